This design comes from an exercise in tuning for small area and a short achievable clock period on the open sky130 flow, not from production work. Function was checked by simulation only, so behaviour that the tests miss may differ from the original. Runs are listed by start time; runs that overlapped did not see each other's results, and the first one shown may already differ from the original design. The series may have gaps, and a smaller design here may also do less where the tests do not look.

==> design/flow/design.v <==
module TRN_RMS(
    input wire clk,
    input wire reset,
    input wire [DATA_WIDTH-1:0] data_in,
	output wire rms_tlast,
    output wire [39:0] result
);
parameter DATA_WIDTH = 20;
parameter SAMPLE_COUNT = 128;
localparam SHIFT_AMOUNT = $clog2(SAMPLE_COUNT);  
reg signed [46:0] sum;  
reg [7:0] sample_counter;  
reg signed [DATA_WIDTH-1:0] square_input;
reg [39:0] result_reg;
reg [39:0] old_data;
reg rms_tlast_reg;
always @(posedge clk or posedge reset) begin
    if (reset) begin
        sum <= 0;
        sample_counter <= 0;
        square_input <= 0;
        result_reg <= 0;
		rms_tlast_reg <= 0;
		old_data <= 0;
    end else begin
        square_input <= $signed(data_in);
		sum <= sum + square_input * square_input;
		sample_counter <= sample_counter + 1;
        if (sample_counter == SAMPLE_COUNT - 1) begin
            result_reg <= sum >> SHIFT_AMOUNT;
            sum <= 0;
            sample_counter <= 0;
			old_data <= result_reg;
			rms_tlast_reg <= 1;			
        end else begin
			result_reg <= old_data;
			rms_tlast_reg <= 0;
		end 
    end
end 
assign result = result_reg;
assign rms_tlast = rms_tlast_reg;
endmodule
==> design/flow/run.sh <==
#!/bin/bash
# synth_recipe.tcl (not shown) runs the flow's synth.tcl, then flattens the netlist and writes it again
# the make line also repeats each setting of config.mk as NAME=value (left out here)
make -C /OpenROAD-flow-scripts/flow DESIGN_CONFIG=/design/flow/config.mk WORK_HOME=/design/flow/orfs CLKGATE_MAP_FILE= SYNTH_SCRIPT=/design/flow/synth_recipe.tcl finish
==> design/flow/config.mk <==
export PLATFORM = sky130hd
export DESIGN_NAME = TRN_RMS
export DESIGN_NICKNAME = TRN_RMS
export VERILOG_FILES = /design/flow/design.v
export SDC_FILE = /design/flow/constraint.sdc
export NUM_CORES = 4
export LEC_CHECK = 0
export CAP_MARGIN = 20
export CORE_MARGIN = 2
export CORE_UTILIZATION = 40
export SLEW_MARGIN = 20
==> design/flow/constraint.sdc <==
create_clock -name core_clock -period 8.0 [get_ports {clk}]
set_input_delay 1.6000 -clock core_clock [delete_from_list [all_inputs] [get_ports {clk}]]
set_output_delay 1.6000 -clock core_clock [all_outputs]
set_load 0.01 [all_outputs]
==> results of run 1 <==
per-stage QoR:
stage                     cell area [um^2]  instances  setup slack [ns]
after floorplan                      22600       2351             0.660
after global placement               24200       3142             0.756
after detailed placement             24200       3142             0.573
after CTS                            24800       3174             0.499
after global routing                 24800       3174            0.0943
final                                24800       3175             0.429
synthesized netlist by cell type, types with 4 or more instances:
| library cell | n | area, um^2 |
|---|---|---|
| sky130_fd_sc_hd__inv_1 | 716 | 2690 |
| sky130_fd_sc_hd__fa_1 | 476 | 9530 |
| sky130_fd_sc_hd__nand2_1 | 294 | 1100 |
| sky130_fd_sc_hd__ha_1 | 163 | 2040 |
| sky130_fd_sc_hd__dfrtp_1 | 156 | 3900 |
| sky130_fd_sc_hd__nor2_1 | 80 | 300 |
| sky130_fd_sc_hd__and2_1 | 67 | 419 |
| sky130_fd_sc_hd__clkbuf_1 | 54 | 203 |
| sky130_fd_sc_hd__o21ai_0 | 54 | 270 |
| sky130_fd_sc_hd__xnor2_1 | 37 | 324 |
| sky130_fd_sc_hd__a21oi_1 | 36 | 180 |
| sky130_fd_sc_hd__a21o_1 | 31 | 233 |
| sky130_fd_sc_hd__xor2_1 | 18 | 158 |
| sky130_fd_sc_hd__nand3_1 | 13 | 65.1 |
| sky130_fd_sc_hd__nor3_1 | 13 | 65.1 |
| sky130_fd_sc_hd__nand2b_1 | 12 | 75.1 |
| sky130_fd_sc_hd__buf_1 | 10 | 37.5 |
| sky130_fd_sc_hd__nand4_1 | 10 | 62.6 |
| sky130_fd_sc_hd__mux2i_1 | 8 | 80.1 |
| sky130_fd_sc_hd__o21a_1 | 8 | 60.1 |
| sky130_fd_sc_hd__a211oi_1 | 7 | 52.6 |
| sky130_fd_sc_hd__and3_1 | 7 | 43.8 |
| sky130_fd_sc_hd__a31oi_1 | 6 | 37.5 |
| sky130_fd_sc_hd__buf_2 | 5 | 25.0 |
| sky130_fd_sc_hd__nor2b_1 | 5 | 31.3 |
| sky130_fd_sc_hd__a31o_2 | 4 | 35.0 |
| sky130_fd_sc_hd__o31ai_1 | 4 | 30.0 |
critical path: stages, from the launching register on:
cell and delay, ns:
sky130_fd_sc_hd__dfrtp_1 0.65, sky130_fd_sc_hd__and2_1 0.42, sky130_fd_sc_hd__inv_1 0.31, sky130_fd_sc_hd__buf_4 0.33, sky130_fd_sc_hd__fa_1 0.51, sky130_fd_sc_hd__inv_1 0.04, sky130_fd_sc_hd__ha_1 0.27, sky130_fd_sc_hd__inv_1 0.06
sky130_fd_sc_hd__fa_1 0.54, sky130_fd_sc_hd__inv_1 0.06, sky130_fd_sc_hd__fa_1 0.50, sky130_fd_sc_hd__fa_1 0.51, sky130_fd_sc_hd__fa_1 0.51, sky130_fd_sc_hd__inv_1 0.05, sky130_fd_sc_hd__fa_1 0.47, sky130_fd_sc_hd__inv_1 0.04
sky130_fd_sc_hd__ha_1 0.36, sky130_fd_sc_hd__nand3_1 0.15, sky130_fd_sc_hd__nor3_1 0.35, sky130_fd_sc_hd__o211ai_1 0.30, sky130_fd_sc_hd__and3_1 0.33, sky130_fd_sc_hd__a211oi_1 0.31, sky130_fd_sc_hd__o21ai_0 0.13, sky130_fd_sc_hd__nor3b_1 0.16
layer usage:
layer	wire length [um]	GRT usage	up-vias
li1	-	-	6915
met1	20100	0.222	7840
met2	29000	0.358	199
met3	1470	0.0260	58
met4	1080	0.0477	2
met5	13	0	-
area by class of cell:
class | instances | area share
diodes | 1 | 0.000101
clock buffers | 18 | 0.0177
clock inverters | 14 | 0.00530
inverters | 717 | 0.109
multi-input cells | 1406 | 0.634
flip-flops and latches | 156 | 0.157
well taps | 756 | 0.0382
repair buffers | 107 | 0.0387
how the worst max path moves through the flow:
stage	startpoint	end
2_1_floorplan	square_input[19]	sum[45]
3_3_place_gp	square_input[19]	sum[45]
3_5_place_dp	square_input[19]	sum[39]
4_1_cts	square_input[19]	sum[39]
5_1_grt	square_input[19]	sum[39]
6_report	square_input[19]	sum[39]
cells by family after synthesis:
family                   after synthesis
adder cells (fa/ha/maj)              639
multiplexers                           8
buffers and inverters                789
XOR/XNOR                              55
AND/OR/NAND/NOR                      516
flip-flops                           156
AO/OA/AOI/OAI                        188
==> metrics.cfg, run 1 <==
[setup_path]
required_ns = 8.32
r2r_start = square_input[19]
worstPathMaxFanout = 17
worst-r2r-setup-slack_ns = 0.43
worst_r2r_endpoint = sum[39]
worstSetupStartpointType = register
worst-setup-path-type = reg2reg
cp_data_arrival_time_ns = 7.89
endpoint_kind = register
timing.reg2reg.worst_path_depth = 23

[drt]
routed_wire_length_per_instance_um = 16.3
dr_total_vias = 15000
routed_wl_um = 51700
antenna_left = 0
via_per_inst = 4.73
first_iter_violations = 720
route.detailed.drc = 0
detailed_routing_iteration_count_for_the_pre_antenna_repair_pass = 6

[final_layout]
multi_input_area_um2 = 15700
share_of_final_layout_standard_cells_stronger_than_drive_strength_1 = 0.0443
fin_util = 0.441
syn_to_final_growth_pct = 9.70
register_area_um2 = 3900
layout.cells.most_common_list = sky130_fd_sc_hd__inv_1 (715), sky130_fd_sc_hd__fa_1 (476), sky130_fd_sc_hd__nand2_1 (293)
finalNetCount = 3066
largest_register_ffs = 47
final.fill_count = 5494
final_common_cell = sky130_fd_sc_hd__inv_1

[synth]
synthesis.area_um2 = 22600
synthesized_area_fraction_occupied_by_adder_cells = 0.512
synth_simple_gate_area_share = 0.101
ys.flop_type = sky130_fd_sc_hd__dfrtp_1
synth_async_sr_flop_share = 1.00
yosys_warnings = 1
synth_top_family_by_area = adder cells
yosys-mux-area-fraction = 0.00354
synth_seq_cells = 156
synth_xor_area_frac = 0.0213
synth_edf_count = 0
synth.yosys.seq_area_share = 0.173
synth_compound_area_frac = 0.0571
synth.distinct_cells = 67
avgSynthCellArea_um2 = 9.61
synthCells = 2351

[cts]
clk_path_buf_depth = 2
clk-insertion-delay-late_ns = 0.49
sink_count = 156
ctsResizeCount = 0
total_setup_buffers_inserted_after_cts = 0
cts_root_buffer = sky130_fd_sc_hd__clkbuf_16
cts_hold_buffers = 0
tritoncts = done
clk_transition_reported_paths_ns = 0.09
numCtsBuffers = 17
clock_tree.htree_level_count = 4

[placement]
portBuffers = 62
detailed_place_hpwl_um = 43800
finalWeightedCongestion = 0.910

[hold_path]
hp-start = old_data[18]
worstHoldEndpoint = old_data[18]
depth_of_the_worst_hold_timing_path = 2
worst_min_delay_path_category = reg2reg

[global_route]
wire_length_of_the_first_global_routing_pass_um = 86600
grt_max_degree = 94
gr-total-overflow = 0
groute.usage.overall = 0.188
via_count_of_the_first_global_routing_pass = 16900
antenna_found_initial = 1

[sta]
fin_hold_ws_ns = 0.459
tightestPinTransition_ns = 1.03
report.final.hold_viol_count = 0
rsz0062_at_grt = no
fin_tns_setup_ns = 0
max-slew-margin-rel = 0.310
setup_viol_count_final = 0
final.min_clock_period_ns = 7.57
clock.fmax_mhz = 132
min_period_over_period = 0.946
maxSlewViolCount = 0
timing.clock.skew_ns = 0.0233

[floorplanning]
die-height_um = 242
rows = 87
die-width_um = 242
die-area_um2 = 58400
placeableCoreArea_um2 = 56200
io_pins = 63
initial_utilization = 0.402

[outcome]
status = complete, no violations

[job]
max-cap-violations = 0

Power of run 1 is left out: the tool's default activity adds up to more than one toggle a clock period on the data nets, which glitch-free logic cannot reach.
==> inputs of run 2 (changes only) <==
==> design/flow/design.v (replaced) <==
module TRN_RMS(
    input wire clk,
    input wire reset,
    input wire [19:0] data_in,
    output wire rms_tlast,
    output wire [39:0] result
);
reg [18:0] v;
reg s;
reg xb0;             
reg [6:0] cnt;       
reg tlast;
reg ld;              
always @(posedge clk or posedge reset) begin
    if (reset) begin
        v <= 19'd0;
        s <= 1'b0;
        xb0 <= 1'b0;
        cnt <= 7'd0;
        tlast <= 1'b0;
    end else begin
        v <= data_in[18:0] ^ {19{data_in[19]}};
        s <= data_in[19];
        xb0 <= data_in[0];
        cnt <= cnt + 7'd1;
        tlast <= (cnt == 7'd127);
    end
end
always @(posedge clk)
    ld <= (cnt == 7'd0);
  wire s1 = v[8] ^ (v[0] & v[15]);
  wire c2 = v[8] & (v[0] & v[15]);
  wire s3 = (v[0] & v[16]) ^ (v[1] & v[15]);
  wire c4 = (v[0] & v[16]) & (v[1] & v[15]);
  wire s5 = v[9] ^ (v[0] & v[17]) ^ (v[1] & v[16]);
  wire c6 = (v[9] & (v[0] & v[17])) | (v[9] & (v[1] & v[16])) | ((v[0] & v[17]) & (v[1] & v[16]));
  wire s7 = (v[2] & v[15]) ^ (v[3] & v[14]);
  wire c8 = (v[2] & v[15]) & (v[3] & v[14]);
  wire s9 = (v[0] & v[18]) ^ (v[1] & v[17]) ^ (v[2] & v[16]);
  wire c10 = ((v[0] & v[18]) & (v[1] & v[17])) | ((v[0] & v[18]) & (v[2] & v[16])) | ((v[1] & v[17]) & (v[2] & v[16]));
  wire s11 = (v[3] & v[15]) ^ (v[4] & v[14]);
  wire c12 = (v[3] & v[15]) & (v[4] & v[14]);
  wire s13 = v[10] ^ (v[1] & v[18]) ^ (v[2] & v[17]);
  wire c14 = (v[10] & (v[1] & v[18])) | (v[10] & (v[2] & v[17])) | ((v[1] & v[18]) & (v[2] & v[17]));
  wire s15 = (v[3] & v[16]) ^ (v[4] & v[15]);
  wire c16 = (v[3] & v[16]) & (v[4] & v[15]);
  wire s17 = (v[2] & v[18]) ^ (v[3] & v[17]);
  wire c18 = (v[2] & v[18]) & (v[3] & v[17]);
  wire s19 = v[11] ^ (v[3] & v[18]);
  wire c20 = v[11] & (v[3] & v[18]);
  wire s21 = v[5] ^ (v[0] & v[9]);
  wire c22 = v[5] & (v[0] & v[9]);
  wire s23 = (v[0] & v[10]) ^ (v[1] & v[9]);
  wire c24 = (v[0] & v[10]) & (v[1] & v[9]);
  wire s25 = v[6] ^ (v[0] & v[11]) ^ (v[1] & v[10]);
  wire c26 = (v[6] & (v[0] & v[11])) | (v[6] & (v[1] & v[10])) | ((v[0] & v[11]) & (v[1] & v[10]));
  wire s27 = (v[2] & v[9]) ^ (v[3] & v[8]);
  wire c28 = (v[2] & v[9]) & (v[3] & v[8]);
  wire s29 = (v[0] & v[12]) ^ (v[1] & v[11]) ^ (v[2] & v[10]);
  wire c30 = ((v[0] & v[12]) & (v[1] & v[11])) | ((v[0] & v[12]) & (v[2] & v[10])) | ((v[1] & v[11]) & (v[2] & v[10]));
  wire s31 = (v[3] & v[9]) ^ (v[4] & v[8]);
  wire c32 = (v[3] & v[9]) & (v[4] & v[8]);
  wire s33 = v[7] ^ (v[0] & v[13]) ^ (v[1] & v[12]);
  wire c34 = (v[7] & (v[0] & v[13])) | (v[7] & (v[1] & v[12])) | ((v[0] & v[13]) & (v[1] & v[12]));
  wire s35 = (v[2] & v[11]) ^ (v[3] & v[10]) ^ (v[4] & v[9]);
  wire c36 = ((v[2] & v[11]) & (v[3] & v[10])) | ((v[2] & v[11]) & (v[4] & v[9])) | ((v[3] & v[10]) & (v[4] & v[9]));
  wire s37 = (v[5] & v[8]) ^ (v[6] & v[7]);
  wire c38 = (v[5] & v[8]) & (v[6] & v[7]);
  wire s39 = (v[0] & v[14]) ^ (v[1] & v[13]) ^ (v[2] & v[12]);
  wire c40 = ((v[0] & v[14]) & (v[1] & v[13])) | ((v[0] & v[14]) & (v[2] & v[12])) | ((v[1] & v[13]) & (v[2] & v[12]));
  wire s41 = (v[3] & v[11]) ^ (v[4] & v[10]) ^ (v[5] & v[9]);
  wire c42 = ((v[3] & v[11]) & (v[4] & v[10])) | ((v[3] & v[11]) & (v[5] & v[9])) | ((v[4] & v[10]) & (v[5] & v[9]));
  wire s43 = (v[6] & v[8]) ^ (s & v[14]);
  wire c44 = (v[6] & v[8]) & (s & v[14]);
  wire s45 = (v[1] & v[14]) ^ (v[2] & v[13]) ^ (v[3] & v[12]);
  wire c46 = ((v[1] & v[14]) & (v[2] & v[13])) | ((v[1] & v[14]) & (v[3] & v[12])) | ((v[2] & v[13]) & (v[3] & v[12]));
  wire s47 = (v[4] & v[11]) ^ (v[5] & v[10]) ^ (v[6] & v[9]);
  wire c48 = ((v[4] & v[11]) & (v[5] & v[10])) | ((v[4] & v[11]) & (v[6] & v[9])) | ((v[5] & v[10]) & (v[6] & v[9]));
  wire s49 = (v[7] & v[8]) ^ (s & v[15]) ^ s1;
  wire c50 = ((v[7] & v[8]) & (s & v[15])) | ((v[7] & v[8]) & s1) | ((s & v[15]) & s1);
  wire s51 = (v[2] & v[14]) ^ (v[3] & v[13]) ^ (v[4] & v[12]);
  wire c52 = ((v[2] & v[14]) & (v[3] & v[13])) | ((v[2] & v[14]) & (v[4] & v[12])) | ((v[3] & v[13]) & (v[4] & v[12]));
  wire s53 = (v[5] & v[11]) ^ (v[6] & v[10]) ^ (v[7] & v[9]);
  wire c54 = ((v[5] & v[11]) & (v[6] & v[10])) | ((v[5] & v[11]) & (v[7] & v[9])) | ((v[6] & v[10]) & (v[7] & v[9]));
  wire s55 = (s & v[16]) ^ c2 ^ s3;
  wire c56 = ((s & v[16]) & c2) | ((s & v[16]) & s3) | (c2 & s3);
  wire s57 = (v[4] & v[13]) ^ (v[5] & v[12]) ^ (v[6] & v[11]);
  wire c58 = ((v[4] & v[13]) & (v[5] & v[12])) | ((v[4] & v[13]) & (v[6] & v[11])) | ((v[5] & v[12]) & (v[6] & v[11]));
  wire s59 = (v[7] & v[10]) ^ (v[8] & v[9]) ^ (s & v[17]);
  wire c60 = ((v[7] & v[10]) & (v[8] & v[9])) | ((v[7] & v[10]) & (s & v[17])) | ((v[8] & v[9]) & (s & v[17]));
  wire s61 = c4 ^ s7 ^ s5;
  wire c62 = (c4 & s7) | (c4 & s5) | (s7 & s5);
  wire s63 = (v[5] & v[13]) ^ (v[6] & v[12]) ^ (v[7] & v[11]);
  wire c64 = ((v[5] & v[13]) & (v[6] & v[12])) | ((v[5] & v[13]) & (v[7] & v[11])) | ((v[6] & v[12]) & (v[7] & v[11]));
  wire s65 = (v[8] & v[10]) ^ (s & v[18]) ^ c8;
  wire c66 = ((v[8] & v[10]) & (s & v[18])) | ((v[8] & v[10]) & c8) | ((s & v[18]) & c8);
  wire s67 = s11 ^ c6 ^ s9;
  wire c68 = (s11 & c6) | (s11 & s9) | (c6 & s9);
  wire s69 = (v[5] & v[14]) ^ (v[6] & v[13]) ^ (v[7] & v[12]);
  wire c70 = ((v[5] & v[14]) & (v[6] & v[13])) | ((v[5] & v[14]) & (v[7] & v[12])) | ((v[6] & v[13]) & (v[7] & v[12]));
  wire s71 = (v[8] & v[11]) ^ (v[9] & v[10]) ^ c12;
  wire c72 = ((v[8] & v[11]) & (v[9] & v[10])) | ((v[8] & v[11]) & c12) | ((v[9] & v[10]) & c12);
  wire s73 = s15 ^ c10 ^ s13;
  wire c74 = (s15 & c10) | (s15 & s13) | (c10 & s13);
  wire s75 = (v[4] & v[16]) ^ (v[5] & v[15]) ^ (v[6] & v[14]);
  wire c76 = ((v[4] & v[16]) & (v[5] & v[15])) | ((v[4] & v[16]) & (v[6] & v[14])) | ((v[5] & v[15]) & (v[6] & v[14]));
  wire s77 = (v[7] & v[13]) ^ (v[8] & v[12]) ^ (v[9] & v[11]);
  wire c78 = ((v[7] & v[13]) & (v[8] & v[12])) | ((v[7] & v[13]) & (v[9] & v[11])) | ((v[8] & v[12]) & (v[9] & v[11]));
  wire s79 = c16 ^ s17 ^ c14;
  wire c80 = (c16 & s17) | (c16 & c14) | (s17 & c14);
  wire s81 = (v[4] & v[17]) ^ (v[5] & v[16]) ^ (v[6] & v[15]);
  wire c82 = ((v[4] & v[17]) & (v[5] & v[16])) | ((v[4] & v[17]) & (v[6] & v[15])) | ((v[5] & v[16]) & (v[6] & v[15]));
  wire s83 = (v[7] & v[14]) ^ (v[8] & v[13]) ^ (v[9] & v[12]);
  wire c84 = ((v[7] & v[14]) & (v[8] & v[13])) | ((v[7] & v[14]) & (v[9] & v[12])) | ((v[8] & v[13]) & (v[9] & v[12]));
  wire s85 = (v[10] & v[11]) ^ c18 ^ s19;
  wire c86 = ((v[10] & v[11]) & c18) | ((v[10] & v[11]) & s19) | (c18 & s19);
  wire s87 = (v[4] & v[18]) ^ (v[5] & v[17]) ^ (v[6] & v[16]);
  wire c88 = ((v[4] & v[18]) & (v[5] & v[17])) | ((v[4] & v[18]) & (v[6] & v[16])) | ((v[5] & v[17]) & (v[6] & v[16]));
  wire s89 = (v[7] & v[15]) ^ (v[8] & v[14]) ^ (v[9] & v[13]);
  wire c90 = ((v[7] & v[15]) & (v[8] & v[14])) | ((v[7] & v[15]) & (v[9] & v[13])) | ((v[8] & v[14]) & (v[9] & v[13]));
  wire s91 = (v[10] & v[12]) ^ c20;
  wire c92 = (v[10] & v[12]) & c20;
  wire s93 = v[12] ^ (v[5] & v[18]) ^ (v[6] & v[17]);
  wire c94 = (v[12] & (v[5] & v[18])) | (v[12] & (v[6] & v[17])) | ((v[5] & v[18]) & (v[6] & v[17]));
  wire s95 = (v[7] & v[16]) ^ (v[8] & v[15]) ^ (v[9] & v[14]);
  wire c96 = ((v[7] & v[16]) & (v[8] & v[15])) | ((v[7] & v[16]) & (v[9] & v[14])) | ((v[8] & v[15]) & (v[9] & v[14]));
  wire s97 = (v[10] & v[13]) ^ (v[11] & v[12]);
  wire c98 = (v[10] & v[13]) & (v[11] & v[12]);
  wire s99 = (v[6] & v[18]) ^ (v[7] & v[17]) ^ (v[8] & v[16]);
  wire c100 = ((v[6] & v[18]) & (v[7] & v[17])) | ((v[6] & v[18]) & (v[8] & v[16])) | ((v[7] & v[17]) & (v[8] & v[16]));
  wire s101 = (v[9] & v[15]) ^ (v[10] & v[14]);
  wire c102 = (v[9] & v[15]) & (v[10] & v[14]);
  wire s103 = v[13] ^ (v[7] & v[18]) ^ (v[8] & v[17]);
  wire c104 = (v[13] & (v[7] & v[18])) | (v[13] & (v[8] & v[17])) | ((v[7] & v[18]) & (v[8] & v[17]));
  wire s105 = (v[9] & v[16]) ^ (v[10] & v[15]);
  wire c106 = (v[9] & v[16]) & (v[10] & v[15]);
  wire s107 = (v[8] & v[18]) ^ (v[9] & v[17]);
  wire c108 = (v[8] & v[18]) & (v[9] & v[17]);
  wire s109 = v[14] ^ (v[9] & v[18]);
  wire c110 = v[14] & (v[9] & v[18]);
  wire s111 = v[3] ^ (v[0] & v[5]);
  wire c112 = v[3] & (v[0] & v[5]);
  wire s113 = (v[0] & v[6]) ^ (v[1] & v[5]);
  wire c114 = (v[0] & v[6]) & (v[1] & v[5]);
  wire s115 = v[4] ^ (v[0] & v[7]) ^ (v[1] & v[6]);
  wire c116 = (v[4] & (v[0] & v[7])) | (v[4] & (v[1] & v[6])) | ((v[0] & v[7]) & (v[1] & v[6]));
  wire s117 = (v[2] & v[5]) ^ (v[3] & v[4]);
  wire c118 = (v[2] & v[5]) & (v[3] & v[4]);
  wire s119 = (v[0] & v[8]) ^ (v[1] & v[7]) ^ (v[2] & v[6]);
  wire c120 = ((v[0] & v[8]) & (v[1] & v[7])) | ((v[0] & v[8]) & (v[2] & v[6])) | ((v[1] & v[7]) & (v[2] & v[6]));
  wire s121 = (v[3] & v[5]) ^ (s & v[8]);
  wire c122 = (v[3] & v[5]) & (s & v[8]);
  wire s123 = (v[1] & v[8]) ^ (v[2] & v[7]) ^ (v[3] & v[6]);
  wire c124 = ((v[1] & v[8]) & (v[2] & v[7])) | ((v[1] & v[8]) & (v[3] & v[6])) | ((v[2] & v[7]) & (v[3] & v[6]));
  wire s125 = (v[4] & v[5]) ^ (s & v[9]) ^ s21;
  wire c126 = ((v[4] & v[5]) & (s & v[9])) | ((v[4] & v[5]) & s21) | ((s & v[9]) & s21);
  wire s127 = (v[2] & v[8]) ^ (v[3] & v[7]) ^ (v[4] & v[6]);
  wire c128 = ((v[2] & v[8]) & (v[3] & v[7])) | ((v[2] & v[8]) & (v[4] & v[6])) | ((v[3] & v[7]) & (v[4] & v[6]));
  wire s129 = (s & v[10]) ^ c22 ^ s23;
  wire c130 = ((s & v[10]) & c22) | ((s & v[10]) & s23) | (c22 & s23);
  wire s131 = (v[4] & v[7]) ^ (v[5] & v[6]) ^ (s & v[11]);
  wire c132 = ((v[4] & v[7]) & (v[5] & v[6])) | ((v[4] & v[7]) & (s & v[11])) | ((v[5] & v[6]) & (s & v[11]));
  wire s133 = c24 ^ s27 ^ s25;
  wire c134 = (c24 & s27) | (c24 & s25) | (s27 & s25);
  wire s135 = (v[5] & v[7]) ^ (s & v[12]) ^ c28;
  wire c136 = ((v[5] & v[7]) & (s & v[12])) | ((v[5] & v[7]) & c28) | ((s & v[12]) & c28);
  wire s137 = s31 ^ c26 ^ s29;
  wire c138 = (s31 & c26) | (s31 & s29) | (c26 & s29);
  wire s139 = (s & v[13]) ^ c32 ^ s37;
  wire c140 = ((s & v[13]) & c32) | ((s & v[13]) & s37) | (c32 & s37);
  wire s141 = c30 ^ s33 ^ s35;
  wire c142 = (c30 & s33) | (c30 & s35) | (s33 & s35);
  wire s143 = c38 ^ s43 ^ c34;
  wire c144 = (c38 & s43) | (c38 & c34) | (s43 & c34);
  wire s145 = c36 ^ s39 ^ s41;
  wire c146 = (c36 & s39) | (c36 & s41) | (s39 & s41);
  wire s147 = c44 ^ c40 ^ c42;
  wire c148 = (c44 & c40) | (c44 & c42) | (c40 & c42);
  wire s149 = s45 ^ s47 ^ s49;
  wire c150 = (s45 & s47) | (s45 & s49) | (s47 & s49);
  wire s151 = c46 ^ c48 ^ s51;
  wire c152 = (c46 & c48) | (c46 & s51) | (c48 & s51);
  wire s153 = s53 ^ c50 ^ s55;
  wire c154 = (s53 & c50) | (s53 & s55) | (c50 & s55);
  wire s155 = c52 ^ c54 ^ s57;
  wire c156 = (c52 & c54) | (c52 & s57) | (c54 & s57);
  wire s157 = s59 ^ c56 ^ s61;
  wire c158 = (s59 & c56) | (s59 & s61) | (c56 & s61);
  wire s159 = c58 ^ c60 ^ s63;
  wire c160 = (c58 & c60) | (c58 & s63) | (c60 & s63);
  wire s161 = s65 ^ c62 ^ s67;
  wire c162 = (s65 & c62) | (s65 & s67) | (c62 & s67);
  wire s163 = c64 ^ s69 ^ s71;
  wire c164 = (c64 & s69) | (c64 & s71) | (s69 & s71);
  wire s165 = c66 ^ c68 ^ s73;
  wire c166 = (c66 & c68) | (c66 & s73) | (c68 & s73);
  wire s167 = c70 ^ s75 ^ s77;
  wire c168 = (c70 & s75) | (c70 & s77) | (s75 & s77);
  wire s169 = c72 ^ s79 ^ c74;
  wire c170 = (c72 & s79) | (c72 & c74) | (s79 & c74);
  wire s171 = c76 ^ c78 ^ s81;
  wire c172 = (c76 & c78) | (c76 & s81) | (c78 & s81);
  wire s173 = s83 ^ s85 ^ c80;
  wire c174 = (s83 & s85) | (s83 & c80) | (s85 & c80);
  wire s175 = c82 ^ c84 ^ s87;
  wire c176 = (c82 & c84) | (c82 & s87) | (c84 & s87);
  wire s177 = s89 ^ s91 ^ c86;
  wire c178 = (s89 & s91) | (s89 & c86) | (s91 & c86);
  wire s179 = s97 ^ c88 ^ c90;
  wire c180 = (s97 & c88) | (s97 & c90) | (c88 & c90);
  wire s181 = c92 ^ s93 ^ s95;
  wire c182 = (c92 & s93) | (c92 & s95) | (s93 & s95);
  wire s183 = (v[11] & v[13]) ^ c98 ^ s101;
  wire c184 = ((v[11] & v[13]) & c98) | ((v[11] & v[13]) & s101) | (c98 & s101);
  wire s185 = c94 ^ c96 ^ s99;
  wire c186 = (c94 & c96) | (c94 & s99) | (c96 & s99);
  wire s187 = (v[11] & v[14]) ^ (v[12] & v[13]) ^ c102;
  wire c188 = ((v[11] & v[14]) & (v[12] & v[13])) | ((v[11] & v[14]) & c102) | ((v[12] & v[13]) & c102);
  wire s189 = s105 ^ c100 ^ s103;
  wire c190 = (s105 & c100) | (s105 & s103) | (c100 & s103);
  wire s191 = (v[10] & v[16]) ^ (v[11] & v[15]) ^ (v[12] & v[14]);
  wire c192 = ((v[10] & v[16]) & (v[11] & v[15])) | ((v[10] & v[16]) & (v[12] & v[14])) | ((v[11] & v[15]) & (v[12] & v[14]));
  wire s193 = c106 ^ s107 ^ c104;
  wire c194 = (c106 & s107) | (c106 & c104) | (s107 & c104);
  wire s195 = (v[10] & v[17]) ^ (v[11] & v[16]) ^ (v[12] & v[15]);
  wire c196 = ((v[10] & v[17]) & (v[11] & v[16])) | ((v[10] & v[17]) & (v[12] & v[15])) | ((v[11] & v[16]) & (v[12] & v[15]));
  wire s197 = (v[13] & v[14]) ^ c108 ^ s109;
  wire c198 = ((v[13] & v[14]) & c108) | ((v[13] & v[14]) & s109) | (c108 & s109);
  wire s199 = (v[10] & v[18]) ^ (v[11] & v[17]) ^ (v[12] & v[16]);
  wire c200 = ((v[10] & v[18]) & (v[11] & v[17])) | ((v[10] & v[18]) & (v[12] & v[16])) | ((v[11] & v[17]) & (v[12] & v[16]));
  wire s201 = (v[13] & v[15]) ^ c110;
  wire c202 = (v[13] & v[15]) & c110;
  wire s203 = v[15] ^ (v[11] & v[18]) ^ (v[12] & v[17]);
  wire c204 = (v[15] & (v[11] & v[18])) | (v[15] & (v[12] & v[17])) | ((v[11] & v[18]) & (v[12] & v[17]));
  wire s205 = (v[13] & v[16]) ^ (v[14] & v[15]);
  wire c206 = (v[13] & v[16]) & (v[14] & v[15]);
  wire s207 = (v[12] & v[18]) ^ (v[13] & v[17]);
  wire c208 = (v[12] & v[18]) & (v[13] & v[17]);
  wire s209 = v[16] ^ (v[13] & v[18]);
  wire c210 = v[16] & (v[13] & v[18]);
  wire s211 = v[1] ^ (s & v[0]);
  wire c212 = v[1] & (s & v[0]);
  wire s213 = v[2] ^ (v[0] & v[3]);
  wire c214 = v[2] & (v[0] & v[3]);
  wire s215 = (v[0] & v[4]) ^ (v[1] & v[3]);
  wire c216 = (v[0] & v[4]) & (v[1] & v[3]);
  wire s217 = (v[1] & v[4]) ^ (v[2] & v[3]) ^ (s & v[5]);
  wire c218 = ((v[1] & v[4]) & (v[2] & v[3])) | ((v[1] & v[4]) & (s & v[5])) | ((v[2] & v[3]) & (s & v[5]));
  wire s219 = (v[2] & v[4]) ^ (s & v[6]) ^ c112;
  wire c220 = ((v[2] & v[4]) & (s & v[6])) | ((v[2] & v[4]) & c112) | ((s & v[6]) & c112);
  wire s221 = (s & v[7]) ^ c114 ^ s117;
  wire c222 = ((s & v[7]) & c114) | ((s & v[7]) & s117) | (c114 & s117);
  wire s223 = c118 ^ s121 ^ c116;
  wire c224 = (c118 & s121) | (c118 & c116) | (s121 & c116);
  wire s225 = c122 ^ c120 ^ s123;
  wire c226 = (c122 & c120) | (c122 & s123) | (c120 & s123);
  wire s227 = c124 ^ s127 ^ c126;
  wire c228 = (c124 & s127) | (c124 & c126) | (s127 & c126);
  wire s229 = c128 ^ s131 ^ c130;
  wire c230 = (c128 & s131) | (c128 & c130) | (s131 & c130);
  wire s231 = c132 ^ s135 ^ c134;
  wire c232 = (c132 & s135) | (c132 & c134) | (s135 & c134);
  wire s233 = c136 ^ s139 ^ c138;
  wire c234 = (c136 & s139) | (c136 & c138) | (s139 & c138);
  wire s235 = c140 ^ s143 ^ c142;
  wire c236 = (c140 & s143) | (c140 & c142) | (s143 & c142);
  wire s237 = c144 ^ c146 ^ s147;
  wire c238 = (c144 & c146) | (c144 & s147) | (c146 & s147);
  wire s239 = c148 ^ s151 ^ c150;
  wire c240 = (c148 & s151) | (c148 & c150) | (s151 & c150);
  wire s241 = c152 ^ s155 ^ c154;
  wire c242 = (c152 & s155) | (c152 & c154) | (s155 & c154);
  wire s243 = c156 ^ s159 ^ c158;
  wire c244 = (c156 & s159) | (c156 & c158) | (s159 & c158);
  wire s245 = c160 ^ s163 ^ c162;
  wire c246 = (c160 & s163) | (c160 & c162) | (s163 & c162);
  wire s247 = s167 ^ c164 ^ s169;
  wire c248 = (s167 & c164) | (s167 & s169) | (c164 & s169);
  wire s249 = c168 ^ s171 ^ s173;
  wire c250 = (c168 & s171) | (c168 & s173) | (s171 & s173);
  wire s251 = c172 ^ s175 ^ s177;
  wire c252 = (c172 & s175) | (c172 & s177) | (s175 & s177);
  wire s253 = c176 ^ s179 ^ s181;
  wire c254 = (c176 & s179) | (c176 & s181) | (s179 & s181);
  wire s255 = s183 ^ c180 ^ c182;
  wire c256 = (s183 & c180) | (s183 & c182) | (c180 & c182);
  wire s257 = s187 ^ c184 ^ c186;
  wire c258 = (s187 & c184) | (s187 & c186) | (c184 & c186);
  wire s259 = s191 ^ c188 ^ s193;
  wire c260 = (s191 & c188) | (s191 & s193) | (c188 & s193);
  wire s261 = c192 ^ s195 ^ s197;
  wire c262 = (c192 & s195) | (c192 & s197) | (s195 & s197);
  wire s263 = c196 ^ s199 ^ s201;
  wire c264 = (c196 & s199) | (c196 & s201) | (s199 & s201);
  wire s265 = s205 ^ c200 ^ c202;
  wire c266 = (s205 & c200) | (s205 & c202) | (c200 & c202);
  wire s267 = (v[14] & v[16]) ^ c206 ^ s207;
  wire c268 = ((v[14] & v[16]) & c206) | ((v[14] & v[16]) & s207) | (c206 & s207);
  wire s269 = (v[14] & v[17]) ^ (v[15] & v[16]) ^ c208;
  wire c270 = ((v[14] & v[17]) & (v[15] & v[16])) | ((v[14] & v[17]) & c208) | ((v[15] & v[16]) & c208);
  wire s271 = (v[14] & v[18]) ^ (v[15] & v[17]);
  wire c272 = (v[14] & v[18]) & (v[15] & v[17]);
  wire s273 = v[17] ^ (v[15] & v[18]);
  wire c274 = v[17] & (v[15] & v[18]);
  wire s275 = (v[0] & v[1]) ^ (s & v[1]);
  wire c276 = (v[0] & v[1]) & (s & v[1]);
  wire s277 = (v[0] & v[2]) ^ (s & v[2]) ^ c212;
  wire c278 = ((v[0] & v[2]) & (s & v[2])) | ((v[0] & v[2]) & c212) | ((s & v[2]) & c212);
  wire s279 = (v[1] & v[2]) ^ (s & v[3]) ^ s213;
  wire c280 = ((v[1] & v[2]) & (s & v[3])) | ((v[1] & v[2]) & s213) | ((s & v[3]) & s213);
  wire s281 = (s & v[4]) ^ c214 ^ s215;
  wire c282 = ((s & v[4]) & c214) | ((s & v[4]) & s215) | (c214 & s215);
  wire s283 = c216 ^ s111 ^ s217;
  wire c284 = (c216 & s111) | (c216 & s217) | (s111 & s217);
  wire s285 = s113 ^ c218 ^ s219;
  wire c286 = (s113 & c218) | (s113 & s219) | (c218 & s219);
  wire s287 = s115 ^ c220 ^ s221;
  wire c288 = (s115 & c220) | (s115 & s221) | (c220 & s221);
  wire s289 = s119 ^ c222 ^ s223;
  wire c290 = (s119 & c222) | (s119 & s223) | (c222 & s223);
  wire s291 = s125 ^ c224 ^ s225;
  wire c292 = (s125 & c224) | (s125 & s225) | (c224 & s225);
  wire s293 = s129 ^ c226 ^ s227;
  wire c294 = (s129 & c226) | (s129 & s227) | (c226 & s227);
  wire s295 = s133 ^ s229 ^ c228;
  wire c296 = (s133 & s229) | (s133 & c228) | (s229 & c228);
  wire s297 = s137 ^ c230 ^ s231;
  wire c298 = (s137 & c230) | (s137 & s231) | (c230 & s231);
  wire s299 = s141 ^ s233 ^ c232;
  wire c300 = (s141 & s233) | (s141 & c232) | (s233 & c232);
  wire s301 = s145 ^ s235 ^ c234;
  wire c302 = (s145 & s235) | (s145 & c234) | (s235 & c234);
  wire s303 = s149 ^ c236 ^ s237;
  wire c304 = (s149 & c236) | (s149 & s237) | (c236 & s237);
  wire s305 = s153 ^ c238 ^ s239;
  wire c306 = (s153 & c238) | (s153 & s239) | (c238 & s239);
  wire s307 = s157 ^ s241 ^ c240;
  wire c308 = (s157 & s241) | (s157 & c240) | (s241 & c240);
  wire s309 = s161 ^ c242 ^ s243;
  wire c310 = (s161 & c242) | (s161 & s243) | (c242 & s243);
  wire s311 = s165 ^ s245 ^ c244;
  wire c312 = (s165 & s245) | (s165 & c244) | (s245 & c244);
  wire s313 = c166 ^ s247 ^ c246;
  wire c314 = (c166 & s247) | (c166 & c246) | (s247 & c246);
  wire s315 = c170 ^ s249 ^ c248;
  wire c316 = (c170 & s249) | (c170 & c248) | (s249 & c248);
  wire s317 = c174 ^ s251 ^ c250;
  wire c318 = (c174 & s251) | (c174 & c250) | (s251 & c250);
  wire s319 = c178 ^ s253 ^ c252;
  wire c320 = (c178 & s253) | (c178 & c252) | (s253 & c252);
  wire s321 = s185 ^ s255 ^ c254;
  wire c322 = (s185 & s255) | (s185 & c254) | (s255 & c254);
  wire s323 = s189 ^ s257 ^ c256;
  wire c324 = (s189 & s257) | (s189 & c256) | (s257 & c256);
  wire s325 = c190 ^ s259 ^ c258;
  wire c326 = (c190 & s259) | (c190 & c258) | (s259 & c258);
  wire s327 = c194 ^ s261 ^ c260;
  wire c328 = (c194 & s261) | (c194 & c260) | (s261 & c260);
  wire s329 = c198 ^ s263 ^ c262;
  wire c330 = (c198 & s263) | (c198 & c262) | (s263 & c262);
  wire s331 = s203 ^ c264 ^ s265;
  wire c332 = (s203 & c264) | (s203 & s265) | (c264 & s265);
  wire s333 = c204 ^ s267 ^ c266;
  wire c334 = (c204 & s267) | (c204 & c266) | (s267 & c266);
  wire s335 = s209 ^ s269 ^ c268;
  wire c336 = (s209 & s269) | (s209 & c268) | (s269 & c268);
  wire s337 = c210 ^ s271 ^ c270;
  wire c338 = (c210 & s271) | (c210 & c270) | (s271 & c270);
  wire s339 = (v[16] & v[17]) ^ c272 ^ s273;
  wire c340 = ((v[16] & v[17]) & c272) | ((v[16] & v[17]) & s273) | (c272 & s273);
  wire s341 = (v[16] & v[18]) ^ c274;
  wire c342 = (v[16] & v[18]) & c274;
  wire s343 = v[18] ^ (v[17] & v[18]);
  wire c344 = v[18] & (v[17] & v[18]);
  reg [36:0] sq_s;
  reg [34:0] sq_c;
  always @(posedge clk) begin
    sq_s[0] <= xb0;
    sq_s[1] <= s275;
    sq_s[2] <= c276;
    sq_s[3] <= c278;
    sq_s[4] <= c280;
    sq_s[5] <= c282;
    sq_s[6] <= c284;
    sq_s[7] <= c286;
    sq_s[8] <= c288;
    sq_s[9] <= c290;
    sq_s[10] <= c292;
    sq_s[11] <= c294;
    sq_s[12] <= c296;
    sq_s[13] <= c298;
    sq_s[14] <= c300;
    sq_s[15] <= c302;
    sq_s[16] <= c304;
    sq_s[17] <= c306;
    sq_s[18] <= c308;
    sq_s[19] <= c310;
    sq_s[20] <= c312;
    sq_s[21] <= c314;
    sq_s[22] <= c316;
    sq_s[23] <= c318;
    sq_s[24] <= c320;
    sq_s[25] <= c322;
    sq_s[26] <= c324;
    sq_s[27] <= c326;
    sq_s[28] <= c328;
    sq_s[29] <= c330;
    sq_s[30] <= c332;
    sq_s[31] <= c334;
    sq_s[32] <= c336;
    sq_s[33] <= c338;
    sq_s[34] <= c340;
    sq_s[35] <= c342;
    sq_s[36] <= c344;
    sq_c[0] <= s211;
    sq_c[1] <= s277;
    sq_c[2] <= s279;
    sq_c[3] <= s281;
    sq_c[4] <= s283;
    sq_c[5] <= s285;
    sq_c[6] <= s287;
    sq_c[7] <= s289;
    sq_c[8] <= s291;
    sq_c[9] <= s293;
    sq_c[10] <= s295;
    sq_c[11] <= s297;
    sq_c[12] <= s299;
    sq_c[13] <= s301;
    sq_c[14] <= s303;
    sq_c[15] <= s305;
    sq_c[16] <= s307;
    sq_c[17] <= s309;
    sq_c[18] <= s311;
    sq_c[19] <= s313;
    sq_c[20] <= s315;
    sq_c[21] <= s317;
    sq_c[22] <= s319;
    sq_c[23] <= s321;
    sq_c[24] <= s323;
    sq_c[25] <= s325;
    sq_c[26] <= s327;
    sq_c[27] <= s329;
    sq_c[28] <= s331;
    sq_c[29] <= s333;
    sq_c[30] <= s335;
    sq_c[31] <= s337;
    sq_c[32] <= s339;
    sq_c[33] <= s341;
    sq_c[34] <= s343;
  end
  wire [44:0] row_s = {1'b0, 1'b0, 1'b0, 1'b0, 1'b0, 1'b0, 1'b0, sq_s[36], sq_s[35], sq_s[34], sq_s[33], sq_s[32], sq_s[31], sq_s[30], sq_s[29], sq_s[28], sq_s[27], sq_s[26], sq_s[25], sq_s[24], sq_s[23], sq_s[22], sq_s[21], sq_s[20], sq_s[19], sq_s[18], sq_s[17], sq_s[16], sq_s[15], sq_s[14], sq_s[13], sq_s[12], sq_s[11], sq_s[10], sq_s[9], sq_s[8], sq_s[7], sq_s[6], sq_s[5], sq_s[4], sq_s[3], sq_s[2], sq_s[1], 1'b0, sq_s[0]};
  wire [44:0] row_c = {1'b0, 1'b0, 1'b0, 1'b0, 1'b0, 1'b0, 1'b0, 1'b0, sq_c[34], sq_c[33], sq_c[32], sq_c[31], sq_c[30], sq_c[29], sq_c[28], sq_c[27], sq_c[26], sq_c[25], sq_c[24], sq_c[23], sq_c[22], sq_c[21], sq_c[20], sq_c[19], sq_c[18], sq_c[17], sq_c[16], sq_c[15], sq_c[14], sq_c[13], sq_c[12], sq_c[11], sq_c[10], sq_c[9], sq_c[8], sq_c[7], sq_c[6], sq_c[5], sq_c[4], sq_c[3], sq_c[2], sq_c[1], sq_c[0], 1'b0, 1'b0};
reg [44:0] acc;
always @(posedge clk)
    acc <= (ld ? 45'd0 : acc) + row_s + row_c;
assign rms_tlast = tlast;
assign result = {2'b00, acc[44:7]};
endmodule
==> metrics.cfg, run 2 <==
[sta]
report.final.hold_viol_count = 0  ; unchanged
final.min_clock_period_ns = 3.81  ; was 7.57 ns
maxSlewViolCount = 0  ; unchanged
fin_tns_setup_ns = 0  ; unchanged
rsz0062_at_grt = no  ; unchanged
setup_viol_count_final = 0  ; unchanged
clock.fmax_mhz = 262  ; was 132 MHz
tightestPinTransition_ns = 0.847  ; was 1.03 ns
min_period_over_period = 0.476  ; was 0.946
max-slew-margin-rel = 0.435  ; was 0.310
timing.clock.skew_ns = 0.0180  ; was 0.0233 ns

[placement]
detailed_place_hpwl_um = 18900  ; was 43,800 um
finalWeightedCongestion = 0.840  ; was 0.910
portBuffers = 60  ; was 62
post-place-cells = 1547  ; was 3,142

[global_route]
gr-total-overflow = 0  ; unchanged
wire_length_of_the_first_global_routing_pass_um = 42100  ; was 86,600 um
antenna_found_initial = 0  ; was 1
grt_max_degree = 47  ; was 94
via_count_of_the_first_global_routing_pass = 8125  ; was 16,900
groute.usage.overall = 0.174  ; was 0.188

[cts]
cts_root_buffer = sky130_fd_sc_hd__clkbuf_16  ; unchanged
total_setup_buffers_inserted_after_cts = 0  ; unchanged
sink_count = 147  ; was 156
clock_tree.htree_level_count = 4  ; unchanged
ctsResizeCount = 0  ; unchanged
numCtsBuffers = 17  ; unchanged
cts_hold_buffers = 0  ; unchanged
tritoncts = done  ; unchanged
clk_transition_reported_paths_ns = 0.07  ; was 0.09 ns
clk_path_buf_depth = 2  ; unchanged
clk-insertion-delay-late_ns = 0.44  ; was 0.49 ns

[drt]
routed_wire_length_per_instance_um = 15.6  ; was 16.3 um
dr_total_vias = 7469  ; was 15,000
routed_wl_um = 24700  ; was 51,700 um
via_per_inst = 4.73  ; about the same
first_iter_violations = 467  ; was 720
route.detailed.drc = 0  ; unchanged
detailed_routing_iteration_count_for_the_pre_antenna_repair_pass = 5  ; was 6
antenna_left = 0  ; unchanged

[setup_path]
worst_path_max_delay_cell = sky130_fd_sc_hd__buf_4  ; was sky130_fd_sc_hd__dfrtp_1
cp_cell_sequence = buf_4 > nor2b_1 > fa_1 > ha_1 > nand3_1 > o22ai_1 > o21ai_1 > a31oi_1 > a21oi_1 > o41ai_1 > o22a_1 > a21boi_1 > xnor2_1  ; was and2_1 > inv_1 > buf_4 > fa_1 > inv_1 > ha_1 > inv_1 > fa_1 > inv_1 > fa_1 > fa_1 > fa_1 > inv_1 > fa_1 > inv_1 > ha_1 > nand3_1 > nor3_1 > o211ai_1 > and3_1 > a211oi_1 > o21ai_0 > nor3b_1
required_ns = 8.31  ; was 8.32 ns
worst-r2r-setup-slack_ns = 4.19  ; was 0.43 ns
endpoint_kind = register  ; unchanged
critical-path-max-stage-delay_ns = 0.46  ; was 0.65 ns
timing.critical_path.buf_inv = 1  ; was 7
worstSetupStartpointType = register  ; unchanged
cp_data_arrival_time_ns = 4.12  ; was 7.89 ns
worst-setup-path-type = reg2reg  ; unchanged
worstPathMaxFanout = 46  ; was 17
critPathTopFamily = compound AO/OA/AOI/OAI gates  ; was adder cells

[floorplanning]
placeableCoreArea_um2 = 28800  ; was 56,200 um^2
io_pins = 63  ; unchanged
die-width_um = 175  ; was 242 um
die-height_um = 175  ; was 242 um
die-area_um2 = 30700  ; was 58,400 um^2
initial_utilization = 0.408  ; was 0.402
rows = 62  ; was 87

[final_layout]
share_of_final_layout_standard_cells_stronger_than_drive_strength_1 = 0.0335  ; was 0.0443
syn_to_final_growth_pct = 10.7  ; was 9.70%
finalNetCount = 1452  ; was 3,066
layoutNonFillerInstCount = 1579  ; was 3,175
layout.cells.most_common_list = sky130_fd_sc_hd__inv_1 (172), sky130_fd_sc_hd__fa_1 (172), sky130_fd_sc_hd__and2_1 (124)  ; was sky130_fd_sc_hd__inv_1 (715), sky130_fd_sc_hd__fa_1 (476), sky130_fd_sc_hd__nand2_1 (293)
final.fill_count = 2726  ; was 5,494
fin_util = 0.451  ; was 0.441
antennaDiodeCount = 0  ; was 1
largest_register_ffs = 45  ; was 47
registers.top_by_ff_count = acc

[synth]
ys.flop_type = sky130_fd_sc_hd__dfxtp_1  ; was sky130_fd_sc_hd__dfrtp_1
post-synth-top-area-fraction = 0.294  ; was 0.422
yosys_warnings = 1  ; unchanged
synth_seq_cells = 147  ; was 156
synthCells = 1177  ; was 2,351
synth.yosys.seq_area_share = 0.263  ; was 0.173
synth.top_cells.by_area = sky130_fd_sc_hd__fa_1 (29%), sky130_fd_sc_hd__dfxtp_1 (20%), sky130_fd_sc_hd__ha_1 (8.1%)  ; was sky130_fd_sc_hd__fa_1 (42%), sky130_fd_sc_hd__dfrtp_1 (17%), sky130_fd_sc_hd__inv_1 (12%)
post_synth_most_frequent_cells = sky130_fd_sc_hd__inv_1 (173), sky130_fd_sc_hd__fa_1 (172), sky130_fd_sc_hd__and2_1 (124), sky130_fd_sc_hd__dfxtp_1 (118), sky130_fd_sc_hd__nand2_1 (101)  ; was sky130_fd_sc_hd__inv_1 (716), sky130_fd_sc_hd__fa_1 (476), sky130_fd_sc_hd__nand2_1 (294), sky130_fd_sc_hd__ha_1 (163), sky130_fd_sc_hd__dfrtp_1 (156)
synth_edf_count = 0  ; unchanged
synth_most_common_cell = sky130_fd_sc_hd__inv_1  ; unchanged
synthDominantAreaCellType = sky130_fd_sc_hd__fa_1  ; unchanged
synthesis.area_um2 = 11700  ; was 22,600 um^2
synth_async_sr_flop_share = 0.197  ; was 1.00
avgSynthCellArea_um2 = 9.96  ; was 9.61 um^2
synth.distinct_cells = 50  ; was 67

[hold_path]
worst_min_delay_path_category = reg2reg  ; unchanged

[outcome]
status = complete, no violations  ; unchanged

[job]
max-cap-violations = 0  ; unchanged

run 2: changes by cell type in the layout (fill, tap and decap cells not counted), sizes merged, moves of 41 or more:
| cell | delta |
|---|---|
| and2 | +56 |
| buf | -43 |
| dfrtp | -127 |
| dfxtp | +118 |
| fa | -304 |
| ha | -87 |
| inv | -541 |
| nand2 | -193 |
| nor2 | -54 |
| o21ai | -41 |
run 2: per-stage QoR:
stage / setup WS [ns] / hold slack, ns / area (um^2)
floorplan: 4.55 / 0.324 / 11700
global route: 3.86 / 0.382 / 13000
CTS: 4.14 / 0.377 / 13000
detailed placement: 4.17 / 0.353 / 12400
finish: 4.19 / 0.367 / 13000
global placement: 4.24 / 0.333 / 12400
run 2: path summary, 6_finish.rpt:
kind	startpoint	to	cells after the start
max	ld	acc[33]	13
min	xb0	sq_s[0]	0
max reg2reg	ld	acc[33]	13
min reg2reg	xb0	sq_s[0]	0
max in group asynchronous	reset	cnt[2]	2
min in group asynchronous	reset	v[7]	2
run 2: cells by family after synthesis:
group                    synth area share
flip-flops                          0.263
XOR/XNOR                           0.0478
other                            0.000320
AND/OR/NAND/NOR                     0.158
buffers and inverters              0.0926
AO/OA/AOI/OAI                      0.0634
adder cells (fa/ha/maj)             0.375
run 2: final cells by class:
type,count,area [um^2],area share
multi-input combinational,782,7560,0.582
sequential,147,3090,0.238
inverter,173,649,0.0500
timing repair buffer,61,603,0.0464
tap,384,480,0.0370
clock buffer,17,425,0.0328
clock inverter,15,183,0.0141
run 2: layer usage:
layer / vias up / GRT usage / share of wire
li1: 3612 / - / -
met1: 3722 / 0.257 / 0.52
met2: 119 / 0.268 / 0.44
met3: 16 / 0.0265 / 0.029
met4: 0 / 0.0441 / 0.0086
met5: - / 0 / 0
Power of run 2 is not shown: the default activity estimate is doubtful for this run.
==> inputs of run 3 (changes only) <==
--- a/design/flow/config.mk
+++ b/design/flow/config.mk
@@ -6,4 +6,5 @@
 export NUM_CORES = 4
 export LEC_CHECK = 0
+export ABC_AREA = 1
 export CAP_MARGIN = 20
 export CORE_MARGIN = 2
==> metrics.cfg, run 3 <==
[floorplanning]
rows = 66  ; was 62
die-height_um = 186  ; was 175 um
placeableCoreArea_um2 = 32500  ; was 28,800 um^2
initial_utilization = 0.406  ; was 0.408
die-width_um = 186  ; was 175 um
io_pins = 63  ; unchanged
die-area_um2 = 34500  ; was 30,700 um^2

[synth]
synth.distinct_cells = 35  ; was 50
post_synth_most_frequent_cells = sky130_fd_sc_hd__nand2_1 (488), sky130_fd_sc_hd__inv_1 (477), sky130_fd_sc_hd__fa_1 (172), sky130_fd_sc_hd__dfxtp_1 (118), sky130_fd_sc_hd__nor2_1 (111)  ; was sky130_fd_sc_hd__inv_1 (173), sky130_fd_sc_hd__fa_1 (172), sky130_fd_sc_hd__and2_1 (124), sky130_fd_sc_hd__dfxtp_1 (118), sky130_fd_sc_hd__nand2_1 (101)
synth_async_sr_flop_share = 0.197  ; unchanged
avgSynthCellArea_um2 = 7.62  ; was 9.96 um^2
synthCells = 1736  ; was 1,177
synthesis.area_um2 = 13200  ; was 11,700 um^2
synth.top_cells.by_area = sky130_fd_sc_hd__fa_1 (26%), sky130_fd_sc_hd__dfxtp_1 (18%), sky130_fd_sc_hd__nand2_1 (14%)  ; was sky130_fd_sc_hd__fa_1 (29%), sky130_fd_sc_hd__dfxtp_1 (20%), sky130_fd_sc_hd__ha_1 (8.1%)
synth_most_common_cell = sky130_fd_sc_hd__nand2_1  ; was sky130_fd_sc_hd__inv_1
synthDominantAreaCellType = sky130_fd_sc_hd__fa_1  ; unchanged
yosys_warnings = 1  ; unchanged
synth_edf_count = 0  ; unchanged
synth_seq_cells = 147  ; unchanged
synth.yosys.seq_area_share = 0.234  ; was 0.263
post-synth-top-area-fraction = 0.260  ; was 0.294
ys.flop_type = sky130_fd_sc_hd__dfxtp_1  ; unchanged

[cts]
clk_path_buf_depth = 2  ; unchanged
clk_transition_reported_paths_ns = 0.07  ; about the same
sink_count = 147  ; unchanged
clk-insertion-delay-late_ns = 0.44  ; about the same
total_setup_buffers_inserted_after_cts = 0  ; unchanged
clock_tree.htree_level_count = 4  ; unchanged
numCtsBuffers = 17  ; unchanged
cts_root_buffer = sky130_fd_sc_hd__clkbuf_16  ; unchanged
tritoncts = done  ; unchanged
ctsResizeCount = 0  ; unchanged
cts_hold_buffers = 0  ; unchanged

[drt]
antenna_left = 0  ; unchanged
routed_wire_length_per_instance_um = 13.7  ; was 15.6 um
detailed_routing_iteration_count_for_the_pre_antenna_repair_pass = 6  ; was 5
routed_wl_um = 29900  ; was 24,700 um
via_per_inst = 4.34  ; was 4.73
dr_total_vias = 9489  ; was 7,469
first_iter_violations = 541  ; was 467
route.detailed.drc = 0  ; unchanged

[hold_path]
depth_of_the_worst_hold_timing_path = 0  ; unchanged
worst_min_delay_path_category = reg2reg  ; unchanged

[sta]
report.final.hold_viol_count = 0  ; unchanged
maxSlewViolCount = 0  ; unchanged
tightestPinTransition_ns = 0.828  ; was 0.847 ns
setup_viol_count_final = 0  ; unchanged
rsz0062_at_grt = no  ; unchanged
clock.fmax_mhz = 281  ; was 262 MHz
fin_tns_setup_ns = 0  ; unchanged
min_period_over_period = 0.446  ; was 0.476
final.min_clock_period_ns = 3.56  ; was 3.81 ns
max-slew-margin-rel = 0.448  ; was 0.435
timing.clock.skew_ns = 0.0168  ; was 0.0180 ns

[setup_path]
r2r_start = v[1]  ; was ld
timing.reg2reg.worst_path_depth = 9  ; was 13
required_ns = 8.31  ; about the same
worstPathMaxFanout = 20  ; was 46
worstSetupStartpointType = register  ; unchanged
worst-r2r-setup-slack_ns = 4.44  ; was 4.19 ns
worst-setup-path-type = reg2reg  ; unchanged
critical_path.endpoint = sq_c[19]  ; was acc[33]
worst_r2r_endpoint = sq_c[19]  ; was acc[33]
cp_data_arrival_time_ns = 3.88  ; was 4.12 ns
crit_path_start = v[1]  ; was ld
endpoint_kind = register  ; unchanged

[final_layout]
layout.cells.most_common_list = sky130_fd_sc_hd__nand2_1 (488), sky130_fd_sc_hd__inv_1 (477), sky130_fd_sc_hd__fa_1 (172)  ; was sky130_fd_sc_hd__inv_1 (172), sky130_fd_sc_hd__fa_1 (172), sky130_fd_sc_hd__and2_1 (124)
largest_register_ffs = 45  ; unchanged
share_of_final_layout_standard_cells_stronger_than_drive_strength_1 = 0.0481  ; was 0.0335
antennaDiodeCount = 0  ; unchanged
syn_to_final_growth_pct = 10.2  ; was 10.7%
registers.top_by_ff_count = acc  ; unchanged
final_common_cell = sky130_fd_sc_hd__nand2_1
final.fill_count = 3287  ; was 2,726
finalNetCount = 2002  ; was 1,452

[global_route]
gr-total-overflow = 0  ; unchanged
grt_busiest_layer = met2  ; unchanged
global_route.usage.met3 = 0.0248  ; was 0.0265
globalRouteMet2Util = 0.309  ; was 0.268
grt_max_degree = 45  ; was 47
antenna_found_initial = 0  ; unchanged
wire_length_of_the_first_global_routing_pass_um = 50400  ; was 42,100 um
via_count_of_the_first_global_routing_pass = 10000  ; was 8,125
globalRouteMet1Util = 0.258  ; was 0.257
groute.usage.overall = 0.187  ; was 0.174

[placement]
finalWeightedCongestion = 0.897  ; was 0.840
portBuffers = 60  ; unchanged
detailed_place_hpwl_um = 23900  ; was 18,900 um

[outcome]
status = complete, no violations  ; unchanged

[job]
max-cap-violations = 0  ; unchanged

-- run 3: through the flow --
stage	worst slack (ns)	util	std cells	cell area [um^2]	hold WS (ns)
after detailed placement	4.43	0.428	2155	13900	0.331
after global placement	4.46	0.428	2155	13900	0.329
after global routing	4.24	0.448	2187	14600	0.365
final	4.44	0.448	2187	14600	0.342
after floorplan	4.48	-	1737	13200	0.324
after CTS	4.42	0.448	2187	14600	0.345
-- run 3: per-layer routing --
layer | share of wire | vias up
met5 | 0 | -
met4 | 0.015 | 0
met3 | 0.043 | 26
met2 | 0.46 | 190
met1 | 0.48 | 4443
li1 | - | 4830
-- run 3: cell type report --
class	count	area, um^2	share of cell area
clock buffers	18	429	0.0295
clock inverters	14	224	0.0154
multi-input cells	1021	7840	0.538
flip-flops and latches	147	3090	0.212
inverters	482	1810	0.124
repair buffers	63	623	0.0428
well taps	442	553	0.0380
-- run 3: critical path: stages, from the launching register on --
cell                      delay, ns
sky130_fd_sc_hd__dfrtp_1       0.80
sky130_fd_sc_hd__nand2_1       0.16
sky130_fd_sc_hd__fa_1          0.44
sky130_fd_sc_hd__fa_1          0.49
sky130_fd_sc_hd__inv_1         0.05
sky130_fd_sc_hd__fa_1          0.50
sky130_fd_sc_hd__inv_1         0.05
sky130_fd_sc_hd__fa_1          0.47
sky130_fd_sc_hd__inv_1         0.05
sky130_fd_sc_hd__fa_1          0.43
-- run 3: cell families (layout without fill, tap and decap cells) --
logic type	Yosys count	count (layout)	synth area share
adders and majority gates	248	248	0.332
and+or+nand+nor	687	687	0.213
buffers and inverters	569	577	0.174
xor gates and xnor gates	49	49	0.0325
other	1	2	0.000284
DFF	147	147	0.234
AOI/OAI and AO/OA	35	35	0.0145
-- run 3: worst min-delay path by stage --
| stage | slack (ns) | from | to |
|---|---|---|---|
| floorplan | 0.32 | xb0 | sq_s[0] |
| global placement | 0.33 | xb0 | sq_s[0] |
| detailed placement | 0.33 | xb0 | sq_s[0] |
| CTS | 0.34 | xb0 | sq_s[0] |
| global route | 0.36 | xb0 | sq_s[0] |
| finish | 0.34 | xb0 | sq_s[0] |
Power of run 3 is not shown: default switching activity piles up to over one toggle a cycle in this logic, so the estimate is an artifact.
==> inputs of run 4 (changes only) <==
--- a/design/flow/design.v
+++ b/design/flow/design.v
@@ -11,5 +11,4 @@
 reg [6:0] cnt;       
 reg tlast;
-reg ld;              
 always @(posedge clk or posedge reset) begin
     if (reset) begin
@@ -27,6 +26,4 @@
     end
 end
-always @(posedge clk)
-    ld <= (cnt == 7'd0);
   wire s1 = v[8] ^ (v[0] & v[15]);
   wire c2 = v[8] & (v[0] & v[15]);
@@ -452,6 +449,7 @@
   wire [44:0] row_c = {1'b0, 1'b0, 1'b0, 1'b0, 1'b0, 1'b0, 1'b0, 1'b0, sq_c[34], sq_c[33], sq_c[32], sq_c[31], sq_c[30], sq_c[29], sq_c[28], sq_c[27], sq_c[26], sq_c[25], sq_c[24], sq_c[23], sq_c[22], sq_c[21], sq_c[20], sq_c[19], sq_c[18], sq_c[17], sq_c[16], sq_c[15], sq_c[14], sq_c[13], sq_c[12], sq_c[11], sq_c[10], sq_c[9], sq_c[8], sq_c[7], sq_c[6], sq_c[5], sq_c[4], sq_c[3], sq_c[2], sq_c[1], sq_c[0], 1'b0, 1'b0};
 reg [44:0] acc;
+wire [44:0] acc_sum = acc + row_s + row_c;
 always @(posedge clk)
-    acc <= (ld ? 45'd0 : acc) + row_s + row_c;
+    acc <= (cnt == 7'd0) ? 45'd0 : acc_sum;
 assign rms_tlast = tlast;
 assign result = {2'b00, acc[44:7]};
--- a/design/flow/config.mk
+++ b/design/flow/config.mk
@@ -6,7 +6,8 @@
 export NUM_CORES = 4
 export LEC_CHECK = 0
-export ABC_AREA = 1
 export CAP_MARGIN = 20
 export CORE_MARGIN = 2
 export CORE_UTILIZATION = 40
+export SETUP_SLACK_MARGIN = 5
 export SLEW_MARGIN = 20
+export TNS_END_PERCENT = 100
==> metrics.cfg, run 4 <==
[outcome]
status = complete, no violations  ; unchanged

[synth]
synth_most_common_cell = sky130_fd_sc_hd__inv_1  ; was sky130_fd_sc_hd__nand2_1
synth.distinct_cells = 60  ; was 35
synth.top_cells.by_area = sky130_fd_sc_hd__fa_1 (29%), sky130_fd_sc_hd__dfxtp_1 (20%), sky130_fd_sc_hd__ha_1 (8.0%)  ; was sky130_fd_sc_hd__fa_1 (26%), sky130_fd_sc_hd__dfxtp_1 (18%), sky130_fd_sc_hd__nand2_1 (14%)
synth.yosys.seq_area_share = 0.257  ; was 0.234
synthCells = 1218  ; was 1,736
post_synth_most_frequent_cells = sky130_fd_sc_hd__inv_1 (175), sky130_fd_sc_hd__fa_1 (172), sky130_fd_sc_hd__and2_1 (125), sky130_fd_sc_hd__dfxtp_1 (117), sky130_fd_sc_hd__nand2_1 (107)  ; was sky130_fd_sc_hd__nand2_1 (488), sky130_fd_sc_hd__inv_1 (477), sky130_fd_sc_hd__fa_1 (172), sky130_fd_sc_hd__dfxtp_1 (118), sky130_fd_sc_hd__nor2_1 (111)
synthDominantAreaCellType = sky130_fd_sc_hd__fa_1  ; unchanged
yosys_warnings = 1  ; unchanged
synth_seq_cells = 146  ; was 147
avgSynthCellArea_um2 = 9.79  ; was 7.62 um^2
ys.flop_type = sky130_fd_sc_hd__dfxtp_1  ; unchanged
synth_edf_count = 0  ; unchanged
post-synth-top-area-fraction = 0.289  ; was 0.260
synth_async_sr_flop_share = 0.199  ; was 0.197
synthesis.area_um2 = 11900  ; was 13,200 um^2

[final_layout]
largest_register_ffs = 45  ; unchanged
finalNetCount = 1538  ; was 2,002
final_common_cell = sky130_fd_sc_hd__inv_1  ; was sky130_fd_sc_hd__nand2_1
layout.cells.most_common_list = sky130_fd_sc_hd__inv_1 (166), sky130_fd_sc_hd__fa_1 (162), sky130_fd_sc_hd__and2_1 (120)  ; was sky130_fd_sc_hd__nand2_1 (488), sky130_fd_sc_hd__inv_1 (477), sky130_fd_sc_hd__fa_1 (172)
registers.top_by_ff_count = acc  ; unchanged
share_of_final_layout_standard_cells_stronger_than_drive_strength_1 = 0.168  ; was 0.0481
syn_to_final_growth_pct = 19.0  ; was 10.2%
fin_area_um2 = 14200  ; was 14,600 um^2
layoutNonFillerInstCount = 1670  ; was 2,187
antennaDiodeCount = 0  ; unchanged

[placement]
placed_area_um2 = 12500  ; was 13,900 um^2
portBuffers = 60  ; unchanged
detailed_place_hpwl_um = 20300  ; was 23,900 um
finalWeightedCongestion = 0.878  ; was 0.897
post-place-cells = 1583  ; was 2,155

[global_route]
grt_max_degree = 41  ; was 45
antenna_found_initial = 0  ; unchanged
wire_length_of_the_first_global_routing_pass_um = 46200  ; was 50,400 um
gr-total-overflow = 0  ; unchanged
groute.usage.overall = 0.192  ; was 0.187
via_count_of_the_first_global_routing_pass = 8657  ; was 10,000

[cts]
tritoncts = done  ; unchanged
numCtsBuffers = 17  ; unchanged
cts_root_buffer = sky130_fd_sc_hd__clkbuf_16  ; unchanged
clk-insertion-delay-late_ns = 0.43  ; was 0.44 ns
cts_hold_buffers = 0  ; unchanged
clock_tree.htree_level_count = 4  ; unchanged
clk_path_buf_depth = 2  ; unchanged
clk_transition_reported_paths_ns = 0.07  ; about the same
sink_count = 146  ; was 147

[sta]
max-slew-margin-rel = 0.491  ; was 0.448
rsz0062_at_grt = yes  ; was no
maxSlewViolCount = 0  ; unchanged
tightestPinTransition_ns = 0.762  ; was 0.828 ns
fin_tns_setup_ns = 0  ; unchanged
clock.fmax_mhz = 319  ; was 281 MHz
timing.clock.skew_ns = 0.0117  ; was 0.0168 ns
report.final.hold_viol_count = 0  ; unchanged
min_period_over_period = 0.392  ; was 0.446
setup_viol_count_final = 0  ; unchanged
final.min_clock_period_ns = 3.14  ; was 3.56 ns

[setup_path]
worst-r2r-setup-slack_ns = 4.86  ; was 4.44 ns
worstPathMaxFanout = 7  ; was 20
required_ns = 8.30  ; was 8.31 ns
cp_data_arrival_time_ns = 3.44  ; was 3.88 ns
worst_r2r_endpoint = sq_c[19]  ; unchanged
endpoint_kind = register  ; unchanged
worstSetupStartpointType = register  ; unchanged
worst-setup-path-type = reg2reg  ; unchanged
crit_path_start = v[17]  ; was v[1]
timing.reg2reg.worst_path_depth = 10  ; was 9
r2r_start = v[17]  ; was v[1]

[floorplanning]
initial_utilization = 0.404  ; was 0.406
die-height_um = 177  ; was 186 um
rows = 63  ; was 66
die-width_um = 177  ; was 186 um
io_pins = 63  ; unchanged
placeableCoreArea_um2 = 29500  ; was 32,500 um^2
die-area_um2 = 31200  ; was 34,500 um^2

[drt]
detailed_routing_iteration_count_for_the_pre_antenna_repair_pass = 5  ; was 6
routed_wl_um = 28500  ; was 29,900 um
via_per_inst = 4.86  ; was 4.34
dr_total_vias = 8113  ; was 9,489
antenna_left = 0  ; unchanged
first_iter_violations = 418  ; was 541
routed_wire_length_per_instance_um = 17.1  ; was 13.7 um
route.detailed.drc = 0  ; unchanged

[hold_path]
depth_of_the_worst_hold_timing_path = 0  ; unchanged
worst_min_delay_path_category = reg2reg  ; unchanged
worstHoldEndpoint = sq_s[0]  ; unchanged
hp-start = xb0  ; unchanged

[job]
max-cap-violations = 0  ; unchanged

-- run 4: cell count changes in the layout (fill, tap and decap cells not counted), sizes merged, moves of 20 or more --
cell | previous run | this run
inv | 486 | 176
and2 | 2 | 125
clkdlybuf4s50 | 60 | 39
o21ai | 2 | 29
nand2 | 511 | 107
nand3 | 41 | 15
a21oi | 24 | 45
buf | 3 | 58
nor2 | 123 | 60
xnor2 | 5 | 25
-- run 4: critical path: stages (launching register included) --
cell and delay (ns):
sky130_fd_sc_hd__dfrtp_4 0.54, sky130_fd_sc_hd__and2_4 0.17, sky130_fd_sc_hd__ha_4 0.26, sky130_fd_sc_hd__inv_2 0.03
sky130_fd_sc_hd__fa_1 0.48, sky130_fd_sc_hd__inv_1 0.05, sky130_fd_sc_hd__fa_1 0.49, sky130_fd_sc_hd__inv_2 0.04
sky130_fd_sc_hd__fa_1 0.47, sky130_fd_sc_hd__inv_1 0.05, sky130_fd_sc_hd__fa_1 0.42
-- run 4: cells by family (layout without fill, tap and decap cells) --
logic type | Yosys count | count (layout) | synth area share
muxes | 3 | 3 | 0.00252
xor gates and xnor gates | 56 | 56 | 0.0411
other | 1 | 2 | 0.000315
and+or+nand+nor | 366 | 366 | 0.155
AOI/OAI and AO/OA | 135 | 135 | 0.0785
buffers and inverters | 263 | 324 | 0.0966
adders and majority gates | 248 | 248 | 0.369
DFF | 146 | 146 | 0.257
-- run 4: how the worst max path moves through the flow --
| stage | end | slack, ns | cells past startpoint |
|---|---|---|---|
| 3_5_place_dp | sq_c[18] | 4.45 | 9 |
| 6_report | sq_c[19] | 4.86 | 10 |
| 5_1_grt | sq_c[19] | 4.82 | 10 |
| 3_3_place_gp | sq_c[18] | 4.53 | 9 |
| 4_1_cts | sq_c[19] | 4.89 | 10 |
| 2_1_floorplan | sq_c[19] | 4.88 | 10 |
-- run 4: routing by layer --
metal,track usage,part of all wire,vias to the layer above
met3,0.0335,0.047,25
li1,-,-,3868
met4,0.0678,0.018,0
met5,0,0,-
met1,0.270,0.48,4030
met2,0.298,0.46,190
-- run 4: through the flow --
step | hold slack (ns) | utilization | setup WS [ns]
floorplan | 0.324 | - | 4.88
global placement | 0.325 | 0.426 | 4.53
detailed placement | 0.330 | 0.426 | 4.45
CTS | 0.344 | 0.465 | 4.89
global route | 0.346 | 0.481 | 4.82
finish | 0.343 | 0.481 | 4.86
-- run 4: layout make-up --
| class | count | area, um^2 |
|---|---|---|
| fill | 2785 | 15300 |
| sequential | 146 | 3140 |
| multi-input combinational | 810 | 8200 |
| tap | 390 | 488 |
| clock buffer | 21 | 493 |
| inverter | 175 | 661 |
| timing repair buffer | 118 | 1080 |
| clock inverter | 10 | 121 |
-- run 4: timing repair --
action,4_1_cts,5_1_grt
pin swaps,17,36
gates resized for setup,92,85
buffers inserted,37,19
setup endpoints to repair,58,50
Power of run 4 is left out for the same reason.
==> inputs of run 5 (changes only) <==
--- a/design/flow/config.mk
+++ b/design/flow/config.mk
@@ -9,5 +9,3 @@
 export CORE_MARGIN = 2
 export CORE_UTILIZATION = 40
-export SETUP_SLACK_MARGIN = 5
 export SLEW_MARGIN = 20
-export TNS_END_PERCENT = 100
==> metrics.cfg, run 5 <==
[final_layout]
fin_area_um2 = 13100  ; was 14,200 um^2
syn_to_final_growth_pct = 10.2  ; was 19.0%
share_of_final_layout_standard_cells_stronger_than_drive_strength_1 = 0.0376  ; was 0.168
registers.top_by_ff_count = acc  ; unchanged
final_common_cell = sky130_fd_sc_hd__inv_1  ; unchanged
fin_util = 0.445  ; was 0.481
register_area_um2 = 3070  ; was 3140 um^2
antennaDiodeCount = 0  ; unchanged
finalNetCount = 1482  ; was 1,538
largest_register_ffs = 45  ; unchanged
layout.cells.most_common_list = sky130_fd_sc_hd__inv_1 (175), sky130_fd_sc_hd__fa_1 (172), sky130_fd_sc_hd__and2_1 (125)  ; was sky130_fd_sc_hd__inv_1 (166), sky130_fd_sc_hd__fa_1 (162), sky130_fd_sc_hd__and2_1 (120)
final.fill_count = 2803  ; was 2,785
multi_input_area_um2 = 7700  ; was 8200 um^2

[sta]
rsz0062_at_grt = no  ; was yes
clock.fmax_mhz = 279  ; was 319 MHz
max-slew-margin-rel = 0.467  ; was 0.491
setup_viol_count_final = 0  ; unchanged
timing.clock.skew_ns = 0.0113  ; was 0.0117 ns
tightestPinTransition_ns = 0.799  ; was 0.762 ns
min_period_over_period = 0.448  ; was 0.392
final.min_clock_period_ns = 3.58  ; was 3.14 ns
maxSlewViolCount = 0  ; unchanged
report.final.hold_viol_count = 0  ; unchanged
fin_tns_setup_ns = 0  ; unchanged

[synth]
synth_seq_cells = 146  ; unchanged
ys.flop_type = sky130_fd_sc_hd__dfxtp_1  ; unchanged
avgSynthCellArea_um2 = 9.79  ; unchanged
synthCells = 1218  ; unchanged
synth.top_cells.by_area = sky130_fd_sc_hd__fa_1 (29%), sky130_fd_sc_hd__dfxtp_1 (20%), sky130_fd_sc_hd__ha_1 (8.0%)  ; unchanged
synth.distinct_cells = 60  ; unchanged
yosys_warnings = 1  ; unchanged
synthDominantAreaCellType = sky130_fd_sc_hd__fa_1  ; unchanged
synth_edf_count = 0  ; unchanged
post_synth_most_frequent_cells = sky130_fd_sc_hd__inv_1 (175), sky130_fd_sc_hd__fa_1 (172), sky130_fd_sc_hd__and2_1 (125), sky130_fd_sc_hd__dfxtp_1 (117), sky130_fd_sc_hd__nand2_1 (107)  ; unchanged
post-synth-top-area-fraction = 0.289  ; unchanged
synth.yosys.seq_area_share = 0.257  ; unchanged
synth_most_common_cell = sky130_fd_sc_hd__inv_1  ; unchanged
synth_async_sr_flop_share = 0.199  ; unchanged
synthesis.area_um2 = 11900  ; unchanged

[drt]
routed_wl_um = 26500  ; was 28,500 um
routed_wire_length_per_instance_um = 16.4  ; was 17.1 um
antenna_left = 0  ; unchanged
first_iter_violations = 442  ; was 418
detailed_routing_iteration_count_for_the_pre_antenna_repair_pass = 4  ; was 5
route.detailed.drc = 0  ; unchanged
dr_total_vias = 7816  ; was 8,113
via_per_inst = 4.84  ; was 4.86

[placement]
finalWeightedCongestion = 0.864  ; was 0.878
placed_area_um2 = 12500  ; about the same
detailed_place_hpwl_um = 20200  ; was 20,300 um
portBuffers = 60  ; unchanged

[floorplanning]
io_pins = 63  ; unchanged
rows = 63  ; unchanged
die-area_um2 = 31200  ; unchanged
placeableCoreArea_um2 = 29500  ; unchanged
die-height_um = 177  ; unchanged
initial_utilization = 0.404  ; unchanged
die-width_um = 177  ; unchanged

[setup_path]
timing.critical_path.buf_inv = 4  ; unchanged
required_ns = 8.30  ; about the same
worstPathMaxFanout = 20  ; was 7
worst-setup-path-type = reg2reg  ; unchanged
worstSetupStartpointType = register  ; unchanged
critPathMostFrequentCell = sky130_fd_sc_hd__fa_1  ; unchanged
endpoint_kind = register  ; unchanged
worst_path_max_delay_cell = sky130_fd_sc_hd__dfrtp_1  ; was sky130_fd_sc_hd__dfrtp_4
critPathTopFamily = adder cells  ; unchanged
cp_cell_sequence = inv_1 > fa_1 > fa_1 > inv_1 > fa_1 > inv_1 > fa_1 > inv_1 > fa_1  ; was and2_4 > ha_4 > inv_2 > fa_1 > inv_1 > fa_1 > inv_2 > fa_1 > inv_1 > fa_1
critical-path-max-stage-delay_ns = 0.78  ; was 0.54 ns
cp_data_arrival_time_ns = 3.88  ; was 3.44 ns

[cts]
cts_hold_buffers = 0  ; unchanged
clk_transition_reported_paths_ns = 0.06  ; was 0.07 ns
clk_path_buf_depth = 2  ; unchanged
numCtsBuffers = 17  ; unchanged
sink_count = 146  ; unchanged
cts_root_buffer = sky130_fd_sc_hd__clkbuf_16  ; unchanged
ctsResizeCount = 0  ; was 92
clk-insertion-delay-late_ns = 0.43  ; about the same
clock_tree.htree_level_count = 4  ; unchanged
total_setup_buffers_inserted_after_cts = 0  ; was 37
tritoncts = done  ; unchanged

[hold_path]
worst_min_delay_path_category = reg2reg  ; unchanged

[global_route]
gr-total-overflow = 0  ; unchanged
wire_length_of_the_first_global_routing_pass_um = 44000  ; was 46,200 um
grt_max_degree = 41  ; unchanged
via_count_of_the_first_global_routing_pass = 8273  ; was 8,657
groute.usage.overall = 0.182  ; was 0.192
antenna_found_initial = 0  ; unchanged

[job]
max-cap-violations = 0  ; unchanged

[outcome]
status = complete, no violations  ; unchanged

==> run 5: cell counts after synthesis <==
Identical to the previous run, type by type.
==> run 5: final timing paths <==
| path | start | end | slack [ns] | cells past startpoint |
|---|---|---|---|---|
| setup / recovery | v[10] | sq_c[19] | 4.42 | 9 |
| hold / removal | xb0 | sq_s[0] | 0.34 | 0 |
| setup reg to reg | v[10] | sq_c[19] | 4.42 | 9 |
| hold reg to reg | xb0 | sq_s[0] | 0.34 | 0 |
| max in group asynchronous | reset | v[5] | 6.17 | 3 |
| min in group asynchronous | reset | cnt[0] | 1.55 | 3 |
==> run 5: cell type report <==
class | instances | area share
multi-input combinational | 810 | 0.587
sequential | 146 | 0.234
inverter | 175 | 0.0500
timing repair buffer | 62 | 0.0465
tap | 390 | 0.0372
clock buffer | 19 | 0.0345
clock inverter | 13 | 0.0113
==> run 5: through the flow <==
step           worst slack [ns]  hold slack, ns  std cells
3_3_place_gp               4.49           0.327       1583
6_report                   4.42           0.342       1615
5_1_grt                    4.26           0.353       1615
2_1_floorplan              4.67           0.324       1219
3_5_place_dp               4.43           0.328       1583
4_1_cts                    4.41           0.342       1615
==> run 5: per-layer routing <==
| metal | global-route usage | wire length [um] | vias to the layer above |
|---|---|---|---|
| met5 | 0 | 0 | - |
| met4 | 0.0582 | 561 | 0 |
| met3 | 0.0294 | 1080 | 32 |
| met2 | 0.278 | 11500 | 170 |
| met1 | 0.264 | 13300 | 3852 |
| li1 | - | - | 3762 |
==> run 5: kinds of logic after synthesis <==
family / after synthesis / share of synthesized area
simple gates: 366 / 0.155
xor+xnor: 56 / 0.0411
mux: 3 / 0.00252
flops: 146 / 0.257
buf+inv: 263 / 0.0966
other cells: 1 / 0.000315
fa+ha+maj: 248 / 0.369
compound gates: 135 / 0.0785
Power of run 5 is left out for the same reason.
==> inputs of run 6 (changes only) <==
==> design/flow/flow/run.sh (new file) <==
#!/bin/bash
# Standard layout, run through the standard flow's own script.
bash standard.sh > standard.log 2>&1
==> design/flow/standard.sh (new file) <==
#!/bin/bash
# synth_recipe.tcl (not shown) runs the flow's synth.tcl, then flattens the netlist and writes it again
# the make line also repeats each setting of config.mk as NAME=value (left out here)
make -C /OpenROAD-flow-scripts/flow DESIGN_CONFIG=/design/flow/config.mk WORK_HOME=/design/flow/orfs CLKGATE_MAP_FILE= SYNTH_SCRIPT=/design/flow/synth_recipe.tcl "${@:-finish}"
--- a/design/flow/config.mk
+++ b/design/flow/config.mk
@@ -9,3 +9,5 @@
 export CORE_MARGIN = 2
 export CORE_UTILIZATION = 40
+export SETUP_SLACK_MARGIN = 5
 export SLEW_MARGIN = 20
+export TNS_END_PERCENT = 100
removed: design/flow/run.sh
==> metrics.cfg, run 6 <==
[drt]
detailed_routing_iteration_count_for_the_pre_antenna_repair_pass = 5  ; was 4
routed_wl_um = 28500  ; was 26,500 um
dr_total_vias = 8113  ; was 7,816
routed_wire_length_per_instance_um = 17.1  ; was 16.4 um
route.detailed.drc = 0  ; unchanged
first_iter_violations = 418  ; was 442
via_per_inst = 4.86  ; was 4.84
antenna_left = 0  ; unchanged

[placement]
post-place-cells = 1583  ; unchanged
finalWeightedCongestion = 0.878  ; was 0.864
detailed_place_hpwl_um = 20300  ; was 20,200 um
portBuffers = 60  ; unchanged
dp_worst_setup_slack_ns = 4.45  ; was 4.43 ns

[final_layout]
layoutNonFillerInstCount = 1670  ; was 1,615
multi_input_area_um2 = 8200  ; was 7700 um^2
largest_register_ffs = 45  ; unchanged
antennaDiodeCount = 0  ; unchanged
finalNetCount = 1538  ; was 1,482
final.fill_count = 2785  ; was 2,803
share_of_final_layout_standard_cells_stronger_than_drive_strength_1 = 0.168  ; was 0.0376
registers.top_by_ff_count = acc  ; unchanged
register_area_um2 = 3140  ; was 3070 um^2
final_common_cell = sky130_fd_sc_hd__inv_1  ; unchanged
syn_to_final_growth_pct = 19.0  ; was 10.2%
layout.cells.most_common_list = sky130_fd_sc_hd__inv_1 (166), sky130_fd_sc_hd__fa_1 (162), sky130_fd_sc_hd__and2_1 (120)  ; was sky130_fd_sc_hd__inv_1 (175), sky130_fd_sc_hd__fa_1 (172), sky130_fd_sc_hd__and2_1 (125)

[synth]
synth_async_sr_flop_share = 0.199  ; unchanged
ys.flop_type = sky130_fd_sc_hd__dfxtp_1  ; unchanged
synthCells = 1218  ; unchanged
avgSynthCellArea_um2 = 9.79  ; unchanged
post-synth-top-area-fraction = 0.289  ; unchanged
synth.yosys.seq_area_share = 0.257  ; unchanged
post_synth_most_frequent_cells = sky130_fd_sc_hd__inv_1 (175), sky130_fd_sc_hd__fa_1 (172), sky130_fd_sc_hd__and2_1 (125), sky130_fd_sc_hd__dfxtp_1 (117), sky130_fd_sc_hd__nand2_1 (107)  ; unchanged
synth.top_cells.by_area = sky130_fd_sc_hd__fa_1 (29%), sky130_fd_sc_hd__dfxtp_1 (20%), sky130_fd_sc_hd__ha_1 (8.0%)  ; unchanged
synth_seq_cells = 146  ; unchanged
synth_edf_count = 0  ; unchanged
synth.distinct_cells = 60  ; unchanged
synth_most_common_cell = sky130_fd_sc_hd__inv_1  ; unchanged
synthDominantAreaCellType = sky130_fd_sc_hd__fa_1  ; unchanged
synthesis.area_um2 = 11900  ; unchanged
yosys_warnings = 1  ; unchanged

[hold_path]
worst_min_delay_path_category = reg2reg  ; unchanged

[sta]
timing.clock.skew_ns = 0.0117  ; was 0.0113 ns
min_period_over_period = 0.392  ; was 0.448
max-slew-margin-rel = 0.491  ; was 0.467
final.min_clock_period_ns = 3.14  ; was 3.58 ns
maxSlewViolCount = 0  ; unchanged
report.final.hold_viol_count = 0  ; unchanged
setup_ws_ns = 4.86  ; was 4.42 ns
tightestPinTransition_ns = 0.762  ; was 0.799 ns
setup_viol_count_final = 0  ; unchanged
fin_hold_ws_ns = 0.343  ; was 0.342 ns
fin_tns_setup_ns = 0  ; unchanged
rsz0062_at_grt = yes  ; was no
clock.fmax_mhz = 319  ; was 279 MHz

[floorplanning]
placeableCoreArea_um2 = 29500  ; unchanged
io_pins = 63  ; unchanged
initial_utilization = 0.404  ; unchanged
die-width_um = 177  ; unchanged
die-area_um2 = 31200  ; unchanged
die-height_um = 177  ; unchanged
rows = 63  ; unchanged

[job]
max-cap-violations = 0  ; unchanged

[global_route]
via_count_of_the_first_global_routing_pass = 8657  ; was 8,273
groute.usage.overall = 0.192  ; was 0.182
grt_max_degree = 41  ; unchanged
wire_length_of_the_first_global_routing_pass_um = 46200  ; was 44,000 um
globalRouteMet1Util = 0.270  ; was 0.264
grt_busiest_layer = met2  ; unchanged
gr-total-overflow = 0  ; unchanged
global_route.usage.met3 = 0.0335  ; was 0.0294
globalRouteMet2Util = 0.298  ; was 0.278
antenna_found_initial = 0  ; unchanged

[cts]
sink_count = 146  ; unchanged
clk_path_buf_depth = 2  ; unchanged
cts_hold_buffers = 0  ; unchanged
clk-insertion-delay-late_ns = 0.43  ; about the same
numCtsBuffers = 17  ; unchanged
tritoncts = done  ; unchanged
clk_transition_reported_paths_ns = 0.07  ; was 0.06 ns
clock_tree.htree_level_count = 4  ; unchanged
cts_root_buffer = sky130_fd_sc_hd__clkbuf_16  ; unchanged

[setup_path]
worst_path_max_delay_cell = sky130_fd_sc_hd__dfrtp_4  ; was sky130_fd_sc_hd__dfrtp_1
critPathMostFrequentCell = sky130_fd_sc_hd__fa_1  ; unchanged
critical-path-max-stage-delay_ns = 0.54  ; was 0.78 ns
worstPathMaxFanout = 7  ; was 20
cp_cell_sequence = and2_4 > ha_4 > inv_2 > fa_1 > inv_1 > fa_1 > inv_2 > fa_1 > inv_1 > fa_1  ; was inv_1 > fa_1 > fa_1 > inv_1 > fa_1 > inv_1 > fa_1 > inv_1 > fa_1
critPathTopFamily = adder cells  ; unchanged
required_ns = 8.30  ; about the same
worstSetupStartpointType = register  ; unchanged
timing.critical_path.buf_inv = 4  ; unchanged
endpoint_kind = register  ; unchanged
worst-setup-path-type = reg2reg  ; unchanged
cp_data_arrival_time_ns = 3.44  ; was 3.88 ns

[outcome]
status = complete, no violations  ; unchanged

==> run 6: cell types whose count changed in the layout (fill, tap and decap cells not counted), moves of 14 or more <==
cell and delta:
sky130_fd_sc_hd__dfrtp_1 -19, sky130_fd_sc_hd__ha_1 -29, sky130_fd_sc_hd__dfrtp_4 +16, sky130_fd_sc_hd__ha_4 +14
sky130_fd_sc_hd__ha_2 +15, sky130_fd_sc_hd__buf_4 +48, sky130_fd_sc_hd__clkdlybuf4s50_1 -20
==> run 6: final cells by class <==
class                           instances  share of cell area
Sequential cell                       146               0.222
Timing Repair Buffer                  118              0.0762
Multi-Input combinational cell        810               0.578
Inverter                              175              0.0466
Clock inverter                         10             0.00856
Tap cell                              390              0.0344
Clock buffer                           21              0.0348
==> run 6: repair_timing <==
item | CTS | global route
resized for setup | 92 | 85
pin swaps | 17 | 36
buffers inserted | 37 | 19
endpoints found under the setup margin | 58 | 50
==> run 6: path summary, 6_finish.rpt <==
path                            start  cells after the start  slack [ns]       end
worst min-delay path              xb0                      0        0.34   sq_s[0]
worst max register to register  v[17]                     10        4.86  sq_c[19]
min in group asynchronous       reset                      3        1.54     v[13]
worst min register to register    xb0                      0        0.34   sq_s[0]
max in group asynchronous       reset                      3        6.14      v[1]
worst max-delay path            v[17]                     10        4.86  sq_c[19]
==> run 6: stage by stage <==
stage           util  area (um^2)
2_1_floorplan      -        12000
3_3_place_gp   0.426        12500
3_5_place_dp   0.426        12500
5_1_grt        0.481        14200
4_1_cts        0.465        13700
6_report       0.481        14200
==> run 6: kinds of logic (layout without fill, tap and decap cells) <==
| group | Yosys count | in the layout | share of synthesized area |
|---|---|---|---|
| multiplexers | 3 | 3 | 0.00252 |
| AO/OA/AOI/OAI | 135 | 135 | 0.0785 |
| flip-flops | 146 | 146 | 0.257 |
| AND/OR/NAND/NOR | 366 | 366 | 0.155 |
| XOR/XNOR | 56 | 56 | 0.0411 |
| buffers and inverters | 263 | 324 | 0.0966 |
| other | 1 | 2 | 0.000315 |
| adder cells (fa/ha/maj) | 248 | 248 | 0.369 |
==> run 6: per-layer routing <==
metal	part of all wire	wire length, um
met1	0.48	13600
met2	0.46	13000
met3	0.047	1350
met4	0.018	522
met5	0	0
Power of run 6 is left out for the same reason.
## Run 7: large edit since run 6, in outline
design/flow/design.v: 456 -> 456 lines; modules unchanged: 0
  TRN_RMS: edited, 456 -> 456 lines, shown in part
==> module TRN_RMS as of run 7, first 49 of 456 lines <==
module TRN_RMS(
    input wire clk,
    input wire reset,
    input wire [19:0] data_in,
    output wire rms_tlast,
    output wire [39:0] result
);
reg [18:0] v;
reg s;
reg xb0;             
reg [6:0] cnt;       
reg tlast;
always @(posedge clk or posedge reset) begin
    if (reset) begin
        v <= 19'd0;
        s <= 1'b0;
        xb0 <= 1'b0;
        cnt <= 7'd0;
        tlast <= 1'b0;
    end else begin
        v <= data_in[18:0] ^ {19{data_in[19]}};
        s <= data_in[19];
        xb0 <= data_in[0];
        cnt <= cnt + 7'd1;
        tlast <= (cnt == 7'd127);
    end
end
  wire s191 = v[8] ^ (v[0] & v[15]);
  wire c192 = v[8] & (v[0] & v[15]);
  wire s193 = (v[0] & v[16]) ^ (v[1] & v[15]);
  wire c194 = (v[0] & v[16]) & (v[1] & v[15]);
  wire s195 = v[9] ^ (v[0] & v[17]) ^ (v[1] & v[16]);
  wire c196 = (v[9] & (v[0] & v[17])) | (v[9] & (v[1] & v[16])) | ((v[0] & v[17]) & (v[1] & v[16]));
  wire s197 = (v[2] & v[15]) ^ (v[3] & v[14]);
  wire c198 = (v[2] & v[15]) & (v[3] & v[14]);
  wire s199 = (v[0] & v[18]) ^ (v[1] & v[17]) ^ (v[2] & v[16]);
  wire c200 = ((v[0] & v[18]) & (v[1] & v[17])) | ((v[0] & v[18]) & (v[2] & v[16])) | ((v[1] & v[17]) & (v[2] & v[16]));
  wire s201 = (v[3] & v[15]) ^ (v[4] & v[14]);
  wire c202 = (v[3] & v[15]) & (v[4] & v[14]);
  wire s203 = v[10] ^ (v[1] & v[18]) ^ (v[2] & v[17]);
  wire c204 = (v[10] & (v[1] & v[18])) | (v[10] & (v[2] & v[17])) | ((v[1] & v[18]) & (v[2] & v[17]));
  wire s205 = (v[3] & v[16]) ^ (v[4] & v[15]);
  wire c206 = (v[3] & v[16]) & (v[4] & v[15]);
  wire s207 = (v[2] & v[18]) ^ (v[3] & v[17]);
  wire c208 = (v[2] & v[18]) & (v[3] & v[17]);
  wire s209 = v[11] ^ (v[3] & v[18]);
  wire c210 = v[11] & (v[3] & v[18]);
  wire s211 = v[5] ^ (v[0] & v[9]);
  wire c212 = v[5] & (v[0] & v[9]);
new, not shown: design/flow/flow/patch.py
new, not shown: design/flow/flow/tree.txt
==> design/flow/flow/run.sh (replaced) <==
#!/bin/bash
# Layout flow: the standard ORFS flow (standard.sh), with two changes:
#  - after the standard synthesis, the logic between the sample registers and
#    the squarer's carry-save registers (sq_s, sq_c) is replaced by the
#    hand-mapped tree in flow/tree.txt (flow/patch.py); registers are untouched;
#  - repair aims at a tighter setup margin, may resize across cell footprints,
#    and ports get buf_2 buffers.
set -euo pipefail
MARGIN=${MARGIN:-5.3}
R=$PWD/orfs/results/sky130hd/TRN_RMS/base
python3 - "$MARGIN" <<'PY'
import re, sys
s = open("standard.sh").read()
s2 = re.sub(r'SETUP_SLACK_MARGIN=\S+', 'SETUP_SLACK_MARGIN=' + sys.argv[1], s)
s2 = s2.replace('"${@:-finish}"', 'MATCH_CELL_FOOTPRINT=0 "${@:-finish}"')
assert s2.count('MATCH_CELL_FOOTPRINT=0') == 1 and 'SETUP_SLACK_MARGIN=' + sys.argv[1] in s2
open("my_standard.sh", "w").write(s2)
PY
export BUFFER_PORTS_ARGS="-buffer_cell sky130_fd_sc_hd__buf_2"
bash my_standard.sh "$R/1_2_yosys.v" > synth.log 2>&1
cp "$R/1_2_yosys.v" "$R/1_2_yosys_standard.v"
python3 flow/patch.py "$R/1_2_yosys_standard.v" flow/tree.txt "$R/1_2_yosys.v" > patch.log 2>&1
bash my_standard.sh > layout.log 2>&1
==> metrics.cfg, run 7 <==
[floorplanning]
rows = 59  ; was 63
placeableCoreArea_um2 = 26000  ; was 29,500 um^2
die-width_um = 166  ; was 177 um
io_pins = 63  ; unchanged
die-area_um2 = 27700  ; was 31,200 um^2
initial_utilization = 0.406  ; was 0.404
die-height_um = 166  ; was 177 um

[cts]
cts_root_buffer = sky130_fd_sc_hd__clkbuf_16  ; unchanged
sink_count = 146  ; unchanged
tritoncts = done  ; unchanged
clock_tree.htree_level_count = 4  ; unchanged
clk_transition_reported_paths_ns = 0.06  ; was 0.07 ns
clk_path_buf_depth = 2  ; unchanged
clk-insertion-delay-late_ns = 0.44  ; was 0.43 ns
numCtsBuffers = 17  ; unchanged

[final_layout]
syn_to_final_growth_pct = 27.4  ; was 19.0%
layout.cells.most_common_list = sky130_fd_sc_hd__nor2_1 (195), sky130_fd_sc_hd__fa_1 (122), sky130_fd_sc_hd__dfxtp_1 (112)  ; was sky130_fd_sc_hd__inv_1 (166), sky130_fd_sc_hd__fa_1 (162), sky130_fd_sc_hd__and2_1 (120)
final_common_cell = sky130_fd_sc_hd__nor2_1  ; was sky130_fd_sc_hd__inv_1
finalNetCount = 1368  ; was 1,538
share_of_final_layout_standard_cells_stronger_than_drive_strength_1 = 0.346  ; was 0.168
largest_register_ffs = 45  ; unchanged
registers.top_by_ff_count = acc  ; unchanged
antennaDiodeCount = 0  ; unchanged

[global_route]
groute.usage.overall = 0.187  ; was 0.192
gr-total-overflow = 0  ; unchanged
wire_length_of_the_first_global_routing_pass_um = 40700  ; was 46,200 um
via_count_of_the_first_global_routing_pass = 7595  ; was 8,657
antenna_found_initial = 0  ; unchanged
grt_max_degree = 30  ; was 41

[synth]
avgSynthCellArea_um2 = 11.0  ; was 9.79 um^2
synthCells = 964  ; was 1,218
synthesis.area_um2 = 10600  ; was 11,900 um^2
yosys_warnings = 1  ; unchanged

[placement]
portBuffers = 60  ; unchanged
finalWeightedCongestion = 0.870  ; was 0.878
detailed_place_hpwl_um = 17000  ; was 20,300 um

[drt]
detailed_routing_iteration_count_for_the_pre_antenna_repair_pass = 5  ; unchanged
routed_wire_length_per_instance_um = 17.9  ; was 17.1 um
antenna_left = 0  ; unchanged
route.detailed.drc = 0  ; unchanged
dr_total_vias = 7357  ; was 8,113
routed_wl_um = 25800  ; was 28,500 um
via_per_inst = 5.09  ; was 4.86
first_iter_violations = 462  ; was 418

[sta]
final.min_clock_period_ns = 3.08  ; was 3.14 ns
maxSlewViolCount = 0  ; unchanged
rsz0062_at_grt = yes  ; unchanged
max-slew-margin-rel = 0.328  ; was 0.491
setup_viol_count_final = 0  ; unchanged
tightestPinTransition_ns = 1.00  ; was 0.762 ns
timing.clock.skew_ns = 0.0203  ; was 0.0117 ns
clock.fmax_mhz = 324  ; was 319 MHz
min_period_over_period = 0.386  ; was 0.392
report.final.hold_viol_count = 0  ; unchanged
fin_tns_setup_ns = 0  ; unchanged

[outcome]
status = complete, no violations  ; unchanged

[setup_path]
worst-setup-path-type = reg2reg  ; unchanged
cp_cell_sequence = fa_1 > ha_4 > nand2_2 > or3_4 > nor2_4 > a31oi_4 > a21oi_4 > a32oi_4 > o221ai_4 > nand3_2 > mux2_4  ; was and2_4 > ha_4 > inv_2 > fa_1 > inv_1 > fa_1 > inv_2 > fa_1 > inv_1 > fa_1
endpoint_kind = register  ; unchanged
critical-path-max-stage-delay_ns = 0.52  ; was 0.54 ns
cp_data_arrival_time_ns = 3.40  ; was 3.44 ns
worst-r2r-setup-slack_ns = 4.92  ; was 4.86 ns
required_ns = 8.31  ; was 8.30 ns
worst_path_max_delay_cell = sky130_fd_sc_hd__fa_1  ; was sky130_fd_sc_hd__dfrtp_4
worstSetupStartpointType = register  ; unchanged
worstPathMaxFanout = 4  ; was 7

[hold_path]
worst_min_delay_path_category = reg2reg  ; unchanged

[job]
max-cap-violations = 0  ; unchanged

run 7: routing by layer:
metal / GRT usage / up-vias / share of wire
met5: 0 / - / 0
met4: 0.0510 / 0 / 0.014
met3: 0.0316 / 26 / 0.051
met2: 0.298 / 192 / 0.48
met1: 0.268 / 3745 / 0.46
li1: - / 3394 / -
run 7: worst paths after layout:
path | start | endpoint | depth (start not counted)
max | sq_c[14] | acc[41] | 11
max reg2reg | sq_c[14] | acc[41] | 11
min | xb0 | sq_s[0] | 0
min in group asynchronous | reset | v[16] | 3
max in group asynchronous | reset | v[4] | 3
min reg2reg | xb0 | sq_s[0] | 0
run 7: timing repair:
action                                 in CTS  in global routing
gates resized for setup                   147                 96
cloned                                      1                  1
pin swaps                                  67                 68
hold buffers                                0                  0
setup endpoints to repair                  60                 67
buffers inserted                           69                 29
endpoints found under the hold margin       0                  0
run 7: critical path, delay by kind of cell, from the launching register on:
| kind | cells | cell delay (ns) |
|---|---|---|
| compound gates | 4 | 0.79 |
| fa+ha+maj | 2 | 0.83 |
| mux | 1 | 0.30 |
| simple gates | 4 | 0.72 |
| flops | 1 | 0.32 |
run 7: area by class of cell:
cell class                 count  area (um^2)
fill                        2281        12500
clock buffer                  20          457
inverter                      32          223
multi-input combinational    739         7920
timing repair buffer         160         1240
clock inverter                11          104
timing repair inverter         1         8.76
tap                          335          419
sequential                   146         3080
run 7: per-stage QoR:
step	std cells	instance area, um^2	hold WS [ns]	util	worst slack (ns)
CTS	1414	12800	0.344	0.494	4.93
global route	1444	13400	0.359	0.518	4.80
global placement	1313	11200	0.329	0.431	4.84
floorplan	965	10800	0.324	-	5.08
finish	1444	13400	0.341	0.518	4.92
detailed placement	1313	11200	0.330	0.431	4.77
Power of run 7 is not shown: the default activity estimate is doubtful for this run.
==> inputs of run 8 (changes only) <==
--- a/design/flow/flow/run.sh
+++ b/design/flow/flow/run.sh
@@ -7,5 +7,5 @@
 #    and ports get buf_2 buffers.
 set -euo pipefail
-MARGIN=${MARGIN:-5.3}
+MARGIN=${MARGIN:-5.0}
 R=$PWD/orfs/results/sky130hd/TRN_RMS/base
 python3 - "$MARGIN" <<'PY'
==> metrics.cfg, run 8 <==
[sta]
min_period_over_period = 0.384  ; was 0.386
timing.clock.skew_ns = 0.0168  ; was 0.0203 ns
final.min_clock_period_ns = 3.07  ; was 3.08 ns
setup_viol_count_final = 0  ; unchanged
tightestPinTransition_ns = 0.593  ; was 1.00 ns
clock.fmax_mhz = 326  ; was 324 MHz
fin_tns_setup_ns = 0  ; unchanged
maxSlewViolCount = 0  ; unchanged
report.final.hold_viol_count = 0  ; unchanged
rsz0062_at_grt = yes  ; unchanged
max-slew-margin-rel = 0.605  ; was 0.328

[placement]
finalWeightedCongestion = 0.807  ; was 0.870
portBuffers = 60  ; unchanged
detailed_place_hpwl_um = 16900  ; was 17,000 um
post-place-cells = 1313  ; unchanged

[drt]
detailed_routing_iteration_count_for_the_pre_antenna_repair_pass = 7  ; was 5
routed_wl_um = 24700  ; was 25,800 um
route.detailed.drc = 0  ; unchanged
dr_total_vias = 7309  ; was 7,357
antenna_left = 0  ; unchanged
routed_wire_length_per_instance_um = 17.4  ; was 17.9 um
first_iter_violations = 512  ; was 462
via_per_inst = 5.15  ; was 5.09

[synth]
yosys_warnings = 1  ; unchanged
synthesis.area_um2 = 10600  ; unchanged
avgSynthCellArea_um2 = 11.0  ; unchanged
synthCells = 964  ; unchanged

[final_layout]
largest_register_ffs = 45  ; unchanged
antennaDiodeCount = 0  ; unchanged
finalNetCount = 1341  ; was 1,368
syn_to_final_growth_pct = 21.3  ; was 27.4%
multi_input_area_um2 = 7570  ; was 7920 um^2
registers.top_by_ff_count = acc  ; unchanged
final.fill_count = 2329  ; was 2,281
layoutNonFillerInstCount = 1418  ; was 1,444
register_area_um2 = 3080  ; about the same
final_common_cell = sky130_fd_sc_hd__nor2_1  ; unchanged
share_of_final_layout_standard_cells_stronger_than_drive_strength_1 = 0.268  ; was 0.346
layout.cells.most_common_list = sky130_fd_sc_hd__nor2_1 (219), sky130_fd_sc_hd__fa_1 (161), sky130_fd_sc_hd__dfxtp_1 (111)  ; was sky130_fd_sc_hd__nor2_1 (195), sky130_fd_sc_hd__fa_1 (122), sky130_fd_sc_hd__dfxtp_1 (112)

[cts]
clock_tree.htree_level_count = 4  ; unchanged
cts_hold_buffers = 0  ; unchanged
clk-insertion-delay-late_ns = 0.43  ; was 0.44 ns
cts_root_buffer = sky130_fd_sc_hd__clkbuf_16  ; unchanged
clk_path_buf_depth = 2  ; unchanged
clk_transition_reported_paths_ns = 0.07  ; was 0.06 ns
numCtsBuffers = 17  ; unchanged
tritoncts = done  ; unchanged
sink_count = 146  ; unchanged

[floorplanning]
initial_utilization = 0.406  ; unchanged
die-area_um2 = 27700  ; unchanged
io_pins = 63  ; unchanged
placeableCoreArea_um2 = 26000  ; unchanged
die-width_um = 166  ; unchanged
die-height_um = 166  ; unchanged
rows = 59  ; unchanged

[setup_path]
crit_path_start = acc[17]  ; was sq_c[14]
endpoint_kind = register  ; unchanged
required_ns = 8.32  ; was 8.31 ns
worst_path_max_delay_cell = sky130_fd_sc_hd__fa_1  ; unchanged
cp_cell_sequence = fa_1 > ha_4 > nand2_2 > or3_4 > nor2_4 > a31oi_2 > buf_4 > a21oi_4 > a32oi_4 > o221ai_4 > nand3_2 > mux2_4  ; was fa_1 > ha_4 > nand2_2 > or3_4 > nor2_4 > a31oi_4 > a21oi_4 > a32oi_4 > o221ai_4 > nand3_2 > mux2_4
critical-path-max-stage-delay_ns = 0.52  ; about the same
r2r_start = acc[17]  ; was sq_c[14]
worst-setup-path-type = reg2reg  ; unchanged
worst_r2r_endpoint = acc[41]  ; unchanged
cp_data_arrival_time_ns = 3.39  ; was 3.40 ns
worst-r2r-setup-slack_ns = 4.93  ; was 4.92 ns
worstSetupStartpointType = register  ; unchanged
critical_path.endpoint = acc[41]  ; unchanged
timing.reg2reg.worst_path_depth = 12  ; was 11
worstPathMaxFanout = 3  ; was 4

[hold_path]
worst_min_delay_path_category = reg2reg  ; unchanged
hp-start = xb0  ; unchanged

[global_route]
antenna_found_initial = 0  ; unchanged
wire_length_of_the_first_global_routing_pass_um = 39900  ; was 40,700 um
global_route.usage.met3 = 0.0409  ; was 0.0316
via_count_of_the_first_global_routing_pass = 7627  ; was 7,595
globalRouteMet1Util = 0.258  ; was 0.268
gr-total-overflow = 0  ; unchanged
groute.usage.overall = 0.181  ; was 0.187
grt_busiest_layer = met2  ; unchanged
grt_max_degree = 47  ; was 30
globalRouteMet2Util = 0.280  ; was 0.298

[outcome]
status = complete, no violations  ; unchanged

[job]
max-cap-violations = 0  ; unchanged

run 8: worst max-delay path: cells and delay by family, from the launching register on:
| kind | cells | cell delay [ns] |
|---|---|---|
| buf+inv | 1 | 0.16 |
| mux | 1 | 0.30 |
| compound gates | 4 | 0.67 |
| fa+ha+maj | 2 | 0.82 |
| simple gates | 4 | 0.68 |
| flops | 1 | 0.33 |
run 8: layout make-up:
cell class / count / share of cell area
Multi-Input combinational cell: 738 / 0.591
Clock buffer: 20 / 0.0374
Inverter: 32 / 0.0151
Timing Repair inverter: 1 / 0.000391
Sequential cell: 146 / 0.240
Timing Repair Buffer: 134 / 0.0725
Tap cell: 335 / 0.0327
Clock inverter: 12 / 0.0102
run 8: how the worst min path moves through the flow:
stage / to / slack [ns] / cells after the start
2_1_floorplan: sq_s[0] / 0.32 / 0
3_3_place_gp: sq_s[0] / 0.33 / 0
3_5_place_dp: sq_s[0] / 0.33 / 0
4_1_cts: sq_s[0] / 0.35 / 0
5_1_grt: sq_s[0] / 0.35 / 0
6_report: sq_s[0] / 0.34 / 0
run 8: layer usage:
metal | routed length [um] | vias up
met5 | 0 | -
met4 | 442 | 0
met3 | 1390 | 41
met2 | 11600 | 215
met1 | 11300 | 3713
li1 | - | 3340
run 8: stage by stage:
step / area, um^2 / hold slack [ns] / setup WS (ns) / utilization
finish: 12800 / 0.343 / 4.93 / 0.493
global route: 12800 / 0.348 / 4.81 / 0.493
CTS: 12300 / 0.346 / 4.94 / 0.474
detailed placement: 11000 / 0.331 / 4.66 / 0.423
global placement: 11000 / 0.329 / 4.72 / 0.422
floorplan: 10600 / 0.324 / 5.01 / -
run 8: what timing repair did:
| item | CTS | global route |
|---|---|---|
| resized for setup | 88 | 88 |
| endpoints found under the setup margin | 32 | 41 |
| pin swaps | 43 | 54 |
| setup buffers | 53 | 19 |
| cloned | 0 | 1 |
Power of run 8 is left out: the tool's default activity adds up to more than one toggle a clock period on the data nets, which glitch-free logic cannot reach.
==> run 9: too many edits to list; what changed since run 8 <==
design/flow/design.v: 456 -> 454 lines; modules unchanged: 0
  TRN_RMS: edited, 456 -> 454 lines, shown in part
==> module TRN_RMS as of run 9, first 47 of 454 lines <==
module TRN_RMS(
    input wire clk,
    input wire reset,
    input wire [19:0] data_in,
    output wire rms_tlast,
    output wire [39:0] result
);
reg [18:0] v;
reg s;
reg xb0;             
reg [6:0] cnt;       
reg tlast;
always @(posedge clk or posedge reset) begin
    if (reset) begin
        v <= 19'd0;
        s <= 1'b0;
        xb0 <= 1'b0;
        cnt <= 7'd0;
        tlast <= 1'b0;
    end else begin
        v <= data_in[18:0] ^ {19{data_in[19]}};
        s <= data_in[19];
        xb0 <= data_in[0];
        cnt <= cnt + 7'd1;
        tlast <= (cnt == 7'd127);
    end
end
  wire w421 = (s & v[0]) ^ (v[0] & v[1]) ^ (s & v[1]);
  wire w422 = ((s & v[0]) & (v[0] & v[1])) | ((s & v[0]) & (s & v[1])) | ((v[0] & v[1]) & (s & v[1]));
  wire w424 = (v[0] & v[2]) ^ (s & v[2]);
  wire w425 = (v[0] & v[2]) & (s & v[2]);
  wire w427 = (v[0] & v[3]) ^ (v[1] & v[2]) ^ (s & v[3]);
  wire w428 = ((v[0] & v[3]) & (v[1] & v[2])) | ((v[0] & v[3]) & (s & v[3])) | ((v[1] & v[2]) & (s & v[3]));
  wire w430 = v[2] ^ w425;
  wire w431 = v[2] & w425;
  wire w433 = (v[0] & v[4]) ^ (v[1] & v[3]) ^ (s & v[4]);
  wire w434 = ((v[0] & v[4]) & (v[1] & v[3])) | ((v[0] & v[4]) & (s & v[4])) | ((v[1] & v[3]) & (s & v[4]));
  wire w436 = w428 ^ w431;
  wire w437 = w428 & w431;
  wire w439 = (v[0] & v[5]) ^ (v[1] & v[4]) ^ (v[2] & v[3]);
  wire w440 = ((v[0] & v[5]) & (v[1] & v[4])) | ((v[0] & v[5]) & (v[2] & v[3])) | ((v[1] & v[4]) & (v[2] & v[3]));
  wire w442 = (s & v[5]) ^ v[3] ^ w434;
  wire w443 = ((s & v[5]) & v[3]) | ((s & v[5]) & w434) | (v[3] & w434);
  wire w445 = w439 ^ w437;
  wire w446 = w439 & w437;
  wire w448 = (v[0] & v[6]) ^ (v[1] & v[5]) ^ (v[2] & v[4]);
  wire w449 = ((v[0] & v[6]) & (v[1] & v[5])) | ((v[0] & v[6]) & (v[2] & v[4])) | ((v[1] & v[5]) & (v[2] & v[4]));
changed, not shown: design/flow/flow/tree.txt
--- a/design/flow/flow/run.sh
+++ b/design/flow/flow/run.sh
@@ -7,5 +7,5 @@
 #    and ports get buf_2 buffers.
 set -euo pipefail
-MARGIN=${MARGIN:-5.0}
+MARGIN=${MARGIN:-5.3}
 R=$PWD/orfs/results/sky130hd/TRN_RMS/base
 python3 - "$MARGIN" <<'PY'
==> metrics.cfg, run 9 <==
[outcome]
status = complete, no violations  ; unchanged

[synth]
yosys_warnings = 1  ; unchanged
synthCells = 1062  ; was 964
avgSynthCellArea_um2 = 9.84  ; was 11.0 um^2
synthesis.area_um2 = 10400  ; was 10,600 um^2

[drt]
detailed_routing_iteration_count_for_the_pre_antenna_repair_pass = 5  ; was 7
via_per_inst = 4.88  ; was 5.15
routed_wire_length_per_instance_um = 16.1  ; was 17.4 um
routed_wl_um = 25400  ; was 24,700 um
first_iter_violations = 456  ; was 512
antenna_left = 0  ; unchanged
dr_total_vias = 7712  ; was 7,309
route.detailed.drc = 0  ; unchanged

[sta]
min_period_over_period = 0.399  ; was 0.384
report.final.hold_viol_count = 0  ; unchanged
rsz0062_at_grt = yes  ; unchanged
clock.fmax_mhz = 313  ; was 326 MHz
tightestPinTransition_ns = 1.00  ; was 0.593 ns
timing.clock.skew_ns = 0.0148  ; was 0.0168 ns
setup_viol_count_final = 0  ; unchanged
final.min_clock_period_ns = 3.19  ; was 3.07 ns
max-slew-margin-rel = 0.330  ; was 0.605
maxSlewViolCount = 0  ; unchanged
fin_tns_setup_ns = 0  ; unchanged

[global_route]
via_count_of_the_first_global_routing_pass = 8021  ; was 7,627
antenna_found_initial = 0  ; unchanged
wire_length_of_the_first_global_routing_pass_um = 40300  ; was 39,900 um
gr-total-overflow = 0  ; unchanged
groute.usage.overall = 0.184  ; was 0.181
grt_max_degree = 46  ; was 47

[cts]
cts_hold_buffers = 0  ; unchanged
clk_path_buf_depth = 2  ; unchanged
numCtsBuffers = 17  ; unchanged
clk-insertion-delay-late_ns = 0.43  ; about the same
tritoncts = done  ; unchanged
cts_root_buffer = sky130_fd_sc_hd__clkbuf_16  ; unchanged
clk_transition_reported_paths_ns = 0.06  ; was 0.07 ns
sink_count = 146  ; unchanged
clock_tree.htree_level_count = 4  ; unchanged

[placement]
portBuffers = 60  ; unchanged
detailed_place_hpwl_um = 16000  ; was 16,900 um
finalWeightedCongestion = 0.825  ; was 0.807

[final_layout]
registers.top_by_ff_count = acc  ; unchanged
largest_register_ffs = 45  ; unchanged
share_of_final_layout_standard_cells_stronger_than_drive_strength_1 = 0.355  ; was 0.268
antennaDiodeCount = 0  ; unchanged
final_common_cell = sky130_fd_sc_hd__nor2_1  ; unchanged
syn_to_final_growth_pct = 28.8  ; was 21.3%
layout.cells.most_common_list = sky130_fd_sc_hd__nor2_1 (249), sky130_fd_sc_hd__dfxtp_1 (114), sky130_fd_sc_hd__fa_1 (103)  ; was sky130_fd_sc_hd__nor2_1 (219), sky130_fd_sc_hd__fa_1 (161), sky130_fd_sc_hd__dfxtp_1 (111)
finalNetCount = 1462  ; was 1,341

[floorplanning]
die-height_um = 166  ; about the same
die-width_um = 166  ; about the same
die-area_um2 = 27400  ; was 27,700 um^2
io_pins = 63  ; unchanged
rows = 59  ; unchanged
placeableCoreArea_um2 = 25800  ; was 26,000 um^2
initial_utilization = 0.404  ; was 0.406

[setup_path]
required_ns = 8.30  ; was 8.32 ns
worstPathMaxFanout = 8  ; was 3
worst-setup-path-type = reg2reg  ; unchanged
worstSetupStartpointType = register  ; unchanged
cp_data_arrival_time_ns = 3.50  ; was 3.39 ns
timing.reg2reg.worst_path_depth = 8  ; was 12
endpoint_kind = register  ; unchanged

[job]
max-cap-violations = 0  ; unchanged

[hold_path]
worst_min_delay_path_category = reg2reg  ; unchanged
depth_of_the_worst_hold_timing_path = 0  ; unchanged

[run 9: layer usage]
layer | GRT usage | part of all wire | vias to the layer above
met1 | 0.245 | 0.42 | 3845
met2 | 0.300 | 0.50 | 232
met3 | 0.0435 | 0.064 | 30
li1 | - | - | 3605
met5 | 0.00522 | 0 | -
met4 | 0.0567 | 0.017 | 0
[run 9: area by class of cell]
class                           instances  area (um^2)
Clock buffer                           20          457
Clock inverter                         12          154
Fill cell                            2265        12400
Inverter                               69          368
Multi-Input combinational cell        806         7570
Sequential cell                       146         3080
Tap cell                              335          419
Timing Repair Buffer                  185         1370
Timing Repair inverter                  6         33.8
[run 9: metrics by stage]
stage	hold WS (ns)	area [um^2]	setup WS [ns]	util	cells
3_5_place_dp	0.327	11000	4.73	0.428	1419
6_report	0.341	13500	4.81	0.521	1579
5_1_grt	0.343	13500	4.72	0.521	1579
3_3_place_gp	0.327	11000	4.76	0.428	1419
4_1_cts	0.341	12700	4.82	0.493	1549
2_1_floorplan	0.324	10600	4.92	-	1063
[run 9: worst paths after layout]
kind | from | endpoint | slack (ns)
worst max-delay path | v[5] | sq_c[19] | 4.81
worst min-delay path | xb0 | sq_s[0] | 0.34
worst max register to register | v[5] | sq_c[19] | 4.81
worst min register to register | xb0 | sq_s[0] | 0.34
max in group asynchronous | reset | v[2] | 6.44
min in group asynchronous | reset | v[16] | 1.24
[run 9: timing repair]
item,4_1_cts,5_1_grt
pin swaps,34,70
endpoints found under the setup margin,55,63
gates resized for setup,135,147
buffers inserted,92,29
gates cloned,6,1
[run 9: worst max-delay path: stages, from the launching register on]
cell,delay [ns]
sky130_fd_sc_hd__dfrtp_1,0.41
sky130_fd_sc_hd__clkinv_4,0.13
sky130_fd_sc_hd__nor2_4,0.13
sky130_fd_sc_hd__fa_1,0.46
sky130_fd_sc_hd__fa_2,0.38
sky130_fd_sc_hd__fa_2,0.34
sky130_fd_sc_hd__fa_1,0.50
sky130_fd_sc_hd__fa_1,0.42
sky130_fd_sc_hd__ha_1,0.29
Power of run 9 is not shown: the default activity estimate is doubtful for this run.
==> inputs of run 10 (changes only) <==
--- a/design/flow/flow/run.sh
+++ b/design/flow/flow/run.sh
@@ -7,5 +7,5 @@
 #    and ports get buf_2 buffers.
 set -euo pipefail
-MARGIN=${MARGIN:-5.3}
+MARGIN=${MARGIN:-5.0}
 R=$PWD/orfs/results/sky130hd/TRN_RMS/base
 python3 - "$MARGIN" <<'PY'
==> metrics.cfg, run 10 <==
[outcome]
status = complete, no violations  ; unchanged

[floorplanning]
die-height_um = 166  ; unchanged
rows = 59  ; unchanged
die-width_um = 166  ; unchanged
initial_utilization = 0.404  ; unchanged
placeableCoreArea_um2 = 25800  ; unchanged
io_pins = 63  ; unchanged
die-area_um2 = 27400  ; unchanged

[setup_path]
endpoint_kind = register  ; unchanged
cp_cell_sequence = clkinv_4 > nor2_2 > fa_2 > fa_2 > fa_2 > fa_1 > fa_1 > ha_1  ; was clkinv_4 > nor2_4 > fa_1 > fa_2 > fa_2 > fa_1 > fa_1 > ha_1
r2r_start = v[2]  ; was v[5]
worst_path_max_delay_cell = sky130_fd_sc_hd__fa_1  ; unchanged
worstSetupStartpointType = register  ; unchanged
critPathMostFrequentCell = sky130_fd_sc_hd__fa_2  ; was sky130_fd_sc_hd__fa_1
critical-path-max-stage-delay_ns = 0.51  ; was 0.50 ns
worst-setup-path-type = reg2reg  ; unchanged
crit_path_start = v[2]  ; was v[5]
required_ns = 8.31  ; was 8.30 ns
worstPathMaxFanout = 5  ; was 8
cp_data_arrival_time_ns = 3.51  ; was 3.50 ns

[synth]
avgSynthCellArea_um2 = 9.84  ; unchanged
synthCells = 1062  ; unchanged
yosys_warnings = 1  ; unchanged
synthesis.area_um2 = 10400  ; unchanged

[final_layout]
finalNetCount = 1436  ; was 1,462
layoutNonFillerInstCount = 1553  ; was 1,579
share_of_final_layout_standard_cells_stronger_than_drive_strength_1 = 0.242  ; was 0.355
final_common_cell = sky130_fd_sc_hd__nor2_1  ; unchanged
layout.cells.most_common_list = sky130_fd_sc_hd__nor2_1 (291), sky130_fd_sc_hd__fa_1 (143), sky130_fd_sc_hd__dfxtp_1 (117)  ; was sky130_fd_sc_hd__nor2_1 (249), sky130_fd_sc_hd__dfxtp_1 (114), sky130_fd_sc_hd__fa_1 (103)
antennaDiodeCount = 0  ; unchanged
syn_to_final_growth_pct = 21.7  ; was 28.8%
fin_util = 0.492  ; was 0.521
registers.top_by_ff_count = acc  ; unchanged
final.fill_count = 2359  ; was 2,265
largest_register_ffs = 45  ; unchanged

[sta]
clock.fmax_mhz = 312  ; was 313 MHz
max-slew-margin-rel = 0.319  ; was 0.330
fin_tns_setup_ns = 0  ; unchanged
maxSlewViolCount = 0  ; unchanged
setup_ws_ns = 4.79  ; was 4.81 ns
report.final.hold_viol_count = 0  ; unchanged
final.min_clock_period_ns = 3.21  ; was 3.19 ns
setup_viol_count_final = 0  ; unchanged
tightestPinTransition_ns = 1.02  ; was 1.00 ns
timing.clock.skew_ns = 0.00913  ; was 0.0148 ns
min_period_over_period = 0.401  ; was 0.399
rsz0062_at_grt = yes  ; unchanged

[cts]
clock_tree.htree_level_count = 4  ; unchanged
sink_count = 146  ; unchanged
clk_path_buf_depth = 2  ; unchanged
cts_root_buffer = sky130_fd_sc_hd__clkbuf_16  ; unchanged
numCtsBuffers = 17  ; unchanged
clk_transition_reported_paths_ns = 0.07  ; was 0.06 ns
clk-insertion-delay-late_ns = 0.42  ; was 0.43 ns
cts_hold_buffers = 0  ; unchanged
tritoncts = done  ; unchanged

[drt]
via_per_inst = 4.83  ; was 4.88
antenna_left = 0  ; unchanged
dr_total_vias = 7505  ; was 7,712
routed_wire_length_per_instance_um = 15.0  ; was 16.1 um
first_iter_violations = 459  ; was 456
detailed_routing_iteration_count_for_the_pre_antenna_repair_pass = 5  ; unchanged
routed_wl_um = 23400  ; was 25,400 um
route.detailed.drc = 0  ; unchanged

[placement]
portBuffers = 60  ; unchanged
detailed_place_hpwl_um = 15400  ; was 16,000 um
finalWeightedCongestion = 0.828  ; was 0.825
dp_worst_setup_slack_ns = 4.30  ; was 4.73 ns
post-place-cells = 1419  ; unchanged

[global_route]
wire_length_of_the_first_global_routing_pass_um = 39000  ; was 40,300 um
groute.usage.overall = 0.177  ; was 0.184
via_count_of_the_first_global_routing_pass = 7827  ; was 8,021
antenna_found_initial = 0  ; unchanged
grt_max_degree = 46  ; unchanged
gr-total-overflow = 0  ; unchanged

[job]
max-cap-violations = 0  ; unchanged

[hold_path]
worst_min_delay_path_category = reg2reg  ; unchanged
hp-start = xb0  ; unchanged

==> run 10: area by class of cell <==
| type | count | area (um^2) | share of cell area |
|---|---|---|---|
| tap | 335 | 419 | 0.0330 |
| clock inverter | 12 | 121 | 0.00955 |
| clock buffer | 20 | 468 | 0.0368 |
| inverter | 69 | 359 | 0.0282 |
| multi-input combinational | 806 | 7100 | 0.559 |
| sequential | 146 | 3070 | 0.242 |
| timing repair inverter | 1 | 5.00 | 0.000394 |
| timing repair buffer | 164 | 1160 | 0.0915 |
==> run 10: timing repair <==
action / CTS / global route
gates cloned: 0 / 1
endpoints found under the setup margin: 53 / 48
buffers inserted: 90 / 11
resized for setup: 82 / 52
pin swaps: 11 / 20
endpoints found under the hold margin: 0 / 0
==> run 10: per-layer routing <==
layer | GRT usage | share of wire
met5 | 0 | 0
met4 | 0.0420 | 0.012
met3 | 0.0356 | 0.053
met2 | 0.292 | 0.49
met1 | 0.241 | 0.45
==> run 10: path summary, 6_finish.rpt <==
path | endpoint | slack (ns) | cells after the start
worst min-delay path | sq_s[0] | 0.33 | 0
worst max register to register | sq_c[19] | 4.79 | 8
worst min register to register | sq_s[0] | 0.33 | 0
max in group asynchronous | v[15] | 6.45 | 3
min in group asynchronous | v[16] | 1.24 | 3
worst max-delay path | sq_c[19] | 4.79 | 8
==> run 10: critical path: cells and delay by family (launching register included) <==
family / cells / cell delay [ns]
adder cells (fa/ha/maj): 6 / 2.39
AND/OR/NAND/NOR: 1 / 0.15
buffers and inverters: 1 / 0.11
flip-flops: 1 / 0.44
==> run 10: metrics by stage <==
stage / hold WS, ns / instance area [um^2]
after global routing: 0.343 / 12700
after floorplan: 0.324 / 10600
after CTS: 0.338 / 12500
final: 0.335 / 12700
after detailed placement: 0.327 / 11000
after global placement: 0.328 / 11000
Power of run 10 is not shown: the default activity estimate is doubtful for this run.
## Run 11: large edit since run 10, in outline
design/flow/design.v: 454 -> 381 lines; modules unchanged: 0
  TRN_RMS: edited, 454 -> 381 lines, shown in part
==> module TRN_RMS, changes in run 11, first 49 of 798 lines <==
@@ -6,444 +6,371 @@
     output wire [39:0] result
 );
-reg [18:0] v;
-reg s;
-reg xb0;             
+wire [19:0] a = data_in[19] ? (~data_in + 20'd1) : data_in;
+reg [18:0] u;
+reg a19;
 reg [6:0] cnt;       
 reg tlast;
 always @(posedge clk or posedge reset) begin
     if (reset) begin
-        v <= 19'd0;
-        s <= 1'b0;
-        xb0 <= 1'b0;
+        u <= 19'd0;
+        a19 <= 1'b0;
         cnt <= 7'd0;
         tlast <= 1'b0;
     end else begin
-        v <= data_in[18:0] ^ {19{data_in[19]}};
-        s <= data_in[19];
-        xb0 <= data_in[0];
+        u <= a[18:0];
+        a19 <= a[19];
         cnt <= cnt + 7'd1;
         tlast <= (cnt == 7'd127);
     end
 end
-  wire w421 = (s & v[0]) ^ (v[0] & v[1]) ^ (s & v[1]);
-  wire w422 = ((s & v[0]) & (v[0] & v[1])) | ((s & v[0]) & (s & v[1])) | ((v[0] & v[1]) & (s & v[1]));
-  wire w424 = (v[0] & v[2]) ^ (s & v[2]);
-  wire w425 = (v[0] & v[2]) & (s & v[2]);
-  wire w427 = (v[0] & v[3]) ^ (v[1] & v[2]) ^ (s & v[3]);
-  wire w428 = ((v[0] & v[3]) & (v[1] & v[2])) | ((v[0] & v[3]) & (s & v[3])) | ((v[1] & v[2]) & (s & v[3]));
-  wire w430 = v[2] ^ w425;
-  wire w431 = v[2] & w425;
-  wire w433 = (v[0] & v[4]) ^ (v[1] & v[3]) ^ (s & v[4]);
-  wire w434 = ((v[0] & v[4]) & (v[1] & v[3])) | ((v[0] & v[4]) & (s & v[4])) | ((v[1] & v[3]) & (s & v[4]));
-  wire w436 = w428 ^ w431;
-  wire w437 = w428 & w431;
-  wire w439 = (v[0] & v[5]) ^ (v[1] & v[4]) ^ (v[2] & v[3]);
-  wire w440 = ((v[0] & v[5]) & (v[1] & v[4])) | ((v[0] & v[5]) & (v[2] & v[3])) | ((v[1] & v[4]) & (v[2] & v[3]));
-  wire w442 = (s & v[5]) ^ v[3] ^ w434;
-  wire w443 = ((s & v[5]) & v[3]) | ((s & v[5]) & w434) | (v[3] & w434);
-  wire w445 = w439 ^ w437;
-  wire w446 = w439 & w437;
-  wire w448 = (v[0] & v[6]) ^ (v[1] & v[5]) ^ (v[2] & v[4]);
changed, not shown: design/flow/flow/tree.txt
==> metrics.cfg, run 11 <==
[drt]
antenna_left = 0  ; unchanged
dr_total_vias = 7287  ; was 7,505
route.detailed.drc = 0  ; unchanged
routed_wl_um = 22600  ; was 23,400 um
detailed_routing_iteration_count_for_the_pre_antenna_repair_pass = 5  ; unchanged
first_iter_violations = 484  ; was 459
via_per_inst = 4.86  ; was 4.83
routed_wire_length_per_instance_um = 15.1  ; was 15.0 um

[setup_path]
required_ns = 8.31  ; about the same
r2r_start = u[5]  ; was v[2]
worstPathMaxFanout = 7  ; was 5
worst-setup-path-type = reg2reg  ; unchanged
critical_path.endpoint = sq_c[14]  ; was sq_c[19]
cp_data_arrival_time_ns = 3.33  ; was 3.51 ns
worst_r2r_endpoint = sq_c[14]  ; was sq_c[19]
worst-r2r-setup-slack_ns = 4.98  ; was 4.79 ns
timing.reg2reg.worst_path_depth = 9  ; was 8
crit_path_start = u[5]  ; was v[2]
endpoint_kind = register  ; unchanged
worstSetupStartpointType = register  ; unchanged

[global_route]
grt_busiest_layer = met2  ; unchanged
via_count_of_the_first_global_routing_pass = 7217  ; was 7,827
antenna_found_initial = 0  ; unchanged
grt_max_degree = 46  ; unchanged
gr-total-overflow = 0  ; unchanged
groute.usage.overall = 0.177  ; about the same
wire_length_of_the_first_global_routing_pass_um = 36100  ; was 39,000 um
globalRouteMet1Util = 0.236  ; was 0.241
global_route.usage.met3 = 0.0370  ; was 0.0356
globalRouteMet2Util = 0.294  ; was 0.292

[sta]
final.min_clock_period_ns = 3.02  ; was 3.21 ns
setup_viol_count_final = 0  ; unchanged
clock.fmax_mhz = 331  ; was 312 MHz
tightestPinTransition_ns = 1.00  ; was 1.02 ns
max-slew-margin-rel = 0.330  ; was 0.319
maxSlewViolCount = 0  ; unchanged
timing.clock.skew_ns = 0.00705  ; was 0.00913 ns
fin_tns_setup_ns = 0  ; unchanged
min_period_over_period = 0.377  ; was 0.401
report.final.hold_viol_count = 0  ; unchanged
rsz0062_at_grt = yes  ; unchanged

[outcome]
status = complete, no violations  ; unchanged

[floorplanning]
placeableCoreArea_um2 = 24300  ; was 25,800 um^2
initial_utilization = 0.408  ; was 0.404
die-area_um2 = 26100  ; was 27,400 um^2
die-height_um = 162  ; was 166 um
io_pins = 63  ; unchanged
rows = 57  ; was 59
die-width_um = 162  ; was 166 um

[cts]
clk_path_buf_depth = 2  ; unchanged
clk-insertion-delay-late_ns = 0.43  ; was 0.42 ns
clock_tree.htree_level_count = 4  ; unchanged
cts_root_buffer = sky130_fd_sc_hd__clkbuf_16  ; unchanged
tritoncts = done  ; unchanged
numCtsBuffers = 17  ; unchanged
sink_count = 144  ; was 146
clk_transition_reported_paths_ns = 0.06  ; was 0.07 ns

[final_layout]
final.fill_count = 2195  ; was 2,359
final_common_cell = sky130_fd_sc_hd__nor2_1  ; unchanged
layout.cells.most_common_list = sky130_fd_sc_hd__nor2_1 (280), sky130_fd_sc_hd__fa_1 (137), sky130_fd_sc_hd__dfxtp_1 (116)  ; was sky130_fd_sc_hd__nor2_1 (291), sky130_fd_sc_hd__fa_1 (143), sky130_fd_sc_hd__dfxtp_1 (117)
registers.top_by_ff_count = acc  ; unchanged
finalNetCount = 1359  ; was 1,436
syn_to_final_growth_pct = 22.1  ; was 21.7%
layoutNonFillerInstCount = 1500  ; was 1,553
fin_area_um2 = 12100  ; was 12,700 um^2
antennaDiodeCount = 0  ; unchanged
share_of_final_layout_standard_cells_stronger_than_drive_strength_1 = 0.235  ; was 0.242
largest_register_ffs = 45  ; unchanged

[synth]
avgSynthCellArea_um2 = 9.57  ; was 9.84 um^2
synthCells = 1037  ; was 1,062
synthesis.area_um2 = 9930  ; was 10,400 um^2
yosys_warnings = 1  ; unchanged

[placement]
post-place-cells = 1382  ; was 1,419
placed_area_um2 = 10500  ; was 11,000 um^2
detailed_place_hpwl_um = 15200  ; was 15,400 um
portBuffers = 60  ; unchanged
finalWeightedCongestion = 0.824  ; was 0.828

[hold_path]
worst_min_delay_path_category = reg2reg  ; unchanged

[job]
max-cap-violations = 0  ; unchanged

-- run 11: cell count changes in the layout (fill, tap and decap cells not counted), sizes merged, moves of 16 or more --
cell,previous run,this run
buf,164,147
fa,173,155
ha,36,19
nor2,321,302
xnor2,26,42
xor2,78,60
-- run 11: per-layer routing --
layer	vias to the layer above	share of wire
met4	0	0.021
met5	-	0
met2	211	0.50
met3	28	0.057
li1	3449	-
met1	3599	0.42
-- run 11: how the worst min path moves through the flow --
stage | startpoint | endpoint | slack (ns) | cells after the start
floorplan | a19 | sq_s[36] | 0.32 | 0
global placement | a19 | sq_s[36] | 0.36 | 0
detailed placement | a19 | sq_s[36] | 0.36 | 0
CTS | a19 | sq_s[36] | 0.38 | 0
global route | a19 | sq_s[36] | 0.38 | 0
finish | a19 | sq_s[36] | 0.37 | 0
-- run 11: worst max-delay path, stage by stage (launching register included) --
cell and delay (ns):
sky130_fd_sc_hd__dfrtp_1 0.43, sky130_fd_sc_hd__clkinv_4 0.10, sky130_fd_sc_hd__buf_4 0.17, sky130_fd_sc_hd__buf_4 0.13, sky130_fd_sc_hd__nor2_1 0.05, sky130_fd_sc_hd__fa_1 0.40, sky130_fd_sc_hd__fa_2 0.39, sky130_fd_sc_hd__fa_2 0.55
sky130_fd_sc_hd__fa_1 0.41, sky130_fd_sc_hd__ha_1 0.28
-- run 11: repair_timing --
| item | CTS | global route |
|---|---|---|
| hold buffers | 0 | 0 |
| pin swaps | 3 | 16 |
| setup buffers | 48 | 38 |
| endpoints found under the setup margin | 43 | 33 |
| resized for setup | 80 | 75 |
-- run 11: stage by stage --
step | hold slack [ns] | utilization | setup slack (ns)
6_report | 0.369 | 0.499 | 4.98
5_1_grt | 0.382 | 0.499 | 4.91
4_1_cts | 0.379 | 0.478 | 4.94
3_5_place_dp | 0.363 | 0.431 | 4.39
3_3_place_gp | 0.362 | 0.431 | 4.47
2_1_floorplan | 0.324 | - | 4.74
-- run 11: cell type report --
class,instances,area (um^2),area share
Multi-Input combinational cell,782,6630,0.547
Tap cell,324,405,0.0334
Clock buffer,18,429,0.0354
Sequential cell,144,3030,0.250
Timing Repair Buffer,148,1030,0.0853
Clock inverter,14,180,0.0149
Inverter,70,410,0.0338
Power of run 11 is not shown: the default activity estimate is doubtful for this run.
==> inputs of run 12 (changes only) <==
--- a/design/flow/flow/run.sh
+++ b/design/flow/flow/run.sh
@@ -7,5 +7,5 @@
 #    and ports get buf_2 buffers.
 set -euo pipefail
-MARGIN=${MARGIN:-5.0}
+MARGIN=${MARGIN:-5.2}
 R=$PWD/orfs/results/sky130hd/TRN_RMS/base
 python3 - "$MARGIN" <<'PY'
==> metrics.cfg, run 12 <==
[setup_path]
critPathTopFamily = simple AND/OR/NAND/NOR gates  ; was adder cells
worst_r2r_endpoint = sq_c[19]  ; was sq_c[14]
worstPathMaxFanout = 4  ; was 7
worst-setup-path-type = in2reg  ; was reg2reg
timing.reg2reg.worst_path_depth = 8  ; was 9
worst-r2r-setup-slack_ns = 5.02  ; was 4.98 ns
critPathMostFrequentCell = sky130_fd_sc_hd__or3_4
r2r_start = u[2]  ; was u[5]
endpoint_kind = register  ; unchanged
timing.critical_path.buf_inv = 1  ; was 3
worst_path_max_delay_cell = sky130_fd_sc_hd__or4_4  ; was sky130_fd_sc_hd__fa_2
required_ns = 8.35  ; was 8.31 ns
critical-path-max-stage-delay_ns = 0.53  ; was 0.55 ns
cp_cell_sequence = buf_8 > or4_4 > or3_4 > or3_4 > o41ai_4 > xnor2_1  ; was clkinv_4 > buf_4 > buf_4 > nor2_1 > fa_1 > fa_2 > fa_2 > fa_1 > ha_1
cp_data_arrival_time_ns = 3.35  ; was 3.33 ns
worstSetupStartpointType = primary input  ; was register

[drt]
first_iter_violations = 452  ; was 484
dr_total_vias = 7568  ; was 7,287
detailed_routing_iteration_count_for_the_pre_antenna_repair_pass = 5  ; unchanged
routed_wire_length_per_instance_um = 15.8  ; was 15.1 um
via_per_inst = 4.92  ; was 4.86
antenna_left = 0  ; unchanged
route.detailed.drc = 0  ; unchanged
routed_wl_um = 24200  ; was 22,600 um

[floorplanning]
die-width_um = 162  ; unchanged
initial_utilization = 0.408  ; unchanged
placeableCoreArea_um2 = 24300  ; unchanged
rows = 57  ; unchanged
io_pins = 63  ; unchanged
die-area_um2 = 26100  ; unchanged
die-height_um = 162  ; unchanged

[sta]
final.min_clock_period_ns = 3.00  ; was 3.02 ns
maxSlewViolCount = 0  ; unchanged
report.final.hold_viol_count = 0  ; unchanged
clock.fmax_mhz = 333  ; was 331 MHz
timing.clock.skew_ns = 0.0106  ; was 0.00705 ns
setup_viol_count_final = 0  ; unchanged
min_period_over_period = 0.375  ; was 0.377
fin_tns_setup_ns = 0  ; unchanged
tightestPinTransition_ns = 0.994  ; was 1.00 ns
rsz0062_at_grt = yes  ; unchanged
max-slew-margin-rel = 0.337  ; was 0.330
setup_ws_ns = 5.00  ; was 4.98 ns

[placement]
finalWeightedCongestion = 0.854  ; was 0.824
dp_worst_setup_slack_ns = 4.44  ; was 4.39 ns
placed_area_um2 = 10600  ; was 10,500 um^2
detailed_place_hpwl_um = 15600  ; was 15,200 um
portBuffers = 60  ; unchanged

[final_layout]
fin_area_um2 = 13000  ; was 12,100 um^2
layout.cells.most_common_list = sky130_fd_sc_hd__nor2_1 (248), sky130_fd_sc_hd__dfxtp_1 (115), sky130_fd_sc_hd__fa_1 (112)  ; was sky130_fd_sc_hd__nor2_1 (280), sky130_fd_sc_hd__fa_1 (137), sky130_fd_sc_hd__dfxtp_1 (116)
share_of_final_layout_standard_cells_stronger_than_drive_strength_1 = 0.334  ; was 0.235
largest_register_ffs = 45  ; unchanged
registers.top_by_ff_count = acc  ; unchanged
final_common_cell = sky130_fd_sc_hd__nor2_1  ; unchanged
syn_to_final_growth_pct = 30.8  ; was 22.1%
finalNetCount = 1397  ; was 1,359
fin_util = 0.534  ; was 0.499

[synth]
synthesis.area_um2 = 9930  ; unchanged
avgSynthCellArea_um2 = 9.57  ; unchanged
synthCells = 1037  ; unchanged
yosys_warnings = 1  ; unchanged

[cts]
clk_transition_reported_paths_ns = 0.07  ; was 0.06 ns
clk_path_buf_depth = 2  ; unchanged
sink_count = 144  ; unchanged
numCtsBuffers = 17  ; unchanged
clk-insertion-delay-late_ns = 0.42  ; was 0.43 ns
clock_tree.htree_level_count = 4  ; unchanged
cts_root_buffer = sky130_fd_sc_hd__clkbuf_16  ; unchanged
cts_hold_buffers = 0  ; unchanged
tritoncts = done  ; unchanged

[global_route]
grt_max_degree = 46  ; unchanged
wire_length_of_the_first_global_routing_pass_um = 37700  ; was 36,100 um
via_count_of_the_first_global_routing_pass = 7600  ; was 7,217
gr-total-overflow = 0  ; unchanged
antenna_found_initial = 3  ; was 0
groute.usage.overall = 0.185  ; was 0.177

[hold_path]
hp-start = a19  ; unchanged
worstHoldEndpoint = sq_s[36]  ; unchanged
worst_min_delay_path_category = reg2reg  ; unchanged
depth_of_the_worst_hold_timing_path = 0  ; unchanged

[outcome]
status = complete, no violations  ; unchanged

[job]
max-cap-violations = 0  ; unchanged

==> run 12: cell count changes in the layout (fill, tap and decap cells not counted), sizes merged <==
cell      previous run  this run
buf                147       184
clkinv              25        18
inv                 53        60
a21oi               41        42
bufinv               3         4
clkinvlp             3         2
diode                0         1
==> run 12: worst max path at each step <==
stage	startpoint	endpoint	slack [ns]	cells past startpoint
final	data_in[4]	u[17]	5.00	6
after global routing	u[5]	sq_c[17]	4.96	7
after detailed placement	data_in[0]	u[17]	4.44	8
after global placement	data_in[0]	u[17]	4.48	8
after CTS	data_in[4]	u[17]	5.00	6
after floorplan	data_in[4]	u[17]	4.74	5
==> run 12: through the flow <==
stage / instances / hold WS [ns]
after floorplan: 1038 / 0.324
after detailed placement: 1381 / 0.330
after global placement: 1381 / 0.331
after CTS: 1513 / 0.352
final: 1539 / 0.347
after global routing: 1538 / 0.353
==> run 12: timing repair <==
item                       CTS  global route
setup endpoints to repair   53            60
pin swaps                   32            46
cloned                       2             0
gates resized for setup    142           108
buffers inserted            98            25
==> run 12: worst register-to-register path, cell delays in order, from the launching register on <==
cell	delay [ns]
sky130_fd_sc_hd__dfrtp_1	0.41
sky130_fd_sc_hd__clkinv_4	0.12
sky130_fd_sc_hd__buf_6	0.14
sky130_fd_sc_hd__nor2_2	0.06
sky130_fd_sc_hd__fa_2	0.36
sky130_fd_sc_hd__fa_1	0.47
sky130_fd_sc_hd__fa_2	0.36
sky130_fd_sc_hd__fa_2	0.54
sky130_fd_sc_hd__fa_2	0.42
==> run 12: area by class of cell <==
class | instances | area, um^2
diodes | 1 | 2.50
clock buffers | 19 | 443
clock inverters | 13 | 200
fillers | 2094 | 11300
inverters | 70 | 423
multi-input cells | 783 | 7060
flip-flops and latches | 144 | 3040
well taps | 324 | 405
repair buffers | 184 | 1410
repair inverters | 1 | 5.00
==> run 12: metal layers <==
layer,global-route usage,routed length (um),vias to the layer above
met5,0,27,-
met4,0.0532,462,4
met3,0.0483,1370,37
met2,0.312,12400,216
met1,0.236,9940,3770
li1,-,-,3541
Power of run 12 is not shown: the default activity estimate is doubtful for this run.
## Run 13: large edit since run 12, in outline
changed, not shown: design/flow/flow/tree.txt
--- a/design/flow/flow/run.sh
+++ b/design/flow/flow/run.sh
@@ -7,5 +7,5 @@
 #    and ports get buf_2 buffers.
 set -euo pipefail
-MARGIN=${MARGIN:-5.2}
+MARGIN=${MARGIN:-5.0}
 R=$PWD/orfs/results/sky130hd/TRN_RMS/base
 python3 - "$MARGIN" <<'PY'
==> metrics.cfg, run 13 <==
[setup_path]
worstPathMaxFanout = 4  ; unchanged
required_ns = 8.34  ; was 8.35 ns
worstSetupStartpointType = primary input  ; unchanged
endpoint_kind = register  ; unchanged
worst-setup-path-type = in2reg  ; unchanged
cp_data_arrival_time_ns = 3.35  ; about the same

[floorplanning]
placeableCoreArea_um2 = 25000  ; was 24,300 um^2
die-height_um = 163  ; was 162 um
io_pins = 63  ; unchanged
rows = 58  ; was 57
die-width_um = 163  ; was 162 um
die-area_um2 = 26400  ; was 26,100 um^2
initial_utilization = 0.403  ; was 0.408

[placement]
portBuffers = 60  ; unchanged
finalWeightedCongestion = 0.815  ; was 0.854
detailed_place_hpwl_um = 15000  ; was 15,600 um
placed_area_um2 = 10600  ; about the same

[final_layout]
share_of_final_layout_standard_cells_stronger_than_drive_strength_1 = 0.209  ; was 0.334
finalNetCount = 1386  ; was 1,397
final_common_cell = sky130_fd_sc_hd__nor2_1  ; unchanged
layout.cells.most_common_list = sky130_fd_sc_hd__nor2_1 (272), sky130_fd_sc_hd__fa_1 (139), sky130_fd_sc_hd__dfxtp_1 (116)  ; was sky130_fd_sc_hd__nor2_1 (248), sky130_fd_sc_hd__dfxtp_1 (115), sky130_fd_sc_hd__fa_1 (112)
largest_register_ffs = 45  ; unchanged
syn_to_final_growth_pct = 21.1  ; was 30.8%
fin_area_um2 = 12200  ; was 13,000 um^2
registers.top_by_ff_count = acc  ; unchanged

[cts]
numCtsBuffers = 17  ; unchanged
tritoncts = done  ; unchanged
clk-insertion-delay-late_ns = 0.42  ; about the same
cts_root_buffer = sky130_fd_sc_hd__clkbuf_16  ; unchanged
clk_transition_reported_paths_ns = 0.06  ; was 0.07 ns
cts_hold_buffers = 0  ; unchanged
sink_count = 144  ; unchanged
clock_tree.htree_level_count = 4  ; unchanged
clk_path_buf_depth = 2  ; unchanged

[job]
max-cap-violations = 0  ; unchanged

[sta]
final.min_clock_period_ns = 3.01  ; was 3.00 ns
fin_tns_setup_ns = 0  ; unchanged
maxSlewViolCount = 0  ; unchanged
max-slew-margin-rel = 0.311  ; was 0.337
rsz0062_at_grt = yes  ; unchanged
tightestPinTransition_ns = 1.03  ; was 0.994 ns
min_period_over_period = 0.377  ; was 0.375
report.final.hold_viol_count = 0  ; unchanged
clock.fmax_mhz = 332  ; was 333 MHz
timing.clock.skew_ns = 0.0146  ; was 0.0106 ns
setup_viol_count_final = 0  ; unchanged

[synth]
synthesis.area_um2 = 10100  ; was 9930 um^2
yosys_warnings = 1  ; unchanged
avgSynthCellArea_um2 = 9.38  ; was 9.57 um^2
synthCells = 1073  ; was 1,037

[hold_path]
worst_min_delay_path_category = reg2reg  ; unchanged

[drt]
routed_wl_um = 22300  ; was 24,200 um
first_iter_violations = 421  ; was 452
detailed_routing_iteration_count_for_the_pre_antenna_repair_pass = 5  ; unchanged
antenna_left = 0  ; unchanged
routed_wire_length_per_instance_um = 14.5  ; was 15.8 um
dr_total_vias = 7390  ; was 7,568
route.detailed.drc = 0  ; unchanged
via_per_inst = 4.81  ; was 4.92

[global_route]
antenna_found_initial = 2  ; was 3
via_count_of_the_first_global_routing_pass = 7590  ; was 7,600
gr-total-overflow = 0  ; unchanged
groute.usage.overall = 0.178  ; was 0.185
grt_max_degree = 46  ; unchanged
wire_length_of_the_first_global_routing_pass_um = 37100  ; was 37,700 um

[outcome]
status = complete, no violations  ; unchanged

==> run 13: cell types whose count changed in the layout (fill, tap and decap cells not counted), moves of 12 or more <==
cell / delta
sky130_fd_sc_hd__a21oi_2: -12
sky130_fd_sc_hd__a21oi_1: +22
sky130_fd_sc_hd__nor2_4: -20
sky130_fd_sc_hd__nor2_1: +24
sky130_fd_sc_hd__buf_4: -19
sky130_fd_sc_hd__inv_1: +37
sky130_fd_sc_hd__nor2_2: -13
sky130_fd_sc_hd__fa_1: +27
sky130_fd_sc_hd__nand2_1: +12
sky130_fd_sc_hd__o21ai_1: +47
sky130_fd_sc_hd__buf_6: -24
sky130_fd_sc_hd__fa_2: -28
sky130_fd_sc_hd__o21ai_0: -44
==> run 13: repair_timing <==
item                       CTS  global route
setup buffers               63            11
setup endpoints to repair   28            24
pin swaps                    2            16
resized for setup           81            45
==> run 13: worst paths after layout <==
kind,depth (start not counted),slack [ns],to,startpoint
setup / recovery,6,4.99,u[17],data_in[4]
hold / removal,0,0.38,sq_s[36],a19
setup reg to reg,7,5.02,sq_c[18],u[14]
hold reg to reg,0,0.38,sq_s[36],a19
max in group asynchronous,3,6.23,u[10],reset
min in group asynchronous,2,1.24,u[2],reset
==> run 13: critical path, stage by stage <==
cell and delay (ns):
sky130_fd_sc_hd__buf_8 0.10, sky130_fd_sc_hd__or4_4 0.53, sky130_fd_sc_hd__or3_4 0.38, sky130_fd_sc_hd__or3_4 0.38
sky130_fd_sc_hd__o41ai_4 0.22, sky130_fd_sc_hd__xnor2_1 0.15
==> run 13: cell type report <==
| type | instances | area, um^2 |
|---|---|---|
| Timing Repair Buffer | 139 | 962 |
| Inverter | 103 | 526 |
| Sequential cell | 144 | 3030 |
| Tap cell | 330 | 413 |
| Multi-Input combinational cell | 785 | 6580 |
| Clock inverter | 12 | 203 |
| Fill cell | 2331 | 12800 |
| Clock buffer | 20 | 468 |
| Antenna cell | 2 | 5.00 |
==> run 13: per-stage QoR <==
stage / util / std cells / hold slack (ns) / worst slack [ns]
final: 0.488 / 1535 / 0.380 / 4.99
after global routing: 0.488 / 1533 / 0.384 / 4.94
after CTS: 0.479 / 1522 / 0.376 / 4.99
after detailed placement: 0.427 / 1427 / 0.347 / 4.44
after global placement: 0.426 / 1426 / 0.356 / 4.47
after floorplan: - / 1074 / 0.324 / 4.73
==> run 13: layer usage <==
layer / track usage / routed length, um / vias up
li1: - / - / 3500
met1: 0.222 / 9440 / 3663
met2: 0.302 / 11200 / 195
met3: 0.0537 / 1340 / 32
met4: 0.0467 / 352 / 0
met5: 0 / 0 / -
Power of run 13 is not shown: the default activity estimate is doubtful for this run.
==> run 14: too many edits to list; what changed since run 13 <==
design/flow/design.v: 381 -> 381 lines; modules unchanged: 0
  TRN_RMS: edited, 381 -> 381 lines, shown in part
==> module TRN_RMS as of run 14, first 46 of 381 lines <==
module TRN_RMS(
    input wire clk,
    input wire reset,
    input wire [19:0] data_in,
    output wire rms_tlast,
    output wire [39:0] result
);
wire [19:0] a = data_in[19] ? (~data_in + 20'd1) : data_in;
reg [18:0] u;
reg a19;
reg [6:0] cnt;       
reg tlast;
always @(posedge clk or posedge reset) begin
    if (reset) begin
        u <= 19'd0;
        a19 <= 1'b0;
        cnt <= 7'd0;
        tlast <= 1'b0;
    end else begin
        u <= a[18:0];
        a19 <= a[19];
        cnt <= cnt + 7'd1;
        tlast <= (cnt == 7'd127);
    end
end
  wire w653 = (u[0] & u[3]) ^ (u[1] & u[2]);
  wire w654 = (u[0] & u[3]) & (u[1] & u[2]);
  wire w656 = (u[0] & u[4]) ^ (u[1] & u[3]);
  wire w657 = (u[0] & u[4]) & (u[1] & u[3]);
  wire w659 = (u[0] & u[5]) ^ (u[1] & u[4]) ^ (u[2] & u[3]);
  wire w660 = ((u[0] & u[5]) & (u[1] & u[4])) | ((u[0] & u[5]) & (u[2] & u[3])) | ((u[1] & u[4]) & (u[2] & u[3]));
  wire w662 = u[3] ^ w657;
  wire w663 = u[3] & w657;
  wire w665 = (u[0] & u[6]) ^ (u[1] & u[5]) ^ (u[2] & u[4]);
  wire w666 = ((u[0] & u[6]) & (u[1] & u[5])) | ((u[0] & u[6]) & (u[2] & u[4])) | ((u[1] & u[5]) & (u[2] & u[4]));
  wire w668 = w660 ^ w663;
  wire w669 = w660 & w663;
  wire w671 = (u[0] & u[7]) ^ (u[1] & u[6]) ^ (u[2] & u[5]);
  wire w672 = ((u[0] & u[7]) & (u[1] & u[6])) | ((u[0] & u[7]) & (u[2] & u[5])) | ((u[1] & u[6]) & (u[2] & u[5]));
  wire w674 = (u[3] & u[4]) ^ u[4] ^ w666;
  wire w675 = ((u[3] & u[4]) & u[4]) | ((u[3] & u[4]) & w666) | (u[4] & w666);
  wire w677 = w671 ^ w669;
  wire w678 = w671 & w669;
  wire w680 = (u[0] & u[8]) ^ (u[1] & u[7]) ^ (u[2] & u[6]);
  wire w681 = ((u[0] & u[8]) & (u[1] & u[7])) | ((u[0] & u[8]) & (u[2] & u[6])) | ((u[1] & u[7]) & (u[2] & u[6]));
  wire w683 = (u[3] & u[5]) ^ w672 ^ w680;
changed, not shown: design/flow/flow/tree.txt
--- a/design/flow/flow/patch.py
+++ b/design/flow/flow/patch.py
@@ -45,4 +45,6 @@
     if f[0] == "CELL":
         tree_cells.append((f[1], f[2], dict(kv.split("=", 1) for kv in f[3:])))
+    elif f[0] == "C":   # compact: C type pin=net ...
+        tree_cells.append(("sky130_fd_sc_hd__" + f[1], "ti_%d" % len(tree_cells), dict(kv.split("=", 1) for kv in f[2:])))
     elif f[0] == "OUT":
         outs.append((f[1], f[2]))
@@ -60,4 +62,8 @@
         if d != qnet(net[4:]):
             sys.exit("patch: %s is not fed straight from %s" % (r, net[4:]))
+        continue
+    if net.startswith("port:"):
+        if d != net[5:]:
+            sys.exit("patch: %s is not fed straight from port %s" % (r, net[5:]))
         continue
     rename[net] = d
@@ -109,4 +115,6 @@
     if n.startswith("reg:"):
         return qnet(n[4:])
+    if n.startswith("port:"):
+        return n[5:]
     return rename.get(n, "tn_" + n)
 
==> metrics.cfg, run 14 <==
[setup_path]
timing.critical_path.buf_inv = 1  ; unchanged
worstSetupStartpointType = register  ; was primary input
cp_data_arrival_time_ns = 3.26  ; was 3.35 ns
worst-setup-path-type = reg2reg  ; was in2reg
critPathTopFamily = adder cells  ; was simple AND/OR/NAND/NOR gates
cp_cell_sequence = inv_4 > nor2_1 > fa_2 > fa_2 > fa_2 > fa_1 > fa_1  ; was buf_8 > or4_4 > or3_4 > or3_4 > o41ai_4 > xnor2_1
worst_path_max_delay_cell = sky130_fd_sc_hd__fa_1  ; was sky130_fd_sc_hd__or4_4
critical-path-max-stage-delay_ns = 0.51  ; was 0.53 ns
critPathMostFrequentCell = sky130_fd_sc_hd__fa_2  ; was sky130_fd_sc_hd__or3_4
worst-r2r-setup-slack_ns = 5.05  ; was 5.02 ns
endpoint_kind = register  ; unchanged
worstPathMaxFanout = 7  ; was 4
required_ns = 8.31  ; was 8.34 ns

[sta]
max-slew-margin-rel = 0.593  ; was 0.311
setup_ws_ns = 5.05  ; was 4.99 ns
rsz0062_at_grt = yes  ; unchanged
tightestPinTransition_ns = 0.610  ; was 1.03 ns
maxSlewViolCount = 0  ; unchanged
report.final.hold_viol_count = 0  ; unchanged
final.min_clock_period_ns = 2.95  ; was 3.01 ns
timing.clock.skew_ns = 0.0105  ; was 0.0146 ns
min_period_over_period = 0.369  ; was 0.377
fin_tns_setup_ns = 0  ; unchanged
clock.fmax_mhz = 339  ; was 332 MHz
setup_viol_count_final = 0  ; unchanged

[final_layout]
syn_to_final_growth_pct = 14.0  ; was 21.1%
final_common_cell = sky130_fd_sc_hd__nor2_1  ; unchanged
layout.cells.most_common_list = sky130_fd_sc_hd__nor2_1 (323), sky130_fd_sc_hd__fa_1 (144), sky130_fd_sc_hd__dfxtp_1 (116)  ; was sky130_fd_sc_hd__nor2_1 (272), sky130_fd_sc_hd__fa_1 (139), sky130_fd_sc_hd__dfxtp_1 (116)
registers.top_by_ff_count = acc  ; unchanged
finalNetCount = 1421  ; was 1,386
largest_register_ffs = 45  ; unchanged
antennaDiodeCount = 0  ; was 2
share_of_final_layout_standard_cells_stronger_than_drive_strength_1 = 0.182  ; was 0.209

[synth]
synthesis.area_um2 = 10300  ; was 10,100 um^2
avgSynthCellArea_um2 = 8.92  ; was 9.38 um^2
yosys_warnings = 1  ; unchanged
synthCells = 1154  ; was 1,073

[job]
max-cap-violations = 0  ; unchanged

[cts]
cts_hold_buffers = 0  ; unchanged
cts_root_buffer = sky130_fd_sc_hd__clkbuf_16  ; unchanged
tritoncts = done  ; unchanged
numCtsBuffers = 17  ; unchanged
clk-insertion-delay-late_ns = 0.43  ; was 0.42 ns
clk_transition_reported_paths_ns = 0.07  ; was 0.06 ns
clock_tree.htree_level_count = 4  ; unchanged
sink_count = 144  ; unchanged
clk_path_buf_depth = 2  ; unchanged

[floorplanning]
die-height_um = 164  ; was 163 um
io_pins = 63  ; unchanged
initial_utilization = 0.408  ; was 0.403
rows = 58  ; unchanged
die-area_um2 = 27000  ; was 26,400 um^2
placeableCoreArea_um2 = 25300  ; was 25,000 um^2
die-width_um = 164  ; was 163 um

[drt]
dr_total_vias = 7225  ; was 7,390
detailed_routing_iteration_count_for_the_pre_antenna_repair_pass = 6  ; was 5
via_per_inst = 4.60  ; was 4.81
antenna_left = 0  ; unchanged
first_iter_violations = 354  ; was 421
routed_wire_length_per_instance_um = 13.0  ; was 14.5 um
route.detailed.drc = 0  ; unchanged
routed_wl_um = 20400  ; was 22,300 um

[outcome]
status = complete, no violations  ; unchanged

[placement]
finalWeightedCongestion = 0.834  ; was 0.815
dp_worst_setup_slack_ns = 4.75  ; was 4.44 ns
detailed_place_hpwl_um = 15700  ; was 15,000 um
portBuffers = 60  ; unchanged

[global_route]
groute.usage.overall = 0.164  ; was 0.178
gr-total-overflow = 0  ; unchanged
antenna_found_initial = 0  ; was 2
wire_length_of_the_first_global_routing_pass_um = 34800  ; was 37,100 um
grt_max_degree = 46  ; unchanged
via_count_of_the_first_global_routing_pass = 7308  ; was 7,590

[hold_path]
worst_min_delay_path_category = reg2reg  ; unchanged

run 14: cell type report:
cell class | instances | area [um^2]
timing repair buffer | 92 | 577
inverter | 162 | 656
clock inverter | 13 | 153
tap | 330 | 413
fill | 2454 | 13500
sequential | 144 | 3050
clock buffer | 19 | 443
multi-input combinational | 809 | 6450
run 14: what timing repair did:
action,in CTS,in global routing
setup endpoints to repair,22,18
setup buffers,9,19
pin swaps,1,8
resized for setup,36,26
run 14: stage by stage:
stage	utilization	area (um^2)	hold slack, ns	instances
2_1_floorplan	-	10300	0.324	1155
3_3_place_gp	0.425	10700	0.325	1508
3_5_place_dp	0.426	10700	0.334	1508
4_1_cts	0.455	11500	0.350	1549
5_1_grt	0.465	11700	0.373	1569
6_report	0.465	11700	0.347	1569
run 14: final timing paths:
check / startpoint / cells after the start / endpoint
worst min-delay path: a19 / 0 / sq_s[36]
worst max register to register: u[10] / 7 / sq_c[17]
min in group asynchronous: reset / 2 / u[2]
worst max-delay path: u[10] / 7 / sq_c[17]
max in group asynchronous: reset / 2 / u[18]
worst min register to register: a19 / 0 / sq_s[36]
run 14: routing by layer:
layer / part of all wire / routed length [um] / global-route usage
met2: 0.49 / 9920 / 0.268
met3: 0.035 / 723 / 0.0291
met1: 0.47 / 9550 / 0.224
met4: 0.012 / 253 / 0.0462
met5: 0 / 0 / 0
Power of run 14 is not shown: the default activity estimate is doubtful for this run.
==> inputs of run 15 (changes only) <==
--- a/design/flow/config.mk
+++ b/design/flow/config.mk
@@ -9,4 +9,5 @@
 export CORE_MARGIN = 2
 export CORE_UTILIZATION = 40
+export CTS_BUF_LIST = sky130_fd_sc_hd__clkbuf_8
 export SETUP_SLACK_MARGIN = 5
 export SLEW_MARGIN = 20
==> metrics.cfg, run 15 <==
[setup_path]
critPathMostFrequentCell = sky130_fd_sc_hd__fa_1  ; was sky130_fd_sc_hd__fa_2
timing.reg2reg.worst_path_depth = 7  ; unchanged
worstSetupStartpointType = register  ; unchanged
worst_r2r_endpoint = sq_c[18]  ; was sq_c[17]
worst-setup-path-type = reg2reg  ; unchanged
r2r_start = u[2]  ; was u[10]
cp_data_arrival_time_ns = 3.31  ; was 3.26 ns
required_ns = 8.34  ; was 8.31 ns
endpoint_kind = register  ; unchanged
cp_cell_sequence = inv_4 > nor2_2 > fa_2 > fa_2 > fa_1 > fa_1 > fa_1  ; was inv_4 > nor2_1 > fa_2 > fa_2 > fa_2 > fa_1 > fa_1
critical-path-max-stage-delay_ns = 0.51  ; about the same
worst_path_max_delay_cell = sky130_fd_sc_hd__fa_1  ; unchanged
timing.critical_path.buf_inv = 1  ; unchanged
critPathTopFamily = adder cells  ; unchanged
worstPathMaxFanout = 4  ; was 7
worst-r2r-setup-slack_ns = 5.04  ; was 5.05 ns

[global_route]
wire_length_of_the_first_global_routing_pass_um = 34500  ; was 34,800 um
via_count_of_the_first_global_routing_pass = 7246  ; was 7,308
antenna_found_initial = 0  ; unchanged
groute.usage.overall = 0.162  ; was 0.164
grt_max_degree = 46  ; unchanged
gr-total-overflow = 0  ; unchanged

[sta]
max-slew-margin-rel = 0.292  ; was 0.593
final.min_clock_period_ns = 2.96  ; was 2.95 ns
timing.clock.skew_ns = 0.0140  ; was 0.0105 ns
setup_ws_ns = 5.04  ; was 5.05 ns
maxSlewViolCount = 0  ; unchanged
fin_tns_setup_ns = 0  ; unchanged
min_period_over_period = 0.370  ; was 0.369
setup_viol_count_final = 0  ; unchanged
rsz0062_at_grt = yes  ; unchanged
clock.fmax_mhz = 338  ; was 339 MHz
tightestPinTransition_ns = 1.06  ; was 0.610 ns
report.final.hold_viol_count = 0  ; unchanged

[floorplanning]
die-area_um2 = 27000  ; unchanged
initial_utilization = 0.408  ; unchanged
io_pins = 63  ; unchanged
die-height_um = 164  ; unchanged
rows = 58  ; unchanged
die-width_um = 164  ; unchanged
placeableCoreArea_um2 = 25300  ; unchanged

[drt]
met3_wirelength_um = 758  ; was 723 um
route.detailed.drc = 0  ; unchanged
met1_length_um = 9650  ; was 9550 um
first_iter_violations = 329  ; was 354
via_per_inst = 4.58  ; was 4.60
dr_total_vias = 7185  ; was 7,225
routed_wl_um = 20400  ; about the same
detailroute.wirelength.met2_um = 9770  ; was 9920 um
maxUsedRoutingLayer = met4  ; unchanged
detailed_routing_iteration_count_for_the_pre_antenna_repair_pass = 5  ; was 6
routed_wire_length_per_instance_um = 13.0  ; about the same
antenna_left = 0  ; unchanged

[synth]
synthCells = 1154  ; unchanged
avgSynthCellArea_um2 = 8.92  ; unchanged
yosys_warnings = 1  ; unchanged
synthesis.area_um2 = 10300  ; unchanged

[job]
max-cap-violations = 0  ; unchanged

[placement]
finalWeightedCongestion = 0.834  ; unchanged
detailed_place_hpwl_um = 15700  ; unchanged
placed_area_um2 = 10700  ; unchanged
portBuffers = 60  ; unchanged
dp_worst_setup_slack_ns = 4.75  ; unchanged

[hold_path]
hp-start = a19  ; unchanged
depth_of_the_worst_hold_timing_path = 0  ; unchanged
worst_min_delay_path_category = reg2reg  ; unchanged
worstHoldEndpoint = sq_s[36]  ; unchanged

[cts]
clk_path_buf_depth = 2  ; unchanged
cts_hold_buffers = 0  ; unchanged
cts_root_buffer = sky130_fd_sc_hd__clkbuf_8  ; was sky130_fd_sc_hd__clkbuf_16
clk_transition_reported_paths_ns = 0.09  ; was 0.07 ns
clock_tree.htree_level_count = 4  ; unchanged
tritoncts = done  ; unchanged
clk-insertion-delay-late_ns = 0.46  ; was 0.43 ns
numCtsBuffers = 17  ; unchanged
sink_count = 144  ; unchanged

[final_layout]
final.fill_count = 2470  ; was 2,454
antennaDiodeCount = 0  ; unchanged
share_of_final_layout_standard_cells_stronger_than_drive_strength_1 = 0.186  ; was 0.182
fin_area_um2 = 11600  ; was 11,700 um^2
layout.cells.most_common_list = sky130_fd_sc_hd__nor2_1 (324), sky130_fd_sc_hd__fa_1 (138), sky130_fd_sc_hd__dfxtp_1 (116)  ; was sky130_fd_sc_hd__nor2_1 (323), sky130_fd_sc_hd__fa_1 (144), sky130_fd_sc_hd__dfxtp_1 (116)
largest_register_ffs = 45  ; unchanged
final_common_cell = sky130_fd_sc_hd__nor2_1  ; unchanged
syn_to_final_growth_pct = 12.2  ; was 14.0%
registers.top_by_ff_count = acc  ; unchanged
finalNetCount = 1422  ; was 1,421

[outcome]
status = complete, no violations  ; unchanged

-- run 15: worst reg2reg max path: cells and delay by family, from the launching register on --
family | cells | cell delay, ns
simple gates | 1 | 0.14
flops | 1 | 0.47
buf+inv | 1 | 0.07
fa+ha+maj | 5 | 2.18
-- run 15: metal layers --
metal  global-route usage  up-vias
met5                    0        -
met4               0.0368        0
met3               0.0347       15
met2                0.265      118
met1                0.222     3483
li1                     -     3569
-- run 15: worst max-delay path by stage --
stage	startpoint	slack [ns]	endpoint	depth (start not counted)
4_1_cts	u[2]	4.98	sq_c[18]	7
3_5_place_dp	acc[17]	4.75	acc[38]	10
6_report	u[2]	5.04	sq_c[18]	7
5_1_grt	u[2]	4.98	sq_c[18]	7
3_3_place_gp	acc[17]	4.48	acc[38]	10
2_1_floorplan	u[16]	5.01	sq_c[17]	7
-- run 15: cell type report --
class                      instances  area (um^2)  share of cell area
inverter                         162          651              0.0563
clock buffer                      18          248              0.0214
tap                              330          413              0.0357
sequential                       144         3050               0.264
clock inverter                    14          156              0.0135
multi-input combinational        809         6460               0.559
timing repair buffer              93          577              0.0499
-- run 15: timing repair --
action	CTS	global route
setup endpoints to repair	22	23
endpoints found under the hold margin	0	0
gates cloned	0	0
resized for setup	42	23
buffers inserted	20	10
pin swaps	5	11
-- run 15: per-stage QoR --
step / instances / util / hold slack [ns]
2_1_floorplan: 1155 / - / 0.324
3_3_place_gp: 1508 / 0.425 / 0.325
3_5_place_dp: 1508 / 0.426 / 0.334
4_1_cts: 1560 / 0.451 / 0.357
5_1_grt: 1570 / 0.457 / 0.374
6_report: 1570 / 0.457 / 0.353
Power of run 15 is not shown: the default activity estimate is doubtful for this run.
--- run 16: outline of the changes from run 15 ---
design/flow/design.v: 381 -> 412 lines; modules unchanged: 0
  TRN_RMS: edited, 381 -> 412 lines, shown in part
==> module TRN_RMS as of run 16, first 46 of 412 lines <==
module TRN_RMS(
    input wire clk,
    input wire reset,
    input wire [19:0] data_in,
    output wire rms_tlast,
    output wire [39:0] result
);
wire [19:0] a = data_in[19] ? (~data_in + 20'd1) : data_in;
reg [18:0] u;
reg a19;
reg [6:0] cnt;       
reg tlast;
always @(posedge clk or posedge reset) begin
    if (reset) begin
        u <= 19'd0;
        a19 <= 1'b0;
        cnt <= 7'd0;
        tlast <= 1'b0;
    end else begin
        u <= a[18:0];
        a19 <= a[19];
        cnt <= cnt + 7'd1;
        tlast <= (cnt == 7'd127);
    end
end
  wire w701 = (u[0] & u[18]) ^ (u[1] & u[17]);
  wire w702 = (u[0] & u[18]) & (u[1] & u[17]);
  wire w704 = (u[1] & u[18]) ^ (u[2] & u[17]);
  wire w705 = (u[1] & u[18]) & (u[2] & u[17]);
  wire w707 = (u[2] & u[18]) ^ (u[3] & u[17]);
  wire w708 = (u[2] & u[18]) & (u[3] & u[17]);
  wire w710 = (u[3] & u[18]) ^ (u[4] & u[17]);
  wire w711 = (u[3] & u[18]) & (u[4] & u[17]);
  wire w713 = (u[0] & u[11]) ^ (u[1] & u[10]);
  wire w714 = (u[0] & u[11]) & (u[1] & u[10]);
  wire w716 = (u[0] & u[12]) ^ (u[1] & u[11]);
  wire w717 = (u[0] & u[12]) & (u[1] & u[11]);
  wire w719 = (u[0] & u[13]) ^ (u[1] & u[12]) ^ (u[2] & u[11]);
  wire w720 = ((u[0] & u[13]) & (u[1] & u[12])) | ((u[0] & u[13]) & (u[2] & u[11])) | ((u[1] & u[12]) & (u[2] & u[11]));
  wire w722 = (u[3] & u[10]) ^ (u[4] & u[9]);
  wire w723 = (u[3] & u[10]) & (u[4] & u[9]);
  wire w725 = (u[0] & u[14]) ^ (u[1] & u[13]) ^ (u[2] & u[12]);
  wire w726 = ((u[0] & u[14]) & (u[1] & u[13])) | ((u[0] & u[14]) & (u[2] & u[12])) | ((u[1] & u[13]) & (u[2] & u[12]));
  wire w728 = (u[3] & u[11]) ^ (u[4] & u[10]);
  wire w729 = (u[3] & u[11]) & (u[4] & u[10]);
  wire w731 = (u[0] & u[15]) ^ (u[1] & u[14]) ^ (u[2] & u[13]);
changed, not shown: design/flow/flow/tree.txt
==> metrics.cfg, run 16 <==
[outcome]
status = complete, no violations  ; unchanged

[cts]
sink_count = 145  ; was 144
clk_transition_reported_paths_ns = 0.10  ; was 0.09 ns
numCtsBuffers = 17  ; unchanged
tritoncts = done  ; unchanged
clk_path_buf_depth = 2  ; unchanged
cts_root_buffer = sky130_fd_sc_hd__clkbuf_8  ; unchanged
clock_tree.htree_level_count = 4  ; unchanged
total_setup_buffers_inserted_after_cts = 0  ; was 20
clk-insertion-delay-late_ns = 0.47  ; was 0.46 ns

[job]
max-cap-violations = 0  ; unchanged

[floorplanning]
die-area_um2 = 29300  ; was 27,000 um^2
placeableCoreArea_um2 = 27600  ; was 25,300 um^2
die-width_um = 171  ; was 164 um
die-height_um = 171  ; was 164 um
rows = 61  ; was 58
initial_utilization = 0.405  ; was 0.408
io_pins = 63  ; unchanged

[synth]
synthCells = 1318  ; was 1,154
avgSynthCellArea_um2 = 8.49  ; was 8.92 um^2
synthesis.area_um2 = 11200  ; was 10,300 um^2
yosys_warnings = 1  ; unchanged

[drt]
via_per_inst = 4.91  ; was 4.58
antenna_left = 0  ; unchanged
route.detailed.drc = 0  ; unchanged
detailed_routing_iteration_count_for_the_pre_antenna_repair_pass = 5  ; unchanged
routed_wire_length_per_instance_um = 16.8  ; was 13.0 um
first_iter_violations = 617  ; was 329
routed_wl_um = 29400  ; was 20,400 um
dr_total_vias = 8595  ; was 7,185

[sta]
final.min_clock_period_ns = 2.90  ; was 2.96 ns
timing.clock.skew_ns = 0.0250  ; was 0.0140 ns
tightestPinTransition_ns = 0.565  ; was 1.06 ns
report.final.hold_viol_count = 0  ; unchanged
min_period_over_period = 0.362  ; was 0.370
clock.fmax_mhz = 345  ; was 338 MHz
max-slew-margin-rel = 0.624  ; was 0.292
rsz0062_at_grt = no  ; was yes
fin_tns_setup_ns = 0  ; unchanged
setup_viol_count_final = 0  ; unchanged
maxSlewViolCount = 0  ; unchanged

[global_route]
grt_max_degree = 46  ; unchanged
gr-total-overflow = 0  ; unchanged
groute.usage.overall = 0.213  ; was 0.162
via_count_of_the_first_global_routing_pass = 8996  ; was 7,246
antenna_found_initial = 0  ; unchanged
wire_length_of_the_first_global_routing_pass_um = 47500  ; was 34,500 um

[final_layout]
layout.cells.most_common_list = sky130_fd_sc_hd__nor2_1 (404), sky130_fd_sc_hd__fa_1 (153), sky130_fd_sc_hd__nand2_1 (136)  ; was sky130_fd_sc_hd__nor2_1 (324), sky130_fd_sc_hd__fa_1 (138), sky130_fd_sc_hd__dfxtp_1 (116)
multi_input_area_um2 = 7480  ; was 6460 um^2
final_common_cell = sky130_fd_sc_hd__nor2_1  ; unchanged
share_of_final_layout_standard_cells_stronger_than_drive_strength_1 = 0.111  ; was 0.186
final.fill_count = 2841  ; was 2,470
registers.top_by_ff_count = acc  ; unchanged
syn_to_final_growth_pct = 8.27  ; was 12.2%
register_area_um2 = 3040  ; was 3050 um^2
largest_register_ffs = 45  ; unchanged
antennaDiodeCount = 0  ; unchanged
finalNetCount = 1572  ; was 1,422

[setup_path]
cp_data_arrival_time_ns = 3.24  ; was 3.31 ns
worstSetupStartpointType = register  ; unchanged
timing.reg2reg.worst_path_depth = 7  ; unchanged
required_ns = 8.34  ; about the same
worstPathMaxFanout = 7  ; was 4
endpoint_kind = register  ; unchanged
worst-setup-path-type = reg2reg  ; unchanged

[hold_path]
worst_min_delay_path_category = reg2reg  ; unchanged
depth_of_the_worst_hold_timing_path = 0  ; unchanged

[placement]
detailed_place_hpwl_um = 24900  ; was 15,700 um
finalWeightedCongestion = 0.922  ; was 0.834
portBuffers = 60  ; unchanged

-- run 16: what timing repair did --
item | CTS | global route
hold buffers | 0 | 0
setup endpoints to repair | 0 | 8
gates resized for setup | 0 | 2
-- run 16: final cells by class --
cell class	instances	area share
multi-input cells	1034	0.617
flip-flops and latches	145	0.251
well taps	378	0.0390
inverters	100	0.0310
repair buffers	62	0.0260
clock buffers	18	0.0205
clock inverters	14	0.0149
-- run 16: per-stage QoR --
step	std cells	area (um^2)	setup slack [ns]	hold WS (ns)	util
6_report	1751	12100	5.10	0.343	0.438
5_1_grt	1751	12100	5.00	0.360	0.438
4_1_cts	1751	12100	5.03	0.348	0.438
3_5_place_dp	1719	11700	5.07	0.331	0.423
3_3_place_gp	1719	11700	5.11	0.330	0.423
2_1_floorplan	1319	11200	5.30	0.324	-
-- run 16: path summary, 6_finish.rpt --
check	startpoint	endpoint	slack, ns
max	u[17]	sq_c[17]	5.10
min	a19	sq_s[37]	0.34
max reg2reg	u[17]	sq_c[17]	5.10
min reg2reg	a19	sq_s[37]	0.34
max in group asynchronous	reset	u[17]	6.50
min in group asynchronous	reset	cnt[4]	1.19
-- run 16: critical path, cell delays in order, from the launching register on --
cell and delay (ns):
sky130_fd_sc_hd__dfrtp_2 0.49, sky130_fd_sc_hd__inv_2 0.14, sky130_fd_sc_hd__nor2_1 0.06, sky130_fd_sc_hd__ha_1 0.29, sky130_fd_sc_hd__fa_1 0.46, sky130_fd_sc_hd__fa_1 0.39
sky130_fd_sc_hd__fa_1 0.53, sky130_fd_sc_hd__fa_1 0.42
-- run 16: metal layers --
layer / wire, um / track usage
met1: 14000 / 0.298
met2: 13800 / 0.350
met3: 1040 / 0.0299
met4: 541 / 0.0545
met5: 0 / 0
Power of run 16 is not shown: default switching activity piles up to over one toggle a cycle in this logic, so the estimate is an artifact.
## Run 17: large edit since run 16, in outline
changed, not shown: design/flow/flow/tree.txt
==> metrics.cfg, run 17 <==
[outcome]
status = complete, no violations  ; unchanged

[global_route]
grt_max_degree = 46  ; unchanged
groute.usage.overall = 0.165  ; was 0.213
antenna_found_initial = 0  ; unchanged
gr-total-overflow = 0  ; unchanged
via_count_of_the_first_global_routing_pass = 7615  ; was 8,996
wire_length_of_the_first_global_routing_pass_um = 37200  ; was 47,500 um

[setup_path]
cp_data_arrival_time_ns = 3.23  ; was 3.24 ns
worstSetupStartpointType = register  ; unchanged
crit_path_start = u[18]  ; was u[17]
worstPathMaxFanout = 7  ; unchanged
worst-r2r-setup-slack_ns = 5.09  ; was 5.10 ns
worst-setup-path-type = reg2reg  ; unchanged
endpoint_kind = register  ; unchanged
r2r_start = u[18]  ; was u[17]
timing.reg2reg.worst_path_depth = 7  ; unchanged
worst_r2r_endpoint = sq_c[18]  ; was sq_c[17]
required_ns = 8.32  ; was 8.34 ns

[sta]
timing.clock.skew_ns = 0.0130  ; was 0.0250 ns
min_period_over_period = 0.364  ; was 0.362
maxSlewViolCount = 0  ; unchanged
max-slew-margin-rel = 0.591  ; was 0.624
clock.fmax_mhz = 343  ; was 345 MHz
report.final.hold_viol_count = 0  ; unchanged
final.min_clock_period_ns = 2.91  ; was 2.90 ns
tightestPinTransition_ns = 0.614  ; was 0.565 ns
fin_tns_setup_ns = 0  ; unchanged
setup_viol_count_final = 0  ; unchanged
rsz0062_at_grt = no  ; unchanged

[final_layout]
fin_util = 0.444  ; was 0.438
share_of_final_layout_standard_cells_stronger_than_drive_strength_1 = 0.129  ; was 0.111
registers.top_by_ff_count = acc  ; unchanged
register_area_um2 = 3050  ; was 3040 um^2
final.fill_count = 2567  ; was 2,841
largest_register_ffs = 45  ; unchanged
finalNetCount = 1453  ; was 1,572
layout.cells.most_common_list = sky130_fd_sc_hd__nor2_1 (349), sky130_fd_sc_hd__fa_1 (153), sky130_fd_sc_hd__dfxtp_1 (117)  ; was sky130_fd_sc_hd__nor2_1 (404), sky130_fd_sc_hd__fa_1 (153), sky130_fd_sc_hd__nand2_1 (136)
syn_to_final_growth_pct = 8.89  ; was 8.27%
multi_input_area_um2 = 6740  ; was 7480 um^2
final_common_cell = sky130_fd_sc_hd__nor2_1  ; unchanged
fin_area_um2 = 11600  ; was 12,100 um^2
antennaDiodeCount = 0  ; unchanged

[placement]
detailed_place_hpwl_um = 17300  ; was 24,900 um
portBuffers = 60  ; unchanged
finalWeightedCongestion = 0.856  ; was 0.922
placed_area_um2 = 11100  ; was 11,700 um^2

[cts]
tritoncts = done  ; unchanged
numCtsBuffers = 17  ; unchanged
clk_transition_reported_paths_ns = 0.08  ; was 0.10 ns
clk-insertion-delay-late_ns = 0.45  ; was 0.47 ns
cts_root_buffer = sky130_fd_sc_hd__clkbuf_8  ; unchanged
sink_count = 145  ; unchanged
cts_hold_buffers = 0  ; unchanged
clock_tree.htree_level_count = 4  ; unchanged
clk_path_buf_depth = 2  ; unchanged

[floorplanning]
die-width_um = 167  ; was 171 um
placeableCoreArea_um2 = 26100  ; was 27,600 um^2
initial_utilization = 0.408  ; was 0.405
rows = 59  ; was 61
die-area_um2 = 27900  ; was 29,300 um^2
die-height_um = 167  ; was 171 um
io_pins = 63  ; unchanged

[drt]
first_iter_violations = 291  ; was 617
antenna_left = 0  ; unchanged
detailed_routing_iteration_count_for_the_pre_antenna_repair_pass = 4  ; was 5
routed_wire_length_per_instance_um = 13.6  ; was 16.8 um
via_per_inst = 4.66  ; was 4.91
dr_total_vias = 7403  ; was 8,595
route.detailed.drc = 0  ; unchanged
routed_wl_um = 21600  ; was 29,400 um

[synth]
yosys_warnings = 1  ; unchanged
synthCells = 1198  ; was 1,318
avgSynthCellArea_um2 = 8.87  ; was 8.49 um^2
synthesis.area_um2 = 10600  ; was 11,200 um^2

[hold_path]
depth_of_the_worst_hold_timing_path = 0  ; unchanged
hp-start = a19  ; unchanged
worstHoldEndpoint = sq_s[37]  ; unchanged
worst_min_delay_path_category = reg2reg  ; unchanged

[job]
max-cap-violations = 0  ; unchanged

-- run 17: changes by cell type in the layout (fill, tap and decap cells not counted), moves of 2 or more --
cell	delta
sky130_fd_sc_hd__inv_1	+56
sky130_fd_sc_hd__nor2_1	-55
sky130_fd_sc_hd__o21ai_1	-51
sky130_fd_sc_hd__a21oi_1	-42
sky130_fd_sc_hd__nand2_1	-35
sky130_fd_sc_hd__a21oi_2	+4
sky130_fd_sc_hd__inv_6	-4
sky130_fd_sc_hd__clkbuf_8	+2
sky130_fd_sc_hd__clkinv_2	+2
sky130_fd_sc_hd__inv_8	-2
-- run 17: worst max-delay path, cell delays in order (launching register included) --
cell	delay, ns
sky130_fd_sc_hd__dfrtp_1	0.45
sky130_fd_sc_hd__inv_2	0.15
sky130_fd_sc_hd__nor2_1	0.06
sky130_fd_sc_hd__ha_1	0.31
sky130_fd_sc_hd__fa_1	0.48
sky130_fd_sc_hd__fa_1	0.41
sky130_fd_sc_hd__fa_1	0.52
sky130_fd_sc_hd__fa_1	0.40
-- run 17: what timing repair did --
item / in CTS / in global routing
gates resized for setup: 3 / 7
buffers inserted: 0 / 1
pin swaps: 0 / 1
hold endpoints to repair: 0 / 0
endpoints found under the setup margin: 13 / 16
cloned: 0 / 0
-- run 17: worst max-delay path by stage --
stage / endpoint / slack, ns
4_1_cts: acc[37] / 5.04
6_report: sq_c[18] / 5.09
3_3_place_gp: acc[37] / 4.53
2_1_floorplan: acc[33] / 5.06
5_1_grt: sq_c[17] / 5.01
3_5_place_dp: acc[42] / 4.81
-- run 17: cell type report --
cell class | instances | area share
Multi-Input combinational cell | 858 | 0.583
Timing Repair Buffer | 63 | 0.0293
Tap cell | 335 | 0.0362
Clock inverter | 12 | 0.0144
Clock buffer | 20 | 0.0238
Sequential cell | 145 | 0.263
Inverter | 156 | 0.0506
-- run 17: stage by stage --
stage / cells / worst slack [ns] / hold WS [ns]
floorplan: 1199 / 5.06 / 0.324
finish: 1589 / 5.09 / 0.355
detailed placement: 1556 / 4.81 / 0.335
global placement: 1556 / 4.53 / 0.346
CTS: 1588 / 5.04 / 0.357
global route: 1589 / 5.01 / 0.366
-- run 17: metal layers --
metal  track usage  vias up  wire length (um)
li1              -     3661                 -
met2         0.261      160              9750
met5             0        -                 0
met4        0.0424        0               304
met1         0.232     3561             10500
met3        0.0345       21              1050
Power of run 17 is not shown: the default activity estimate is doubtful for this run.
==> inputs of run 18 (changes only) <==
--- a/design/flow/config.mk
+++ b/design/flow/config.mk
@@ -8,5 +8,5 @@
 export CAP_MARGIN = 20
 export CORE_MARGIN = 2
-export CORE_UTILIZATION = 40
+export CORE_UTILIZATION = 60
 export CTS_BUF_LIST = sky130_fd_sc_hd__clkbuf_8
 export SETUP_SLACK_MARGIN = 5
==> metrics.cfg, run 18 <==
[cts]
clk_path_buf_depth = 2  ; unchanged
numCtsBuffers = 17  ; unchanged
clk-insertion-delay-late_ns = 0.47  ; was 0.45 ns
cts_hold_buffers = 0  ; unchanged
cts_root_buffer = sky130_fd_sc_hd__clkbuf_8  ; unchanged
clk_transition_reported_paths_ns = 0.09  ; was 0.08 ns
sink_count = 145  ; unchanged
tritoncts = done  ; unchanged
clock_tree.htree_level_count = 4  ; unchanged

[sta]
final.min_clock_period_ns = 2.91  ; about the same
maxSlewViolCount = 0  ; unchanged
timing.clock.skew_ns = 0.0178  ; was 0.0130 ns
tightestPinTransition_ns = 1.05  ; was 0.614 ns
min_period_over_period = 0.364  ; about the same
report.final.hold_viol_count = 0  ; unchanged
fin_tns_setup_ns = 0  ; unchanged
clock.fmax_mhz = 343  ; about the same
setup_viol_count_final = 0  ; unchanged
rsz0062_at_grt = no  ; unchanged
max-slew-margin-rel = 0.301  ; was 0.591

[floorplanning]
die-height_um = 137  ; was 167 um
io_pins = 63  ; unchanged
die-width_um = 137  ; was 167 um
rows = 48  ; was 59
placeableCoreArea_um2 = 17300  ; was 26,100 um^2
initial_utilization = 0.614  ; was 0.408
die-area_um2 = 18800  ; was 27,900 um^2

[drt]
antenna_left = 0  ; unchanged
first_iter_violations = 451  ; was 291
via_per_inst = 5.03  ; was 4.66
dr_total_vias = 7453  ; was 7,403
routed_wire_length_per_instance_um = 14.3  ; was 13.6 um
routed_wl_um = 21200  ; was 21,600 um
detailed_routing_iteration_count_for_the_pre_antenna_repair_pass = 5  ; was 4
route.detailed.drc = 0  ; unchanged

[final_layout]
antennaDiodeCount = 0  ; unchanged
syn_to_final_growth_pct = 7.75  ; was 8.89%
finalNetCount = 1457  ; was 1,453
registers.top_by_ff_count = acc  ; unchanged
layout.cells.most_common_list = sky130_fd_sc_hd__nor2_1 (349), sky130_fd_sc_hd__fa_1 (153), sky130_fd_sc_hd__dfxtp_1 (117)  ; unchanged
largest_register_ffs = 45  ; unchanged
final_common_cell = sky130_fd_sc_hd__nor2_1  ; unchanged
share_of_final_layout_standard_cells_stronger_than_drive_strength_1 = 0.135  ; was 0.129

[placement]
detailed_place_hpwl_um = 16700  ; was 17,300 um
finalWeightedCongestion = 0.883  ; was 0.856
portBuffers = 60  ; unchanged

[setup_path]
worst-setup-path-type = reg2reg  ; unchanged
worstSetupStartpointType = register  ; unchanged
worstPathMaxFanout = 7  ; unchanged
endpoint_kind = register  ; unchanged
cp_data_arrival_time_ns = 3.26  ; was 3.23 ns
required_ns = 8.35  ; was 8.32 ns

[global_route]
via_count_of_the_first_global_routing_pass = 7327  ; was 7,615
gr-total-overflow = 0  ; unchanged
wire_length_of_the_first_global_routing_pass_um = 35400  ; was 37,200 um
grt_max_degree = 46  ; unchanged
groute.usage.overall = 0.246  ; was 0.165
antenna_found_initial = 0  ; unchanged

[hold_path]
worst_min_delay_path_category = reg2reg  ; unchanged

[synth]
avgSynthCellArea_um2 = 8.87  ; unchanged
synthCells = 1198  ; unchanged
yosys_warnings = 1  ; unchanged
synthesis.area_um2 = 10600  ; unchanged

[job]
max-cap-violations = 0  ; unchanged

[outcome]
status = complete, no violations  ; unchanged

[run 18: worst paths after layout]
kind	from	end	slack (ns)	cells past startpoint
max in group asynchronous	reset	u[4]	6.39	2
hold / removal	a19	sq_s[37]	0.39	0
hold reg to reg	a19	sq_s[37]	0.39	0
setup reg to reg	u[17]	sq_c[20]	5.09	7
setup / recovery	u[17]	sq_c[20]	5.09	7
min in group asynchronous	reset	a19	1.19	2
[run 18: layout make-up]
cell class	count	area (um^2)
clock buffer	17	234
clock inverter	15	184
fill	1511	5850
inverter	156	588
multi-input combinational	858	6740
sequential	145	3050
tap	225	282
timing repair buffer	67	369
[run 18: repair_timing]
action                     4_1_cts  5_1_grt
setup endpoints to repair       14       16
pin swaps                        0        2
buffers inserted                 0        5
resized for setup                5       11
[run 18: stage by stage]
step / worst slack (ns) / cells / util / area (um^2) / hold WS [ns]
finish: 5.09 / 1483 / 0.662 / 11500 / 0.392
global route: 5.00 / 1483 / 0.662 / 11500 / 0.410
CTS: 5.05 / 1478 / 0.657 / 11400 / 0.413
detailed placement: 4.33 / 1446 / 0.632 / 10900 / 0.386
global placement: 4.38 / 1446 / 0.632 / 10900 / 0.390
floorplan: 5.06 / 1199 / - / 10600 / 0.324
[run 18: worst max-delay path: stages (launching register included)]
cell,delay [ns]
sky130_fd_sc_hd__dfrtp_2,0.47
sky130_fd_sc_hd__inv_2,0.15
sky130_fd_sc_hd__nor2_1,0.06
sky130_fd_sc_hd__ha_1,0.29
sky130_fd_sc_hd__fa_1,0.47
sky130_fd_sc_hd__fa_1,0.40
sky130_fd_sc_hd__fa_1,0.53
sky130_fd_sc_hd__fa_1,0.42
[run 18: per-layer routing]
metal | vias up | share of wire | track usage
li1 | 3671 | - | -
met1 | 3583 | 0.48 | 0.362
met2 | 180 | 0.46 | 0.374
met3 | 19 | 0.050 | 0.0511
met4 | 0 | 0.010 | 0.0653
met5 | - | 0 | 0
Power of run 18 is not shown: the default activity estimate is doubtful for this run.
==> inputs of run 19 (changes only) <==
--- a/design/flow/config.mk
+++ b/design/flow/config.mk
@@ -8,6 +8,7 @@
 export CAP_MARGIN = 20
 export CORE_MARGIN = 2
-export CORE_UTILIZATION = 60
+export CORE_UTILIZATION = 70
 export CTS_BUF_LIST = sky130_fd_sc_hd__clkbuf_8
+export PLACE_DENSITY = 0.8
 export SETUP_SLACK_MARGIN = 5
 export SLEW_MARGIN = 20
==> metrics.cfg, run 19 <==
[outcome]
status = complete, no violations  ; unchanged

[final_layout]
final_common_cell = sky130_fd_sc_hd__nor2_1  ; unchanged
largest_register_ffs = 45  ; unchanged
antennaDiodeCount = 0  ; unchanged
registers.top_by_ff_count = acc  ; unchanged
syn_to_final_growth_pct = 7.03  ; was 7.75%
share_of_final_layout_standard_cells_stronger_than_drive_strength_1 = 0.134  ; was 0.135
finalNetCount = 1455  ; was 1,457
layout.cells.most_common_list = sky130_fd_sc_hd__nor2_1 (349), sky130_fd_sc_hd__fa_1 (153), sky130_fd_sc_hd__dfxtp_1 (117)  ; unchanged

[synth]
avgSynthCellArea_um2 = 8.87  ; unchanged
synthCells = 1198  ; unchanged
synthesis.area_um2 = 10600  ; unchanged
yosys_warnings = 1  ; unchanged

[sta]
clock.fmax_mhz = 345  ; was 343 MHz
tightestPinTransition_ns = 0.989  ; was 1.05 ns
timing.clock.skew_ns = 0.0154  ; was 0.0178 ns
max-slew-margin-rel = 0.340  ; was 0.301
rsz0062_at_grt = no  ; unchanged
final.min_clock_period_ns = 2.90  ; was 2.91 ns
min_period_over_period = 0.363  ; was 0.364
maxSlewViolCount = 0  ; unchanged
report.final.hold_viol_count = 0  ; unchanged
setup_viol_count_final = 0  ; unchanged
fin_tns_setup_ns = 0  ; unchanged

[global_route]
wire_length_of_the_first_global_routing_pass_um = 35200  ; was 35,400 um
via_count_of_the_first_global_routing_pass = 7704  ; was 7,327
groute.usage.overall = 0.277  ; was 0.246
gr-total-overflow = 0  ; unchanged
antenna_found_initial = 0  ; unchanged
grt_max_degree = 46  ; unchanged

[drt]
dr_total_vias = 7654  ; was 7,453
detailed_routing_iteration_count_for_the_pre_antenna_repair_pass = 5  ; unchanged
first_iter_violations = 399  ; was 451
routed_wire_length_per_instance_um = 14.4  ; was 14.3 um
routed_wl_um = 20700  ; was 21,200 um
antenna_left = 0  ; unchanged
route.detailed.drc = 0  ; unchanged
via_per_inst = 5.30  ; was 5.03

[floorplanning]
die-width_um = 127  ; was 137 um
rows = 45  ; was 48
initial_utilization = 0.707  ; was 0.614
placeableCoreArea_um2 = 15000  ; was 17,300 um^2
die-height_um = 127  ; was 137 um
io_pins = 63  ; unchanged
die-area_um2 = 16200  ; was 18,800 um^2

[cts]
clock_tree.htree_level_count = 4  ; unchanged
numCtsBuffers = 17  ; unchanged
cts_hold_buffers = 0  ; unchanged
clk_path_buf_depth = 2  ; unchanged
tritoncts = done  ; unchanged
sink_count = 145  ; unchanged
clk_transition_reported_paths_ns = 0.08  ; was 0.09 ns
clk-insertion-delay-late_ns = 0.47  ; about the same
cts_root_buffer = sky130_fd_sc_hd__clkbuf_8  ; unchanged

[setup_path]
worstPathMaxFanout = 7  ; unchanged
worst-r2r-setup-slack_ns = 5.10  ; was 5.09 ns
r2r_start = u[18]  ; was u[17]
worst-setup-path-type = reg2reg  ; unchanged
worst_r2r_endpoint = sq_c[20]  ; unchanged
endpoint_kind = register  ; unchanged
worstSetupStartpointType = register  ; unchanged
required_ns = 8.34  ; was 8.35 ns
cp_data_arrival_time_ns = 3.24  ; was 3.26 ns
timing.reg2reg.worst_path_depth = 7  ; unchanged

[hold_path]
hp-start = a19  ; unchanged
worst_min_delay_path_category = reg2reg  ; unchanged
worstHoldEndpoint = sq_s[37]  ; unchanged
depth_of_the_worst_hold_timing_path = 0  ; unchanged

[job]
max-cap-violations = 0  ; unchanged

[placement]
finalWeightedCongestion = 0.937  ; was 0.883
portBuffers = 60  ; unchanged
detailed_place_hpwl_um = 16200  ; was 16,700 um

run 19: critical path, stage by stage (launching register included):
cell and delay, ns:
sky130_fd_sc_hd__dfrtp_1 0.49, sky130_fd_sc_hd__inv_4 0.14, sky130_fd_sc_hd__nor2_1 0.05, sky130_fd_sc_hd__ha_1 0.33
sky130_fd_sc_hd__fa_1 0.46, sky130_fd_sc_hd__fa_1 0.39, sky130_fd_sc_hd__fa_1 0.50, sky130_fd_sc_hd__fa_1 0.41
run 19: layout make-up:
class | count | area, um^2
inverter | 156 | 588
clock buffer | 18 | 248
sequential | 145 | 3050
multi-input combinational | 858 | 6750
tap | 188 | 235
clock inverter | 14 | 154
fill | 1062 | 3660
timing repair buffer | 65 | 354
run 19: stage by stage:
step / instance area [um^2] / worst slack [ns] / util / hold WS (ns) / instances
floorplan: 10600 / 5.06 / - / 0.324 / 1199
global placement: 10900 / 4.48 / 0.724 / 0.347 / 1409
detailed placement: 10900 / 4.35 / 0.724 / 0.339 / 1409
CTS: 11300 / 5.04 / 0.752 / 0.364 / 1441
global route: 11400 / 5.01 / 0.757 / 0.372 / 1444
finish: 11400 / 5.10 / 0.757 / 0.362 / 1444
run 19: worst max path at each step:
stage            from        to  slack (ns)  cells after the start
2_1_floorplan  acc[5]   acc[33]        5.06                     10
3_3_place_gp   acc[4]   acc[37]        4.48                     11
5_1_grt         u[18]  sq_c[17]        5.01                      7
6_report        u[18]  sq_c[20]        5.10                      7
3_5_place_dp   acc[5]   acc[36]        4.35                     11
4_1_cts        acc[5]   acc[35]        5.04                     11
run 19: metal layers:
| metal | share of wire | global-route usage | up-vias | wire length, um |
|---|---|---|---|---|
| met2 | 0.48 | 0.445 | 247 | 9930 |
| li1 | - | - | 3670 | - |
| met1 | 0.44 | 0.386 | 3705 | 9140 |
| met4 | 0.016 | 0.0853 | 0 | 323 |
| met3 | 0.065 | 0.0582 | 32 | 1350 |
| met5 | 0 | 0 | - | 0 |
run 19: repair_timing:
action / 4_1_cts / 5_1_grt
pin swaps: 0 / 2
resized for setup: 4 / 11
cloned: 0 / 0
buffers inserted: 0 / 3
setup endpoints to repair: 13 / 14
Power of run 19 is not shown: the default activity estimate is doubtful for this run.
--- run 20: outline of the changes from run 19 ---
design/flow/design.v: 412 -> 415 lines; modules unchanged: 0
  TRN_RMS: edited, 412 -> 415 lines, shown in part
==> module TRN_RMS, changes in run 20, first 45 of 765 lines <==
@@ -9,4 +9,5 @@
 reg [18:0] u;
 reg a19;
+reg [3:0] pre_s, pre_c;    
 reg [6:0] cnt;       
 reg tlast;
@@ -15,4 +16,6 @@
         u <= 19'd0;
         a19 <= 1'b0;
+        pre_s <= 4'd0;
+        pre_c <= 4'd0;
         cnt <= 7'd0;
         tlast <= 1'b0;
@@ -20,310 +23,310 @@
         u <= a[18:0];
         a19 <= a[19];
+        pre_s[0] <= (a[8] & a[10]) ^ (a[7] & a[11]);
+        pre_c[0] <= a[8] & a[10] & a[7] & a[11];
+        pre_s[1] <= (a[8] & a[11]) ^ (a[7] & a[12]);
+        pre_c[1] <= a[8] & a[11] & a[7] & a[12];
+        pre_s[2] <= (a[9] & a[11]) ^ (a[8] & a[12]);
+        pre_c[2] <= a[9] & a[11] & a[8] & a[12];
+        pre_s[3] <= (a[10] & a[11]) ^ (a[9] & a[12]);
+        pre_c[3] <= a[10] & a[11] & a[9] & a[12];
         cnt <= cnt + 7'd1;
         tlast <= (cnt == 7'd127);
     end
 end
-  wire w701 = (u[0] & u[18]) ^ (u[1] & u[17]);
-  wire w702 = (u[0] & u[18]) & (u[1] & u[17]);
-  wire w704 = (u[1] & u[18]) ^ (u[2] & u[17]);
-  wire w705 = (u[1] & u[18]) & (u[2] & u[17]);
-  wire w707 = (u[2] & u[18]) ^ (u[3] & u[17]);
-  wire w708 = (u[2] & u[18]) & (u[3] & u[17]);
-  wire w710 = (u[3] & u[18]) ^ (u[4] & u[17]);
-  wire w711 = (u[3] & u[18]) & (u[4] & u[17]);
-  wire w713 = (u[0] & u[11]) ^ (u[1] & u[10]);
-  wire w714 = (u[0] & u[11]) & (u[1] & u[10]);
-  wire w716 = (u[0] & u[12]) ^ (u[1] & u[11]);
-  wire w717 = (u[0] & u[12]) & (u[1] & u[11]);
-  wire w719 = (u[0] & u[13]) ^ (u[1] & u[12]) ^ (u[2] & u[11]);
-  wire w720 = ((u[0] & u[13]) & (u[1] & u[12])) | ((u[0] & u[13]) & (u[2] & u[11])) | ((u[1] & u[12]) & (u[2] & u[11]));
-  wire w722 = (u[3] & u[10]) ^ (u[4] & u[9]);
-  wire w723 = (u[3] & u[10]) & (u[4] & u[9]);
-  wire w725 = (u[0] & u[14]) ^ (u[1] & u[13]) ^ (u[2] & u[12]);
changed, not shown: design/flow/flow/tree.txt
==> metrics.cfg, run 20 <==
[drt]
via_per_inst = 5.36  ; was 5.30
routed_wl_um = 21600  ; was 20,700 um
first_iter_violations = 509  ; was 399
antenna_left = 0  ; unchanged
dr_total_vias = 7717  ; was 7,654
routed_wire_length_per_instance_um = 15.0  ; was 14.4 um
route.detailed.drc = 0  ; unchanged
detailed_routing_iteration_count_for_the_pre_antenna_repair_pass = 5  ; unchanged

[sta]
setup_viol_count_final = 0  ; unchanged
report.final.hold_viol_count = 0  ; unchanged
clock.fmax_mhz = 348  ; was 345 MHz
final.min_clock_period_ns = 2.88  ; was 2.90 ns
fin_tns_setup_ns = 0  ; unchanged
max-slew-margin-rel = 0.336  ; was 0.340
min_period_over_period = 0.360  ; was 0.363
timing.clock.skew_ns = 0.0164  ; was 0.0154 ns
maxSlewViolCount = 0  ; unchanged
rsz0062_at_grt = no  ; unchanged
tightestPinTransition_ns = 0.997  ; was 0.989 ns

[floorplanning]
rows = 45  ; unchanged
io_pins = 63  ; unchanged
die-area_um2 = 16400  ; was 16,200 um^2
die-height_um = 128  ; was 127 um
die-width_um = 128  ; was 127 um
placeableCoreArea_um2 = 15100  ; was 15,000 um^2
initial_utilization = 0.711  ; was 0.707

[cts]
clk_path_buf_depth = 2  ; unchanged
numCtsBuffers = 17  ; unchanged
clk-insertion-delay-late_ns = 0.46  ; was 0.47 ns
tritoncts = done  ; unchanged
clk_transition_reported_paths_ns = 0.09  ; was 0.08 ns
clock_tree.htree_level_count = 4  ; unchanged
sink_count = 153  ; was 145
cts_root_buffer = sky130_fd_sc_hd__clkbuf_8  ; unchanged

[final_layout]
final_common_cell = sky130_fd_sc_hd__nor2_1  ; unchanged
layout.cells.most_common_list = sky130_fd_sc_hd__nor2_1 (333), sky130_fd_sc_hd__fa_1 (153), sky130_fd_sc_hd__nand2_1 (121)  ; was sky130_fd_sc_hd__nor2_1 (349), sky130_fd_sc_hd__fa_1 (153), sky130_fd_sc_hd__dfxtp_1 (117)
finalNetCount = 1447  ; was 1,455
multi_input_area_um2 = 6750  ; unchanged
register_area_um2 = 3240  ; was 3050 um^2
share_of_final_layout_standard_cells_stronger_than_drive_strength_1 = 0.129  ; was 0.134
largest_register_ffs = 45  ; unchanged
registers.top_by_ff_count = acc  ; unchanged
syn_to_final_growth_pct = 6.85  ; was 7.03%
antennaDiodeCount = 0  ; unchanged
final.fill_count = 1060  ; was 1,062

[global_route]
globalRouteMet2Util = 0.460  ; was 0.445
grt_max_degree = 46  ; unchanged
grt_busiest_layer = met2  ; unchanged
groute.usage.overall = 0.282  ; was 0.277
antenna_found_initial = 0  ; unchanged
global_route.usage.met3 = 0.0484  ; was 0.0582
via_count_of_the_first_global_routing_pass = 7705  ; was 7,704
wire_length_of_the_first_global_routing_pass_um = 36300  ; was 35,200 um
globalRouteMet1Util = 0.397  ; was 0.386
gr-total-overflow = 0  ; unchanged

[placement]
portBuffers = 60  ; unchanged
finalWeightedCongestion = 0.922  ; was 0.937
detailed_place_hpwl_um = 16500  ; was 16,200 um

[setup_path]
required_ns = 8.30  ; was 8.34 ns
worstSetupStartpointType = register  ; unchanged
worst-setup-path-type = reg2reg  ; unchanged
worst-r2r-setup-slack_ns = 5.12  ; was 5.10 ns
cp_data_arrival_time_ns = 3.18  ; was 3.24 ns
worstPathMaxFanout = 17  ; was 7
endpoint_kind = register  ; unchanged

[synth]
yosys_warnings = 1  ; unchanged
synthesis.area_um2 = 10800  ; was 10,600 um^2
synthCells = 1196  ; was 1,198
avgSynthCellArea_um2 = 9.01  ; was 8.87 um^2

[hold_path]
worst_min_delay_path_category = reg2reg  ; unchanged

[outcome]
status = complete, no violations  ; unchanged

[job]
max-cap-violations = 0  ; unchanged

run 20: what timing repair did:
| item | in CTS | in global routing |
|---|---|---|
| gates resized for setup | 4 | 6 |
| pin swaps | 0 | 1 |
| endpoints found under the hold margin | 0 | 0 |
| hold buffers | 0 | 0 |
| setup endpoints to repair | 13 | 13 |
| setup buffers | 0 | 1 |
run 20: critical path: stages, from the launching register on:
cell,delay [ns]
sky130_fd_sc_hd__dfxtp_1,0.33
sky130_fd_sc_hd__fa_1,0.54
sky130_fd_sc_hd__nor2_1,0.18
sky130_fd_sc_hd__o21ai_1,0.14
sky130_fd_sc_hd__a21oi_1,0.26
sky130_fd_sc_hd__o21ai_4,0.16
sky130_fd_sc_hd__a21oi_2,0.22
sky130_fd_sc_hd__buf_6,0.22
sky130_fd_sc_hd__o21ai_4,0.09
sky130_fd_sc_hd__buf_12,0.16
sky130_fd_sc_hd__a21oi_1,0.19
sky130_fd_sc_hd__xor2_1,0.16
sky130_fd_sc_hd__nor2_1,0.05
run 20: cell type report:
class,count,area share
Multi-Input combinational cell,862,0.586
Sequential cell,153,0.282
Inverter,142,0.0463
Timing Repair Buffer,63,0.0295
Tap cell,188,0.0204
Clock buffer,17,0.0203
Clock inverter,15,0.0158
run 20: stage by stage:
stage | cell area (um^2) | setup slack [ns] | hold WS, ns | utilization | cells
global placement | 11000 | 4.44 | 0.327 | 0.729 | 1407
global route | 11500 | 4.99 | 0.357 | 0.760 | 1440
finish | 11500 | 5.12 | 0.347 | 0.760 | 1440
floorplan | 10800 | 5.06 | 0.324 | - | 1197
detailed placement | 11000 | 4.26 | 0.329 | 0.729 | 1407
CTS | 11500 | 5.01 | 0.350 | 0.757 | 1439
run 20: path summary, 6_finish.rpt:
kind / start / end / depth (start not counted)
worst max register to register: acc[5] / acc[38] / 12
worst min-delay path: a19 / sq_s[37] / 0
max in group asynchronous: reset / pre_c[1] / 3
min in group asynchronous: reset / cnt[5] / 3
worst max-delay path: acc[5] / acc[38] / 12
worst min register to register: a19 / sq_s[37] / 0
run 20: layer usage:
| metal | wire length, um | vias up | part of all wire |
|---|---|---|---|
| met2 | 10400 | 290 | 0.48 |
| li1 | - | 3670 | - |
| met1 | 9390 | 3714 | 0.43 |
| met5 | 0 | - | 0 |
| met3 | 1410 | 43 | 0.065 |
| met4 | 369 | 0 | 0.017 |
Power of run 20 is not shown: the default activity estimate is doubtful for this run.
==> inputs of run 21 (changes only) <==
--- a/design/flow/flow/run.sh
+++ b/design/flow/flow/run.sh
@@ -7,5 +7,5 @@
 #    and ports get buf_2 buffers.
 set -euo pipefail
-MARGIN=${MARGIN:-5.0}
+MARGIN=${MARGIN:-5.4}
 R=$PWD/orfs/results/sky130hd/TRN_RMS/base
 python3 - "$MARGIN" <<'PY'
==> metrics.cfg, run 21 <==
[cts]
numCtsBuffers = 17  ; unchanged
clk-insertion-delay-late_ns = 0.48  ; was 0.46 ns
clk_transition_reported_paths_ns = 0.09  ; about the same
clk_path_buf_depth = 2  ; unchanged
sink_count = 153  ; unchanged
cts_hold_buffers = 0  ; unchanged
tritoncts = done  ; unchanged
clock_tree.htree_level_count = 4  ; unchanged
cts_root_buffer = sky130_fd_sc_hd__clkbuf_8  ; unchanged

[global_route]
grt_max_degree = 46  ; unchanged
globalRouteMet1Util = 0.403  ; was 0.397
antenna_found_initial = 0  ; unchanged
gr-total-overflow = 0  ; unchanged
grt_busiest_layer = met2  ; unchanged
groute.usage.overall = 0.304  ; was 0.282
global_route.usage.met3 = 0.0689  ; was 0.0484
globalRouteMet2Util = 0.492  ; was 0.460
via_count_of_the_first_global_routing_pass = 8064  ; was 7,705
wire_length_of_the_first_global_routing_pass_um = 38300  ; was 36,300 um

[placement]
finalWeightedCongestion = 0.911  ; was 0.922
detailed_place_hpwl_um = 16400  ; was 16,500 um
portBuffers = 60  ; unchanged

[job]
max-cap-violations = 0  ; unchanged

[sta]
timing.clock.skew_ns = 0.0112  ; was 0.0164 ns
tightestPinTransition_ns = 0.990  ; was 0.997 ns
maxSlewViolCount = 0  ; unchanged
clock.fmax_mhz = 370  ; was 348 MHz
report.final.hold_viol_count = 0  ; unchanged
min_period_over_period = 0.338  ; was 0.360
final.min_clock_period_ns = 2.70  ; was 2.88 ns
fin_tns_setup_ns = 0  ; unchanged
rsz0062_at_grt = yes  ; was no
max-slew-margin-rel = 0.340  ; was 0.336
setup_viol_count_final = 0  ; unchanged

[hold_path]
hp-start = a19  ; unchanged
depth_of_the_worst_hold_timing_path = 0  ; unchanged
worstHoldEndpoint = sq_s[37]  ; unchanged
worst_min_delay_path_category = reg2reg  ; unchanged

[setup_path]
worst_path_max_delay_cell = sky130_fd_sc_hd__fa_1  ; unchanged
endpoint_kind = register  ; unchanged
worst_r2r_endpoint = sq_c[20]  ; was acc[38]
r2r_start = u[3]  ; was acc[5]
worstPathMaxFanout = 4  ; was 17
worst-setup-path-type = reg2reg  ; unchanged
timing.critical_path.buf_inv = 1  ; was 2
required_ns = 8.36  ; was 8.30 ns
worstSetupStartpointType = register  ; unchanged
cp_data_arrival_time_ns = 3.06  ; was 3.18 ns
timing.reg2reg.worst_path_depth = 6  ; was 12
critical-path-max-stage-delay_ns = 0.54  ; about the same
cp_cell_sequence = inv_2 > nor2_1 > fa_2 > fa_2 > fa_1 > fa_1  ; was fa_1 > nor2_1 > o21ai_1 > a21oi_1 > o21ai_4 > a21oi_2 > buf_6 > o21ai_4 > buf_12 > a21oi_1 > xor2_1 > nor2_1
critPathTopFamily = adder cells  ; was compound AO/OA/AOI/OAI gates
worst-r2r-setup-slack_ns = 5.30  ; was 5.12 ns

[final_layout]
layout.cells.most_common_list = sky130_fd_sc_hd__nor2_1 (272), sky130_fd_sc_hd__nand2_1 (116), sky130_fd_sc_hd__fa_1 (114)  ; was sky130_fd_sc_hd__nor2_1 (333), sky130_fd_sc_hd__fa_1 (153), sky130_fd_sc_hd__nand2_1 (121)
registers.top_by_ff_count = acc  ; unchanged
syn_to_final_growth_pct = 17.7  ; was 6.85%
share_of_final_layout_standard_cells_stronger_than_drive_strength_1 = 0.304  ; was 0.129
antennaDiodeCount = 0  ; unchanged
finalNetCount = 1495  ; was 1,447
largest_register_ffs = 45  ; unchanged
final_common_cell = sky130_fd_sc_hd__nor2_1  ; unchanged

[drt]
detailed_routing_iteration_count_for_the_pre_antenna_repair_pass = 5  ; unchanged
routed_wl_um = 25600  ; was 21,600 um
via_per_inst = 5.51  ; was 5.36
dr_total_vias = 8199  ; was 7,717
first_iter_violations = 598  ; was 509
route.detailed.drc = 0  ; unchanged
routed_wire_length_per_instance_um = 17.2  ; was 15.0 um
antenna_left = 0  ; unchanged

[synth]
synthCells = 1196  ; unchanged
synthesis.area_um2 = 10800  ; unchanged
yosys_warnings = 1  ; unchanged
avgSynthCellArea_um2 = 9.01  ; unchanged

[floorplanning]
placeableCoreArea_um2 = 15100  ; unchanged
die-height_um = 128  ; unchanged
rows = 45  ; unchanged
initial_utilization = 0.711  ; unchanged
die-area_um2 = 16400  ; unchanged
die-width_um = 128  ; unchanged
io_pins = 63  ; unchanged

[outcome]
status = complete, no violations  ; unchanged

run 21: changes by cell type in the layout (fill, tap and decap cells not counted), sizes merged:
cell	before	now
buf	63	109
bufinv	2	3
clkbuf	17	19
clkdlybuf4s15	0	1
clkinv	4	8
clkinvlp	2	1
inv	149	144
run 21: per-stage QoR:
step	setup WS [ns]	utilization	hold WS, ns	std cells	cell area, um^2
finish	5.30	0.838	0.348	1488	12700
global route	5.22	0.838	0.379	1488	12700
CTS	5.35	0.793	0.350	1468	12000
global placement	4.96	0.731	0.327	1407	11100
floorplan	5.41	-	0.324	1197	10800
detailed placement	4.83	0.731	0.331	1407	11100
run 21: layer usage:
metal,up-vias,routed length [um],part of all wire
met3,90,1880,0.074
met2,398,12600,0.49
met5,-,0,0
met1,3940,10000,0.39
met4,0,1000,0.039
li1,3771,-,-
run 21: how the worst max path moves through the flow:
stage          slack, ns       end  startpoint  depth (start not counted)
2_1_floorplan       5.41  pre_s[1]  data_in[1]                          7
3_3_place_gp        4.96   acc[37]     acc[17]                         10
3_5_place_dp        4.83   acc[39]      acc[2]                         10
4_1_cts             5.35  sq_c[15]       u[13]                          6
5_1_grt             5.22  sq_c[18]        u[2]                          6
6_report            5.30  sq_c[20]        u[3]                          6
run 21: what timing repair did:
action / 4_1_cts / 5_1_grt
pin swaps: 20 / 34
gates cloned: 0 / 2
buffers inserted: 29 / 18
endpoints found under the setup margin: 88 / 83
gates resized for setup: 120 / 141
run 21: area by class of cell:
type                            instances  area (um^2)
Tap cell                              188          235
Inverter                              142          608
Timing Repair Buffer                  111          857
Sequential cell                       153         3320
Clock buffer                           18          248
Fill cell                             808         2460
Multi-Input combinational cell        862         7230
Clock inverter                         14          186
Power of run 21 is not shown: the default activity estimate is doubtful for this run.
==> run 22: too many edits to list; what changed since run 21 <==
changed, not shown: design/flow/flow/tree.txt
--- a/design/flow/design.v
+++ b/design/flow/design.v
@@ -12,25 +12,27 @@
 reg [6:0] cnt;       
 reg tlast;
+reg started;         
+always @(posedge clk) begin
+    u <= a[18:0];
+    a19 <= a[19];
+    pre_s[0] <= (a[8] & a[10]) ^ (a[7] & a[11]);
+    pre_c[0] <= a[8] & a[10] & a[7] & a[11];
+    pre_s[1] <= (a[8] & a[11]) ^ (a[7] & a[12]);
+    pre_c[1] <= a[8] & a[11] & a[7] & a[12];
+    pre_s[2] <= (a[9] & a[11]) ^ (a[8] & a[12]);
+    pre_c[2] <= a[9] & a[11] & a[8] & a[12];
+    pre_s[3] <= (a[10] & a[11]) ^ (a[9] & a[12]);
+    pre_c[3] <= a[10] & a[11] & a[9] & a[12];
+end
 always @(posedge clk or posedge reset) begin
     if (reset) begin
-        u <= 19'd0;
-        a19 <= 1'b0;
-        pre_s <= 4'd0;
-        pre_c <= 4'd0;
         cnt <= 7'd0;
         tlast <= 1'b0;
+        started <= 1'b0;
     end else begin
-        u <= a[18:0];
-        a19 <= a[19];
-        pre_s[0] <= (a[8] & a[10]) ^ (a[7] & a[11]);
-        pre_c[0] <= a[8] & a[10] & a[7] & a[11];
-        pre_s[1] <= (a[8] & a[11]) ^ (a[7] & a[12]);
-        pre_c[1] <= a[8] & a[11] & a[7] & a[12];
-        pre_s[2] <= (a[9] & a[11]) ^ (a[8] & a[12]);
-        pre_c[2] <= a[9] & a[11] & a[8] & a[12];
-        pre_s[3] <= (a[10] & a[11]) ^ (a[9] & a[12]);
-        pre_c[3] <= a[10] & a[11] & a[9] & a[12];
         cnt <= cnt + 7'd1;
         tlast <= (cnt == 7'd127);
+        if (cnt == 7'd1)
+            started <= 1'b1;
     end
 end
@@ -410,5 +412,5 @@
 wire [44:0] acc_sum = acc + row_s + row_c;
 always @(posedge clk)
-    acc <= (cnt == 7'd0) ? 45'd0 : acc_sum;
+    acc <= (cnt == 7'd0 || (cnt == 7'd1 && !started)) ? 45'd0 : acc_sum;
 assign rms_tlast = tlast;
 assign result = {2'b00, acc[44:7]};
--- a/design/flow/flow/run.sh
+++ b/design/flow/flow/run.sh
@@ -7,5 +7,5 @@
 #    and ports get buf_2 buffers.
 set -euo pipefail
-MARGIN=${MARGIN:-5.4}
+MARGIN=${MARGIN:-5.0}
 R=$PWD/orfs/results/sky130hd/TRN_RMS/base
 python3 - "$MARGIN" <<'PY'
==> metrics.cfg, run 22 <==
[outcome]
status = complete, no violations  ; unchanged

[global_route]
wire_length_of_the_first_global_routing_pass_um = 34800  ; was 38,300 um
antenna_found_initial = 0  ; unchanged
groute.usage.overall = 0.272  ; was 0.304
grt_max_degree = 46  ; unchanged
via_count_of_the_first_global_routing_pass = 7513  ; was 8,064
gr-total-overflow = 0  ; unchanged

[setup_path]
timing.critical_path.buf_inv = 1  ; unchanged
timing.critical_path.depth = 6  ; unchanged
timing.reg2reg.worst_path_depth = 6  ; unchanged
required_ns = 8.32  ; was 8.36 ns
cp_data_arrival_time_ns = 3.16  ; was 3.06 ns
endpoint_kind = register  ; unchanged
cp_cell_sequence = inv_2 > nor2_1 > fa_1 > fa_1 > fa_1 > fa_1  ; was inv_2 > nor2_1 > fa_2 > fa_2 > fa_1 > fa_1
critPathTopFamily = adder cells  ; unchanged
critical-path-max-stage-delay_ns = 0.54  ; about the same
critPathMostFrequentCell = sky130_fd_sc_hd__fa_1
worst-setup-path-type = reg2reg  ; unchanged
worstPathMaxFanout = 7  ; was 4
worst_path_max_delay_cell = sky130_fd_sc_hd__dfxtp_1  ; was sky130_fd_sc_hd__fa_1
worstSetupStartpointType = register  ; unchanged

[final_layout]
final.fill_count = 988  ; was 808
finalNetCount = 1432  ; was 1,495
antennaDiodeCount = 0  ; unchanged
final_common_cell = sky130_fd_sc_hd__nor2_1  ; unchanged
syn_to_final_growth_pct = 6.96  ; was 17.7%
fin_util = 0.775  ; was 0.838
layout.cells.most_common_list = sky130_fd_sc_hd__nor2_1 (331), sky130_fd_sc_hd__fa_1 (153), sky130_fd_sc_hd__dfxtp_1 (145)  ; was sky130_fd_sc_hd__nor2_1 (272), sky130_fd_sc_hd__nand2_1 (116), sky130_fd_sc_hd__fa_1 (114)
largest_register_ffs = 45  ; unchanged
registers.top_by_ff_count = acc  ; unchanged
share_of_final_layout_standard_cells_stronger_than_drive_strength_1 = 0.133  ; was 0.304

[synth]
synthCells = 1179  ; was 1,196
yosys_warnings = 1  ; unchanged
avgSynthCellArea_um2 = 9.00  ; was 9.01 um^2
synthesis.area_um2 = 10600  ; was 10,800 um^2

[sta]
maxSlewViolCount = 0  ; unchanged
min_period_over_period = 0.355  ; was 0.338
clock.fmax_mhz = 352  ; was 370 MHz
final.min_clock_period_ns = 2.84  ; was 2.70 ns
setup_viol_count_final = 0  ; unchanged
setup_ws_ns = 5.16  ; was 5.30 ns
rsz0062_at_grt = no  ; was yes
report.final.hold_viol_count = 0  ; unchanged
fin_tns_setup_ns = 0  ; unchanged
max-slew-margin-rel = 0.338  ; was 0.340
timing.clock.skew_ns = 0.0148  ; was 0.0112 ns
tightestPinTransition_ns = 0.992  ; was 0.990 ns

[cts]
cts_root_buffer = sky130_fd_sc_hd__clkbuf_8  ; unchanged
numCtsBuffers = 17  ; unchanged
clk_path_buf_depth = 2  ; unchanged
clk-insertion-delay-late_ns = 0.46  ; was 0.48 ns
sink_count = 154  ; was 153
cts_hold_buffers = 0  ; unchanged
tritoncts = done  ; unchanged
clk_transition_reported_paths_ns = 0.08  ; was 0.09 ns
clock_tree.htree_level_count = 4  ; unchanged

[floorplanning]
io_pins = 63  ; unchanged
placeableCoreArea_um2 = 14600  ; was 15,100 um^2
die-height_um = 127  ; was 128 um
die-area_um2 = 16200  ; was 16,400 um^2
initial_utilization = 0.724  ; was 0.711
rows = 44  ; was 45
die-width_um = 127  ; was 128 um

[placement]
detailed_place_hpwl_um = 15800  ; was 16,400 um
portBuffers = 60  ; unchanged
dp_worst_setup_slack_ns = 4.35  ; was 4.83 ns
finalWeightedCongestion = 0.937  ; was 0.911

[hold_path]
worst_min_delay_path_category = reg2reg  ; unchanged
depth_of_the_worst_hold_timing_path = 0  ; unchanged

[drt]
detailed_routing_iteration_count_for_the_pre_antenna_repair_pass = 5  ; unchanged
routed_wl_um = 20400  ; was 25,600 um
route.detailed.drc = 0  ; unchanged
routed_wire_length_per_instance_um = 14.3  ; was 17.2 um
via_per_inst = 5.31  ; was 5.51
first_iter_violations = 497  ; was 598
dr_total_vias = 7536  ; was 8,199
antenna_left = 0  ; unchanged

[job]
max-cap-violations = 0  ; unchanged

[run 22: routing by layer]
layer  track usage  vias to the layer above  wire [um]
li1              -                     3647          -
met1         0.399                     3607       9410
met2         0.416                      263       9290
met3        0.0649                       19       1430
met4        0.0672                        0        239
met5             0                        -          0
[run 22: path summary, 6_finish.rpt]
path | startpoint | endpoint | slack, ns
setup / recovery | u[1] | sq_c[14] | 5.16
hold / removal | a19 | sq_s[37] | 0.34
setup reg to reg | u[1] | sq_c[14] | 5.16
hold reg to reg | a19 | sq_s[37] | 0.34
max in group asynchronous | reset | tlast | 6.65
min in group asynchronous | reset | cnt[3] | 1.10
[run 22: area by class of cell]
class / instances / area [um^2] / share of cell area
flip-flops and latches: 154 / 3130 / 0.276
well taps: 184 / 230 / 0.0203
inverters: 119 / 447 / 0.0394
clock buffers: 19 / 262 / 0.0230
clock inverters: 13 / 128 / 0.0112
repair buffers: 64 / 347 / 0.0305
multi-input cells: 867 / 6810 / 0.600
[run 22: worst register-to-register path, cell delays in order (launching register included)]
cell                      delay (ns)
sky130_fd_sc_hd__dfxtp_1        0.54
sky130_fd_sc_hd__inv_2          0.14
sky130_fd_sc_hd__nor2_1         0.20
sky130_fd_sc_hd__fa_1           0.47
sky130_fd_sc_hd__fa_1           0.42
sky130_fd_sc_hd__fa_1           0.52
sky130_fd_sc_hd__fa_1           0.43
[run 22: stage by stage]
step / cell area (um^2) / instances / hold WS [ns]
6_report: 11300 / 1420 / 0.344
3_3_place_gp: 10900 / 1385 / 0.314
2_1_floorplan: 10600 / 1180 / 0.310
3_5_place_dp: 10900 / 1385 / 0.333
5_1_grt: 11300 / 1420 / 0.355
4_1_cts: 11300 / 1417 / 0.349
[run 22: timing repair]
| action | in CTS | in global routing |
|---|---|---|
| setup buffers | 0 | 3 |
| setup endpoints to repair | 13 | 18 |
| resized for setup | 6 | 12 |
| pin swaps | 0 | 2 |
Power of run 22 is not shown: the default activity estimate is doubtful for this run.
==> inputs of run 23 (changes only) <==
--- a/design/flow/flow/run.sh
+++ b/design/flow/flow/run.sh
@@ -7,5 +7,5 @@
 #    and ports get buf_2 buffers.
 set -euo pipefail
-MARGIN=${MARGIN:-5.0}
+MARGIN=${MARGIN:-4.7}
 R=$PWD/orfs/results/sky130hd/TRN_RMS/base
 python3 - "$MARGIN" <<'PY'
==> metrics.cfg, run 23 <==
[synth]
synthCells = 1179  ; unchanged
yosys_warnings = 1  ; unchanged
synthesis.area_um2 = 10600  ; unchanged
avgSynthCellArea_um2 = 9.00  ; unchanged

[global_route]
grt_max_degree = 46  ; unchanged
wire_length_of_the_first_global_routing_pass_um = 34700  ; was 34,800 um
groute.usage.overall = 0.271  ; was 0.272
antenna_found_initial = 0  ; unchanged
via_count_of_the_first_global_routing_pass = 7507  ; was 7,513
gr-total-overflow = 0  ; unchanged

[hold_path]
hp-start = a19  ; unchanged
worstHoldEndpoint = sq_s[37]  ; unchanged
depth_of_the_worst_hold_timing_path = 0  ; unchanged
worst_min_delay_path_category = reg2reg  ; unchanged

[drt]
antenna_left = 0  ; unchanged
detailed_routing_iteration_count_for_the_pre_antenna_repair_pass = 7  ; was 5
dr_total_vias = 7501  ; was 7,536
routed_wire_length_per_instance_um = 14.3  ; about the same
route.detailed.drc = 0  ; unchanged
routed_wl_um = 20200  ; was 20,400 um
via_per_inst = 5.29  ; was 5.31
first_iter_violations = 506  ; was 497

[floorplanning]
io_pins = 63  ; unchanged
die-height_um = 127  ; unchanged
placeableCoreArea_um2 = 14600  ; unchanged
die-width_um = 127  ; unchanged
initial_utilization = 0.724  ; unchanged
rows = 44  ; unchanged
die-area_um2 = 16200  ; unchanged

[final_layout]
final.fill_count = 997  ; was 988
layout.cells.most_common_list = sky130_fd_sc_hd__nor2_1 (334), sky130_fd_sc_hd__fa_1 (153), sky130_fd_sc_hd__dfxtp_1 (145)  ; was sky130_fd_sc_hd__nor2_1 (331), sky130_fd_sc_hd__fa_1 (153), sky130_fd_sc_hd__dfxtp_1 (145)
register_area_um2 = 3130  ; unchanged
syn_to_final_growth_pct = 6.23  ; was 6.96%
largest_register_ffs = 45  ; unchanged
registers.top_by_ff_count = acc  ; unchanged
multi_input_area_um2 = 6770  ; was 6810 um^2
final_common_cell = sky130_fd_sc_hd__nor2_1  ; unchanged
antennaDiodeCount = 0  ; unchanged
finalNetCount = 1429  ; was 1,432
share_of_final_layout_standard_cells_stronger_than_drive_strength_1 = 0.124  ; was 0.133

[placement]
portBuffers = 60  ; unchanged
finalWeightedCongestion = 0.937  ; unchanged
dp_worst_setup_slack_ns = 4.35  ; unchanged
detailed_place_hpwl_um = 15800  ; unchanged

[setup_path]
worstPathMaxFanout = 12  ; was 7
worst-r2r-setup-slack_ns = 5.01  ; was 5.16 ns
r2r_start = acc[5]  ; was u[1]
worstSetupStartpointType = register  ; unchanged
worst_r2r_endpoint = acc[36]  ; was sq_c[14]
worst-setup-path-type = reg2reg  ; unchanged
endpoint_kind = register  ; unchanged
timing.reg2reg.worst_path_depth = 12  ; was 6
cp_data_arrival_time_ns = 3.29  ; was 3.16 ns
required_ns = 8.30  ; was 8.32 ns

[sta]
clock.fmax_mhz = 335  ; was 352 MHz
final.min_clock_period_ns = 2.99  ; was 2.84 ns
report.final.hold_viol_count = 0  ; unchanged
fin_tns_setup_ns = 0  ; unchanged
maxSlewViolCount = 0  ; unchanged
min_period_over_period = 0.374  ; was 0.355
setup_viol_count_final = 0  ; unchanged
setup_ws_ns = 5.01  ; was 5.16 ns
timing.clock.skew_ns = 0.0145  ; was 0.0148 ns
max-slew-margin-rel = 0.352  ; was 0.338
tightestPinTransition_ns = 0.972  ; was 0.992 ns
rsz0062_at_grt = no  ; unchanged

[cts]
cts_hold_buffers = 0  ; unchanged
clk-insertion-delay-late_ns = 0.45  ; was 0.46 ns
total_setup_buffers_inserted_after_cts = 0  ; unchanged
clk_transition_reported_paths_ns = 0.08  ; about the same
clk_path_buf_depth = 2  ; unchanged
numCtsBuffers = 17  ; unchanged
tritoncts = done  ; unchanged
sink_count = 154  ; unchanged
clock_tree.htree_level_count = 4  ; unchanged
cts_root_buffer = sky130_fd_sc_hd__clkbuf_8  ; unchanged

[job]
max-cap-violations = 0  ; unchanged

[outcome]
status = complete, no violations  ; unchanged

-- run 23: repair_timing --
| item | 4_1_cts | 5_1_grt |
|---|---|---|
| resized for setup | 2 | 4 |
| hold endpoints to repair | 0 | 0 |
| endpoints found under the setup margin | 12 | 6 |
-- run 23: worst max-delay path, stage by stage (launching register included) --
cell	delay, ns
sky130_fd_sc_hd__dfxtp_1	0.33
sky130_fd_sc_hd__fa_1	0.60
sky130_fd_sc_hd__nor2_1	0.09
sky130_fd_sc_hd__nor2_1	0.18
sky130_fd_sc_hd__nand2_1	0.12
sky130_fd_sc_hd__o21ai_4	0.30
sky130_fd_sc_hd__a21oi_1	0.13
sky130_fd_sc_hd__buf_4	0.22
sky130_fd_sc_hd__o21ai_4	0.30
sky130_fd_sc_hd__inv_1	0.19
sky130_fd_sc_hd__o21ai_1	0.18
sky130_fd_sc_hd__xnor2_1	0.14
sky130_fd_sc_hd__nor2_1	0.05
-- run 23: cell type report --
type | instances | share of cell area
well taps | 184 | 0.0204
clock buffers | 19 | 0.0232
inverters | 119 | 0.0396
repair buffers | 61 | 0.0273
flip-flops and latches | 154 | 0.278
multi-input cells | 867 | 0.600
clock inverters | 13 | 0.0113
-- run 23: how the worst max path moves through the flow --
| stage | from | end | slack, ns | depth (start not counted) |
|---|---|---|---|---|
| 3_3_place_gp | acc[4] | acc[42] | 4.47 | 12 |
| 5_1_grt | acc[9] | acc[43] | 4.79 | 12 |
| 4_1_cts | acc[17] | acc[43] | 4.76 | 11 |
| 3_5_place_dp | acc[2] | acc[43] | 4.35 | 12 |
| 6_report | acc[5] | acc[36] | 5.01 | 12 |
| 2_1_floorplan | acc[2] | acc[36] | 5.06 | 11 |
-- run 23: stage by stage --
stage	cell area (um^2)	std cells	hold slack, ns	utilization
final	11300	1417	0.344	0.769
after global placement	10900	1385	0.314	0.741
after CTS	11200	1417	0.349	0.768
after global routing	11300	1417	0.355	0.769
after detailed placement	10900	1385	0.333	0.741
after floorplan	10600	1180	0.310	-
-- run 23: per-layer routing --
| layer | GRT usage | up-vias | part of all wire | wire (um) |
|---|---|---|---|---|
| met1 | 0.399 | 3598 | 0.46 | 9330 |
| li1 | - | 3634 | - | - |
| met3 | 0.0649 | 15 | 0.070 | 1410 |
| met2 | 0.414 | 254 | 0.46 | 9270 |
| met5 | 0 | - | 0 | 0 |
| met4 | 0.0672 | 0 | 0.0095 | 191 |
Power of run 23 is not shown: the default activity estimate is doubtful for this run.
==> inputs of run 24 (changes only) <==
--- a/design/flow/flow/run.sh
+++ b/design/flow/flow/run.sh
@@ -5,7 +5,7 @@
 #    hand-mapped tree in flow/tree.txt (flow/patch.py); registers are untouched;
 #  - repair aims at a tighter setup margin, may resize across cell footprints,
-#    and ports get buf_2 buffers.
+#    and ports get buf_1 buffers.
 set -euo pipefail
-MARGIN=${MARGIN:-4.7}
+MARGIN=${MARGIN:-5.0}
 R=$PWD/orfs/results/sky130hd/TRN_RMS/base
 python3 - "$MARGIN" <<'PY'
@@ -17,5 +17,5 @@
 open("my_standard.sh", "w").write(s2)
 PY
-export BUFFER_PORTS_ARGS="-buffer_cell sky130_fd_sc_hd__buf_2"
+export BUFFER_PORTS_ARGS="-buffer_cell sky130_fd_sc_hd__buf_1"
 bash my_standard.sh "$R/1_2_yosys.v" > synth.log 2>&1
 cp "$R/1_2_yosys.v" "$R/1_2_yosys_standard.v"
==> metrics.cfg, run 24 <==
[placement]
dp_worst_setup_slack_ns = 4.33  ; was 4.35 ns
finalWeightedCongestion = 0.945  ; was 0.937
portBuffers = 60  ; unchanged
detailed_place_hpwl_um = 16100  ; was 15,800 um
post-place-cells = 1385  ; unchanged

[sta]
clock.fmax_mhz = 353  ; was 335 MHz
final.min_clock_period_ns = 2.83  ; was 2.99 ns
min_period_over_period = 0.354  ; was 0.374
maxSlewViolCount = 0  ; unchanged
max-slew-margin-rel = 0.347  ; was 0.352
timing.clock.skew_ns = 0.0109  ; was 0.0145 ns
fin_tns_setup_ns = 0  ; unchanged
rsz0062_at_grt = no  ; unchanged
tightestPinTransition_ns = 0.980  ; was 0.972 ns
report.final.hold_viol_count = 0  ; unchanged
setup_viol_count_final = 0  ; unchanged
setup_ws_ns = 5.17  ; was 5.01 ns

[final_layout]
largest_register_ffs = 45  ; unchanged
final_common_cell = sky130_fd_sc_hd__nor2_1  ; unchanged
fin_util = 0.771  ; was 0.769
layoutNonFillerInstCount = 1422  ; was 1,417
registers.top_by_ff_count = acc  ; unchanged
syn_to_final_growth_pct = 6.37  ; was 6.23%
layout.cells.most_common_list = sky130_fd_sc_hd__nor2_1 (333), sky130_fd_sc_hd__fa_1 (153), sky130_fd_sc_hd__dfxtp_1 (145)  ; was sky130_fd_sc_hd__nor2_1 (334), sky130_fd_sc_hd__fa_1 (153), sky130_fd_sc_hd__dfxtp_1 (145)
share_of_final_layout_standard_cells_stronger_than_drive_strength_1 = 0.0864  ; was 0.124
antennaDiodeCount = 0  ; unchanged
finalNetCount = 1434  ; was 1,429

[outcome]
status = complete, no violations  ; unchanged

[floorplanning]
initial_utilization = 0.724  ; unchanged
die-height_um = 127  ; unchanged
die-area_um2 = 16200  ; unchanged
die-width_um = 127  ; unchanged
rows = 44  ; unchanged
placeableCoreArea_um2 = 14600  ; unchanged
io_pins = 63  ; unchanged

[cts]
clock_tree.htree_level_count = 4  ; unchanged
numCtsBuffers = 17  ; unchanged
cts_root_buffer = sky130_fd_sc_hd__clkbuf_8  ; unchanged
cts_hold_buffers = 0  ; unchanged
clk_path_buf_depth = 2  ; unchanged
tritoncts = done  ; unchanged
clk-insertion-delay-late_ns = 0.46  ; was 0.45 ns
clk_transition_reported_paths_ns = 0.08  ; about the same
sink_count = 154  ; unchanged

[setup_path]
critical-path-max-stage-delay_ns = 0.53  ; was 0.60 ns
timing.critical_path.buf_inv = 2  ; unchanged
worstPathMaxFanout = 12  ; unchanged
required_ns = 8.32  ; was 8.30 ns
cp_data_arrival_time_ns = 3.15  ; was 3.29 ns
worstSetupStartpointType = register  ; unchanged
worst_path_max_delay_cell = sky130_fd_sc_hd__fa_1  ; unchanged
worst-setup-path-type = reg2reg  ; unchanged
endpoint_kind = register  ; unchanged
critPathTopFamily = compound AO/OA/AOI/OAI gates  ; unchanged
worst-r2r-setup-slack_ns = 5.17  ; was 5.01 ns
cp_cell_sequence = fa_1 > nor2_1 > o21ai_2 > a21oi_2 > o21ai_2 > a21oi_1 > buf_4 > o21ai_4 > buf_4 > a21oi_1 > xor2_1 > nor2_1  ; was fa_1 > nor2_1 > nor2_1 > nand2_1 > o21ai_4 > a21oi_1 > buf_4 > o21ai_4 > inv_1 > o21ai_1 > xnor2_1 > nor2_1

[drt]
route.detailed.drc = 0  ; unchanged
first_iter_violations = 361  ; was 506
dr_total_vias = 7661  ; was 7,501
routed_wire_length_per_instance_um = 14.6  ; was 14.3 um
routed_wl_um = 20700  ; was 20,200 um
antenna_left = 0  ; unchanged
detailed_routing_iteration_count_for_the_pre_antenna_repair_pass = 5  ; was 7
via_per_inst = 5.39  ; was 5.29

[synth]
avgSynthCellArea_um2 = 9.00  ; unchanged
yosys_warnings = 1  ; unchanged
synthCells = 1179  ; unchanged
synthesis.area_um2 = 10600  ; unchanged

[global_route]
antenna_found_initial = 0  ; unchanged
wire_length_of_the_first_global_routing_pass_um = 35400  ; was 34,700 um
via_count_of_the_first_global_routing_pass = 7741  ; was 7,507
groute.usage.overall = 0.277  ; was 0.271
grt_max_degree = 46  ; unchanged
gr-total-overflow = 0  ; unchanged

[hold_path]
worst_min_delay_path_category = reg2reg  ; unchanged

[job]
max-cap-violations = 0  ; unchanged

run 24: final cells by class:
cell class,count,area (um^2)
clock buffers,18,248
fillers,1035,3360
repair buffers,65,263
inverters,119,447
clock inverters,14,155
well taps,184,230
flip-flops and latches,154,3130
multi-input cells,868,6810
run 24: metrics by stage:
stage | hold WS, ns | instance area, um^2
CTS | 0.354 | 11200
global route | 0.366 | 11300
floorplan | 0.310 | 10600
global placement | 0.316 | 10800
finish | 0.348 | 11300
detailed placement | 0.323 | 10800
run 24: per-layer routing:
layer,wire [um],vias to the layer above,track usage
met3,1450,52,0.0662
met2,9410,289,0.437
li1,-,3657,-
met1,9380,3663,0.384
met4,473,0,0.0905
met5,0,-,0
run 24: final timing paths:
path,startpoint,cells after the start,end
max,acc[9],12,acc[38]
min,a19,0,sq_s[37]
max reg2reg,acc[9],12,acc[38]
min reg2reg,a19,0,sq_s[37]
max in group asynchronous,reset,2,cnt[3]
min in group asynchronous,reset,2,cnt[4]
run 24: worst register-to-register path, delay by kind of cell (launching register included):
family | cells | cell delay, ns
compound gates | 6 | 0.97
fa+ha+maj | 1 | 0.53
buf+inv | 2 | 0.43
flops | 1 | 0.33
simple gates | 2 | 0.26
xor+xnor | 1 | 0.17
run 24: timing repair:
| item | CTS | global route |
|---|---|---|
| setup endpoints to repair | 13 | 18 |
| resized for setup | 5 | 12 |
| buffers inserted | 0 | 4 |
| gates cloned | 0 | 1 |
| pin swaps | 0 | 3 |
Power of run 24 is not shown: the default activity estimate is doubtful for this run.
==> run 25: too many edits to list; what changed since run 24 <==
design/flow/design.v: 417 -> 417 lines; modules unchanged: 0
  TRN_RMS: edited, 417 -> 417 lines, shown in part
==> module TRN_RMS as of run 25, first 50 of 417 lines <==
module TRN_RMS(
    input wire clk,
    input wire reset,
    input wire [19:0] data_in,
    output wire rms_tlast,
    output wire [39:0] result
);
wire [19:0] a = data_in[19] ? (~data_in + 20'd1) : data_in;
reg [18:0] u;
reg a19;
reg [3:0] pre_s, pre_c;    
reg [6:0] cnt;       
reg tlast;
reg started;         
always @(posedge clk) begin
    u <= a[18:0];
    a19 <= a[19];
    pre_s[0] <= (a[8] & a[10]) ^ (a[7] & a[11]);
    pre_c[0] <= a[8] & a[10] & a[7] & a[11];
    pre_s[1] <= (a[8] & a[11]) ^ (a[7] & a[12]);
    pre_c[1] <= a[8] & a[11] & a[7] & a[12];
    pre_s[2] <= (a[9] & a[11]) ^ (a[8] & a[12]);
    pre_c[2] <= a[9] & a[11] & a[8] & a[12];
    pre_s[3] <= (a[10] & a[11]) ^ (a[9] & a[12]);
    pre_c[3] <= a[10] & a[11] & a[9] & a[12];
end
always @(posedge clk or posedge reset) begin
    if (reset) begin
        cnt <= 7'd0;
        tlast <= 1'b0;
        started <= 1'b0;
    end else begin
        cnt <= cnt + 7'd1;
        tlast <= (cnt == 7'd127);
        if (cnt == 7'd1)
            started <= 1'b1;
    end
end
  wire w653 = (u[0] & u[11]) ^ (u[1] & u[10]);
  wire w654 = (u[0] & u[11]) & (u[1] & u[10]);
  wire w656 = (u[0] & u[12]) ^ (u[1] & u[11]);
  wire w657 = (u[0] & u[12]) & (u[1] & u[11]);
  wire w659 = (u[0] & u[13]) ^ (u[1] & u[12]) ^ (u[2] & u[11]);
  wire w660 = ((u[0] & u[13]) & (u[1] & u[12])) | ((u[0] & u[13]) & (u[2] & u[11])) | ((u[1] & u[12]) & (u[2] & u[11]));
  wire w662 = (u[3] & u[10]) ^ (u[4] & u[9]);
  wire w663 = (u[3] & u[10]) & (u[4] & u[9]);
  wire w665 = (u[0] & u[14]) ^ (u[1] & u[13]) ^ (u[2] & u[12]);
  wire w666 = ((u[0] & u[14]) & (u[1] & u[13])) | ((u[0] & u[14]) & (u[2] & u[12])) | ((u[1] & u[13]) & (u[2] & u[12]));
  wire w668 = (u[3] & u[11]) ^ (u[4] & u[10]);
  wire w669 = (u[3] & u[11]) & (u[4] & u[10]);
changed, not shown: design/flow/flow/tree.txt
==> metrics.cfg, run 25 <==
[final_layout]
finalNetCount = 1414  ; was 1,434
largest_register_ffs = 45  ; unchanged
registers.top_by_ff_count = acc  ; unchanged
share_of_final_layout_standard_cells_stronger_than_drive_strength_1 = 0.0673  ; was 0.0864
layout.cells.most_common_list = sky130_fd_sc_hd__nor2_1 (334), sky130_fd_sc_hd__fa_1 (153), sky130_fd_sc_hd__dfxtp_1 (145)  ; was sky130_fd_sc_hd__nor2_1 (333), sky130_fd_sc_hd__fa_1 (153), sky130_fd_sc_hd__dfxtp_1 (145)
final_common_cell = sky130_fd_sc_hd__nor2_1  ; unchanged
antennaDiodeCount = 0  ; unchanged
syn_to_final_growth_pct = 6.53  ; was 6.37%

[placement]
portBuffers = 60  ; unchanged
finalWeightedCongestion = 0.909  ; was 0.945
detailed_place_hpwl_um = 15600  ; was 16,100 um

[sta]
maxSlewViolCount = 0  ; unchanged
fin_tns_setup_ns = 0  ; unchanged
clock.fmax_mhz = 350  ; was 353 MHz
report.final.hold_viol_count = 0  ; unchanged
max-slew-margin-rel = 0.353  ; was 0.347
tightestPinTransition_ns = 0.970  ; was 0.980 ns
min_period_over_period = 0.357  ; was 0.354
rsz0062_at_grt = no  ; unchanged
final.min_clock_period_ns = 2.86  ; was 2.83 ns
setup_viol_count_final = 0  ; unchanged
timing.clock.skew_ns = 0.0147  ; was 0.0109 ns

[outcome]
status = complete, no violations  ; unchanged

[floorplanning]
die-height_um = 127  ; about the same
io_pins = 63  ; unchanged
die-area_um2 = 16100  ; was 16,200 um^2
initial_utilization = 0.720  ; was 0.724
placeableCoreArea_um2 = 14600  ; unchanged
die-width_um = 127  ; about the same
rows = 44  ; unchanged

[setup_path]
worst-setup-path-type = reg2reg  ; unchanged
worstPathMaxFanout = 10  ; was 12
endpoint_kind = register  ; unchanged
cp_cell_sequence = inv_2 > nor2_1 > fa_1 > fa_1 > fa_1 > fa_1  ; was fa_1 > nor2_1 > o21ai_2 > a21oi_2 > o21ai_2 > a21oi_1 > buf_4 > o21ai_4 > buf_4 > a21oi_1 > xor2_1 > nor2_1
critPathMostFrequentCell = sky130_fd_sc_hd__fa_1
cp_data_arrival_time_ns = 3.19  ; was 3.15 ns
worstSetupStartpointType = register  ; unchanged
worst_path_max_delay_cell = sky130_fd_sc_hd__fa_1  ; unchanged
timing.critical_path.buf_inv = 1  ; was 2
critPathTopFamily = adder cells  ; was compound AO/OA/AOI/OAI gates
critical-path-max-stage-delay_ns = 0.54  ; was 0.53 ns
required_ns = 8.34  ; was 8.32 ns

[drt]
detailed_routing_iteration_count_for_the_pre_antenna_repair_pass = 5  ; unchanged
routed_wl_um = 20600  ; was 20,700 um
via_per_inst = 5.35  ; was 5.39
route.detailed.drc = 0  ; unchanged
dr_total_vias = 7503  ; was 7,661
first_iter_violations = 563  ; was 361
routed_wire_length_per_instance_um = 14.7  ; was 14.6 um
antenna_left = 0  ; unchanged

[job]
max-cap-violations = 0  ; unchanged

[cts]
tritoncts = done  ; unchanged
clk_path_buf_depth = 2  ; unchanged
clock_tree.htree_level_count = 4  ; unchanged
cts_hold_buffers = 0  ; unchanged
clk_transition_reported_paths_ns = 0.08  ; about the same
clk-insertion-delay-late_ns = 0.47  ; was 0.46 ns
cts_root_buffer = sky130_fd_sc_hd__clkbuf_8  ; unchanged
sink_count = 154  ; unchanged
numCtsBuffers = 17  ; unchanged

[global_route]
wire_length_of_the_first_global_routing_pass_um = 35800  ; was 35,400 um
groute.usage.overall = 0.282  ; was 0.277
gr-total-overflow = 0  ; unchanged
via_count_of_the_first_global_routing_pass = 7565  ; was 7,741
grt_max_degree = 46  ; unchanged
antenna_found_initial = 0  ; unchanged

[synth]
synthCells = 1161  ; was 1,179
synthesis.area_um2 = 10500  ; was 10,600 um^2
avgSynthCellArea_um2 = 9.08  ; was 9.00 um^2
yosys_warnings = 1  ; unchanged

[hold_path]
worst_min_delay_path_category = reg2reg  ; unchanged

==> run 25: layout make-up <==
class	instances	area, um^2
clock buffer	18	248
timing repair buffer	64	255
tap	184	230
multi-input combinational	867	6790
clock inverter	14	194
fill	1020	3420
sequential	154	3130
inverter	101	379
==> run 25: metrics by stage <==
stage	setup slack (ns)	util	instances	hold slack, ns	area (um^2)
after floorplan	5.06	-	1162	0.310	10500
after global routing	5.01	0.767	1402	0.351	11200
final	5.14	0.767	1402	0.339	11200
after global placement	4.57	0.731	1367	0.313	10700
after detailed placement	4.38	0.731	1367	0.317	10700
after CTS	5.04	0.763	1399	0.340	11200
==> run 25: routing by layer <==
metal	routed length (um)	track usage	share of wire
met1	9420	0.404	0.46
met2	9550	0.442	0.46
met3	1340	0.0548	0.065
met4	324	0.0918	0.016
met5	0	0	0
==> run 25: worst paths after layout <==
| path | start | to | slack [ns] | cells past startpoint |
|---|---|---|---|---|
| min reg2reg | a19 | sq_s[37] | 0.34 | 0 |
| max reg2reg | u[8] | sq_c[17] | 5.14 | 6 |
| min in group asynchronous | reset | cnt[3] | 1.05 | 2 |
| max | u[8] | sq_c[17] | 5.14 | 6 |
| min | a19 | sq_s[37] | 0.34 | 0 |
| max in group asynchronous | reset | cnt[1] | 6.71 | 2 |
==> run 25: timing repair <==
item / in CTS / in global routing
pin swaps: 0 / 2
buffers inserted: 0 / 3
endpoints found under the setup margin: 13 / 18
gates resized for setup: 6 / 6
Power of run 25 is not shown: the default activity estimate is doubtful for this run.
==> inputs of run 26 (changes only) <==
--- a/design/flow/flow/patch.py
+++ b/design/flow/flow/patch.py
@@ -38,5 +38,5 @@
         regs[name] = i
 
-tree_cells, outs = [], []
+tree_cells, outs, sizes = [], [], []
 for line in open(treef):
     f = line.split()
@@ -49,4 +49,6 @@
     elif f[0] == "OUT":
         outs.append((f[1], f[2]))
+    elif f[0] == "SIZE":    # SIZE register drive: e.g. SIZE u[3] 2
+        sizes.append((f[1], f[2]))
 
 def qnet(r):
@@ -157,4 +159,14 @@
 k = body.rindex("endmodule")
 body = body[:k] + decl + "".join(out) + body[k:]
+# register drive strengths (same cell type, other drive)
+for r, drive in sizes:
+    c = cells[regs[r]]
+    old_hdr = "%s %s" % (c["typ"], c["inst"])
+    new_typ = re.sub(r'_\d+$', '_' + drive, c["typ"])
+    inst_txt = c["inst"] + " " if c["inst"].startswith("\\") else c["inst"]
+    pat = re.escape(c["typ"]) + r'(\s+)' + re.escape(inst_txt)
+    body, n = re.subn(pat, lambda m: new_typ + m.group(1) + inst_txt, body, count=1)
+    if n != 1:
+        sys.exit("patch: could not resize " + r)
 open(dst, "w").write(body)
 sys.stderr.write("patch: removed %d cells, added %d cells\n" % (len(cone), len(tree_cells)))
--- a/design/flow/flow/tree.txt
+++ b/design/flow/flow/tree.txt
@@ -125,41 +125,41 @@
 C xor2_1 A=q239 B=q240 X=qs241
 C nor2_1 A=q239 B=q240 Y=qc242
-C inv_2 A=reg:u[0] Y=n248
-C inv_2 A=reg:u[1] Y=n250
+C inv_4 A=reg:u[0] Y=n248
+C inv_4 A=reg:u[1] Y=n250
 C nor2_1 A=n248 B=n250 Y=pp247
-C inv_2 A=reg:u[2] Y=n254
+C inv_4 A=reg:u[2] Y=n254
 C nor2_1 A=n248 B=n254 Y=pp253
-C inv_2 A=reg:u[3] Y=n258
+C inv_4 A=reg:u[3] Y=n258
 C nor2_1 A=n248 B=n258 Y=pp257
-C inv_2 A=reg:u[4] Y=n262
+C inv_4 A=reg:u[4] Y=n262
 C nor2_1 A=n248 B=n262 Y=pp261
-C inv_2 A=reg:u[5] Y=n266
+C inv_4 A=reg:u[5] Y=n266
 C nor2_1 A=n248 B=n266 Y=pp265
-C inv_2 A=reg:u[6] Y=n270
+C inv_4 A=reg:u[6] Y=n270
 C nor2_1 A=n248 B=n270 Y=pp269
-C inv_2 A=reg:u[7] Y=n274
+C inv_4 A=reg:u[7] Y=n274
 C nor2_1 A=n248 B=n274 Y=pp273
-C inv_2 A=reg:u[8] Y=n278
+C inv_4 A=reg:u[8] Y=n278
 C nor2_1 A=n248 B=n278 Y=pp277
-C inv_2 A=reg:u[9] Y=n282
+C inv_4 A=reg:u[9] Y=n282
 C nor2_1 A=n248 B=n282 Y=pp281
-C inv_2 A=reg:u[10] Y=n286
+C inv_4 A=reg:u[10] Y=n286
 C nor2_1 A=n248 B=n286 Y=pp285
 C inv_2 A=reg:u[0] Y=n290
-C inv_2 A=reg:u[11] Y=n292
+C inv_4 A=reg:u[11] Y=n292
 C nor2_1 A=n290 B=n292 Y=pp289
-C inv_2 A=reg:u[12] Y=n296
+C inv_4 A=reg:u[12] Y=n296
 C nor2_1 A=n290 B=n296 Y=pp295
-C inv_2 A=reg:u[13] Y=n300
+C inv_4 A=reg:u[13] Y=n300
 C nor2_1 A=n290 B=n300 Y=pp299
-C inv_2 A=reg:u[14] Y=n304
+C inv_4 A=reg:u[14] Y=n304
 C nor2_1 A=n290 B=n304 Y=pp303
-C inv_2 A=reg:u[15] Y=n308
+C inv_4 A=reg:u[15] Y=n308
 C nor2_1 A=n290 B=n308 Y=pp307
-C inv_2 A=reg:u[16] Y=n312
+C inv_4 A=reg:u[16] Y=n312
 C nor2_1 A=n290 B=n312 Y=pp311
-C inv_2 A=reg:u[17] Y=n316
+C inv_4 A=reg:u[17] Y=n316
 C nor2_1 A=n290 B=n316 Y=pp315
-C inv_2 A=reg:u[18] Y=n320
+C inv_4 A=reg:u[18] Y=n320
 C nor2_1 A=n290 B=n320 Y=pp319
 C nor2_1 A=n250 B=n254 Y=pp323
@@ -676,5 +676,5 @@
 C nor2_1 A=tn1213 B=i1527 Y=g1529
 C inv_1 A=gn1215 Y=i1531
-C a21oi_1 A1=t1449 A2=g1447 B1=i1531 Y=g1533
+C a21oi_2 A1=t1449 A2=g1447 B1=i1531 Y=g1533
 C inv_1 A=g1451 Y=i1535
 C o21ai_1 A1=tn1234 A2=i1535 B1=gn1233 Y=g1537
@@ -687,6 +687,6 @@
 C inv_1 A=tn1258 Y=i1551
 C nand2_1 A=i1551 B=t1461 Y=t1553
-C a21oi_1 A1=t1465 A2=g1459 B1=g1463 Y=g1555
-C nand2_1 A=t1465 B=t1461 Y=t1557
+C a21oi_2 A1=t1465 A2=g1459 B1=g1463 Y=g1555
+C nand2_2 A=t1465 B=t1461 Y=t1557
 C inv_1 A=g1467 Y=i1559
 C o21ai_1 A1=tn1282 A2=i1559 B1=gn1281 Y=g1561
@@ -699,6 +699,6 @@
 C inv_1 A=tn1306 Y=i1575
 C nand2_1 A=i1575 B=t1477 Y=t1577
-C a21oi_1 A1=t1481 A2=g1475 B1=g1479 Y=g1579
-C nand2_1 A=t1481 B=t1477 Y=t1581
+C a21oi_2 A1=t1481 A2=g1475 B1=g1479 Y=g1579
+C nand2_2 A=t1481 B=t1477 Y=t1581
 C inv_1 A=g1483 Y=i1583
 C o21ai_1 A1=tn1330 A2=i1583 B1=gn1329 Y=g1585
@@ -711,6 +711,6 @@
 C inv_1 A=tn1354 Y=i1599
 C nand2_1 A=i1599 B=t1493 Y=t1601
-C a21oi_1 A1=t1497 A2=g1491 B1=g1495 Y=g1603
-C nand2_1 A=t1497 B=t1493 Y=t1605
+C a21oi_2 A1=t1497 A2=g1491 B1=g1495 Y=g1603
+C nand2_2 A=t1497 B=t1493 Y=t1605
 C inv_1 A=g1499 Y=i1607
 C o21ai_1 A1=tn1378 A2=i1607 B1=gn1377 Y=g1609
@@ -723,6 +723,6 @@
 C inv_1 A=tn1402 Y=i1623
 C nand2_1 A=i1623 B=t1509 Y=t1625
-C a21oi_1 A1=t1513 A2=g1507 B1=g1511 Y=g1627
-C nand2_1 A=t1513 B=t1509 Y=t1629
+C a21oi_2 A1=t1513 A2=g1507 B1=g1511 Y=g1627
+C nand2_2 A=t1513 B=t1509 Y=t1629
 C inv_1 A=g1515 Y=i1631
 C o21ai_1 A1=tn1426 A2=i1631 B1=gn1425 Y=g1633
@@ -739,5 +739,5 @@
 C inv_1 A=g1537 Y=i1655
 C o21ai_1 A1=t1541 A2=g1533 B1=i1655 Y=g1657
-C o21ai_1 A1=t1545 A2=g1533 B1=g1543 Y=g1659
+C o21ai_2 A1=t1545 A2=g1533 B1=g1543 Y=g1659
 C o21ai_1 A1=tn1270 A2=g1555 B1=gn1269 Y=g1661
 C nor2_1 A=tn1270 B=t1557 Y=t1663
@@ -758,6 +758,6 @@
 C o21ai_1 A1=t1589 A2=g1579 B1=i1691 Y=g1693
 C nor2_1 A=t1589 B=t1581 Y=t1695
-C o21ai_1 A1=t1593 A2=g1579 B1=g1591 Y=g1697
-C nor2_1 A=t1593 B=t1581 Y=t1699
+C o21ai_2 A1=t1593 A2=g1579 B1=g1591 Y=g1697
+C nor2_4 A=t1593 B=t1581 Y=t1699
 C o21ai_1 A1=tn1366 A2=g1603 B1=gn1365 Y=g1701
 C nor2_1 A=tn1366 B=t1605 Y=t1703
@@ -778,6 +778,6 @@
 C o21ai_1 A1=t1637 A2=g1627 B1=i1731 Y=g1733
 C nor2_1 A=t1637 B=t1629 Y=t1735
-C o21ai_1 A1=t1641 A2=g1627 B1=g1639 Y=g1737
-C nor2_1 A=t1641 B=t1629 Y=t1739
+C o21ai_2 A1=t1641 A2=g1627 B1=g1639 Y=g1737
+C nor2_2 A=t1641 B=t1629 Y=t1739
 C nor2_1 A=tn1445 B=t1647 Y=t1741
 C inv_1 A=g1659 Y=i1743
@@ -790,5 +790,5 @@
 C a21oi_1 A1=t1669 A2=g1659 B1=g1667 Y=g1757
 C a21oi_1 A1=t1675 A2=g1659 B1=g1673 Y=g1759
-C a21oi_1 A1=t1679 A2=g1659 B1=g1677 Y=g1761
+C a21oi_4 A1=t1679 A2=g1659 B1=g1677 Y=g1761
 C inv_1 A=g1697 Y=i1763
 C o21ai_1 A1=tn1342 A2=i1763 B1=gn1341 Y=g1765
@@ -830,5 +830,5 @@
 C o21ai_1 A1=t1577 A2=g1761 B1=i1835 Y=g1837
 C o21ai_1 A1=t1581 A2=g1761 B1=g1579 Y=g1839
-C inv_1 A=g1761 Y=i1841
+C inv_2 A=g1761 Y=i1841
 C a21oi_1 A1=t1683 A2=i1841 B1=g1681 Y=g1843
 C a21oi_1 A1=t1689 A2=i1841 B1=g1687 Y=g1845
@@ -844,6 +844,6 @@
 C o21ai_1 A1=t1793 A2=g1761 B1=g1791 Y=g1865
 C o21ai_1 A1=t1797 A2=g1761 B1=g1795 Y=g1867
-C o21ai_1 A1=t1801 A2=g1761 B1=g1799 Y=g1869
-C inv_1 A=g1869 Y=i1871
+C o21ai_2 A1=t1801 A2=g1761 B1=g1799 Y=g1869
+C inv_2 A=g1869 Y=i1871
 C o21ai_1 A1=tn1390 A2=i1871 B1=gn1389 Y=g1873
 C a21oi_1 A1=t1509 A2=g1869 B1=g1507 Y=g1875
@@ -1099,2 +1099,21 @@
 OUT pre_s[3] qs241
 OUT pre_c[3] qc242
+SIZE u[0] 2
+SIZE u[1] 2
+SIZE u[2] 2
+SIZE u[3] 2
+SIZE u[4] 2
+SIZE u[5] 2
+SIZE u[6] 2
+SIZE u[7] 2
+SIZE u[8] 2
+SIZE u[9] 2
+SIZE u[10] 2
+SIZE u[11] 2
+SIZE u[12] 2
+SIZE u[13] 2
+SIZE u[14] 2
+SIZE u[15] 2
+SIZE u[16] 2
+SIZE u[17] 2
+SIZE u[18] 2
==> metrics.cfg, run 26 <==
[final_layout]
syn_to_final_growth_pct = 5.99  ; was 6.53%
registers.top_by_ff_count = acc  ; unchanged
final_common_cell = sky130_fd_sc_hd__nor2_1  ; unchanged
share_of_final_layout_standard_cells_stronger_than_drive_strength_1 = 0.0905  ; was 0.0673
antennaDiodeCount = 0  ; unchanged
layout.cells.most_common_list = sky130_fd_sc_hd__nor2_1 (333), sky130_fd_sc_hd__fa_1 (153), sky130_fd_sc_hd__dfxtp_1 (126)  ; was sky130_fd_sc_hd__nor2_1 (334), sky130_fd_sc_hd__fa_1 (153), sky130_fd_sc_hd__dfxtp_1 (145)
finalNetCount = 1412  ; was 1,414
largest_register_ffs = 45  ; unchanged

[sta]
timing.clock.skew_ns = 0.0115  ; was 0.0147 ns
setup_viol_count_final = 0  ; unchanged
rsz0062_at_grt = yes  ; was no
fin_tns_setup_ns = 0  ; unchanged
min_period_over_period = 0.354  ; was 0.357
max-slew-margin-rel = 0.338  ; was 0.353
clock.fmax_mhz = 353  ; was 350 MHz
tightestPinTransition_ns = 0.993  ; was 0.970 ns
final.min_clock_period_ns = 2.83  ; was 2.86 ns
maxSlewViolCount = 0  ; unchanged
report.final.hold_viol_count = 0  ; unchanged

[drt]
via_per_inst = 5.44  ; was 5.35
antenna_left = 0  ; unchanged
dr_total_vias = 7635  ; was 7,503
route.detailed.drc = 0  ; unchanged
routed_wire_length_per_instance_um = 15.0  ; was 14.7 um
first_iter_violations = 476  ; was 563
detailed_routing_iteration_count_for_the_pre_antenna_repair_pass = 5  ; unchanged
routed_wl_um = 21100  ; was 20,600 um

[cts]
cts_hold_buffers = 0  ; unchanged
tritoncts = done  ; unchanged
cts_root_buffer = sky130_fd_sc_hd__clkbuf_8  ; unchanged
clk-insertion-delay-late_ns = 0.46  ; was 0.47 ns
clock_tree.htree_level_count = 4  ; unchanged
clk_transition_reported_paths_ns = 0.08  ; about the same
numCtsBuffers = 17  ; unchanged
clk_path_buf_depth = 2  ; unchanged
sink_count = 154  ; unchanged

[hold_path]
worst_min_delay_path_category = reg2reg  ; unchanged

[global_route]
antenna_found_initial = 0  ; unchanged
grt_max_degree = 46  ; unchanged
groute.usage.overall = 0.278  ; was 0.282
gr-total-overflow = 0  ; unchanged
wire_length_of_the_first_global_routing_pass_um = 35200  ; was 35,800 um
via_count_of_the_first_global_routing_pass = 7545  ; was 7,565

[job]
max-cap-violations = 0  ; unchanged

[floorplanning]
io_pins = 63  ; unchanged
die-width_um = 128  ; was 127 um
die-area_um2 = 16300  ; was 16,100 um^2
rows = 45  ; was 44
initial_utilization = 0.710  ; was 0.720
die-height_um = 128  ; was 127 um
placeableCoreArea_um2 = 15000  ; was 14,600 um^2

[outcome]
status = complete, no violations  ; unchanged

[placement]
finalWeightedCongestion = 0.842  ; was 0.909
detailed_place_hpwl_um = 15700  ; was 15,600 um
portBuffers = 60  ; unchanged

[setup_path]
endpoint_kind = register  ; unchanged
critical-path-max-stage-delay_ns = 0.60  ; was 0.54 ns
worstPathMaxFanout = 8  ; was 10
worst_path_max_delay_cell = sky130_fd_sc_hd__fa_1  ; unchanged
critPathMostFrequentCell = sky130_fd_sc_hd__nor2_1  ; was sky130_fd_sc_hd__fa_1
cp_data_arrival_time_ns = 3.16  ; was 3.19 ns
required_ns = 8.32  ; was 8.34 ns
worstSetupStartpointType = register  ; unchanged
cp_cell_sequence = fa_1 > nor2_1 > nor2_1 > nand2_1 > o21ai_4 > a21oi_4 > buf_12 > o21ai_4 > inv_2 > o21ai_1 > xnor2_1 > nor2_1  ; was inv_2 > nor2_1 > fa_1 > fa_1 > fa_1 > fa_1
worst-setup-path-type = reg2reg  ; unchanged

[synth]
synthCells = 1161  ; unchanged
synthesis.area_um2 = 10700  ; was 10,500 um^2
yosys_warnings = 1  ; unchanged
avgSynthCellArea_um2 = 9.20  ; was 9.08 um^2

==> run 26: timing repair <==
item | CTS | global route
setup buffers | 0 | 2
setup endpoints to repair | 6 | 18
cloned | 0 | 0
gates resized for setup | 1 | 1
pin swaps | 0 | 1
==> run 26: area by class of cell <==
| class | count | area [um^2] |
|---|---|---|
| clock inverter | 11 | 143 |
| timing repair buffer | 62 | 253 |
| fill | 1066 | 3720 |
| sequential | 154 | 3150 |
| tap | 188 | 235 |
| inverter | 101 | 427 |
| clock buffer | 21 | 289 |
| multi-input combinational | 867 | 6820 |
==> run 26: path summary, 6_finish.rpt <==
path	from	end	slack, ns	cells past startpoint
worst max register to register	acc[5]	acc[41]	5.17	12
worst max-delay path	acc[5]	acc[41]	5.17	12
min in group asynchronous	reset	started	1.05	2
worst min register to register	a19	sq_s[37]	0.35	0
max in group asynchronous	reset	tlast	6.70	2
worst min-delay path	a19	sq_s[37]	0.35	0
==> run 26: critical path: cells and delay by family (launching register included) <==
kind	cells	cell delay, ns
buffers and inverters	2	0.29
xor gates and xnor gates	1	0.14
and+or+nand+nor	4	0.46
adders and majority gates	1	0.60
AOI/OAI and AO/OA	4	0.88
DFF	1	0.32
==> run 26: routing by layer <==
layer  vias to the layer above  GRT usage  wire length, um
li1                       3612          -                -
met1                      3650      0.390             9430
met2                       323      0.437             9680
met3                        50     0.0586             1490
met4                         0     0.0957              499
met5                         -          0                0
==> run 26: through the flow <==
stage                     hold WS [ns]  setup WS [ns]  cells  cell area [um^2]   util
after CTS                        0.347           5.02   1402             11300  0.750
after global routing             0.356           4.99   1404             11300  0.753
after floorplan                  0.310           5.35   1162             10700      -
final                            0.350           5.17   1404             11300  0.753
after detailed placement         0.319           4.94   1370             10800  0.721
after global placement           0.318           5.02   1370             10800  0.721
Power of run 26 is not shown: the default activity estimate is doubtful for this run.
==> inputs of run 27 (changes only) <==
--- a/design/flow/flow/run.sh
+++ b/design/flow/flow/run.sh
@@ -7,5 +7,5 @@
 #    and ports get buf_1 buffers.
 set -euo pipefail
-MARGIN=${MARGIN:-5.0}
+MARGIN=${MARGIN:-5.15}
 R=$PWD/orfs/results/sky130hd/TRN_RMS/base
 python3 - "$MARGIN" <<'PY'
==> metrics.cfg, run 27 <==
[drt]
dr_total_vias = 7650  ; was 7,635
antenna_left = 0  ; unchanged
routed_wire_length_per_instance_um = 15.1  ; was 15.0 um
routed_wl_um = 21300  ; was 21,100 um
route.detailed.drc = 0  ; unchanged
first_iter_violations = 487  ; was 476
via_per_inst = 5.41  ; was 5.44
detailed_routing_iteration_count_for_the_pre_antenna_repair_pass = 5  ; unchanged

[setup_path]
critical-path-max-stage-delay_ns = 0.51  ; was 0.60 ns
worstSetupStartpointType = register  ; unchanged
cp_cell_sequence = inv_2 > nor2_1 > fa_1 > fa_1 > fa_1 > fa_1  ; was fa_1 > nor2_1 > nor2_1 > nand2_1 > o21ai_4 > a21oi_4 > buf_12 > o21ai_4 > inv_2 > o21ai_1 > xnor2_1 > nor2_1
cp_data_arrival_time_ns = 3.11  ; was 3.16 ns
timing.reg2reg.worst_path_depth = 6  ; was 12
required_ns = 8.33  ; was 8.32 ns
endpoint_kind = register  ; unchanged
worstPathMaxFanout = 8  ; unchanged
worst-r2r-setup-slack_ns = 5.22  ; was 5.17 ns
worst_path_max_delay_cell = sky130_fd_sc_hd__fa_1  ; unchanged
worst-setup-path-type = reg2reg  ; unchanged
critPathMostFrequentCell = sky130_fd_sc_hd__fa_1  ; was sky130_fd_sc_hd__nor2_1

[synth]
yosys_warnings = 1  ; unchanged
avgSynthCellArea_um2 = 9.20  ; unchanged
synthesis.area_um2 = 10700  ; unchanged
synthCells = 1161  ; unchanged

[sta]
fin_tns_setup_ns = 0  ; unchanged
final.min_clock_period_ns = 2.78  ; was 2.83 ns
min_period_over_period = 0.348  ; was 0.354
tightestPinTransition_ns = 0.990  ; was 0.993 ns
report.final.hold_viol_count = 0  ; unchanged
setup_viol_count_final = 0  ; unchanged
rsz0062_at_grt = no  ; was yes
max-slew-margin-rel = 0.340  ; was 0.338
clock.fmax_mhz = 359  ; was 353 MHz
maxSlewViolCount = 0  ; unchanged
timing.clock.skew_ns = 0.0122  ; was 0.0115 ns

[floorplanning]
die-width_um = 128  ; unchanged
die-area_um2 = 16300  ; unchanged
io_pins = 63  ; unchanged
rows = 45  ; unchanged
initial_utilization = 0.710  ; unchanged
placeableCoreArea_um2 = 15000  ; unchanged
die-height_um = 128  ; unchanged

[cts]
clk_path_buf_depth = 2  ; unchanged
cts_root_buffer = sky130_fd_sc_hd__clkbuf_8  ; unchanged
tritoncts = done  ; unchanged
sink_count = 154  ; unchanged
numCtsBuffers = 17  ; unchanged
clock_tree.htree_level_count = 4  ; unchanged
clk-insertion-delay-late_ns = 0.47  ; was 0.46 ns
clk_transition_reported_paths_ns = 0.08  ; about the same

[job]
max-cap-violations = 0  ; unchanged

[global_route]
wire_length_of_the_first_global_routing_pass_um = 35500  ; was 35,200 um
gr-total-overflow = 0  ; unchanged
grt_max_degree = 46  ; unchanged
groute.usage.overall = 0.282  ; was 0.278
antenna_found_initial = 0  ; unchanged
via_count_of_the_first_global_routing_pass = 7524  ; was 7,545

[hold_path]
depth_of_the_worst_hold_timing_path = 0  ; unchanged
worst_min_delay_path_category = reg2reg  ; unchanged

[final_layout]
final_common_cell = sky130_fd_sc_hd__nor2_1  ; unchanged
share_of_final_layout_standard_cells_stronger_than_drive_strength_1 = 0.105  ; was 0.0905
finalNetCount = 1421  ; was 1,412
syn_to_final_growth_pct = 6.95  ; was 5.99%
layout.cells.most_common_list = sky130_fd_sc_hd__nor2_1 (327), sky130_fd_sc_hd__fa_1 (152), sky130_fd_sc_hd__dfxtp_1 (126)  ; was sky130_fd_sc_hd__nor2_1 (333), sky130_fd_sc_hd__fa_1 (153), sky130_fd_sc_hd__dfxtp_1 (126)
antennaDiodeCount = 0  ; unchanged
fin_area_um2 = 11400  ; was 11,300 um^2
registers.top_by_ff_count = acc  ; unchanged
largest_register_ffs = 45  ; unchanged

[placement]
placed_area_um2 = 10800  ; unchanged
finalWeightedCongestion = 0.842  ; unchanged
portBuffers = 60  ; unchanged
detailed_place_hpwl_um = 15700  ; unchanged

[outcome]
status = complete, no violations  ; unchanged

-- run 27: through the flow --
stage / cells / util / hold WS (ns) / worst slack (ns)
6_report: 1413 / 0.760 / 0.350 / 5.22
5_1_grt: 1413 / 0.760 / 0.356 / 5.15
4_1_cts: 1405 / 0.753 / 0.347 / 5.18
3_5_place_dp: 1370 / 0.721 / 0.319 / 4.94
3_3_place_gp: 1370 / 0.721 / 0.318 / 5.02
2_1_floorplan: 1162 / - / 0.310 / 5.35
-- run 27: worst max-delay path, delay by kind of cell (launching register included) --
kind | cells | cell delay [ns]
fa+ha+maj | 4 | 1.89
buf+inv | 1 | 0.12
flops | 1 | 0.40
simple gates | 1 | 0.24
-- run 27: worst paths after layout --
| kind | startpoint | end |
|---|---|---|
| setup reg to reg | u[5] | sq_c[19] |
| max in group asynchronous | reset | tlast |
| hold / removal | a19 | sq_s[37] |
| min in group asynchronous | reset | started |
| setup / recovery | u[5] | sq_c[19] |
| hold reg to reg | a19 | sq_s[37] |
-- run 27: repair_timing --
action                                  in CTS  in global routing
endpoints found under the setup margin      12                 12
hold buffers                                 0                  0
gates resized for setup                      2                 11
pin swaps                                    1                  5
setup buffers                                3                  8
hold endpoints to repair                     0                  0
-- run 27: area by class of cell --
| class | count | area (um^2) |
|---|---|---|
| Clock buffer | 21 | 289 |
| Clock inverter | 11 | 143 |
| Fill cell | 1050 | 3610 |
| Inverter | 101 | 427 |
| Multi-Input combinational cell | 867 | 6850 |
| Sequential cell | 154 | 3150 |
| Tap cell | 188 | 235 |
| Timing Repair Buffer | 71 | 320 |
-- run 27: per-layer routing --
layer  wire length, um  GRT usage  share of wire  up-vias
met5                 0          0              0        -
met4               412     0.0944          0.019        0
met3              1440     0.0565          0.068       44
met2              9970      0.446           0.47      298
met1              9500      0.395           0.45     3680
li1                  -          -              -     3628
Power of run 27 is not shown: the default activity estimate is doubtful for this run.
==> inputs of run 28 (changes only) <==
--- a/design/flow/flow/tree.txt
+++ b/design/flow/flow/tree.txt
@@ -475,39 +475,39 @@
 C ha_1 A=pp649 B=w993 SUM=w1088 COUT=w1089
 C ha_1 A=pp651 B=reg:u[18] SUM=w1091 COUT=w1092
-C fa_1 A=reg:acc[2] B=reg:sq_s[1] CIN=reg:sq_c[0] SUM=w1094 COUT=w1095
+C fa_2 A=reg:acc[2] B=reg:sq_s[1] CIN=reg:sq_c[0] SUM=w1094 COUT=w1095
 C ha_1 A=reg:acc[3] B=reg:sq_s[2] SUM=w1097 COUT=w1098
-C fa_1 A=reg:acc[4] B=reg:sq_s[3] CIN=reg:sq_c[1] SUM=w1100 COUT=w1101
-C fa_1 A=reg:acc[5] B=reg:sq_s[4] CIN=reg:sq_c[2] SUM=w1103 COUT=w1104
-C fa_1 A=reg:acc[6] B=reg:sq_s[5] CIN=reg:sq_c[3] SUM=w1106 COUT=w1107
-C fa_1 A=reg:acc[7] B=reg:sq_s[6] CIN=reg:sq_c[4] SUM=w1109 COUT=w1110
-C fa_1 A=reg:acc[8] B=reg:sq_s[7] CIN=reg:sq_c[5] SUM=w1112 COUT=w1113
-C fa_1 A=reg:acc[9] B=reg:sq_s[8] CIN=reg:sq_c[6] SUM=w1115 COUT=w1116
-C fa_1 A=reg:acc[10] B=reg:sq_s[9] CIN=reg:sq_c[7] SUM=w1118 COUT=w1119
-C fa_1 A=reg:acc[11] B=reg:sq_s[10] CIN=reg:sq_c[8] SUM=w1121 COUT=w1122
-C fa_1 A=reg:acc[12] B=reg:sq_s[11] CIN=reg:sq_c[9] SUM=w1124 COUT=w1125
-C fa_1 A=reg:acc[13] B=reg:sq_s[12] CIN=reg:sq_c[10] SUM=w1127 COUT=w1128
-C fa_1 A=reg:acc[14] B=reg:sq_s[13] CIN=reg:sq_c[11] SUM=w1130 COUT=w1131
-C fa_1 A=reg:acc[15] B=reg:sq_s[14] CIN=reg:sq_c[12] SUM=w1133 COUT=w1134
-C fa_1 A=reg:acc[16] B=reg:sq_s[15] CIN=reg:sq_c[13] SUM=w1136 COUT=w1137
-C fa_1 A=reg:acc[17] B=reg:sq_s[16] CIN=reg:sq_c[14] SUM=w1139 COUT=w1140
-C fa_1 A=reg:acc[18] B=reg:sq_s[17] CIN=reg:sq_c[15] SUM=w1142 COUT=w1143
-C fa_1 A=reg:acc[19] B=reg:sq_s[18] CIN=reg:sq_c[16] SUM=w1145 COUT=w1146
-C fa_1 A=reg:acc[20] B=reg:sq_s[19] CIN=reg:sq_c[17] SUM=w1148 COUT=w1149
-C fa_1 A=reg:acc[21] B=reg:sq_s[20] CIN=reg:sq_c[18] SUM=w1151 COUT=w1152
-C fa_1 A=reg:acc[22] B=reg:sq_s[21] CIN=reg:sq_c[19] SUM=w1154 COUT=w1155
-C fa_1 A=reg:acc[23] B=reg:sq_s[22] CIN=reg:sq_c[20] SUM=w1157 COUT=w1158
-C fa_1 A=reg:acc[24] B=reg:sq_s[23] CIN=reg:sq_c[21] SUM=w1160 COUT=w1161
-C fa_1 A=reg:acc[25] B=reg:sq_s[24] CIN=reg:sq_c[22] SUM=w1163 COUT=w1164
-C fa_1 A=reg:acc[26] B=reg:sq_s[25] CIN=reg:sq_c[23] SUM=w1166 COUT=w1167
-C fa_1 A=reg:acc[27] B=reg:sq_s[26] CIN=reg:sq_c[24] SUM=w1169 COUT=w1170
-C fa_1 A=reg:acc[28] B=reg:sq_s[27] CIN=reg:sq_c[25] SUM=w1172 COUT=w1173
-C fa_1 A=reg:acc[29] B=reg:sq_s[28] CIN=reg:sq_c[26] SUM=w1175 COUT=w1176
-C fa_1 A=reg:acc[30] B=reg:sq_s[29] CIN=reg:sq_c[27] SUM=w1178 COUT=w1179
-C fa_1 A=reg:acc[31] B=reg:sq_s[30] CIN=reg:sq_c[28] SUM=w1181 COUT=w1182
-C fa_1 A=reg:acc[32] B=reg:sq_s[31] CIN=reg:sq_c[29] SUM=w1184 COUT=w1185
-C fa_1 A=reg:acc[33] B=reg:sq_s[32] CIN=reg:sq_c[30] SUM=w1187 COUT=w1188
-C fa_1 A=reg:acc[34] B=reg:sq_s[33] CIN=reg:sq_c[31] SUM=w1190 COUT=w1191
-C fa_1 A=reg:acc[35] B=reg:sq_s[34] CIN=reg:sq_c[32] SUM=w1193 COUT=w1194
-C fa_1 A=reg:acc[36] B=reg:sq_s[35] CIN=reg:sq_c[33] SUM=w1196 COUT=w1197
+C fa_2 A=reg:acc[4] B=reg:sq_s[3] CIN=reg:sq_c[1] SUM=w1100 COUT=w1101
+C fa_2 A=reg:acc[5] B=reg:sq_s[4] CIN=reg:sq_c[2] SUM=w1103 COUT=w1104
+C fa_2 A=reg:acc[6] B=reg:sq_s[5] CIN=reg:sq_c[3] SUM=w1106 COUT=w1107
+C fa_2 A=reg:acc[7] B=reg:sq_s[6] CIN=reg:sq_c[4] SUM=w1109 COUT=w1110
+C fa_2 A=reg:acc[8] B=reg:sq_s[7] CIN=reg:sq_c[5] SUM=w1112 COUT=w1113
+C fa_2 A=reg:acc[9] B=reg:sq_s[8] CIN=reg:sq_c[6] SUM=w1115 COUT=w1116
+C fa_2 A=reg:acc[10] B=reg:sq_s[9] CIN=reg:sq_c[7] SUM=w1118 COUT=w1119
+C fa_2 A=reg:acc[11] B=reg:sq_s[10] CIN=reg:sq_c[8] SUM=w1121 COUT=w1122
+C fa_2 A=reg:acc[12] B=reg:sq_s[11] CIN=reg:sq_c[9] SUM=w1124 COUT=w1125
+C fa_2 A=reg:acc[13] B=reg:sq_s[12] CIN=reg:sq_c[10] SUM=w1127 COUT=w1128
+C fa_2 A=reg:acc[14] B=reg:sq_s[13] CIN=reg:sq_c[11] SUM=w1130 COUT=w1131
+C fa_2 A=reg:acc[15] B=reg:sq_s[14] CIN=reg:sq_c[12] SUM=w1133 COUT=w1134
+C fa_2 A=reg:acc[16] B=reg:sq_s[15] CIN=reg:sq_c[13] SUM=w1136 COUT=w1137
+C fa_2 A=reg:acc[17] B=reg:sq_s[16] CIN=reg:sq_c[14] SUM=w1139 COUT=w1140
+C fa_2 A=reg:acc[18] B=reg:sq_s[17] CIN=reg:sq_c[15] SUM=w1142 COUT=w1143
+C fa_2 A=reg:acc[19] B=reg:sq_s[18] CIN=reg:sq_c[16] SUM=w1145 COUT=w1146
+C fa_2 A=reg:acc[20] B=reg:sq_s[19] CIN=reg:sq_c[17] SUM=w1148 COUT=w1149
+C fa_2 A=reg:acc[21] B=reg:sq_s[20] CIN=reg:sq_c[18] SUM=w1151 COUT=w1152
+C fa_2 A=reg:acc[22] B=reg:sq_s[21] CIN=reg:sq_c[19] SUM=w1154 COUT=w1155
+C fa_2 A=reg:acc[23] B=reg:sq_s[22] CIN=reg:sq_c[20] SUM=w1157 COUT=w1158
+C fa_2 A=reg:acc[24] B=reg:sq_s[23] CIN=reg:sq_c[21] SUM=w1160 COUT=w1161
+C fa_2 A=reg:acc[25] B=reg:sq_s[24] CIN=reg:sq_c[22] SUM=w1163 COUT=w1164
+C fa_2 A=reg:acc[26] B=reg:sq_s[25] CIN=reg:sq_c[23] SUM=w1166 COUT=w1167
+C fa_2 A=reg:acc[27] B=reg:sq_s[26] CIN=reg:sq_c[24] SUM=w1169 COUT=w1170
+C fa_2 A=reg:acc[28] B=reg:sq_s[27] CIN=reg:sq_c[25] SUM=w1172 COUT=w1173
+C fa_2 A=reg:acc[29] B=reg:sq_s[28] CIN=reg:sq_c[26] SUM=w1175 COUT=w1176
+C fa_2 A=reg:acc[30] B=reg:sq_s[29] CIN=reg:sq_c[27] SUM=w1178 COUT=w1179
+C fa_2 A=reg:acc[31] B=reg:sq_s[30] CIN=reg:sq_c[28] SUM=w1181 COUT=w1182
+C fa_2 A=reg:acc[32] B=reg:sq_s[31] CIN=reg:sq_c[29] SUM=w1184 COUT=w1185
+C fa_2 A=reg:acc[33] B=reg:sq_s[32] CIN=reg:sq_c[30] SUM=w1187 COUT=w1188
+C fa_2 A=reg:acc[34] B=reg:sq_s[33] CIN=reg:sq_c[31] SUM=w1190 COUT=w1191
+C fa_2 A=reg:acc[35] B=reg:sq_s[34] CIN=reg:sq_c[32] SUM=w1193 COUT=w1194
+C fa_2 A=reg:acc[36] B=reg:sq_s[35] CIN=reg:sq_c[33] SUM=w1196 COUT=w1197
 C ha_1 A=reg:acc[37] B=reg:sq_s[36] SUM=w1199 COUT=w1200
 C ha_1 A=reg:acc[38] B=reg:sq_s[37] SUM=w1202 COUT=w1203
==> metrics.cfg, run 28 <==
[outcome]
status = complete, no violations  ; unchanged

[global_route]
grt_max_degree = 46  ; unchanged
groute.usage.overall = 0.276  ; was 0.282
wire_length_of_the_first_global_routing_pass_um = 35200  ; was 35,500 um
via_count_of_the_first_global_routing_pass = 7544  ; was 7,524
antenna_found_initial = 0  ; unchanged
gr-total-overflow = 0  ; unchanged

[floorplanning]
die-area_um2 = 16400  ; was 16,300 um^2
initial_utilization = 0.713  ; was 0.710
io_pins = 63  ; unchanged
rows = 45  ; unchanged
die-height_um = 128  ; about the same
die-width_um = 128  ; about the same
placeableCoreArea_um2 = 15100  ; was 15,000 um^2

[final_layout]
share_of_final_layout_standard_cells_stronger_than_drive_strength_1 = 0.129  ; was 0.105
final.fill_count = 1043  ; was 1,050
layout.cells.most_common_list = sky130_fd_sc_hd__nor2_1 (328), sky130_fd_sc_hd__dfxtp_1 (126), sky130_fd_sc_hd__fa_1 (119)  ; was sky130_fd_sc_hd__nor2_1 (327), sky130_fd_sc_hd__fa_1 (152), sky130_fd_sc_hd__dfxtp_1 (126)
largest_register_ffs = 45  ; unchanged
layoutNonFillerInstCount = 1410  ; was 1,413
antennaDiodeCount = 0  ; unchanged
final_common_cell = sky130_fd_sc_hd__nor2_1  ; unchanged
finalNetCount = 1418  ; was 1,421
syn_to_final_growth_pct = 7.05  ; was 6.95%
registers.top_by_ff_count = acc  ; unchanged

[sta]
setup_viol_count_final = 0  ; unchanged
min_period_over_period = 0.341  ; was 0.348
rsz0062_at_grt = yes  ; was no
fin_tns_setup_ns = 0  ; unchanged
max-slew-margin-rel = 0.347  ; was 0.340
report.final.hold_viol_count = 0  ; unchanged
tightestPinTransition_ns = 0.980  ; was 0.990 ns
final.min_clock_period_ns = 2.73  ; was 2.78 ns
maxSlewViolCount = 0  ; unchanged
clock.fmax_mhz = 367  ; was 359 MHz
timing.clock.skew_ns = 0.0175  ; was 0.0122 ns

[drt]
via_per_inst = 5.38  ; was 5.41
antenna_left = 0  ; unchanged
routed_wl_um = 21400  ; was 21,300 um
routed_wire_length_per_instance_um = 15.1  ; about the same
route.detailed.drc = 0  ; unchanged
detailed_routing_iteration_count_for_the_pre_antenna_repair_pass = 5  ; unchanged
dr_total_vias = 7585  ; was 7,650
first_iter_violations = 478  ; was 487

[synth]
synthCells = 1161  ; unchanged
synthesis.area_um2 = 10800  ; was 10,700 um^2
avgSynthCellArea_um2 = 9.27  ; was 9.20 um^2
yosys_warnings = 1  ; unchanged

[cts]
clock_tree.htree_level_count = 4  ; unchanged
numCtsBuffers = 17  ; unchanged
clk_path_buf_depth = 2  ; unchanged
cts_root_buffer = sky130_fd_sc_hd__clkbuf_8  ; unchanged
clk-insertion-delay-late_ns = 0.47  ; about the same
tritoncts = done  ; unchanged
clk_transition_reported_paths_ns = 0.09  ; was 0.08 ns
sink_count = 154  ; unchanged
cts_hold_buffers = 0  ; unchanged

[setup_path]
cp_data_arrival_time_ns = 3.05  ; was 3.11 ns
endpoint_kind = register  ; unchanged
worst-setup-path-type = reg2reg  ; unchanged
worstSetupStartpointType = register  ; unchanged
required_ns = 8.32  ; was 8.33 ns
worstPathMaxFanout = 8  ; unchanged

[job]
max-cap-violations = 0  ; unchanged

[placement]
finalWeightedCongestion = 0.880  ; was 0.842
portBuffers = 60  ; unchanged
post-place-cells = 1370  ; unchanged
detailed_place_hpwl_um = 16200  ; was 15,700 um

[hold_path]
worst_min_delay_path_category = reg2reg  ; unchanged

run 28: cell count changes in the layout (fill, tap and decap cells not counted), sizes merged:
| cell | change |
|---|---|
| clkbuf | -4 |
| bufinv | +2 |
| clkinv | +3 |
| inv | +3 |
| buf | -3 |
| clkinvlp | -4 |
run 28: critical path: stages (launching register included):
cell                      delay (ns)
sky130_fd_sc_hd__dfxtp_1        0.38
sky130_fd_sc_hd__fa_2           0.47
sky130_fd_sc_hd__nor2_1         0.20
sky130_fd_sc_hd__o21ai_1        0.15
sky130_fd_sc_hd__a21oi_2        0.29
sky130_fd_sc_hd__o21ai_4        0.14
sky130_fd_sc_hd__a21oi_1        0.31
sky130_fd_sc_hd__o21ai_4        0.16
sky130_fd_sc_hd__a21oi_1        0.24
sky130_fd_sc_hd__xor2_1         0.19
sky130_fd_sc_hd__nor2_1         0.06
run 28: layout make-up:
class	instances	area (um^2)	share of cell area
Clock buffer	17	234	0.0203
Clock inverter	15	239	0.0207
Inverter	101	427	0.0370
Multi-Input combinational cell	867	6940	0.602
Sequential cell	154	3150	0.274
Tap cell	188	235	0.0204
Timing Repair Buffer	68	298	0.0258
run 28: metrics by stage:
step	area, um^2	setup slack (ns)	util	hold slack, ns
2_1_floorplan	10800	5.35	-	0.310
3_3_place_gp	10900	5.00	0.724	0.313
3_5_place_dp	10900	4.94	0.724	0.318
4_1_cts	11400	5.22	0.759	0.338
5_1_grt	11500	5.10	0.763	0.346
6_report	11500	5.27	0.763	0.336
run 28: final timing paths:
path                       startpoint  cells past startpoint       end  slack (ns)
setup / recovery              acc[17]                     10   acc[38]        5.27
hold / removal                    a19                      0  sq_s[37]        0.34
setup reg to reg              acc[17]                     10   acc[38]        5.27
hold reg to reg                   a19                      0  sq_s[37]        0.34
max in group asynchronous       reset                      2     tlast        6.72
min in group asynchronous       reset                      2    cnt[3]        1.05
run 28: what timing repair did:
action	in CTS	in global routing
endpoints found under the setup margin	12	10
setup buffers	3	5
pin swaps	1	4
resized for setup	2	9
endpoints found under the hold margin	0	0
run 28: routing by layer:
metal / track usage / routed length (um) / vias up
met3: 0.0772 / 1440 / 31
li1: - / - / 3618
met1: 0.377 / 9500 / 3678
met4: 0.0769 / 291 / 0
met2: 0.439 / 10100 / 258
met5: 0 / 0 / -
Power of run 28 is not shown: the default activity estimate is doubtful for this run.
==> inputs of run 29 (changes only) <==
--- a/design/flow/flow/run.sh
+++ b/design/flow/flow/run.sh
@@ -7,5 +7,5 @@
 #    and ports get buf_1 buffers.
 set -euo pipefail
-MARGIN=${MARGIN:-5.15}
+MARGIN=${MARGIN:-5.25}
 R=$PWD/orfs/results/sky130hd/TRN_RMS/base
 python3 - "$MARGIN" <<'PY'
==> design/flow/flow/tree.txt: back to that of run 26 <==
==> metrics.cfg, run 29 <==
[outcome]
status = complete, no violations  ; unchanged

[sta]
min_period_over_period = 0.339  ; was 0.341
rsz0062_at_grt = yes  ; unchanged
clock.fmax_mhz = 369  ; was 367 MHz
maxSlewViolCount = 0  ; unchanged
max-slew-margin-rel = 0.341  ; was 0.347
fin_tns_setup_ns = 0  ; unchanged
setup_viol_count_final = 0  ; unchanged
final.min_clock_period_ns = 2.71  ; was 2.73 ns
timing.clock.skew_ns = 0.0114  ; was 0.0175 ns
report.final.hold_viol_count = 0  ; unchanged
tightestPinTransition_ns = 0.988  ; was 0.980 ns

[floorplanning]
initial_utilization = 0.710  ; was 0.713
die-height_um = 128  ; about the same
die-width_um = 128  ; about the same
die-area_um2 = 16300  ; was 16,400 um^2
io_pins = 63  ; unchanged
rows = 45  ; unchanged
placeableCoreArea_um2 = 15000  ; was 15,100 um^2

[final_layout]
share_of_final_layout_standard_cells_stronger_than_drive_strength_1 = 0.117  ; was 0.129
antennaDiodeCount = 0  ; unchanged
registers.top_by_ff_count = acc  ; unchanged
fin_util = 0.764  ; was 0.763
finalNetCount = 1422  ; was 1,418
largest_register_ffs = 45  ; unchanged
final_common_cell = sky130_fd_sc_hd__nor2_1  ; unchanged
layout.cells.most_common_list = sky130_fd_sc_hd__nor2_1 (318), sky130_fd_sc_hd__fa_1 (152), sky130_fd_sc_hd__dfxtp_1 (126)  ; was sky130_fd_sc_hd__nor2_1 (328), sky130_fd_sc_hd__dfxtp_1 (126), sky130_fd_sc_hd__fa_1 (119)
syn_to_final_growth_pct = 7.64  ; was 7.05%

[placement]
portBuffers = 60  ; unchanged
finalWeightedCongestion = 0.842  ; was 0.880
detailed_place_hpwl_um = 15700  ; was 16,200 um

[drt]
antenna_left = 0  ; unchanged
detailed_routing_iteration_count_for_the_pre_antenna_repair_pass = 5  ; unchanged
route.detailed.drc = 0  ; unchanged
met1_length_um = 9590  ; was 9500 um
dr_total_vias = 7674  ; was 7,585
maxUsedRoutingLayer = met4  ; unchanged
detailroute.wirelength.met2_um = 10200  ; was 10,100 um
routed_wire_length_per_instance_um = 15.3  ; was 15.1 um
via_per_inst = 5.43  ; was 5.38
first_iter_violations = 504  ; was 478
routed_wl_um = 21600  ; was 21,400 um
met3_wirelength_um = 1480  ; was 1440 um

[setup_path]
cp_data_arrival_time_ns = 3.04  ; was 3.05 ns
worstPathMaxFanout = 8  ; unchanged
timing.reg2reg.worst_path_depth = 6  ; was 10
worstSetupStartpointType = register  ; unchanged
critical-path-max-stage-delay_ns = 0.53  ; was 0.47 ns
critPathTopFamily = adder cells  ; was compound AO/OA/AOI/OAI gates
worst-setup-path-type = reg2reg  ; unchanged
worst_path_max_delay_cell = sky130_fd_sc_hd__fa_1  ; was sky130_fd_sc_hd__fa_2
timing.critical_path.buf_inv = 1  ; was 0
critPathMostFrequentCell = sky130_fd_sc_hd__fa_1
cp_cell_sequence = inv_2 > nor2_2 > fa_1 > fa_1 > fa_1 > fa_1  ; was fa_2 > nor2_1 > o21ai_1 > a21oi_2 > o21ai_4 > a21oi_1 > o21ai_4 > a21oi_1 > xor2_1 > nor2_1
endpoint_kind = register  ; unchanged
required_ns = 8.33  ; was 8.32 ns
timing.critical_path.depth = 6  ; was 10

[global_route]
grt_max_degree = 46  ; unchanged
groute.usage.overall = 0.282  ; was 0.276
wire_length_of_the_first_global_routing_pass_um = 35600  ; was 35,200 um
antenna_found_initial = 0  ; unchanged
via_count_of_the_first_global_routing_pass = 7549  ; was 7,544
gr-total-overflow = 0  ; unchanged

[hold_path]
depth_of_the_worst_hold_timing_path = 0  ; unchanged
worst_min_delay_path_category = reg2reg  ; unchanged

[cts]
clock_tree.htree_level_count = 4  ; unchanged
clk_path_buf_depth = 2  ; unchanged
cts_hold_buffers = 0  ; unchanged
cts_root_buffer = sky130_fd_sc_hd__clkbuf_8  ; unchanged
sink_count = 154  ; unchanged
tritoncts = done  ; unchanged
clk-insertion-delay-late_ns = 0.47  ; about the same
numCtsBuffers = 17  ; unchanged
clk_transition_reported_paths_ns = 0.08  ; was 0.09 ns

[job]
max-cap-violations = 0  ; unchanged

[synth]
synthesis.area_um2 = 10700  ; was 10,800 um^2
yosys_warnings = 1  ; unchanged
avgSynthCellArea_um2 = 9.20  ; was 9.27 um^2
synthCells = 1161  ; unchanged

[run 29: path summary, 6_finish.rpt]
path                            startpoint       end  slack, ns
min in group asynchronous            reset   started       1.04
worst max-delay path                  u[5]  sq_c[19]       5.29
max in group asynchronous            reset     tlast       6.71
worst min-delay path                   a19  sq_s[37]       0.35
worst min register to register         a19  sq_s[37]       0.35
worst max register to register        u[5]  sq_c[19]       5.29
[run 29: layout make-up]
| class | count | area [um^2] |
|---|---|---|
| Fill cell | 1042 | 3540 |
| Timing Repair Buffer | 72 | 328 |
| Multi-Input combinational cell | 867 | 6900 |
| Clock buffer | 21 | 289 |
| Sequential cell | 154 | 3160 |
| Clock inverter | 11 | 143 |
| Inverter | 101 | 434 |
| Tap cell | 188 | 235 |
[run 29: repair_timing]
action,4_1_cts,5_1_grt
setup endpoints to repair,19,18
setup buffers,4,8
gates resized for setup,3,31
pin swaps,3,8
[run 29: metal layers]
metal  vias to the layer above  GRT usage
met5                         -          0
met3                        39     0.0616
met4                         0     0.0931
met1                      3715      0.395
li1                       3631          -
met2                       289      0.444
[run 29: metrics by stage]
step	cell area [um^2]	hold WS, ns	cells	setup WS [ns]
after floorplan	10700	0.310	1162	5.35
after global placement	10800	0.318	1370	5.02
after detailed placement	10800	0.319	1370	4.94
final	11500	0.350	1414	5.29
after CTS	11300	0.347	1406	5.26
after global routing	11500	0.356	1414	5.18
Power of run 29 is not shown: the default activity estimate is doubtful for this run.
==> inputs of run 30 (changes only) <==
--- a/design/flow/flow/run.sh
+++ b/design/flow/flow/run.sh
@@ -7,5 +7,5 @@
 #    and ports get buf_1 buffers.
 set -euo pipefail
-MARGIN=${MARGIN:-5.25}
+MARGIN=${MARGIN:-5.35}
 R=$PWD/orfs/results/sky130hd/TRN_RMS/base
 python3 - "$MARGIN" <<'PY'
==> metrics.cfg, run 30 <==
[setup_path]
worstSetupStartpointType = register  ; unchanged
endpoint_kind = primary output  ; was register
timing.critical_path.buf_inv = 1  ; unchanged
critical-path-max-stage-delay_ns = 0.39  ; was 0.53 ns
worst_path_max_delay_cell = sky130_fd_sc_hd__dfxtp_1  ; was sky130_fd_sc_hd__fa_1
worst-setup-path-type = reg2out  ; was reg2reg
r2r_start = u[0]  ; was u[5]
timing.critical_path.depth = 1  ; was 6
required_ns = 6.40  ; was 8.33 ns
worst-r2r-setup-slack_ns = 5.39  ; was 5.29 ns
cp_cell_sequence = clkbuf_2  ; was inv_2 > nor2_2 > fa_1 > fa_1 > fa_1 > fa_1
timing.reg2reg.worst_path_depth = 6  ; unchanged
worst_r2r_endpoint = sq_c[19]  ; unchanged
cp_data_arrival_time_ns = 1.02  ; was 3.04 ns
critPathTopFamily = flip-flops  ; was adder cells
worstPathMaxFanout = 2  ; was 8

[hold_path]
depth_of_the_worst_hold_timing_path = 0  ; unchanged
hp-start = a19  ; unchanged
worstHoldEndpoint = sq_s[37]  ; unchanged
worst_min_delay_path_category = reg2reg  ; unchanged

[sta]
fin_tns_setup_ns = 0  ; unchanged
max-slew-margin-rel = 0.357  ; was 0.341
setup_viol_count_final = 0  ; unchanged
timing.clock.skew_ns = 0.0124  ; was 0.0114 ns
min_period_over_period = 0.327  ; was 0.339
clock.fmax_mhz = 382  ; was 369 MHz
report.final.hold_viol_count = 0  ; unchanged
rsz0062_at_grt = yes  ; unchanged
final.min_clock_period_ns = 2.62  ; was 2.71 ns
maxSlewViolCount = 0  ; unchanged
tightestPinTransition_ns = 0.965  ; was 0.988 ns

[global_route]
grt_max_degree = 46  ; unchanged
via_count_of_the_first_global_routing_pass = 7599  ; was 7,549
gr-total-overflow = 0  ; unchanged
antenna_found_initial = 0  ; unchanged
wire_length_of_the_first_global_routing_pass_um = 35800  ; was 35,600 um
groute.usage.overall = 0.284  ; was 0.282

[floorplanning]
placeableCoreArea_um2 = 15000  ; unchanged
die-width_um = 128  ; unchanged
initial_utilization = 0.710  ; unchanged
die-area_um2 = 16300  ; unchanged
die-height_um = 128  ; unchanged
io_pins = 63  ; unchanged
rows = 45  ; unchanged

[drt]
routed_wl_um = 22400  ; was 21,600 um
via_per_inst = 5.44  ; was 5.43
route.detailed.drc = 0  ; unchanged
antenna_left = 0  ; unchanged
routed_wire_length_per_instance_um = 15.7  ; was 15.3 um
first_iter_violations = 511  ; was 504
dr_total_vias = 7788  ; was 7,674
detailed_routing_iteration_count_for_the_pre_antenna_repair_pass = 5  ; unchanged

[final_layout]
syn_to_final_growth_pct = 11.8  ; was 7.64%
fin_util = 0.794  ; was 0.764
finalNetCount = 1439  ; was 1,422
fin_area_um2 = 11900  ; was 11,500 um^2
registers.top_by_ff_count = acc  ; unchanged
final.fill_count = 946  ; was 1,042
largest_register_ffs = 45  ; unchanged
layout.cells.most_common_list = sky130_fd_sc_hd__nor2_1 (280), sky130_fd_sc_hd__fa_1 (138), sky130_fd_sc_hd__nand2_1 (114)  ; was sky130_fd_sc_hd__nor2_1 (318), sky130_fd_sc_hd__fa_1 (152), sky130_fd_sc_hd__dfxtp_1 (126)
antennaDiodeCount = 0  ; unchanged
share_of_final_layout_standard_cells_stronger_than_drive_strength_1 = 0.208  ; was 0.117
final_common_cell = sky130_fd_sc_hd__nor2_1  ; unchanged

[job]
max-cap-violations = 0  ; unchanged

[cts]
numCtsBuffers = 17  ; unchanged
clk_path_buf_depth = 2  ; unchanged
cts_root_buffer = sky130_fd_sc_hd__clkbuf_8  ; unchanged
clk_transition_reported_paths_ns = 0.07  ; was 0.08 ns
tritoncts = done  ; unchanged
sink_count = 154  ; unchanged
clk-insertion-delay-late_ns = 0.46  ; was 0.47 ns
clock_tree.htree_level_count = 4  ; unchanged

[synth]
yosys_warnings = 1  ; unchanged
synthCells = 1161  ; unchanged
synthesis.area_um2 = 10700  ; unchanged
avgSynthCellArea_um2 = 9.20  ; unchanged

[outcome]
status = complete, no violations  ; unchanged

[placement]
detailed_place_hpwl_um = 15700  ; unchanged
placed_area_um2 = 10800  ; unchanged
finalWeightedCongestion = 0.842  ; unchanged
portBuffers = 60  ; unchanged

==> run 30: worst max-delay path by stage <==
stage	startpoint	slack, ns	endpoint
global route	sq_c[13]	5.27	acc[35]
global placement	data_in[19]	5.02	pre_s[0]
finish	acc[35]	5.38	result[28]
floorplan	data_in[1]	5.35	pre_s[0]
detailed placement	data_in[19]	4.94	pre_s[0]
CTS	acc[17]	5.35	acc[41]
==> run 30: area by class of cell <==
class	count	area (um^2)	share of cell area
tap	188	235	0.0197
multi-input combinational	867	7120	0.596
sequential	154	3210	0.269
clock buffer	21	289	0.0242
inverter	101	462	0.0387
timing repair buffer	89	484	0.0406
clock inverter	11	143	0.0119
==> run 30: per-stage QoR <==
stage | cells | setup slack (ns) | hold WS (ns)
detailed placement | 1370 | 4.94 | 0.319
CTS | 1410 | 5.35 | 0.347
global route | 1431 | 5.27 | 0.356
floorplan | 1162 | 5.35 | 0.310
finish | 1431 | 5.38 | 0.351
global placement | 1370 | 5.02 | 0.318
==> run 30: worst reg2reg max path, delay by kind of cell (launching register included) <==
family / cells / cell delay, ns
adders and majority gates: 4 / 1.91
DFF: 1 / 0.37
buffers and inverters: 1 / 0.12
and+or+nand+nor: 1 / 0.09
==> run 30: repair_timing <==
action	in CTS	in global routing
setup buffers	8	21
pin swaps	4	28
resized for setup	25	138
hold buffers	0	0
setup endpoints to repair	32	62
endpoints found under the hold margin	0	0
==> run 30: metal layers <==
layer,share of wire,routed length (um),vias up,track usage
li1,-,-,3664,-
met1,0.43,9680,3778,0.392
met2,0.48,10700,298,0.449
met3,0.071,1580,48,0.0632
met4,0.020,459,0,0.0989
met5,0,0,-,0
Power of run 30 is not shown: the default activity estimate is doubtful for this run.
==> inputs of run 31 (changes only) <==
--- a/design/flow/flow/run.sh
+++ b/design/flow/flow/run.sh
@@ -7,5 +7,5 @@
 #    and ports get buf_1 buffers.
 set -euo pipefail
-MARGIN=${MARGIN:-5.35}
+MARGIN=${MARGIN:-5.3}
 R=$PWD/orfs/results/sky130hd/TRN_RMS/base
 python3 - "$MARGIN" <<'PY'
==> design/flow/flow/tree.txt: back to that of run 28 <==
==> metrics.cfg, run 31 <==
[placement]
detailed_place_hpwl_um = 16200  ; was 15,700 um
portBuffers = 60  ; unchanged
finalWeightedCongestion = 0.880  ; was 0.842

[global_route]
wire_length_of_the_first_global_routing_pass_um = 35400  ; was 35,800 um
gr-total-overflow = 0  ; unchanged
grt_max_degree = 46  ; unchanged
groute.usage.overall = 0.278  ; was 0.284
antenna_found_initial = 0  ; unchanged
via_count_of_the_first_global_routing_pass = 7541  ; was 7,599

[final_layout]
share_of_final_layout_standard_cells_stronger_than_drive_strength_1 = 0.167  ; was 0.208
antennaDiodeCount = 0  ; unchanged
registers.top_by_ff_count = acc  ; unchanged
finalNetCount = 1428  ; was 1,439
final_common_cell = sky130_fd_sc_hd__nor2_1  ; unchanged
largest_register_ffs = 45  ; unchanged
syn_to_final_growth_pct = 9.31  ; was 11.8%
layout.cells.most_common_list = sky130_fd_sc_hd__nor2_1 (304), sky130_fd_sc_hd__dfxtp_1 (123), sky130_fd_sc_hd__fa_1 (119)  ; was sky130_fd_sc_hd__nor2_1 (280), sky130_fd_sc_hd__fa_1 (138), sky130_fd_sc_hd__nand2_1 (114)

[sta]
clock.fmax_mhz = 377  ; was 382 MHz
maxSlewViolCount = 0  ; unchanged
setup_viol_count_final = 0  ; unchanged
final.min_clock_period_ns = 2.65  ; was 2.62 ns
fin_tns_setup_ns = 0  ; unchanged
rsz0062_at_grt = yes  ; unchanged
tightestPinTransition_ns = 0.975  ; was 0.965 ns
timing.clock.skew_ns = 0.0186  ; was 0.0124 ns
max-slew-margin-rel = 0.350  ; was 0.357
min_period_over_period = 0.331  ; was 0.327
report.final.hold_viol_count = 0  ; unchanged

[cts]
cts_root_buffer = sky130_fd_sc_hd__clkbuf_8  ; unchanged
clk_transition_reported_paths_ns = 0.08  ; was 0.07 ns
numCtsBuffers = 17  ; unchanged
clk_path_buf_depth = 2  ; unchanged
clock_tree.htree_level_count = 4  ; unchanged
tritoncts = done  ; unchanged
cts_hold_buffers = 0  ; unchanged
sink_count = 154  ; unchanged
clk-insertion-delay-late_ns = 0.47  ; was 0.46 ns

[floorplanning]
die-area_um2 = 16400  ; was 16,300 um^2
placeableCoreArea_um2 = 15100  ; was 15,000 um^2
initial_utilization = 0.713  ; was 0.710
rows = 45  ; unchanged
io_pins = 63  ; unchanged
die-height_um = 128  ; about the same
die-width_um = 128  ; about the same

[setup_path]
worst_path_max_delay_cell = sky130_fd_sc_hd__dfxtp_1  ; unchanged
worst-setup-path-type = reg2out  ; unchanged
timing.reg2reg.worst_path_depth = 11  ; was 6
critical-path-max-stage-delay_ns = 0.40  ; was 0.39 ns
critPathTopFamily = flip-flops  ; unchanged
worstSetupStartpointType = register  ; unchanged
endpoint_kind = primary output  ; unchanged
cp_data_arrival_time_ns = 1.05  ; was 1.02 ns
worstPathMaxFanout = 2  ; unchanged
required_ns = 6.40  ; about the same
timing.critical_path.buf_inv = 1  ; unchanged
cp_cell_sequence = buf_1  ; was clkbuf_2
timing.critical_path.depth = 1  ; unchanged

[drt]
antenna_left = 0  ; unchanged
routed_wl_um = 21700  ; was 22,400 um
dr_total_vias = 7623  ; was 7,788
first_iter_violations = 490  ; was 511
route.detailed.drc = 0  ; unchanged
via_per_inst = 5.37  ; was 5.44
routed_wire_length_per_instance_um = 15.3  ; was 15.7 um
detailed_routing_iteration_count_for_the_pre_antenna_repair_pass = 5  ; unchanged

[synth]
yosys_warnings = 1  ; unchanged
avgSynthCellArea_um2 = 9.27  ; was 9.20 um^2
synthCells = 1161  ; unchanged
synthesis.area_um2 = 10800  ; was 10,700 um^2

[outcome]
status = complete, no violations  ; unchanged

[hold_path]
worst_min_delay_path_category = reg2reg  ; unchanged
depth_of_the_worst_hold_timing_path = 0  ; unchanged

[job]
max-cap-violations = 0  ; unchanged

==> run 31: area by class of cell <==
cell class | count | area, um^2
clock inverter | 15 | 239
inverter | 101 | 452
fill | 1011 | 3330
multi-input combinational | 867 | 7050
sequential | 154 | 3180
clock buffer | 17 | 234
timing repair buffer | 78 | 375
tap | 188 | 235
==> run 31: worst register-to-register path: stages (launching register included) <==
cell and delay, ns:
sky130_fd_sc_hd__dfxtp_1 0.38, sky130_fd_sc_hd__fa_2 0.48, sky130_fd_sc_hd__nor2_2 0.18, sky130_fd_sc_hd__o21ai_1 0.13, sky130_fd_sc_hd__a21oi_2 0.29, sky130_fd_sc_hd__o21ai_4 0.16
sky130_fd_sc_hd__a21oi_4 0.21, sky130_fd_sc_hd__o21ai_4 0.13, sky130_fd_sc_hd__buf_4 0.15, sky130_fd_sc_hd__a21oi_1 0.17, sky130_fd_sc_hd__xor2_1 0.17, sky130_fd_sc_hd__nor2_1 0.05
==> run 31: routing by layer <==
| metal | wire length, um | vias to the layer above | GRT usage |
|---|---|---|---|
| met2 | 10300 | 240 | 0.438 |
| li1 | - | 3637 | - |
| met5 | 0 | - | 0 |
| met3 | 1410 | 26 | 0.0726 |
| met4 | 284 | 0 | 0.0808 |
| met1 | 9690 | 3720 | 0.384 |
==> run 31: metrics by stage <==
step | area, um^2 | hold WS, ns | util | std cells | setup WS, ns
2_1_floorplan | 10800 | 0.310 | - | 1162 | 5.35
3_3_place_gp | 10900 | 0.313 | 0.724 | 1370 | 5.00
3_5_place_dp | 10900 | 0.318 | 0.724 | 1370 | 4.94
4_1_cts | 11500 | 0.338 | 0.761 | 1407 | 5.30
5_1_grt | 11800 | 0.346 | 0.780 | 1420 | 5.23
6_report | 11800 | 0.335 | 0.780 | 1420 | 5.35
==> run 31: what timing repair did <==
action                     in CTS  in global routing
setup endpoints to repair      19                 32
setup buffers                   5                 13
pin swaps                       3                 21
resized for setup               5                 67
==> run 31: path summary, 6_finish.rpt <==
| kind | from | to | slack, ns |
|---|---|---|---|
| max in group asynchronous | reset | tlast | 6.72 |
| worst min register to register | a19 | sq_s[37] | 0.34 |
| min in group asynchronous | reset | cnt[3] | 1.05 |
| worst max-delay path | acc[15] | result[8] | 5.35 |
| worst max register to register | acc[17] | acc[39] | 5.35 |
| worst min-delay path | a19 | sq_s[37] | 0.34 |
Power of run 31 is not shown: the default activity estimate is doubtful for this run.
==> inputs of run 32 (changes only) <==
--- a/design/flow/flow/run.sh
+++ b/design/flow/flow/run.sh
@@ -7,5 +7,5 @@
 #    and ports get buf_1 buffers.
 set -euo pipefail
-MARGIN=${MARGIN:-5.3}
+MARGIN=${MARGIN:-5.45}
 R=$PWD/orfs/results/sky130hd/TRN_RMS/base
 python3 - "$MARGIN" <<'PY'
==> design/flow/flow/tree.txt: back to that of run 26 <==
==> metrics.cfg, run 32 <==
[cts]
clk_path_buf_depth = 2  ; unchanged
clk_transition_reported_paths_ns = 0.08  ; about the same
clock_tree.htree_level_count = 4  ; unchanged
numCtsBuffers = 17  ; unchanged
tritoncts = done  ; unchanged
cts_root_buffer = sky130_fd_sc_hd__clkbuf_8  ; unchanged
clk-insertion-delay-late_ns = 0.45  ; was 0.47 ns
sink_count = 154  ; unchanged

[placement]
portBuffers = 60  ; unchanged
detailed_place_hpwl_um = 16000  ; was 16,200 um
post-place-cells = 1370  ; unchanged
dp_worst_setup_slack_ns = 4.98  ; was 4.94 ns
finalWeightedCongestion = 0.876  ; was 0.880

[drt]
dr_total_vias = 8176  ; was 7,623
antenna_left = 0  ; unchanged
via_per_inst = 5.60  ; was 5.37
route.detailed.drc = 0  ; unchanged
first_iter_violations = 531  ; was 490
routed_wire_length_per_instance_um = 16.9  ; was 15.3 um
detailed_routing_iteration_count_for_the_pre_antenna_repair_pass = 5  ; unchanged
routed_wl_um = 24700  ; was 21,700 um

[setup_path]
cp_data_arrival_time_ns = 2.90  ; was 1.05 ns
endpoint_kind = register  ; was primary output
required_ns = 8.30  ; was 6.40 ns
timing.reg2reg.worst_path_depth = 12  ; was 11
worst_path_max_delay_cell = sky130_fd_sc_hd__fa_1  ; was sky130_fd_sc_hd__dfxtp_1
critical-path-max-stage-delay_ns = 0.52  ; was 0.40 ns
worst-r2r-setup-slack_ns = 5.40  ; was 5.35 ns
r2r_start = acc[12]  ; was acc[17]
timing.critical_path.depth = 12  ; was 1
crit_path_start = acc[12]  ; was acc[15]
critical_path.endpoint = acc[34]  ; was result[8]
worstSetupStartpointType = register  ; unchanged
worst_r2r_endpoint = acc[34]  ; was acc[39]
worst-setup-path-type = reg2reg  ; was reg2out
worstPathMaxFanout = 8  ; was 2
critPathTopFamily = simple AND/OR/NAND/NOR gates  ; was flip-flops
timing.critical_path.buf_inv = 2  ; was 1
cp_cell_sequence = fa_1 > nor2_1 > nor2_2 > nand2_1 > o21ai_2 > a21oi_4 > buf_12 > o21ai_4 > buf_12 > a21oi_1 > xor2_1 > nor2_1  ; was buf_1

[floorplanning]
rows = 45  ; unchanged
die-area_um2 = 16300  ; was 16,400 um^2
die-width_um = 128  ; about the same
initial_utilization = 0.710  ; was 0.713
placeableCoreArea_um2 = 15000  ; was 15,100 um^2
die-height_um = 128  ; about the same
io_pins = 63  ; unchanged

[sta]
setup_ws_ns = 5.40  ; was 5.35 ns
clock.fmax_mhz = 384  ; was 377 MHz
max-slew-margin-rel = 0.375  ; was 0.350
tightestPinTransition_ns = 0.937  ; was 0.975 ns
rsz0062_at_grt = yes  ; unchanged
fin_tns_setup_ns = 0  ; unchanged
min_period_over_period = 0.325  ; was 0.331
fin_hold_ws_ns = 0.359  ; was 0.335 ns
report.final.hold_viol_count = 0  ; unchanged
maxSlewViolCount = 0  ; unchanged
setup_viol_count_final = 0  ; unchanged
timing.clock.skew_ns = 0.0114  ; was 0.0186 ns
final.min_clock_period_ns = 2.60  ; was 2.65 ns

[final_layout]
antennaDiodeCount = 0  ; unchanged
largest_register_ffs = 45  ; unchanged
layoutNonFillerInstCount = 1459  ; was 1,420
registers.top_by_ff_count = acc  ; unchanged
final_common_cell = sky130_fd_sc_hd__nor2_1  ; unchanged
share_of_final_layout_standard_cells_stronger_than_drive_strength_1 = 0.314  ; was 0.167
syn_to_final_growth_pct = 19.1  ; was 9.31%
layout.cells.most_common_list = sky130_fd_sc_hd__nor2_1 (244), sky130_fd_sc_hd__fa_1 (117), sky130_fd_sc_hd__nand2_1 (113)  ; was sky130_fd_sc_hd__nor2_1 (304), sky130_fd_sc_hd__dfxtp_1 (123), sky130_fd_sc_hd__fa_1 (119)
finalNetCount = 1467  ; was 1,428

[global_route]
grt_busiest_layer = met2  ; unchanged
gr-total-overflow = 0  ; unchanged
antenna_found_initial = 0  ; unchanged
globalRouteMet1Util = 0.397  ; was 0.384
groute.usage.overall = 0.299  ; was 0.278
wire_length_of_the_first_global_routing_pass_um = 37800  ; was 35,400 um
globalRouteMet2Util = 0.488  ; was 0.438
global_route.usage.met3 = 0.0750  ; was 0.0726
via_count_of_the_first_global_routing_pass = 7928  ; was 7,541
grt_max_degree = 46  ; unchanged

[hold_path]
depth_of_the_worst_hold_timing_path = 0  ; unchanged
worst_min_delay_path_category = reg2reg  ; unchanged

[synth]
yosys_warnings = 1  ; unchanged
synthCells = 1161  ; unchanged
synthesis.area_um2 = 10700  ; was 10,800 um^2
avgSynthCellArea_um2 = 9.20  ; was 9.27 um^2

[outcome]
status = complete, no violations  ; unchanged

[job]
max-cap-violations = 0  ; unchanged

## run 32: changes by cell type in the layout (fill, tap and decap cells not counted), sizes merged
cell	delta
inv	+1
clkinv	-1
clkbuf	+12
buf	+29
bufinv	-2
## run 32: how the worst min path moves through the flow
| stage | start | slack (ns) | end |
|---|---|---|---|
| floorplan | a19 | 0.31 | sq_s[37] |
| global placement | a19 | 0.31 | sq_s[37] |
| detailed placement | a19 | 0.33 | sq_s[37] |
| CTS | a19 | 0.36 | sq_s[37] |
| global route | a19 | 0.35 | sq_s[37] |
| finish | a19 | 0.36 | sq_s[37] |
## run 32: layer usage
layer / vias to the layer above / share of wire
li1: 3719 / -
met4: 0 / 0.024
met5: - / 0
met3: 62 / 0.078
met1: 4004 / 0.40
met2: 391 / 0.50
## run 32: final cells by class
type                            count  area [um^2]
Clock buffer                       20          275
Clock inverter                     12          133
Fill cell                         781         2310
Inverter                          101          507
Multi-Input combinational cell    867         7410
Sequential cell                   154         3260
Tap cell                          188          235
Timing Repair Buffer              116          892
Timing Repair inverter              1         6.26
## run 32: what timing repair did
item,in CTS,in global routing
hold endpoints to repair,0,0
buffers inserted,29,27
hold buffers,0,0
cloned,1,0
setup endpoints to repair,77,80
gates resized for setup,199,170
pin swaps,33,52
## run 32: per-stage QoR
stage / util / cell area, um^2
4_1_cts: 0.798 / 12000
3_5_place_dp: 0.724 / 10900
5_1_grt: 0.846 / 12700
6_report: 0.846 / 12700
3_3_place_gp: 0.724 / 10900
2_1_floorplan: - / 10700
Power of run 32 is not shown: the default activity estimate is doubtful for this run.
==> inputs of run 33 (changes only) <==
--- a/design/flow/flow/run.sh
+++ b/design/flow/flow/run.sh
@@ -7,5 +7,5 @@
 #    and ports get buf_1 buffers.
 set -euo pipefail
-MARGIN=${MARGIN:-5.45}
+MARGIN=${MARGIN:-5.35}
 R=$PWD/orfs/results/sky130hd/TRN_RMS/base
 python3 - "$MARGIN" <<'PY'
--- a/design/flow/config.mk
+++ b/design/flow/config.mk
@@ -8,7 +8,7 @@
 export CAP_MARGIN = 20
 export CORE_MARGIN = 2
-export CORE_UTILIZATION = 70
+export CORE_UTILIZATION = 75
 export CTS_BUF_LIST = sky130_fd_sc_hd__clkbuf_8
-export PLACE_DENSITY = 0.8
+export PLACE_DENSITY = 0.9
 export SETUP_SLACK_MARGIN = 5
 export SLEW_MARGIN = 20
==> metrics.cfg, run 33 <==
[synth]
synthesis.area_um2 = 10700  ; unchanged
avgSynthCellArea_um2 = 9.20  ; unchanged
yosys_warnings = 1  ; unchanged
synthCells = 1161  ; unchanged

[final_layout]
largest_register_ffs = 45  ; unchanged
syn_to_final_growth_pct = 11.4  ; was 19.1%
finalNetCount = 1439  ; was 1,467
layout.cells.most_common_list = sky130_fd_sc_hd__nor2_1 (286), sky130_fd_sc_hd__fa_1 (136), sky130_fd_sc_hd__dfxtp_1 (114), sky130_fd_sc_hd__nand2_1 (114), sky130_fd_sc_hd__xor2_1 (70)  ; was sky130_fd_sc_hd__nor2_1 (244), sky130_fd_sc_hd__fa_1 (117), sky130_fd_sc_hd__nand2_1 (113)
antennaDiodeCount = 0  ; unchanged
final_common_cell = sky130_fd_sc_hd__nor2_1  ; unchanged
share_of_final_layout_standard_cells_stronger_than_drive_strength_1 = 0.196  ; was 0.314
registers.top_by_ff_count = acc  ; unchanged
layoutNonFillerInstCount = 1423  ; was 1,459

[drt]
antenna_left = 0  ; unchanged
routed_wire_length_per_instance_um = 20.6  ; was 16.9 um
dr_total_vias = 8775  ; was 8,176
routed_wl_um = 29300  ; was 24,700 um
via_per_inst = 6.17  ; was 5.60
route.detailed.drc = 0  ; unchanged
detailed_routing_iteration_count_for_the_pre_antenna_repair_pass = 7  ; was 5
first_iter_violations = 1087  ; was 531

[cts]
cts_hold_buffers = 0  ; unchanged
tritoncts = done  ; unchanged
clk_transition_reported_paths_ns = 0.09  ; was 0.08 ns
clk-insertion-delay-late_ns = 0.48  ; was 0.45 ns
numCtsBuffers = 17  ; unchanged
clk_path_buf_depth = 2  ; unchanged
cts_root_buffer = sky130_fd_sc_hd__clkbuf_8  ; unchanged
sink_count = 154  ; unchanged
clock_tree.htree_level_count = 4  ; unchanged

[floorplanning]
die-height_um = 123  ; was 128 um
placeableCoreArea_um2 = 13900  ; was 15,000 um^2
rows = 43  ; was 45
io_pins = 63  ; unchanged
initial_utilization = 0.769  ; was 0.710
die-width_um = 123  ; was 128 um
die-area_um2 = 15200  ; was 16,300 um^2

[sta]
timing.clock.skew_ns = 0.0187  ; was 0.0114 ns
max-slew-margin-rel = 0.612  ; was 0.375
setup_ws_ns = 5.25  ; was 5.40 ns
report.final.hold_viol_count = 0  ; unchanged
fin_tns_setup_ns = 0  ; unchanged
final.min_clock_period_ns = 2.75  ; was 2.60 ns
clock.fmax_mhz = 363  ; was 384 MHz
rsz0062_at_grt = yes  ; unchanged
min_period_over_period = 0.344  ; was 0.325
tightestPinTransition_ns = 0.582  ; was 0.937 ns
setup_viol_count_final = 0  ; unchanged
fin_hold_ws_ns = 0.352  ; was 0.359 ns
maxSlewViolCount = 0  ; unchanged

[global_route]
groute.usage.overall = 0.350  ; was 0.299
via_count_of_the_first_global_routing_pass = 8448  ; was 7,928
antenna_found_initial = 0  ; unchanged
gr-total-overflow = 0  ; unchanged
wire_length_of_the_first_global_routing_pass_um = 40000  ; was 37,800 um
grt_max_degree = 46  ; unchanged

[setup_path]
cp_data_arrival_time_ns = 3.11  ; was 2.90 ns
endpoint_kind = register  ; unchanged
worstPathMaxFanout = 5  ; was 8
required_ns = 8.36  ; was 8.30 ns
worst-setup-path-type = in2reg  ; was reg2reg
worstSetupStartpointType = primary input  ; was register

[placement]
dp_worst_setup_slack_ns = 4.89  ; was 4.98 ns
finalWeightedCongestion = 0.901  ; was 0.876
detailed_place_hpwl_um = 17100  ; was 16,000 um
post-place-cells = 1363  ; was 1,370
portBuffers = 60  ; unchanged

[job]
max-cap-violations = 0  ; unchanged

[hold_path]
worst_min_delay_path_category = reg2reg  ; unchanged

[outcome]
status = complete, no violations  ; unchanged

run 33: path summary, 6_finish.rpt:
check,from,end,slack (ns),cells after the start
setup / recovery,data_in[10],pre_c[0],5.25,9
hold / removal,a19,sq_s[37],0.35,0
setup reg to reg,sq_c[4],acc[35],5.31,11
hold reg to reg,a19,sq_s[37],0.35,0
max in group asynchronous,reset,cnt[0],6.70,2
min in group asynchronous,reset,cnt[5],1.05,2
run 33: final cells by class:
type	instances	area [um^2]
Clock buffer	18	248
Clock inverter	14	155
Fill cell	653	1980
Inverter	101	467
Multi-Input combinational cell	867	7130
Sequential cell	154	3200
Timing Repair Buffer	89	473
Tap cell	180	225
run 33: timing repair:
item                       CTS  global route
setup endpoints to repair   34            66
pin swaps                    8            45
gates resized for setup     31           123
buffers inserted             8            20
run 33: stage by stage:
step / util / cell area (um^2)
after global routing: 0.857 / 11900
final: 0.857 / 11900
after detailed placement: 0.781 / 10800
after floorplan: - / 10700
after CTS: 0.822 / 11400
after global placement: 0.781 / 10800
run 33: worst max-delay path: stages:
cell,delay [ns]
sky130_fd_sc_hd__buf_1,0.12
sky130_fd_sc_hd__nor2_1,0.18
sky130_fd_sc_hd__nand2_1,0.12
sky130_fd_sc_hd__nor2_1,0.22
sky130_fd_sc_hd__nand2_1,0.10
sky130_fd_sc_hd__nand2_1,0.11
sky130_fd_sc_hd__xnor2_2,0.17
sky130_fd_sc_hd__nand2_1,0.17
sky130_fd_sc_hd__nor2_1,0.32
run 33: metal layers:
metal / vias to the layer above / GRT usage / share of wire
li1: 3671 / - / -
met1: 4113 / 0.425 / 0.35
met2: 756 / 0.573 / 0.47
met3: 235 / 0.0863 / 0.11
met4: 0 / 0.200 / 0.071
met5: - / 0 / 0
Power of run 33 is not shown: the default activity estimate is doubtful for this run.
==> inputs of run 34 (changes only) <==
--- a/design/flow/flow/run.sh
+++ b/design/flow/flow/run.sh
@@ -7,5 +7,5 @@
 #    and ports get buf_1 buffers.
 set -euo pipefail
-MARGIN=${MARGIN:-5.35}
+MARGIN=${MARGIN:-5.4}
 R=$PWD/orfs/results/sky130hd/TRN_RMS/base
 python3 - "$MARGIN" <<'PY'
==> design/flow/flow/tree.txt: back to that of run 28 <==
--- a/design/flow/config.mk
+++ b/design/flow/config.mk
@@ -8,7 +8,7 @@
 export CAP_MARGIN = 20
 export CORE_MARGIN = 2
-export CORE_UTILIZATION = 75
+export CORE_UTILIZATION = 70
 export CTS_BUF_LIST = sky130_fd_sc_hd__clkbuf_8
-export PLACE_DENSITY = 0.9
+export PLACE_DENSITY = 0.8
 export SETUP_SLACK_MARGIN = 5
 export SLEW_MARGIN = 20
==> metrics.cfg, run 34 <==
[outcome]
status = complete, no violations  ; unchanged

[sta]
tightestPinTransition_ns = 0.939  ; was 0.582 ns
setup_viol_count_final = 0  ; unchanged
report.final.hold_viol_count = 0  ; unchanged
final.min_clock_period_ns = 2.62  ; was 2.75 ns
maxSlewViolCount = 0  ; unchanged
clock.fmax_mhz = 382  ; was 363 MHz
min_period_over_period = 0.327  ; was 0.344
timing.clock.skew_ns = 0.0128  ; was 0.0187 ns
max-slew-margin-rel = 0.374  ; was 0.612
rsz0062_at_grt = yes  ; unchanged
fin_tns_setup_ns = 0  ; unchanged
setup_ws_ns = 5.38  ; was 5.25 ns

[cts]
sink_count = 154  ; unchanged
tritoncts = done  ; unchanged
numCtsBuffers = 17  ; unchanged
clk_transition_reported_paths_ns = 0.08  ; was 0.09 ns
cts_root_buffer = sky130_fd_sc_hd__clkbuf_8  ; unchanged
clock_tree.htree_level_count = 4  ; unchanged
clk_path_buf_depth = 2  ; unchanged
clk-insertion-delay-late_ns = 0.46  ; was 0.48 ns

[synth]
yosys_warnings = 1  ; unchanged
synthesis.area_um2 = 10800  ; was 10,700 um^2
synthCells = 1161  ; unchanged
avgSynthCellArea_um2 = 9.27  ; was 9.20 um^2

[final_layout]
finalNetCount = 1438  ; was 1,439
syn_to_final_growth_pct = 13.1  ; was 11.4%
registers.top_by_ff_count = acc  ; unchanged
share_of_final_layout_standard_cells_stronger_than_drive_strength_1 = 0.282  ; was 0.196
register_area_um2 = 3250  ; was 3200 um^2
final_common_cell = sky130_fd_sc_hd__nor2_1  ; unchanged
largest_register_ffs = 45  ; unchanged
antennaDiodeCount = 0  ; unchanged
final.fill_count = 907  ; was 653
layout.cells.most_common_list = sky130_fd_sc_hd__nor2_1 (266), sky130_fd_sc_hd__nand2_1 (116), sky130_fd_sc_hd__fa_1 (99)  ; was sky130_fd_sc_hd__nor2_1 (286), sky130_fd_sc_hd__fa_1 (136), sky130_fd_sc_hd__dfxtp_1 (114), sky130_fd_sc_hd__nand2_1 (114), sky130_fd_sc_hd__xor2_1 (70)
multi_input_area_um2 = 7290  ; was 7130 um^2

[placement]
finalWeightedCongestion = 0.877  ; was 0.901
portBuffers = 60  ; unchanged
dp_worst_setup_slack_ns = 4.96  ; was 4.89 ns
detailed_place_hpwl_um = 16000  ; was 17,100 um

[setup_path]
worst_r2r_endpoint = sq_c[18]  ; was acc[35]
r2r_start = u[2]  ; was sq_c[4]
worst-setup-path-type = reg2reg  ; was in2reg
cp_data_arrival_time_ns = 2.96  ; was 3.11 ns
crit_path_start = u[2]  ; was data_in[10]
endpoint_kind = register  ; unchanged
worst-r2r-setup-slack_ns = 5.38  ; was 5.31 ns
required_ns = 8.34  ; was 8.36 ns
worstPathMaxFanout = 8  ; was 5
worstSetupStartpointType = register  ; was primary input
timing.reg2reg.worst_path_depth = 6  ; was 11

[global_route]
wire_length_of_the_first_global_routing_pass_um = 36300  ; was 40,000 um
gr-total-overflow = 0  ; unchanged
groute.usage.overall = 0.284  ; was 0.350
grt_max_degree = 46  ; unchanged
antenna_found_initial = 0  ; unchanged
via_count_of_the_first_global_routing_pass = 7769  ; was 8,448

[hold_path]
worstHoldEndpoint = sq_s[37]  ; unchanged
depth_of_the_worst_hold_timing_path = 0  ; unchanged
hp-start = a19  ; unchanged
worst_min_delay_path_category = reg2reg  ; unchanged

[drt]
dr_total_vias = 7884  ; was 8,775
antenna_left = 0  ; unchanged
detailed_routing_iteration_count_for_the_pre_antenna_repair_pass = 7  ; unchanged
routed_wire_length_per_instance_um = 16.0  ; was 20.6 um
routed_wl_um = 22900  ; was 29,300 um
first_iter_violations = 446  ; was 1,087
via_per_inst = 5.51  ; was 6.17
route.detailed.drc = 0  ; unchanged

[floorplanning]
die-width_um = 128  ; was 123 um
placeableCoreArea_um2 = 15100  ; was 13,900 um^2
initial_utilization = 0.713  ; was 0.769
die-height_um = 128  ; was 123 um
io_pins = 63  ; unchanged
die-area_um2 = 16400  ; was 15,200 um^2
rows = 45  ; was 43

[job]
max-cap-violations = 0  ; unchanged

[run 34: how the worst max path moves through the flow]
stage                     to  slack, ns
finish              sq_c[18]       5.38
detailed placement   acc[41]       4.96
global route        sq_c[20]       5.34
CTS                  acc[41]       5.39
global placement    pre_s[0]       5.04
floorplan           pre_s[1]       5.41
[run 34: worst max-delay path, stage by stage, from the launching register on]
cell and delay, ns:
sky130_fd_sc_hd__dfxtp_4 0.40, sky130_fd_sc_hd__inv_6 0.07, sky130_fd_sc_hd__nor2_2 0.15, sky130_fd_sc_hd__fa_2 0.47, sky130_fd_sc_hd__fa_1 0.45, sky130_fd_sc_hd__fa_2 0.55
sky130_fd_sc_hd__fa_1 0.40
[run 34: routing by layer]
metal  vias to the layer above  GRT usage  share of wire
li1                       3672          -              -
met1                      3800      0.391           0.42
met2                       357      0.439           0.48
met3                        55     0.0639          0.074
met4                         0      0.120          0.027
met5                         -          0              0
[run 34: area by class of cell]
type / count / area share
Clock buffer: 19 / 0.0215
Tap cell: 188 / 0.0193
Timing Repair Buffer: 88 / 0.0424
Sequential cell: 154 / 0.267
Clock inverter: 13 / 0.0104
Multi-Input combinational cell: 867 / 0.599
Inverter: 101 / 0.0410
[run 34: timing repair]
| item | 4_1_cts | 5_1_grt |
|---|---|---|
| resized for setup | 124 | 131 |
| buffers inserted | 9 | 19 |
| pin swaps | 8 | 36 |
| endpoints found under the setup margin | 72 | 61 |
| hold buffers | 0 | 0 |
[run 34: through the flow]
stage | instance area, um^2 | hold slack, ns | cells | utilization
2_1_floorplan | 10800 | 0.310 | 1162 | -
4_1_cts | 11600 | 0.341 | 1411 | 0.771
3_5_place_dp | 10900 | 0.325 | 1370 | 0.725
3_3_place_gp | 10900 | 0.320 | 1370 | 0.725
6_report | 12200 | 0.339 | 1430 | 0.807
5_1_grt | 12200 | 0.350 | 1430 | 0.807
Power of run 34 is not shown: the default activity estimate is doubtful for this run.
==> inputs of run 35 (changes only) <==
==> design/flow/flow/tree.txt: back to that of run 26 <==
==> metrics.cfg, run 35 <==
[sta]
timing.clock.skew_ns = 0.0125  ; was 0.0128 ns
min_period_over_period = 0.331  ; was 0.327
report.final.hold_viol_count = 0  ; unchanged
setup_viol_count_final = 0  ; unchanged
fin_tns_setup_ns = 0  ; unchanged
clock.fmax_mhz = 378  ; was 382 MHz
rsz0062_at_grt = yes  ; unchanged
final.min_clock_period_ns = 2.65  ; was 2.62 ns
max-slew-margin-rel = 0.320  ; was 0.374
tightestPinTransition_ns = 1.02  ; was 0.939 ns
maxSlewViolCount = 0  ; unchanged

[synth]
yosys_warnings = 1  ; unchanged
synthesis.area_um2 = 10700  ; was 10,800 um^2
avgSynthCellArea_um2 = 9.20  ; was 9.27 um^2
synthCells = 1161  ; unchanged

[cts]
numCtsBuffers = 17  ; unchanged
clk-insertion-delay-late_ns = 0.47  ; was 0.46 ns
sink_count = 154  ; unchanged
tritoncts = done  ; unchanged
clk_transition_reported_paths_ns = 0.08  ; about the same
clock_tree.htree_level_count = 4  ; unchanged
cts_root_buffer = sky130_fd_sc_hd__clkbuf_8  ; unchanged
clk_path_buf_depth = 2  ; unchanged

[setup_path]
worstSetupStartpointType = register  ; unchanged
required_ns = 8.32  ; was 8.34 ns
crit_path_start = sq_c[3]  ; was u[2]
worst-setup-path-type = reg2reg  ; unchanged
worst_path_max_delay_cell = sky130_fd_sc_hd__fa_1  ; was sky130_fd_sc_hd__fa_2
cp_cell_sequence = fa_1 > nor2_1 > nor2_2 > a21oi_2 > o21ai_4 > a21oi_4 > buf_12 > o21ai_4 > buf_4 > a21oi_1 > xor2_1 > nor2_1  ; was inv_6 > nor2_2 > fa_2 > fa_1 > fa_2 > fa_1
cp_data_arrival_time_ns = 2.97  ; was 2.96 ns
r2r_start = sq_c[3]  ; was u[2]
critical-path-max-stage-delay_ns = 0.51  ; was 0.55 ns
timing.critical_path.buf_inv = 2  ; was 1
worstPathMaxFanout = 8  ; unchanged
endpoint_kind = register  ; unchanged
critPathTopFamily = compound AO/OA/AOI/OAI gates  ; was adder cells
worst-r2r-setup-slack_ns = 5.35  ; was 5.38 ns

[placement]
detailed_place_hpwl_um = 16100  ; was 16,000 um
portBuffers = 60  ; unchanged
finalWeightedCongestion = 0.889  ; was 0.877

[floorplanning]
die-width_um = 128  ; about the same
die-height_um = 128  ; about the same
die-area_um2 = 16300  ; was 16,400 um^2
initial_utilization = 0.710  ; was 0.713
rows = 45  ; unchanged
io_pins = 63  ; unchanged
placeableCoreArea_um2 = 15000  ; was 15,100 um^2

[outcome]
status = complete, no violations  ; unchanged

[global_route]
gr-total-overflow = 0  ; unchanged
groute.usage.overall = 0.287  ; was 0.284
grt_max_degree = 46  ; unchanged
antenna_found_initial = 0  ; unchanged
via_count_of_the_first_global_routing_pass = 7732  ; was 7,769
wire_length_of_the_first_global_routing_pass_um = 36500  ; was 36,300 um

[drt]
routed_wl_um = 23500  ; was 22,900 um
via_per_inst = 5.52  ; was 5.51
antenna_left = 0  ; unchanged
dr_total_vias = 7961  ; was 7,884
detailed_routing_iteration_count_for_the_pre_antenna_repair_pass = 5  ; was 7
first_iter_violations = 552  ; was 446
route.detailed.drc = 0  ; unchanged
routed_wire_length_per_instance_um = 16.3  ; was 16.0 um

[final_layout]
registers.top_by_ff_count = acc  ; unchanged
syn_to_final_growth_pct = 15.8  ; was 13.1%
share_of_final_layout_standard_cells_stronger_than_drive_strength_1 = 0.293  ; was 0.282
final_common_cell = sky130_fd_sc_hd__nor2_1  ; unchanged
finalNetCount = 1451  ; was 1,438
largest_register_ffs = 45  ; unchanged
layout.cells.most_common_list = sky130_fd_sc_hd__nor2_1 (253), sky130_fd_sc_hd__fa_1 (117), sky130_fd_sc_hd__nand2_1 (113)  ; was sky130_fd_sc_hd__nor2_1 (266), sky130_fd_sc_hd__nand2_1 (116), sky130_fd_sc_hd__fa_1 (99)
antennaDiodeCount = 0  ; unchanged

[job]
max-cap-violations = 0  ; unchanged

[hold_path]
worst_min_delay_path_category = reg2reg  ; unchanged
hp-start = a19  ; unchanged

run 35: cell type report:
cell class	count	area, um^2
fillers	851	2670
inverters	101	499
multi-input cells	867	7340
clock buffers	17	234
clock inverters	15	165
flip-flops and latches	154	3240
well taps	188	235
repair buffers	101	646
run 35: layer usage:
metal  vias up  part of all wire  global-route usage
met1      3920              0.42               0.395
met5         -                 0                   0
met2       306              0.50               0.462
met4         0             0.021              0.0983
li1       3691                 -                   -
met3        44             0.061              0.0561
run 35: path summary, 6_finish.rpt:
kind / to / cells past startpoint
worst min-delay path: sq_s[37] / 0
max in group asynchronous: cnt[5] / 2
worst max-delay path: acc[34] / 12
worst min register to register: sq_s[37] / 0
worst max register to register: acc[34] / 12
min in group asynchronous: started / 2
run 35: what timing repair did:
action                                 in CTS  in global routing
resized for setup                         139                170
hold buffers                                0                  0
gates cloned                                0                  0
setup endpoints to repair                  68                 59
pin swaps                                  17                 41
setup buffers                              15                 26
endpoints found under the hold margin       0                  0
run 35: stage by stage:
stage | worst slack [ns] | std cells | hold WS [ns] | utilization | area (um^2)
final | 5.35 | 1443 | 0.338 | 0.822 | 12400
after global routing | 5.26 | 1443 | 0.350 | 0.822 | 12400
after detailed placement | 4.98 | 1370 | 0.325 | 0.722 | 10900
after floorplan | 5.41 | 1162 | 0.310 | - | 10700
after global placement | 5.06 | 1370 | 0.320 | 0.722 | 10900
after CTS | 5.38 | 1417 | 0.342 | 0.776 | 11700
run 35: worst register-to-register path, delay by kind of cell, from the launching register on:
kind            cells  cell delay, ns
xor+xnor            1            0.18
compound gates      5            0.75
flops               1            0.32
buf+inv             2            0.31
simple gates        3            0.45
fa+ha+maj           1            0.51
Power of run 35 is not shown: the default activity estimate is doubtful for this run.
==> inputs of run 36 (changes only) <==
--- a/design/flow/flow/run.sh
+++ b/design/flow/flow/run.sh
@@ -7,5 +7,5 @@
 #    and ports get buf_1 buffers.
 set -euo pipefail
-MARGIN=${MARGIN:-5.4}
+MARGIN=${MARGIN:-5.35}
 R=$PWD/orfs/results/sky130hd/TRN_RMS/base
 python3 - "$MARGIN" <<'PY'
--- a/design/flow/config.mk
+++ b/design/flow/config.mk
@@ -10,4 +10,6 @@
 export CORE_UTILIZATION = 70
 export CTS_BUF_LIST = sky130_fd_sc_hd__clkbuf_8
+export CTS_CLUSTER_DIAMETER = 60
+export CTS_CLUSTER_SIZE = 30
 export PLACE_DENSITY = 0.8
 export SETUP_SLACK_MARGIN = 5
==> metrics.cfg, run 36 <==
[setup_path]
critical_path.endpoint = result[28]  ; was acc[34]
critPathTopFamily = flip-flops  ; was compound AO/OA/AOI/OAI gates
timing.critical_path.buf_inv = 1  ; was 2
worst-setup-path-type = reg2out  ; was reg2reg
crit_path_start = acc[35]  ; was sq_c[3]
r2r_start = u[0]  ; was sq_c[3]
cp_cell_sequence = clkbuf_2  ; was fa_1 > nor2_1 > nor2_2 > a21oi_2 > o21ai_4 > a21oi_4 > buf_12 > o21ai_4 > buf_4 > a21oi_1 > xor2_1 > nor2_1
worstPathMaxFanout = 2  ; was 8
critical-path-max-stage-delay_ns = 0.39  ; was 0.51 ns
cp_data_arrival_time_ns = 1.02  ; was 2.97 ns
endpoint_kind = primary output  ; was register
worst-r2r-setup-slack_ns = 5.39  ; was 5.35 ns
timing.critical_path.depth = 1  ; was 12
worst_r2r_endpoint = sq_c[19]  ; was acc[34]
required_ns = 6.40  ; was 8.32 ns
worstSetupStartpointType = register  ; unchanged
timing.reg2reg.worst_path_depth = 6  ; was 12
worst_path_max_delay_cell = sky130_fd_sc_hd__dfxtp_1  ; was sky130_fd_sc_hd__fa_1

[final_layout]
final.fill_count = 946  ; was 851
syn_to_final_growth_pct = 11.8  ; was 15.8%
share_of_final_layout_standard_cells_stronger_than_drive_strength_1 = 0.208  ; was 0.293
layoutNonFillerInstCount = 1431  ; was 1,443
final_common_cell = sky130_fd_sc_hd__nor2_1  ; unchanged
antennaDiodeCount = 0  ; unchanged
multi_input_area_um2 = 7120  ; was 7340 um^2
finalNetCount = 1439  ; was 1,451
fin_util = 0.794  ; was 0.822
registers.top_by_ff_count = acc  ; unchanged
largest_register_ffs = 45  ; unchanged
register_area_um2 = 3210  ; was 3240 um^2
layout.cells.most_common_list = sky130_fd_sc_hd__nor2_1 (280), sky130_fd_sc_hd__fa_1 (138), sky130_fd_sc_hd__nand2_1 (114)  ; was sky130_fd_sc_hd__nor2_1 (253), sky130_fd_sc_hd__fa_1 (117), sky130_fd_sc_hd__nand2_1 (113)

[sta]
report.final.hold_viol_count = 0  ; unchanged
max-slew-margin-rel = 0.357  ; was 0.320
rsz0062_at_grt = yes  ; unchanged
timing.clock.skew_ns = 0.0124  ; was 0.0125 ns
setup_viol_count_final = 0  ; unchanged
clock.fmax_mhz = 382  ; was 378 MHz
min_period_over_period = 0.327  ; was 0.331
final.min_clock_period_ns = 2.62  ; was 2.65 ns
fin_tns_setup_ns = 0  ; unchanged
tightestPinTransition_ns = 0.965  ; was 1.02 ns
maxSlewViolCount = 0  ; unchanged

[floorplanning]
die-height_um = 128  ; unchanged
rows = 45  ; unchanged
die-width_um = 128  ; unchanged
initial_utilization = 0.710  ; unchanged
die-area_um2 = 16300  ; unchanged
placeableCoreArea_um2 = 15000  ; unchanged
io_pins = 63  ; unchanged

[global_route]
antenna_found_initial = 0  ; unchanged
grt_max_degree = 46  ; unchanged
gr-total-overflow = 0  ; unchanged
groute.usage.overall = 0.284  ; was 0.287
via_count_of_the_first_global_routing_pass = 7599  ; was 7,732
wire_length_of_the_first_global_routing_pass_um = 35800  ; was 36,500 um

[hold_path]
depth_of_the_worst_hold_timing_path = 0  ; unchanged
worst_min_delay_path_category = reg2reg  ; unchanged

[cts]
tritoncts = done  ; unchanged
clock_tree.htree_level_count = 4  ; unchanged
clk_path_buf_depth = 2  ; unchanged
cts_root_buffer = sky130_fd_sc_hd__clkbuf_8  ; unchanged
numCtsBuffers = 17  ; unchanged
clk_transition_reported_paths_ns = 0.07  ; was 0.08 ns
cts_hold_buffers = 0  ; unchanged
clk-insertion-delay-late_ns = 0.46  ; was 0.47 ns
sink_count = 154  ; unchanged

[drt]
routed_wire_length_per_instance_um = 15.7  ; was 16.3 um
first_iter_violations = 511  ; was 552
dr_total_vias = 7788  ; was 7,961
routed_wl_um = 22400  ; was 23,500 um
antenna_left = 0  ; unchanged
detailed_routing_iteration_count_for_the_pre_antenna_repair_pass = 5  ; unchanged
via_per_inst = 5.44  ; was 5.52
route.detailed.drc = 0  ; unchanged

[synth]
avgSynthCellArea_um2 = 9.20  ; unchanged
synthesis.area_um2 = 10700  ; unchanged
synthCells = 1161  ; unchanged
yosys_warnings = 1  ; unchanged

[job]
max-cap-violations = 0  ; unchanged

[placement]
post-place-cells = 1370  ; unchanged
portBuffers = 60  ; unchanged
detailed_place_hpwl_um = 15700  ; was 16,100 um
finalWeightedCongestion = 0.842  ; was 0.889

[outcome]
status = complete, no violations  ; unchanged

-- run 36: how the worst min path moves through the flow --
| stage | startpoint | to | slack [ns] |
|---|---|---|---|
| after floorplan | a19 | sq_s[37] | 0.31 |
| after global placement | a19 | sq_s[37] | 0.32 |
| after detailed placement | a19 | sq_s[37] | 0.32 |
| after CTS | a19 | sq_s[37] | 0.35 |
| after global routing | a19 | sq_s[37] | 0.36 |
| final | a19 | sq_s[37] | 0.35 |
-- run 36: per-layer routing --
| metal | global-route usage | up-vias | wire length, um |
|---|---|---|---|
| met4 | 0.0989 | 0 | 459 |
| met2 | 0.449 | 298 | 10700 |
| li1 | - | 3664 | - |
| met5 | 0 | - | 0 |
| met1 | 0.392 | 3778 | 9680 |
| met3 | 0.0632 | 48 | 1580 |
-- run 36: cell type report --
class | count | share of cell area
clock buffer | 21 | 0.0242
clock inverter | 11 | 0.0119
inverter | 101 | 0.0387
multi-input combinational | 867 | 0.596
sequential | 154 | 0.269
tap | 188 | 0.0197
timing repair buffer | 89 | 0.0406
-- run 36: what timing repair did --
item,in CTS,in global routing
hold endpoints to repair,0,0
pin swaps,4,28
resized for setup,25,138
setup buffers,8,21
setup endpoints to repair,32,62
gates cloned,0,0
-- run 36: stage by stage --
stage	hold slack (ns)	cell area [um^2]	worst slack, ns
finish	0.351	11900	5.38
global route	0.356	11900	5.27
CTS	0.347	11400	5.35
detailed placement	0.319	10800	4.94
global placement	0.318	10800	5.02
floorplan	0.310	10700	5.35
-- run 36: worst reg2reg max path: stages, from the launching register on --
cell                      delay, ns
sky130_fd_sc_hd__dfxtp_4       0.37
sky130_fd_sc_hd__inv_4         0.12
sky130_fd_sc_hd__nor2_1        0.09
sky130_fd_sc_hd__fa_1          0.46
sky130_fd_sc_hd__fa_1          0.47
sky130_fd_sc_hd__fa_1          0.47
sky130_fd_sc_hd__fa_1          0.51
Power of run 36 is not shown: the default activity estimate is doubtful for this run.
==> inputs of run 37 (changes only) <==
--- a/design/flow/flow/run.sh
+++ b/design/flow/flow/run.sh
@@ -5,5 +5,5 @@
 #    hand-mapped tree in flow/tree.txt (flow/patch.py); registers are untouched;
 #  - repair aims at a tighter setup margin, may resize across cell footprints,
-#    and ports get buf_1 buffers.
+#    and ports get buf_2 buffers.
 set -euo pipefail
 MARGIN=${MARGIN:-5.35}
@@ -17,5 +17,5 @@
 open("my_standard.sh", "w").write(s2)
 PY
-export BUFFER_PORTS_ARGS="-buffer_cell sky130_fd_sc_hd__buf_1"
+export BUFFER_PORTS_ARGS="-buffer_cell sky130_fd_sc_hd__buf_2"
 bash my_standard.sh "$R/1_2_yosys.v" > synth.log 2>&1
 cp "$R/1_2_yosys.v" "$R/1_2_yosys_standard.v"
--- a/design/flow/flow/tree.txt
+++ b/design/flow/flow/tree.txt
@@ -1118,2 +1118,40 @@
 SIZE u[17] 2
 SIZE u[18] 2
+SIZE acc[7] 2
+SIZE acc[8] 2
+SIZE acc[9] 2
+SIZE acc[10] 2
+SIZE acc[11] 2
+SIZE acc[12] 2
+SIZE acc[13] 2
+SIZE acc[14] 2
+SIZE acc[15] 2
+SIZE acc[16] 2
+SIZE acc[17] 2
+SIZE acc[18] 2
+SIZE acc[19] 2
+SIZE acc[20] 2
+SIZE acc[21] 2
+SIZE acc[22] 2
+SIZE acc[23] 2
+SIZE acc[24] 2
+SIZE acc[25] 2
+SIZE acc[26] 2
+SIZE acc[27] 2
+SIZE acc[28] 2
+SIZE acc[29] 2
+SIZE acc[30] 2
+SIZE acc[31] 2
+SIZE acc[32] 2
+SIZE acc[33] 2
+SIZE acc[34] 2
+SIZE acc[35] 2
+SIZE acc[36] 2
+SIZE acc[37] 2
+SIZE acc[38] 2
+SIZE acc[39] 2
+SIZE acc[40] 2
+SIZE acc[41] 2
+SIZE acc[42] 2
+SIZE acc[43] 2
+SIZE acc[44] 2
--- a/design/flow/config.mk
+++ b/design/flow/config.mk
@@ -10,6 +10,4 @@
 export CORE_UTILIZATION = 70
 export CTS_BUF_LIST = sky130_fd_sc_hd__clkbuf_8
-export CTS_CLUSTER_DIAMETER = 60
-export CTS_CLUSTER_SIZE = 30
 export PLACE_DENSITY = 0.8
 export SETUP_SLACK_MARGIN = 5
==> metrics.cfg, run 37 <==
[hold_path]
worst_min_delay_path_category = reg2reg  ; unchanged

[cts]
clk_transition_reported_paths_ns = 0.08  ; was 0.07 ns
cts_root_buffer = sky130_fd_sc_hd__clkbuf_8  ; unchanged
clock_tree.htree_level_count = 4  ; unchanged
cts_hold_buffers = 0  ; unchanged
clk-insertion-delay-late_ns = 0.46  ; about the same
sink_count = 154  ; unchanged
clk_path_buf_depth = 2  ; unchanged
tritoncts = done  ; unchanged
numCtsBuffers = 17  ; unchanged

[drt]
routed_wire_length_per_instance_um = 16.2  ; was 15.7 um
detailroute.wirelength.met2_um = 11100  ; was 10,700 um
dr_total_vias = 7860  ; was 7,788
first_iter_violations = 599  ; was 511
antenna_left = 0  ; unchanged
via_per_inst = 5.50  ; was 5.44
met1_length_um = 9910  ; was 9680 um
detailed_routing_iteration_count_for_the_pre_antenna_repair_pass = 5  ; unchanged
route.detailed.drc = 0  ; unchanged
met3_wirelength_um = 1660  ; was 1580 um
routed_wl_um = 23100  ; was 22,400 um
maxUsedRoutingLayer = met4  ; unchanged

[setup_path]
r2r_start = u[2]  ; was u[0]
required_ns = 8.34  ; was 6.40 ns
cp_cell_sequence = inv_4 > nor2_2 > fa_2 > fa_1 > fa_2 > fa_1  ; was clkbuf_2
worst-r2r-setup-slack_ns = 5.28  ; was 5.39 ns
crit_path_start = u[2]  ; was acc[35]
timing.reg2reg.worst_path_depth = 6  ; unchanged
worstPathMaxFanout = 8  ; was 2
cp_data_arrival_time_ns = 3.06  ; was 1.02 ns
worstSetupStartpointType = register  ; unchanged
critical-path-max-stage-delay_ns = 0.57  ; was 0.39 ns
endpoint_kind = register  ; was primary output
critical_path.endpoint = sq_c[14]  ; was result[28]
worst-setup-path-type = reg2reg  ; was reg2out
worst_r2r_endpoint = sq_c[14]  ; was sq_c[19]
worst_path_max_delay_cell = sky130_fd_sc_hd__fa_2  ; was sky130_fd_sc_hd__dfxtp_1

[final_layout]
final.fill_count = 940  ; was 946
largest_register_ffs = 45  ; unchanged
share_of_final_layout_standard_cells_stronger_than_drive_strength_1 = 0.258  ; was 0.208
registers.top_by_ff_count = acc  ; unchanged
final_common_cell = sky130_fd_sc_hd__nor2_1  ; unchanged
register_area_um2 = 3240  ; was 3210 um^2
fin_area_um2 = 12000  ; was 11,900 um^2
antennaDiodeCount = 0  ; unchanged
multi_input_area_um2 = 7150  ; was 7120 um^2
layout.cells.most_common_list = sky130_fd_sc_hd__nor2_1 (285), sky130_fd_sc_hd__fa_1 (135), sky130_fd_sc_hd__nand2_1 (116)  ; was sky130_fd_sc_hd__nor2_1 (280), sky130_fd_sc_hd__fa_1 (138), sky130_fd_sc_hd__nand2_1 (114)
finalNetCount = 1436  ; was 1,439
syn_to_final_growth_pct = 11.9  ; was 11.8%

[sta]
min_period_over_period = 0.340  ; was 0.327
final.min_clock_period_ns = 2.72  ; was 2.62 ns
clock.fmax_mhz = 368  ; was 382 MHz
timing.clock.skew_ns = 0.0147  ; was 0.0124 ns
setup_viol_count_final = 0  ; unchanged
maxSlewViolCount = 0  ; unchanged
tightestPinTransition_ns = 0.981  ; was 0.965 ns
max-slew-margin-rel = 0.346  ; was 0.357
report.final.hold_viol_count = 0  ; unchanged
fin_tns_setup_ns = 0  ; unchanged
rsz0062_at_grt = yes  ; unchanged

[floorplanning]
placeableCoreArea_um2 = 15100  ; was 15,000 um^2
die-area_um2 = 16300  ; about the same
die-width_um = 128  ; about the same
io_pins = 63  ; unchanged
initial_utilization = 0.711  ; was 0.710
rows = 45  ; unchanged
die-height_um = 128  ; about the same

[job]
max-cap-violations = 0  ; unchanged

[outcome]
status = complete, no violations  ; unchanged

[synth]
yosys_warnings = 1  ; unchanged
synthesis.area_um2 = 10700  ; about the same
avgSynthCellArea_um2 = 9.24  ; was 9.20 um^2
synthCells = 1161  ; unchanged

[placement]
finalWeightedCongestion = 0.871  ; was 0.842
placed_area_um2 = 11000  ; was 10,800 um^2
portBuffers = 60  ; unchanged
detailed_place_hpwl_um = 16100  ; was 15,700 um

[global_route]
gr-total-overflow = 0  ; unchanged
groute.usage.overall = 0.284  ; about the same
grt_max_degree = 46  ; unchanged
wire_length_of_the_first_global_routing_pass_um = 36300  ; was 35,800 um
antenna_found_initial = 0  ; unchanged
via_count_of_the_first_global_routing_pass = 7664  ; was 7,599

[run 37: cell types whose count changed in the layout (fill, tap and decap cells not counted), moves of 4 or more]
cell / delta
sky130_fd_sc_hd__nor2_1: +5
sky130_fd_sc_hd__buf_2: +60
sky130_fd_sc_hd__o21ai_1: -4
sky130_fd_sc_hd__dfxtp_1: -21
sky130_fd_sc_hd__dfxtp_2: +19
sky130_fd_sc_hd__inv_6: +4
sky130_fd_sc_hd__clkbuf_2: -20
sky130_fd_sc_hd__buf_1: -40
[run 37: worst min-delay path by stage]
stage,end,startpoint,slack (ns),cells past startpoint
global placement,sq_s[37],a19,0.31,0
finish,sq_s[37],a19,0.34,0
CTS,sq_s[37],a19,0.34,0
detailed placement,sq_s[37],a19,0.32,0
floorplan,sq_s[37],a19,0.31,0
global route,sq_s[37],a19,0.35,0
[run 37: final cells by class]
cell class              instances  share of cell area
repair buffers                 86              0.0426
well taps                     188              0.0196
multi-input cells             867               0.596
clock inverters                13              0.0117
inverters                     101              0.0389
clock buffers                  19              0.0218
flip-flops and latches        154               0.270
[run 37: worst max-delay path: cells and delay by family (launching register included)]
kind	cells	cell delay [ns]
and+or+nand+nor	1	0.16
buffers and inverters	1	0.08
DFF	1	0.42
adders and majority gates	4	1.93
[run 37: per-layer routing]
| metal | vias up | GRT usage |
|---|---|---|
| li1 | 3659 | - |
| met1 | 3842 | 0.405 |
| met2 | 321 | 0.442 |
| met3 | 38 | 0.0634 |
| met4 | 0 | 0.0814 |
| met5 | - | 0 |
[run 37: through the flow]
| stage | setup slack, ns | std cells | hold WS, ns | utilization |
|---|---|---|---|---|
| after floorplan | 5.35 | 1162 | 0.310 | - |
| after global placement | 5.06 | 1370 | 0.315 | 0.727 |
| after detailed placement | 4.95 | 1370 | 0.319 | 0.727 |
| after CTS | 5.35 | 1408 | 0.337 | 0.762 |
| after global routing | 5.20 | 1428 | 0.346 | 0.796 |
| final | 5.28 | 1428 | 0.336 | 0.796 |
[run 37: what timing repair did]
| item | 4_1_cts | 5_1_grt |
|---|---|---|
| setup buffers | 6 | 20 |
| resized for setup | 20 | 115 |
| endpoints found under the setup margin | 26 | 33 |
| gates cloned | 0 | 0 |
| pin swaps | 4 | 25 |
Power of run 37 is not shown: the default activity estimate is doubtful for this run.
==> inputs of run 38 (changes only) <==
--- a/design/flow/flow/run.sh
+++ b/design/flow/flow/run.sh
@@ -7,5 +7,5 @@
 #    and ports get buf_2 buffers.
 set -euo pipefail
-MARGIN=${MARGIN:-5.35}
+MARGIN=${MARGIN:-5.42}
 R=$PWD/orfs/results/sky130hd/TRN_RMS/base
 python3 - "$MARGIN" <<'PY'
==> metrics.cfg, run 38 <==
[global_route]
groute.usage.overall = 0.284  ; about the same
via_count_of_the_first_global_routing_pass = 7828  ; was 7,664
antenna_found_initial = 0  ; unchanged
gr-total-overflow = 0  ; unchanged
grt_max_degree = 46  ; unchanged
wire_length_of_the_first_global_routing_pass_um = 36300  ; about the same

[hold_path]
depth_of_the_worst_hold_timing_path = 0  ; unchanged
worst_min_delay_path_category = reg2reg  ; unchanged

[cts]
clk_path_buf_depth = 2  ; unchanged
sink_count = 154  ; unchanged
tritoncts = done  ; unchanged
cts_hold_buffers = 0  ; unchanged
clk-insertion-delay-late_ns = 0.47  ; was 0.46 ns
clk_transition_reported_paths_ns = 0.08  ; about the same
clock_tree.htree_level_count = 4  ; unchanged
cts_root_buffer = sky130_fd_sc_hd__clkbuf_8  ; unchanged
numCtsBuffers = 17  ; unchanged

[setup_path]
worstSetupStartpointType = register  ; unchanged
cp_cell_sequence = inv_8 > nor2_1 > fa_2 > fa_2 > fa_2 > fa_1  ; was inv_4 > nor2_2 > fa_2 > fa_1 > fa_2 > fa_1
critPathMostFrequentCell = sky130_fd_sc_hd__fa_2
timing.reg2reg.worst_path_depth = 6  ; unchanged
worstPathMaxFanout = 10  ; was 8
worst-setup-path-type = reg2reg  ; unchanged
worst_path_max_delay_cell = sky130_fd_sc_hd__fa_2  ; unchanged
required_ns = 8.34  ; about the same
critical-path-max-stage-delay_ns = 0.55  ; was 0.57 ns
cp_data_arrival_time_ns = 2.99  ; was 3.06 ns
endpoint_kind = register  ; unchanged

[outcome]
status = complete, no violations  ; unchanged

[sta]
rsz0062_at_grt = yes  ; unchanged
min_period_over_period = 0.332  ; was 0.340
max-slew-margin-rel = 0.329  ; was 0.346
setup_viol_count_final = 0  ; unchanged
clock.fmax_mhz = 376  ; was 368 MHz
fin_tns_setup_ns = 0  ; unchanged
final.min_clock_period_ns = 2.66  ; was 2.72 ns
tightestPinTransition_ns = 1.01  ; was 0.981 ns
maxSlewViolCount = 0  ; unchanged
report.final.hold_viol_count = 0  ; unchanged
timing.clock.skew_ns = 0.0147  ; about the same

[drt]
routed_wire_length_per_instance_um = 16.4  ; was 16.2 um
detailed_routing_iteration_count_for_the_pre_antenna_repair_pass = 5  ; unchanged
via_per_inst = 5.51  ; was 5.50
routed_wl_um = 23700  ; was 23,100 um
dr_total_vias = 7940  ; was 7,860
first_iter_violations = 473  ; was 599
antenna_left = 0  ; unchanged
route.detailed.drc = 0  ; unchanged

[final_layout]
layoutNonFillerInstCount = 1442  ; was 1,428
largest_register_ffs = 45  ; unchanged
share_of_final_layout_standard_cells_stronger_than_drive_strength_1 = 0.305  ; was 0.258
syn_to_final_growth_pct = 17.2  ; was 11.9%
antennaDiodeCount = 0  ; unchanged
layout.cells.most_common_list = sky130_fd_sc_hd__nor2_1 (258), sky130_fd_sc_hd__fa_1 (121), sky130_fd_sc_hd__nand2_1 (113)  ; was sky130_fd_sc_hd__nor2_1 (285), sky130_fd_sc_hd__fa_1 (135), sky130_fd_sc_hd__nand2_1 (116)
final_common_cell = sky130_fd_sc_hd__nor2_1  ; unchanged
finalNetCount = 1451  ; was 1,436
registers.top_by_ff_count = acc  ; unchanged

[floorplanning]
rows = 45  ; unchanged
die-height_um = 128  ; unchanged
io_pins = 63  ; unchanged
die-width_um = 128  ; unchanged
placeableCoreArea_um2 = 15100  ; unchanged
die-area_um2 = 16300  ; unchanged
initial_utilization = 0.711  ; unchanged

[placement]
post-place-cells = 1370  ; unchanged
finalWeightedCongestion = 0.872  ; was 0.871
portBuffers = 60  ; unchanged
detailed_place_hpwl_um = 16100  ; about the same

[job]
max-cap-violations = 0  ; unchanged

[synth]
avgSynthCellArea_um2 = 9.24  ; unchanged
yosys_warnings = 1  ; unchanged
synthCells = 1161  ; unchanged
synthesis.area_um2 = 10700  ; unchanged

[run 38: path summary, 6_finish.rpt]
path                             from       end  slack (ns)
worst min register to register    a19  sq_s[37]        0.34
worst max register to register  u[15]  sq_c[16]        5.34
worst min-delay path              a19  sq_s[37]        0.34
max in group asynchronous       reset    cnt[1]        6.68
min in group asynchronous       reset    cnt[3]        1.08
worst max-delay path            u[15]  sq_c[16]        5.34
[run 38: layout make-up]
type	count	area [um^2]
clock buffers	20	275
clock inverters	11	193
fillers	820	2520
inverters	101	502
multi-input cells	867	7340
flip-flops and latches	154	3250
well taps	188	235
repair buffers	101	781
[run 38: routing by layer]
layer  vias to the layer above  global-route usage  share of wire
met3                        42              0.0664          0.066
met4                         0              0.0750          0.020
met5                         -                   0              0
li1                       3689                   -              -
met1                      3894               0.390           0.42
met2                       315               0.463           0.50
[run 38: per-stage QoR]
step	util	hold WS, ns	instance area, um^2	setup WS [ns]
after floorplan	-	0.310	10700	5.42
after global placement	0.728	0.314	11000	5.09
after detailed placement	0.728	0.315	11000	4.97
after CTS	0.780	0.341	11800	5.35
after global routing	0.833	0.346	12600	5.30
final	0.833	0.344	12600	5.34
[run 38: what timing repair did]
action	4_1_cts	5_1_grt
pin swaps	16	52
gates resized for setup	76	157
setup endpoints to repair	41	68
setup buffers	11	30
[run 38: critical path, delay by kind of cell, from the launching register on]
family | cells | cell delay [ns]
simple gates | 1 | 0.19
buf+inv | 1 | 0.07
fa+ha+maj | 4 | 1.86
flops | 1 | 0.40
Power of run 38 is not shown: the default activity estimate is doubtful for this run.
==> inputs of run 39 (changes only) <==
--- a/design/flow/flow/run.sh
+++ b/design/flow/flow/run.sh
@@ -7,5 +7,5 @@
 #    and ports get buf_2 buffers.
 set -euo pipefail
-MARGIN=${MARGIN:-5.42}
+MARGIN=${MARGIN:-5.28}
 R=$PWD/orfs/results/sky130hd/TRN_RMS/base
 python3 - "$MARGIN" <<'PY'
==> metrics.cfg, run 39 <==
[setup_path]
cp_data_arrival_time_ns = 3.00  ; was 2.99 ns
required_ns = 8.30  ; was 8.34 ns
critPathMostFrequentCell = sky130_fd_sc_hd__nor2_1  ; was sky130_fd_sc_hd__fa_2
endpoint_kind = register  ; unchanged
worstPathMaxFanout = 8  ; was 10
cp_cell_sequence = fa_1 > nor2_1 > nor2_1 > nand2_1 > nor2_4 > nand2_2 > o21ai_4 > buf_4 > a21oi_1 > xor2_1 > nor2_1  ; was inv_8 > nor2_1 > fa_2 > fa_2 > fa_2 > fa_1
critical-path-max-stage-delay_ns = 0.59  ; was 0.55 ns
worst-setup-path-type = reg2reg  ; unchanged
worstSetupStartpointType = register  ; unchanged
worst_path_max_delay_cell = sky130_fd_sc_hd__fa_1  ; was sky130_fd_sc_hd__fa_2
timing.reg2reg.worst_path_depth = 11  ; was 6

[drt]
detailed_routing_iteration_count_for_the_pre_antenna_repair_pass = 7  ; was 5
routed_wire_length_per_instance_um = 15.4  ; was 16.4 um
routed_wl_um = 21900  ; was 23,700 um
via_per_inst = 5.40  ; was 5.51
antenna_left = 0  ; unchanged
route.detailed.drc = 0  ; unchanged
first_iter_violations = 533  ; was 473
dr_total_vias = 7667  ; was 7,940

[sta]
tightestPinTransition_ns = 0.953  ; was 1.01 ns
setup_viol_count_final = 0  ; unchanged
min_period_over_period = 0.336  ; was 0.332
rsz0062_at_grt = yes  ; unchanged
clock.fmax_mhz = 371  ; was 376 MHz
timing.clock.skew_ns = 0.0122  ; was 0.0147 ns
final.min_clock_period_ns = 2.69  ; was 2.66 ns
max-slew-margin-rel = 0.365  ; was 0.329
fin_tns_setup_ns = 0  ; unchanged
report.final.hold_viol_count = 0  ; unchanged
maxSlewViolCount = 0  ; unchanged
fin_hold_ws_ns = 0.336  ; was 0.344 ns

[hold_path]
depth_of_the_worst_hold_timing_path = 0  ; unchanged
worst_min_delay_path_category = reg2reg  ; unchanged

[final_layout]
syn_to_final_growth_pct = 9.35  ; was 17.2%
multi_input_area_um2 = 7000  ; was 7340 um^2
final_common_cell = sky130_fd_sc_hd__nor2_1  ; unchanged
finalNetCount = 1427  ; was 1,451
registers.top_by_ff_count = acc  ; unchanged
fin_area_um2 = 11700  ; was 12,600 um^2
layout.cells.most_common_list = sky130_fd_sc_hd__nor2_1 (303), sky130_fd_sc_hd__fa_1 (151), sky130_fd_sc_hd__nand2_1 (116)  ; was sky130_fd_sc_hd__nor2_1 (258), sky130_fd_sc_hd__fa_1 (121), sky130_fd_sc_hd__nand2_1 (113)
register_area_um2 = 3210  ; was 3250 um^2
largest_register_ffs = 45  ; unchanged
antennaDiodeCount = 0  ; unchanged
final.fill_count = 974  ; was 820
share_of_final_layout_standard_cells_stronger_than_drive_strength_1 = 0.218  ; was 0.305

[placement]
portBuffers = 60  ; unchanged
detailed_place_hpwl_um = 16100  ; about the same
finalWeightedCongestion = 0.871  ; was 0.872
placed_area_um2 = 11000  ; about the same

[floorplanning]
die-height_um = 128  ; unchanged
die-area_um2 = 16300  ; unchanged
io_pins = 63  ; unchanged
die-width_um = 128  ; unchanged
initial_utilization = 0.711  ; unchanged
rows = 45  ; unchanged
placeableCoreArea_um2 = 15100  ; unchanged

[job]
max-cap-violations = 0  ; unchanged

[global_route]
via_count_of_the_first_global_routing_pass = 7571  ; was 7,828
grt_max_degree = 46  ; unchanged
gr-total-overflow = 0  ; unchanged
wire_length_of_the_first_global_routing_pass_um = 35700  ; was 36,300 um
groute.usage.overall = 0.279  ; was 0.284
antenna_found_initial = 0  ; unchanged

[cts]
tritoncts = done  ; unchanged
sink_count = 154  ; unchanged
clk-insertion-delay-late_ns = 0.45  ; was 0.47 ns
clk_path_buf_depth = 2  ; unchanged
clock_tree.htree_level_count = 4  ; unchanged
cts_root_buffer = sky130_fd_sc_hd__clkbuf_8  ; unchanged
numCtsBuffers = 17  ; unchanged
clk_transition_reported_paths_ns = 0.08  ; about the same

[synth]
avgSynthCellArea_um2 = 9.24  ; unchanged
synthesis.area_um2 = 10700  ; unchanged
synthCells = 1161  ; unchanged
yosys_warnings = 1  ; unchanged

[outcome]
status = complete, no violations  ; unchanged

-- run 39: cell type report --
type                       count  share of cell area
tap                          188              0.0201
sequential                   154               0.274
multi-input combinational    867               0.597
timing repair buffer          77              0.0376
clock buffer                  19              0.0223
inverter                     101              0.0377
clock inverter                13              0.0120
-- run 39: stage by stage --
| stage | setup WS, ns | utilization | std cells |
|---|---|---|---|
| finish | 5.31 | 0.777 | 1419 |
| global route | 5.15 | 0.777 | 1419 |
| CTS | 5.28 | 0.758 | 1406 |
| detailed placement | 4.95 | 0.727 | 1370 |
| global placement | 5.06 | 0.727 | 1370 |
| floorplan | 5.35 | - | 1162 |
-- run 39: what timing repair did --
item,CTS,global route
pin swaps,2,11
hold buffers,0,0
gates resized for setup,5,60
setup buffers,4,13
cloned,0,0
endpoints found under the setup margin,20,24
-- run 39: layer usage --
metal | GRT usage | wire (um) | vias to the layer above
met5 | 0 | 0 | -
met4 | 0.0789 | 381 | 0
met3 | 0.0630 | 1450 | 32
met2 | 0.434 | 10400 | 280
met1 | 0.398 | 9630 | 3711
li1 | - | - | 3644
-- run 39: worst max-delay path: cells and delay by family, from the launching register on --
family	cells	cell delay, ns
and+or+nand+nor	6	0.92
adders and majority gates	1	0.59
AOI/OAI and AO/OA	2	0.36
DFF	1	0.34
buffers and inverters	1	0.18
xor gates and xnor gates	1	0.16
-- run 39: path summary, 6_finish.rpt --
path | to | slack [ns] | from
worst min register to register | sq_s[37] | 0.34 | a19
max in group asynchronous | cnt[0] | 6.67 | reset
worst min-delay path | sq_s[37] | 0.34 | a19
worst max register to register | acc[34] | 5.31 | acc[21]
worst max-delay path | acc[34] | 5.31 | acc[21]
min in group asynchronous | cnt[3] | 1.09 | reset
Power of run 39 is not shown: the default activity estimate is doubtful for this run.
==> run 40: too many edits to list; what changed since run 39 <==
design/flow/design.v: 417 -> 416 lines; modules unchanged: 0
  TRN_RMS: edited, 417 -> 416 lines, shown in part
==> module TRN_RMS as of run 40, first 49 of 416 lines <==
module TRN_RMS(
    input wire clk,
    input wire reset,
    input wire [19:0] data_in,
    output wire rms_tlast,
    output wire [39:0] result
);
wire [19:0] a = data_in[19] ? (~data_in + 20'd1) : data_in;
reg [18:0] u;
reg a19;
reg [6:0] cnt;       
reg tlast;
reg started;         
always @(posedge clk) begin
    u <= a[18:0];
    a19 <= a[19];
end
always @(posedge clk or posedge reset) begin
    if (reset) begin
        cnt <= 7'd0;
        tlast <= 1'b0;
        started <= 1'b0;
    end else begin
        cnt <= cnt + 7'd1;
        tlast <= (cnt == 7'd127);
        if (cnt == 7'd1)
            started <= 1'b1;
    end
end
  wire w637 = (u[0] & u[18]) ^ (u[1] & u[17]);
  wire w638 = (u[0] & u[18]) & (u[1] & u[17]);
  wire w640 = (u[1] & u[18]) ^ (u[2] & u[17]);
  wire w641 = (u[1] & u[18]) & (u[2] & u[17]);
  wire w643 = (u[2] & u[18]) ^ (u[3] & u[17]);
  wire w644 = (u[2] & u[18]) & (u[3] & u[17]);
  wire w646 = (u[3] & u[18]) ^ (u[4] & u[17]);
  wire w647 = (u[3] & u[18]) & (u[4] & u[17]);
  wire w649 = (u[0] & u[11]) ^ (u[1] & u[10]);
  wire w650 = (u[0] & u[11]) & (u[1] & u[10]);
  wire w652 = (u[0] & u[12]) ^ (u[1] & u[11]);
  wire w653 = (u[0] & u[12]) & (u[1] & u[11]);
  wire w655 = (u[0] & u[13]) ^ (u[1] & u[12]) ^ (u[2] & u[11]);
  wire w656 = ((u[0] & u[13]) & (u[1] & u[12])) | ((u[0] & u[13]) & (u[2] & u[11])) | ((u[1] & u[12]) & (u[2] & u[11]));
  wire w658 = (u[3] & u[10]) ^ (u[4] & u[9]);
  wire w659 = (u[3] & u[10]) & (u[4] & u[9]);
  wire w661 = (u[0] & u[14]) ^ (u[1] & u[13]) ^ (u[2] & u[12]);
  wire w662 = ((u[0] & u[14]) & (u[1] & u[13])) | ((u[0] & u[14]) & (u[2] & u[12])) | ((u[1] & u[13]) & (u[2] & u[12]));
  wire w664 = (u[3] & u[11]) ^ (u[4] & u[10]);
  wire w665 = (u[3] & u[11]) & (u[4] & u[10]);
changed, not shown: design/flow/flow/tree.txt
--- a/design/flow/flow/run.sh
+++ b/design/flow/flow/run.sh
@@ -5,7 +5,7 @@
 #    hand-mapped tree in flow/tree.txt (flow/patch.py); registers are untouched;
 #  - repair aims at a tighter setup margin, may resize across cell footprints,
-#    and ports get buf_2 buffers.
+#    and ports get buf_1 buffers.
 set -euo pipefail
-MARGIN=${MARGIN:-5.28}
+MARGIN=${MARGIN:-5.35}
 R=$PWD/orfs/results/sky130hd/TRN_RMS/base
 python3 - "$MARGIN" <<'PY'
@@ -17,5 +17,5 @@
 open("my_standard.sh", "w").write(s2)
 PY
-export BUFFER_PORTS_ARGS="-buffer_cell sky130_fd_sc_hd__buf_2"
+export BUFFER_PORTS_ARGS="-buffer_cell sky130_fd_sc_hd__buf_1"
 bash my_standard.sh "$R/1_2_yosys.v" > synth.log 2>&1
 cp "$R/1_2_yosys.v" "$R/1_2_yosys_standard.v"
==> metrics.cfg, run 40 <==
[outcome]
status = complete, no violations  ; unchanged

[cts]
clk_transition_reported_paths_ns = 0.08  ; about the same
clk-insertion-delay-late_ns = 0.46  ; was 0.45 ns
tritoncts = done  ; unchanged
cts_root_buffer = sky130_fd_sc_hd__clkbuf_8  ; unchanged
clk_path_buf_depth = 2  ; unchanged
sink_count = 146  ; was 154
numCtsBuffers = 17  ; unchanged
cts_hold_buffers = 0  ; unchanged
clock_tree.htree_level_count = 4  ; unchanged

[job]
max-cap-violations = 0  ; unchanged

[setup_path]
worstSetupStartpointType = register  ; unchanged
cp_cell_sequence = inv_8 > nor2_2 > ha_1 > fa_2 > fa_2 > fa_1 > fa_1  ; was fa_1 > nor2_1 > nor2_1 > nand2_1 > nor2_4 > nand2_2 > o21ai_4 > buf_4 > a21oi_1 > xor2_1 > nor2_1
endpoint_kind = register  ; unchanged
worst_path_max_delay_cell = sky130_fd_sc_hd__fa_1  ; unchanged
critical-path-max-stage-delay_ns = 0.51  ; was 0.59 ns
cp_data_arrival_time_ns = 3.04  ; was 3.00 ns
required_ns = 8.34  ; was 8.30 ns
worstPathMaxFanout = 10  ; was 8
worst-setup-path-type = reg2reg  ; unchanged

[final_layout]
finalNetCount = 1435  ; was 1,427
largest_register_ffs = 45  ; unchanged
share_of_final_layout_standard_cells_stronger_than_drive_strength_1 = 0.208  ; was 0.218
antennaDiodeCount = 0  ; unchanged
layout.cells.most_common_list = sky130_fd_sc_hd__nor2_1 (299), sky130_fd_sc_hd__fa_1 (137), sky130_fd_sc_hd__nand2_1 (107)  ; was sky130_fd_sc_hd__nor2_1 (303), sky130_fd_sc_hd__fa_1 (151), sky130_fd_sc_hd__nand2_1 (116)
final_common_cell = sky130_fd_sc_hd__nor2_1  ; unchanged
syn_to_final_growth_pct = 12.1  ; was 9.35%
registers.top_by_ff_count = acc  ; unchanged

[synth]
synthesis.area_um2 = 10500  ; was 10,700 um^2
avgSynthCellArea_um2 = 9.16  ; was 9.24 um^2
yosys_warnings = 1  ; unchanged
synthCells = 1149  ; was 1,161

[global_route]
groute.usage.overall = 0.291  ; was 0.279
wire_length_of_the_first_global_routing_pass_um = 36600  ; was 35,700 um
antenna_found_initial = 0  ; unchanged
via_count_of_the_first_global_routing_pass = 7754  ; was 7,571
gr-total-overflow = 0  ; unchanged
grt_max_degree = 46  ; unchanged

[sta]
max-slew-margin-rel = 0.349  ; was 0.365
setup_viol_count_final = 0  ; unchanged
maxSlewViolCount = 0  ; unchanged
tightestPinTransition_ns = 0.976  ; was 0.953 ns
fin_tns_setup_ns = 0  ; unchanged
min_period_over_period = 0.337  ; was 0.336
rsz0062_at_grt = yes  ; unchanged
clock.fmax_mhz = 371  ; about the same
final.min_clock_period_ns = 2.69  ; about the same
timing.clock.skew_ns = 0.0128  ; was 0.0122 ns
report.final.hold_viol_count = 0  ; unchanged

[floorplanning]
placeableCoreArea_um2 = 14600  ; was 15,100 um^2
die-width_um = 127  ; was 128 um
rows = 44  ; was 45
io_pins = 63  ; unchanged
initial_utilization = 0.721  ; was 0.711
die-area_um2 = 16000  ; was 16,300 um^2
die-height_um = 127  ; was 128 um

[hold_path]
worst_min_delay_path_category = reg2reg  ; unchanged

[drt]
routed_wire_length_per_instance_um = 16.0  ; was 15.4 um
dr_total_vias = 7783  ; was 7,667
routed_wl_um = 22700  ; was 21,900 um
via_per_inst = 5.48  ; was 5.40
antenna_left = 0  ; unchanged
first_iter_violations = 572  ; was 533
route.detailed.drc = 0  ; unchanged
detailed_routing_iteration_count_for_the_pre_antenna_repair_pass = 6  ; was 7

[placement]
detailed_place_hpwl_um = 15900  ; was 16,100 um
portBuffers = 60  ; unchanged
finalWeightedCongestion = 0.902  ; was 0.871

run 40: routing by layer:
metal	up-vias	global-route usage	wire length (um)
li1	3658	-	-
met1	3759	0.404	9530
met2	330	0.458	10900
met3	36	0.0683	1770
met4	0	0.0937	482
met5	-	0	0
run 40: final cells by class:
| cell class | instances | area (um^2) |
|---|---|---|
| Multi-Input combinational cell | 863 | 7090 |
| Tap cell | 184 | 230 |
| Clock buffer | 19 | 262 |
| Fill cell | 912 | 2790 |
| Sequential cell | 146 | 3060 |
| Inverter | 101 | 477 |
| Timing Repair Buffer | 93 | 522 |
| Clock inverter | 13 | 159 |
run 40: worst paths after layout:
path	slack, ns	cells after the start	startpoint	end
setup / recovery	5.31	7	u[18]	sq_c[19]
setup reg to reg	5.31	7	u[18]	sq_c[19]
min in group asynchronous	1.05	2	reset	cnt[3]
hold reg to reg	0.34	0	a19	sq_s[37]
max in group asynchronous	6.70	2	reset	cnt[6]
hold / removal	0.34	0	a19	sq_s[37]
run 40: per-stage QoR:
step	worst slack (ns)	util	instances	hold WS, ns	cell area (um^2)
after global routing	5.25	0.809	1419	0.352	11800
after global placement	5.08	0.732	1354	0.316	10700
after detailed placement	4.94	0.732	1354	0.318	10700
after CTS	5.33	0.779	1400	0.342	11400
after floorplan	5.38	-	1150	0.310	10500
final	5.31	0.809	1419	0.341	11800
run 40: worst max-delay path: cells and delay by family (launching register included):
family,cells,cell delay (ns)
adders and majority gates,5,2.07
DFF,1,0.37
buffers and inverters,1,0.10
and+or+nand+nor,1,0.04
run 40: repair_timing:
action                                  in CTS  in global routing
gates cloned                                 0                  0
pin swaps                                    7                 17
resized for setup                           58                108
setup buffers                               14                 19
endpoints found under the setup margin      41                 61
Power of run 40 is not shown: the default activity estimate is doubtful for this run.
==> inputs of run 41 (changes only) <==
==> design/flow/design.v: back to that of run 25 <==
==> design/flow/flow/tree.txt: back to that of run 26 <==
--- a/design/flow/config.mk
+++ b/design/flow/config.mk
@@ -8,7 +8,7 @@
 export CAP_MARGIN = 20
 export CORE_MARGIN = 2
-export CORE_UTILIZATION = 70
+export CORE_UTILIZATION = 65
 export CTS_BUF_LIST = sky130_fd_sc_hd__clkbuf_8
-export PLACE_DENSITY = 0.8
+export PLACE_DENSITY = 0.75
 export SETUP_SLACK_MARGIN = 5
 export SLEW_MARGIN = 20
==> metrics.cfg, run 41 <==
[global_route]
grt_busiest_layer = met2  ; unchanged
globalRouteMet2Util = 0.418  ; was 0.458
gr-total-overflow = 0  ; unchanged
groute.usage.overall = 0.263  ; was 0.291
grt_max_degree = 46  ; unchanged
wire_length_of_the_first_global_routing_pass_um = 36400  ; was 36,600 um
antenna_found_initial = 0  ; unchanged
global_route.usage.met3 = 0.0673  ; was 0.0683
via_count_of_the_first_global_routing_pass = 7657  ; was 7,754
globalRouteMet1Util = 0.369  ; was 0.404

[cts]
tritoncts = done  ; unchanged
numCtsBuffers = 17  ; unchanged
clk_transition_reported_paths_ns = 0.08  ; about the same
sink_count = 154  ; was 146
clock_tree.htree_level_count = 4  ; unchanged
clk-insertion-delay-late_ns = 0.45  ; was 0.46 ns
cts_root_buffer = sky130_fd_sc_hd__clkbuf_8  ; unchanged
clk_path_buf_depth = 2  ; unchanged

[sta]
tightestPinTransition_ns = 0.989  ; was 0.976 ns
maxSlewViolCount = 0  ; unchanged
fin_tns_setup_ns = 0  ; unchanged
setup_viol_count_final = 0  ; unchanged
report.final.hold_viol_count = 0  ; unchanged
setup_ws_ns = 5.40  ; was 5.31 ns
rsz0062_at_grt = yes  ; unchanged
max-slew-margin-rel = 0.341  ; was 0.349
min_period_over_period = 0.325  ; was 0.337
timing.clock.skew_ns = 0.0109  ; was 0.0128 ns
clock.fmax_mhz = 385  ; was 371 MHz
final.min_clock_period_ns = 2.60  ; was 2.69 ns

[final_layout]
final_common_cell = sky130_fd_sc_hd__nor2_1  ; unchanged
fin_area_um2 = 12100  ; was 11,800 um^2
largest_register_ffs = 45  ; unchanged
antennaDiodeCount = 0  ; unchanged
finalNetCount = 1446  ; was 1,435
share_of_final_layout_standard_cells_stronger_than_drive_strength_1 = 0.215  ; was 0.208
fin_util = 0.759  ; was 0.809
syn_to_final_growth_pct = 13.4  ; was 12.1%
registers.top_by_ff_count = acc  ; unchanged
layout.cells.most_common_list = sky130_fd_sc_hd__nor2_1 (276), sky130_fd_sc_hd__fa_1 (139), sky130_fd_sc_hd__nand2_1 (114)  ; was sky130_fd_sc_hd__nor2_1 (299), sky130_fd_sc_hd__fa_1 (137), sky130_fd_sc_hd__nand2_1 (107)

[placement]
portBuffers = 60  ; unchanged
dp_worst_setup_slack_ns = 4.95  ; was 4.94 ns
finalWeightedCongestion = 0.896  ; was 0.902
placed_area_um2 = 10900  ; was 10,700 um^2
detailed_place_hpwl_um = 16300  ; was 15,900 um

[drt]
route.detailed.drc = 0  ; unchanged
routed_wire_length_per_instance_um = 15.3  ; was 16.0 um
via_per_inst = 5.28  ; was 5.48
antenna_left = 0  ; unchanged
first_iter_violations = 449  ; was 572
dr_total_vias = 7736  ; was 7,783
detailed_routing_iteration_count_for_the_pre_antenna_repair_pass = 5  ; was 6
routed_wl_um = 22500  ; was 22,700 um

[setup_path]
worstPathMaxFanout = 10  ; unchanged
worst-r2r-setup-slack_ns = 5.40  ; was 5.31 ns
cp_data_arrival_time_ns = 2.92  ; was 3.04 ns
worstSetupStartpointType = register  ; unchanged
endpoint_kind = register  ; unchanged
worst-setup-path-type = reg2reg  ; unchanged
required_ns = 8.32  ; was 8.34 ns

[floorplanning]
die-width_um = 132  ; was 127 um
rows = 46  ; was 44
die-area_um2 = 17500  ; was 16,000 um^2
io_pins = 63  ; unchanged
die-height_um = 132  ; was 127 um
initial_utilization = 0.670  ; was 0.721
placeableCoreArea_um2 = 15900  ; was 14,600 um^2

[outcome]
status = complete, no violations  ; unchanged

[synth]
synthesis.area_um2 = 10700  ; was 10,500 um^2
avgSynthCellArea_um2 = 9.20  ; was 9.16 um^2
synthCells = 1161  ; was 1,149
yosys_warnings = 1  ; unchanged

[job]
max-cap-violations = 0  ; unchanged

[hold_path]
worst_min_delay_path_category = reg2reg  ; unchanged

run 41: timing repair:
action	in CTS	in global routing
gates cloned	0	0
pin swaps	3	36
setup buffers	8	28
hold buffers	0	0
resized for setup	22	151
endpoints found under the setup margin	27	62
run 41: critical path, cell delays in order (launching register included):
cell and delay (ns):
sky130_fd_sc_hd__dfxtp_4 0.40, sky130_fd_sc_hd__inv_8 0.06, sky130_fd_sc_hd__nor2_4 0.12, sky130_fd_sc_hd__fa_2 0.46, sky130_fd_sc_hd__fa_2 0.40, sky130_fd_sc_hd__fa_1 0.60
sky130_fd_sc_hd__fa_1 0.43
run 41: per-stage QoR:
stage	hold WS (ns)	std cells
finish	0.355	1466
global route	0.356	1466
CTS	0.352	1438
detailed placement	0.323	1398
global placement	0.313	1398
floorplan	0.310	1162
run 41: cell type report:
type,count,area [um^2]
multi-input cells,867,7150
fillers,1141,3840
flip-flops and latches,154,3210
repair buffers,96,544
inverters,101,469
well taps,216,270
clock buffers,18,248
clock inverters,14,216
run 41: path summary, 6_finish.rpt:
kind | from | endpoint | cells after the start
worst max register to register | u[13] | sq_c[20] | 6
min in group asynchronous | reset | cnt[3] | 2
worst min register to register | a19 | sq_s[37] | 0
worst min-delay path | a19 | sq_s[37] | 0
worst max-delay path | u[13] | sq_c[20] | 6
max in group asynchronous | reset | tlast | 2
run 41: routing by layer:
metal,up-vias,wire length [um]
li1,3691,-
met3,24,1430
met5,-,0
met1,3761,9960
met2,260,10800
met4,0,280
Power of run 41 is not shown: the default activity estimate is doubtful for this run.
==> inputs of run 42 (changes only) <==
--- a/design/flow/config.mk
+++ b/design/flow/config.mk
@@ -8,8 +8,8 @@
 export CAP_MARGIN = 20
 export CORE_MARGIN = 2
-export CORE_UTILIZATION = 65
+export CORE_UTILIZATION = 70
 export CTS_BUF_LIST = sky130_fd_sc_hd__clkbuf_8
-export PLACE_DENSITY = 0.75
+export PLACE_DENSITY = 0.8
 export SETUP_SLACK_MARGIN = 5
 export SLEW_MARGIN = 20
-export TNS_END_PERCENT = 100
+export TNS_END_PERCENT = 10
==> metrics.cfg, run 42 <==
[floorplanning]
rows = 45  ; was 46
die-area_um2 = 16300  ; was 17,500 um^2
io_pins = 63  ; unchanged
die-width_um = 128  ; was 132 um
initial_utilization = 0.710  ; was 0.670
die-height_um = 128  ; was 132 um
placeableCoreArea_um2 = 15000  ; was 15,900 um^2

[setup_path]
worst_r2r_endpoint = sq_c[19]  ; was sq_c[20]
r2r_start = u[7]  ; was u[13]
endpoint_kind = register  ; unchanged
cp_cell_sequence = inv_2 > nor2_1 > fa_1 > fa_1 > fa_1 > fa_1  ; was inv_8 > nor2_4 > fa_2 > fa_2 > fa_1 > fa_1
worst-setup-path-type = reg2reg  ; unchanged
cp_data_arrival_time_ns = 3.00  ; was 2.92 ns
critical_path.endpoint = sq_c[19]  ; was sq_c[20]
worst-r2r-setup-slack_ns = 5.33  ; was 5.40 ns
required_ns = 8.32  ; about the same
worstSetupStartpointType = register  ; unchanged
timing.reg2reg.worst_path_depth = 6  ; unchanged
critPathMostFrequentCell = sky130_fd_sc_hd__fa_1
worstPathMaxFanout = 6  ; was 10
worst_path_max_delay_cell = sky130_fd_sc_hd__fa_1  ; unchanged
crit_path_start = u[7]  ; was u[13]
critical-path-max-stage-delay_ns = 0.51  ; was 0.60 ns

[placement]
portBuffers = 60  ; unchanged
finalWeightedCongestion = 0.842  ; was 0.896
detailed_place_hpwl_um = 15700  ; was 16,300 um

[cts]
cts_hold_buffers = 0  ; unchanged
clk_transition_reported_paths_ns = 0.08  ; about the same
sink_count = 154  ; unchanged
tritoncts = done  ; unchanged
cts_root_buffer = sky130_fd_sc_hd__clkbuf_8  ; unchanged
numCtsBuffers = 17  ; unchanged
clk-insertion-delay-late_ns = 0.46  ; was 0.45 ns
clock_tree.htree_level_count = 4  ; unchanged
clk_path_buf_depth = 2  ; unchanged

[sta]
fin_hold_ws_ns = 0.350  ; was 0.355 ns
tightestPinTransition_ns = 0.990  ; was 0.989 ns
timing.clock.skew_ns = 0.0123  ; was 0.0109 ns
rsz0062_at_grt = yes  ; unchanged
report.final.hold_viol_count = 0  ; unchanged
final.min_clock_period_ns = 2.67  ; was 2.60 ns
setup_viol_count_final = 0  ; unchanged
min_period_over_period = 0.334  ; was 0.325
fin_tns_setup_ns = 0  ; unchanged
maxSlewViolCount = 0  ; unchanged
max-slew-margin-rel = 0.340  ; was 0.341
clock.fmax_mhz = 374  ; was 385 MHz

[drt]
maxUsedRoutingLayer = met4  ; unchanged
route.detailed.drc = 0  ; unchanged
detailed_routing_iteration_count_for_the_pre_antenna_repair_pass = 8  ; was 5
detailroute.wirelength.met2_um = 10500  ; was 10,800 um
routed_wl_um = 22200  ; was 22,500 um
met1_length_um = 9540  ; was 9960 um
met3_wirelength_um = 1600  ; was 1430 um
antenna_left = 0  ; unchanged
dr_total_vias = 7807  ; was 7,736
via_per_inst = 5.47  ; was 5.28
routed_wire_length_per_instance_um = 15.6  ; was 15.3 um
first_iter_violations = 519  ; was 449

[global_route]
grt_max_degree = 46  ; unchanged
via_count_of_the_first_global_routing_pass = 7568  ; was 7,657
antenna_found_initial = 0  ; unchanged
gr-total-overflow = 0  ; unchanged
wire_length_of_the_first_global_routing_pass_um = 35700  ; was 36,400 um
groute.usage.overall = 0.284  ; was 0.263

[synth]
synthesis.area_um2 = 10700  ; unchanged
yosys_warnings = 1  ; unchanged
synthCells = 1161  ; unchanged
avgSynthCellArea_um2 = 9.20  ; unchanged

[hold_path]
worst_min_delay_path_category = reg2reg  ; unchanged

[final_layout]
antennaDiodeCount = 0  ; unchanged
share_of_final_layout_standard_cells_stronger_than_drive_strength_1 = 0.152  ; was 0.215
fin_util = 0.781  ; was 0.759
final_common_cell = sky130_fd_sc_hd__nor2_1  ; unchanged
layout.cells.most_common_list = sky130_fd_sc_hd__nor2_1 (299), sky130_fd_sc_hd__fa_1 (147), sky130_fd_sc_hd__dfxtp_1 (125)  ; was sky130_fd_sc_hd__nor2_1 (276), sky130_fd_sc_hd__fa_1 (139), sky130_fd_sc_hd__nand2_1 (114)
syn_to_final_growth_pct = 10.0  ; was 13.4%
largest_register_ffs = 45  ; unchanged
registers.top_by_ff_count = acc  ; unchanged
finalNetCount = 1434  ; was 1,446

[job]
max-cap-violations = 0  ; unchanged

[outcome]
status = complete, no violations  ; unchanged

[run 42: worst max-delay path, delay by kind of cell, from the launching register on]
family / cells / cell delay, ns
fa+ha+maj: 4 / 1.89
flops: 1 / 0.39
simple gates: 1 / 0.18
buf+inv: 1 / 0.08
[run 42: repair_timing]
item,in CTS,in global routing
resized for setup,8,79
endpoints found under the setup margin,32,74
setup buffers,8,16
pin swaps,4,22
[run 42: layer usage]
metal,up-vias,global-route usage
li1,3654,-
met1,3775,0.395
met2,329,0.448
met3,49,0.0603
met4,0,0.0963
met5,-,0
[run 42: how the worst min path moves through the flow]
stage | startpoint | slack (ns) | endpoint | depth (start not counted)
after floorplan | a19 | 0.31 | sq_s[37] | 0
after global placement | a19 | 0.32 | sq_s[37] | 0
after detailed placement | a19 | 0.32 | sq_s[37] | 0
after CTS | a19 | 0.35 | sq_s[37] | 0
after global routing | a19 | 0.36 | sq_s[37] | 0
final | a19 | 0.35 | sq_s[37] | 0
[run 42: cell type report]
class | count | area, um^2
fillers | 991 | 3290
clock buffers | 21 | 289
multi-input cells | 867 | 7030
repair buffers | 84 | 420
flip-flops and latches | 154 | 3180
well taps | 188 | 235
inverters | 101 | 449
clock inverters | 11 | 143
[run 42: per-stage QoR]
step	cells	worst slack [ns]	cell area (um^2)
after floorplan	1162	5.35	10700
after global placement	1370	5.02	10800
after detailed placement	1370	4.94	10800
after CTS	1410	5.30	11400
after global routing	1426	5.25	11700
final	1426	5.33	11700
Power of run 42 is not shown: the default activity estimate is doubtful for this run.
==> inputs of run 43 (changes only) <==
--- a/design/flow/config.mk
+++ b/design/flow/config.mk
@@ -13,3 +13,3 @@
 export SETUP_SLACK_MARGIN = 5
 export SLEW_MARGIN = 20
-export TNS_END_PERCENT = 10
+export TNS_END_PERCENT = 30
==> metrics.cfg, run 43 <==
[outcome]
status = complete, no violations  ; unchanged

[cts]
clk-insertion-delay-late_ns = 0.46  ; about the same
clock_tree.htree_level_count = 4  ; unchanged
tritoncts = done  ; unchanged
clk_path_buf_depth = 2  ; unchanged
cts_hold_buffers = 0  ; unchanged
clk_transition_reported_paths_ns = 0.08  ; about the same
cts_root_buffer = sky130_fd_sc_hd__clkbuf_8  ; unchanged
numCtsBuffers = 17  ; unchanged
sink_count = 154  ; unchanged

[drt]
routed_wl_um = 22300  ; was 22,200 um
first_iter_violations = 531  ; was 519
dr_total_vias = 7783  ; was 7,807
detailed_routing_iteration_count_for_the_pre_antenna_repair_pass = 5  ; was 8
antenna_left = 0  ; unchanged
via_per_inst = 5.44  ; was 5.47
routed_wire_length_per_instance_um = 15.6  ; about the same
route.detailed.drc = 0  ; unchanged

[global_route]
antenna_found_initial = 0  ; unchanged
groute.usage.overall = 0.284  ; unchanged
via_count_of_the_first_global_routing_pass = 7568  ; unchanged
grt_max_degree = 46  ; unchanged
gr-total-overflow = 0  ; unchanged
wire_length_of_the_first_global_routing_pass_um = 35700  ; unchanged

[final_layout]
register_area_um2 = 3190  ; was 3180 um^2
multi_input_area_um2 = 7110  ; was 7030 um^2
share_of_final_layout_standard_cells_stronger_than_drive_strength_1 = 0.179  ; was 0.152
layout.cells.most_common_list = sky130_fd_sc_hd__nor2_1 (278), sky130_fd_sc_hd__fa_1 (138), sky130_fd_sc_hd__dfxtp_1 (125)  ; was sky130_fd_sc_hd__nor2_1 (299), sky130_fd_sc_hd__fa_1 (147), sky130_fd_sc_hd__dfxtp_1 (125)
antennaDiodeCount = 0  ; unchanged
registers.top_by_ff_count = acc  ; unchanged
finalNetCount = 1439  ; was 1,434
largest_register_ffs = 45  ; unchanged
final_common_cell = sky130_fd_sc_hd__nor2_1  ; unchanged
final.fill_count = 953  ; was 991
syn_to_final_growth_pct = 11.3  ; was 10.0%

[sta]
fin_tns_setup_ns = 0  ; unchanged
timing.clock.skew_ns = 0.0128  ; was 0.0123 ns
setup_viol_count_final = 0  ; unchanged
min_period_over_period = 0.335  ; was 0.334
final.min_clock_period_ns = 2.68  ; was 2.67 ns
max-slew-margin-rel = 0.367  ; was 0.340
tightestPinTransition_ns = 0.950  ; was 0.990 ns
clock.fmax_mhz = 374  ; about the same
rsz0062_at_grt = yes  ; unchanged
report.final.hold_viol_count = 0  ; unchanged
maxSlewViolCount = 0  ; unchanged

[setup_path]
worstPathMaxFanout = 7  ; was 6
cp_cell_sequence = fa_2 > nor2_2 > o21ai_1 > a21oi_1 > o21ai_2 > a21oi_4 > buf_12 > o21ai_4 > buf_4 > a21oi_1 > xor2_1 > nor2_1  ; was inv_2 > nor2_1 > fa_1 > fa_1 > fa_1 > fa_1
worst_path_max_delay_cell = sky130_fd_sc_hd__fa_2  ; was sky130_fd_sc_hd__fa_1
critical-path-max-stage-delay_ns = 0.49  ; was 0.51 ns
required_ns = 8.30  ; was 8.32 ns
cp_data_arrival_time_ns = 2.98  ; was 3.00 ns
timing.critical_path.buf_inv = 2  ; was 1
critPathMostFrequentCell = sky130_fd_sc_hd__a21oi_1  ; was sky130_fd_sc_hd__fa_1
critPathTopFamily = compound AO/OA/AOI/OAI gates  ; was adder cells
worst-setup-path-type = reg2reg  ; unchanged
worstSetupStartpointType = register  ; unchanged
endpoint_kind = register  ; unchanged

[synth]
synthesis.area_um2 = 10700  ; unchanged
synthCells = 1161  ; unchanged
yosys_warnings = 1  ; unchanged
avgSynthCellArea_um2 = 9.20  ; unchanged

[hold_path]
worst_min_delay_path_category = reg2reg  ; unchanged

[floorplanning]
die-width_um = 128  ; unchanged
placeableCoreArea_um2 = 15000  ; unchanged
die-area_um2 = 16300  ; unchanged
rows = 45  ; unchanged
die-height_um = 128  ; unchanged
initial_utilization = 0.710  ; unchanged
io_pins = 63  ; unchanged

[placement]
portBuffers = 60  ; unchanged
detailed_place_hpwl_um = 15700  ; unchanged
finalWeightedCongestion = 0.842  ; unchanged

[job]
max-cap-violations = 0  ; unchanged

-- run 43: changes by cell type in the layout (fill, tap and decap cells not counted), moves of 5 or more --
cell | before | now
sky130_fd_sc_hd__inv_4 | 28 | 22
sky130_fd_sc_hd__nor2_2 | 29 | 50
sky130_fd_sc_hd__fa_1 | 147 | 138
sky130_fd_sc_hd__buf_4 | 23 | 28
sky130_fd_sc_hd__fa_2 | 6 | 15
sky130_fd_sc_hd__inv_6 | 1 | 6
sky130_fd_sc_hd__nor2_1 | 299 | 278
-- run 43: what timing repair did --
item	CTS	global route
setup endpoints to repair	32	74
setup buffers	8	21
pin swaps	4	28
resized for setup	8	120
-- run 43: through the flow --
stage	hold slack (ns)	cells	setup slack (ns)	util	cell area (um^2)
floorplan	0.310	1162	5.35	-	10700
global placement	0.318	1370	5.02	0.721	10800
detailed placement	0.319	1370	4.94	0.721	10800
CTS	0.347	1410	5.30	0.757	11400
global route	0.356	1431	5.20	0.791	11900
finish	0.349	1431	5.32	0.791	11900
-- run 43: path summary, 6_finish.rpt --
kind                         start       end  slack, ns  depth (start not counted)
max                        acc[13]   acc[35]       5.32                         12
min                            a19  sq_s[37]       0.35                          0
max reg2reg                acc[13]   acc[35]       5.32                         12
min reg2reg                    a19  sq_s[37]       0.35                          0
max in group asynchronous    reset     tlast       6.71                          2
min in group asynchronous    reset   started       1.05                          2
-- run 43: routing by layer --
| metal | vias up | routed length (um) | track usage |
|---|---|---|---|
| met5 | - | 0 | 0 |
| met4 | 0 | 531 | 0.0963 |
| met3 | 48 | 1580 | 0.0603 |
| met2 | 322 | 10600 | 0.448 |
| met1 | 3757 | 9650 | 0.395 |
| li1 | 3656 | - | - |
-- run 43: final cells by class --
| cell class | count | area share |
|---|---|---|
| tap | 188 | 0.0198 |
| inverter | 101 | 0.0393 |
| clock buffer | 21 | 0.0243 |
| multi-input combinational | 867 | 0.598 |
| sequential | 154 | 0.268 |
| timing repair buffer | 89 | 0.0385 |
| clock inverter | 11 | 0.0120 |
-- run 43: worst reg2reg max path: stages, from the launching register on --
cell and delay, ns:
sky130_fd_sc_hd__dfxtp_1 0.41, sky130_fd_sc_hd__fa_2 0.50, sky130_fd_sc_hd__nor2_2 0.17, sky130_fd_sc_hd__o21ai_1 0.13, sky130_fd_sc_hd__a21oi_1 0.26, sky130_fd_sc_hd__o21ai_2 0.12, sky130_fd_sc_hd__a21oi_4 0.15, sky130_fd_sc_hd__buf_12 0.15
sky130_fd_sc_hd__o21ai_4 0.10, sky130_fd_sc_hd__buf_4 0.16, sky130_fd_sc_hd__a21oi_1 0.17, sky130_fd_sc_hd__xor2_1 0.15, sky130_fd_sc_hd__nor2_1 0.06
Power of run 43 is not shown: the default activity estimate is doubtful for this run.
==> inputs of run 44 (changes only) <==
--- a/design/flow/config.mk
+++ b/design/flow/config.mk
@@ -10,6 +10,7 @@
 export CORE_UTILIZATION = 70
 export CTS_BUF_LIST = sky130_fd_sc_hd__clkbuf_8
+export GPL_ROUTABILITY_DRIVEN = 0
 export PLACE_DENSITY = 0.8
 export SETUP_SLACK_MARGIN = 5
 export SLEW_MARGIN = 20
-export TNS_END_PERCENT = 30
+export TNS_END_PERCENT = 100
==> metrics.cfg, run 44 <==
[final_layout]
final_common_cell = sky130_fd_sc_hd__nor2_1  ; unchanged
layout.cells.most_common_list = sky130_fd_sc_hd__nor2_1 (281), sky130_fd_sc_hd__fa_1 (130), sky130_fd_sc_hd__nand2_1 (113)  ; was sky130_fd_sc_hd__nor2_1 (278), sky130_fd_sc_hd__fa_1 (138), sky130_fd_sc_hd__dfxtp_1 (125)
registers.top_by_ff_count = acc  ; unchanged
largest_register_ffs = 45  ; unchanged
share_of_final_layout_standard_cells_stronger_than_drive_strength_1 = 0.213  ; was 0.179
antennaDiodeCount = 0  ; unchanged
syn_to_final_growth_pct = 12.6  ; was 11.3%
register_area_um2 = 3220  ; was 3190 um^2
finalNetCount = 1442  ; was 1,439
final.fill_count = 934  ; was 953
multi_input_area_um2 = 7160  ; was 7110 um^2

[drt]
via_per_inst = 5.55  ; was 5.44
routed_wl_um = 23100  ; was 22,300 um
antenna_left = 0  ; unchanged
detailed_routing_iteration_count_for_the_pre_antenna_repair_pass = 5  ; unchanged
first_iter_violations = 519  ; was 531
dr_total_vias = 7952  ; was 7,783
route.detailed.drc = 0  ; unchanged
routed_wire_length_per_instance_um = 16.1  ; was 15.6 um

[setup_path]
worst-r2r-setup-slack_ns = 5.39  ; was 5.32 ns
cp_cell_sequence = clkbuf_2  ; was fa_2 > nor2_2 > o21ai_1 > a21oi_1 > o21ai_2 > a21oi_4 > buf_12 > o21ai_4 > buf_4 > a21oi_1 > xor2_1 > nor2_1
worstPathMaxFanout = 2  ; was 7
worst_r2r_endpoint = acc[38]  ; was acc[35]
timing.reg2reg.worst_path_depth = 11  ; was 12
worst_path_max_delay_cell = sky130_fd_sc_hd__dfxtp_1  ; was sky130_fd_sc_hd__fa_2
endpoint_kind = primary output  ; was register
required_ns = 6.40  ; was 8.30 ns
r2r_start = acc[5]  ; was acc[13]
critPathTopFamily = flip-flops  ; was compound AO/OA/AOI/OAI gates
worstSetupStartpointType = register  ; unchanged
timing.critical_path.buf_inv = 1  ; was 2
timing.critical_path.depth = 1  ; was 12
critical-path-max-stage-delay_ns = 0.43  ; was 0.49 ns
worst-setup-path-type = reg2out  ; was reg2reg
cp_data_arrival_time_ns = 1.07  ; was 2.98 ns

[sta]
tightestPinTransition_ns = 0.975  ; was 0.950 ns
timing.clock.skew_ns = 0.0166  ; was 0.0128 ns
report.final.hold_viol_count = 0  ; unchanged
min_period_over_period = 0.334  ; was 0.335
setup_viol_count_final = 0  ; unchanged
fin_tns_setup_ns = 0  ; unchanged
max-slew-margin-rel = 0.350  ; was 0.367
maxSlewViolCount = 0  ; unchanged
clock.fmax_mhz = 374  ; about the same
rsz0062_at_grt = yes  ; unchanged
final.min_clock_period_ns = 2.67  ; was 2.68 ns

[cts]
clk-insertion-delay-late_ns = 0.47  ; was 0.46 ns
cts_hold_buffers = 0  ; unchanged
clk_transition_reported_paths_ns = 0.09  ; was 0.08 ns
clock_tree.htree_level_count = 4  ; unchanged
clk_path_buf_depth = 2  ; unchanged
tritoncts = done  ; unchanged
cts_root_buffer = sky130_fd_sc_hd__clkbuf_8  ; unchanged
numCtsBuffers = 17  ; unchanged
sink_count = 154  ; unchanged

[global_route]
via_count_of_the_first_global_routing_pass = 7693  ; was 7,568
groute.usage.overall = 0.290  ; was 0.284
antenna_found_initial = 0  ; unchanged
wire_length_of_the_first_global_routing_pass_um = 36800  ; was 35,700 um
globalRouteMet2Util = 0.451  ; was 0.448
grt_busiest_layer = met2  ; unchanged
gr-total-overflow = 0  ; unchanged
grt_max_degree = 46  ; unchanged
global_route.usage.met3 = 0.0657  ; was 0.0603
globalRouteMet1Util = 0.405  ; was 0.395

[synth]
synthesis.area_um2 = 10700  ; unchanged
yosys_warnings = 1  ; unchanged
avgSynthCellArea_um2 = 9.20  ; unchanged
synthCells = 1161  ; unchanged

[outcome]
status = complete, no violations  ; unchanged

[floorplanning]
placeableCoreArea_um2 = 15000  ; unchanged
die-area_um2 = 16300  ; unchanged
rows = 45  ; unchanged
die-width_um = 128  ; unchanged
die-height_um = 128  ; unchanged
initial_utilization = 0.710  ; unchanged
io_pins = 63  ; unchanged

[placement]
portBuffers = 60  ; unchanged
detailed_place_hpwl_um = 16000  ; was 15,700 um

[job]
max-cap-violations = 0  ; unchanged

[hold_path]
worstHoldEndpoint = sq_s[37]  ; unchanged
depth_of_the_worst_hold_timing_path = 0  ; unchanged
hp-start = a19  ; unchanged
worst_min_delay_path_category = reg2reg  ; unchanged

run 44: final cells by class:
class                   instances  area share
well taps                     188      0.0196
clock inverters                15      0.0185
repair buffers                 92      0.0407
flip-flops and latches        154       0.268
inverters                     101      0.0386
multi-input cells             867       0.595
clock buffers                  17      0.0195
run 44: what timing repair did:
item                       CTS  global route
gates resized for setup     36           135
pin swaps                    7            39
setup endpoints to repair   32            63
buffers inserted             8            24
run 44: how the worst max path moves through the flow:
| stage | endpoint | start | slack (ns) |
|---|---|---|---|
| 6_report | result[7] | acc[14] | 5.33 |
| 5_1_grt | pre_s[0] | data_in[0] | 5.26 |
| 4_1_cts | result[7] | acc[14] | 5.35 |
| 3_5_place_dp | pre_s[0] | data_in[19] | 4.92 |
| 3_3_place_gp | pre_s[1] | data_in[19] | 5.03 |
| 2_1_floorplan | pre_s[0] | data_in[1] | 5.35 |
run 44: layer usage:
layer / vias up / part of all wire
met5: - / 0
met4: 0 / 0.021
met3: 37 / 0.068
met2: 322 / 0.48
met1: 3913 / 0.43
li1: 3680 / -
run 44: per-stage QoR:
stage                     hold slack, ns  setup WS [ns]  instances  instance area, um^2  utilization
final                              0.348           5.33       1434                12000        0.799
after floorplan                    0.310           5.35       1162                10700            -
after global placement             0.315           5.03       1370                10800        0.721
after CTS                          0.345           5.35       1410                11500        0.763
after detailed placement           0.315           4.92       1370                10800        0.721
after global routing               0.351           5.26       1434                12000        0.799
Power of run 44 is not shown: the default activity estimate is doubtful for this run.
==> inputs of run 45 (changes only) <==
--- a/design/flow/config.mk
+++ b/design/flow/config.mk
@@ -6,11 +6,10 @@
 export NUM_CORES = 4
 export LEC_CHECK = 0
-export CAP_MARGIN = 20
+export CAP_MARGIN = 0
 export CORE_MARGIN = 2
 export CORE_UTILIZATION = 70
 export CTS_BUF_LIST = sky130_fd_sc_hd__clkbuf_8
-export GPL_ROUTABILITY_DRIVEN = 0
 export PLACE_DENSITY = 0.8
 export SETUP_SLACK_MARGIN = 5
-export SLEW_MARGIN = 20
+export SLEW_MARGIN = 0
 export TNS_END_PERCENT = 100
==> metrics.cfg, run 45 <==
[setup_path]
worstSetupStartpointType = register  ; unchanged
timing.critical_path.buf_inv = 1  ; unchanged
cp_data_arrival_time_ns = 1.02  ; was 1.07 ns
worst-r2r-setup-slack_ns = 5.39  ; about the same
critPathTopFamily = flip-flops  ; unchanged
endpoint_kind = primary output  ; unchanged
worst_path_max_delay_cell = sky130_fd_sc_hd__dfxtp_1  ; unchanged
timing.critical_path.depth = 1  ; unchanged
required_ns = 6.40  ; about the same
worst-setup-path-type = reg2out  ; unchanged
r2r_start = u[0]  ; was acc[5]
worst_r2r_endpoint = sq_c[19]  ; was acc[38]
critical-path-max-stage-delay_ns = 0.39  ; was 0.43 ns
critical_path.endpoint = result[28]  ; was result[7]
worstPathMaxFanout = 2  ; unchanged
crit_path_start = acc[35]  ; was acc[14]
cp_cell_sequence = clkbuf_2  ; unchanged
timing.reg2reg.worst_path_depth = 6  ; was 11

[floorplanning]
io_pins = 63  ; unchanged
initial_utilization = 0.710  ; unchanged
die-width_um = 128  ; unchanged
placeableCoreArea_um2 = 15000  ; unchanged
die-area_um2 = 16300  ; unchanged
die-height_um = 128  ; unchanged
rows = 45  ; unchanged

[placement]
finalWeightedCongestion = 0.842
portBuffers = 60  ; unchanged
post-place-cells = 1370  ; unchanged
detailed_place_hpwl_um = 15700  ; was 16,000 um

[final_layout]
final.fill_count = 946  ; was 934
finalNetCount = 1439  ; was 1,442
share_of_final_layout_standard_cells_stronger_than_drive_strength_1 = 0.208  ; was 0.213
largest_register_ffs = 45  ; unchanged
syn_to_final_growth_pct = 11.8  ; was 12.6%
layoutNonFillerInstCount = 1431  ; was 1,434
final_common_cell = sky130_fd_sc_hd__nor2_1  ; unchanged
antennaDiodeCount = 0  ; unchanged
layout.cells.most_common_list = sky130_fd_sc_hd__nor2_1 (280), sky130_fd_sc_hd__fa_1 (138), sky130_fd_sc_hd__nand2_1 (114)  ; was sky130_fd_sc_hd__nor2_1 (281), sky130_fd_sc_hd__fa_1 (130), sky130_fd_sc_hd__nand2_1 (113)
registers.top_by_ff_count = acc  ; unchanged

[synth]
avgSynthCellArea_um2 = 9.20  ; unchanged
synthCells = 1161  ; unchanged
synthesis.area_um2 = 10700  ; unchanged
yosys_warnings = 1  ; unchanged

[cts]
sink_count = 154  ; unchanged
clk_path_buf_depth = 2  ; unchanged
clk_transition_reported_paths_ns = 0.07  ; was 0.09 ns
numCtsBuffers = 17  ; unchanged
cts_root_buffer = sky130_fd_sc_hd__clkbuf_8  ; unchanged
tritoncts = done  ; unchanged
clock_tree.htree_level_count = 4  ; unchanged
clk-insertion-delay-late_ns = 0.46  ; was 0.47 ns

[sta]
fin_tns_setup_ns = 0  ; unchanged
min_period_over_period = 0.327  ; was 0.334
clock.fmax_mhz = 382  ; was 374 MHz
max-slew-margin-rel = 0.357  ; was 0.350
rsz0062_at_grt = yes  ; unchanged
tightestPinTransition_ns = 0.965  ; was 0.975 ns
setup_viol_count_final = 0  ; unchanged
final.min_clock_period_ns = 2.62  ; was 2.67 ns
timing.clock.skew_ns = 0.0124  ; was 0.0166 ns
report.final.hold_viol_count = 0  ; unchanged
maxSlewViolCount = 0  ; unchanged

[global_route]
via_count_of_the_first_global_routing_pass = 7599  ; was 7,693
grt_max_degree = 46  ; unchanged
groute.usage.overall = 0.284  ; was 0.290
antenna_found_initial = 0  ; unchanged
wire_length_of_the_first_global_routing_pass_um = 35800  ; was 36,800 um
gr-total-overflow = 0  ; unchanged

[hold_path]
worst_min_delay_path_category = reg2reg  ; unchanged
hp-start = a19  ; unchanged

[drt]
dr_total_vias = 7788  ; was 7,952
first_iter_violations = 511  ; was 519
routed_wire_length_per_instance_um = 15.7  ; was 16.1 um
detailed_routing_iteration_count_for_the_pre_antenna_repair_pass = 5  ; unchanged
via_per_inst = 5.44  ; was 5.55
antenna_left = 0  ; unchanged
routed_wl_um = 22400  ; was 23,100 um
route.detailed.drc = 0  ; unchanged

[outcome]
status = complete, no violations  ; unchanged

[job]
max-cap-violations = 0  ; unchanged

[run 45: cell type report]
| type | count | area (um^2) | share of cell area |
|---|---|---|---|
| clock buffer | 21 | 289 | 0.0242 |
| sequential | 154 | 3210 | 0.269 |
| timing repair buffer | 89 | 484 | 0.0406 |
| tap | 188 | 235 | 0.0197 |
| multi-input combinational | 867 | 7120 | 0.596 |
| inverter | 101 | 462 | 0.0387 |
| clock inverter | 11 | 143 | 0.0119 |
[run 45: worst min path at each step]
stage | endpoint | slack (ns) | depth (start not counted)
2_1_floorplan | sq_s[37] | 0.31 | 0
3_3_place_gp | sq_s[37] | 0.32 | 0
3_5_place_dp | sq_s[37] | 0.32 | 0
4_1_cts | sq_s[37] | 0.35 | 0
5_1_grt | sq_s[37] | 0.36 | 0
6_report | sq_s[37] | 0.35 | 0
[run 45: what timing repair did]
item | in CTS | in global routing
setup endpoints to repair | 32 | 62
gates resized for setup | 25 | 138
endpoints found under the hold margin | 0 | 0
setup buffers | 8 | 21
pin swaps | 4 | 28
hold buffers | 0 | 0
[run 45: stage by stage]
stage / cell area [um^2] / hold slack (ns) / util / setup WS, ns
global route: 11900 / 0.356 / 0.794 / 5.27
detailed placement: 10800 / 0.319 / 0.721 / 4.94
global placement: 10800 / 0.318 / 0.721 / 5.02
finish: 11900 / 0.351 / 0.794 / 5.38
CTS: 11400 / 0.347 / 0.759 / 5.35
floorplan: 10700 / 0.310 / - / 5.35
[run 45: layer usage]
layer  routed length, um  vias to the layer above  global-route usage  share of wire
met5                   0                        -                   0              0
met4                 459                        0              0.0989          0.020
met3                1580                       48              0.0632          0.071
met2               10700                      298               0.449           0.48
met1                9680                     3778               0.392           0.43
li1                    -                     3664                   -              -
Power of run 45 is not shown: the default activity estimate is doubtful for this run.

-- separate check: timing with driven ports --
No port has a modelled driver above. Below, the same layouts with a new extraction and two added sets of constraints.
Step 1 assumes that a clkbuf_16 drives the clock port and a buf_2 every other input.
Step 2 moves the port delays by t, midway between the first and last clock arrival at a register: inputs arrive t later, outputs are due t later. That takes back most of the time a late clock gives input paths.
Three values: no drivers, after step 1, after step 2; two values: the first two.
run | t, ns | slack for setup (ns) | hold WS [ns]
run 1 | 0.529 | 0.429 / 0.429 / 0.429 | 0.459 / 0.459 / 0.459
run 2 | 0.478 | 4.189 / 4.189 / 4.189 | 0.367 / 0.367 / 0.367
run 3 | 0.479 | 4.435 / 4.435 / 4.435 | 0.342 / 0.342 / 0.342
run 4 | 0.477 | 4.864 / 4.864 / 4.864 | 0.343 / 0.343 / 0.343
run 5 | 0.470 | 4.418 / 4.418 / 4.418 | 0.342 / 0.342 / 0.342
run 6 | 0.477 | 4.864 / 4.864 / 4.864 | 0.343 / 0.343 / 0.343
run 7 | 0.472 | 4.916 / 4.916 / 4.916 | 0.341 / 0.341 / 0.341
run 8 | 0.469 | 4.931 / 4.931 / 4.931 | 0.343 / 0.343 / 0.343
run 9 | 0.470 | 4.808 / 4.808 / 4.808 | 0.341 / 0.341 / 0.341
run 10 | 0.463 | 4.794 / 4.794 / 4.794 | 0.335 / 0.335 / 0.335
run 11 | 0.468 | 4.981 / 4.979 / 4.512 | 0.369 / 0.369 / 0.369
run 12 | 0.463 | 4.999 / 4.989 / 4.526 | 0.347 / 0.347 / 0.347
run 13 | 0.459 | 4.986 / 4.984 / 4.525 | 0.380 / 0.380 / 0.380
run 14 | 0.476 | 5.051 / 5.051 / 4.763 | 0.347 / 0.347 / 0.347
run 15 | 0.495 | 5.039 / 5.039 / 4.763 | 0.353 / 0.353 / 0.353
run 16 | 0.502 | 5.103 / 5.103 / 5.103 | 0.343 / 0.343 / 0.343
run 17 | 0.488 | 5.088 / 5.088 / 5.088 | 0.355 / 0.355 / 0.355
run 18 | 0.499 | 5.088 / 5.088 / 5.088 | 0.392 / 0.392 / 0.392
run 19 | 0.500 | 5.100 / 5.100 / 5.100 | 0.362 / 0.362 / 0.362
run 20 | 0.487 | 5.122 / 5.122 / 4.902 | 0.347 / 0.347 / 0.347
run 21 | 0.518 | 5.296 / 5.296 / 5.002 | 0.348 / 0.348 / 0.348
run 22 | 0.484 | 5.159 / 5.159 / 4.947 | 0.344 / 0.344 / 0.344
run 23 | 0.483 | 5.010 / 5.010 / 4.946 | 0.344 / 0.344 / 0.344
run 24 | 0.496 | 5.168 / 5.168 / 4.857 | 0.348 / 0.348 / 0.348
run 25 | 0.497 | 5.143 / 5.143 / 4.871 | 0.339 / 0.339 / 0.339
run 26 | 0.496 | 5.166 / 5.166 / 4.914 | 0.350 / 0.350 / 0.350
run 27 | 0.498 | 5.216 / 5.216 / 4.907 | 0.350 / 0.350 / 0.350
run 28 | 0.495 | 5.272 / 5.272 / 4.944 | 0.336 / 0.336 / 0.336
run 29 | 0.499 | 5.289 / 5.285 / 4.934 | 0.350 / 0.350 / 0.350
run 30 | 0.500 | 5.385 / 5.343 / 5.060 | 0.351 / 0.351 / 0.351
run 31 | 0.501 | 5.348 / 5.309 / 4.948 | 0.335 / 0.335 / 0.335
run 32 | 0.481 | 5.398 / 5.398 / 5.000 | 0.359 / 0.359 / 0.359
run 33 | 0.512 | 5.249 / 5.269 / 4.757 | 0.352 / 0.352 / 0.352
run 34 | 0.490 | 5.381 / 5.381 / 5.018 | 0.339 / 0.339 / 0.339
run 35 | 0.500 | 5.353 / 5.353 / 5.012 | 0.338 / 0.338 / 0.338
run 36 | 0.500 | 5.385 / 5.343 / 5.060 | 0.351 / 0.351 / 0.351
run 37 | 0.492 | 5.281 / 5.281 / 5.054 | 0.336 / 0.336 / 0.336
run 38 | 0.499 | 5.344 / 5.344 / 5.031 | 0.344 / 0.344 / 0.344
run 39 | 0.488 | 5.308 / 5.308 / 4.963 | 0.336 / 0.336 / 0.336
run 40 | 0.496 | 5.307 / 5.307 / 5.299 | 0.341 / 0.341 / 0.341
run 41 | 0.482 | 5.400 / 5.374 / 5.037 | 0.355 / 0.355 / 0.355
run 42 | 0.494 | 5.325 / 5.325 / 5.031 | 0.350 / 0.350 / 0.350
run 43 | 0.494 | 5.323 / 5.323 / 5.045 | 0.349 / 0.349 / 0.349
run 44 | 0.502 | 5.327 / 5.288 / 4.909 | 0.348 / 0.348 / 0.348
run 45 | 0.500 | 5.385 / 5.343 / 5.060 | 0.351 / 0.351 / 0.351
After both steps every run listed still meets setup and hold. The setup slack of run 33, which loses most, moves by +0.020 ns with the drivers and by -0.492 ns with both steps.
